What follows belongs to an exercise in optimizing a design on an open flow for small area, a short achievable clock period and few clock cycles per item; a production flow would make more cautious choices. Where RTL was checked, it was by simulation tests only, not by an equivalence proof against the original. Runs are listed by start time; runs that overlapped did not see each other's results, and the first one shown may already differ from the original design. The series may have gaps, and a smaller design here may also do less where the tests do not look. Only the layout flow was run in runs 2 to 8, 14, 16 to 18, 29, 30, 34, 35, 46 and 47; the RTL was not checked for function there. The clock input has no modelled driver; a real chip could not lean on it and would need a root buffer or a full tree. Power figures rest on the tool's default switching activity, not on a simulated workload.

## design/flow/design.v

```verilog
`timescale 1ns / 1ps
module bin2bcd(
    input clk,
    input reset,
    input start,               
    input [11:0] bin_in,       
    output reg [15:0] bcd_out,  
    output reg done             
);
    reg [11:0] bin_q;
    always @(posedge clk)
        bin_q <= bin_in;
    always @(posedge clk or posedge reset)
    begin
        if (reset)
            done <= 1'b0;
        else
            done <= start;
    end
    integer i;
    reg [27:0] d;
    always @(*)
    begin
        d = {16'd0, bin_q};
        for (i = 0; i < 12; i = i + 1) begin
            if (d[15:12] > 4) d[15:12] = d[15:12] + 4'd3;
            if (d[19:16] > 4) d[19:16] = d[19:16] + 4'd3;
            if (d[23:20] > 4) d[23:20] = d[23:20] + 4'd3;
            if (d[27:24] > 4) d[27:24] = d[27:24] + 4'd3;
            d = d << 1;
        end
        bcd_out = d[27:12];
    end
endmodule
```

## design/flow/run.sh

```bash
#!/bin/bash
# synth_recipe.tcl (not shown) runs the flow's synth.tcl, then flattens the netlist and writes it again
# the make line also repeats each setting of config.mk as NAME=value (left out here)
make -C /OpenROAD-flow-scripts/flow DESIGN_CONFIG=/design/flow/config.mk WORK_HOME=/design/flow/orfs CLKGATE_MAP_FILE= SYNTH_SCRIPT=/design/flow/synth_recipe.tcl finish
```

## design/flow/config.mk

```make
export PLATFORM = sky130hd
export DESIGN_NAME = bin2bcd
export DESIGN_NICKNAME = bin2bcd
export VERILOG_FILES = /design/flow/design.v
export SDC_FILE = /design/flow/constraint.sdc
export NUM_CORES = 4
export LEC_CHECK = 0
export CAP_MARGIN = 20
export CORE_MARGIN = 2
export CORE_UTILIZATION = 40
export SLEW_MARGIN = 20
```

## design/flow/constraint.sdc

```tcl
create_clock -name core_clock -period 5.0 [get_ports {clk}]
set_input_delay 1.0000 -clock core_clock [delete_from_list [all_inputs] [get_ports {clk}]]
set_output_delay 1.0000 -clock core_clock [all_outputs]
set_load 0.01 [all_outputs]
```

==> impl_results.md, run 1 <==
* Outcome: complete, but fails checks
* Fail Reasons: negative setup slack
* Root buffer cell: clkbuf_8
* CP max stage delay at 390 ps
* Clock Sinks at 13
* Pwr dens at 537 nW/µm²
* Post-DP HPWL at 7260 µm
* Antenna diodes at 0
* F_max at 142 MHz
* CTS tree: done
* Clock buffer depth at 2
* Setup violators final at 12
* Fill cells at 528
* EDFF count, synth at 0
* Non-Filler Instances at ~670
* Endpoints failing hold at 0
* Power, Total at 2.64 mW
* Clock slew at reported path FFs at 70 ps
* Total GRT Usage at 0.272
* Die area at 7570 µm²
* Leak at 2.14 nW
* IO Count at 32
* First-pass iteration count of the detailed router at 5
* Starting DRT DRC Count at 364
* Max_slew headroom at 0.591
* Most used cell, CP: ha_4
* Layout area overhead at 78.2%
* Final period utilization at 1.41
* Vias in the first global route at 3817
* Drt drc at 0
* Placer Congestion at 0.942
* Area of the mapped netlist at 2760 µm²
* Drt via density at 5.88
* Register share of total power at 0.043
* Switching Share at 0.435
* Distinct cells, synth at 80
* Initial antenna violation count at 0
* Hold WS at 872 ps
* RSZ-0062 raised after global routing: yes
* CP arrival at 6050 ps
* Logic pwr share at 0.917
* P_int at 1.49 mW
* Fin. max-slew vios at 0
* Detail Route Antenna Nets at 0
* Synth warn at 1
* Initial Util at 0.410
* Setup Crit Path Kind: reg -> out
* Layout cells sized above 1 at 0.493
* Post-synthesis area per instance at 6.91 µm²
* CP startpoint kind: flop
* Max-cap violations at 0
* #FFs+latches synth at 13
* Slowest-stage cell, CP: a2111oi_4
* GRT overflow at 0
* Detailed Route WL at 10600 µm
* Mapped Nets at 427
* Input/output buffers at 30
* Drt wl/cell at 15.8 µm
* Placeable Area at between 6000 and 7000 µm²
* Final WS setup at -2050 ps
* Top_reg_cell synth: dfxtp_1
* Placed Cells at 631
* Die span in x at roughly 87 µm
* Clock network fraction of total power at 0.039
* Final nets at a little over 600
* Post-layout min period at approximately 7000 ps
* Max H-tree Level at 1
* Register area share after synthesis at 0.0963
* Req. time, crit path at 4000 ps
* First-pass GRT wire length at 17100 µm
* Crit. End Element: output pin
* Die H at 87.0 µm
* Synth Instances at 399
* Largest net degree at the start of global routing at 24
* Worst VDD drop at 0.000840 V
* Post-synth ARST share at 0.0769
* Worst slew pin tran at 605 ps
* NetSw at 1.15 mW
* Hold buffers post-CTS at 0
* Crit-path max FO at 7
* DR vias at 3929
* TritonCTS Buffers at 3
* Num rows at 30
* Hold WC Path Type: in -> async
[cells in the mapped netlist (5+ instances only)]
master / instances / area share
a21oi_1: 31 / 0.056
a31oi_1: 5 / 0.011
buf_2: 6 / 0.011
clkbuf_1: 18 / 0.025
dfxtp_1: 12 / 0.087
ha_1: 13 / 0.059
inv_1: 17 / 0.023
mux2_2: 5 / 0.020
mux2i_1: 10 / 0.036
nand2_1: 42 / 0.057
nand2b_1: 7 / 0.016
nand3_1: 18 / 0.033
nor2_1: 44 / 0.060
nor3_1: 13 / 0.024
nor4_1: 6 / 0.014
o211ai_1: 10 / 0.027
o21ai_0: 25 / 0.045
xnor2_1: 11 / 0.035
[state kept, by name, summed over array words and instances (netlist names)]
name	count
done	1
bin_q	12
[path summary, 6_finish.rpt]
| check | start | slack (ps) | cells past startpoint | to |
|---|---|---|---|---|
| min in group core_clock | bin_in[9] | 1170 | 1 | bin_q[9] |
| worst max-delay path | bin_q[9] | -2050 | 32 | bcd_out[10] |
| worst min-delay path | reset | 870 | 2 | done |
| max in group asynchronous | reset | 4040 | 2 | done |
[cell families after synthesis]
kind of cell    after synthesis  share of synthesized area
buf+inv                      44                     0.0681
mux                          20                     0.0808
flops                        13                     0.0963
fa+ha+maj                    13                     0.0590
simple gates                158                      0.284
other cells                   1                    0.00136
xor+xnor                     15                     0.0531
compound gates              135                      0.357
[final cells by class]
cell class | instances | area, µm² | area share
Tap cell | 80 | 100 | 0.0204
Inverter | 17 | 66.3 | 0.0135
Multi-Input combinational cell | 342 | 2760 | 0.562
Clock buffer | 3 | 41.3 | 0.00841
Clock inverter | 1 | 5.00 | 0.00102
Sequential cell | 13 | 270 | 0.0550
Timing Repair Buffer | 212 | 1670 | 0.339
[stage by stage]
step / setup TNS, ps / area [µm²] / worst slack, ps / utilization
after detailed placement: -24600 / 4410 / -2230 / 0.657
after floorplan: -18700 / 3020 / -1740 / -
after CTS: -21670 / 4740 / -2020 / 0.706
after global routing: -25650 / 4910 / -2360 / 0.731
after global placement: -23170 / 4410 / -2130 / 0.657
final: -22280 / 4910 / -2050 / 0.731
[worst max-delay path, delay by kind of cell, from the launching register on]
kind | cells | cell delay, ps
fa+ha+maj | 5 | 1000
mux | 3 | 760
flops | 1 | 360
buf+inv | 5 | 550
simple gates | 7 | 700
compound gates | 11 | 2210
xor+xnor | 1 | 200
[routing by layer]
layer / vias to the layer above / GRT usage / wire length, µm
met2: 164 / 0.474 / 5250
met5: - / 0 / 0
met4: 0 / 0.0696 / 217
met1: 1860 / 0.346 / 4560
li1: 1875 / - / -
met3: 30 / 0.0436 / 534
[layout by cell type (no fill, tap or decap), drive strengths merged, types with 6 or more instances in the layout]
cell type	Yosys	final
nor3	14	14
a31oi	6	6
inv	17	17
dfxtp	12	12
o21ai	29	29
nand2	42	42
a21oi	33	33
ha	13	13
nand2b	7	7
o211ai	11	11
mux2	9	9
nor4	8	8
xnor2	12	12
mux2i	11	11
nand3	19	19
clkdlybuf4s50	0	16
nor2	44	44
buf	9	195
[power groups by stage]
stage                     Sequential (mW)  Combinational (mW)  Clock (mW)
after floorplan                     0.116                1.29           0
after global placement              0.116                2.16           0
after detailed placement            0.116                2.19           0
after CTS                           0.114                2.24       0.106
after global routing                0.115                2.60       0.109
final                               0.114                2.42       0.104
[timing repair]
item                       in CTS  in global routing
gates resized for setup        75                 38
setup buffers                  29                  8
pin swaps                      21                 19
setup endpoints to repair      14                 14
Testbench counts, summed over its fixed seeds: cycles 3,200, conversions 3,200.
==> run 2: changes to the inputs <==
==> design/flow/design.v (replaced) <==
`timescale 1ns / 1ps
module bin2bcd(
    input clk,
    input reset,
    input start,               
    input [11:0] bin_in,       
    output reg [15:0] bcd_out,  
    output reg done             
);
    function [3:0] div5_step;    
        input [2:0] r;
        input b;
        reg [3:0] t;
        begin
            t = {r, b};          
            if (t >= 4'd5) div5_step = {1'b1, t[2:0] - 3'd5};
            else           div5_step = {1'b0, t[2:0]};
        end
    endfunction
    reg [8:0]  q1;
    reg [2:0]  r1;
    reg [3:0]  s;
    integer i;
    always @(*)
    begin : in_side
        r1 = 3'd0;
        q1 = 9'd0;
        for (i = 11; i >= 1; i = i - 1) begin
            s = div5_step(r1, bin_in[i]);
            if (i <= 9) q1[i-1] = s[3];
            r1 = s[2:0];
        end
    end
    reg [8:0] q1_q;      
    reg [2:0] r1_q;      
    reg       b0_q;      
    always @(posedge clk)
    begin
        q1_q <= q1;
        r1_q <= r1;
        b0_q <= bin_in[0];
    end
    always @(posedge clk or posedge reset)
    begin
        if (reset)
            done <= 1'b0;
        else
            done <= start;
    end
    reg [5:0] q2;
    reg [2:0] r2;
    reg [2:0] q3;
    reg [2:0] r3;
    reg [3:0] t;
    integer j;
    always @(*)
    begin
        r2 = 3'd0;
        q2 = 6'd0;
        for (j = 8; j >= 1; j = j - 1) begin
            t = div5_step(r2, q1_q[j]);
            if (j <= 6) q2[j-1] = t[3];
            r2 = t[2:0];
        end
        r3 = 3'd0;
        q3 = 3'd0;
        for (j = 5; j >= 1; j = j - 1) begin
            t = div5_step(r3, q2[j]);
            if (j <= 3) q3[j-1] = t[3];
            r3 = t[2:0];
        end
        bcd_out = {1'b0, q3, r3, q2[0], r2, q1_q[0], r1_q, b0_q};
    end
endmodule
==> run 2 against run 1 <==
Final cell count decreased by 26%; critical path type is now in -> reg; synthesized area shrank 20%; highest routed layer unchanged; count of clock-buffer cells in the layout up 1; synthesized cell count fell by 36%; first-iteration DRC count down 76%; the layout still fails its checks (negative setup slack); sequential share of layout area increased by 0.78 points; die area is 19% lower; routed wire length down 31%; core utilization grew 15 points; critical path depth increased by 18.
==> impl_results.md, run 2 <==
* Max-cap violations at 0
* Place WS at -5080 ps
* Setup violators final at 17
* Max_slew headroom at 0.660
* Die H at between 70 and 80 µm
* CP arrival at 9280 ps
* Worst setup startpoint: bin_in[9]
* Max FFs per register at 9
* Detailed Route WL at 7330 µm
* RSZ-0062 raised after global routing: yes
* Input/output buffers at 30
* Finished Cell Area at 4580 µm²
* Hold WC Path Type: in -> async
* Hold buffers post-CTS at 0
* First-pass iteration count of the detailed router at 7
* Die area at 6100 µm²
* Endpoints failing hold at 0
* Largest registers: q1_q: 9 flops, r1_q: 3 flops
* Slowest-stage cell, CP: a221oi_4
* Largest net degree at the start of global routing at 9
* Count leader, synth: ha_1
* Max H-tree Level at 1
* Top cells by count, synth: 39 x ha_1, 38 x inv_1, 16 x nor2_1
* Die span in x at 78.1 µm
* Synth warn at 1
* Synth top area share at 0.222
* Initial Util at 0.422
* CP Buf/Inv Count at 6
* Placeable Area at 5200 µm²
* Most common cell after layout, fill and taps aside: buf_4
* Crit-path max FO at 3
* Detail Route Antenna Nets at 0
* Final period utilization at 1.83
* GRT overflow at 0
* Top_reg_cell synth: dfxtp_1
* Fail Reasons: negative setup slack
* Final WS setup at -4160 ps
* Placer Congestion at 0.804
* Post-DP HPWL at 4480 µm
* Crit. End Element: flop
* Drt wl/cell at 14.9 µm
* Leading area contributor after synthesis: ha_1
* #FFs+latches synth at 14
* Drt via density at approximately 4.9
* Final nets at 478
* Total GRT Usage at 0.212
* TritonCTS Buffers at 3
* First-pass GRT wire length at around 11000 µm
* Fin. max-slew vios at 0
* Initial antenna violation count at 0
* Vias in the first global route at 2353
* CTS tree: done
* Post-synth ARST share at 0.0714
* Outcome: complete, but fails checks
* Layout cells sized above 1 at 0.695
* Clock buffer depth at 2
* Layout area overhead at 109%
* Most frequent cells in the layout: 120 x buf_4, 27 x inv_1, 24 x buf_6
* Synth Instances at 255
* Hold WS at slightly below 900 ps
* Distinct cells, synth at around 60
* Area of the mapped netlist at approximately 2200 µm²
* Root buffer cell: clkbuf_8
* Starting DRT DRC Count at 89
* Clock slew at reported path FFs at 70 ps
* CP top delay family: compound AO/OA/AOI/OAI gates
* Num rows at 26
* Clock Sinks at 14
* CP startpoint kind: input port
* Largest Register: q1_q
* DR vias at 2406
* Setup Crit Path Kind: in -> reg
* Synth top area cells: ha_1 22%, dfxtp_1 12%, inv_1 6.5%
* F_max at 109 MHz
* Mapped Nets at between 300 and 400
* Post-synthesis area per instance at approximately 8.6 µm²
* Req. time, crit path at 5130 ps
* EDFF count, synth at 0
* Register area share after synthesis at 0.130
* Antenna diodes at 0
* Placement Cell Area at 3750 µm²
* CP max stage delay at 350 ps
* Final core utilization at 0.880
* IO Count at 32
* Post-layout min period at 9160 ps
* Worst slew pin tran at 507 ps
* Drt drc at 0
## run 2: changes by cell type in the layout (fill, tap and decap cells not counted), moves of 13 or more
cell	change
nor2_1	-24
ha_4	+13
buf_6	+14
nand3_1	-15
inv_1	+15
buf_4	-52
o21ai_0	-14
ha_2	+13
a21oi_1	-19
nand2_1	-39
## run 2: routing by layer
layer | up-vias | part of all wire | track usage
li1 | 1226 | - | -
met1 | 1138 | 0.45 | 0.283
met2 | 34 | 0.52 | 0.377
met3 | 8 | 0.016 | 0.0103
met4 | 0 | 0.014 | 0.0509
met5 | - | 0 | 0
## run 2: metrics by stage
stage	cells	TNS [ps]
2_1_floorplan	255	-30240
3_3_place_gp	448	-37610
3_5_place_dp	448	-39820
4_1_cts	478	-29970
5_1_grt	493	-37190
6_report	493	-32820
## run 2: layout make-up
| class | count | area, µm² |
|---|---|---|
| Multi-Input combinational cell | 199 | 2600 |
| Fill cell | 258 | 624 |
| Timing Repair Buffer | 168 | 1400 |
| Tap cell | 70 | 87.6 |
| Clock buffer | 4 | 55.1 |
| Inverter | 38 | 149 |
| Sequential cell | 14 | 288 |
## run 2: worst max-delay path by stage
| stage | end | slack, ps | cells past startpoint |
|---|---|---|---|
| after CTS | r1_q[1] | -3950 | 50 |
| after detailed placement | r1_q[1] | -5080 | 53 |
| after floorplan | r1_q[1] | -4560 | 51 |
| after global routing | r1_q[1] | -4570 | 51 |
| after global placement | r1_q[1] | -4880 | 51 |
| final | r1_q[1] | -4160 | 50 |
## run 2: logic make-up after synthesis
family                   count (synthesis)  share of synthesized area
AND/OR/NAND/NOR                         62                      0.158
adder cells (fa/ha/maj)                 39                      0.222
XOR/XNOR                                15                     0.0633
flip-flops                              14                      0.130
AO/OA/AOI/OAI                           58                      0.224
buffers and inverters                   42                     0.0786
multiplexers                            24                      0.122
other                                    1                    0.00171
## run 2: timing repair
| item | 4_1_cts | 5_1_grt |
|---|---|---|
| gates resized for setup | 109 | 39 |
| pin swaps | 51 | 24 |
| endpoints found under the setup margin | 18 | 18 |
| endpoints found under the hold margin | 0 | 0 |
| buffers inserted | 26 | 20 |
Power of run 2 is not shown: default switching activity piles up to over one toggle a cycle in this logic, so the estimate is an artifact.
==> run 3: changes to the inputs <==
==> design/flow/design.v (replaced) <==
`timescale 1ns / 1ps
module bin2bcd(
    input clk,
    input reset,
    input start,               
    input [11:0] bin_in,       
    output reg [15:0] bcd_out,  
    output reg done             
);
    reg [11:0] bin_q;
    always @(posedge clk)
        bin_q <= bin_in;
    always @(posedge clk or posedge reset)
    begin
        if (reset)
            done <= 1'b0;
        else
            done <= start;
    end
    function [3:0] add3;
        input [3:0] d;
        reg ge5;
        begin
            ge5 = d[3] | (d[2] & (d[1] | d[0]));
            add3[3] = ge5;
            add3[2] = (d[2] & ~d[1] & ~d[0]) | (d[3] & d[0]);
            add3[1] = (d[1] & (~d[2] | d[0])) | (d[3] & ~d[0]);
            add3[0] = ge5 ? ~d[0] : d[0];
        end
    endfunction
    integer i;
    reg [27:0] d;
    always @(*)
    begin
        d = {16'd0, bin_q};
        for (i = 0; i < 12; i = i + 1) begin
            if (i >= 3) d[15:12] = add3(d[15:12]);
            if (i >= 6) d[19:16] = add3(d[19:16]);
            if (i >= 9) d[23:20] = add3(d[23:20]);
            d = d << 1;
        end
        bcd_out = d[27:12];
    end
endmodule
==> run 3 against run 2 <==
Routed wire length fell by 21%; setup slack improved by 4300 ps; highest routed layer unchanged; final cell count fell by 18%; now clean on timing, DRC and antenna.
==> impl_results.md, run 3 <==
* Total GRT Usage at 0.183
* Clock Sinks at 13
* CTS tree: done
* Setup violators final at 0
* Max-cap violations at 0
* Critical Path Stages at 15
* Leak at 1.14 nW
* Largest net degree at the start of global routing at 22
* Layout area overhead at 29.6%
* Most Crowded Layer GR: met2
* Input/output buffers at 30
* Crit-path max FO at 10
* Grt met2 use at 0.322
* Synth warn at 1
* CP max stage delay at 550 ps
* Drt drc at 0
* Fin. max-slew vios at 0
* EDFF count, synth at 0
* Final period utilization at 0.969
* CP arrival at 3840 ps
* Die area at 6080 µm²
* Most frequent cells in the layout: 22 x clkdlybuf4s50_1, 21 x nand2_1, 20 x buf_4
* First-pass GRT wire length at 9630 µm
* Die H at 78.0 µm
* Layout cells sized above 1 at 0.226
* Most common cell after layout, fill and taps aside: clkdlybuf4s50_1
* Detailed Route WL at 5800 µm
* Grt met3 use at 0.00814
* Hold WC Path Type: in -> async
* First-pass iteration count of the detailed router at 4
* Die span in x at 78.0 µm
* GRT overflow at 0
* Post-synthesis area per instance at 7.16 µm²
* Slowest-stage cell, CP: clkdlybuf4s50_1
* CP top delay family: compound AO/OA/AOI/OAI gates
* Mapped Nets at 321
* Register area share after synthesis at 0.121
* Non-Filler Instances at 406
* Largest Register: bin_q
* Area of the mapped netlist at 2190 µm²
* Largest registers: bin_q: 12 flops, done: 1 flops
* Final nets at between 300 and 400
* Root buffer cell: clkbuf_8
* Antenna diodes at 0
* Synth top area cells: dfxtp_1 11%, o21ai_0 3.9%, nand3_1 3.7%
* Worst slew pin tran at 620 ps
* Req. time, crit path at 4000 ps
* Post-layout min period at 4840 ps
* Endpoints failing hold at 0
* CP Buf/Inv Count at 4
* Placed Cells at 398
* Fill cells at 529
* M1 GR Usage at 0.246
* CP startpoint kind: flop
* Critical path cell sequence: nor4bb_4 > a221o_1 > buf_4 > o31ai_4 > nand3_1 > buf_4 > o21ai_1 > a211oi_1 > buf_4 > a211o_1 > nand3_2 > nor2_2 > o32a_1 > o21ai_1 > clkdlybuf4s50_1
* Synth top area share at 0.110
* Pwr dens at about 240 nW/µm²
* Leading area contributor after synthesis: dfxtp_1
* Hold WS at 894 ps
* Top cells by count, synth: 21 x nand2_1, 21 x nor2_1, 17 x o21ai_0
* Placer Congestion at approximately 0.85
* Post-synth ARST share at 0.0769
* TritonCTS Buffers at 3
* Vias in the first global route at 2145
* Top_reg_cell synth: dfxtp_1
* Synth Instances at 306
* #FFs+latches synth at 13
* Final core utilization at 0.545
* Num rows at 26
* Starting DRT DRC Count at around 230
* Max H-tree Level at 1
* Initial antenna violation count at 0
* F_max at 206 MHz
* Detail Route Antenna Nets at 0
* Setup Crit Path Kind: reg -> out
* Outcome: finished clean
* IO Count at 32
* Most used cell, CP: buf_4
* Initial Util at 0.421
* Post-route setup TNS at 0 ps
* Max_slew headroom at 0.587
* Post-DP HPWL at roughly 4200 µm
* Drt via density at 6.04
* Crit. End Element: output pin
* DR vias at about 2500
* Distinct cells, synth at 80
* Max FFs per register at 12
* Clock buffer depth at 2
* Clock slew at reported path FFs at 50 ps
* Drt wl/cell at 14.3 µm
* Placeable Area at 5200 µm²
* Worst VDD drop at 0.000184 V
## run 3: cell count changes in the layout (fill, tap and decap cells not counted), sizes merged, moves of 12 or more
cell   delta
nor3     +12
ha       -39
buf     -125
inv      -27
nand3    +13
nand2    +16
o21ai    +13
## run 3: worst max-delay path by stage
stage | start | endpoint | slack [ps]
after floorplan | bin_q[9] | bcd_out[7] | 620
after global routing | bin_q[7] | bcd_out[10] | -20
after global placement | bin_q[11] | bcd_out[7] | 160
after detailed placement | bin_q[7] | bcd_out[7] | 150
after CTS | bin_q[11] | bcd_out[9] | -20
final | bin_q[7] | bcd_out[10] | 160
## run 3: cell type report
cell class / count / area (µm²) / share of cell area
Timing Repair Buffer: 54 / 512 / 0.180
Multi-Input combinational cell: 255 / 1880 / 0.664
Clock buffer: 4 / 45.0 / 0.0159
Inverter: 10 / 37.5 / 0.0132
Tap cell: 70 / 87.6 / 0.0309
Sequential cell: 13 / 272 / 0.0957
## run 3: metal layers
layer / part of all wire / routed length [µm] / up-vias
met5: 0 / 0 / -
met4: 0.0060 / 35 / 0
met3: 0.041 / 236 / 4
met2: 0.48 / 2770 / 66
met1: 0.47 / 2750 / 1149
li1: - / - / 1234
## run 3: kinds of logic (layout without fill, tap and decap cells)
logic type	Yosys count	in the layout	synth area share
DFF	13	13	0.121
muxes	6	6	0.0303
other	1	1	0.00171
xor gates and xnor gates	5	5	0.0200
adders and majority gates	5	5	0.0246
buffers and inverters	38	68	0.0846
AOI/OAI and AO/OA	106	106	0.367
and+or+nand+nor	132	132	0.350
## run 3: through the flow
step	setup WS, ps	instance area (µm²)	power [mW]
3_3_place_gp	165	2580	0.576
4_1_cts	-18.1	2650	0.664
6_report	156	2840	0.693
2_1_floorplan	622	2190	0.428
5_1_grt	-22.8	2840	0.748
3_5_place_dp	151	2580	0.577
## run 3: power by group
part           switching [mW]  internal, mW
logic                   0.250         0.232
registers              0.0136         0.110
clock network          0.0317        0.0558
## run 3: timing repair
item,in CTS,in global routing
pin swaps,1,7
endpoints found under the setup margin,5,12
cloned,0,0
setup buffers,1,3
gates resized for setup,6,41
hold endpoints to repair,0,0
hold buffers,0,0
==> run 4: changes to the inputs <==
==> design/flow/design.v (replaced) <==
`timescale 1ns / 1ps
module bin2bcd(
    input clk,
    input reset,
    input start,               
    input [11:0] bin_in,       
    output reg [15:0] bcd_out,  
    output reg done             
);
    function [3:0] div5_step;    
        input [2:0] r;
        input b;
        begin
            div5_step[3] = r[2] | (r[1] & (r[0] | b));
            div5_step[2] = (r[1] & ~r[0] & ~b) | (r[2] & b);
            div5_step[1] = (~r[2] & ~r[1] & r[0]) | (r[1] & r[0] & b) | (r[2] & ~b);
            div5_step[0] = (~r[2] & ~r[1] & b) | (r[1] & r[0] & ~b) | (r[2] & ~b);
        end
    endfunction
    reg [8:0]  q1;
    reg [2:0]  r1;
    reg [3:0]  s;
    integer i;
    always @(*)
    begin : in_side
        r1 = 3'd0;
        q1 = 9'd0;
        for (i = 11; i >= 1; i = i - 1) begin
            s = div5_step(r1, bin_in[i]);
            if (i <= 9) q1[i-1] = s[3];
            r1 = s[2:0];
        end
    end
    reg [8:0] q1_q;      
    reg [2:0] r1_q;      
    reg       b0_q;      
    always @(posedge clk)
    begin
        q1_q <= q1;
        r1_q <= r1;
        b0_q <= bin_in[0];
    end
    always @(posedge clk or posedge reset)
    begin
        if (reset)
            done <= 1'b0;
        else
            done <= start;
    end
    reg [5:0] q2;
    reg [2:0] r2;
    reg [2:0] q3;
    reg [2:0] r3;
    reg [3:0] t;
    integer j;
    always @(*)
    begin
        r2 = 3'd0;
        q2 = 6'd0;
        for (j = 8; j >= 1; j = j - 1) begin
            t = div5_step(r2, q1_q[j]);
            if (j <= 6) q2[j-1] = t[3];
            r2 = t[2:0];
        end
        r3 = 3'd0;
        q3 = 3'd0;
        for (j = 5; j >= 1; j = j - 1) begin
            t = div5_step(r3, q2[j]);
            if (j <= 3) q3[j-1] = t[3];
            r3 = t[2:0];
        end
        bcd_out = {1'b0, q3, r3, q2[0], r2, q1_q[0], r1_q, b0_q};
    end
endmodule
==> run 4 against run 3 <==
Still clean on timing, DRC and antenna; synthesized cell count rose by 32%; global-route usage is 0.21 points higher; die area grew 21%; clock power rose by 22%; routed wire length up 19%; critical path type unchanged.
==> impl_results.md, run 4 <==
* CP arrival at roughly 3400 ps
* Largest registers: q1_q: 9 flops, r1_q: 3 flops
* Detailed Route WL at 6880 µm
* Input/output buffers at 30
* Crit-path max FO at 20
* First-pass GRT wire length at 11700 µm
* Most common cell after layout, fill and taps aside: nand2_1
* Drt wl/cell at 14.4 µm
* Area of the mapped netlist at 2680 µm²
* GRT overflow at 0
* Total GRT Usage at 0.185
* Worst slew pin tran at 831 ps
* Layout area overhead at 10.6%
* Clock slew at reported path FFs at 60 ps
* Synth top area cells: dfxtp_1 9.7%, a21oi_1 5.8%, nand2_1 5.8%
* Vias in the first global route at about 2500
* Setup Crit Path Kind: reg -> out
* Drt via density at between 6 and 7
* Clock Sinks at 14
* Final nets at 416
* Synth warn at 1
* Most used cell, CP: inv_1
* Top_reg_cell synth: dfxtp_1
* TritonCTS Buffers at 3
* Drt drc at 0
* CTS tree: done
* Distinct cells, synth at 83
* EDFF count, synth at 0
* Most frequent cells in the layout: 41 x nand2_1, 35 x nor2_1, 31 x a21oi_1
* Worst VDD drop at 0.0000937 V
* Starting DRT DRC Count at 279
* Hold WC Path Type: in -> async
* Hold WS at 885 ps
* Leading area contributor after synthesis: dfxtp_1
* Critical path cell sequence: inv_1 > and4_1 > o21ai_0 > a31oi_1 > a211oi_1 > buf_4 > inv_1 > mux2_2 > o311ai_0 > clkdlybuf4s50_1
* Count leader, synth: nand2_1
* Die H at 85.8 µm
* Detail Route Antenna Nets at 0
* Post-synthesis area per instance at 6.64 µm²
* Initial Util at 0.417
* Post-CTS setup buffers at 0
* Mapped Nets at 418
* RSZ-0062 raised after global routing: no
* CP startpoint kind: flop
* Register area share after synthesis at 0.107
* Clock buffer depth at 2
* Num rows at 29
* Pwr dens at 253 nW/µm²
* Endpoints failing hold at 0
* Post-layout min period at 4410 ps
* Post_cts resized at 0
* Root buffer cell: clkbuf_8
* Top cells by count, synth: 41 x nand2_1, 35 x nor2_1, 31 x a21oi_1
* Die span in x at 85.8 µm
* Outcome: finished clean
* Largest net degree at the start of global routing at 35
* Crit. End Element: output pin
* Max FFs per register at 9
* Hold buffers post-CTS at 0
* CP max stage delay at about 730 ps
* Req. time, crit path at 4000 ps
* #FFs+latches synth at 14
* Synth top area share at 0.0973
* CP top delay family: buffers and inverters
* First-pass iteration count of the detailed router at 19
* Layout cells sized above 1 at 0.0900
* Max_slew headroom at 0.444
* Post-DP HPWL at a little under 5000 µm
* Antenna diodes at 0
* Leak at between 1 and 1.5 nW
* DR vias at 3017
* Setup violators final at 0
* Post-route setup TNS at 0 ps
* IO Count at 32
* Die area at 7360 µm²
* Final period utilization at 0.882
* Fin. max-slew vios at 0
* Power, Total at 747 µW
* Largest Register: q1_q
* Post-synth ARST share at 0.0714
* F_max at 227 MHz
* Max-cap violations at 0
* Placer Congestion at about 0.92
* CP Buf/Inv Count at 4
* Max H-tree Level at 1
* Synth Instances at 403
* Slowest-stage cell, CP: dfxtp_1
* Placeable Area at 6420 µm²
* Initial antenna violation count at 0
==> run 4: cell types whose count changed after synthesis, sizes merged, moves of 6 or more <==
| cell | delta |
|---|---|
| a21oi | +22 |
| nand2 | +20 |
| nor2 | +14 |
| clkbuf | +11 |
| o21ai | +11 |
| nand3 | -8 |
| buf | +7 |
| a211oi | +6 |
==> run 4: worst paths after layout <==
check / from / to / depth (start not counted)
worst min-delay path: reset / done / 2
min in group core_clock: start / done / 1
max in group asynchronous: reset / done / 2
worst max-delay path: q1_q[5] / bcd_out[5] / 10
==> run 4: final cells by class <==
type / count / area [µm²]
clock buffers: 4 / 55.1
fillers: 673 / 3460
inverters: 13 / 48.8
multi-input cells: 330 / 2100
flip-flops and latches: 14 / 285
well taps: 77 / 96.3
repair buffers: 39 / 368
==> run 4: logic make-up after synthesis <==
family / share of synthesized area
AO/OA/AOI/OAI: 0.423
other: 0.00140
flip-flops: 0.107
buffers and inverters: 0.107
adder cells (fa/ha/maj): 0.00374
AND/OR/NAND/NOR: 0.295
XOR/XNOR: 0.0290
multiplexers: 0.0341
==> run 4: per-stage QoR <==
stage	setup WS (ps)	util	cells	area, µm²
after floorplan	1640	-	403	2680
after global placement	675	0.452	473	2900
after detailed placement	569	0.452	473	2900
after CTS	617	0.461	477	2960
after global routing	173	0.461	477	2960
final	591	0.461	477	2960
==> run 4: report_power, final <==
part           switching, mW  internal [mW]  total, mW
registers             0.0356          0.130      0.166
logic                  0.254          0.220      0.475
clock network         0.0371         0.0696      0.107
==> run 4: layer usage <==
metal,vias up,share of wire,track usage
li1,1521,-,-
met1,1359,0.48,0.277
met2,130,0.44,0.291
met3,7,0.070,0.00962
met4,0,0.0089,0.0418
met5,-,0,0
==> run 5: changes to the inputs <==
--- a/design/flow/config.mk
+++ b/design/flow/config.mk
@@ -8,4 +8,5 @@
 export CAP_MARGIN = 20
 export CORE_MARGIN = 2
 export CORE_UTILIZATION = 40
+export SETUP_SLACK_MARGIN = 1.5
 export SLEW_MARGIN = 20
==> run 5 against run 4 <==
Routed wire length increased by 11%; setup slack gained 1000 ps; die area unchanged; core utilization is 4.8 points higher; power grew 7.7%; via count grew 5.5%; non-clock buffer count up 19; critical path depth rose by 2; still clean; global-route usage grew 0.85 points; combinational power increased by 13%; first-iteration DRC count shrank 10%.
==> impl_results.md, run 5 <==
* Outcome: finished clean
* Highest-power group: combinational cells
* #FFs+latches synth at 14
* Crit. End Element: flop
* Largest net degree at the start of global routing at 35
* Final nets at 437
* Logic pwr share at 0.667
* Register area share after synthesis at 0.107
* Root buffer cell: clkbuf_8
* F_max at just under 300 MHz
* Most frequent cells in the layout: 39 x nand2_1, 30 x nor2_1, 29 x a21oi_1
* Input/output buffers at 30
* Largest family of logic cells by synthesized area: compound AO/OA/AOI/OAI gates
* Layout area overhead at 22.2%
* Top cells by count, synth: 41 x nand2_1, 35 x nor2_1, 31 x a21oi_1
* Final period utilization at 0.680
* Starting DRT DRC Count at approximately 250
* Initial Util at 0.417
* IO Count at 32
* GRT overflow at 0
* Seq pwr at ~160 µW
* CTS tree: done
* Largest registers: q1_q: 9 flops, r1_q: 3 flops
* DR vias at roughly 3200
* Setup violators final at 0
* Clock Sinks at 14
* Switching Share at 0.448
* Post-synth ARST share at 0.0714
* Max FFs per register at 9
* Vias in the first global route at 2591
* Fill cells at 645
* P_clk at 107 µW
* Max-cap violations at 0
* Comb. pwr at 537 µW
* Placed Cells at 473
* DR top layer: met4
* Top_reg_cell synth: dfxtp_1
* Mapped Nets at 418
* Synth top area share at 0.0973
* RSZ-0062 raised after global routing: yes
* Final WS setup at 1600 ps
* Die H at 85.8 µm
* CP startpoint kind: input port
* Post-DP HPWL at between 4000 and 5000 µm
* Clock network fraction of total power at 0.133
* Met2 wire length at 3540 µm
* Pwr dens at about 250 nW/µm²
* Multiplexer area fraction after synthesis at 0.0341
* Count leader, synth: nand2_1
* Placeable Area at around 6400 µm²
* Drt via density at between 6 and 7
* Post-synthesis simple-gate area fraction at 0.295
* Most common cell after layout, fill and taps aside: nand2_1
* Final core utilization at 0.509
* Num rows at 29
* Max_slew headroom at 0.439
* NetSw at 360 µW
* Met3 routed WL at 552 µm
* Initial antenna violation count at 0
* Placer Congestion at 0.922
* Detail Route Antenna Nets at 0
* Worst VDD drop at between 0.00009 and 0.0001 V
* Area of the mapped netlist at 2680 µm²
* Setup Crit Path Kind: in -> reg
* Non-Filler Instances at 498
* Leading area contributor after synthesis: dfxtp_1
* Fin. max-slew vios at 0
* Die area at 7360 µm²
* Register share of total power at 0.200
* Antenna diodes at 0
* P_int at 444 µW
* Synth warn at 1
* TritonCTS Buffers at 3
* Drt drc at 0
* Req. time, crit path at 5160 ps
* Worst slew pin tran at 839 ps
* Clock buffer depth at 2
* Die span in x at 85.8 µm
* Adder-Cell Fraction of Synth Area at 0.00374
* Post-layout min period at between 3000 and 4000 ps
* Detailed Route WL at 7610 µm
* Post-route setup TNS at 0 ps
* EDFF count, synth at 0
* Drt wl/cell at 15.3 µm
* Total GRT Usage at 0.193
* CP arrival at between 3000 and 4000 ps
* Post-synthesis area per instance at 6.64 µm²
* XOR/XNOR Fraction of Synth Area at 0.0290
* First-pass GRT wire length at around 12000 µm
* Largest Register: q1_q
* Max H-tree Level at 1
* Endpoints failing hold at 0
* WL met1 at 3410 µm
* Hold WC Path Type: in -> async
* Clock slew at reported path FFs at 60 ps
* Synth Instances at 403
* Leak at 1.26 nW
* Layout cells sized above 1 at 0.228
* Post-synthesis compound-gate area fraction at 0.423
* Distinct cells, synth at 83
* Crit-path max FO at 17
* First-pass iteration count of the detailed router at 23
* Place WS at roughly 570 ps
* Synth top area cells: dfxtp_1 9.7%, a21oi_1 5.8%, nand2_1 5.8%
## run 5: changes by cell type in the layout (fill, tap and decap cells not counted), sizes merged
cell	previous run	this run
buf	9	33
clkbuf	4	8
or2	1	2
dlygate4sd2	0	4
clkdlybuf4s50	30	16
dlymetal6s2s	0	1
nor2	36	37
## run 5: worst max-delay path: stages
cell and delay, ps:
clkbuf_4 250, nand2b_1 280, o21ai_0 240, a32oi_4 360, nor2_4 110, buf_4 160
a21oi_2 180, nand3_1 100, a31o_1 240, o211a_1 250, and2_1 180, a221oi_2 210
## run 5: cells by family (layout without fill, tap and decap cells)
logic type	count (synthesis)	after routing
DFF	14	14
adders and majority gates	1	1
and+or+nand+nor	153	155
AOI/OAI and AO/OA	159	159
muxes	8	8
other	1	1
buffers and inverters	59	75
xor gates and xnor gates	8	8
## run 5: layer usage
metal / vias to the layer above / global-route usage
li1: 1561 / -
met1: 1452 / 0.283
met2: 150 / 0.312
met3: 20 / 0.00962
met4: 0 / 0.0462
met5: - / 0
## run 5: worst max path at each step
stage	start	to	slack [ps]	cells after the start
4_1_cts	q1_q[5]	bcd_out[5]	1420	10
3_5_place_dp	bin_in[7]	r1_q[2]	570	11
5_1_grt	q1_q[3]	bcd_out[12]	1420	12
6_report	bin_in[7]	r1_q[0]	1600	12
2_1_floorplan	q1_q[8]	bcd_out[5]	1640	9
3_3_place_gp	bin_in[6]	r1_q[2]	670	11
## run 5: timing repair
item                                    CTS  global route
endpoints found under the setup margin   15            11
resized for setup                        53            50
gates cloned                              0             2
buffers inserted                          9            10
pin swaps                                 3            11
hold buffers                              0             0
## run 5: final cells by class
| cell class | instances | area (µm²) | area share |
|---|---|---|---|
| clock buffer | 4 | 55.1 | 0.0168 |
| inverter | 13 | 51.3 | 0.0157 |
| multi-input combinational | 332 | 2280 | 0.698 |
| sequential | 14 | 304 | 0.0930 |
| tap | 77 | 96.3 | 0.0295 |
| timing repair buffer | 58 | 480 | 0.147 |
## run 5: through the flow
stage / power [mW] / hold slack [ps] / instance area (µm²)
6_report: 0.805 / 885 / 3270
4_1_cts: 0.766 / 878 / 3110
3_3_place_gp: 0.638 / 1140 / 2900
2_1_floorplan: 0.496 / 729 / 2680
5_1_grt: 0.869 / 887 / 3270
3_5_place_dp: 0.638 / 1140 / 2900
==> run 6: changes to the inputs <==
--- a/design/flow/config.mk
+++ b/design/flow/config.mk
@@ -5,6 +5,7 @@
 export SDC_FILE = /design/flow/constraint.sdc
 export NUM_CORES = 4
 export LEC_CHECK = 0
+export ABC_CLOCK_PERIOD_IN_PS = 2500
 export CAP_MARGIN = 20
 export CORE_MARGIN = 2
 export CORE_UTILIZATION = 40
==> run 6 against run 5 <==
Hold slack unchanged; die area did not move; synthesized cell count unchanged; critical path type unchanged; highest routed layer unchanged.
==> impl_results.md, run 6 <==
* Synth Instances at 403
* CP startpoint kind: input port
* CP max stage delay at 360 ps
* Placement Cell Area at 2900 µm²
* Vias in the first global route at 2591
* Max H-tree Level at 1
* EDFF count, synth at 0
* GRT overflow at 0
* Outcome: finished clean
* Hold WC Path Type: in -> async
* Pwr dens at about 250 nW/µm²
* #FFs+latches synth at 14
* Post-synthesis area per instance at 6.64 µm²
* Grt met3 use at 0.00962
* Top_reg_cell synth: dfxtp_1
* Input/output buffers at 30
* Most frequent cells in the layout: 39 x nand2_1, 30 x nor2_1, 29 x a21oi_1
* Setup violators final at 0
* Finished Cell Area at around 3300 µm²
* CTS tree: done
* Leak at 1.26 nW
* Final nets at ~440
* Critical path cell sequence: clkbuf_4 > nand2b_1 > o21ai_0 > a32oi_4 > nor2_4 > buf_4 > a21oi_2 > nand3_1 > a31o_1 > o211a_1 > and2_1 > a221oi_2
* M1 GR Usage at 0.283
* Most Crowded Layer GR: met2
* First-pass GRT wire length at 12200 µm
* Post-DP HPWL at 4820 µm
* Drt via density at 6.39
* Crit-path max FO at 17
* Die span in x at 85.8 µm
* Antenna diodes at 0
* Die area at between 7000 and 8000 µm²
* Synth top area cells: dfxtp_1 9.7%, a21oi_1 5.8%, nand2_1 5.8%
* Root buffer cell: clkbuf_8
* IO Count at 32
* RSZ-0062 raised after global routing: yes
* Worst slew pin tran at 839 ps
* TritonCTS Buffers at 3
* Post-synth ARST share at 0.0714
* Layout cells sized above 1 at 0.228
* Placeable Area at 6420 µm²
* Worst VDD drop at 0.0000995 V
* Max FFs per register at 9
* Clock buffer depth at 2
* Clock Sinks at 14
* Setup Crit Path Kind: in -> reg
* Hold buffers post-CTS at 0
* Synth warn at 1
* Placed Cells at 473
* Die H at 85.8 µm
* Top cells by count, synth: 41 x nand2_1, 35 x nor2_1, 31 x a21oi_1
* Largest registers: q1_q: 9 flops, r1_q: 3 flops
* Largest Register: q1_q
* Drt wl/cell at 15.3 µm
* CP endpoint: r1_q[0]
* Initial Util at 0.417
* F_max at between 200 and 300 MHz
* Clock slew at reported path FFs at 60 ps
* Max_slew headroom at 0.439
* Detailed Route WL at roughly 7600 µm
* Hold WS at slightly below 900 ps
* Placer Congestion at roughly 0.9
* Most common cell after layout, fill and taps aside: nand2_1
* First-pass iteration count of the detailed router at 23
* Max-cap violations at 0
* Req. time, crit path at 5160 ps
* Num rows at 29
* Distinct cells, synth at 83
* Total GRT Usage at 0.193
* Largest net degree at the start of global routing at 35
* CP arrival at 3560 ps
* Mapped Nets at between 400 and 500
* Slowest-stage cell, CP: a32oi_4
* Drt drc at 0
* DR vias at 3183
* Worst setup startpoint: bin_in[7]
* Fin. max-slew vios at 0
* Count leader, synth: nand2_1
* Post-route setup TNS at 0 ps
* Grt met2 use at 0.312
* Layout area overhead at 22.2%
* Non-Filler Instances at 498
* Post-layout min period at ~3400 ps
* Leading area contributor after synthesis: dfxtp_1
* Starting DRT DRC Count at ~250
* Crit. End Element: flop
* Power, Total at 805 µW
* Endpoints failing hold at 0
* Detail Route Antenna Nets at 0
* Synth top area share at 0.0973
* Area of the mapped netlist at ~2700 µm²
* Final period utilization at 0.680
* Register area share after synthesis at 0.107
* Initial antenna violation count at 0
-- run 6: cell counts in the layout (fill, tap and decap cells not counted) --
No cell type changed its count.
-- run 6: metal layers --
layer,share of wire,routed length [µm]
met5,0,0
met4,0.014,106
met3,0.073,552
met2,0.47,3540
met1,0.45,3410
-- run 6: logic make-up after synthesis --
family / Yosys count / synth area share
AOI/OAI and AO/OA: 159 / 0.423
xor gates and xnor gates: 8 / 0.0290
adders and majority gates: 1 / 0.00374
buffers and inverters: 59 / 0.107
DFF: 14 / 0.107
muxes: 8 / 0.0341
other: 1 / 0.00140
and+or+nand+nor: 153 / 0.295
-- run 6: how the worst min path moves through the flow --
stage / start / end / slack, ps
after global routing: reset / done / 890
final: reset / done / 880
after detailed placement: reset / done / 1140
after global placement: reset / done / 1140
after floorplan: reset / done / 730
after CTS: reset / done / 880
-- run 6: layout make-up --
class	instances	area [µm²]
Multi-Input combinational cell	332	2280
Timing Repair Buffer	58	480
Inverter	13	51.3
Tap cell	77	96.3
Sequential cell	14	304
Clock buffer	4	55.1
Fill cell	645	3150
-- run 6: power by group --
part,switching [mW],internal (mW)
sequential,0.0294,0.132
combinational,0.294,0.243
clock,0.0372,0.0696
total,0.360,0.444
-- run 6: what timing repair did --
item                       4_1_cts  5_1_grt
pin swaps                        3       11
gates cloned                     0        2
gates resized for setup         53       50
setup endpoints to repair       15       11
setup buffers                    9       10
-- run 6: critical path: cells and delay by family --
| kind | cells | cell delay (ps) |
|---|---|---|
| compound gates | 6 | 1480 |
| simple gates | 4 | 670 |
| buf+inv | 2 | 410 |
-- run 6: per-stage QoR --
stage	setup slack, ps	utilization
floorplan	1640	-
global placement	675	0.452
detailed placement	569	0.452
CTS	1420	0.484
global route	1420	0.509
finish	1600	0.509
==> run 7: changes to the inputs <==
--- a/design/flow/config.mk
+++ b/design/flow/config.mk
@@ -5,7 +5,7 @@
 export SDC_FILE = /design/flow/constraint.sdc
 export NUM_CORES = 4
 export LEC_CHECK = 0
-export ABC_CLOCK_PERIOD_IN_PS = 2500
+export ABC_AREA = 1
 export CAP_MARGIN = 20
 export CORE_MARGIN = 2
 export CORE_UTILIZATION = 40
==> run 7 against run 6 <==
Clock power grew 4%; via count fell by 36%; non-clock buffer count fell by 18; synthesized area is 37% lower; sequential power decreased by 9%; combinational power rose by 21%; synthesized cell count fell by 21%; setup slack got worse by 400 ps; power grew 13%; routed wire length down 43%; largest power group unchanged.
==> impl_results.md, run 7 <==
* Synth warn at 1
* Post-layout min period at 3810 ps
* Crit-path max FO at 4
* Count leader, synth: nand2_1
* TritonCTS Buffers at 3
* Largest family of logic cells by synthesized area: simple AND/OR/NAND/NOR gates
* Hold WC Path Type: in -> async
* Distinct cells, synth at 29
* CP startpoint kind: flop
* Layout area overhead at 49.6%
* Most frequent cells in the layout: 70 x nand2_1, 40 x inv_1, 27 x nand2_2
* Fill cells at 402
* Synth top area cells: nand2_1 20%, dfxtp_1 15%, inv_1 11%
* CP max stage delay at 330 ps
* Total GRT Usage at 0.172
* Vias in the first global route at ~1600
* CTS tree: done
* Post-route setup TNS at 0 ps
* Clock network fraction of total power at 0.123
* Synth top area share at 0.203
* Final WS setup at between 1000 and 1500 ps
* Outcome: finished clean
* Input/output buffers at 30
* RSZ-0062 raised after global routing: yes
* Most common cell after layout, fill and taps aside: nand2_1
* Placer Congestion at ~0.83
* Root buffer cell: clkbuf_8
* Post-synthesis simple-gate area fraction at 0.524
* Setup violators final at 0
* Detailed Route WL at 4370 µm
* Largest Register: q1_q
* Final period utilization at 0.761
* IO Count at 32
* Mapped Nets at 335
* Endpoints failing hold at 0
* Die area at 4750 µm²
* Req. time, crit path at 4000 ps
* Layout cells sized above 1 at 0.414
* Register share of total power at 0.161
* Hold buffers post-CTS at 0
* Drt drc at 0
* Clock Sinks at 14
* Top cells by count, synth: 91 x nand2_1, 49 x inv_1, 37 x nor2_1
* Clock slew at reported path FFs at 60 ps
* Max H-tree Level at 1
* NetSw at 439 µW
* Most used cell, CP: inv_2
* Leading area contributor after synthesis: nand2_1
* #FFs+latches synth at 14
* Placeable Area at 4030 µm²
* Area of the mapped netlist at 1690 µm²
* Hold WS at 880 ps
* Top_reg_cell synth: dfxtp_1
* F_max at between 200 and 300 MHz
* First-pass GRT wire length at roughly 6400 µm
* Worst VDD drop at 0.000121 V
* Drt via density at 5.00
* Setup Crit Path Kind: reg -> out
* EDFF count, synth at 0
* Initial antenna violation count at 0
* Post-synthesis area per instance at ~5.3 µm²
* Max FFs per register at 9
* Post-synth ARST share at 0.0714
* Placement Cell Area at between 2000 and 2500 µm²
* Antenna diodes at 0
* DR vias at ~2000
* Crit. End Element: output pin
* Max-cap violations at 0
* Post-synthesis compound-gate area fraction at 0.154
* Critical path cell sequence: inv_2 > nor2_4 > inv_2 > nor2_4 > inv_2 > nor2_2 > inv_2 > nand3_4 > o31ai_4 > nand2_1 > nand3_1 > o21a_1 > nor2_2 > inv_2 > o21ai_4 > buf_4 > buf_4 > o22ai_4 > nor2_2 > nor2_1 > a31oi_1 > buf_2
* Place WS at 782 ps
* Final core utilization at 0.626
* Pwr dens at 359 nW/µm²
* Switching Share at 0.484
* Multiplexer area fraction after synthesis at 0
* Register area at 287 µm²
* CP Buf/Inv Count at 8
* Leak at 1.28 nW
* Largest net degree at the start of global routing at 9
* Post-DP HPWL at 2980 µm
* Num rows at 23
* Fin. max-slew vios at 0
* GRT overflow at 0
* Die H at 68.9 µm
* CP top delay family: simple AND/OR/NAND/NOR gates
* First-pass iteration count of the detailed router at 4
* Synth Instances at 320
* P_int at 467 µW
* Die span in x at 68.9 µm
* Register area share after synthesis at 0.169
* Largest registers: q1_q: 9 flops, r1_q: 3 flops
* Initial Util at 0.419
* XOR/XNOR Fraction of Synth Area at 0
* Slowest-stage cell, CP: dfxtp_2
* Finished Cell Area at 2520 µm²
* Starting DRT DRC Count at 46
* Logic pwr share at 0.716
* Adder-Cell Fraction of Synth Area at 0
* Detail Route Antenna Nets at 0
* Multi-input logic area at roughly 1600 µm²
* CP arrival at 2810 ps
* Drt wl/cell at 10.7 µm
* Final nets at approximately 380
* Clock buffer depth at 2
[run 7: changes by cell type after synthesis, moves of 12 or more]
cell	delta
nand2_1	+50
inv_1	+36
a21oi_1	-24
nand3_1	+24
clkbuf_1	-21
nor3_1	-14
buf_2	-12
inv_2	+12
nand2_2	+12
o21ai_0	-12
[run 7: area by class of cell]
class                   instances  share of cell area
inverters                      61              0.0918
multi-input cells             241               0.621
clock buffers                   4              0.0218
well taps                      50              0.0248
flip-flops and latches         14               0.114
repair buffers                 40               0.127
[run 7: per-stage QoR]
step                total power, mW  instances
floorplan                     0.477        320
global placement              0.657        396
detailed placement            0.657        396
CTS                           0.802        405
global route                  0.991        410
finish                        0.906        410
[run 7: cell families (layout without fill, tap and decap cells)]
| group | after synthesis | in the layout |
|---|---|---|
| other | 1 | 1 |
| flip-flops | 14 | 14 |
| AO/OA/AOI/OAI | 46 | 46 |
| buffers and inverters | 65 | 105 |
| AND/OR/NAND/NOR | 194 | 194 |
[run 7: routing by layer]
layer	vias up	GRT usage	routed length, µm
met1	922	0.226	2020
met4	0	0.0662	61
li1	1094	-	-
met3	4	0.0276	112
met2	29	0.282	2180
met5	-	0	0
[run 7: repair_timing]
item / CTS / global route
endpoints found under the setup margin: 13 / 15
resized for setup: 70 / 109
buffers inserted: 5 / 5
cloned: 0 / 0
pin swaps: 13 / 41
[run 7: worst max-delay path by stage]
stage | slack, ps | cells after the start | end | start
6_report | 1190 | 22 | bcd_out[9] | q1_q[8]
5_1_grt | 990 | 22 | bcd_out[10] | q1_q[8]
4_1_cts | 1130 | 20 | bcd_out[5] | q1_q[8]
3_5_place_dp | 780 | 22 | bcd_out[11] | q1_q[8]
3_3_place_gp | 820 | 20 | bcd_out[11] | q1_q[8]
2_1_floorplan | 1530 | 19 | bcd_out[11] | q1_q[8]
[run 7: power groups by stage]
stage          Clock, mW  Combinational [mW]  Sequential [mW]
2_1_floorplan          0               0.331            0.146
3_3_place_gp           0               0.513            0.144
3_5_place_dp           0               0.513            0.145
4_1_cts            0.116               0.541            0.144
5_1_grt            0.123               0.719            0.149
6_report           0.111               0.649            0.146
==> run 8: changes to the inputs <==
--- a/design/flow/config.mk
+++ b/design/flow/config.mk
@@ -9,5 +9,4 @@
 export CAP_MARGIN = 20
 export CORE_MARGIN = 2
 export CORE_UTILIZATION = 40
-export SETUP_SLACK_MARGIN = 1.5
 export SLEW_MARGIN = 20
==> run 8 against run 7 <==
Via count is 7.7% lower; core utilization fell by 11 points; fmax is 16% lower; critical path type unchanged; highest routed layer unchanged.
==> impl_results.md, run 8 <==
* GRT overflow at 0
* Input/output buffers at 30
* Largest net degree at the start of global routing at 9
* Most frequent cells in the layout: 91 x nand2_1, 49 x inv_1, 37 x nor2_1
* Clock slew at reported path FFs at 60 ps
* Clock Sinks at 14
* Synth Instances at 320
* Largest Register: q1_q
* CTS tree: done
* Req. time, crit path at 4000 ps
* Placement Cell Area at 2020 µm²
* Drt via density at 4.73
* Hold WC Path Type: in -> async
* Max-cap violations at 0
* Mapped Nets at 335
* Top_reg_cell synth: dfxtp_1
* Root buffer cell: clkbuf_8
* Place WS at 782 ps
* Drt wl/cell at 8.84 µm
* Antenna diodes at 0
* F_max at approximately 220 MHz
* Fill cells at 434
* Num rows at 23
* Post-layout min period at 4520 ps
* Drt drc at 0
* Detailed Route WL at 3530 µm
* Synth top area share at 0.203
* Leading area contributor after synthesis: nand2_1
* Most common cell after layout, fill and taps aside: nand2_1
* CP arrival at 3520 ps
* Post-route setup TNS at 0 ps
* Top cells by count, synth: 91 x nand2_1, 49 x inv_1, 37 x nor2_1
* XOR/XNOR Fraction of Synth Area at 0
* Hold buffers post-CTS at 0
* Setup violators final at 0
* IO Count at 32
* Post-synthesis compound-gate area fraction at 0.154
* P_int at 429 µW
* Outcome: finished clean
* Fin. max-slew vios at 0
* Max FFs per register at 9
* Largest registers: q1_q: 9 flops, r1_q: 3 flops
* Register area share after synthesis at 0.169
* Clock network fraction of total power at 0.144
* DR vias at 1891
* Crit. End Element: output pin
* Total GRT Usage at 0.160
* Die area at about 4800 µm²
* CP startpoint kind: flop
* Post-DP HPWL at between 2000 and 3000 µm
* Final WS setup at 483 ps
* Post-CTS setup buffers at 0
* Detail Route Antenna Nets at 0
* Max H-tree Level at 1
* Setup Crit Path Kind: reg -> out
* Placer Congestion at 0.828
* Final period utilization at 0.903
* Final core utilization at 0.516
* Synth top area cells: nand2_1 20%, dfxtp_1 15%, inv_1 11%
* Die span in x at ~69 µm
* Pwr dens at 367 nW/µm²
* Area of the mapped netlist at 1690 µm²
* TritonCTS Buffers at 3
* First-pass GRT wire length at about 6000 µm
* Placeable Area at roughly 4000 µm²
* #FFs+latches synth at 14
* Leak at between 1 and 1.5 nW
* Final nets at 366
* Synth warn at 1
* Count leader, synth: nand2_1
* Worst VDD drop at 0.000121 V
* Multiplexer area fraction after synthesis at 0
* Vias in the first global route at around 1500
* Register area at about 290 µm²
* NetSw at 335 µW
* Post-synthesis simple-gate area fraction at 0.524
* Finished Cell Area at 2080 µm²
* Power, Total at around 760 µW
* Register share of total power at 0.186
* RSZ-0062 raised after global routing: no
* First-pass iteration count of the detailed router at 4
* Crit-path max FO at 4
* Post-synth ARST share at 0.0714
* EDFF count, synth at 0
* Starting DRT DRC Count at slightly above 70
* Clock buffer depth at 2
* Endpoints failing hold at 0
* Logic pwr share at 0.670
* Initial Util at 0.419
* Layout cells sized above 1 at 0.123
* Switching Share at 0.439
* Post-synthesis area per instance at 5.27 µm²
* Distinct cells, synth at 29
* Die H at 68.9 µm
* Initial antenna violation count at 0
* Largest family of logic cells by synthesized area: simple AND/OR/NAND/NOR gates
* Layout area overhead at 23.2%
* Post_cts resized at 0
* Multi-input logic area at 1150 µm²
* Adder-Cell Fraction of Synth Area at 0
-- run 8: changes by cell type in the layout (fill, tap and decap cells not counted), moves of 9 or more --
cell / change
nand2_1: +21
nor2_1: +17
nand2_2: -15
clkdlybuf4s50_1: +14
nand3_1: +13
buf_4: -11
o21ai_0: +11
buf_2: -9
inv_1: +9
nor2_2: -9
-- run 8: final timing paths --
kind                         start           to  slack (ps)  depth (start not counted)
max                        q1_q[8]  bcd_out[11]         480                         20
min                          reset         done         880                          2
max in group asynchronous    reset         done        4030                          2
min in group core_clock      start         done        1190                          1
-- run 8: power groups by stage --
| stage | combinational (mW) | clock (mW) | sequential [mW] |
|---|---|---|---|
| floorplan | 0.331 | 0 | 0.146 |
| detailed placement | 0.513 | 0 | 0.145 |
| global placement | 0.513 | 0 | 0.144 |
| CTS | 0.514 | 0.116 | 0.142 |
| finish | 0.512 | 0.110 | 0.142 |
| global route | 0.583 | 0.123 | 0.145 |
-- run 8: cell families (layout without fill, tap and decap cells) --
kind of cell	after synthesis	count (layout)
other	1	1
and+or+nand+nor	194	194
DFF	14	14
AOI/OAI and AO/OA	46	46
buffers and inverters	65	95
-- run 8: cell type report --
cell class                 count  area share
multi-input combinational    241       0.551
timing repair buffer          30       0.144
inverter                      61       0.110
sequential                    14       0.137
clock buffer                   4      0.0265
tap                           50      0.0301
-- run 8: per-layer routing --
metal  vias up  wire (µm)  track usage
met4         0         35       0.0613
met5         -          0            0
li1       1071          -            -
met2        21       1460        0.243
met3         2         68       0.0211
met1       797       1970        0.228
-- run 8: through the flow --
stage	cells	hold slack, ps
global placement	396	1140
detailed placement	396	1140
CTS	400	874
finish	400	883
global route	400	892
floorplan	320	729
-- run 8: critical path, stage by stage (launching register included) --
cell and delay [ps]:
dfxtp_1 320, inv_1 50, nor2_1 130, inv_1 70, nor2_1 120, inv_1 70
nor2_1 80, inv_1 60, o21ai_1 160, nor2_1 100, o21a_1 210, nor2_1 120
inv_1 40, o21ai_0 380, inv_1 140, nor2_1 140, inv_1 50, o22ai_1 210
inv_1 110, o21ai_0 170, clkdlybuf4s50_1 550
==> run 9: changes to the inputs <==
==> design/flow/design.v (replaced) <==
`timescale 1ns / 1ps
module bin2bcd(
    input clk,
    input reset,
    input start,               
    input [11:0] bin_in,       
    output reg [15:0] bcd_out,  
    output reg done             
);
    wire [10:0] x = bin_in[11:1];
    wire [8:0]  q1;
    wire [2:0]  r1;
    wire i_24, i_25, i_26, i_27, i_28, i_29, i_30, i_31, i_32, i_33, i_34, i_35, i_36, i_37, i_38, i_39, i_40, i_41, i_42, i_43, i_44, i_45, i_46, i_47, i_48, i_49, i_50, i_51, i_52, i_53, i_54, i_55, i_56, i_57, i_58, i_59, i_60, i_61, i_62, i_63, i_64, i_65, i_66, i_67, i_68, i_69, i_70, i_71, i_72, i_73, i_74, i_75, i_76, i_77, i_78, i_79, i_80, i_81, i_82, i_83, i_84, i_85, i_86, i_87, i_88, i_89, i_90, i_91, i_92, i_93, i_94, i_95, i_96, i_97, i_98, i_99, i_100, i_101, i_102, i_103, i_104, i_105, i_106, i_107, i_108, i_116, i_117, i_120, i_121, i_123, i_124, i_125;
    assign i_24 = ~x[7]& x[9];
    assign i_25 = x[8]& ~x[10];
    assign i_26 = ~i_24 & i_25;
    assign i_27 = x[7]& ~x[9];
    assign i_28 = ~x[8]& x[10];
    assign i_29 = ~i_27 & i_28;
    assign i_30 = ~i_26 & ~i_29;
    assign i_31 = ~i_24 & ~i_27;
    assign i_32 = ~x[7]& ~i_25;
    assign i_33 = ~i_28 & ~i_32;
    assign i_34 = ~i_31 & ~i_33;
    assign i_35 = i_30 & i_34;
    assign i_36 = x[6]& i_35;
    assign i_37 = ~x[6]& ~i_30;
    assign i_38 = ~i_28 & i_31;
    assign i_39 = i_28 & ~i_31;
    assign i_40 = ~i_38 & ~i_39;
    assign i_41 = i_37 & ~i_40;
    assign i_42 = ~i_36 & ~i_41;
    assign i_43 = ~x[5]& ~i_42;
    assign i_44 = ~i_37 & i_40;
    assign i_45 = ~i_35 & ~i_44;
    assign i_46 = ~x[5]& ~i_36;
    assign i_47 = ~i_45 & i_46;
    assign i_48 = i_30 & ~i_34;
    assign i_49 = ~x[6]& ~i_48;
    assign i_50 = x[6]& i_48;
    assign i_51 = ~i_49 & ~i_50;
    assign i_52 = ~i_41 & ~i_51;
    assign i_53 = ~i_47 & i_52;
    assign i_54 = ~i_43 & ~i_53;
    assign i_55 = ~x[4]& ~i_54;
    assign i_56 = ~i_41 & i_45;
    assign i_57 = x[5]& ~i_56;
    assign i_58 = ~x[5]& i_56;
    assign i_59 = ~i_57 & ~i_58;
    assign i_60 = i_55 & ~i_59;
    assign i_61 = i_47 & i_51;
    assign i_62 = x[5]& ~i_42;
    assign i_63 = ~i_61 & ~i_62;
    assign i_64 = ~i_60 & i_63;
    assign i_65 = ~x[4]& ~i_60;
    assign i_66 = ~i_64 & ~i_65;
    assign i_67 = x[3]& i_66;
    assign i_68 = i_54 & i_63;
    assign i_69 = x[4]& ~i_68;
    assign i_70 = ~x[4]& i_68;
    assign i_71 = ~i_69 & ~i_70;
    assign i_72 = ~i_55 & i_59;
    assign i_73 = ~x[3]& ~i_61;
    assign i_74 = i_72 & i_73;
    assign i_75 = ~i_71 & i_74;
    assign i_76 = ~i_67 & ~i_75;
    assign i_77 = x[2]& ~i_76;
    assign i_78 = i_64 & ~i_72;
    assign i_79 = ~x[3]& ~i_78;
    assign i_80 = i_71 & ~i_79;
    assign i_81 = ~i_66 & ~i_75;
    assign i_82 = ~i_80 & i_81;
    assign i_83 = ~x[2]& ~i_82;
    assign i_84 = x[3]& i_78;
    assign i_85 = ~i_79 & ~i_84;
    assign i_86 = ~i_66 & i_85;
    assign i_87 = i_83 & i_86;
    assign i_88 = ~i_77 & ~i_87;
    assign i_89 = x[2]& i_82;
    assign i_90 = ~i_83 & ~i_89;
    assign i_91 = i_88 & i_90;
    assign i_92 = x[1]& ~i_88;
    assign i_93 = ~i_83 & ~i_85;
    assign i_94 = i_76 & ~i_93;
    assign i_95 = ~i_87 & i_94;
    assign i_96 = ~x[1]& ~i_95;
    assign i_97 = i_88 & i_96;
    assign i_98 = ~i_92 & ~i_97;
    assign i_99 = ~i_91 & i_98;
    assign i_100 = ~x[0]& i_99;
    assign i_101 = x[1]& i_95;
    assign i_102 = ~i_96 & ~i_101;
    assign i_103 = i_100 & i_102;
    assign i_104 = ~x[1]& i_90;
    assign i_105 = ~i_77 & ~i_94;
    assign i_106 = ~i_104 & i_105;
    assign i_107 = ~i_98 & ~i_106;
    assign i_108 = ~i_99 & ~i_107;
    assign q1[0]= ~i_103 & ~i_108;
    assign q1[1]= ~i_88 | i_106;
    assign q1[2]= ~i_82 & ~i_87;
    assign q1[3]= ~i_75 & ~i_78;
    assign q1[4]= ~i_60 & ~i_68;
    assign q1[5]= ~i_56 & ~i_61;
    assign q1[6]= ~i_41 & ~i_48;
    assign i_116 = x[9]& i_33;
    assign i_117 = ~x[9]& i_28;
    assign q1[7]= i_116 | i_117;
    assign q1[8]= x[10]& ~i_117;
    assign i_120 = x[0]& ~i_108;
    assign i_121 = ~x[0]& ~q1[0];
    assign r1[0]= ~i_120 & ~i_121;
    assign i_123 = i_102 & ~i_107;
    assign i_124 = x[0]& i_107;
    assign i_125 = ~i_100 & ~i_124;
    assign r1[1]= ~i_123 & i_125;
    assign r1[2]= i_103 | i_124;
    reg [8:0] q1_q;      
    reg [2:0] r1_q;      
    reg       b0_q;      
    always @(posedge clk)
    begin
        q1_q <= q1;
        r1_q <= r1;
        b0_q <= bin_in[0];
    end
    always @(posedge clk or posedge reset)
    begin
        if (reset)
            done <= 1'b0;
        else
            done <= start;
    end
    wire [7:0] y = q1_q[8:1];
    wire [9:0] o;
    wire o_19, o_20, o_21, o_22, o_23, o_24, o_25, o_26, o_27, o_28, o_29, o_30, o_31, o_32, o_33, o_34, o_35, o_36, o_37, o_38, o_39, o_40, o_41, o_42, o_43, o_44, o_45, o_46, o_47, o_48, o_49, o_50, o_51, o_52, o_53, o_54, o_55, o_56, o_57, o_58, o_59, o_60, o_61, o_62, o_63, o_64, o_65, o_66, o_67, o_68, o_69, o_70, o_71, o_72, o_73, o_75, o_77, o_78, o_79, o_82, o_83, o_84, o_85, o_86, o_87, o_88, o_89, o_90, o_91, o_92, o_93, o_94, o_95, o_96, o_97, o_98, o_99, o_100, o_101, o_102, o_103, o_104, o_105, o_106, o_108, o_109, o_111, o_112, o_114, o_115;
    assign o_19 = ~y[5]& y[7];
    assign o_20 = ~y[6]& o_19;
    assign o_21 = y[4]& o_20;
    assign o_22 = y[6]& ~o_19;
    assign o_23 = ~y[4]& o_22;
    assign o_24 = y[5]& ~y[7];
    assign o_25 = o_23 & ~o_24;
    assign o_26 = ~o_21 & ~o_25;
    assign o_27 = y[3]& ~o_26;
    assign o_28 = ~o_19 & ~o_24;
    assign o_29 = ~y[3]& o_26;
    assign o_30 = ~o_20 & ~o_22;
    assign o_31 = y[4]& o_30;
    assign o_32 = ~y[4]& ~o_30;
    assign o_33 = ~o_31 & ~o_32;
    assign o_34 = o_29 & o_33;
    assign o_35 = ~o_28 & o_34;
    assign o_36 = ~o_27 & ~o_35;
    assign o_37 = y[2]& ~o_36;
    assign o_38 = ~o_23 & ~o_28;
    assign o_39 = ~o_33 & o_38;
    assign o_40 = y[3]& ~o_39;
    assign o_41 = ~o_29 & ~o_40;
    assign o_42 = o_26 & ~o_38;
    assign o_43 = ~o_33 & o_42;
    assign o_44 = ~o_41 & ~o_43;
    assign o_45 = ~y[2]& ~o_44;
    assign o_46 = ~y[3]& ~o_42;
    assign o_47 = y[3]& o_42;
    assign o_48 = ~o_46 & ~o_47;
    assign o_49 = o_45 & o_48;
    assign o_50 = ~o_37 & ~o_49;
    assign o_51 = y[1]& ~o_50;
    assign o_52 = o_36 & o_48;
    assign o_53 = ~o_37 & ~o_45;
    assign o_54 = ~o_52 & o_53;
    assign o_55 = ~y[1]& o_54;
    assign o_56 = o_36 & o_44;
    assign o_57 = ~y[2]& ~o_56;
    assign o_58 = y[2]& o_56;
    assign o_59 = ~o_57 & ~o_58;
    assign o_60 = o_55 & o_59;
    assign o_61 = ~o_51 & ~o_60;
    assign o_62 = ~y[1]& ~o_50;
    assign o_63 = ~o_49 & ~o_59;
    assign o_64 = ~o_55 & o_63;
    assign o_65 = ~o_62 & ~o_64;
    assign o_66 = o_61 & o_65;
    assign o_67 = y[0]& ~o_66;
    assign o_68 = ~y[0]& ~o_65;
    assign o_69 = o_50 & ~o_54;
    assign o_70 = ~y[1]& ~o_69;
    assign o_71 = y[1]& o_69;
    assign o_72 = ~o_70 & ~o_71;
    assign o_73 = o_68 & o_72;
    assign o[3]= ~o_66 & ~o_73;
    assign o_75 = ~y[0]& ~o[3];
    assign o[0]= ~o_67 & ~o_75;
    assign o_77 = y[0]& ~o_61;
    assign o_78 = o_61 & o_72;
    assign o_79 = ~o_68 & ~o_78;
    assign o[1]= ~o_77 & o_79;
    assign o[2]= o_73 | o_77;
    assign o_82 = ~o_60 & ~o_69;
    assign o_83 = ~o_49 & ~o_56;
    assign o_84 = ~o_25 & ~o_30;
    assign o_85 = ~o_34 & ~o_42;
    assign o_86 = y[7]& ~o_20;
    assign o_87 = ~o_85 & o_86;
    assign o_88 = ~o_84 & o_87;
    assign o_89 = o_83 & o_88;
    assign o_90 = o_84 & ~o_86;
    assign o_91 = ~o_85 & o_90;
    assign o_92 = ~o_83 & o_91;
    assign o_93 = ~o_89 & ~o_92;
    assign o_94 = ~o_88 & ~o_90;
    assign o_95 = o_85 & ~o_86;
    assign o_96 = ~o_87 & ~o_95;
    assign o_97 = ~o_83 & ~o_96;
    assign o_98 = ~o_94 & ~o_97;
    assign o_99 = ~o_83 & o_94;
    assign o_100 = ~o_98 & ~o_99;
    assign o_101 = ~o_82 & ~o_100;
    assign o_102 = o_20 & o_83;
    assign o_103 = ~o_90 & ~o_96;
    assign o_104 = ~o_89 & o_103;
    assign o_105 = ~o_102 & ~o_104;
    assign o_106 = ~o_101 & ~o_105;
    assign o[7]= ~o_93 | o_106;
    assign o_108 = ~o_82 & o[7];
    assign o_109 = o_82 & ~o[7];
    assign o[4]= o_108 | o_109;
    assign o_111 = ~o_82 & ~o_93;
    assign o_112 = o_100 & ~o_108;
    assign o[5]= o_111 | o_112;
    assign o_114 = o_82 & ~o_93;
    assign o_115 = o_101 & ~o_105;
    assign o[6]= o_114 | o_115;
    assign o[8]= ~o_92 & ~o_94;
    assign o[9]= y[7]& o_94;
    always @(*)
        bcd_out = {1'b0, o, q1_q[0], r1_q, b0_q};
endmodule
==> run 9 against run 8 <==
Count of clock-buffer cells in the layout stayed put; non-clock buffer count up 1; power up 17%; core utilization up 1.9 points; clock power is about 30% lower; hold slack got worse by 33 ps; sequential share of layout area grew 1.9 points; critical path depth is 2 lower; sequential power is 15% higher; critical endpoint is now bcd_out[10]; setup slack worse by 94 ps; largest power group unchanged; cell area down 12%; still clean on timing, DRC and antenna.
==> impl_results.md, run 9 <==
* Outcome: finished clean
* Hold WS at approximately 850 ps
* Count leader, synth: nand2_1
* Root buffer cell: clkbuf_4
* #FFs+latches synth at 14
* Top_reg_cell synth: dfxtp_1
* DR vias at 1379
* First-pass GRT wire length at roughly 4400 µm
* Max H-tree Level at 1
* Antenna diodes at 0
* Largest net degree at the start of global routing at 9
* Largest family of logic cells by synthesized area: simple AND/OR/NAND/NOR gates
* Slowest-stage cell, CP: clkdlybuf4s50_1
* Post-layout min period at 4610 ps
* Post-route setup TNS at 0 ps
* CTS tree: done
* Placeable Area at 3420 µm²
* CP arrival at 3610 ps
* Fin. max-slew vios at 0
* Crit-path max FO at 4
* Critical path cell sequence: inv_1 > ha_1 > ha_1 > xnor2_1 > nor3_1 > a21boi_1 > inv_1 > nand2_1 > nand3b_1 > or2_1 > or2_1 > nand2_1 > nand2_1 > inv_1 > o21ai_0 > ha_1 > o21ai_0 > clkdlybuf4s50_1
* Register area share after synthesis at 0.197
* XOR/XNOR Fraction of Synth Area at 0.0354
* Area of the mapped netlist at ~1400 µm²
* Final nets at 282
* RSZ-0062 raised after global routing: no
* Max FFs per register at 9
* Req. time, crit path at about 4000 ps
* CP startpoint kind: flop
* Largest Register: q1_q
* Die span in x at roughly 64 µm
* F_max at 217 MHz
* Placer Congestion at 0.790
* Pwr dens at 488 nW/µm²
* Detailed Route WL at approximately 2500 µm
* Post-synth ARST share at 0.0714
* Drt via density at 4.58
* Die H at 64.2 µm
* Final period utilization at 0.922
* Top cells by count, synth: 48 x nand2_1, 46 x inv_1, 19 x nand3_1
* Multiplexer area fraction after synthesis at 0
* Synth Instances at 223
* Clock Sinks at 14
* Post-CTS setup buffers at 0
* TritonCTS Buffers at 3
* Adder-Cell Fraction of Synth Area at 0.0951
* Most common cell after layout, fill and taps aside: nand2_1
* Post-DP HPWL at 2200 µm
* Clock buffer depth at 2
* IO Count at 32
* CP max stage delay at 550 ps
* Clock network fraction of total power at 0.087
* Worst VDD drop at 0.000148 V
* Die area at 4120 µm²
* Layout area overhead at 26.2%
* Leak at 0.973 nW
* Hold buffers post-CTS at 0
* Drt wl/cell at 8.30 µm
* Num rows at 21
* First-pass iteration count of the detailed router at 4
* Post-synthesis compound-gate area fraction at 0.114
* Clock slew at reported path FFs at roughly 80 ps
* Starting DRT DRC Count at 24
* Most frequent cells in the layout: 48 x nand2_1, 46 x inv_1, 30 x clkdlybuf4s50_1
* Setup Crit Path Kind: reg -> out
* Initial antenna violation count at 0
* Vias in the first global route at 1159
* Synth top area share at 0.180
* Input/output buffers at 30
* Mapped Nets at 249
* Final core utilization at 0.535
* Crit. End Element: output pin
* Post_cts resized at 0
* Setup violators final at 0
* Layout cells sized above 1 at 0.145
* Power, Total at ~900 µW
* Switching Share at 0.427
* Detail Route Antenna Nets at 0
* GRT overflow at 0
* Placement Cell Area at 1790 µm²
* Initial Util at 0.424
* Max-cap violations at 0
* EDFF count, synth at 0
* Drt drc at 0
* Logic pwr share at 0.730
* Distinct cells, synth at 37
* Endpoints failing hold at 0
* Total GRT Usage at 0.128
* Register share of total power at 0.183
* Largest registers: q1_q: 9 flops, r1_q: 3 flops
* Leading area contributor after synthesis: dfxtp_1
* Post-synthesis area per instance at 6.49 µm²
* NetSw at 381 µW
* Synth warn at 1
* Post-synthesis simple-gate area fraction at 0.411
* Hold WC Path Type: in -> async
* Synth top area cells: dfxtp_1 18%, nand2_1 12%, inv_1 12%
* P_int at 511 µW
* Finished Cell Area at 1830 µm²
-- run 9: cell types whose count changed after synthesis, moves of 8 or more --
| cell | change |
|---|---|
| ha_1 | +11 |
| inv_2 | -8 |
| nand2_1 | -43 |
| nand3_1 | -13 |
| nor2_1 | -24 |
| o21ai_0 | -10 |
-- run 9: cells by family (layout without fill, tap and decap cells) --
logic type | Yosys count | count (layout)
flops | 14 | 14
other cells | 1 | 1
simple gates | 113 | 113
compound gates | 26 | 26
fa+ha+maj | 11 | 11
buf+inv | 53 | 85
xor+xnor | 5 | 5
-- run 9: per-stage QoR --
stage          instances  setup slack, ps
5_1_grt              301             46.7
6_report             301              389
2_1_floorplan        223             1130
3_3_place_gp         297              564
4_1_cts              301              350
3_5_place_dp         297              423
-- run 9: worst max path at each step --
stage	depth (start not counted)	to	start
6_report	18	bcd_out[10]	q1_q[6]
3_5_place_dp	22	r1_q[0]	bin_in[8]
2_1_floorplan	21	r1_q[0]	bin_in[8]
3_3_place_gp	22	r1_q[0]	bin_in[8]
5_1_grt	20	bcd_out[10]	q1_q[6]
4_1_cts	18	bcd_out[10]	q1_q[6]
-- run 9: layout make-up --
| type | instances | area, µm² |
|---|---|---|
| Fill cell | 351 | 1590 |
| Timing Repair Buffer | 31 | 308 |
| Multi-Input combinational cell | 156 | 952 |
| Clock buffer | 4 | 36.3 |
| Tap cell | 46 | 57.6 |
| Sequential cell | 14 | 285 |
| Inverter | 50 | 188 |
-- run 9: layer usage --
layer  vias up  GRT usage  wire length [µm]
met1       581      0.170              1300
met5         -          0                 0
li1        768          -                 -
met3         4    0.00528                57
met4         0     0.0559                23
met2        26      0.214              1110
-- run 9: critical path, delay by kind of cell, from the launching register on --
kind	cells	cell delay, ps
XOR/XNOR	1	220
adder cells (fa/ha/maj)	3	710
buffers and inverters	4	710
flip-flops	1	340
AND/OR/NAND/NOR	7	910
AO/OA/AOI/OAI	3	470
-- run 9: power by group through the flow --
stage	combinational, mW	sequential, mW	clock (mW)
floorplan	0.400	0.170	0
finish	0.651	0.163	0.0773
global route	0.730	0.167	0.0865
detailed placement	0.658	0.166	0
CTS	0.659	0.163	0.0822
global placement	0.661	0.166	0
Testbench counts for the RTL of run 9, summed over its fixed seeds: cycles 3,200, conversions 3,200.
==> run 10: changes to the inputs <==
--- a/design/flow/config.mk
+++ b/design/flow/config.mk
@@ -9,4 +9,5 @@
 export CAP_MARGIN = 20
 export CORE_MARGIN = 2
 export CORE_UTILIZATION = 40
+export SETUP_SLACK_MARGIN = 1.0
 export SLEW_MARGIN = 20
==> run 10 against run 9 <==
Synthesized area unchanged; largest power group unchanged; sequential cell count unchanged; highest routed layer is now met3; clock power decreased by 0.8%.
==> impl_results.md, run 10 <==
* Post-DP HPWL at roughly 2200 µm
* Placeable Area at 3420 µm²
* Post-layout min period at 3920 ps
* Non-Filler Instances at 310
* Die area at 4120 µm²
* Synth warn at 1
* Max FFs per register at 9
* GRT overflow at 0
* Most common cell after layout, fill and taps aside: inv_1
* Most frequent cells in the layout: 42 x inv_1, 41 x nand2_1, 18 x clkdlybuf4s50_1
* Final nets at 291
* Final period utilization at 0.785
* Vias in the first global route at around 1200
* Synth top area share at 0.180
* Die span in x at 64.2 µm
* Input/output buffers at 30
* Mapped Nets at 249
* Initial Util at 0.424
* Leak at 1.07 nW
* Distinct cells, synth at 37
* Top_reg_cell synth: dfxtp_1
* Layout cells sized above 1 at 0.326
* Outcome: finished clean
* IO Count at 32
* Detail Route Antenna Nets at 0
* Placed Cells at just under 300
* Detailed Route WL at 2960 µm
* Fill cells at 328
* Clock slew at reported path FFs at 80 ps
* Endpoints failing hold at 0
* Final core utilization at 0.606
* Req. time, crit path at around 4000 ps
* Initial antenna violation count at 0
* TritonCTS Buffers at 3
* Starting DRT DRC Count at 25
* Synth top area cells: dfxtp_1 18%, nand2_1 12%, inv_1 12%
* Post-synthesis area per instance at 6.49 µm²
* Synth Instances at 223
* Max H-tree Level at 1
* CP max stage delay at 340 ps
* Post-synth ARST share at 0.0714
* Count leader, synth: nand2_1
* Fin. max-slew vios at 0
* First-pass GRT wire length at 4730 µm
* EDFF count, synth at 0
* Worst VDD drop at approximately 0.00015 V
* Post-route setup TNS at 0 ps
* First-pass iteration count of the detailed router at 4
* Drt wl/cell at 9.55 µm
* Root buffer cell: clkbuf_4
* Setup violators final at 0
* Placement Cell Area at 1790 µm²
* Crit. End Element: output pin
* Die H at 64.2 µm
* Register area at roughly 290 µm²
* Finished Cell Area at 2070 µm²
* Drt via density at 4.67
* Setup Crit Path Kind: reg -> out
* Most used cell, CP: inv_2
* Largest net degree at the start of global routing at 9
* Register area share after synthesis at 0.197
* Antenna diodes at 0
* Crit-path max FO at 4
* Placer Congestion at between 0.7 and 0.8
* Leading area contributor after synthesis: dfxtp_1
* Area of the mapped netlist at 1450 µm²
* Hold WC Path Type: in -> async
* Slowest-stage cell, CP: dfxtp_2
* Max-cap violations at 0
* CP arrival at 2920 ps
* Clock buffer depth at 2
* Multi-input logic area at between 1000 and 1500 µm²
* Largest Register: q1_q
* Power, Total at 946 µW
* Pwr dens at 457 nW/µm²
* CP startpoint kind: flop
* RSZ-0062 raised after global routing: yes
* #FFs+latches synth at 14
* Drt drc at 0
* DR vias at between 1000 and 1500
* Total GRT Usage at 0.137
* Largest registers: q1_q: 9 flops, r1_q: 3 flops
* F_max at approximately 250 MHz
* Clock Sinks at 14
* Top cells by count, synth: 48 x nand2_1, 46 x inv_1, 19 x nand3_1
* CTS tree: done
* Critical path cell sequence: inv_2 > ha_4 > inv_2 > ha_4 > nand3b_1 > o21ai_2 > nor2_2 > and2_4 > nor2_4 > nor2_2 > nand3b_1 > or2_1 > or2_1 > nand2_2 > nand2_2 > inv_2 > o21ai_2 > ha_1 > inv_1 > buf_2
* Layout area overhead at 43.0%
* Num rows at 21
run 10: changes by cell type in the layout (fill, tap and decap cells not counted), sizes merged:
cell / delta
clkdlybuf4s50: -12
buf: +11
dlymetal6s2s: +2
clkdlybuf4s15: +1
dlygate4sd2: +4
clkbuf: +3
run 10: timing repair:
item | CTS | global route
gates resized for setup | 40 | 34
hold buffers | 0 | 0
endpoints found under the setup margin | 12 | 12
setup buffers | 6 | 3
hold endpoints to repair | 0 | 0
pin swaps | 14 | 16
run 10: worst max path at each step:
stage                         start     endpoint  slack (ps)  depth (start not counted)
after floorplan           bin_in[8]      r1_q[0]        1130                         21
after global placement    bin_in[8]      r1_q[0]         560                         22
after detailed placement  bin_in[8]      r1_q[0]         420                         22
after CTS                   q1_q[6]  bcd_out[10]         970                         20
after global routing        q1_q[6]   bcd_out[9]         860                         20
final                       q1_q[6]   bcd_out[9]        1080                         20
run 10: cell families after synthesis:
| kind of cell | share of synthesized area |
|---|---|
| other | 0.00259 |
| buffers and inverters | 0.145 |
| XOR/XNOR | 0.0354 |
| AO/OA/AOI/OAI | 0.114 |
| adder cells (fa/ha/maj) | 0.0951 |
| flip-flops | 0.197 |
| AND/OR/NAND/NOR | 0.411 |
run 10: through the flow:
step                      hold slack, ps  setup slack, ps
final                                852             1080
after global routing                 835              858
after CTS                            837              966
after detailed placement            1150              423
after global placement              1150              564
after floorplan                      729             1130
run 10: power breakdown:
| part | internal (mW) | switching, mW | leakage [nW] | total [mW] |
|---|---|---|---|---|
| logic | 0.325 | 0.377 | 0.932 | 0.702 |
| clock network | 0.0442 | 0.0324 | 0.0210 | 0.0767 |
| registers | 0.145 | 0.0224 | 0.121 | 0.168 |
| total | 0.514 | 0.432 | 1.07 | 0.946 |
run 10: area by class of cell:
| class | count | share of cell area |
|---|---|---|
| multi-input cells | 156 | 0.555 |
| repair buffers | 40 | 0.169 |
| flip-flops and latches | 14 | 0.139 |
| inverters | 50 | 0.0918 |
| well taps | 46 | 0.0278 |
| clock buffers | 4 | 0.0175 |
run 10: critical path, delay by kind of cell, from the launching register on:
kind	cells	cell delay [ps]
adders and majority gates	3	560
buffers and inverters	5	320
and+or+nand+nor	10	1260
DFF	1	340
AOI/OAI and AO/OA	2	180
run 10: layer usage:
layer	vias to the layer above	global-route usage	share of wire
met2	18	0.249	0.52
met5	-	0	0
li1	788	-	-
met1	642	0.169	0.46
met4	0	0.0559	0
met3	0	0.00528	0.019
==> run 11: changes to the inputs <==
==> design/flow/flow/run.sh (new file) <==
#!/bin/bash
# Own flow: the standard layout, with two changes:
#  - synthesis maps the logic with an area-oriented ABC script (flow/abc_map.script);
#    everything else in synthesis is the standard script;
#  - ports are buffered with sky130_fd_sc_hd__buf_1 instead of the default buffer.
set -euo pipefail
W=$(pwd)
F=$W/flow
export MY_ABC_SCRIPT=$F/abc_map.script
export FLOW_SYNTH_TCL=$W/synth_recipe.tcl
make -C "$FLOW_HOME" DESIGN_CONFIG="$W/config.mk" WORK_HOME="$W/orfs" CLKGATE_MAP_FILE= \
  SYNTH_SCRIPT="$F/my_synth.tcl" synth > "$W/synth.log" 2>&1
export BUFFER_PORTS_ARGS="-buffer_cell sky130_fd_sc_hd__buf_1"
cp standard.sh standard_used.sh
bash standard.sh > "$W/layout.log" 2>&1
==> design/flow/flow/abc_map.script (new file) <==
strash
dch
amap
topo
stime -c
==> design/flow/flow/my_synth.tcl (new file) <==
# The standard synthesis script (synth_recipe.tcl), with only the script
# that ABC maps the logic with replaced by MY_ABC_SCRIPT. Yosys's -import skips
# commands that already exist, so this abc wrapper is the one synth.tcl calls.
proc abc {args} {
  set i [lsearch -exact $args -script]
  if {$i >= 0} { lset args [expr {$i + 1}] $::env(MY_ABC_SCRIPT) }
  yosys abc {*}$args
}
source $::env(FLOW_SYNTH_TCL)
==> design/flow/standard.sh (new file) <==
#!/bin/bash
# synth_recipe.tcl (not shown) runs the flow's synth.tcl, then flattens the netlist and writes it again
# the make line also repeats each setting of config.mk as NAME=value (left out here)
make -C /OpenROAD-flow-scripts/flow DESIGN_CONFIG=/design/flow/config.mk WORK_HOME=/design/flow/orfs CLKGATE_MAP_FILE= SYNTH_SCRIPT=/design/flow/synth_recipe.tcl "${@:-finish}"
--- a/design/flow/config.mk
+++ b/design/flow/config.mk
@@ -5,7 +5,6 @@
 export SDC_FILE = /design/flow/constraint.sdc
 export NUM_CORES = 4
 export LEC_CHECK = 0
-export ABC_AREA = 1
 export CAP_MARGIN = 20
 export CORE_MARGIN = 2
 export CORE_UTILIZATION = 40
removed: design/flow/run.sh
==> run 11 against run 10 <==
Hold slack worse by 330 ps; power up 29%; still clean on timing, DRC and antenna; first-iteration DRC count up 110%; die area down 20%; cell area up 9.5%; routed wire length up 30%; non-clock buffer count up 27.
==> impl_results.md, run 11 <==
* Largest family of logic cells by synthesized area: simple AND/OR/NAND/NOR gates
* Clock buffer depth at 2
* Setup violators final at 0
* Post-layout min period at 4290 ps
* Max FFs per register at 9
* Switching Share at 0.462
* Die H at 57.6 µm
* Max-cap violations at 0
* Distinct cells, synth at 27
* XOR/XNOR Fraction of Synth Area at 0
* Post-synth ARST share at 0.0714
* Die span in x at 57.6 µm
* Hold WC Path Type: in -> async
* Final nets at 271
* Clock network fraction of total power at 0.053
* Largest net degree at the start of global routing at 9
* Initial Util at 0.420
* Antenna diodes at 0
* Total GRT Usage at 0.201
* Initial antenna violation count at 0
* Count leader, synth: nor2_1
* Drt drc at 0
* CTS tree: done
* #FFs+latches synth at 14
* Synth top area share at 0.227
* GRT overflow at 0
* Register area share after synthesis at 0.249
* Detailed Route WL at 3850 µm
* Layout cells sized above 1 at 0.615
* Post-synthesis simple-gate area fraction at 0.269
* Starting DRT DRC Count at between 50 and 60
* Clock slew at reported path FFs at 80 ps
* CP max stage delay at 260 ps
* Crit-path max FO at 4
* Outcome: finished clean
* Fin. max-slew vios at 0
* Req. time, crit path at about 5200 ps
* Placeable Area at 2730 µm²
* Clock Sinks at 14
* Input/output buffers at 30
* Fill cells at roughly 150
* Multiplexer area fraction after synthesis at 0
* Detail Route Antenna Nets at 0
* CP top delay family: compound AO/OA/AOI/OAI gates
* TritonCTS Buffers at 3
* NetSw at 562 µW
* F_max at 233 MHz
* Top_reg_cell synth: dfxtp_1
* Slowest-stage cell, CP: o22ai_4
* First-pass GRT wire length at 5260 µm
* Post-synthesis area per instance at 6.52 µm²
* Drt via density at 5.28
* Vias in the first global route at 1303
* Post-synthesis compound-gate area fraction at 0.241
* Final period utilization at 0.858
* Num rows at 19
* Endpoints failing hold at 0
* Hold WS at 521 ps
* Synth warn at 1
* CP startpoint kind: input port
* EDFF count, synth at 0
* Top cells by count, synth: 38 x nor2_1, 30 x clkinv_1, 15 x o21ai_0
* Largest Register: q1_q
* Max H-tree Level at 1
* Leading area contributor after synthesis: dfxtp_1
* Critical Path Stages at 25
* Area of the mapped netlist at 1150 µm²
* RSZ-0062 raised after global routing: yes
* Die area at 3310 µm²
* Crit. End Element: flop
* P_int at 656 µW
* Leak at 0.881 nW
* First-pass iteration count of the detailed router at 4
* Most common cell after layout, fill and taps aside: buf_4
* Setup Crit Path Kind: in -> reg
* DR vias at 1452
* Largest registers: q1_q: 9 flops, r1_q: 3 flops
* Placer Congestion at approximately 0.76
* Mapped Nets at around 200
* IO Count at 32
* CP arrival at ~4500 ps
* Root buffer cell: clkbuf_4
* Post-DP HPWL at roughly 2000 µm
* CP Buf/Inv Count at 5
* Synth top area cells: dfxtp_1 23%, nor2_1 12%, ha_1 12%
* Synth Instances at roughly 180
* Adder-Cell Fraction of Synth Area at 0.120
* Worst VDD drop at 0.000608 V
* Post-route setup TNS at 0 ps
* Logic pwr share at 0.814
* Register share of total power at 0.133
* Drt wl/cell at around 14 µm
* Layout area overhead at 97.7%
* Pwr dens at 537 nW/µm²
* Most frequent cells in the layout: 26 x buf_4, 18 x buf_1, 17 x clkinv_1
[run 11: changes by cell type in the layout (fill, tap and decap cells not counted), sizes merged, moves of 5 or more]
| cell | delta |
|---|---|
| nor2 | +21 |
| inv | -47 |
| clkdlybuf4s50 | -18 |
| o22ai | +6 |
| buf | +54 |
| nand3 | -24 |
| a21oi | +5 |
| nand2 | -44 |
| clkinv | +27 |
[run 11: logic make-up (layout without fill, tap and decap cells)]
logic type,Yosys count,after routing
fa+ha+maj,11,11
simple gates,71,71
compound gates,46,46
buf+inv,33,101
flops,14,14
other cells,1,1
[run 11: what timing repair did]
action | in CTS | in global routing
setup buffers | 31 | 6
pin swaps | 39 | 30
resized for setup | 87 | 70
hold buffers | 0 | 0
endpoints found under the setup margin | 12 | 12
[run 11: layout make-up]
type / count / area, µm² / area share
Clock buffer: 4 / 26.3 / 0.0116
Timing Repair Buffer: 67 / 495 / 0.218
Tap cell: 31 / 38.8 / 0.0171
Multi-Input combinational cell: 129 / 1260 / 0.555
Inverter: 30 / 160 / 0.0706
Sequential cell: 14 / 288 / 0.127
[run 11: power groups by stage]
stage	combinational, mW	clock [mW]	sequential, mW
6_report	0.992	0.0648	0.162
5_1_grt	1.05	0.0737	0.165
3_5_place_dp	0.462	0	0.160
2_1_floorplan	0.347	0	0.164
4_1_cts	0.723	0.0686	0.160
3_3_place_gp	0.444	0	0.159
[run 11: metrics by stage]
stage	worst slack, ps	instance area, µm²	power [mW]	util	cells
finish	712	2270	1.22	0.830	275
floorplan	701	1280	0.511	-	176
global route	489	2270	1.29	0.830	275
global placement	223	1410	0.603	0.516	234
CTS	698	1960	0.951	0.716	269
detailed placement	67.9	1410	0.621	0.516	234
[run 11: final timing paths]
check / from / end / slack [ps]
setup / recovery: bin_in[11] / r1_q[0] / 710
hold / removal: reset / done / 520
max in group asynchronous: reset / done / 4400
min in group core_clock: bin_in[0] / b0_q / 810
[run 11: per-layer routing]
metal	routed length (µm)	up-vias	GRT usage
li1	-	737	-
met1	1510	681	0.214
met4	74	0	0.0864
met3	87	8	0.0317
met2	2180	26	0.381
met5	0	-	0
==> run 12: changes to the inputs <==
--- a/design/flow/config.mk
+++ b/design/flow/config.mk
@@ -8,5 +8,5 @@
 export CAP_MARGIN = 20
 export CORE_MARGIN = 2
 export CORE_UTILIZATION = 40
-export SETUP_SLACK_MARGIN = 1.0
+export SETUP_SLACK_MARGIN = 0.5
 export SLEW_MARGIN = 20
==> run 12 against run 11 <==
Routed wire length is 25% lower; critical path depth stayed put; synthesized cell count unchanged; cell area is 28% lower; non-clock buffer count decreased by 25; fmax is 4.1% lower; core utilization down 23 points; largest cell class unchanged; highest routed layer unchanged.
==> impl_results.md, run 12 <==
* Largest net degree at the start of global routing at 9
* Hold WC Path Type: in -> async
* Setup violators final at 0
* Largest Register: q1_q
* GRT overflow at 0
* Most Crowded Layer GR: met2
* CP startpoint kind: input port
* First-pass GRT wire length at 4670 µm
* Synth Instances at 176
* Total GRT Usage at 0.173
* Drt wl/cell at 11.6 µm
* CTS tree: done
* Post-route setup TNS at 0 ps
* Input/output buffers at 30
* Grt met3 use at 0.0204
* Max H-tree Level at 1
* Clock buffer depth at 2
* Outcome: finished clean
* Detailed Route WL at 2900 µm
* Max-cap violations at 0
* Antenna diodes at 0
* Mapped Nets at 202
* F_max at about 220 MHz
* Crit. End Element: flop
* Logic pwr share at 0.701
* Distinct cells, synth at 27
* Final period utilization at 0.894
* DR vias at between 1000 and 1500
* Die H at 57.6 µm
* First-pass iteration count of the detailed router at 4
* Endpoints failing hold at 0
* TritonCTS Buffers at 3
* Post-synth ARST share at 0.0714
* Synth top area cells: dfxtp_1 23%, nor2_1 12%, ha_1 12%
* Layout area overhead at 43.0%
* Synth warn at 1
* Pwr dens at 489 nW/µm²
* Register area share after synthesis at 0.249
* Crit-path max FO at 5
* Post-DP HPWL at roughly 2000 µm
* Hold buffers post-CTS at 0
* Most common cell after layout, fill and taps aside: nor2_1
* NetSw at 384 µW
* RSZ-0062 raised after global routing: yes
* M1 GR Usage at 0.201
* Placement Cell Area at between 1000 and 1500 µm²
* Leak at 0.661 nW
* Post-layout min period at 4470 ps
* Critical Path Stages at 25
* Leading area contributor after synthesis: dfxtp_1
* Placeable Area at 2730 µm²
* Hold WS at 513 ps
* Slowest-stage cell, CP: ha_4
* Top_reg_cell synth: dfxtp_1
* Power, Total at about 800 µW
* Detail Route Antenna Nets at 0
* Die area at 3310 µm²
* CP Buf/Inv Count at 4
* CP arrival at 4650 ps
* Fin. max-slew vios at 0
* CP max stage delay at 310 ps
* Final core utilization at 0.600
* Starting DRT DRC Count at 40
* Root buffer cell: clkbuf_4
* Placer Congestion at 0.774
* Fill cells at approximately 270
* Initial Util at 0.420
* Initial antenna violation count at 0
* CP top delay family: compound AO/OA/AOI/OAI gates
* Synth top area share at 0.227
* IO Count at 32
* Worst VDD drop at 0.000453 V
* Clock network fraction of total power at 0.101
* Final nets at 246
* Most frequent cells in the layout: 28 x nor2_1, 26 x buf_1, 20 x clkinv_1
* Setup Crit Path Kind: in -> reg
* Drt drc at 0
* Switching Share at 0.479
* Vias in the first global route at 1175
* P_int at 418 µW
* Layout cells sized above 1 at 0.320
* Top cells by count, synth: 38 x nor2_1, 30 x clkinv_1, 15 x o21ai_0
* Req. time, crit path at ~5200 ps
* Grt met2 use at 0.318
* Clock Sinks at 14
* Max FFs per register at 9
* Drt via density at slightly above 5
* Num rows at 19
* EDFF count, synth at 0
* Finished Cell Area at 1640 µm²
* Post-synthesis area per instance at 6.52 µm²
* Largest registers: q1_q: 9 flops, r1_q: 3 flops
* Area of the mapped netlist at 1150 µm²
* Die span in x at 57.6 µm
* #FFs+latches synth at 14
* Clock slew at reported path FFs at 90 ps
* Register share of total power at 0.198
* Count leader, synth: nor2_1
## run 12: cell counts after synthesis
No cell type changed its count.
## run 12: routing by layer
| metal | vias up | wire length (µm) |
|---|---|---|
| met3 | 8 | 73 |
| li1 | 672 | - |
| met4 | 0 | 76 |
| met2 | 25 | 1550 |
| met5 | - | 0 |
| met1 | 594 | 1200 |
## run 12: cells by family (layout without fill, tap and decap cells)
| kind of cell | after synthesis | after routing | share of synthesized area |
|---|---|---|---|
| other cells | 1 | 1 | 0.00327 |
| flops | 14 | 14 | 0.249 |
| fa+ha+maj | 11 | 11 | 0.120 |
| compound gates | 46 | 46 | 0.241 |
| buf+inv | 33 | 76 | 0.118 |
| simple gates | 71 | 71 | 0.269 |
## run 12: path summary, 6_finish.rpt
path | startpoint | endpoint | slack [ps]
worst max-delay path | bin_in[8] | r1_q[0] | 530
max in group asynchronous | reset | done | 4400
min in group core_clock | bin_in[0] | b0_q | 810
worst min-delay path | reset | done | 510
## run 12: metrics by stage
step	cells	worst slack, ps
2_1_floorplan	176	510
3_3_place_gp	234	105
3_5_place_dp	234	-114
4_1_cts	239	449
5_1_grt	250	348
6_report	250	529
## run 12: repair_timing
item | in CTS | in global routing
resized for setup | 22 | 54
pin swaps | 3 | 21
buffers inserted | 1 | 11
setup endpoints to repair | 6 | 12
cloned | 0 | 0
## run 12: power by group through the flow
stage          logic (mW)  clock network [mW]  registers [mW]
4_1_cts             0.458              0.0814           0.157
5_1_grt             0.626              0.0888           0.163
3_3_place_gp        0.416                   0           0.159
6_report            0.562              0.0807           0.159
2_1_floorplan       0.320                   0           0.164
3_5_place_dp        0.434                   0           0.160
## run 12: final cells by class
class | instances | area [µm²] | share of cell area
multi-input cells | 129 | 955 | 0.582
flip-flops and latches | 14 | 285 | 0.174
repair buffers | 42 | 208 | 0.127
well taps | 31 | 38.8 | 0.0236
clock buffers | 4 | 36.3 | 0.0221
inverters | 30 | 118 | 0.0717
==> run 13: changes to the inputs <==
--- a/design/flow/config.mk
+++ b/design/flow/config.mk
@@ -8,5 +8,4 @@
 export CAP_MARGIN = 20
 export CORE_MARGIN = 2
 export CORE_UTILIZATION = 40
-export SETUP_SLACK_MARGIN = 0.5
 export SLEW_MARGIN = 20
==> run 13 against run 12 <==
Sequential power about the same; sequential share of layout area up 3.6 points; setup slack worse by 150 ps; non-clock buffer count down 11; hold slack worse by 3.9 ps; combinational power down about 20%; global-route usage down 2.0 points; clock power down 19%; first-iteration DRC count up 25%; critical endpoint unchanged.
==> impl_results.md, run 13 <==
* Finished Cell Area at 1360 µm²
* Max-cap violations at 0
* Setup violators final at 0
* IO Count at 32
* Die area at 3310 µm²
* Synth warn at 1
* Clock Sinks at 14
* Most frequent cells in the layout: 38 x nor2_1, 30 x buf_1, 29 x clkinv_1
* Area of the mapped netlist at ~1100 µm²
* CTS tree: done
* Placement Cell Area at 1280 µm²
* Fin. max-slew vios at 0
* Outcome: finished clean
* Root buffer cell: clkbuf_4
* Max FFs per register at 9
* Layout area overhead at 18.4%
* Synth top area share at 0.227
* Adder-Cell Fraction of Synth Area at 0.120
* CP Buf/Inv Count at 3
* Placed Cells at ~240
* Largest net degree at the start of global routing at 9
* CP max stage delay at 330 ps
* Final period utilization at 0.923
* Leak at 0.529 nW
* Initial antenna violation count at 0
* Post-DP HPWL at 1990 µm
* Register area share after synthesis at 0.249
* Endpoints failing hold at 0
* Starting DRT DRC Count at 50
* Grt met2 use at 0.279
* Most used cell, CP: ha_1
* Die H at 57.6 µm
* Max H-tree Level at 1
* GRT overflow at 0
* Num rows at 19
* Largest registers: q1_q: 9 flops, r1_q: 3 flops
* First-pass iteration count of the detailed router at 4
* Leading area contributor after synthesis: dfxtp_1
* Detailed Route WL at approximately 2400 µm
* Critical path cell sequence: buf_1 > clkinv_1 > ha_1 > o22ai_4 > nor3_1 > o21ai_0 > nor3_1 > o32ai_1 > nand2b_1 > nor2_1 > a211oi_2 > clkinv_1 > ha_1 > o211ai_1 > ha_1 > and3_1 > or2_0 > ha_1 > o22ai_1 > o21ai_1 > nor2_1 > and2_0 > a21oi_1 > a32o_1
* Hold buffers post-CTS at 0
* Hold WC Path Type: in -> async
* Drt wl/cell at 10.0 µm
* Total GRT Usage at 0.154
* Most Crowded Layer GR: met2
* Grt met3 use at 0.0204
* Final nets at 235
* CP top delay family: compound AO/OA/AOI/OAI gates
* F_max at roughly 220 MHz
* DR vias at 1224
* Pwr dens at between 400 and 500 nW/µm²
* Distinct cells, synth at 27
* Placeable Area at 2730 µm²
* Synth top area cells: dfxtp_1 23%, nor2_1 12%, ha_1 12%
* Top cells by count, synth: 38 x nor2_1, 30 x clkinv_1, 15 x o21ai_0
* Count leader, synth: nor2_1
* Post-layout min period at around 4600 ps
* Clock slew at reported path FFs at 90 ps
* #FFs+latches synth at 14
* Synth Instances at between 150 and 200
* First-pass GRT wire length at around 4100 µm
* XOR/XNOR Fraction of Synth Area at 0
* Crit-path max FO at 4
* RSZ-0062 raised after global routing: yes
* Setup Crit Path Kind: in -> reg
* Drt drc at 0
* Largest Register: q1_q
* M1 GR Usage at 0.172
* Drt via density at 5.12
* Detail Route Antenna Nets at 0
* Largest family of logic cells by synthesized area: simple AND/OR/NAND/NOR gates
* Most common cell after layout, fill and taps aside: nor2_1
* CP startpoint kind: input port
* Multiplexer area fraction after synthesis at 0
* Post-synth ARST share at 0.0714
* Layout cells sized above 1 at 0.0625
* Post-synthesis area per instance at 6.52 µm²
* Non-Filler Instances at 239
* Vias in the first global route at 1089
* Slowest-stage cell, CP: o32ai_1
* Die span in x at 57.6 µm
* CP arrival at 4780 ps
* Worst VDD drop at ~0.00038 V
* Placer Congestion at about 0.74
* TritonCTS Buffers at 3
* Req. time, crit path at between 5000 and 6000 ps
* Clock buffer depth at 2
* Post-synthesis simple-gate area fraction at 0.269
* Initial Util at 0.420
* Crit. End Element: flop
* EDFF count, synth at 0
* Antenna diodes at 0
* Post-synthesis compound-gate area fraction at 0.241
* Mapped Nets at 202
* Top_reg_cell synth: dfxtp_1
* Input/output buffers at 30
[run 13: area by class of cell]
| cell class | instances | area [µm²] |
|---|---|---|
| well taps | 31 | 38.8 |
| multi-input cells | 129 | 776 |
| flip-flops and latches | 14 | 285 |
| clock buffers | 4 | 26.3 |
| fillers | 285 | 1380 |
| repair buffers | 31 | 120 |
| inverters | 30 | 113 |
[run 13: metrics by stage]
stage / setup slack, ps / hold WS [ps] / power, mW / utilization / TNS (ps)
floorplan: 417 / 723 / 0.481 / - / 0
global placement: 113 / 809 / 0.576 / 0.470 / 0
detailed placement: -192 / 808 / 0.596 / 0.470 / -192
CTS: 93.4 / 498 / 0.663 / 0.479 / 0
global route: -17.0 / 496 / 0.745 / 0.497 / -17.0
finish: 383 / 509 / 0.673 / 0.497 / 0
[run 13: timing repair]
action,in CTS,in global routing
hold endpoints to repair,0,0
buffers inserted,0,0
setup endpoints to repair,0,6
gates resized for setup,0,14
[run 13: report_power, final]
| part | internal, mW | switching (mW) |
|---|---|---|
| combinational | 0.169 | 0.281 |
| sequential | 0.144 | 0.0137 |
| clock | 0.0309 | 0.0343 |
| total | 0.344 | 0.329 |
[run 13: final timing paths]
path | slack, ps | depth (start not counted) | endpoint | from
min | 510 | 2 | done | reset
max | 380 | 24 | r1_q[0] | bin_in[10]
min in group core_clock | 820 | 1 | b0_q | bin_in[0]
max in group asynchronous | 4410 | 2 | done | reset
[run 13: logic make-up after synthesis]
kind of cell	Yosys count
buffers and inverters	33
AND/OR/NAND/NOR	71
other	1
AO/OA/AOI/OAI	46
flip-flops	14
adder cells (fa/ha/maj)	11
[run 13: routing by layer]
layer | share of wire | wire, µm
met5 | 0 | 0
met4 | 0.018 | 44
met3 | 0.047 | 112
met2 | 0.52 | 1250
met1 | 0.41 | 990
==> run 14: changes to the inputs <==
==> design/flow/design.v (replaced) <==
`timescale 1ns / 1ps
module bin2bcd(
    input clk,
    input reset,
    input start,               
    input [11:0] bin_in,       
    output reg [15:0] bcd_out,  
    output reg done             
);
    wire [11:0] x = bin_in;
    wire [13:0] s;          
    wire i_27, i_28, i_29, i_30, i_31, i_32, i_33, i_34, i_35, i_36, i_37, i_38, i_39, i_40, i_41, i_42, i_43, i_44, i_45, i_46, i_47, i_48, i_49, i_50, i_51, i_52, i_53, i_54, i_55, i_56, i_57, i_58, i_59, i_60, i_61, i_62, i_63, i_64, i_65, i_66, i_67, i_68, i_69, i_70, i_71, i_72, i_73, i_74, i_75, i_76, i_77, i_78, i_79, i_80, i_82, i_83, i_85, i_87, i_89, i_90, i_91, i_92, i_93, i_94, i_95, i_97, i_98, i_99, i_100, i_101, i_102, i_103, i_104, i_105, i_106, i_107, i_109, i_110, i_112, i_113, i_115;
    assign i_27 = ~x[9]& x[11];
    assign i_28 = x[8]& ~x[10];
    assign i_29 = i_27 & ~i_28;
    assign i_30 = x[9]& ~x[11];
    assign i_31 = ~x[8]& x[10];
    assign i_32 = i_30 & ~i_31;
    assign i_33 = ~i_29 & ~i_32;
    assign i_34 = ~x[7]& ~i_33;
    assign i_35 = ~x[10]& i_27;
    assign i_36 = x[10]& ~i_27;
    assign i_37 = ~x[8]& ~i_30;
    assign i_38 = i_36 & ~i_37;
    assign i_39 = ~i_35 & ~i_38;
    assign i_40 = x[8]& ~i_39;
    assign i_41 = ~x[8]& i_39;
    assign i_42 = ~i_40 & ~i_41;
    assign i_43 = i_34 & ~i_42;
    assign i_44 = ~i_33 & ~i_43;
    assign i_45 = i_36 & i_37;
    assign i_46 = x[8]& i_35;
    assign i_47 = ~i_45 & ~i_46;
    assign i_48 = ~i_44 & i_47;
    assign i_49 = ~x[7]& ~i_48;
    assign i_50 = ~i_42 & ~i_49;
    assign i_51 = ~i_34 & ~i_50;
    assign i_52 = ~x[6]& i_51;
    assign i_53 = x[7]& i_48;
    assign i_54 = ~i_49 & ~i_53;
    assign i_55 = x[7]& ~i_47;
    assign i_56 = ~i_43 & ~i_55;
    assign i_57 = i_52 & i_54;
    assign i_58 = i_51 & ~i_57;
    assign i_59 = i_56 & ~i_58;
    assign i_60 = ~x[6]& ~i_59;
    assign i_61 = i_54 & ~i_60;
    assign i_62 = ~i_52 & ~i_61;
    assign i_63 = ~x[5]& i_62;
    assign i_64 = x[6]& i_59;
    assign i_65 = ~i_60 & ~i_64;
    assign i_66 = i_63 & i_65;
    assign i_67 = x[6]& ~i_56;
    assign i_68 = ~i_57 & ~i_67;
    assign i_69 = x[5]& ~i_68;
    assign i_70 = ~i_66 & ~i_69;
    assign i_71 = i_62 & ~i_66;
    assign i_72 = i_68 & ~i_71;
    assign i_73 = ~x[5]& ~i_72;
    assign i_74 = i_65 & ~i_73;
    assign i_75 = ~i_63 & ~i_74;
    assign i_76 = ~x[4]& i_75;
    assign i_77 = x[5]& i_72;
    assign i_78 = ~i_73 & ~i_77;
    assign i_79 = i_76 & i_78;
    assign i_80 = i_75 & ~i_79;
    assign s[7]= ~i_70 | i_80;
    assign i_82 = ~x[4]& s[7];
    assign i_83 = x[4]& ~s[7];
    assign s[4]= i_82 | i_83;
    assign i_85 = i_78 & ~i_82;
    assign s[5]= ~i_76 & ~i_85;
    assign i_87 = x[4]& ~i_70;
    assign s[6]= i_79 | i_87;
    assign i_89 = x[11]& ~i_35;
    assign i_90 = i_48 & i_89;
    assign i_91 = i_59 & i_90;
    assign i_92 = ~i_48 & ~i_89;
    assign i_93 = ~i_38 & i_90;
    assign i_94 = i_59 & ~i_92;
    assign i_95 = ~i_39 & ~i_94;
    assign s[12]= i_93 | i_95;
    assign i_97 = i_59 & s[12];
    assign i_98 = i_92 & ~i_97;
    assign i_99 = ~i_91 & ~i_98;
    assign i_100 = ~i_59 & ~s[12];
    assign i_101 = ~i_97 & ~i_100;
    assign i_102 = i_72 & ~i_99;
    assign i_103 = i_101 & i_102;
    assign i_104 = ~i_99 & ~i_103;
    assign i_105 = ~i_39 & i_94;
    assign i_106 = ~i_90 & ~i_105;
    assign i_107 = ~i_91 & ~i_106;
    assign s[11]= i_104 | i_107;
    assign i_109 = ~i_72 & ~s[11];
    assign i_110 = i_72 & s[11];
    assign s[8]= i_109 | i_110;
    assign i_112 = ~i_101 & ~i_102;
    assign i_113 = i_72 & i_107;
    assign s[9]= i_112 | i_113;
    assign i_115 = ~i_72 & i_107;
    assign s[10]= i_103 | i_115;
    assign s[13]= i_89 & ~i_93;
    assign s[0]= x[0];
    assign s[1]= x[1];
    assign s[2]= x[2];
    assign s[3]= x[3];
    reg [13:0] s_q;
    always @(posedge clk)
        s_q <= s;
    always @(posedge clk or posedge reset)
    begin
        if (reset)
            done <= 1'b0;
        else
            done <= start;
    end
    wire [13:0] y = s_q;
    wire [15:0] o;
    wire o_32, o_33, o_34, o_35, o_36, o_37, o_38, o_39, o_40, o_41, o_42, o_43, o_44, o_45, o_46, o_47, o_48, o_49, o_50, o_51, o_52, o_53, o_54, o_55, o_56, o_57, o_58, o_60, o_61, o_63, o_64, o_66, o_68, o_69, o_70, o_71, o_72, o_73, o_74, o_75, o_76, o_77, o_78, o_79, o_80, o_81, o_82, o_83, o_84, o_85, o_86, o_87, o_88, o_89, o_90, o_91, o_92, o_93, o_94, o_96, o_97, o_99, o_100, o_102, o_104, o_105, o_106, o_107, o_108, o_109, o_110, o_111, o_112, o_113, o_114, o_115, o_116, o_118, o_119, o_120, o_121, o_122, o_124, o_125, o_127, o_128, o_130;
    assign o_32 = ~y[3]& y[5];
    assign o_33 = y[4]& ~o_32;
    assign o_34 = ~y[3]& y[6];
    assign o_35 = ~o_33 & ~o_34;
    assign o_36 = ~y[2]& ~o_35;
    assign o_37 = ~y[4]& o_32;
    assign o_38 = y[5]& ~o_37;
    assign o_39 = ~y[6]& ~o_38;
    assign o_40 = ~y[3]& ~o_39;
    assign o_41 = y[3]& o_39;
    assign o_42 = ~o_40 & ~o_41;
    assign o_43 = o_36 & o_42;
    assign o_44 = y[3]& y[6];
    assign o_45 = ~o_37 & ~o_44;
    assign o_46 = y[2]& ~o_45;
    assign o_47 = ~o_43 & ~o_46;
    assign o_48 = ~o_36 & ~o_42;
    assign o_49 = ~y[2]& ~o_45;
    assign o_50 = ~o_48 & ~o_49;
    assign o_51 = ~y[1]& ~o_50;
    assign o_52 = ~o_35 & ~o_43;
    assign o_53 = o_45 & ~o_52;
    assign o_54 = ~y[2]& ~o_53;
    assign o_55 = y[2]& o_53;
    assign o_56 = ~o_54 & ~o_55;
    assign o_57 = o_51 & o_56;
    assign o_58 = ~o_50 & ~o_57;
    assign o[4]= ~o_47 | o_58;
    assign o_60 = ~y[1]& o[4];
    assign o_61 = y[1]& ~o[4];
    assign o[1]= o_60 | o_61;
    assign o_63 = ~o_51 & ~o_56;
    assign o_64 = ~y[1]& ~o_47;
    assign o[2]= o_63 | o_64;
    assign o_66 = y[1]& ~o_47;
    assign o[3]= o_57 | o_66;
    assign o_68 = ~y[7]& y[9];
    assign o_69 = y[8]& ~o_68;
    assign o_70 = ~y[7]& y[10];
    assign o_71 = ~o_69 & ~o_70;
    assign o_72 = o_39 & ~o_71;
    assign o_73 = ~y[8]& o_68;
    assign o_74 = y[9]& ~o_73;
    assign o_75 = ~y[10]& ~o_74;
    assign o_76 = ~y[7]& ~o_75;
    assign o_77 = y[7]& o_75;
    assign o_78 = ~o_76 & ~o_77;
    assign o_79 = o_72 & o_78;
    assign o_80 = y[7]& y[10];
    assign o_81 = ~o_73 & ~o_80;
    assign o_82 = ~o_39 & ~o_81;
    assign o_83 = ~o_79 & ~o_82;
    assign o_84 = ~o_72 & ~o_78;
    assign o_85 = o_39 & ~o_81;
    assign o_86 = ~o_84 & ~o_85;
    assign o_87 = o_53 & ~o_86;
    assign o_88 = ~o_71 & ~o_79;
    assign o_89 = o_81 & ~o_88;
    assign o_90 = o_39 & ~o_89;
    assign o_91 = ~o_39 & o_89;
    assign o_92 = ~o_90 & ~o_91;
    assign o_93 = o_87 & o_92;
    assign o_94 = ~o_86 & ~o_93;
    assign o[8]= ~o_83 | o_94;
    assign o_96 = o_53 & o[8];
    assign o_97 = ~o_53 & ~o[8];
    assign o[5]= o_96 | o_97;
    assign o_99 = o_53 & ~o_83;
    assign o_100 = ~o_87 & ~o_92;
    assign o[6]= o_99 | o_100;
    assign o_102 = ~o_53 & ~o_83;
    assign o[7]= o_93 | o_102;
    assign o_104 = y[11]& ~y[13];
    assign o_105 = ~y[11]& y[13];
    assign o_106 = y[12]& ~o_105;
    assign o_107 = o_75 & o_106;
    assign o_108 = ~o_104 & o_107;
    assign o_109 = ~y[12]& o_105;
    assign o_110 = ~o_75 & o_109;
    assign o_111 = ~o_108 & ~o_110;
    assign o_112 = o_105 & ~o_110;
    assign o_113 = ~o_104 & ~o_112;
    assign o_114 = ~o_107 & ~o_113;
    assign o_115 = o_89 & o_114;
    assign o_116 = o_106 & ~o_108;
    assign o[13]= o_109 | o_116;
    assign o_118 = o_75 & o[13];
    assign o_119 = ~o_75 & ~o[13];
    assign o_120 = ~o_118 & ~o_119;
    assign o_121 = o_115 & o_120;
    assign o_122 = o_114 & ~o_121;
    assign o[12]= ~o_111 | o_122;
    assign o_124 = o_89 & o[12];
    assign o_125 = ~o_89 & ~o[12];
    assign o[9]= o_124 | o_125;
    assign o_127 = ~o_115 & ~o_120;
    assign o_128 = o_89 & ~o_111;
    assign o[10]= o_127 | o_128;
    assign o_130 = ~o_89 & ~o_111;
    assign o[11]= o_121 | o_130;
    assign o[14]= y[13]& ~o_109;
    assign o[15]= 1'b0;
    assign o[0]= y[0];
    always @(*)
        bcd_out = o;
endmodule
==> design/flow/flow/run.sh (replaced) <==
#!/bin/bash
# Own flow: the standard layout, with two changes:
#  - synthesis maps the logic with an area-oriented ABC script (flow/abc_map.script);
#    Yosys does not extract half/full adders (ADDER_MAP_FILE empty);
#    everything else in synthesis is the standard script;
#  - ports are buffered with sky130_fd_sc_hd__buf_1 instead of the default buffer.
set -euo pipefail
W=$(pwd)
F=$W/flow
export MY_ABC_SCRIPT=$F/abc_map.script
export FLOW_SYNTH_TCL=$W/synth_recipe.tcl
make -C "$FLOW_HOME" DESIGN_CONFIG="$W/config.mk" WORK_HOME="$W/orfs" CLKGATE_MAP_FILE= \
  SYNTH_SCRIPT="$F/my_synth.tcl" ADDER_MAP_FILE= synth > "$W/synth.log" 2>&1
export BUFFER_PORTS_ARGS="-buffer_cell sky130_fd_sc_hd__buf_1"
cp standard.sh standard_used.sh
bash standard.sh > "$W/layout.log" 2>&1
==> run 14 against run 13 <==
Sequential cell count grew 1; final cell count shrank 0.42%; core utilization grew 1.5 points; routed wire length shrank 11%; sequential power is essentially flat; via count shrank 2.5%; setup slack gained 280 ps; synthesized area shrank 9.1%; power shrank 16%; synthesized cell count shrank 3.4%; sequential share of layout area grew 3.1 points.
==> impl_results.md, run 14 <==
* Setup Crit Path Kind: in -> reg
* Post-layout min period at 4330 ps
* Clock slew at reported path FFs at 80 ps
* Outcome: finished clean
* F_max at 231 MHz
* IO Count at 32
* CTS tree: done
* Drt via density at 5.02
* Drt wl/cell at around 9.0 µm
* CP startpoint kind: input port
* Area of the mapped netlist at 1040 µm²
* Mapped Nets at 185
* Input/output buffers at 30
* Register area share after synthesis at 0.293
* Hold WC Path Type: in -> async
* Largest registers: s_q: 14 flops, done: 1 flops
* Antenna diodes at 0
* Starting DRT DRC Count at 17
* Non-Filler Instances at 238
* Detailed Route WL at around 2100 µm
* Fin. max-slew vios at 0
* Final nets at between 200 and 250
* Placed Cells at 234
* Most common cell after layout, fill and taps aside: nor2_1
* Leading area contributor after synthesis: dfxtp_1
* RSZ-0062 raised after global routing: no
* Post-DP HPWL at 1840 µm
* EDFF count, synth at 0
* Power, Total at 566 µW
* Pwr dens at 446 nW/µm²
* Setup violators final at 0
* First-pass GRT wire length at 3410 µm
* Placer Congestion at 0.736
* Req. time, crit path at 5220 ps
* Synth top area cells: dfxtp_1 27%, nor2_1 14%, o21ai_0 12%
* Synth Instances at 170
* CP arrival at 4550 ps
* Max-cap violations at 0
* Post-synth ARST share at 0.0667
* Root buffer cell: clkbuf_4
* Synth top area share at 0.269
* Clock buffer depth at 2
* Most frequent cells in the layout: 37 x nor2_1, 28 x clkinv_1, 28 x buf_1
* Post-CTS setup buffers at 0
* Placeable Area at 2480 µm²
* #FFs+latches synth at 15
* DR top layer: met4
* Drt drc at 0
* Leak at 0.474 nW
* GRT overflow at 0
* Layout area overhead at 21.5%
* Layout cells sized above 1 at 0.0769
* Synth warn at 1
* First-pass iteration count of the detailed router at 4
* DR vias at 1194
* Crit-path max FO at 4
* Count leader, synth: nor2_1
* Max FFs per register at 14
* Crit. End Element: flop
* Largest net degree at the start of global routing at 9
* Post-synthesis area per instance at 6.14 µm²
* Largest Register: s_q
* Met2 wire length at 1060 µm
* Detail Route Antenna Nets at 0
* Initial Util at 0.421
* Initial antenna violation count at 0
* Num rows at 18
* WL met1 at 983 µm
* Met3 routed WL at 77 µm
* Die span in x at 55.1 µm
* Endpoints failing hold at 0
* Final period utilization at 0.867
* Worst VDD drop at 0.000247 V
* Clock Sinks at 15
* Die area at 3030 µm²
* Vias in the first global route at 951
* Top_reg_cell synth: dfxtp_1
* TritonCTS Buffers at 3
* Top cells by count, synth: 38 x nor2_1, 29 x clkinv_1, 24 x o21ai_0
* Distinct cells, synth at 20
* Total GRT Usage at 0.151
* Max H-tree Level at 1
* Die H at 55.1 µm
## run 14: metrics by stage
stage	TNS [ps]	hold WS, ps	utilization	instance area [µm²]	setup WS [ps]
floorplan	0	723	-	1040	171
global placement	0	804	0.494	1220	95.5
detailed placement	-94.8	808	0.494	1220	-83.4
CTS	0	504	0.505	1250	195
global route	0	516	0.512	1270	40.5
finish	0	519	0.512	1270	665
## run 14: cells by family (layout without fill, tap and decap cells)
family | Yosys count | in the layout | synth area share
AOI/OAI and AO/OA | 58 | 58 | 0.326
buffers and inverters | 31 | 69 | 0.119
DFF | 15 | 15 | 0.293
other | 1 | 1 | 0.00359
and+or+nand+nor | 65 | 65 | 0.259
## run 14: routing by layer
| metal | vias to the layer above | GRT usage |
|---|---|---|
| met2 | 22 | 0.282 |
| met1 | 516 | 0.172 |
| met3 | 2 | 0.0161 |
| li1 | 654 | - |
| met5 | - | 0 |
| met4 | 0 | 0.0610 |
## run 14: timing repair
| action | 4_1_cts | 5_1_grt |
|---|---|---|
| endpoints found under the setup margin | 0 | 5 |
| resized for setup | 0 | 13 |
| hold buffers | 0 | 0 |
## run 14: critical path, stage by stage
cell	delay, ps
buf_1	170
nor2_1	70
nor3_1	130
a31oi_1	80
or2_0	230
nor2_1	140
o21ai_1	90
clkinv_1	100
nor2_1	50
o21ai_0	200
or2_0	170
nor2_1	60
o21ai_0	220
clkinv_1	130
nor2_1	100
o21ai_1	70
or2_0	220
nor2_1	150
o21ai_1	100
clkinv_1	80
nor2_1	40
o21ai_0	180
or2_0	200
nor2_1	60
o21ai_1	170
clkinv_1	110
nor2_1	110
o21a_1	120
## run 14: final cells by class
cell class / instances / area, µm²
repair buffers: 36 / 160
well taps: 30 / 37.5
flip-flops and latches: 15 / 305
fillers: 255 / 1210
clock buffers: 4 / 26.3
multi-input cells: 124 / 629
inverters: 29 / 109
## run 14: power by group
part	switching, mW	internal (mW)	total [mW]
logic	0.220	0.128	0.348
clock network	0.0321	0.0309	0.0630
registers	0.0126	0.143	0.155
total	0.264	0.301	0.566
## run 14: worst paths after layout
check / start / end / slack, ps / cells after the start
worst max-delay path: bin_in[10] / s_q[5] / 670 / 28
worst min-delay path: reset / done / 520 / 2
max in group asynchronous: reset / done / 4400 / 2
min in group core_clock: bin_in[0] / s_q[0] / 820 / 1
==> run 15: changes to the inputs <==
==> design/flow/design.v (replaced) <==
`timescale 1ns / 1ps
module bin2bcd(
    input clk,
    input reset,
    input start,               
    input [11:0] bin_in,       
    output reg [15:0] bcd_out,  
    output reg done             
);
    wire [11:0] x = bin_in;
    wire [13:0] s;          
    wire i_27, i_28, i_29, i_30, i_31, i_32, i_33, i_34, i_35, i_36, i_37, i_38, i_39, i_40, i_41, i_42, i_43, i_44, i_45, i_46, i_47, i_48, i_49, i_50, i_51, i_52, i_53, i_54, i_55, i_56, i_57, i_58, i_59, i_60, i_61, i_62, i_63, i_64, i_65, i_66, i_67, i_68, i_69, i_71, i_72, i_74, i_76, i_78, i_79, i_80, i_81, i_82, i_83, i_84, i_85, i_86, i_88, i_89, i_91, i_92, i_94;
    assign i_27 = ~x[9]& x[11];
    assign i_28 = x[8]& ~x[10];
    assign i_29 = i_27 & ~i_28;
    assign i_30 = x[9]& ~x[11];
    assign i_31 = ~x[8]& x[10];
    assign i_32 = i_30 & ~i_31;
    assign i_33 = ~i_29 & ~i_32;
    assign i_34 = ~x[7]& ~i_33;
    assign i_35 = ~x[10]& i_27;
    assign i_36 = x[10]& ~i_27;
    assign i_37 = ~x[8]& ~i_30;
    assign i_38 = i_36 & ~i_37;
    assign i_39 = ~i_35 & ~i_38;
    assign i_40 = x[8]& ~i_39;
    assign i_41 = ~x[8]& i_39;
    assign i_42 = ~i_40 & ~i_41;
    assign i_43 = i_34 & ~i_42;
    assign i_44 = ~i_33 & ~i_43;
    assign i_45 = i_36 & i_37;
    assign i_46 = x[8]& i_35;
    assign i_47 = ~i_45 & ~i_46;
    assign i_48 = ~i_44 & i_47;
    assign i_49 = ~x[7]& ~i_48;
    assign i_50 = ~i_42 & ~i_49;
    assign i_51 = ~i_34 & ~i_50;
    assign i_52 = ~x[6]& i_51;
    assign i_53 = x[7]& i_48;
    assign i_54 = ~i_49 & ~i_53;
    assign i_55 = i_52 & i_54;
    assign i_56 = x[7]& ~i_47;
    assign i_57 = ~i_43 & ~i_56;
    assign i_58 = x[6]& ~i_57;
    assign i_59 = ~i_55 & ~i_58;
    assign i_60 = i_51 & ~i_55;
    assign i_61 = i_57 & ~i_60;
    assign i_62 = ~x[6]& ~i_61;
    assign i_63 = i_54 & ~i_62;
    assign i_64 = ~i_52 & ~i_63;
    assign i_65 = ~x[5]& i_64;
    assign i_66 = x[6]& i_61;
    assign i_67 = ~i_62 & ~i_66;
    assign i_68 = i_65 & i_67;
    assign i_69 = i_64 & ~i_68;
    assign s[8]= ~i_59 | i_69;
    assign i_71 = ~x[5]& s[8];
    assign i_72 = x[5]& ~s[8];
    assign s[5]= i_71 | i_72;
    assign i_74 = i_67 & ~i_71;
    assign s[6]= ~i_65 & ~i_74;
    assign i_76 = x[5]& ~i_59;
    assign s[7]= i_68 | i_76;
    assign i_78 = x[11]& ~i_35;
    assign i_79 = ~i_36 & i_48;
    assign i_80 = i_78 & i_79;
    assign i_81 = ~i_48 & ~i_78;
    assign i_82 = x[11]& i_38;
    assign i_83 = ~i_81 & ~i_82;
    assign i_84 = i_61 & i_83;
    assign i_85 = ~i_39 & ~i_78;
    assign i_86 = ~i_84 & i_85;
    assign s[12]= i_80 | i_86;
    assign i_88 = i_61 & s[12];
    assign i_89 = ~i_61 & ~s[12];
    assign s[9]= i_88 | i_89;
    assign i_91 = i_61 & i_85;
    assign i_92 = i_83 & ~i_88;
    assign s[10]= ~i_91 & ~i_92;
    assign i_94 = ~i_80 & ~i_91;
    assign s[11]= ~i_88 & ~i_94;
    assign s[13]= i_78 & ~i_79;
    assign s[0]= x[0];
    assign s[1]= x[1];
    assign s[2]= x[2];
    assign s[3]= x[3];
    assign s[4]= x[4];
    reg [13:0] s_q;
    always @(posedge clk)
        s_q <= s;
    always @(posedge clk or posedge reset)
    begin
        if (reset)
            done <= 1'b0;
        else
            done <= start;
    end
    wire [13:0] y = s_q;
    wire [15:0] o;
    wire o_32, o_33, o_34, o_35, o_36, o_37, o_38, o_39, o_40, o_41, o_42, o_43, o_44, o_45, o_46, o_47, o_48, o_49, o_50, o_51, o_52, o_53, o_54, o_55, o_56, o_57, o_58, o_59, o_60, o_61, o_62, o_63, o_64, o_65, o_66, o_67, o_68, o_69, o_70, o_72, o_73, o_75, o_76, o_78, o_80, o_81, o_82, o_83, o_84, o_85, o_86, o_87, o_88, o_89, o_90, o_91, o_92, o_93, o_94, o_95, o_96, o_97, o_98, o_99, o_100, o_101, o_102, o_103, o_104, o_105, o_106, o_107, o_108, o_109, o_110, o_111, o_112, o_113, o_114, o_115, o_116, o_117, o_118, o_120, o_121, o_123, o_124, o_126, o_128, o_129, o_130, o_131, o_132, o_133, o_134, o_135, o_136, o_137, o_138, o_139, o_140, o_142, o_143, o_144, o_145, o_146, o_148, o_149, o_151, o_152, o_154;
    assign o_32 = ~y[4]& y[6];
    assign o_33 = y[5]& ~o_32;
    assign o_34 = ~y[4]& y[7];
    assign o_35 = ~o_33 & ~o_34;
    assign o_36 = ~y[3]& ~o_35;
    assign o_37 = ~y[5]& o_32;
    assign o_38 = y[6]& ~o_37;
    assign o_39 = ~y[7]& ~o_38;
    assign o_40 = ~y[4]& ~o_39;
    assign o_41 = y[4]& o_39;
    assign o_42 = ~o_40 & ~o_41;
    assign o_43 = ~o_36 & ~o_42;
    assign o_44 = y[4]& y[7];
    assign o_45 = ~o_37 & ~o_44;
    assign o_46 = ~y[3]& ~o_45;
    assign o_47 = ~o_43 & ~o_46;
    assign o_48 = ~y[2]& ~o_47;
    assign o_49 = o_36 & o_42;
    assign o_50 = ~o_35 & ~o_49;
    assign o_51 = o_45 & ~o_50;
    assign o_52 = ~y[3]& ~o_51;
    assign o_53 = y[3]& o_51;
    assign o_54 = ~o_52 & ~o_53;
    assign o_55 = o_48 & o_54;
    assign o_56 = y[3]& ~o_45;
    assign o_57 = ~o_49 & ~o_56;
    assign o_58 = y[2]& ~o_57;
    assign o_59 = ~o_55 & ~o_58;
    assign o_60 = ~o_48 & ~o_54;
    assign o_61 = ~y[2]& ~o_57;
    assign o_62 = ~o_60 & ~o_61;
    assign o_63 = ~y[1]& ~o_62;
    assign o_64 = ~o_47 & ~o_55;
    assign o_65 = o_57 & ~o_64;
    assign o_66 = ~y[2]& ~o_65;
    assign o_67 = y[2]& o_65;
    assign o_68 = ~o_66 & ~o_67;
    assign o_69 = o_63 & o_68;
    assign o_70 = ~o_62 & ~o_69;
    assign o[4]= ~o_59 | o_70;
    assign o_72 = ~y[1]& o[4];
    assign o_73 = y[1]& ~o[4];
    assign o[1]= o_72 | o_73;
    assign o_75 = ~o_63 & ~o_68;
    assign o_76 = ~y[1]& ~o_59;
    assign o[2]= o_75 | o_76;
    assign o_78 = y[1]& ~o_59;
    assign o[3]= o_69 | o_78;
    assign o_80 = ~y[8]& y[10];
    assign o_81 = y[9]& ~o_80;
    assign o_82 = ~y[8]& y[11];
    assign o_83 = ~o_81 & ~o_82;
    assign o_84 = o_39 & ~o_83;
    assign o_85 = ~y[9]& o_80;
    assign o_86 = y[10]& ~o_85;
    assign o_87 = ~y[11]& ~o_86;
    assign o_88 = ~y[8]& ~o_87;
    assign o_89 = y[8]& o_87;
    assign o_90 = ~o_88 & ~o_89;
    assign o_91 = ~o_84 & ~o_90;
    assign o_92 = y[8]& y[11];
    assign o_93 = ~o_85 & ~o_92;
    assign o_94 = o_39 & ~o_93;
    assign o_95 = ~o_91 & ~o_94;
    assign o_96 = o_51 & ~o_95;
    assign o_97 = o_84 & o_90;
    assign o_98 = ~o_83 & ~o_97;
    assign o_99 = o_93 & ~o_98;
    assign o_100 = o_39 & ~o_99;
    assign o_101 = ~o_39 & o_99;
    assign o_102 = ~o_100 & ~o_101;
    assign o_103 = o_96 & o_102;
    assign o_104 = ~o_39 & ~o_93;
    assign o_105 = ~o_97 & ~o_104;
    assign o_106 = ~o_51 & ~o_105;
    assign o_107 = ~o_103 & ~o_106;
    assign o_108 = ~o_96 & ~o_102;
    assign o_109 = o_51 & ~o_105;
    assign o_110 = ~o_108 & ~o_109;
    assign o_111 = o_65 & ~o_110;
    assign o_112 = ~o_95 & ~o_103;
    assign o_113 = o_105 & ~o_112;
    assign o_114 = o_51 & ~o_113;
    assign o_115 = ~o_51 & o_113;
    assign o_116 = ~o_114 & ~o_115;
    assign o_117 = o_111 & o_116;
    assign o_118 = ~o_110 & ~o_117;
    assign o[8]= ~o_107 | o_118;
    assign o_120 = o_65 & o[8];
    assign o_121 = ~o_65 & ~o[8];
    assign o[5]= o_120 | o_121;
    assign o_123 = ~o_111 & ~o_116;
    assign o_124 = o_65 & ~o_107;
    assign o[6]= o_123 | o_124;
    assign o_126 = ~o_65 & ~o_107;
    assign o[7]= o_117 | o_126;
    assign o_128 = y[13]& o_87;
    assign o_129 = ~y[12]& o_128;
    assign o_130 = ~o_99 & o_129;
    assign o_131 = ~y[13]& ~o_87;
    assign o_132 = y[12]& ~o_128;
    assign o_133 = o_99 & o_132;
    assign o_134 = ~o_131 & o_133;
    assign o_135 = ~o_130 & ~o_134;
    assign o_136 = o_128 & ~o_130;
    assign o_137 = o_131 & ~o_133;
    assign o_138 = ~o_136 & ~o_137;
    assign o_139 = o_113 & ~o_138;
    assign o_140 = o_132 & ~o_134;
    assign o[13]= o_129 | o_140;
    assign o_142 = o_99 & o[13];
    assign o_143 = ~o_99 & ~o[13];
    assign o_144 = ~o_142 & ~o_143;
    assign o_145 = o_139 & o_144;
    assign o_146 = ~o_138 & ~o_145;
    assign o[12]= ~o_135 | o_146;
    assign o_148 = o_113 & o[12];
    assign o_149 = ~o_113 & ~o[12];
    assign o[9]= o_148 | o_149;
    assign o_151 = ~o_139 & ~o_144;
    assign o_152 = o_113 & ~o_135;
    assign o[10]= o_151 | o_152;
    assign o_154 = ~o_113 & ~o_135;
    assign o[11]= o_145 | o_154;
    assign o[14]= y[13]& ~o_129;
    assign o[15]= 1'b0;
    assign o[0]= y[0];
    always @(*)
        bcd_out = o;
endmodule
==> run 15 against run 14 <==
Sequential cell count is the same; final cell count shrank 0.42%; sequential power shrank 6%; first-iteration DRC count grew 59%; setup slack lost 76 ps; die area grew 1.4%; routed wire length shrank 8.0%; sequential share of layout area grew 0.76 points; highest routed layer unchanged.
==> impl_results.md, run 15 <==
* Outcome: finished clean
* Clock Sinks at 15
* Post-synth ARST share at 0.0667
* Final period utilization at 0.882
* Drt via density at 5.00
* Largest Register: s_q
* First-pass iteration count of the detailed router at 4
* Post-DP HPWL at 1760 µm
* Switching Share at 0.474
* Non-Filler Instances at around 240
* Die H at 55.5 µm
* Fin. max-slew vios at 0
* Count leader, synth: nor2_1
* Most frequent cells in the layout: 48 x nor2_1, 30 x buf_1, 29 x clkinv_1
* Power, Total at 535 µW
* TritonCTS Buffers at 3
* Clock slew at reported path FFs at 90 ps
* Post-CTS setup buffers at 0
* Post-route setup TNS at 0 ps
* CP arrival at 3410 ps
* EDFF count, synth at 0
* Synth warn at 1
* CP startpoint kind: flop
* Fill cells at 266
* RSZ-0062 raised after global routing: no
* Setup Crit Path Kind: reg -> out
* Layout area overhead at 15.9%
* Drt drc at 0
* Synth top area share at 0.264
* Register area share after synthesis at 0.288
* Hold WC Path Type: in -> async
* Largest net degree at the start of global routing at 11
* Die area at 3080 µm²
* Placed Cells at 233
* Max FFs per register at 14
* Placeable Area at 2500 µm²
* Placement Cell Area at 1190 µm²
* Clock network fraction of total power at 0.126
* Num rows at 18
* Worst VDD drop at ~0.00025 V
* Leak at around 0.44 nW
* Logic pwr share at 0.602
* Top_reg_cell synth: dfxtp_1
* Placer Congestion at 0.812
* Post-layout min period at 4410 ps
* IO Count at 32
* First-pass GRT wire length at between 3000 and 4000 µm
* Worst slew pin tran at around 560 ps
* Distinct cells, synth at 18
* Starting DRT DRC Count at 27
* Detailed Route WL at around 2000 µm
* DR vias at 1186
* Max-cap violations at 0
* Max_slew headroom at 0.622
* Endpoints failing hold at 0
* Clock buffer depth at 2
* Antenna diodes at 0
* Setup violators final at 0
* Layout cells sized above 1 at 0.0242
* Synth Instances at 175
* Drt wl/cell at 8.31 µm
* Synth top area cells: dfxtp_1 26%, nor2_1 17%, o21ai_0 10%
* Most common cell after layout, fill and taps aside: nor2_1
* Initial Util at 0.424
* Req. time, crit path at roughly 4000 ps
* Top cells by count, synth: 48 x nor2_1, 29 x clkinv_1, 22 x o21ai_0
* Max H-tree Level at 1
* Vias in the first global route at between 900 and 1000
* Initial antenna violation count at 0
* Finished Cell Area at 1230 µm²
* #FFs+latches synth at 15
* Register share of total power at 0.272
* Largest registers: s_q: 14 flops, done: 1 flops
* Total GRT Usage at 0.136
* Die span in x at 55.5 µm
* Area of the mapped netlist at 1060 µm²
* Input/output buffers at 30
* Pwr dens at 436 nW/µm²
* GRT overflow at 0
* P_int at 282 µW
* NetSw at 254 µW
* Leading area contributor after synthesis: dfxtp_1
* Root buffer cell: clkbuf_4
* Post-synthesis area per instance at 6.06 µm²
* Final core utilization at 0.491
* CTS tree: done
* Mapped Nets at 190
* Detail Route Antenna Nets at 0
* Register area at 305 µm²
* Multi-input logic area at 634 µm²
* Crit-path max FO at 5
* Crit. End Element: output pin
* F_max at 227 MHz
* Final nets at 223
-- run 15: cell families (layout without fill, tap and decap cells) --
kind of cell           count (synthesis)  after routing  share of synthesized area
flip-flops                            15             15                      0.288
AND/OR/NAND/NOR                       76             76                      0.299
AO/OA/AOI/OAI                         52             52                      0.293
other                                  1              1                    0.00354
buffers and inverters                 31             63                      0.117
-- run 15: per-stage QoR --
stage / setup slack (ps) / hold slack (ps)
floorplan: 933 / 723
global placement: 593 / 805
detailed placement: 305 / 812
CTS: 231 / 495
global route: 24.6 / 479
finish: 589 / 502
-- run 15: worst paths after layout --
kind	start	to	slack, ps	cells after the start
worst min-delay path	reset	done	500	2
worst max-delay path	s_q[8]	bcd_out[5]	590	18
max in group asynchronous	reset	done	4420	2
min in group core_clock	bin_in[0]	s_q[0]	800	1
-- run 15: critical path, stage by stage (launching register included) --
cell      delay [ps]
dfxtp_1          350
nor2b_1          200
nand2_1           80
a21oi_1          240
o22ai_1          120
and2_0           180
o21ai_0          390
clkinv_1         170
o22ai_1          170
and2_0           190
o21ai_1          120
clkinv_1         110
o22ai_1           80
nand2_1          100
clkinv_1          50
o21ai_0          250
nand2_1           80
o21ai_0           70
buf_1            160
-- run 15: what timing repair did --
action | 4_1_cts | 5_1_grt
hold buffers | 0 | 0
resized for setup | 0 | 4
endpoints found under the setup margin | 0 | 4
-- run 15: per-layer routing --
metal	track usage	wire length, µm
met2	0.233	950
met5	0	0
met3	0.0141	69
met4	0.0627	36
met1	0.169	912
-- run 15: area by class of cell --
| cell class | instances | area share |
|---|---|---|
| clock inverter | 1 | 0.00611 |
| multi-input combinational | 129 | 0.516 |
| clock buffer | 3 | 0.0183 |
| sequential | 15 | 0.248 |
| inverter | 29 | 0.0886 |
| tap | 30 | 0.0305 |
| timing repair buffer | 30 | 0.0916 |
-- run 15: power groups by stage --
stage | sequential, mW | combinational (mW) | clock, mW
after floorplan | 0.146 | 0.241 | 0
after global placement | 0.148 | 0.315 | 0
after detailed placement | 0.148 | 0.321 | 0
after CTS | 0.146 | 0.323 | 0.0703
after global routing | 0.148 | 0.375 | 0.0767
final | 0.146 | 0.322 | 0.0673
Testbench counts for the RTL of run 15, summed over its fixed seeds: cycles 3,200, conversions 3,200.
==> run 16: changes to the inputs <==
==> design/flow/design.v (replaced) <==
`timescale 1ns / 1ps
module bin2bcd(
    input clk,
    input reset,
    input start,               
    input [11:0] bin_in,       
    output reg [15:0] bcd_out,  
    output reg done             
);
    wire [11:0] x = bin_in;
    wire [13:0] s;          
    wire i_27, i_28, i_29, i_30, i_31, i_32, i_33, i_34, i_35, i_36, i_37, i_38, i_39, i_40, i_41, i_42, i_43, i_44, i_45, i_46, i_47, i_48, i_49, i_50, i_51, i_52, i_53, i_54, i_55, i_56, i_57, i_58, i_59, i_60, i_61, i_62, i_63, i_64, i_65, i_66, i_67, i_68, i_69, i_70, i_71, i_72, i_73, i_74, i_76, i_77, i_79, i_80, i_81, i_83, i_84, i_86, i_87, i_88, i_89, i_90, i_91, i_92, i_93, i_94, i_95, i_97, i_98, i_100, i_101, i_102, i_104, i_105;
    assign i_27 = ~x[9]& x[11];
    assign i_28 = ~x[10]& i_27;
    assign i_29 = x[8]& i_28;
    assign i_30 = x[10]& ~i_27;
    assign i_31 = ~x[8]& i_30;
    assign i_32 = x[9]& x[11];
    assign i_33 = x[10]& x[11];
    assign i_34 = ~x[9]& ~i_33;
    assign i_35 = ~i_32 & ~i_34;
    assign i_36 = i_31 & ~i_35;
    assign i_37 = ~i_29 & ~i_36;
    assign i_38 = x[7]& ~i_37;
    assign i_39 = ~i_31 & i_35;
    assign i_40 = ~x[8]& i_28;
    assign i_41 = ~i_39 & ~i_40;
    assign i_42 = ~x[7]& ~i_41;
    assign i_43 = ~x[8]& ~i_35;
    assign i_44 = i_30 & ~i_43;
    assign i_45 = ~i_28 & ~i_44;
    assign i_46 = ~x[8]& ~i_45;
    assign i_47 = x[8]& i_45;
    assign i_48 = ~i_46 & ~i_47;
    assign i_49 = i_42 & i_48;
    assign i_50 = ~i_38 & ~i_49;
    assign i_51 = ~x[6]& ~i_50;
    assign i_52 = ~i_42 & ~i_48;
    assign i_53 = ~x[7]& ~i_37;
    assign i_54 = ~i_52 & ~i_53;
    assign i_55 = ~x[6]& ~i_54;
    assign i_56 = ~x[7]& i_48;
    assign i_57 = ~i_41 & ~i_56;
    assign i_58 = i_37 & ~i_57;
    assign i_59 = ~x[7]& ~i_58;
    assign i_60 = x[7]& i_58;
    assign i_61 = ~i_59 & ~i_60;
    assign i_62 = ~i_55 & ~i_61;
    assign i_63 = ~i_51 & ~i_62;
    assign i_64 = ~x[6]& i_61;
    assign i_65 = ~i_54 & ~i_64;
    assign i_66 = i_50 & ~i_65;
    assign i_67 = x[6]& ~i_66;
    assign i_68 = ~x[6]& i_66;
    assign i_69 = ~i_67 & ~i_68;
    assign i_70 = ~x[5]& ~i_69;
    assign i_71 = ~i_63 & ~i_70;
    assign i_72 = x[6]& ~i_50;
    assign i_73 = i_55 & i_61;
    assign i_74 = ~i_72 & ~i_73;
    assign s[8]= i_71 | ~i_74;
    assign i_76 = x[5]& s[8];
    assign i_77 = ~x[5]& ~s[8];
    assign s[5]= ~i_76 & ~i_77;
    assign i_79 = ~x[5]& ~i_74;
    assign i_80 = ~x[5]& ~i_63;
    assign i_81 = i_69 & ~i_80;
    assign s[6]= i_79 | i_81;
    assign i_83 = x[5]& ~i_74;
    assign i_84 = ~i_69 & i_80;
    assign s[7]= i_83 | i_84;
    assign i_86 = ~i_32 & ~i_33;
    assign i_87 = i_58 & ~i_86;
    assign i_88 = ~i_45 & ~i_87;
    assign i_89 = ~i_44 & i_58;
    assign i_90 = ~i_58 & i_86;
    assign i_91 = ~i_87 & ~i_90;
    assign i_92 = ~i_89 & ~i_91;
    assign i_93 = i_66 & ~i_92;
    assign i_94 = i_88 & ~i_93;
    assign i_95 = ~i_44 & i_87;
    assign s[12]= i_94 | i_95;
    assign i_97 = i_66 & ~s[12];
    assign i_98 = ~i_66 & s[12];
    assign s[9]= ~i_97 & ~i_98;
    assign i_100 = i_66 & i_95;
    assign i_101 = i_66 & i_88;
    assign i_102 = i_92 & ~i_101;
    assign s[10]= i_100 | i_102;
    assign i_104 = ~i_66 & i_95;
    assign i_105 = i_88 & i_93;
    assign s[11]= i_104 | i_105;
    assign s[13]= ~i_86 & ~i_89;
    assign s[0]= x[0];
    assign s[1]= x[1];
    assign s[2]= x[2];
    assign s[3]= x[3];
    assign s[4]= x[4];
    reg [13:0] s_q;
    always @(posedge clk)
        s_q <= s;
    always @(posedge clk or posedge reset)
    begin
        if (reset)
            done <= 1'b0;
        else
            done <= start;
    end
    wire [13:0] y = s_q;
    wire [15:0] o;
    wire o_32, o_33, o_34, o_35, o_36, o_37, o_38, o_39, o_40, o_41, o_42, o_43, o_44, o_45, o_46, o_47, o_48, o_49, o_50, o_51, o_52, o_53, o_54, o_55, o_56, o_57, o_58, o_59, o_60, o_61, o_62, o_63, o_64, o_65, o_66, o_67, o_68, o_69, o_70, o_71, o_72, o_74, o_75, o_77, o_78, o_79, o_81, o_82, o_84, o_85, o_86, o_87, o_88, o_89, o_90, o_91, o_92, o_93, o_94, o_95, o_96, o_97, o_98, o_99, o_100, o_101, o_102, o_103, o_104, o_105, o_106, o_107, o_108, o_109, o_110, o_111, o_112, o_113, o_114, o_115, o_116, o_117, o_118, o_119, o_120, o_121, o_122, o_123, o_124, o_126, o_127, o_129, o_130, o_131, o_133, o_134, o_136, o_137, o_138, o_139, o_140, o_141, o_142, o_143, o_144, o_145, o_146, o_147, o_148, o_150, o_151, o_152, o_153, o_154, o_155, o_156, o_157, o_159, o_160, o_162, o_163, o_164, o_166, o_167;
    assign o_32 = y[4]& y[7];
    assign o_33 = ~y[4]& ~y[5];
    assign o_34 = y[6]& o_33;
    assign o_35 = ~o_32 & ~o_34;
    assign o_36 = y[3]& ~o_35;
    assign o_37 = ~y[4]& y[6];
    assign o_38 = y[5]& ~o_37;
    assign o_39 = ~y[4]& y[7];
    assign o_40 = ~o_38 & ~o_39;
    assign o_41 = ~y[3]& ~o_40;
    assign o_42 = y[6]& ~o_33;
    assign o_43 = ~y[7]& ~o_42;
    assign o_44 = ~y[4]& ~o_43;
    assign o_45 = y[4]& o_43;
    assign o_46 = ~o_44 & ~o_45;
    assign o_47 = o_41 & o_46;
    assign o_48 = ~o_36 & ~o_47;
    assign o_49 = ~y[2]& ~o_48;
    assign o_50 = ~o_41 & ~o_46;
    assign o_51 = ~y[3]& ~o_35;
    assign o_52 = ~o_50 & ~o_51;
    assign o_53 = ~y[2]& ~o_52;
    assign o_54 = ~y[3]& o_46;
    assign o_55 = ~o_40 & ~o_54;
    assign o_56 = o_35 & ~o_55;
    assign o_57 = y[3]& ~o_56;
    assign o_58 = ~y[3]& o_56;
    assign o_59 = ~o_57 & ~o_58;
    assign o_60 = ~o_53 & o_59;
    assign o_61 = ~o_49 & ~o_60;
    assign o_62 = ~y[2]& ~o_59;
    assign o_63 = ~o_52 & ~o_62;
    assign o_64 = o_48 & ~o_63;
    assign o_65 = y[2]& ~o_64;
    assign o_66 = ~y[2]& o_64;
    assign o_67 = ~o_65 & ~o_66;
    assign o_68 = ~y[1]& ~o_67;
    assign o_69 = ~o_61 & ~o_68;
    assign o_70 = y[2]& ~o_48;
    assign o_71 = o_53 & ~o_59;
    assign o_72 = ~o_70 & ~o_71;
    assign o[4]= o_69 | ~o_72;
    assign o_74 = y[1]& o[4];
    assign o_75 = ~y[1]& ~o[4];
    assign o[1]= ~o_74 & ~o_75;
    assign o_77 = ~y[1]& ~o_72;
    assign o_78 = ~y[1]& ~o_61;
    assign o_79 = o_67 & ~o_78;
    assign o[2]= o_77 | o_79;
    assign o_81 = y[1]& ~o_72;
    assign o_82 = ~o_67 & o_78;
    assign o[3]= o_81 | o_82;
    assign o_84 = y[8]& y[11];
    assign o_85 = ~y[8]& ~y[9];
    assign o_86 = y[10]& o_85;
    assign o_87 = ~o_84 & ~o_86;
    assign o_88 = ~o_43 & ~o_87;
    assign o_89 = ~y[8]& y[11];
    assign o_90 = ~y[8]& y[10];
    assign o_91 = y[9]& ~o_90;
    assign o_92 = ~o_89 & ~o_91;
    assign o_93 = o_43 & ~o_92;
    assign o_94 = y[10]& ~o_85;
    assign o_95 = ~y[11]& ~o_94;
    assign o_96 = ~y[8]& ~o_95;
    assign o_97 = y[8]& o_95;
    assign o_98 = ~o_96 & ~o_97;
    assign o_99 = o_93 & o_98;
    assign o_100 = ~o_88 & ~o_99;
    assign o_101 = o_56 & ~o_100;
    assign o_102 = o_43 & ~o_87;
    assign o_103 = ~o_93 & ~o_98;
    assign o_104 = ~o_102 & ~o_103;
    assign o_105 = o_56 & ~o_104;
    assign o_106 = o_43 & o_98;
    assign o_107 = ~o_92 & ~o_106;
    assign o_108 = o_87 & ~o_107;
    assign o_109 = o_43 & ~o_108;
    assign o_110 = ~o_43 & o_108;
    assign o_111 = ~o_109 & ~o_110;
    assign o_112 = ~o_105 & ~o_111;
    assign o_113 = ~o_101 & ~o_112;
    assign o_114 = o_56 & o_111;
    assign o_115 = ~o_104 & ~o_114;
    assign o_116 = o_100 & ~o_115;
    assign o_117 = o_56 & ~o_116;
    assign o_118 = ~o_56 & o_116;
    assign o_119 = ~o_117 & ~o_118;
    assign o_120 = o_64 & o_119;
    assign o_121 = ~o_113 & ~o_120;
    assign o_122 = ~o_56 & ~o_100;
    assign o_123 = o_105 & o_111;
    assign o_124 = ~o_122 & ~o_123;
    assign o[8]= o_121 | ~o_124;
    assign o_126 = ~o_64 & o[8];
    assign o_127 = o_64 & ~o[8];
    assign o[5]= ~o_126 & ~o_127;
    assign o_129 = o_64 & ~o_124;
    assign o_130 = o_64 & ~o_113;
    assign o_131 = ~o_119 & ~o_130;
    assign o[6]= o_129 | o_131;
    assign o_133 = ~o_64 & ~o_124;
    assign o_134 = o_119 & o_130;
    assign o[7]= o_133 | o_134;
    assign o_136 = y[13]& o_95;
    assign o_137 = ~y[12]& o_136;
    assign o_138 = o_108 & o_137;
    assign o_139 = y[13]& ~o_95;
    assign o_140 = y[12]& y[13];
    assign o_141 = o_95 & ~o_140;
    assign o_142 = ~o_139 & ~o_141;
    assign o_143 = y[12]& ~o_136;
    assign o_144 = o_108 & o_143;
    assign o_145 = o_142 & ~o_144;
    assign o_146 = ~o_138 & ~o_145;
    assign o_147 = o_108 & ~o_142;
    assign o_148 = o_143 & ~o_147;
    assign o[13]= o_137 | o_148;
    assign o_150 = o_108 & o[13];
    assign o_151 = ~o_108 & ~o[13];
    assign o_152 = ~o_150 & ~o_151;
    assign o_153 = o_116 & o_152;
    assign o_154 = ~o_146 & ~o_153;
    assign o_155 = ~o_108 & o_137;
    assign o_156 = ~o_142 & o_144;
    assign o_157 = ~o_155 & ~o_156;
    assign o[12]= o_154 | ~o_157;
    assign o_159 = o_116 & o[12];
    assign o_160 = ~o_116 & ~o[12];
    assign o[9]= o_159 | o_160;
    assign o_162 = o_116 & ~o_157;
    assign o_163 = o_116 & ~o_146;
    assign o_164 = ~o_152 & ~o_163;
    assign o[10]= o_162 | o_164;
    assign o_166 = ~o_116 & ~o_157;
    assign o_167 = o_152 & o_163;
    assign o[11]= o_166 | o_167;
    assign o[14]= o_139 | o_140;
    assign o[15]= 1'b0;
    assign o[0]= y[0];
    always @(*)
        bcd_out = o;
endmodule
--- a/design/flow/config.mk
+++ b/design/flow/config.mk
@@ -6,6 +6,6 @@
 export NUM_CORES = 4
 export LEC_CHECK = 0
 export CAP_MARGIN = 20
-export CORE_MARGIN = 2
-export CORE_UTILIZATION = 40
+export CORE_AREA = 2.3 2.72 59.8 59.84
+export DIE_AREA = 0 0 62 62
 export SLEW_MARGIN = 20
==> run 16 against run 15 <==
Synthesized cell count decreased by 2.3%; sequential share of layout area decreased by 0.37 points; sequential cell count unchanged; die area increased by 25%; still clean; non-clock buffer count increased by 1; cell area increased by 1.5%; critical endpoint unchanged; sequential power about the same; largest cell class unchanged.
==> impl_results.md, run 16 <==
* Mapped Nets at between 150 and 200
* Detailed Route WL at 1960 µm
* Antenna diodes at 0
* Input/output buffers at 30
* Crit. End Element: output pin
* Leading area contributor after synthesis: dfxtp_1
* Largest family of logic cells by synthesized area: compound AO/OA/AOI/OAI gates
* Req. time, crit path at 4000 ps
* Die H at 62 µm
* Top_reg_cell synth: dfxtp_1
* Total GRT Usage at 0.112
* Synth top area cells: dfxtp_1 26%, o21ai_0 13%, clkinv_1 11%
* Post-synth ARST share at 0.0667
* Die span in x at 62 µm
* Post-layout min period at roughly 4400 ps
* Register area share after synthesis at 0.288
* Area of the mapped netlist at 1060 µm²
* Placer Congestion at 0.753
* Setup violators final at 0
* CP startpoint kind: flop
* Max-cap violations at 0
* Vias in the first global route at 888
* Critical path cell sequence: nor2_1 > o21ai_1 > a21oi_1 > o21a_1 > nor2_1 > clkinv_1 > o22ai_1 > a21oi_1 > nor2_1 > clkinv_1 > o22ai_1 > nor2_1 > o21ai_0 > nand2_1 > o21ai_0 > buf_1
* Top cells by count, synth: 31 x clkinv_1, 29 x nor2_1, 28 x o21ai_0
* Initial antenna violation count at 0
* Post-route setup TNS at 0 ps
* Final period utilization at 0.887
* Synth top area share at 0.265
* Layout cells sized above 1 at 0.0196
* Hold buffers post-CTS at 0
* RSZ-0062 raised after global routing: no
* Largest net degree at the start of global routing at 9
* Worst VDD drop at between 0.00009 and 0.0001 V
* Crit-path max FO at 6
* Drt wl/cell at 7.82 µm
* Count leader, synth: clkinv_1
* Post-synthesis compound-gate area fraction at 0.396
* Max H-tree Level at 1
* Most common cell after layout, fill and taps aside: clkinv_1
* Outcome: finished clean
* Hold WC Path Type: in -> async
* Distinct cells, synth at 18
* Post-synthesis area per instance at 6.19 µm²
* Slowest-stage cell, CP: dfxtp_1
* Setup Crit Path Kind: reg -> out
* Post-CTS setup buffers at 0
* Clock buffer depth at 2
* CP max stage delay at 410 ps
* CP arrival at 3440 ps
* Leak at 0.438 nW
* EDFF count, synth at 0
* Multiplexer area fraction after synthesis at 0
* Max FFs per register at 14
* Clock Sinks at 15
* Root buffer cell: clkbuf_4
* Most used cell, CP: nor2_1
* Detail Route Antenna Nets at 0
* Starting DRT DRC Count at 35
* Drt drc at 0
* CTS tree: done
* #FFs+latches synth at 15
* First-pass GRT wire length at 3310 µm
* Synth Instances at 171
* Num rows at 21
* Endpoints failing hold at 0
* IO Count at 32
* Synth warn at 1
* Most frequent cells in the layout: 31 x clkinv_1, 30 x buf_1, 29 x nor2_1
* Final nets at 220
* Largest registers: s_q: 14 flops, done: 1 flops
* First-pass iteration count of the detailed router at 4
* Largest Register: s_q
* Fin. max-slew vios at 0
* Post-DP HPWL at about 1700 µm
* Layout area overhead at 17.8%
* Placeable Area at 3280 µm²
* Die area at 3840 µm²
* TritonCTS Buffers at 3
* XOR/XNOR Fraction of Synth Area at 0
* Post-synthesis simple-gate area fraction at 0.188
* Power, Total at 573 µW
* DR vias at 1167
* Pwr dens at roughly 460 nW/µm²
* Initial Util at 0.322
* Clock slew at reported path FFs at 80 ps
* Drt via density at 4.67
* F_max at about 230 MHz
* Adder-Cell Fraction of Synth Area at 0
* Hold WS at 519 ps
* GRT overflow at 0
run 16: cell types whose count changed in the layout (fill, tap and decap cells not counted), moves of 2 or more:
cell	delta
o22ai_1	+2
and2_0	-5
o22a_1	-5
a21oi_1	+9
o32ai_1	+2
a22oi_1	+6
nor2_1	-19
o21ai_0	+6
or2_0	-2
clkinv_1	+2
run 16: what timing repair did:
item                                   CTS  global route
gates resized for setup                  0             3
setup endpoints to repair                0             3
endpoints found under the hold margin    0             0
run 16: worst max path at each step:
| stage | slack [ps] | start | cells past startpoint | endpoint |
|---|---|---|---|---|
| after floorplan | 990 | s_q[8] | 15 | bcd_out[5] |
| after global placement | 640 | s_q[4] | 16 | bcd_out[1] |
| after detailed placement | 650 | s_q[4] | 16 | bcd_out[1] |
| after CTS | 360 | s_q[4] | 16 | bcd_out[1] |
| after global routing | 30 | s_q[8] | 16 | bcd_out[5] |
| final | 560 | s_q[8] | 16 | bcd_out[5] |
run 16: final cells by class:
cell class,instances,area (µm²)
Clock buffer,4,26.3
Sequential cell,15,305
Timing Repair Buffer,31,120
Fill cell,380,2040
Inverter,31,116
Multi-Input combinational cell,123,622
Tap cell,46,57.6
run 16: logic make-up after synthesis:
logic type,count (synthesis)
other cells,1
flops,15
buf+inv,33
simple gates,50
compound gates,72
run 16: worst max-delay path, delay by kind of cell, from the launching register on:
kind                   cells  cell delay [ps]
AOI/OAI and AO/OA          8             1550
buffers and inverters      3              530
DFF                        1              410
and+or+nand+nor            5              700
run 16: where the power goes:
part / switching (mW) / leakage (nW) / internal (mW)
clock network: 0.0321 / 0.0150 / 0.0308
logic: 0.235 / 0.294 / 0.127
registers: 0.0109 / 0.129 / 0.137
run 16: through the flow:
stage               worst slack, ps  instances  utilization  instance area, µm²
global route                   25.1        250        0.380                1250
detailed placement              649        246        0.372                1220
CTS                             356        250        0.380                1250
global placement                639        246        0.372                1220
floorplan                       987        171            -                1060
finish                          564        250        0.380                1250
run 16: metal layers:
layer	global-route usage	vias up	share of wire	wire length, µm
met5	0	-	0	0
met3	0.0207	2	0.033	64
met4	0.0547	0	0.011	22
met2	0.196	18	0.47	912
li1	-	668	-	-
met1	0.131	479	0.49	955
==> run 17: changes to the inputs <==
==> design/flow/design.v (replaced) <==
`timescale 1ns / 1ps
module bin2bcd(
    input clk,
    input reset,
    input start,               
    input [11:0] bin_in,       
    output reg [15:0] bcd_out,  
    output reg done             
);
    wire [11:0] x = bin_in;
    wire [13:0] s;          
    wire i_27, i_28, i_29, i_30, i_31, i_32, i_33, i_34, i_35, i_36, i_37, i_38, i_39, i_40, i_41, i_42, i_43, i_44, i_45, i_46, i_47, i_48, i_49, i_50, i_51, i_52, i_53, i_54, i_55, i_56, i_57, i_58, i_60, i_61, i_63, i_65, i_67, i_68, i_69, i_72;
    assign i_27 = ~x[9]& x[11];
    assign i_28 = x[8]& ~x[10];
    assign i_29 = i_27 & ~i_28;
    assign i_30 = x[9]& ~x[11];
    assign i_31 = ~x[8]& x[10];
    assign i_32 = i_30 & ~i_31;
    assign i_33 = ~i_29 & ~i_32;
    assign i_34 = ~x[7]& ~i_33;
    assign i_35 = ~x[10]& i_27;
    assign i_36 = x[10]& ~i_27;
    assign i_37 = ~x[8]& ~i_30;
    assign i_38 = i_36 & ~i_37;
    assign i_39 = ~i_35 & ~i_38;
    assign i_40 = x[8]& ~i_39;
    assign i_41 = ~x[8]& i_39;
    assign i_42 = ~i_40 & ~i_41;
    assign i_43 = i_34 & ~i_42;
    assign i_44 = i_36 & i_37;
    assign i_45 = x[8]& i_35;
    assign i_46 = ~i_44 & ~i_45;
    assign i_47 = x[7]& ~i_46;
    assign i_48 = ~i_43 & ~i_47;
    assign i_49 = ~i_33 & ~i_43;
    assign i_50 = i_46 & ~i_49;
    assign i_51 = ~x[7]& ~i_50;
    assign i_52 = ~i_42 & ~i_51;
    assign i_53 = ~i_34 & ~i_52;
    assign i_54 = ~x[6]& i_53;
    assign i_55 = x[7]& i_50;
    assign i_56 = ~i_51 & ~i_55;
    assign i_57 = i_54 & i_56;
    assign i_58 = i_53 & ~i_57;
    assign s[9]= ~i_48 | i_58;
    assign i_60 = ~x[6]& s[9];
    assign i_61 = x[6]& ~s[9];
    assign s[6]= i_60 | i_61;
    assign i_63 = i_56 & ~i_60;
    assign s[7]= ~i_54 & ~i_63;
    assign i_65 = x[6]& ~i_48;
    assign s[8]= i_57 | i_65;
    assign i_67 = x[11]& ~i_35;
    assign i_68 = ~i_50 & ~i_67;
    assign i_69 = x[11]& i_38;
    assign s[10]= i_68 | i_69;
    assign s[11]= ~i_39 & ~i_67;
    assign i_72 = ~i_36 & i_50;
    assign s[12]= i_67 & i_72;
    assign s[13]= i_67 & ~i_72;
    assign s[0]= x[0];
    assign s[1]= x[1];
    assign s[2]= x[2];
    assign s[3]= x[3];
    assign s[4]= x[4];
    assign s[5]= x[5];
    reg [13:0] s_q;
    always @(posedge clk)
        s_q <= s;
    always @(posedge clk or posedge reset)
    begin
        if (reset)
            done <= 1'b0;
        else
            done <= start;
    end
    wire [13:0] y = s_q;
    wire [15:0] o;
    wire o_32, o_33, o_34, o_35, o_36, o_37, o_38, o_39, o_40, o_41, o_42, o_43, o_44, o_45, o_46, o_47, o_48, o_49, o_50, o_51, o_52, o_53, o_54, o_55, o_56, o_57, o_58, o_59, o_60, o_61, o_62, o_63, o_64, o_65, o_66, o_67, o_68, o_69, o_70, o_71, o_72, o_73, o_74, o_75, o_76, o_77, o_78, o_79, o_80, o_81, o_82, o_84, o_85, o_87, o_88, o_90, o_92, o_93, o_94, o_95, o_96, o_97, o_98, o_99, o_100, o_101, o_102, o_103, o_104, o_105, o_106, o_107, o_108, o_109, o_110, o_111, o_112, o_113, o_114, o_115, o_116, o_117, o_118, o_119, o_120, o_121, o_122, o_123, o_124, o_125, o_126, o_127, o_128, o_129, o_130, o_131, o_132, o_133, o_134, o_135, o_136, o_137, o_138, o_139, o_140, o_141, o_142, o_144, o_145, o_147, o_148, o_150, o_152, o_153, o_154, o_155, o_156, o_157, o_158, o_159, o_160, o_162, o_163, o_164, o_165, o_166, o_167, o_168, o_169, o_171, o_172, o_174, o_175, o_177, o_178;
    assign o_32 = ~y[5]& y[7];
    assign o_33 = y[6]& ~o_32;
    assign o_34 = ~y[5]& y[8];
    assign o_35 = ~o_33 & ~o_34;
    assign o_36 = ~y[4]& ~o_35;
    assign o_37 = ~y[6]& o_32;
    assign o_38 = y[7]& ~o_37;
    assign o_39 = ~y[8]& ~o_38;
    assign o_40 = ~y[5]& ~o_39;
    assign o_41 = y[5]& o_39;
    assign o_42 = ~o_40 & ~o_41;
    assign o_43 = ~o_36 & ~o_42;
    assign o_44 = y[5]& y[8];
    assign o_45 = ~o_37 & ~o_44;
    assign o_46 = ~y[4]& ~o_45;
    assign o_47 = ~o_43 & ~o_46;
    assign o_48 = ~y[3]& ~o_47;
    assign o_49 = o_36 & o_42;
    assign o_50 = ~o_35 & ~o_49;
    assign o_51 = o_45 & ~o_50;
    assign o_52 = ~y[4]& ~o_51;
    assign o_53 = y[4]& o_51;
    assign o_54 = ~o_52 & ~o_53;
    assign o_55 = ~o_48 & ~o_54;
    assign o_56 = y[4]& ~o_45;
    assign o_57 = ~o_49 & ~o_56;
    assign o_58 = ~y[3]& ~o_57;
    assign o_59 = ~o_55 & ~o_58;
    assign o_60 = ~y[2]& ~o_59;
    assign o_61 = o_48 & o_54;
    assign o_62 = ~o_47 & ~o_61;
    assign o_63 = o_57 & ~o_62;
    assign o_64 = ~y[3]& ~o_63;
    assign o_65 = y[3]& o_63;
    assign o_66 = ~o_64 & ~o_65;
    assign o_67 = o_60 & o_66;
    assign o_68 = y[3]& ~o_57;
    assign o_69 = ~o_61 & ~o_68;
    assign o_70 = y[2]& ~o_69;
    assign o_71 = ~o_67 & ~o_70;
    assign o_72 = ~o_60 & ~o_66;
    assign o_73 = ~y[2]& ~o_69;
    assign o_74 = ~o_72 & ~o_73;
    assign o_75 = ~y[1]& ~o_74;
    assign o_76 = ~o_59 & ~o_67;
    assign o_77 = o_69 & ~o_76;
    assign o_78 = ~y[2]& ~o_77;
    assign o_79 = y[2]& o_77;
    assign o_80 = ~o_78 & ~o_79;
    assign o_81 = o_75 & o_80;
    assign o_82 = ~o_74 & ~o_81;
    assign o[4]= ~o_71 | o_82;
    assign o_84 = ~y[1]& o[4];
    assign o_85 = y[1]& ~o[4];
    assign o[1]= o_84 | o_85;
    assign o_87 = ~o_75 & ~o_80;
    assign o_88 = ~y[1]& ~o_71;
    assign o[2]= o_87 | o_88;
    assign o_90 = y[1]& ~o_71;
    assign o[3]= o_81 | o_90;
    assign o_92 = ~y[9]& y[11];
    assign o_93 = y[10]& ~o_92;
    assign o_94 = ~y[9]& y[12];
    assign o_95 = ~o_93 & ~o_94;
    assign o_96 = o_39 & ~o_95;
    assign o_97 = ~y[10]& o_92;
    assign o_98 = y[11]& ~o_97;
    assign o_99 = ~y[12]& ~o_98;
    assign o_100 = ~y[9]& ~o_99;
    assign o_101 = y[9]& o_99;
    assign o_102 = ~o_100 & ~o_101;
    assign o_103 = o_96 & o_102;
    assign o_104 = y[9]& y[12];
    assign o_105 = ~o_97 & ~o_104;
    assign o_106 = ~o_39 & ~o_105;
    assign o_107 = ~o_103 & ~o_106;
    assign o_108 = o_51 & ~o_107;
    assign o_109 = ~o_96 & ~o_102;
    assign o_110 = o_39 & ~o_105;
    assign o_111 = ~o_109 & ~o_110;
    assign o_112 = o_51 & ~o_111;
    assign o_113 = ~o_95 & ~o_103;
    assign o_114 = o_105 & ~o_113;
    assign o_115 = o_39 & ~o_114;
    assign o_116 = ~o_39 & o_114;
    assign o_117 = ~o_115 & ~o_116;
    assign o_118 = ~o_112 & ~o_117;
    assign o_119 = ~o_108 & ~o_118;
    assign o_120 = o_63 & ~o_119;
    assign o_121 = o_112 & o_117;
    assign o_122 = ~o_111 & ~o_121;
    assign o_123 = o_107 & ~o_122;
    assign o_124 = o_51 & ~o_123;
    assign o_125 = ~o_51 & o_123;
    assign o_126 = ~o_124 & ~o_125;
    assign o_127 = o_120 & o_126;
    assign o_128 = ~o_51 & ~o_107;
    assign o_129 = ~o_121 & ~o_128;
    assign o_130 = ~o_63 & ~o_129;
    assign o_131 = ~o_127 & ~o_130;
    assign o_132 = ~o_120 & ~o_126;
    assign o_133 = o_63 & ~o_129;
    assign o_134 = ~o_132 & ~o_133;
    assign o_135 = o_77 & ~o_134;
    assign o_136 = ~o_119 & ~o_127;
    assign o_137 = o_129 & ~o_136;
    assign o_138 = o_63 & ~o_137;
    assign o_139 = ~o_63 & o_137;
    assign o_140 = ~o_138 & ~o_139;
    assign o_141 = o_135 & o_140;
    assign o_142 = ~o_134 & ~o_141;
    assign o[8]= ~o_131 | o_142;
    assign o_144 = o_77 & o[8];
    assign o_145 = ~o_77 & ~o[8];
    assign o[5]= o_144 | o_145;
    assign o_147 = ~o_135 & ~o_140;
    assign o_148 = o_77 & ~o_131;
    assign o[6]= o_147 | o_148;
    assign o_150 = ~o_77 & ~o_131;
    assign o[7]= o_141 | o_150;
    assign o_152 = y[13]& o_114;
    assign o_153 = o_99 & o_152;
    assign o_154 = ~o_123 & o_153;
    assign o_155 = ~o_99 & ~o_152;
    assign o_156 = o_123 & o_155;
    assign o_157 = ~y[13]& ~o_114;
    assign o_158 = o_156 & ~o_157;
    assign o_159 = ~o_154 & ~o_158;
    assign o_160 = o_155 & ~o_158;
    assign o[13]= o_153 | o_160;
    assign o_162 = o_123 & o[13];
    assign o_163 = ~o_123 & ~o[13];
    assign o_164 = ~o_162 & ~o_163;
    assign o_165 = o_137 & o_164;
    assign o_166 = ~o_156 & o_157;
    assign o_167 = o_152 & ~o_154;
    assign o_168 = ~o_166 & ~o_167;
    assign o_169 = ~o_165 & ~o_168;
    assign o[12]= ~o_159 | o_169;
    assign o_171 = o_137 & o[12];
    assign o_172 = ~o_137 & ~o[12];
    assign o[9]= o_171 | o_172;
    assign o_174 = o_137 & ~o_159;
    assign o_175 = ~o_164 & ~o_171;
    assign o[10]= o_174 | o_175;
    assign o_177 = o_165 & ~o_168;
    assign o_178 = ~o_137 & ~o_159;
    assign o[11]= o_177 | o_178;
    assign o[14]= y[13]& ~o_153;
    assign o[15]= 1'b0;
    assign o[0]= y[0];
    always @(*)
        bcd_out = o;
endmodule
==> run 17 against run 16 <==
Final cell count grew 3.2%; sequential power shrank 5%; count of clock-buffer cells in the layout is the same; clock power is essentially flat; still clean on timing, DRC and antenna; critical endpoint is now bcd_out[9]; global-route usage grew 0.18 points; synthesized cell count grew 2.9%; via count grew 0.69%.
==> impl_results.md, run 17 <==
* Outcome: finished clean
* Final nets at 228
* Worst setup startpoint: s_q[5]
* Largest Register: s_q
* Layout cells sized above 1 at 0.142
* Initial Util at 0.322
* Detailed Route WL at 2040 µm
* Total GRT Usage at 0.114
* Synth warn at 1
* Starting DRT DRC Count at 22
* CP arrival at 3560 ps
* Die H at slightly above 60 µm
* Die area at 3840 µm²
* Crit. End Element: output pin
* Final core utilization at 0.408
* CP startpoint kind: flop
* First-pass GRT wire length at 3370 µm
* Detail Route Antenna Nets at 0
* Max FFs per register at 14
* Max H-tree Level at 1
* Top cells by count, synth: 48 x nor2_1, 30 x clkinv_1, 19 x o21ai_0
* Clock slew at reported path FFs at around 80 ps
* Most frequent cells in the layout: 45 x nor2_1, 28 x buf_1, 26 x clkinv_1
* Post-synth ARST share at 0.0667
* Crit-path max FO at 5
* Post-layout min period at 4560 ps
* Synth Instances at 176
* Req. time, crit path at around 4000 ps
* Non-Filler Instances at 258
* Leak at 0.496 nW
* Register area share after synthesis at 0.289
* Synth top area share at 0.265
* Post-CTS setup buffers at 0
* Post-route setup TNS at 0 ps
* Drt drc at 0
* Antenna diodes at 0
* Placed Cells at 254
* Distinct cells, synth at 19
* #FFs+latches synth at 15
* Initial antenna violation count at 0
* Fill cells at about 380
* Count leader, synth: nor2_1
* Hold WS at 521 ps
* Setup violators final at 0
* Hold WC Path Type: in -> async
* Power, Total at just under 600 µW
* Max-cap violations at 0
* Pwr dens at 434 nW/µm²
* Worst VDD drop at 0.000154 V
* Clock Sinks at 15
* GRT overflow at 0
* Top_reg_cell synth: dfxtp_1
* Largest registers: s_q: 14 flops, done: 1 flops
* Post-DP HPWL at 1680 µm
* Setup Crit Path Kind: reg -> out
* IO Count at 32
* DR vias at around 1200
* Leading area contributor after synthesis: dfxtp_1
* Place WS at roughly 130 ps
* Finished Cell Area at 1340 µm²
* Final period utilization at 0.913
* TritonCTS Buffers at 3
* Synth top area cells: dfxtp_1 27%, nor2_1 17%, clkinv_1 11%
* Placement Cell Area at 1240 µm²
* EDFF count, synth at 0
* Area of the mapped netlist at 1060 µm²
* Drt wl/cell at around 7.9 µm
* Largest net degree at the start of global routing at 9
* Placeable Area at 3280 µm²
* Placer Congestion at 0.768
* CTS tree: done
* Clock buffer depth at 2
* Input/output buffers at 30
* First-pass iteration count of the detailed router at 4
* F_max at 219 MHz
* Num rows at 21
* Root buffer cell: clkbuf_4
* Drt via density at 4.55
* Layout area overhead at 27.0%
* Die span in x at between 60 and 70 µm
* Fin. max-slew vios at 0
* Most common cell after layout, fill and taps aside: nor2_1
* Post-synthesis area per instance at between 6 and 7 µm²
* Endpoints failing hold at 0
* Final WS setup at 437 ps
* Vias in the first global route at 906
* Mapped Nets at ~190
==> run 17: changes by cell type after synthesis, moves of 2 or more <==
cell / delta
a21oi_1: -2
or2_0: +6
nand2_1: -3
o32ai_1: -2
nor2_1: +19
o21ai_0: -9
o22a_1: +2
a22oi_1: -6
and2_0: +2
==> run 17: timing repair <==
| item | 4_1_cts | 5_1_grt |
|---|---|---|
| gates resized for setup | 4 | 27 |
| setup endpoints to repair | 5 | 11 |
| hold buffers | 0 | 0 |
| pin swaps | 0 | 2 |
==> run 17: cells by family (layout without fill, tap and decap cells) <==
family / count (synthesis) / after routing / synth area share
other: 1 / 1 / 0.00355
AOI/OAI and AO/OA: 54 / 54 / 0.294
and+or+nand+nor: 74 / 74 / 0.293
buffers and inverters: 32 / 68 / 0.121
DFF: 15 / 15 / 0.289
==> run 17: how the worst max path moves through the flow <==
stage                   to  slack (ps)  cells after the start
3_5_place_dp    bcd_out[1]         130                     25
3_3_place_gp    bcd_out[9]         130                     23
6_report        bcd_out[9]         440                     25
4_1_cts         bcd_out[1]          50                     25
5_1_grt        bcd_out[10]         -30                     26
2_1_floorplan   bcd_out[9]          70                     22
==> run 17: area by class of cell <==
type	instances	area, µm²	share of cell area
multi-input cells	129	694	0.518
inverters	30	113	0.0840
clock buffers	4	26.3	0.0196
flip-flops and latches	15	305	0.228
repair buffers	34	145	0.108
well taps	46	57.6	0.0429
==> run 17: worst max-delay path, cell delays in order, from the launching register on <==
cell      delay [ps]
dfxtp_1          340
clkinv_1          80
nand2_1           60
nor2_1           140
clkinv_1         100
a21oi_2          170
inv_2             60
o22ai_2          150
nor2_1            70
o21ai_0          140
buf_4            160
clkinv_1         130
o22ai_2          180
nor2_1            80
o21ai_2          150
buf_4            150
or2_1            130
nor2_2            60
o21ai_2          160
inv_2             70
nand2_1           80
clkinv_1          70
o21ai_2          150
clkinv_1         100
o22ai_1          140
buf_1            170
==> run 17: per-layer routing <==
metal / up-vias / GRT usage / share of wire
met5: - / 0 / 0
met2: 16 / 0.171 / 0.45
met4: 0 / 0.0729 / 0.013
met3: 2 / 0.0124 / 0.022
li1: 661 / - / -
met1: 496 / 0.155 / 0.51
==> run 17: power breakdown <==
group	leakage (nW)	internal [mW]	switching [mW]	total, mW
combinational	0.352	0.147	0.233	0.380
sequential	0.129	0.131	0.00838	0.139
clock	0.0150	0.0308	0.0317	0.0626
total	0.496	0.309	0.273	0.582
==> run 18: changes to the inputs <==
==> design/flow/design.v: back to that of run 14 <==
==> design/flow/flow/abc_map.script (replaced) <==
strash
dch
map -D 2000
topo
stime -c
==> run 18 against run 17 <==
Synthesized cell count rose by 8.5%; power rose by 7.8%; critical endpoint is now s_q[5]; via count rose by 0.43%; first-iteration DRC count rose by 4.5%; sequential share of layout area rose by 0.11 points; final cell count rose by 4.3%; core utilization fell by 0.19 points; setup slack improved by 840 ps; synthesized area rose by 9.1%; largest power group unchanged.
==> impl_results.md, run 18 <==
* Outcome: finished clean
* Drt wl/cell at between 7 and 8 µm
* IO Count at 32
* F_max at 269 MHz
* Count leader, synth: clkinv_1
* Antenna diodes at 0
* Clock slew at reported path FFs at 80 ps
* Input/output buffers at 30
* Critical path cell sequence: buf_1 > clkinv_1 > o21ai_0 > nand2_1 > nand2_1 > xor2_1 > nand2_1 > a21oi_1 > nand2_1 > nand2_1 > o21ai_0 > nand2_1 > nand2_1 > a21oi_1 > o31ai_1 > a21oi_1 > o22ai_1 > a21oi_1 > o21ai_0 > a21oi_1
* Synth warn at 1
* Vias in the first global route at about 870
* #FFs+latches synth at 15
* Most used cell, CP: nand2_1
* Placer Congestion at 0.773
* Hold buffers post-CTS at 0
* Top cells by count, synth: 45 x clkinv_1, 32 x nand2_1, 27 x nor2_1
* GRT overflow at 0
* First-pass GRT wire length at about 3200 µm
* Drt drc at 0
* Root buffer cell: clkbuf_4
* Hold WS at 510 ps
* Fin. max-slew vios at 0
* CP Buf/Inv Count at 2
* TritonCTS Buffers at 3
* Hold WC Path Type: in -> async
* Max-cap violations at 0
* Post-synthesis compound-gate area fraction at 0.250
* Max H-tree Level at 1
* Die area at 3840 µm²
* Crit. End Element: flop
* Setup Crit Path Kind: in -> reg
* Initial antenna violation count at 0
* Total GRT Usage at 0.109
* Detailed Route WL at between 1500 and 2000 µm
* Post-route setup TNS at 0 ps
* CP max stage delay at 270 ps
* M1 GR Usage at 0.130
* Final period utilization at 0.745
* Most common cell after layout, fill and taps aside: clkinv_1
* Largest registers: s_q: 14 flops, done: 1 flops
* Slowest-stage cell, CP: a21oi_1
* Post-synthesis area per instance at 6.03 µm²
* Die span in x at 62 µm
* Area of the mapped netlist at 1150 µm²
* Num rows at 21
* Grt met3 use at 0.0124
* Synth top area cells: dfxtp_1 24%, clkinv_1 15%, nand2_1 10%
* Initial Util at 0.351
* Die H at between 60 and 70 µm
* Most frequent cells in the layout: 45 x clkinv_1, 32 x nand2_1, 30 x buf_1
* Most Crowded Layer GR: met2
* Layout area overhead at 15.9%
* Drt via density at roughly 4.4
* Top_reg_cell synth: dfxtp_1
* Multiplexer area fraction after synthesis at 0
* DR vias at 1180
* Grt met2 use at 0.177
* CP startpoint kind: input port
* Adder-Cell Fraction of Synth Area at 0
* Req. time, crit path at between 5000 and 6000 ps
* Starting DRT DRC Count at 23
* Final WS setup at 1280 ps
* RSZ-0062 raised after global routing: no
* First-pass iteration count of the detailed router at 4
* Placeable Area at 3280 µm²
* Clock Sinks at 15
* Layout cells sized above 1 at 0.0538
* Leading area contributor after synthesis: dfxtp_1
* Synth Instances at 191
* Post-CTS setup buffers at 0
* XOR/XNOR Fraction of Synth Area at 0.0760
* CP top delay family: compound AO/OA/AOI/OAI gates
* Leak at 0.531 nW
* CP arrival at 3940 ps
* Worst VDD drop at 0.0000982 V
* Largest net degree at the start of global routing at 10
* Post-synth ARST share at 0.0667
* Register area share after synthesis at 0.265
* Max FFs per register at 14
* Largest family of logic cells by synthesized area: compound AO/OA/AOI/OAI gates
* Largest Register: s_q
* Crit-path max FO at 5
* Mapped Nets at 206
* Clock buffer depth at 2
* Post_cts resized at 0
* Detail Route Antenna Nets at 0
* Pwr dens at 470 nW/µm²
* Post-layout min period at between 3000 and 4000 ps
* Place WS at 1040 ps
* Endpoints failing hold at 0
* Final nets at 239
* Post-synthesis simple-gate area fraction at 0.246
* EDFF count, synth at 0
* Synth top area share at 0.243
* Distinct cells, synth at 23
* Setup violators final at 0
* Post-DP HPWL at 1700 µm
* CTS tree: done
-- run 18: path summary, 6_finish.rpt --
path / cells after the start / endpoint / startpoint
max: 20 / s_q[5] / bin_in[9]
min: 2 / done / reset
max in group asynchronous: 2 / done / reset
min in group core_clock: 1 / s_q[0] / bin_in[0]
-- run 18: cell families (layout without fill, tap and decap cells) --
logic type / Yosys count / count (layout)
AND/OR/NAND/NOR: 69 / 69
AO/OA/AOI/OAI: 49 / 49
buffers and inverters: 47 / 79
flip-flops: 15 / 15
XOR/XNOR: 10 / 10
other: 1 / 1
-- run 18: final cells by class --
cell class | instances | area (µm²)
Inverter | 45 | 169
Tap cell | 46 | 57.6
Timing Repair Buffer | 30 | 113
Clock buffer | 3 | 22.5
Fill cell | 371 | 1950
Sequential cell | 15 | 305
Clock inverter | 1 | 5.00
Multi-Input combinational cell | 129 | 663
-- run 18: power by group --
part	total, mW	leakage [nW]	switching (mW)	internal, mW
Combinational	0.406	0.384	0.259	0.147
Clock	0.0640	0.0177	0.0343	0.0296
Sequential	0.157	0.129	0.0135	0.144
-- run 18: stage by stage --
| step | total power, mW | util | instance area, µm² | std cells |
|---|---|---|---|---|
| 6_report | 0.627 | 0.406 | 1340 | 269 |
| 5_1_grt | 0.711 | 0.406 | 1340 | 269 |
| 4_1_cts | 0.637 | 0.406 | 1340 | 269 |
| 2_1_floorplan | 0.472 | - | 1150 | 191 |
| 3_5_place_dp | 0.570 | 0.398 | 1310 | 265 |
| 3_3_place_gp | 0.569 | 0.398 | 1310 | 265 |
-- run 18: metal layers --
metal  share of wire  routed length (µm)
met5               0                   0
met4           0.026                  50
met3           0.031                  60
met2            0.43                 828
met1            0.51                 970
==> run 19: changes to the inputs <==
==> design/flow/design.v: back to that of run 15 <==
==> run 19 against run 18 <==
Still clean on timing, DRC and antenna; core utilization is 1.6 points lower; clock power decreased by 1%; die area is the same; sequential share of layout area up 0.91 points; global-route usage fell by 0.37 points; first-iteration DRC count grew 22%; synthesized cell count is 5.8% lower; combinational power about the same; via count fell by 4.8%; hold slack better by 7.1 ps; final cell count decreased by 4.1%; critical path type is now reg -> out; largest power group unchanged.
==> impl_results.md, run 19 <==
* IO Count at 32
* Initial Util at 0.336
* Worst setup startpoint: s_q[8]
* Die span in x at approximately 62 µm
* Fin. max-slew vios at 0
* Leading area contributor after synthesis: dfxtp_1
* Final period utilization at 0.772
* Distinct cells, synth at 23
* Post-layout min period at approximately 3900 ps
* Mapped Nets at 195
* Clock network fraction of total power at 0.102
* Final nets at 228
* Layout area overhead at 16.5%
* Setup Crit Path Kind: reg -> out
* Starting DRT DRC Count at 28
* Setup violators final at 0
* Hold WS at 517 ps
* Detail Route Antenna Nets at 0
* Place WS at 1400 ps
* Max H-tree Level at 1
* Drt via density at roughly 4.4
* Register share of total power at 0.236
* EDFF count, synth at 0
* Switching Share at 0.495
* Final core utilization at 0.391
* CTS tree: done
* First-pass iteration count of the detailed router at 4
* Placement Cell Area at 1260 µm²
* Synth top area share at 0.254
* Die H at between 60 and 70 µm
* Post-route setup TNS at 0 ps
* Fill cells at 383
* RSZ-0062 raised after global routing: no
* Final WS setup at 1140 ps
* Count leader, synth: nand2_1
* Layout cells sized above 1 at 0.0425
* Total GRT Usage at 0.105
* First-pass GRT wire length at 3060 µm
* Most frequent cells in the layout: 41 x nand2_1, 37 x clkinv_1, 30 x buf_1
* F_max at 259 MHz
* Detailed Route WL at between 1500 and 2000 µm
* Placed Cells at 254
* Clock slew at reported path FFs at about 80 ps
* Placer Congestion at ~0.7
* GRT overflow at 0
* Largest net degree at the start of global routing at 9
* Pwr dens at 482 nW/µm²
* Hold WC Path Type: in -> async
* DR vias at 1123
* Outcome: finished clean
* Crit-path max FO at 4
* Drt wl/cell at 7.00 µm
* Req. time, crit path at 4000 ps
* Hold buffers post-CTS at 0
* Clock buffer depth at 2
* Register area share after synthesis at 0.277
* Clock Sinks at 15
* Most common cell after layout, fill and taps aside: nand2_1
* Vias in the first global route at 875
* CP endpoint: bcd_out[9]
* Drt drc at 0
* #FFs+latches synth at 15
* Synth Instances at 180
* Post_cts resized at 0
* Power, Total at 619 µW
* Top cells by count, synth: 41 x nand2_1, 37 x clkinv_1, 20 x nor2_1
* Finished Cell Area at 1280 µm²
* TritonCTS Buffers at 3
* Initial antenna violation count at 0
* Post-DP HPWL at 1600 µm
* CP arrival at 2860 ps
* Top_reg_cell synth: dfxtp_1
* Worst VDD drop at 0.000116 V
* Max-cap violations at 0
* Root buffer cell: clkbuf_4
* Input/output buffers at 30
* Post-synth ARST share at 0.0667
* Post-synthesis area per instance at between 6 and 7 µm²
* Area of the mapped netlist at 1100 µm²
* Num rows at 21
* Placeable Area at 3280 µm²
* Die area at 3840 µm²
* P_int at 313 µW
* Endpoints failing hold at 0
* Largest registers: s_q: 14 flops, done: 1 flops
* Leak at 0.531 nW
* Post-CTS setup buffers at 0
* Synth top area cells: dfxtp_1 25%, nand2_1 14%, clkinv_1 13%
* Non-Filler Instances at around 260
* NetSw at 306 µW
* Largest Register: s_q
* CP startpoint kind: flop
* Max FFs per register at 14
* Synth warn at 1
* Antenna diodes at 0
* Crit. End Element: output pin
* Logic pwr share at 0.662
run 19: cell types whose count changed in the layout (fill, tap and decap cells not counted), moves of 2 or more:
cell | before | now
nand2_1 | 32 | 41
nor2_1 | 27 | 20
a22o_2 | 2 | 0
a22oi_1 | 4 | 2
xor2_1 | 9 | 11
and2_2 | 3 | 1
a21oi_1 | 15 | 10
o21ai_0 | 15 | 18
clkinv_1 | 45 | 37
a21o_2 | 0 | 2
run 19: metal layers:
| metal | share of wire | GRT usage | wire [µm] | vias to the layer above |
|---|---|---|---|---|
| met2 | 0.47 | 0.198 | 849 | 18 |
| met1 | 0.48 | 0.110 | 875 | 466 |
| met4 | 0.015 | 0.0547 | 27 | 0 |
| met3 | 0.029 | 0.0186 | 52 | 2 |
| met5 | 0 | 0 | 0 | - |
| li1 | - | - | - | 637 |
run 19: worst max-delay path, stage by stage (launching register included):
cell and delay, ps:
dfxtp_1 380, nor2_1 70, clkinv_1 50, nor2_1 40, o21ai_0 320, xnor2_1 180
nand2_1 90, nand2_1 80, nand2_1 110, nor3b_1 330, nand2_1 90, nand3_1 80
nand2_1 70, xor2_1 200, o21ai_0 100, nand2_1 100, xor2_1 140, buf_1 160
run 19: power by group through the flow:
stage / logic, mW / clock network (mW) / registers, mW
3_5_place_dp: 0.414 / 0 / 0.149
5_1_grt: 0.489 / 0.0733 / 0.148
6_report: 0.409 / 0.0632 / 0.146
4_1_cts: 0.415 / 0.0682 / 0.146
3_3_place_gp: 0.414 / 0 / 0.149
2_1_floorplan: 0.314 / 0 / 0.147
run 19: worst min-delay path by stage:
stage,cells after the start,startpoint,slack (ps),endpoint
after floorplan,1,reset,720,done
after global placement,2,reset,810,done
after detailed placement,2,reset,810,done
after CTS,2,reset,500,done
after global routing,2,reset,510,done
final,2,reset,520,done
run 19: kinds of logic after synthesis:
| logic type | share of synthesized area |
|---|---|
| compound gates | 0.238 |
| xor+xnor | 0.0953 |
| buf+inv | 0.140 |
| flops | 0.277 |
| other cells | 0.00340 |
| simple gates | 0.246 |
run 19: final cells by class:
cell class	count	area, µm²	area share
multi-input cells	126	643	0.501
repair buffers	30	113	0.0877
clock buffers	4	26.3	0.0205
inverters	37	139	0.108
well taps	46	57.6	0.0448
flip-flops and latches	15	305	0.238
Testbench counts for the RTL of run 19, summed over its fixed seeds: cycles 3,200, conversions 3,200.
==> run 20: changes to the inputs <==
==> design/flow/flow/abc_map.script (replaced) <==
strash
dch
map -D 1500
topo
stime -c
==> run 20 against run 19 <==
Still clean; first-iteration DRC count rose by 79%; global-route usage rose by 0.93 points; synthesized cell count grew 9.4%; die area unchanged; final cell count is 6.6% higher; clock power about the same; combinational power grew 4%; sequential share of layout area fell by 1.6 points; non-clock buffer count did not move; fmax rose by 3.2%; synthesized area up 8.2%; largest power group unchanged.
==> impl_results.md, run 20 <==
* Power, Total at ~640 µW
* Final period utilization at 0.748
* Clock buffer depth at 2
* Largest net degree at the start of global routing at 9
* Post_cts resized at 0
* Slowest-stage cell, CP: dfxtp_1
* Drt wl/cell at 7.71 µm
* Die area at roughly 3800 µm²
* First-pass GRT wire length at 3430 µm
* Pwr dens at 463 nW/µm²
* Distinct cells, synth at 26
* CP arrival at 2740 ps
* Post-route setup TNS at 0 ps
* Count leader, synth: nand2_1
* Critical path cell sequence: o21ai_0 > nand2_1 > xor2_1 > a21oi_1 > nor2_1 > clkinv_1 > o21ai_0 > and2_2 > nand2_1 > or2_2 > o21ai_0 > buf_1
* Hold WC Path Type: in -> async
* Placer Congestion at 0.758
* Largest registers: s_q: 14 flops, done: 1 flops
* Starting DRT DRC Count at 50
* Max-cap violations at 0
* Placeable Area at about 3300 µm²
* Synth Instances at 197
* Crit-path max FO at 5
* Req. time, crit path at ~4000 ps
* GRT overflow at 0
* Synth top area cells: dfxtp_1 24%, nand2_1 14%, clkinv_1 12%
* DR vias at 1287
* Largest Register: s_q
* #FFs+latches synth at 15
* Input/output buffers at 30
* Leak at 0.554 nW
* Antenna diodes at 0
* Detailed Route WL at about 2100 µm
* Post-synthesis area per instance at around 6.1 µm²
* CP max stage delay at between 300 and 400 ps
* Register area share after synthesis at 0.256
* F_max at 267 MHz
* Top_reg_cell synth: dfxtp_1
* Mapped Nets at 212
* IO Count at 32
* Crit. End Element: output pin
* Post-layout min period at approximately 3700 ps
* Endpoints failing hold at 0
* Drt drc at 0
* Top cells by count, synth: 46 x nand2_1, 38 x clkinv_1, 19 x nor2_1
* EDFF count, synth at 0
* Most common cell after layout, fill and taps aside: nand2_1
* Hold buffers post-CTS at 0
* Synth warn at 1
* Layout cells sized above 1 at 0.0437
* Max H-tree Level at 1
* Clock slew at reported path FFs at 80 ps
* Post-synth ARST share at 0.0667
* Die span in x at 62 µm
* Detail Route Antenna Nets at 0
* Setup Crit Path Kind: reg -> out
* Post-CTS setup buffers at 0
* Most frequent cells in the layout: 46 x nand2_1, 38 x clkinv_1, 30 x buf_1
* Fin. max-slew vios at 0
* CTS tree: done
* Drt via density at 4.68
* Leading area contributor after synthesis: dfxtp_1
* Clock Sinks at 15
* Outcome: finished clean
* First-pass iteration count of the detailed router at 4
* Initial Util at 0.363
* Layout area overhead at 15.2%
* TritonCTS Buffers at 3
* Post-DP HPWL at about 1800 µm
* Setup violators final at 0
* Worst VDD drop at 0.000106 V
* Vias in the first global route at 964
* Area of the mapped netlist at 1190 µm²
* Final nets at between 200 and 250
* Root buffer cell: clkbuf_4
* Die H at approximately 62 µm
* Initial antenna violation count at 0
* Most used cell, CP: o21ai_0
* CP startpoint kind: flop
* Synth top area share at 0.235
* Max FFs per register at 14
* Num rows at 21
* RSZ-0062 raised after global routing: no
* Total GRT Usage at 0.115
[run 20: how the worst max path moves through the flow]
| stage | startpoint | endpoint | slack, ps | depth (start not counted) |
|---|---|---|---|---|
| 6_report | s_q[5] | bcd_out[11] | 1260 | 12 |
| 2_1_floorplan | s_q[4] | bcd_out[11] | 1870 | 11 |
| 3_5_place_dp | s_q[5] | bcd_out[11] | 1550 | 12 |
| 3_3_place_gp | s_q[4] | bcd_out[11] | 1540 | 12 |
| 4_1_cts | s_q[5] | bcd_out[11] | 1240 | 12 |
| 5_1_grt | s_q[5] | bcd_out[12] | 880 | 13 |
[run 20: final cells by class]
cell class / instances / area, µm²
tap: 46 / 57.6
timing repair buffer: 30 / 113
sequential: 15 / 305
multi-input combinational: 142 / 729
fill: 363 / 1910
inverter: 38 / 143
clock buffer: 4 / 26.3
[run 20: metrics by stage]
stage               hold WS, ps  setup WS, ps  utilization  cell area [µm²]  std cells
floorplan                   723          1870            -             1190        197
global placement            805          1540        0.410             1350        271
detailed placement          811          1550        0.410             1350        271
CTS                         509          1240        0.418             1370        275
global route                499           877        0.418             1370        275
finish                      518          1260        0.418             1370        275
[run 20: critical path: cells and delay by family, from the launching register on]
family | cells | cell delay (ps)
compound gates | 4 | 560
buf+inv | 2 | 360
flops | 1 | 320
simple gates | 5 | 990
xor+xnor | 1 | 230
[run 20: where the power goes]
group | internal, mW | switching (mW)
sequential | 0.136 | 0.0102
clock | 0.0309 | 0.0322
combinational | 0.155 | 0.271
total | 0.322 | 0.313
[run 20: cells by family (layout without fill, tap and decap cells)]
| logic type | count (synthesis) | in the layout | share of synthesized area |
|---|---|---|---|
| AO/OA/AOI/OAI | 55 | 55 | 0.281 |
| XOR/XNOR | 7 | 7 | 0.0514 |
| flip-flops | 15 | 15 | 0.256 |
| buffers and inverters | 40 | 72 | 0.132 |
| other | 1 | 1 | 0.00314 |
| AND/OR/NAND/NOR | 79 | 79 | 0.276 |
[run 20: per-layer routing]
metal  vias up  GRT usage  part of all wire
met5         -          0                 0
met4         0     0.0638             0.013
met3         2    0.00621             0.024
met2        20      0.210              0.47
met1       538      0.131              0.50
li1        727          -                 -
==> run 21: changes to the inputs <==
==> design/flow/flow/abc_map.script (replaced) <==
strash
dch
map -D 2500
topo
stime -c
==> run 21 against run 20 <==
Sequential power barely moved; core utilization fell by 2.6 points; critical path depth is 6 higher; synthesized cell count shrank 8.6%; clock power about the same; non-clock buffer count is the same; sequential cell count is the same; count of clock-buffer cells in the layout is the same; hold slack gained 3.3 ps; largest cell class unchanged; power increased by 0.23%.
==> impl_results.md, run 21 <==
* First-pass iteration count of the detailed router at 4
* Post_cts resized at 0
* Leading area contributor after synthesis: dfxtp_1
* Placer Congestion at 0.737
* Hold WC Path Type: in -> async
* Post-layout min period at between 4000 and 5000 ps
* Worst VDD drop at 0.000103 V
* Final WS setup at 894 ps
* Outcome: finished clean
* Final nets at approximately 230
* Total GRT Usage at 0.113
* Setup violators final at 0
* Fill cells at 371
* Final period utilization at 0.821
* Pwr dens at 494 nW/µm²
* Clock slew at reported path FFs at 80 ps
* Die H at a little over 60 µm
* Initial antenna violation count at 0
* Req. time, crit path at 4000 ps
* Multi-input logic area at 633 µm²
* Starting DRT DRC Count at 19
* Largest net degree at the start of global routing at 9
* DR vias at 1135
* IO Count at 32
* Hold buffers post-CTS at 0
* Hold WS at 521 ps
* Distinct cells, synth at 23
* Post-DP HPWL at 1670 µm
* Power, Total at 637 µW
* Crit. End Element: output pin
* Input/output buffers at 30
* Leak at 0.508 nW
* Post-CTS setup buffers at 0
* Area of the mapped netlist at between 1000 and 1500 µm²
* Post-synth ARST share at 0.0667
* Num rows at 21
* Max H-tree Level at 1
* Layout cells sized above 1 at 0.0425
* Fin. max-slew vios at 0
* Placement Cell Area at 1260 µm²
* EDFF count, synth at 0
* GRT overflow at 0
* First-pass GRT wire length at 3280 µm
* Post-synthesis area per instance at 6.15 µm²
* CP startpoint kind: flop
* Most common cell after layout, fill and taps aside: clkinv_1
* Drt drc at 0
* Max-cap violations at 0
* Crit-path max FO at 4
* Drt wl/cell at 7.29 µm
* CP arrival at 3110 ps
* Max FFs per register at 14
* Vias in the first global route at 969
* Drt via density at 4.40
* Synth Instances at 180
* Endpoints failing hold at 0
* Clock Sinks at 15
* Initial Util at 0.337
* Detailed Route WL at ~1900 µm
* Top_reg_cell synth: dfxtp_1
* Detail Route Antenna Nets at 0
* Finished Cell Area at 1290 µm²
* Largest Register: s_q
* Setup Crit Path Kind: reg -> out
* Place WS at a little over 1000 ps
* Mapped Nets at 195
* Die area at 3840 µm²
* Post-route setup TNS at 0 ps
* Root buffer cell: clkbuf_4
* Synth top area cells: dfxtp_1 25%, clkinv_1 14%, nand2_1 10%
* RSZ-0062 raised after global routing: no
* Clock buffer depth at 2
* #FFs+latches synth at 15
* Synth warn at 1
* TritonCTS Buffers at 3
* Die span in x at around 62 µm
* Largest registers: s_q: 14 flops, done: 1 flops
* Synth top area share at 0.253
* Antenna diodes at 0
* Register area share after synthesis at 0.276
* Top cells by count, synth: 41 x clkinv_1, 30 x nand2_1, 26 x nor2_1
* Most frequent cells in the layout: 41 x clkinv_1, 30 x nand2_1, 30 x buf_1
* F_max at 244 MHz
* Layout area overhead at 16.4%
* Placeable Area at 3280 µm²
* CTS tree: done
* Count leader, synth: clkinv_1
* Register area at slightly above 300 µm²
-- run 21: cell type report --
type,count,area share
multi-input combinational,122,0.491
sequential,15,0.237
inverter,41,0.119
timing repair buffer,30,0.0874
tap,46,0.0447
clock buffer,4,0.0204
-- run 21: worst max path at each step --
stage                            end       start  cells after the start
after CTS                 bcd_out[5]     s_q[10]                     18
after detailed placement      s_q[6]  bin_in[11]                     20
final                     bcd_out[5]     s_q[10]                     18
after global routing      bcd_out[5]     s_q[10]                     18
after global placement        s_q[6]  bin_in[11]                     20
after floorplan           bcd_out[5]     s_q[10]                     17
-- run 21: stage by stage --
step	util	instances
3_3_place_gp	0.384	254
6_report	0.392	258
4_1_cts	0.392	258
3_5_place_dp	0.384	254
2_1_floorplan	-	180
5_1_grt	0.392	258
-- run 21: cell families (layout without fill, tap and decap cells) --
| group | after synthesis | count (layout) | share of synthesized area |
|---|---|---|---|
| simple gates | 65 | 65 | 0.238 |
| flops | 15 | 15 | 0.276 |
| buf+inv | 43 | 75 | 0.153 |
| other cells | 1 | 1 | 0.00339 |
| compound gates | 43 | 43 | 0.227 |
| xor+xnor | 13 | 13 | 0.103 |
-- run 21: worst max-delay path: stages (launching register included) --
cell and delay [ps]:
dfxtp_1 320, clkinv_1 60, nor2_1 90, clkinv_1 80
nor2_1 130, nor2_1 50, nor2_1 160, xor2_1 200
nand2_1 90, a21oi_1 310, xor2_1 160, o21ai_0 170
nand2_1 140, xor2_1 170, or2_2 290, nand2_1 60
nand2_1 70, xor2_1 130, buf_1 160
-- run 21: layer usage --
| metal | track usage | vias up | share of wire |
|---|---|---|---|
| met3 | 0.0186 | 2 | 0.039 |
| met5 | 0 | - | 0 |
| met1 | 0.105 | 480 | 0.46 |
| met2 | 0.225 | 20 | 0.49 |
| met4 | 0.0638 | 0 | 0.014 |
| li1 | - | 633 | - |
-- run 21: power breakdown --
group / internal [mW] / switching (mW)
combinational: 0.153 / 0.274
clock: 0.0308 / 0.0324
sequential: 0.137 / 0.00941
total: 0.321 / 0.315
==> run 22: changes to the inputs <==
==> design/flow/flow/run.sh (replaced) <==
#!/bin/bash
# Own flow: the standard layout (standard.sh), with these changes:
#  - synthesis maps the logic with its own ABC scripts: flow/abc_in.script for
#    the logic before the registers, flow/abc_out.script for the logic after
#    them (flow/my_synth.tcl); Yosys does not extract half/full adders
#    (ADDER_MAP_FILE empty); everything else in synthesis is the standard
#    script (synth_recipe.tcl);
#  - ports are buffered with sky130_fd_sc_hd__buf_1 instead of the default buffer.
# Each tool's output goes to a log file of its own in the work folder.
set -euo pipefail
W=$(pwd)
F=$W/flow
export MY_ABC_IN=$F/abc_in.script
export MY_ABC_OUT=$F/abc_out.script
export FLOW_SYNTH_TCL=$W/synth_recipe.tcl
make -C "$FLOW_HOME" DESIGN_CONFIG="$W/config.mk" WORK_HOME="$W/orfs" CLKGATE_MAP_FILE= \
  SYNTH_SCRIPT="$F/my_synth.tcl" ADDER_MAP_FILE= synth > "$W/synth.log" 2>&1
export BUFFER_PORTS_ARGS="-buffer_cell sky130_fd_sc_hd__buf_1"
bash standard.sh > "$W/layout.log" 2>&1
==> design/flow/flow/abc_in.script (new file) <==
strash
dch
map -D 2500
topo
stime -c
==> design/flow/flow/abc_out.script (new file) <==
strash
dch
map -D 1750
topo
stime -c
==> design/flow/flow/my_synth.tcl (replaced) <==
# The standard synthesis script (synth_recipe.tcl), with only ABC's mapping
# scripts replaced. The logic in the input cone of the output ports (after the
# registers) is mapped with MY_ABC_OUT, the rest (before the registers) with
# MY_ABC_IN. Yosys's -import skips commands that already exist, so this abc
# wrapper is the one synth.tcl calls.
proc abc {args} {
  set i [lsearch -exact $args -script]
  set a_out $args
  set a_in $args
  if {$i >= 0} {
    lset a_out [expr {$i + 1}] $::env(MY_ABC_OUT)
    lset a_in [expr {$i + 1}] $::env(MY_ABC_IN)
  }
  yosys select -set my_out_cone o:* %cie*
  yosys abc {*}$a_out @my_out_cone
  yosys select -clear
  yosys abc {*}$a_in
}
source $::env(FLOW_SYNTH_TCL)
removed: design/flow/flow/abc_map.script
==> run 22 against run 21 <==
Largest power group unchanged; setup slack improved by 400 ps; sequential power about the same; power up 1.6%; highest routed layer unchanged; largest cell class unchanged; die area is the same; clock power grew 3%; first-iteration DRC count rose by 63%; synthesized area fell by 2.3%; cell area shrank 1.8%; non-clock buffer count is the same; global-route usage shrank 0.41 points.
==> impl_results.md, run 22 <==
* Outcome: finished clean
* Placed Cells at ~250
* Critical path cell sequence: o21ai_0 > nand2_1 > xor2_1 > a21oi_1 > nor2_1 > clkinv_1 > o21ai_0 > nand2_1 > xor2_1 > o21ai_0 > nand2_1 > xor2_1 > buf_1
* Hold WC Path Type: in -> async
* Die area at 3840 µm²
* Most frequent cells in the layout: 36 x nand2_1, 33 x clkinv_1, 30 x buf_1
* Slowest-stage cell, CP: dfxtp_1
* Clock buffer depth at 2
* Drt via density at 4.47
* Most common cell after layout, fill and taps aside: nand2_1
* Leak at 0.512 nW
* Num rows at 21
* CP startpoint kind: flop
* Req. time, crit path at roughly 4000 ps
* Leading area contributor after synthesis: dfxtp_1
* Placeable Area at 3280 µm²
* Input/output buffers at 30
* First-pass GRT wire length at 3170 µm
* Layout area overhead at 16.9%
* Post-synthesis area per instance at approximately 6.3 µm²
* Post-layout min period at 3710 ps
* TritonCTS Buffers at 3
* Register area at between 300 and 400 µm²
* Antenna diodes at 0
* Synth top area cells: dfxtp_1 26%, nand2_1 12%, clkinv_1 11%
* Largest Register: s_q
* #FFs+latches synth at 15
* Post-CTS setup buffers at 0
* Clock slew at reported path FFs at 90 ps
* Largest net degree at the start of global routing at 10
* CP arrival at 2710 ps
* Register area share after synthesis at 0.282
* Distinct cells, synth at 23
* CTS tree: done
* F_max at between 200 and 300 MHz
* Multi-input logic area at 638 µm²
* Final period utilization at 0.742
* Mapped Nets at 188
* Top cells by count, synth: 36 x nand2_1, 33 x clkinv_1, 21 x nor2_1
* Synth warn at 1
* Max H-tree Level at 1
* Root buffer cell: clkbuf_4
* Layout cells sized above 1 at 0.0390
* Final core utilization at 0.385
* Placer Congestion at 0.759
* EDFF count, synth at 0
* Top_reg_cell synth: dfxtp_1
* Drt drc at 0
* Die H at 62 µm
* Endpoints failing hold at 0
* GRT overflow at 0
* Clock Sinks at 15
* Detail Route Antenna Nets at 0
* Setup violators final at 0
* Fill cells at 381
* Max-cap violations at 0
* Detailed Route WL at 1860 µm
* Final WS setup at 1290 ps
* CP max stage delay at 320 ps
* RSZ-0062 raised after global routing: no
* Synth Instances at 173
* Place WS at 1020 ps
* Fin. max-slew vios at 0
* Count leader, synth: nand2_1
* Max FFs per register at 14
* Vias in the first global route at about 880
* Die span in x at 62 µm
* First-pass iteration count of the detailed router at 4
* Starting DRT DRC Count at 31
* Hold buffers post-CTS at 0
* Worst setup startpoint: s_q[4]
* Post-DP HPWL at 1620 µm
* Post-synth ARST share at 0.0667
* CP top delay family: simple AND/OR/NAND/NOR gates
* Hold WS at 511 ps
* Initial Util at 0.330
* Setup Crit Path Kind: reg -> out
* IO Count at 32
* Drt wl/cell at 7.41 µm
* Crit. End Element: output pin
* Non-Filler Instances at 251
* Worst VDD drop at between 0.0001 and 0.00015 V
* Post_cts resized at 0
* Area of the mapped netlist at 1080 µm²
* Crit-path max FO at 5
* Largest registers: s_q: 14 flops, done: 1 flops
* Final nets at 221
* Synth top area share at 0.259
* DR vias at 1122
* CP Buf/Inv Count at 2
* Total GRT Usage at 0.109
* Post-route setup TNS at 0 ps
* Pwr dens at 511 nW/µm²
* Initial antenna violation count at 0
==> run 22: cell types whose count changed after synthesis, sizes merged <==
cell     before  now
a21oi        12   10
a22oi         3    4
clkinv       41   33
nand2        30   36
nor2         26   21
nor3b         0    1
o21ai        15   16
o22ai         7    9
o2bb2ai       1    0
or2           4    2
==> run 22: worst max-delay path by stage <==
stage | end | cells after the start
2_1_floorplan | s_q[6] | 17
3_3_place_gp | s_q[6] | 18
3_5_place_dp | s_q[6] | 19
4_1_cts | bcd_out[5] | 13
5_1_grt | s_q[6] | 19
6_report | bcd_out[5] | 13
==> run 22: cell type report <==
class,count,share of cell area
multi-input combinational,123,0.504
sequential,15,0.241
inverter,33,0.0979
timing repair buffer,30,0.0890
tap,46,0.0455
clock buffer,3,0.0178
clock inverter,1,0.00396
==> run 22: per-layer routing <==
metal,GRT usage,part of all wire,vias to the layer above
met1,0.120,0.47,480
met3,0.0186,0.038,2
met4,0.0638,0.015,0
met5,0,0,-
met2,0.193,0.47,22
li1,-,-,618
==> run 22: kinds of logic after synthesis <==
kind of cell    share of synthesized area
simple gates                        0.243
flops                               0.282
xor+xnor                            0.105
compound gates                      0.238
other cells                       0.00346
buf+inv                             0.128
==> run 22: per-stage QoR <==
stage,cell area (µm²),total power [mW]
2_1_floorplan,1080,0.480
3_3_place_gp,1240,0.585
3_5_place_dp,1240,0.589
4_1_cts,1260,0.656
5_1_grt,1260,0.739
6_report,1260,0.647
==> run 22: power by group <==
part | switching [mW] | internal [mW]
sequential | 0.0109 | 0.138
combinational | 0.280 | 0.153
clock | 0.0354 | 0.0296
total | 0.327 | 0.320
==> run 23: changes to the inputs <==
==> design/flow/flow/abc_in.script (replaced) <==
strash
dch
map -D 3000
topo
stime -c
==> design/flow/flow/abc_out.script (replaced) <==
strash
dch
map -D 1500
topo
stime -c
==> run 23 against run 22 <==
Critical endpoint is now bcd_out[11]; power grew 3.4%; largest cell class unchanged; combinational power grew 5.3%; critical path depth is 1 lower; via count is 6.6% higher; non-clock buffer count did not move; largest power group unchanged; final cell count grew 5.6%; cell area rose by 5.3%; sequential power is essentially flat.
==> impl_results.md, run 23 <==
* Outcome: finished clean
* RSZ-0062 raised after global routing: no
* Total GRT Usage at 0.112
* Layout area overhead at 15.8%
* Post-DP HPWL at 1720 µm
* Crit. End Element: output pin
* Placer Congestion at 0.751
* Worst VDD drop at 0.000114 V
* Placement Cell Area at 1310 µm²
* Req. time, crit path at 4000 ps
* Root buffer cell: clkbuf_4
* Final WS setup at 1250 ps
* Clock Sinks at 15
* Largest Register: s_q
* Detailed Route WL at 1980 µm
* Max H-tree Level at 1
* Antenna diodes at 0
* First-pass iteration count of the detailed router at 4
* Finished Cell Area at 1330 µm²
* Input/output buffers at 30
* Place WS at 1070 ps
* Hold WC Path Type: in -> async
* Drt wl/cell at 7.45 µm
* #FFs+latches synth at 15
* Post-CTS setup buffers at 0
* Post-synth ARST share at 0.0667
* First-pass GRT wire length at 3270 µm
* Endpoints failing hold at 0
* Pwr dens at 502 nW/µm²
* Largest registers: s_q: 14 flops, done: 1 flops
* Synth top area share at 0.243
* Fin. max-slew vios at 0
* Max-cap violations at 0
* Die H at 62 µm
* CTS tree: done
* Largest net degree at the start of global routing at 9
* DR vias at 1196
* GRT overflow at 0
* Mapped Nets at approximately 200
* Distinct cells, synth at 25
* Placeable Area at 3280 µm²
* Detail Route Antenna Nets at 0
* Setup violators final at 0
* Leak at 0.530 nW
* Crit-path max FO at 5
* Register area share after synthesis at 0.265
* Leading area contributor after synthesis: dfxtp_1
* EDFF count, synth at 0
* Starting DRT DRC Count at 41
* IO Count at 32
* Top cells by count, synth: 41 x nand2_1, 35 x clkinv_1, 23 x nor2_1
* Initial antenna violation count at 0
* Initial Util at 0.350
* Post-route setup TNS at 0 ps
* Layout cells sized above 1 at 0.0457
* Count leader, synth: nand2_1
* Most frequent cells in the layout: 41 x nand2_1, 35 x clkinv_1, 30 x buf_1
* Top_reg_cell synth: dfxtp_1
* Hold buffers post-CTS at 0
* Most common cell after layout, fill and taps aside: nand2_1
* Max FFs per register at 14
* CP arrival at approximately 2800 ps
* Area of the mapped netlist at roughly 1200 µm²
* Synth warn at 1
* Clock buffer depth at 2
* Setup Crit Path Kind: reg -> out
* Die area at 3840 µm²
* Final nets at 235
* Synth Instances at ~190
* Die span in x at 62 µm
* Hold WS at a little over 500 ps
* Drt drc at 0
* Power, Total at 669 µW
* Num rows at 21
* TritonCTS Buffers at 3
* F_max at 266 MHz
* Final period utilization at 0.750
* Post-synthesis area per instance at 6.16 µm²
* Clock slew at reported path FFs at 80 ps
* Vias in the first global route at 928
* CP startpoint kind: flop
* Post_cts resized at 0
* Drt via density at 4.51
* Synth top area cells: dfxtp_1 24%, nand2_1 13%, clkinv_1 11%
* Post-layout min period at 3750 ps
run 23: power breakdown:
group	switching, mW	total [mW]	internal (mW)	leakage (nW)
combinational	0.288	0.456	0.168	0.386
clock	0.0330	0.0639	0.0309	0.0150
sequential	0.0114	0.149	0.138	0.129
run 23: routing by layer:
| layer | share of wire | GRT usage | vias to the layer above | wire [µm] |
|---|---|---|---|---|
| met1 | 0.48 | 0.114 | 496 | 941 |
| met5 | 0 | 0 | - | 0 |
| li1 | - | - | 677 | - |
| met3 | 0.034 | 0.0228 | 2 | 68 |
| met4 | 0.014 | 0.0638 | 0 | 27 |
| met2 | 0.47 | 0.210 | 21 | 937 |
run 23: path summary, 6_finish.rpt:
check	start	endpoint	slack (ps)
max in group asynchronous	reset	done	4400
setup / recovery	s_q[4]	bcd_out[11]	1250
min in group core_clock	bin_in[1]	s_q[1]	810
hold / removal	reset	done	520
run 23: kinds of logic after synthesis:
logic type | after synthesis | synth area share
AOI/OAI and AO/OA | 50 | 0.268
and+or+nand+nor | 75 | 0.267
buffers and inverters | 37 | 0.127
DFF | 15 | 0.265
other | 1 | 0.00326
xor gates and xnor gates | 9 | 0.0685
run 23: layout make-up:
cell class	count	area (µm²)
Multi-Input combinational cell	135	699
Inverter	35	131
Fill cell	373	1950
Sequential cell	15	305
Tap cell	46	57.6
Timing Repair Buffer	30	113
Clock buffer	4	26.3
run 23: critical path, stage by stage (launching register included):
cell and delay, ps:
dfxtp_1 320, o21ai_0 180, nand2_1 140, xor2_1 230, a21oi_1 90, nor2_1 290
clkinv_1 210, o21ai_0 220, and2_2 190, nand2_1 60, or2_2 310, o21ai_0 80
buf_1 160
run 23: stage by stage:
step	util	std cells
final	0.406	265
after global routing	0.406	265
after CTS	0.406	265
after detailed placement	0.398	261
after global placement	0.398	261
after floorplan	-	187
==> run 24: changes to the inputs <==
==> design/flow/flow/abc_out.script (replaced) <==
strash
dch
map -D 1750
topo
stime -c
==> run 24 against run 23 <==
Count of clock-buffer cells in the layout is 1 lower; sequential power about the same; non-clock buffer count stayed put; synthesized area shrank 6.0%; power shrank 3.3%; synthesized cell count is 7.5% lower; setup slack improved by 44 ps; cell area is 5.1% lower; sequential share of layout area rose by 1.2 points; still clean on timing, DRC and antenna; routed wire length decreased by 5.8%; critical path depth increased by 1.
==> impl_results.md, run 24 <==
* Outcome: finished clean
* Distinct cells, synth at 23
* Most common cell after layout, fill and taps aside: nand2_1
* Place WS at approximately 1000 ps
* RSZ-0062 raised after global routing: no
* Die span in x at 62 µm
* CTS tree: done
* Hold WS at 511 ps
* Final WS setup at 1290 ps
* Power, Total at 647 µW
* P_int at 320 µW
* Pwr dens at 511 nW/µm²
* Hold WC Path Type: in -> async
* Vias in the first global route at 878
* Detailed Route WL at 1860 µm
* Initial Util at 0.330
* CP arrival at 2710 ps
* GRT overflow at 0
* Final core utilization at 0.385
* Non-Filler Instances at 251
* Req. time, crit path at 4000 ps
* Most frequent cells in the layout: 36 x nand2_1, 33 x clkinv_1, 30 x buf_1
* Placeable Area at between 3000 and 4000 µm²
* First-pass iteration count of the detailed router at 4
* Max-cap violations at 0
* Initial antenna violation count at 0
* Post-layout min period at 3710 ps
* Leak at 0.512 nW
* Largest Register: s_q
* Root buffer cell: clkbuf_4
* Fin. max-slew vios at 0
* CP startpoint kind: flop
* Clock slew at reported path FFs at roughly 90 ps
* Synth warn at 1
* Largest registers: s_q: 14 flops, done: 1 flops
* Clock Sinks at 15
* Clock network fraction of total power at 0.101
* Register area share after synthesis at 0.282
* Top_reg_cell synth: dfxtp_1
* Logic pwr share at 0.670
* Antenna diodes at 0
* Num rows at 21
* Die H at 62 µm
* Total GRT Usage at 0.109
* Synth Instances at 173
* Synth top area share at 0.259
* Final period utilization at 0.742
* DR vias at between 1000 and 1500
* Switching Share at 0.505
* Max FFs per register at 14
* EDFF count, synth at 0
* Setup Crit Path Kind: reg -> out
* Placer Congestion at 0.759
* Layout cells sized above 1 at 0.0390
* Placement Cell Area at 1240 µm²
* Register share of total power at 0.229
* First-pass GRT wire length at between 3000 and 4000 µm
* Post-DP HPWL at 1620 µm
* Count leader, synth: nand2_1
* Largest net degree at the start of global routing at 10
* #FFs+latches synth at 15
* Post-CTS setup buffers at 0
* Layout area overhead at 16.9%
* NetSw at 327 µW
* Leading area contributor after synthesis: dfxtp_1
* Post-route setup TNS at 0 ps
* Drt drc at 0
* Setup violators final at 0
* Finished Cell Area at 1260 µm²
* Area of the mapped netlist at 1080 µm²
* Post_cts resized at 0
* F_max at 270 MHz
* Post-synth ARST share at 0.0667
* Placed Cells at approximately 250
* Hold buffers post-CTS at 0
* Post-synthesis area per instance at around 6.3 µm²
* Final nets at ~220
* Endpoints failing hold at 0
* Die area at 3840 µm²
* Drt wl/cell at 7.41 µm
* Mapped Nets at 188
* Top cells by count, synth: 36 x nand2_1, 33 x clkinv_1, 21 x nor2_1
* Max H-tree Level at 1
* Starting DRT DRC Count at 31
* Input/output buffers at 30
* Crit-path max FO at 5
* IO Count at 32
* TritonCTS Buffers at 3
* Crit. End Element: output pin
* Worst VDD drop at 0.000118 V
* Clock buffer depth at 2
* Detail Route Antenna Nets at 0
* Synth top area cells: dfxtp_1 26%, nand2_1 12%, clkinv_1 11%
* Drt via density at 4.47
run 24: cell types whose count changed after synthesis, sizes merged, moves of 2 or more:
cell    delta
nand2      -5
xor2       +4
a21oi      +3
o21a       -3
a311oi     -2
and2       -2
clkinv     -2
nor2       -2
run 24: logic make-up (layout without fill, tap and decap cells):
family / Yosys count / in the layout / synth area share
AO/OA/AOI/OAI: 44 / 44 / 0.238
flip-flops: 15 / 15 / 0.282
other: 1 / 1 / 0.00346
buffers and inverters: 35 / 67 / 0.128
AND/OR/NAND/NOR: 65 / 65 / 0.243
XOR/XNOR: 13 / 13 / 0.105
run 24: power groups by stage:
stage                     combinational [mW]  clock (mW)  sequential, mW
after floorplan                        0.331           0           0.149
final                                  0.433      0.0650           0.148
after global placement                 0.434           0           0.151
after global routing                   0.512      0.0750           0.152
after detailed placement               0.437           0           0.151
after CTS                              0.438      0.0691           0.149
run 24: worst max-delay path by stage:
stage	from	to	slack (ps)
finish	s_q[4]	bcd_out[5]	1290
global route	bin_in[11]	s_q[6]	790
CTS	s_q[4]	bcd_out[5]	1260
detailed placement	bin_in[11]	s_q[6]	1020
global placement	bin_in[10]	s_q[6]	1160
floorplan	bin_in[10]	s_q[6]	1500
run 24: area by class of cell:
class | count | area (µm²)
timing repair buffer | 30 | 113
sequential | 15 | 305
multi-input combinational | 123 | 638
fill | 381 | 2020
clock buffer | 3 | 22.5
tap | 46 | 57.6
clock inverter | 1 | 5.00
inverter | 33 | 124
run 24: metal layers:
layer / up-vias / wire length [µm] / GRT usage
met2: 22 / 878 / 0.193
met1: 480 / 882 / 0.120
li1: 618 / - / -
met4: 0 / 27 / 0.0638
met3: 2 / 71 / 0.0186
met5: - / 0 / 0
run 24: worst max-delay path: stages, from the launching register on:
cell,delay (ps)
dfxtp_1,320
o21ai_0,160
nand2_1,160
xor2_1,240
a21oi_1,90
nor2_1,220
clkinv_1,180
o21ai_0,180
nand2_1,150
xor2_1,190
o21ai_0,160
nand2_1,100
xor2_1,130
buf_1,160
==> run 25: changes to the inputs <==
==> design/flow/flow/abc_in.script (replaced) <==
strash
dch
map -D 2500
topo
stime -c
==> design/flow/flow/abc_out.script (replaced) <==
strash
dch
map -D 2000
topo
stime -c
==> run 25 against run 24 <==
Still clean; count of clock-buffer cells in the layout rose by 1; final cell count rose by 1.6%; via count barely moved; die area did not move; first-iteration DRC count fell by 13%; global-route usage fell by 0.081 points; non-clock buffer count did not move.
==> impl_results.md, run 25 <==
* DR top layer: met4
* Clock buffer depth at 2
* Pwr dens at 504 nW/µm²
* Hold WC Path Type: in -> async
* Die span in x at 62 µm
* Initial antenna violation count at 0
* Post_cts resized at 0
* Layout cells sized above 1 at 0.0335
* Input/output buffers at 30
* First-pass GRT wire length at 3150 µm
* Final nets at between 200 and 250
* CP Buf/Inv Count at 2
* IO Count at 32
* Outcome: finished clean
* Final WS setup at 1130 ps
* DR vias at roughly 1100
* Num rows at 21
* Drt drc at 0
* CP top delay family: simple AND/OR/NAND/NOR gates
* CP arrival at 2870 ps
* Met3 routed WL at 63 µm
* Place WS at roughly 1000 ps
* Most used cell, CP: nand2_1
* Post-CTS setup buffers at 0
* CP startpoint kind: flop
* Vias in the first global route at 901
* Post-layout min period at 3870 ps
* Final period utilization at 0.775
* Max-cap violations at 0
* Starting DRT DRC Count at 27
* Most frequent cells in the layout: 38 x clkinv_1, 32 x nand2_1, 30 x buf_1
* Post-synthesis area per instance at just over 6 µm²
* #FFs+latches synth at 15
* Placer Congestion at a little under 0.8
* GRT overflow at 0
* Placeable Area at between 3000 and 4000 µm²
* Crit. End Element: output pin
* RSZ-0062 raised after global routing: no
* Final core utilization at 0.389
* Max FFs per register at 14
* Top_reg_cell synth: dfxtp_1
* Antenna diodes at 0
* Post-DP HPWL at between 1500 and 2000 µm
* Synth Instances at between 150 and 200
* Fill cells at 386
* F_max at 258 MHz
* Clock Sinks at 15
* Leak at 0.504 nW
* Leading area contributor after synthesis: dfxtp_1
* Max H-tree Level at 1
* Most common cell after layout, fill and taps aside: clkinv_1
* Detailed Route WL at 1870 µm
* Layout area overhead at 16.6%
* Req. time, crit path at 4000 ps
* Top cells by count, synth: 38 x clkinv_1, 32 x nand2_1, 22 x nor2_1
* Setup Crit Path Kind: reg -> out
* EDFF count, synth at 0
* Endpoints failing hold at 0
* Met2 wire length at just under 900 µm
* TritonCTS Buffers at 3
* Synth top area cells: dfxtp_1 26%, clkinv_1 13%, nand2_1 11%
* Initial Util at 0.333
* Root buffer cell: clkbuf_4
* Crit-path max FO at 4
* CTS tree: done
* Critical path cell sequence: nor2_1 > clkinv_1 > nor2_1 > o21ai_0 > xnor2_1 > nand2_1 > nand2_1 > nand2_1 > nor3b_1 > nand2_1 > nand3_1 > nand2_1 > xor2_1 > o21ai_0 > nand2_1 > xor2_1 > buf_1
* Largest registers: s_q: 14 flops, done: 1 flops
* Die area at 3840 µm²
* Register area share after synthesis at 0.279
* Drt via density at about 4.4
* Area of the mapped netlist at 1090 µm²
* Fin. max-slew vios at 0
* Synth top area share at 0.256
* Slowest-stage cell, CP: dfxtp_1
* Post-route setup TNS at 0 ps
* Largest Register: s_q
* Die H at around 62 µm
* Hold buffers post-CTS at 0
* Largest net degree at the start of global routing at 9
* Worst VDD drop at 0.000116 V
* Total GRT Usage at 0.108
* Count leader, synth: clkinv_1
* First-pass iteration count of the detailed router at 4
* Clock slew at reported path FFs at 80 ps
* Mapped Nets at between 150 and 200
* Distinct cells, synth at 23
* Drt wl/cell at between 7 and 8 µm
* Synth warn at 1
* CP max stage delay at 380 ps
* Setup violators final at 0
* Post-synth ARST share at 0.0667
* Detail Route Antenna Nets at 0
* WL met1 at slightly below 900 µm
[run 25: changes by cell type after synthesis, sizes merged]
cell and delta:
a21oi +1, a22oi -2, clkinv +5, nand2 -4, nor2 +1, o21ai +3
[run 25: metrics by stage]
step | instances | total power, mW | hold WS [ps] | cell area [µm²]
floorplan | 177 | 0.477 | 723 | 1090
global placement | 251 | 0.583 | 805 | 1250
CTS | 255 | 0.653 | 502 | 1280
detailed placement | 251 | 0.585 | 812 | 1250
finish | 255 | 0.643 | 514 | 1280
global route | 255 | 0.736 | 491 | 1280
[run 25: kinds of logic (layout without fill, tap and decap cells)]
logic type      Yosys count  after routing  share of synthesized area
simple gates             62             62                      0.230
compound gates           46             46                      0.240
flops                    15             15                      0.279
buf+inv                  40             72                      0.144
xor+xnor                 13             13                      0.104
other cells               1              1                    0.00343
[run 25: power breakdown]
part	leakage (nW)	switching, mW	internal, mW
sequential	0.129	0.00983	0.138
combinational	0.359	0.280	0.151
clock	0.0150	0.0335	0.0309
total	0.504	0.324	0.320
[run 25: area by class of cell]
class                   instances  area, µm²  area share
repair buffers                 30        113      0.0882
multi-input cells             122        632       0.495
well taps                      46       57.6      0.0451
flip-flops and latches         15        305       0.239
clock buffers                   4       26.3      0.0206
inverters                      38        143       0.112
[run 25: path summary, 6_finish.rpt]
| check | startpoint | to | slack, ps | cells past startpoint |
|---|---|---|---|---|
| worst max-delay path | s_q[8] | bcd_out[9] | 1130 | 17 |
| max in group asynchronous | reset | done | 4410 | 2 |
| min in group core_clock | bin_in[4] | s_q[4] | 810 | 1 |
| worst min-delay path | reset | done | 510 | 2 |
[run 25: metal layers]
metal  vias to the layer above  global-route usage
li1                        625                   -
met2                        21               0.195
met5                         -                   0
met4                         0              0.0638
met1                       475               0.116
met3                         2              0.0186
==> run 26: changes to the inputs <==
==> design/flow/flow/abc_in.script (replaced) <==
strash
dch
amap
topo
stime -c
==> design/flow/flow/abc_out.script (replaced) <==
strash
dch
map -D 1750
topo
stime -c
==> run 26 against run 25 <==
Via count grew 0.80%; synthesized cell count unchanged; clock power down 3%; sequential share of layout area rose by 0.33 points; critical endpoint is now s_q[6].
==> impl_results.md, run 26 <==
* Outcome: finished clean
* Layout cells sized above 1 at 0.0191
* P_int at 303 µW
* Logic pwr share at 0.652
* Clock buffer depth at 2
* Synth warn at 1
* Post-DP HPWL at 1640 µm
* Initial antenna violation count at 0
* Die span in x at between 60 and 70 µm
* Max FFs per register at 14
* CP startpoint kind: input port
* Setup violators final at 0
* CP top delay family: compound AO/OA/AOI/OAI gates
* Num rows at 21
* Initial Util at 0.328
* Max H-tree Level at 1
* Post-synthesis area per instance at 6.09 µm²
* Clock slew at reported path FFs at 80 ps
* CP arrival at 4550 ps
* Layout area overhead at 16.8%
* Drt via density at ~4.4
* Leading area contributor after synthesis: dfxtp_1
* Pwr dens at around 480 nW/µm²
* Post-route setup TNS at 0 ps
* Finished Cell Area at 1260 µm²
* Distinct cells, synth at 20
* Synth Instances at 177
* Detailed Route WL at approximately 1900 µm
* Post-synth ARST share at 0.0667
* TritonCTS Buffers at 3
* Largest Register: s_q
* Clock network fraction of total power at 0.105
* Most used cell, CP: nor2_1
* CTS tree: done
* Setup Crit Path Kind: in -> reg
* RSZ-0062 raised after global routing: no
* Total GRT Usage at 0.114
* Area of the mapped netlist at 1080 µm²
* Die area at 3840 µm²
* Worst VDD drop at between 0.00009 and 0.0001 V
* Most frequent cells in the layout: 35 x nor2_1, 31 x clkinv_1, 30 x nand2_1, 30 x buf_1, 19 x o21ai_0
* Placeable Area at 3280 µm²
* Leak at 0.496 nW
* Largest net degree at the start of global routing at 9
* GRT overflow at 0
* Crit-path max FO at 6
* Max-cap violations at 0
* Vias in the first global route at 957
* IO Count at 32
* Starting DRT DRC Count at 26
* Final nets at 225
* Register area share after synthesis at 0.283
* #FFs+latches synth at 15
* Critical path cell sequence: buf_1 > clkinv_1 > nor3_1 > nor2_1 > o21ai_0 > nor2_1 > o21ai_0 > clkinv_1 > o22ai_1 > nor2_1 > o21ai_0 > clkinv_1 > nor2_1 > o21ai_0 > or2_0 > nor2_1 > o21ai_0 > clkinv_1 > nor2_1 > o21a_1
* Most common cell after layout, fill and taps aside: nor2_1
* Input/output buffers at 30
* Root buffer cell: clkbuf_4
* EDFF count, synth at 0
* Count leader, synth: nor2_1
* Worst slew pin tran at around 580 ps
* Final core utilization at 0.383
* F_max at 228 MHz
* Hold buffers post-CTS at 0
* Hold WS at roughly 520 ps
* DR vias at 1132
* Placement Cell Area at between 1000 and 1500 µm²
* Clock Sinks at 15
* CP Buf/Inv Count at 5
* NetSw at 295 µW
* Synth top area share at 0.260
* Post-layout min period at 4380 ps
* Drt wl/cell at 7.35 µm
* Synth top area cells: dfxtp_1 26%, nor2_1 12%, clkinv_1 11%
* Top_reg_cell synth: dfxtp_1
* Die H at 62 µm
* Register share of total power at 0.243
* Final period utilization at 0.876
* Hold WC Path Type: in -> async
* First-pass iteration count of the detailed router at 4
* Top cells by count, synth: 35 x nor2_1, 31 x clkinv_1, 30 x nand2_1
* CP max stage delay at 470 ps
* Placer Congestion at 0.757
* Req. time, crit path at 5170 ps
* Drt drc at 0
* Post_cts resized at 0
* First-pass GRT wire length at 3420 µm
* Detail Route Antenna Nets at 0
* Fill cells at 363
* Largest registers: s_q: 14 flops, done: 1 flops
* Crit. End Element: flop
* Endpoints failing hold at 0
* Slowest-stage cell, CP: o21ai_0
* Antenna diodes at 0
* Max_slew headroom at 0.611
* Mapped Nets at 192
* Switching Share at 0.493
* Fin. max-slew vios at 0
* Post-CTS setup buffers at 0
-- run 26: stage by stage --
step	worst slack, ps	power [mW]	instances
final	620	0.599	255
after global routing	84.5	0.686	255
after detailed placement	335	0.543	251
after floorplan	954	0.444	177
after CTS	631	0.608	255
after global placement	465	0.539	251
-- run 26: path summary, 6_finish.rpt --
check	startpoint	end	slack (ps)	cells past startpoint
max	bin_in[11]	s_q[6]	620	20
min	reset	done	520	2
max in group asynchronous	reset	done	4400	2
min in group core_clock	bin_in[0]	s_q[0]	820	1
-- run 26: routing by layer --
metal	vias to the layer above	track usage	wire length [µm]
met5	-	0	0
met4	0	0.0547	27
met3	2	0.0124	65
met2	21	0.213	898
met1	476	0.127	881
li1	633	-	-
-- run 26: kinds of logic (layout without fill, tap and decap cells) --
family | Yosys count | count (layout) | share of synthesized area
simple gates | 75 | 75 | 0.282
flops | 15 | 15 | 0.283
xor+xnor | 10 | 10 | 0.0813
compound gates | 43 | 43 | 0.228
other cells | 1 | 1 | 0.00348
buf+inv | 33 | 65 | 0.122
-- run 26: cell type report --
class,instances,area [µm²],area share
tap,46,57.6,0.0457
clock buffer,4,26.3,0.0209
timing repair buffer,30,113,0.0895
sequential,15,305,0.243
inverter,31,116,0.0924
multi-input combinational,129,641,0.509
-- run 26: power groups by stage --
stage / Clock (mW) / Sequential, mW / Combinational [mW]
CTS: 0.0667 / 0.146 / 0.396
global placement: 0 / 0.148 / 0.391
floorplan: 0 / 0.147 / 0.297
finish: 0.0626 / 0.146 / 0.390
global route: 0.0728 / 0.148 / 0.465
detailed placement: 0 / 0.149 / 0.394
==> run 27: changes to the inputs <==
==> design/flow/flow/abc_in.script (replaced) <==
strash
dch
map -D 2500
topo
stime -c
==> design/flow/flow/abc_out.script (replaced) <==
strash
dch
map -D 1650
topo
stime -c
==> run 27 against run 26 <==
Via count fell by 0.18%; sequential share of layout area fell by 0.54 points; clock power rose by 3.4%; core utilization rose by 0.88 points.
==> impl_results.md, run 27 <==
* Largest Register: s_q
* Synth top area share at 0.254
* Pwr dens at a little over 500 nW/µm²
* Outcome: finished clean
* Placeable Area at 3280 µm²
* IO Count at 32
* TritonCTS Buffers at 3
* Drt via density at 4.43
* Post-synth ARST share at 0.0667
* DR vias at 1130
* Die area at 3840 µm²
* Vias in the first global route at 916
* Die span in x at 62 µm
* Critical path cell sequence: o21ai_0 > nand2_1 > xor2_1 > nand2_1 > a21boi_0 > nand2_1 > nand2_1 > nand2_1 > a21oi_1 > xor2_1 > nand2_1 > nand2_1 > nand2_1 > xor2_1 > buf_1
* Top_reg_cell synth: dfxtp_1
* Leading area contributor after synthesis: dfxtp_1
* Worst VDD drop at roughly 0.0001 V
* EDFF count, synth at 0
* GRT overflow at 0
* Input/output buffers at 30
* Count leader, synth: nand2_1
* Endpoints failing hold at 0
* Synth top area cells: dfxtp_1 25%, nand2_1 13%, clkinv_1 12%
* Multi-input logic area at 657 µm²
* CTS tree: done
* Num rows at 21
* Die H at 62 µm
* Max H-tree Level at 1
* Setup Crit Path Kind: reg -> out
* Req. time, crit path at 4000 ps
* Post_cts resized at 0
* Post-synthesis area per instance at ~6.2 µm²
* Worst setup startpoint: s_q[4]
* Total GRT Usage at 0.118
* Slowest-stage cell, CP: dfxtp_1
* Layout cells sized above 1 at 0.0478
* Clock slew at reported path FFs at 90 ps
* Antenna diodes at 0
* Largest registers: s_q: 14 flops, done: 1 flops
* Critical Path Stages at 15
* Most used cell, CP: nand2_1
* Synth warn at 1
* CP max stage delay at 330 ps
* First-pass iteration count of the detailed router at 4
* Root buffer cell: clkbuf_4
* Most frequent cells in the layout: 39 x nand2_1, 34 x clkinv_1, 30 x buf_1
* Max FFs per register at 14
* Final nets at about 230
* Clock buffer depth at 2
* Area of the mapped netlist at 1100 µm²
* Post-DP HPWL at 1650 µm
* Initial antenna violation count at 0
* Top cells by count, synth: 39 x nand2_1, 34 x clkinv_1, 18 x nor2_1
* Placer Congestion at 0.728
* Drt wl/cell at ~7.4 µm
* CP Buf/Inv Count at 1
* Largest net degree at the start of global routing at 10
* Detail Route Antenna Nets at 0
* F_max at 263 MHz
* CP top delay family: compound AO/OA/AOI/OAI gates
* Most common cell after layout, fill and taps aside: nand2_1
* Detailed Route WL at approximately 1900 µm
* CP startpoint kind: flop
* Setup violators final at 0
* #FFs+latches synth at 15
* Hold buffers post-CTS at 0
* Hold WS at roughly 500 ps
* Final period utilization at 0.761
* First-pass GRT wire length at 3390 µm
* Leak at 0.518 nW
* Starting DRT DRC Count at 60
* Mapped Nets at 192
* Drt drc at 0
* Crit. End Element: output pin
* Post-route setup TNS at 0 ps
* Post-CTS setup buffers at 0
* RSZ-0062 raised after global routing: no
* Layout area overhead at 16.5%
* Distinct cells, synth at 24
* Synth Instances at ~180
* Register area at 305 µm²
* Initial Util at 0.336
* Clock Sinks at 15
* Register area share after synthesis at 0.276
* Crit-path max FO at 5
* Post-layout min period at approximately 3800 ps
* Max-cap violations at 0
* Hold WC Path Type: in -> async
* CP arrival at 2810 ps
* Fill cells at 391
* Fin. max-slew vios at 0
[run 27: changes by cell type after synthesis, sizes merged, moves of 2 or more]
| cell | change |
|---|---|
| a21oi | +2 |
| a22oi | +2 |
| clkinv | +3 |
| nand2 | +9 |
| nand3 | +2 |
| nor2 | -17 |
| nor3 | -2 |
| o21ai | -2 |
| o21bai | +2 |
| o22ai | -4 |
[run 27: logic make-up (layout without fill, tap and decap cells)]
family | count (synthesis) | count (layout) | share of synthesized area
AO/OA/AOI/OAI | 47 | 47 | 0.256
flip-flops | 15 | 15 | 0.276
other | 1 | 1 | 0.00339
buffers and inverters | 36 | 68 | 0.129
AND/OR/NAND/NOR | 67 | 67 | 0.248
XOR/XNOR | 11 | 11 | 0.0872
[run 27: per-layer routing]
| layer | vias up | track usage | part of all wire |
|---|---|---|---|
| met5 | - | 0 | 0 |
| met4 | 0 | 0.0729 | 0.014 |
| met3 | 2 | 0.0186 | 0.029 |
| met2 | 15 | 0.196 | 0.48 |
| met1 | 470 | 0.141 | 0.48 |
| li1 | 643 | - | - |
[run 27: final timing paths]
check	to	slack, ps
min in group core_clock	s_q[1]	810
max in group asynchronous	done	4410
worst min-delay path	done	510
worst max-delay path	bcd_out[1]	1190
[run 27: power breakdown]
group | switching [mW] | internal [mW] | total, mW
registers | 0.0115 | 0.138 | 0.149
clock network | 0.0351 | 0.0296 | 0.0647
logic | 0.279 | 0.156 | 0.435
[run 27: cell type report]
type / instances / share of cell area
flip-flops and latches: 15 / 0.237
inverters: 34 / 0.0991
well taps: 46 / 0.0447
repair buffers: 30 / 0.0875
clock buffers: 3 / 0.0175
clock inverters: 1 / 0.00389
multi-input cells: 126 / 0.510
[run 27: metrics by stage]
step / cell area, µm² / power, mW / utilization / instances / worst slack [ps]
2_1_floorplan: 1100 / 0.483 / - / 177 / 1500
3_3_place_gp: 1260 / 0.585 / 0.384 / 251 / 1120
3_5_place_dp: 1260 / 0.592 / 0.384 / 251 / 1030
4_1_cts: 1290 / 0.659 / 0.392 / 255 / 1140
5_1_grt: 1290 / 0.739 / 0.392 / 255 / 793
6_report: 1290 / 0.649 / 0.392 / 255 / 1190
==> run 28: changes to the inputs <==
==> design/flow/flow/abc_out.script (replaced) <==
strash
dch
map -D 1850
topo
stime -c
==> run 28 against run 27 <==
Hold slack better by 3.0 ps; cell area about the same; setup slack worse by 100 ps; sequential power about the same; sequential cell count unchanged; critical path depth up 3; global-route usage down 1.4 points; critical path type unchanged; critical endpoint is now bcd_out[9].
==> impl_results.md, run 28 <==
* Outcome: finished clean
* Post-CTS setup buffers at 0
* Input/output buffers at 30
* TritonCTS Buffers at 3
* Endpoints failing hold at 0
* Synth top area cells: dfxtp_1 25%, clkinv_1 13%, nand2_1 13%
* RSZ-0062 raised after global routing: no
* Mapped Nets at 196
* Final nets at between 200 and 250
* Drt via density at ~4.4
* Largest net degree at the start of global routing at 9
* First-pass GRT wire length at 3020 µm
* XOR/XNOR Fraction of Synth Area at 0.103
* Placer Congestion at 0.800
* Post-synthesis compound-gate area fraction at 0.223
* Placed Cells at 255
* Register area share after synthesis at 0.276
* CP max stage delay at 350 ps
* Largest Register: s_q
* Adder-Cell Fraction of Synth Area at 0
* Largest family of logic cells by synthesized area: simple AND/OR/NAND/NOR gates
* Root buffer cell: clkbuf_4
* Starting DRT DRC Count at 25
* Layout cells sized above 1 at 0.0376
* Post_cts resized at 0
* Post-synthesis area per instance at 6.12 µm²
* Crit-path max FO at 4
* #FFs+latches synth at 15
* CP arrival at 2910 ps
* Post-synthesis simple-gate area fraction at 0.253
* Hold buffers post-CTS at 0
* Most frequent cells in the layout: 38 x clkinv_1, 37 x nand2_1, 30 x buf_1
* CP Buf/Inv Count at 3
* Req. time, crit path at 4000 ps
* Top cells by count, synth: 38 x clkinv_1, 37 x nand2_1, 23 x nor2_1
* Die H at 62 µm
* Most used cell, CP: nand2_1
* Final period utilization at 0.782
* Placeable Area at 3280 µm²
* CP top delay family: simple AND/OR/NAND/NOR gates
* Area of the mapped netlist at 1110 µm²
* Fin. max-slew vios at 0
* Clock slew at reported path FFs at 80 ps
* Crit. End Element: output pin
* GRT overflow at 0
* Hold WS at ~510 ps
* Non-Filler Instances at 259
* Initial antenna violation count at 0
* Worst VDD drop at between 0.0001 and 0.00015 V
* IO Count at 32
* Final core utilization at 0.392
* Top_reg_cell synth: dfxtp_1
* Largest registers: s_q: 14 flops, done: 1 flops
* Post-route setup TNS at 0 ps
* Max FFs per register at 14
* CP startpoint kind: flop
* Drt wl/cell at around 7.0 µm
* Pwr dens at 499 nW/µm²
* Worst setup startpoint: s_q[4]
* CTS tree: done
* Total GRT Usage at 0.104
* Layout area overhead at 16.4%
* Distinct cells, synth at 23
* F_max at 256 MHz
* Synth warn at 1
* Most common cell after layout, fill and taps aside: clkinv_1
* Post-synth ARST share at 0.0667
* Die area at between 3000 and 4000 µm²
* Count leader, synth: clkinv_1
* EDFF count, synth at 0
* Hold WC Path Type: in -> async
* Post-layout min period at 3910 ps
* Synth Instances at 181
* First-pass iteration count of the detailed router at 4
* Critical path cell sequence: clkinv_1 > a21oi_1 > nor2_1 > clkinv_1 > nor2_1 > nand2_1 > nand2_1 > nand2_1 > nor3b_1 > nand2_1 > nand3_1 > nand2_1 > xor2_1 > or2_2 > nand2_1 > nand2_1 > xor2_1 > buf_1
* Synth top area share at 0.253
* Post-DP HPWL at 1640 µm
* Multiplexer area fraction after synthesis at 0
* DR vias at 1138
* Fill cells at 384
* Clock Sinks at 15
* Max H-tree Level at 1
* Vias in the first global route at between 800 and 900
* Leading area contributor after synthesis: dfxtp_1
* Leak at 0.521 nW
* Max-cap violations at 0
* Drt drc at 0
* Clock buffer depth at 2
* Setup Crit Path Kind: reg -> out
* Setup violators final at 0
* Slowest-stage cell, CP: dfxtp_1
* Antenna diodes at 0
* Detail Route Antenna Nets at 0
* Die span in x at 62 µm
* Initial Util at 0.337
* Num rows at 21
* Detailed Route WL at 1820 µm
## run 28: cell count changes in the layout (fill, tap and decap cells not counted), sizes merged, moves of 2 or more
cell,change
nor2,+5
a21oi,+3
a22oi,-3
clkinv,+3
xor2,+3
nand2,-2
## run 28: report_power, final
group          internal (mW)  switching (mW)
combinational          0.153           0.278
sequential             0.137         0.00893
clock                 0.0309          0.0346
## run 28: kinds of logic after synthesis
family | Yosys count
xor+xnor | 13
simple gates | 69
buf+inv | 40
flops | 15
compound gates | 43
other cells | 1
## run 28: routing by layer
layer	vias up	share of wire	global-route usage
li1	639	-	-
met2	24	0.46	0.168
met5	-	0	0
met3	4	0.040	0.0186
met4	0	0.023	0.0638
met1	471	0.48	0.128
## run 28: worst max-delay path by stage
stage / end / slack [ps] / depth (start not counted)
global route: bcd_out[9] / 650 / 16
detailed placement: s_q[6] / 1030 / 18
CTS: bcd_out[9] / 1040 / 18
global placement: s_q[6] / 1130 / 18
finish: bcd_out[9] / 1090 / 18
floorplan: s_q[6] / 1500 / 17
## run 28: per-stage QoR
step	setup WS [ps]	total power, mW	area [µm²]
2_1_floorplan	1500	0.480	1110
3_3_place_gp	1130	0.583	1260
3_5_place_dp	1030	0.586	1260
4_1_cts	1040	0.653	1290
5_1_grt	652	0.734	1290
6_report	1090	0.643	1290
## run 28: final cells by class
type | instances | area (µm²) | share of cell area
clock buffers | 4 | 26.3 | 0.0204
inverters | 38 | 143 | 0.111
multi-input cells | 126 | 644 | 0.500
flip-flops and latches | 15 | 305 | 0.237
well taps | 46 | 57.6 | 0.0447
repair buffers | 30 | 113 | 0.0874
==> run 29: changes to the inputs <==
==> design/flow/design.v: back to that of run 14 <==
==> design/flow/flow/abc_out.script (replaced) <==
strash
dch
map -D 1750
topo
stime -c
==> run 29 against run 28 <==
Final cell count up 2.3%; fmax decreased by 0.65%; highest routed layer is now met3; first-iteration DRC count is 20% higher; still clean on timing, DRC and antenna; critical path type is now in -> reg; setup slack worse by 25 ps; hold slack worse by 5.0 ps.
==> impl_results.md, run 29 <==
* Outcome: finished clean
* TritonCTS Buffers at 3
* Input/output buffers at 30
* Count leader, synth: clkinv_1
* Detailed Route WL at 1860 µm
* Die span in x at 62 µm
* Most common cell after layout, fill and taps aside: clkinv_1
* Placeable Area at 3280 µm²
* Total GRT Usage at 0.110
* Area of the mapped netlist at roughly 1100 µm²
* Drt drc at 0
* First-pass GRT wire length at around 3200 µm
* Placer Congestion at between 0.8 and 0.9
* Slowest-stage cell, CP: o21ai_0
* Register share of total power at 0.246
* Setup violators final at 0
* Clock slew at reported path FFs at 90 ps
* Critical Path Stages at 26
* Placement Cell Area at 1270 µm²
* Switching Share at 0.495
* Power, Total at 638 µW
* Starting DRT DRC Count at 30
* Synth warn at 1
* Top cells by count, synth: 44 x clkinv_1, 39 x nand2_1, 23 x nor2_1
* NetSw at 316 µW
* Clock network fraction of total power at 0.102
* Worst setup startpoint: bin_in[11]
* Largest Register: s_q
* EDFF count, synth at 0
* Clock buffer depth at 2
* Endpoints failing hold at 0
* Root buffer cell: clkbuf_4
* Initial antenna violation count at 0
* Synth top area cells: dfxtp_1 25%, clkinv_1 15%, nand2_1 13%
* RSZ-0062 raised after global routing: no
* Hold WC Path Type: in -> async
* Crit. End Element: flop
* Max FFs per register at 14
* P_int at 322 µW
* Final core utilization at 0.396
* #FFs+latches synth at 15
* Most frequent cells in the layout: 44 x clkinv_1, 39 x nand2_1, 30 x buf_1
* Req. time, crit path at 5160 ps
* CP startpoint kind: input port
* CP endpoint: s_q[5]
* Finished Cell Area at 1300 µm²
* Register area share after synthesis at 0.273
* Synth top area share at 0.251
* Placed Cells at between 200 and 300
* Largest registers: s_q: 14 flops, done: 1 flops
* DR vias at about 1100
* Distinct cells, synth at 22
* Post-synth ARST share at 0.0667
* Hold buffers post-CTS at 0
* Max H-tree Level at 1
* Post_cts resized at 0
* F_max at about 250 MHz
* Most used cell, CP: nand2_1
* Num rows at 21
* CP Buf/Inv Count at 5
* Leading area contributor after synthesis: dfxtp_1
* Setup Crit Path Kind: in -> reg
* Pwr dens at ~490 nW/µm²
* Drt via density at 4.31
* Antenna diodes at 0
* Leak at 0.531 nW
* Logic pwr share at 0.652
* CP top delay family: simple AND/OR/NAND/NOR gates
* First-pass iteration count of the detailed router at 3
* Layout cells sized above 1 at 0.0365
* Detail Route Antenna Nets at 0
* Largest net degree at the start of global routing at 10
* Synth Instances at 187
* Die H at a little over 60 µm
* Post-route setup TNS at 0 ps
* Fin. max-slew vios at 0
* IO Count at 32
* Worst VDD drop at 0.000109 V
* Post-layout min period at slightly below 4000 ps
* GRT overflow at 0
* Max-cap violations at 0
* Initial Util at 0.340
* Post-synthesis area per instance at 5.97 µm²
* Die area at around 3800 µm²
* Vias in the first global route at 932
* CTS tree: done
* Final nets at ~240
* Mapped Nets at 202
* Top_reg_cell synth: dfxtp_1
* Clock Sinks at 15
* CP arrival at 4100 ps
* Non-Filler Instances at about 270
* Layout area overhead at 16.3%
* Post-CTS setup buffers at 0
* Post-DP HPWL at 1700 µm
* Final period utilization at 0.787
* CP max stage delay at 230 ps
* Drt wl/cell at approximately 7 µm
* Crit-path max FO at 4
==> run 29: power by group through the flow <==
stage	sequential [mW]	combinational, mW	clock, mW
after floorplan	0.158	0.319	0
after global placement	0.160	0.417	0
after detailed placement	0.160	0.422	0
after CTS	0.157	0.423	0.0688
after global routing	0.161	0.490	0.0729
final	0.157	0.416	0.0650
==> run 29: how the worst min path moves through the flow <==
stage	end	cells after the start	slack, ps	startpoint
after floorplan	done	1	720	reset
final	done	2	510	reset
after global routing	done	2	480	reset
after global placement	done	2	810	reset
after detailed placement	done	2	810	reset
after CTS	done	2	490	reset
==> run 29: kinds of logic after synthesis <==
logic type | after synthesis | synth area share
simple gates | 70 | 0.250
buf+inv | 46 | 0.161
compound gates | 44 | 0.226
flops | 15 | 0.273
xor+xnor | 11 | 0.0862
other cells | 1 | 0.00336
==> run 29: cell type report <==
class                           count  area, µm²
Tap cell                           46       57.6
Multi-Input combinational cell    126        632
Sequential cell                    15        305
Timing Repair Buffer               30        113
Fill cell                         365       1980
Clock buffer                        3       22.5
Clock inverter                      1       5.00
Inverter                           44        165
==> run 29: per-layer routing <==
layer	wire length, µm	global-route usage	vias to the layer above	part of all wire
li1	-	-	649	-
met1	862	0.114	474	0.46
met2	935	0.199	19	0.50
met3	60	0.0186	0	0.032
met4	0	0.0729	0	0
met5	0	0	-	0
==> run 29: through the flow <==
step	setup slack (ps)	hold WS, ps
after global routing	566	483
after global placement	804	806
final	1060	508
after floorplan	1310	723
after detailed placement	736	808
after CTS	1030	492
==> run 30: changes to the inputs <==
==> design/flow/design.v: back to that of run 17 <==
==> run 30 against run 29 <==
First-iteration DRC count fell by 6.7%; fmax shrank 10%; routed wire length is 19% higher; clock power is essentially flat; final cell count rose by 6.4%; sequential cell count stayed put; count of clock-buffer cells in the layout is 1 higher; sequential share of layout area fell by 1.2 points; cell area increased by 5.5%; largest power group unchanged.
==> impl_results.md, run 30 <==
* Place WS at 924 ps
* First-pass GRT wire length at 3770 µm
* Fill cells at 374
* Die area at 3840 µm²
* Count leader, synth: nand2_1
* Synth top area share at 0.236
* Largest net degree at the start of global routing at 9
* Largest registers: s_q: 14 flops, done: 1 flops
* Synth warn at 1
* Die span in x at around 62 µm
* Pwr dens at roughly 450 nW/µm²
* Most frequent cells in the layout: 56 x nand2_1, 33 x clkinv_1, 30 x buf_1
* #FFs+latches synth at 15
* Final WS setup at approximately 630 ps
* Post_cts resized at 0
* Die H at 62 µm
* CP Buf/Inv Count at 2
* M1 GR Usage at 0.176
* Input/output buffers at 30
* Drt drc at 0
* Post-synthesis area per instance at 5.83 µm²
* Detail Route Antenna Nets at 0
* Most common cell after layout, fill and taps aside: nand2_1
* P_int at 310 µW
* Slowest-stage cell, CP: dfxtp_1
* Post-synth ARST share at 0.0667
* Non-Filler Instances at around 280
* Endpoints failing hold at 0
* Initial antenna violation count at 0
* Placed Cells at approximately 280
* Drt via density at around 4.6
* Placeable Area at roughly 3300 µm²
* Post-DP HPWL at ~1900 µm
* Num rows at 21
* Placement Cell Area at 1350 µm²
* Hold WS at 515 ps
* Total GRT Usage at 0.129
* EDFF count, synth at 0
* DR vias at 1307
* IO Count at 32
* Clock buffer depth at 2
* Vias in the first global route at between 1000 and 1500
* Max H-tree Level at 1
* Outcome: finished clean
* First-pass iteration count of the detailed router at 5
* Top_reg_cell synth: dfxtp_1
* Worst VDD drop at 0.000125 V
* Clock slew at reported path FFs at roughly 80 ps
* CP startpoint kind: flop
* CP top delay family: compound AO/OA/AOI/OAI gates
* Most Crowded Layer GR: met2
* Register area share after synthesis at 0.257
* Distinct cells, synth at 28
* Power, Total at roughly 620 µW
* Detailed Route WL at 2220 µm
* CP arrival at 3370 ps
* Critical path cell sequence: clkinv_1 > nand2_1 > nand2_1 > o21ai_0 > and2_2 > nand2_1 > a21oi_1 > nand4_1 > a21boi_0 > nand2_1 > nand2_1 > nand3_1 > nand2_1 > nand2_1 > o21ai_0 > a21oi_1 > o22ai_1 > buf_1
* Post-CTS setup buffers at 0
* Initial Util at 0.362
* Clock network fraction of total power at 0.104
* Leak at 0.584 nW
* Max FFs per register at 14
* Drt wl/cell at 7.85 µm
* RSZ-0062 raised after global routing: no
* Final core utilization at 0.418
* Register share of total power at 0.223
* Layout cells sized above 1 at 0.0424
* Hold WC Path Type: in -> async
* Leading area contributor after synthesis: dfxtp_1
* Synth Instances at between 200 and 250
* GRT overflow at 0
* Crit. End Element: output pin
* CP max stage delay at approximately 360 ps
* Setup Crit Path Kind: reg -> out
* Mapped Nets at 219
* Fin. max-slew vios at 0
* Max-cap violations at 0
* Layout area overhead at 15.2%
* Synth top area cells: dfxtp_1 24%, nand2_1 18%, clkinv_1 10%
* Largest Register: s_q
* NetSw at 313 µW
* Crit-path max FO at 6
* CTS tree: done
* Area of the mapped netlist at approximately 1200 µm²
* TritonCTS Buffers at 3
* Post-layout min period at 4370 ps
* Req. time, crit path at 4000 ps
* Grt met3 use at 0.0186
* Placer Congestion at about 0.77
* Setup violators final at 0
* Clock Sinks at 15
* Logic pwr share at 0.673
* Switching Share at 0.502
* Most used cell, CP: nand2_1
* Hold buffers post-CTS at 0
* F_max at around 230 MHz
* Final period utilization at 0.874
* Root buffer cell: clkbuf_4
* Grt met2 use at 0.193
* Post-route setup TNS at 0 ps
* Final nets at 252
* Finished Cell Area at 1370 µm²
* Starting DRT DRC Count at 28
* Antenna diodes at 0
* Top cells by count, synth: 56 x nand2_1, 33 x clkinv_1, 24 x nor2_1
-- run 30: changes by cell type in the layout (fill, tap and decap cells not counted), sizes merged, moves of 2 or more --
cell and delta:
nand2 +17, clkinv -12, xor2 -8, a21oi +4
nand3 +4, a21boi +3, a31o +2, nand4 +2
-- run 30: worst paths after layout --
| kind | to | startpoint | slack (ps) | cells after the start |
|---|---|---|---|---|
| max | bcd_out[10] | s_q[5] | 630 | 18 |
| min | done | reset | 510 | 2 |
| max in group asynchronous | done | reset | 4410 | 2 |
| min in group core_clock | s_q[1] | bin_in[1] | 810 | 1 |
-- run 30: cells by family after synthesis --
| kind of cell | Yosys count | synth area share |
|---|---|---|
| AO/OA/AOI/OAI | 53 | 0.263 |
| AND/OR/NAND/NOR | 97 | 0.339 |
| XOR/XNOR | 3 | 0.0221 |
| flip-flops | 15 | 0.257 |
| other | 1 | 0.00315 |
| buffers and inverters | 35 | 0.117 |
-- run 30: metal layers --
layer | vias up | routed length (µm)
li1 | 739 | -
met1 | 543 | 1140
met2 | 20 | 959
met3 | 5 | 67
met4 | 0 | 51
met5 | - | 0
-- run 30: final cells by class --
type                    instances  area (µm²)  share of cell area
inverters                      33         124              0.0903
flip-flops and latches         15         305               0.223
well taps                      46        57.6              0.0420
repair buffers                 30         113              0.0821
multi-input cells             154         746               0.544
clock buffers                   4        26.3              0.0192
-- run 30: power groups by stage --
stage	clock network [mW]	registers [mW]	logic [mW]
detailed placement	0	0.142	0.423
global placement	0	0.142	0.424
finish	0.0648	0.139	0.420
global route	0.0753	0.140	0.507
CTS	0.0692	0.139	0.425
floorplan	0	0.140	0.325
==> run 31: changes to the inputs <==
==> design/flow/design.v: back to that of run 15 <==
==> design/flow/flow/abc_in.script (replaced) <==
strash
dch
map -D 2000
topo
stime -c
--- a/design/flow/config.mk
+++ b/design/flow/config.mk
@@ -7,5 +7,8 @@
 export LEC_CHECK = 0
 export CAP_MARGIN = 20
 export CORE_AREA = 2.3 2.72 59.8 59.84
+export CTS_BUF_LIST = sky130_fd_sc_hd__clkbuf_8
+export CTS_CLUSTER_DIAMETER = 100
+export CTS_CLUSTER_SIZE = 30
 export DIE_AREA = 0 0 62 62
 export SLEW_MARGIN = 20
==> run 31 against run 30 <==
Still clean; count of clock-buffer cells in the layout shrank 1; power grew 4.2%; combinational power shrank 2%; hold slack gained 34 ps; largest cell class unchanged; largest power group unchanged.
==> impl_results.md, run 31 <==
* Outcome: finished clean
* DR top layer: met4
* Setup Crit Path Kind: reg -> out
* Die H at 62 µm
* Leading area contributor after synthesis: dfxtp_1
* Final WS setup at 1320 ps
* Vias in the first global route at 890
* Multiplexer area fraction after synthesis at 0
* CP arrival at 2680 ps
* Final nets at 224
* CP endpoint: bcd_out[9]
* Initial antenna violation count at 0
* Synth Instances at between 150 and 200
* Hold WC Path Type: in -> async
* Leak at 0.549 nW
* Most common cell after layout, fill and taps aside: nand2_1
* Worst VDD drop at 0.000122 V
* Synth top area cells: dfxtp_1 26%, nand2_1 15%, clkinv_1 11%
* EDFF count, synth at 0
* Clock buffer depth at 2
* Fin. max-slew vios at 0
* RSZ-0062 raised after global routing: no
* Slowest-stage cell, CP: dfxtp_1
* Num rows at 21
* Worst setup startpoint: s_q[8]
* Placeable Area at roughly 3300 µm²
* Die area at 3840 µm²
* Largest net degree at the start of global routing at 9
* Hold buffers post-CTS at 0
* Placed Cells at 250
* Non-Filler Instances at 254
* Synth warn at 1
* Clock slew at reported path FFs at ~50 ps
* Max-cap violations at 0
* Crit. End Element: output pin
* Post-synth ARST share at 0.0667
* Final period utilization at 0.737
* Critical path cell sequence: nor2_1 > o22ai_1 > clkinv_1 > nor2_1 > nand2_1 > nand2_1 > nand2_1 > nor3b_1 > nand2_1 > nand3_1 > nand2_1 > xor2_1 > o21ai_0 > nand2_1 > xor2_1 > buf_1
* Layout area overhead at 18.4%
* Detailed Route WL at between 1500 and 2000 µm
* IO Count at 32
* Most frequent cells in the layout: 45 x nand2_1, 32 x clkinv_1, 30 x buf_1
* Detail Route Antenna Nets at 0
* Post-DP HPWL at 1610 µm
* Root buffer cell: clkbuf_8
* Setup violators final at 0
* Input/output buffers at 30
* Drt drc at 0
* Met2 wire length at 822 µm
* Layout cells sized above 1 at 0.0433
* Drt wl/cell at 7.25 µm
* Top cells by count, synth: 45 x nand2_1, 32 x clkinv_1, 19 x nor2_1
* Drt via density at 4.34
* Post-layout min period at about 3700 ps
* Power, Total at 650 µW
* Synth top area share at 0.257
* Post_cts resized at 0
* Clock Sinks at 15
* Total GRT Usage at 0.115
* Place WS at 1500 ps
* Count leader, synth: nand2_1
* Crit-path max FO at 5
* Die span in x at 62 µm
* Post-synthesis compound-gate area fraction at 0.237
* Pwr dens at between 500 and 600 nW/µm²
* Met3 routed WL at 69 µm
* Post-synthesis simple-gate area fraction at 0.259
* Largest family of logic cells by synthesized area: simple AND/OR/NAND/NOR gates
* GRT overflow at 0
* Antenna diodes at 0
* TritonCTS Buffers at 3
* Area of the mapped netlist at ~1100 µm²
* Placer Congestion at 0.724
* Post-synthesis area per instance at 6.19 µm²
* #FFs+latches synth at 15
* Register area share after synthesis at 0.280
* Endpoints failing hold at 0
* F_max at 271 MHz
* Top_reg_cell synth: dfxtp_1
* CTS tree: done
* DR vias at approximately 1100
* Mapped Nets at 191
* Largest Register: s_q
* Most used cell, CP: nand2_1
* CP max stage delay at 400 ps
* Req. time, crit path at 4000 ps
* Adder-Cell Fraction of Synth Area at 0
* First-pass iteration count of the detailed router at 4
* Post-CTS setup buffers at 0
* Distinct cells, synth at 23
* Max FFs per register at 14
* Post-route setup TNS at 0 ps
* WL met1 at 883 µm
* Starting DRT DRC Count at 45
* XOR/XNOR Fraction of Synth Area at 0.0964
* Initial Util at 0.332
* Max H-tree Level at 1
* Largest registers: s_q: 14 flops, done: 1 flops
* CP startpoint kind: flop
* First-pass GRT wire length at about 3200 µm
-- run 31: cell types whose count changed after synthesis, sizes merged, moves of 2 or more --
| cell | change |
|---|---|
| a21oi | -3 |
| xor2 | +8 |
| nor2 | -5 |
| a21boi | -3 |
| o21ai | -5 |
| nand3 | -6 |
| a22oi | +2 |
| nand4 | -2 |
| a31o | -2 |
| nand2 | -11 |
-- run 31: routing by layer --
layer  track usage  vias to the layer above
li1              -                      631
met1         0.129                      445
met2         0.186                       23
met3        0.0248                        4
met4        0.0912                        0
met5             0                        -
-- run 31: worst min-delay path by stage --
stage | slack, ps | to
floorplan | 720 | done
global placement | 800 | done
detailed placement | 810 | done
CTS | 550 | done
global route | 550 | done
finish | 550 | done
-- run 31: critical path, delay by kind of cell, from the launching register on --
kind	cells	cell delay, ps
compound gates	2	350
xor+xnor	2	300
buf+inv	2	240
flops	1	400
simple gates	10	1150
-- run 31: power by group --
part	internal [mW]	total [mW]	switching (mW)
clock network	0.0543	0.0920	0.0377
logic	0.146	0.411	0.264
registers	0.137	0.147	0.0102
-- run 31: stage by stage --
step	utilization	hold WS (ps)	instance area, µm²
final	0.393	549	1290
after global placement	0.379	805	1240
after floorplan	-	723	1090
after CTS	0.393	547	1290
after global routing	0.393	553	1290
after detailed placement	0.379	811	1240
-- run 31: cell type report --
| cell class | count | area [µm²] |
|---|---|---|
| clock buffer | 3 | 41.3 |
| clock inverter | 1 | 3.75 |
| sequential | 15 | 305 |
| timing repair buffer | 30 | 113 |
| fill | 373 | 1990 |
| inverter | 32 | 120 |
| multi-input combinational | 127 | 649 |
| tap | 46 | 57.6 |
-- run 31: cells by family after synthesis --
group                     Yosys count
buffers and inverters              34
DFF                                15
other                               1
and+or+nand+nor                    71
xor gates and xnor gates           12
AOI/OAI and AO/OA                  43
Testbench counts for the RTL of run 31, summed over its fixed seeds: cycles 3,200, conversions 3,200.
==> run 32: changes to the inputs <==
--- a/design/flow/config.mk
+++ b/design/flow/config.mk
@@ -7,7 +7,6 @@
 export LEC_CHECK = 0
 export CAP_MARGIN = 20
 export CORE_AREA = 2.3 2.72 59.8 59.84
-export CTS_BUF_LIST = sky130_fd_sc_hd__clkbuf_8
 export CTS_CLUSTER_DIAMETER = 100
 export CTS_CLUSTER_SIZE = 30
 export DIE_AREA = 0 0 62 62
==> run 32 against run 31 <==
Still clean on timing, DRC and antenna; first-iteration DRC count is 20% higher; routed wire length is 1.8% lower; sequential power hardly changed; non-clock buffer count stayed put; critical path depth is 3 lower; synthesized area stayed put; hold slack worse by 29 ps; fmax is 0.76% lower; die area stayed put; count of clock-buffer cells in the layout is 1 higher; clock power is 32% lower; via count is 0.73% lower; critical path type unchanged; largest power group unchanged.
==> impl_results.md, run 32 <==
* Hold WC Path Type: in -> async
* F_max at 269 MHz
* Synth Instances at 176
* Clock buffer depth at 2
* Post-DP HPWL at 1610 µm
* Post-CTS setup buffers at 0
* First-pass iteration count of the detailed router at 4
* Largest net degree at the start of global routing at 9
* Placeable Area at ~3300 µm²
* Drt wl/cell at 7.11 µm
* Final core utilization at 0.387
* Synth top area share at 0.257
* Initial Util at 0.332
* Non-Filler Instances at 254
* Leading area contributor after synthesis: dfxtp_1
* Count leader, synth: nand2_1
* Fin. max-slew vios at 0
* GRT overflow at 0
* #FFs+latches synth at 15
* EDFF count, synth at 0
* Antenna diodes at 0
* Post-layout min period at 3710 ps
* Fill cells at 370
* IO Count at 32
* Synth top area cells: dfxtp_1 26%, nand2_1 15%, clkinv_1 11%
* Mapped Nets at 191
* Crit-path max FO at 5
* Layout cells sized above 1 at 0.0433
* Hold WS at 520 ps
* Drt via density at between 4 and 5
* Die H at roughly 62 µm
* Post-synth ARST share at 0.0667
* Distinct cells, synth at 23
* CP arrival at 2710 ps
* Most frequent cells in the layout: 45 x nand2_1, 32 x clkinv_1, 30 x buf_1
* First-pass GRT wire length at 3190 µm
* Input/output buffers at 30
* Starting DRT DRC Count at 54
* TritonCTS Buffers at 3
* Leak at between 0.5 and 0.6 nW
* Endpoints failing hold at 0
* Final nets at 224
* Setup Crit Path Kind: reg -> out
* CTS tree: done
* Synth warn at 1
* Max-cap violations at 0
* Clock Sinks at 15
* Most common cell after layout, fill and taps aside: nand2_1
* Setup violators final at 0
* Top cells by count, synth: 45 x nand2_1, 32 x clkinv_1, 19 x nor2_1
* Layout area overhead at 16.6%
* CP startpoint kind: flop
* Drt drc at 0
* Detail Route Antenna Nets at 0
* Die area at 3840 µm²
* Pwr dens at 488 nW/µm²
* Vias in the first global route at 886
* Top_reg_cell synth: dfxtp_1
* Outcome: finished clean
* Num rows at 21
* Req. time, crit path at ~4000 ps
* Post-synthesis area per instance at 6.19 µm²
* Largest Register: s_q
* Final period utilization at 0.743
* Area of the mapped netlist at 1090 µm²
* Initial antenna violation count at 0
* Clock slew at reported path FFs at 80 ps
* Post-route setup TNS at 0 ps
* Post_cts resized at 0
* Root buffer cell: clkbuf_4
* Largest registers: s_q: 14 flops, done: 1 flops
* RSZ-0062 raised after global routing: no
* Max H-tree Level at 1
* Crit. End Element: output pin
* Placer Congestion at 0.724
* Worst VDD drop at 0.000105 V
* Total GRT Usage at 0.109
* Placed Cells at 250
* Die span in x at between 60 and 70 µm
* Max FFs per register at 14
* Detailed Route WL at 1810 µm
* Register area share after synthesis at 0.280
* Hold buffers post-CTS at 0
* DR vias at 1095
## run 32: cell types whose count changed in the layout (fill, tap and decap cells not counted), sizes merged
| cell | change |
|---|---|
| clkbuf | +1 |
| inv | -1 |
## run 32: cell type report
| cell class | instances | area [µm²] | share of cell area |
|---|---|---|---|
| Timing Repair Buffer | 30 | 113 | 0.0886 |
| Inverter | 32 | 120 | 0.0945 |
| Sequential cell | 15 | 305 | 0.240 |
| Clock buffer | 4 | 26.3 | 0.0207 |
| Tap cell | 46 | 57.6 | 0.0453 |
| Multi-Input combinational cell | 127 | 649 | 0.511 |
## run 32: worst max-delay path: stages (launching register included)
cell and delay (ps):
dfxtp_1 320, o21ai_0 170, nand2_1 170, xor2_1 240, a21oi_1 100, nor2_1 210, clkinv_1 170, o21ai_0 180
nand2_1 150, xor2_1 230, o21ai_0 100, nand2_1 100, xor2_1 140, buf_1 160
## run 32: stage by stage
stage	cell area, µm²	power [mW]	setup slack [ps]
2_1_floorplan	1090	0.464	1770
3_3_place_gp	1240	0.562	1510
3_5_place_dp	1240	0.566	1500
4_1_cts	1270	0.631	1250
5_1_grt	1270	0.710	802
6_report	1270	0.620	1290
## run 32: worst paths after layout
kind	from	endpoint	depth (start not counted)
setup / recovery	s_q[4]	bcd_out[5]	13
hold / removal	reset	done	2
max in group asynchronous	reset	done	2
min in group core_clock	bin_in[3]	s_q[3]	1
## run 32: logic make-up after synthesis
| logic type | synth area share |
|---|---|
| AOI/OAI and AO/OA | 0.237 |
| xor gates and xnor gates | 0.0964 |
| buffers and inverters | 0.124 |
| DFF | 0.280 |
| other | 0.00344 |
| and+or+nand+nor | 0.259 |
## run 32: routing by layer
metal | share of wire | vias up | GRT usage
met1 | 0.49 | 442 | 0.130
met3 | 0.033 | 2 | 0.0186
met2 | 0.46 | 20 | 0.188
li1 | - | 631 | -
met5 | 0 | - | 0
met4 | 0.015 | 0 | 0.0547
## run 32: report_power, final
part	switching [mW]	internal (mW)
logic	0.264	0.146
registers	0.0104	0.137
clock network	0.0316	0.0308
total	0.306	0.314
==> run 33: changes to the inputs <==
--- a/design/flow/flow/run.sh
+++ b/design/flow/flow/run.sh
@@ -16,4 +16,5 @@
 make -C "$FLOW_HOME" DESIGN_CONFIG="$W/config.mk" WORK_HOME="$W/orfs" CLKGATE_MAP_FILE= \
   SYNTH_SCRIPT="$F/my_synth.tcl" ADDER_MAP_FILE= synth > "$W/synth.log" 2>&1
 export BUFFER_PORTS_ARGS="-buffer_cell sky130_fd_sc_hd__buf_1"
+export CTS_ARGS="-buf_list sky130_fd_sc_hd__clkbuf_8 -root_buf sky130_fd_sc_hd__clkbuf_8 -dont_use_dummy_load -repair_clock_nets"
 bash standard.sh > "$W/layout.log" 2>&1
--- a/design/flow/config.mk
+++ b/design/flow/config.mk
@@ -7,7 +7,5 @@
 export LEC_CHECK = 0
 export CAP_MARGIN = 20
 export CORE_AREA = 2.3 2.72 59.8 59.84
-export CTS_CLUSTER_DIAMETER = 100
-export CTS_CLUSTER_SIZE = 30
 export DIE_AREA = 0 0 62 62
 export SLEW_MARGIN = 20
==> run 33 against run 32 <==
Critical endpoint unchanged; routed wire length increased by 1.7%; fmax increased by 0.84%; sequential share of layout area decreased by 0.28 points.
==> impl_results.md, run 33 <==
* Root buffer cell: clkbuf_8
* Input/output buffers at 30
* Num rows at 21
* Placeable Area at 3280 µm²
* Antenna diodes at 0
* CP top delay family: simple AND/OR/NAND/NOR gates
* Most common cell after layout, fill and taps aside: nand2_1
* Power, Total at 646 µW
* Pwr dens at 503 nW/µm²
* Clock Sinks at 15
* First-pass iteration count of the detailed router at 4
* Clock buffer depth at 2
* EDFF count, synth at 0
* Register area share after synthesis at 0.280
* Initial Util at 0.332
* CP arrival at 2680 ps
* Distinct cells, synth at 23
* Logic pwr share at 0.635
* Slowest-stage cell, CP: dfxtp_1
* Top_reg_cell synth: dfxtp_1
* Layout area overhead at 18.0%
* Endpoints failing hold at 0
* Detailed Route WL at 1840 µm
* Mapped Nets at 191
* Fin. max-slew vios at 0
* Multi-input logic area at 649 µm²
* Clock slew at reported path FFs at 50 ps
* Post-synth ARST share at 0.0667
* Max FFs per register at 14
* CP startpoint kind: flop
* Post_cts resized at 0
* Die area at slightly below 4000 µm²
* Post-route setup TNS at 0 ps
* Crit. End Element: output pin
* RSZ-0062 raised after global routing: no
* Setup Crit Path Kind: reg -> out
* Largest registers: s_q: 14 flops, done: 1 flops
* Post-CTS setup buffers at 0
* Max H-tree Level at 1
* Detail Route Antenna Nets at 0
* Most frequent cells in the layout: 45 x nand2_1, 32 x clkinv_1, 30 x buf_1
* Largest Register: s_q
* Area of the mapped netlist at roughly 1100 µm²
* Die H at between 60 and 70 µm
* Max-cap violations at 0
* Final nets at 224
* First-pass GRT wire length at 3230 µm
* Drt wl/cell at 7.26 µm
* Post-DP HPWL at 1610 µm
* Worst VDD drop at 0.000120 V
* TritonCTS Buffers at 3
* Register share of total power at 0.228
* Synth warn at 1
* Starting DRT DRC Count at 50
* GRT overflow at 0
* Critical Path Stages at 13
* Layout cells sized above 1 at 0.0435
* DR vias at approximately 1100
* Die span in x at 62 µm
* Leak at 0.543 nW
* NetSw at 310 µW
* Drt via density at about 4.3
* Initial antenna violation count at 0
* Top cells by count, synth: 45 x nand2_1, 32 x clkinv_1, 19 x nor2_1
* Vias in the first global route at a little under 900
* Critical path cell sequence: o21ai_0 > nand2_1 > xor2_1 > a21oi_1 > nor2_1 > clkinv_1 > o21ai_0 > nand2_1 > xor2_1 > o21ai_0 > nand2_1 > xor2_1 > buf_1
* Hold buffers post-CTS at 0
* CP max stage delay at slightly above 300 ps
* Synth top area cells: dfxtp_1 26%, nand2_1 15%, clkinv_1 11%
* Fill cells at ~370
* Post-synthesis area per instance at between 6 and 7 µm²
* Worst setup startpoint: s_q[4]
* Total GRT Usage at 0.115
* Clock network fraction of total power at 0.137
* Setup violators final at 0
* Synth Instances at 176
* #FFs+latches synth at 15
* CP Buf/Inv Count at 2
* Register area at 305 µm²
* Post-layout min period at 3680 ps
* Final period utilization at 0.736
* Count leader, synth: nand2_1
* Placer Congestion at 0.724
* Outcome: finished clean
* F_max at 272 MHz
* CTS tree: done
* Crit-path max FO at 5
* Switching Share at 0.479
* P_int at around 340 µW
* Largest net degree at the start of global routing at 9
* Leading area contributor after synthesis: dfxtp_1
* Synth top area share at 0.257
* IO Count at 32
* Hold WC Path Type: in -> async
* Req. time, crit path at 4000 ps
* Drt drc at 0
run 33: cell counts after synthesis:
No cell type changed its count.
run 33: layout make-up:
type,count,area share
multi-input cells,127,0.505
repair buffers,30,0.0875
clock buffers,3,0.0321
inverters,32,0.0934
flip-flops and latches,15,0.237
well taps,46,0.0447
run 33: through the flow:
stage / std cells / hold slack, ps / setup WS [ps] / cell area [µm²] / util
detailed placement: 250 / 811 / 1500 / 1240 / 0.379
floorplan: 176 / 723 / 1770 / 1090 / -
global placement: 250 / 805 / 1510 / 1240 / 0.379
finish: 253 / 549 / 1320 / 1290 / 0.392
global route: 253 / 553 / 851 / 1290 / 0.392
CTS: 253 / 547 / 1290 / 1290 / 0.392
run 33: worst paths after layout:
path | endpoint | slack, ps
max in group asynchronous | done | 4370
max | bcd_out[5] | 1320
min in group core_clock | s_q[4] | 840
min | done | 550
run 33: metal layers:
metal / track usage / share of wire / vias to the layer above
met3: 0.0248 / 0.038 / 4
met4: 0.0912 / 0.035 / 0
met2: 0.186 / 0.45 / 23
li1: - / - / 630
met5: 0 / 0 / -
met1: 0.129 / 0.48 / 440
run 33: kinds of logic (layout without fill, tap and decap cells):
group	count (synthesis)	count (layout)	synth area share
XOR/XNOR	12	12	0.0964
AND/OR/NAND/NOR	71	71	0.259
flip-flops	15	15	0.280
AO/OA/AOI/OAI	43	43	0.237
buffers and inverters	34	65	0.124
other	1	1	0.00344
run 33: power by group through the flow:
stage / Clock, mW / Sequential, mW / Combinational [mW]
finish: 0.0884 / 0.147 / 0.411
detailed placement: 0 / 0.150 / 0.416
floorplan: 0 / 0.148 / 0.316
global placement: 0 / 0.150 / 0.413
CTS: 0.0914 / 0.147 / 0.417
global route: 0.0975 / 0.150 / 0.487
==> run 34: changes to the inputs <==
==> design/flow/design.v: back to that of run 14 <==
--- a/design/flow/flow/run.sh
+++ b/design/flow/flow/run.sh
@@ -16,5 +16,4 @@
 make -C "$FLOW_HOME" DESIGN_CONFIG="$W/config.mk" WORK_HOME="$W/orfs" CLKGATE_MAP_FILE= \
   SYNTH_SCRIPT="$F/my_synth.tcl" ADDER_MAP_FILE= synth > "$W/synth.log" 2>&1
 export BUFFER_PORTS_ARGS="-buffer_cell sky130_fd_sc_hd__buf_1"
-export CTS_ARGS="-buf_list sky130_fd_sc_hd__clkbuf_8 -root_buf sky130_fd_sc_hd__clkbuf_8 -dont_use_dummy_load -repair_clock_nets"
 bash standard.sh > "$W/layout.log" 2>&1
==> design/flow/flow/abc_in.script (replaced) <==
strash
dch
map -D 1750
topo
stime -c
==> design/flow/flow/abc_out.script (replaced) <==
strash
dch
map -D 2250
topo
stime -c
==> run 34 against run 33 <==
Via count up 12%; setup slack worse by 210 ps; core utilization up 1.9 points; routed wire length up 6.2%; critical endpoint is now bcd_out[9]; largest power group unchanged.
==> impl_results.md, run 34 <==
* Count leader, synth: clkinv_1
* Slowest-stage cell, CP: o21ai_0
* Antenna diodes at 0
* CP arrival at 2890 ps
* GRT overflow at 0
* Most common cell after layout, fill and taps aside: clkinv_1
* RSZ-0062 raised after global routing: no
* Max FFs per register at 14
* Placeable Area at 3280 µm²
* Hold buffers post-CTS at 0
* CP startpoint kind: flop
* Drt via density at ~4.5
* Endpoints failing hold at 0
* Die H at 62 µm
* Synth top area cells: dfxtp_1 24%, clkinv_1 13%, nor2_1 11%
* Multi-input logic area at 701 µm²
* Post-synthesis area per instance at 6.02 µm²
* Post-route setup TNS at 0 ps
* Die span in x at roughly 62 µm
* Total GRT Usage at 0.113
* Drt wl/cell at 7.18 µm
* Drt drc at 0
* Vias in the first global route at between 900 and 1000
* Distinct cells, synth at 24
* Setup violators final at 0
* Post_cts resized at 0
* Clock slew at reported path FFs at 80 ps
* EDFF count, synth at 0
* Starting DRT DRC Count at 29
* Die area at 3840 µm²
* Input/output buffers at 30
* Most used cell, CP: nor2_1
* Final period utilization at 0.778
* Worst VDD drop at 0.000107 V
* Worst slew pin tran at between 500 and 600 ps
* Register area share after synthesis at 0.262
* DR vias at 1234
* Setup Crit Path Kind: reg -> out
* Max_slew headroom at 0.598
* CTS tree: done
* Mapped Nets at about 210
* Non-Filler Instances at 272
* Critical path cell sequence: clkinv_1 > nor2_1 > clkinv_1 > nor2_1 > nor2_1 > nor2_1 > xor2_1 > and2_2 > o21ai_0 > nor2_1 > nand2_1 > clkinv_1 > o21ai_0 > xor2_1 > buf_1
* Num rows at 21
* Hold WC Path Type: in -> async
* Layout cells sized above 1 at 0.0442
* Most frequent cells in the layout: 39 x clkinv_1, 34 x nor2_1, 30 x buf_1
* First-pass iteration count of the detailed router at 4
* CP max stage delay at around 480 ps
* Clock buffer depth at 2
* Largest net degree at the start of global routing at 9
* Crit-path max FO at 5
* Largest registers: s_q: 14 flops, done: 1 flops
* TritonCTS Buffers at 3
* Leak at 0.544 nW
* Top cells by count, synth: 39 x clkinv_1, 34 x nor2_1, 29 x nand2_1
* Post-DP HPWL at 1730 µm
* Detailed Route WL at 1950 µm
* Detail Route Antenna Nets at 0
* Fin. max-slew vios at 0
* Largest Register: s_q
* Leading area contributor after synthesis: dfxtp_1
* Synth Instances at 194
* Post-layout min period at about 4000 ps
* Pwr dens at 441 nW/µm²
* Outcome: finished clean
* Synth warn at 1
* Post-synth ARST share at 0.0667
* Register area at 305 µm²
* #FFs+latches synth at 15
* F_max at roughly 260 MHz
* Clock Sinks at 15
* Max-cap violations at 0
* Crit. End Element: output pin
* Max H-tree Level at 1
* Synth top area share at 0.240
* First-pass GRT wire length at 3420 µm
* Placer Congestion at slightly below 0.9
* IO Count at 32
* Initial Util at 0.355
* Area of the mapped netlist at approximately 1200 µm²
* Placed Cells at approximately 270
* Root buffer cell: clkbuf_4
* Power, Total at between 500 and 600 µW
* Top_reg_cell synth: dfxtp_1
* Final nets at 242
* Layout area overhead at 15.5%
* Fill cells at between 300 and 400
* Post-CTS setup buffers at 0
* Initial antenna violation count at 0
* Req. time, crit path at approximately 4000 ps
## run 34: metrics by stage
stage | setup slack, ps | utilization | cell area [µm²] | hold slack (ps)
finish | 1110 | 0.411 | 1350 | 515
global route | 648 | 0.411 | 1350 | 510
CTS | 1060 | 0.411 | 1350 | 507
detailed placement | 1230 | 0.403 | 1320 | 811
global placement | 1290 | 0.403 | 1320 | 806
floorplan | 1510 | - | 1170 | 723
## run 34: cell families after synthesis
kind of cell / share of synthesized area
xor gates and xnor gates: 0.0600
other: 0.00321
buffers and inverters: 0.138
AOI/OAI and AO/OA: 0.253
and+or+nand+nor: 0.284
DFF: 0.262
## run 34: worst max-delay path by stage
stage | from | end | slack [ps] | cells after the start
detailed placement | bin_in[11] | s_q[7] | 1230 | 15
global placement | bin_in[11] | s_q[7] | 1290 | 15
CTS | s_q[9] | bcd_out[9] | 1060 | 15
floorplan | s_q[9] | bcd_out[9] | 1510 | 14
finish | s_q[9] | bcd_out[9] | 1110 | 15
global route | s_q[9] | bcd_out[9] | 650 | 15
## run 34: critical path: cells and delay by family, from the launching register on
| family | cells | cell delay, ps |
|---|---|---|
| AO/OA/AOI/OAI | 2 | 700 |
| XOR/XNOR | 2 | 280 |
| buffers and inverters | 4 | 350 |
| flip-flops | 1 | 320 |
| AND/OR/NAND/NOR | 7 | 940 |
## run 34: layout make-up
cell class	instances	share of cell area
Timing Repair Buffer	30	0.0835
Inverter	39	0.109
Multi-Input combinational cell	138	0.519
Sequential cell	15	0.226
Clock buffer	4	0.0195
Tap cell	46	0.0427
## run 34: layer usage
layer  part of all wire  GRT usage
met5                  0          0
met4              0.019     0.0547
met3              0.026    0.00621
met2               0.41      0.188
met1               0.54      0.149
## run 34: report_power, final
group	internal (mW)	switching, mW
sequential	0.142	0.0128
combinational	0.137	0.238
clock	0.0309	0.0346
total	0.310	0.285
==> run 35: changes to the inputs <==
==> design/flow/flow/abc_in.script (replaced) <==
strash
dch
map -D 2000
topo
stime -c
==> design/flow/flow/abc_out.script (replaced) <==
strash
dch
map -D 2000
topo
stime -c
==> run 35 against run 34 <==
Critical path depth up 5; first-iteration DRC count down 34%; sequential share of layout area increased by 0.38 points; fmax rose by 2.4%; routed wire length rose by 2.9%.
==> impl_results.md, run 35 <==
* Hold WC Path Type: in -> async
* Initial Util at 0.349
* Top cells by count, synth: 43 x clkinv_1, 33 x nand2_1, 32 x nor2_1
* Hold WS at 516 ps
* Req. time, crit path at 5200 ps
* EDFF count, synth at 0
* Hold buffers post-CTS at 0
* Distinct cells, synth at 25
* Post-layout min period at approximately 3800 ps
* Endpoints failing hold at 0
* Most Crowded Layer GR: met2
* Largest registers: s_q: 14 flops, done: 1 flops
* Root buffer cell: clkbuf_4
* Vias in the first global route at 923
* Die area at 3840 µm²
* Critical path cell sequence: buf_1 > clkinv_1 > o21ai_0 > nand2_1 > nand2_1 > nand2_1 > and3_2 > o21bai_1 > nand2_1 > a21oi_1 > o21ai_0 > nand2_1 > nand2_1 > a21oi_1 > o31ai_1 > a21oi_1 > o21ai_0 > a21oi_1 > o21ai_0 > a21oi_1
* Largest family of logic cells by synthesized area: compound AO/OA/AOI/OAI gates
* Drt wl/cell at 7.41 µm
* Top_reg_cell synth: dfxtp_1
* Synth warn at 1
* RSZ-0062 raised after global routing: no
* Final nets at about 240
* Area of the mapped netlist at 1140 µm²
* Crit-path max FO at 6
* M1 GR Usage at 0.133
* Synth top area share at 0.245
* Antenna diodes at 0
* Final period utilization at 0.760
* Post-DP HPWL at approximately 1800 µm
* First-pass GRT wire length at 3310 µm
* Layout cells sized above 1 at 0.0311
* Mapped Nets at 208
* Die H at 62 µm
* Clock slew at reported path FFs at roughly 80 ps
* Grt met2 use at 0.192
* Initial antenna violation count at 0
* Post-route setup TNS at 0 ps
* Register area share after synthesis at 0.267
* IO Count at 32
* Largest Register: s_q
* First-pass iteration count of the detailed router at 4
* Outcome: finished clean
* Max-cap violations at 0
* Detailed Route WL at 2010 µm
* Post_cts resized at 0
* Drt via density at between 4 and 5
* Grt met3 use at 0.0186
* Post-CTS setup buffers at 0
* Synth top area cells: dfxtp_1 24%, clkinv_1 14%, nand2_1 11%
* Post-synthesis compound-gate area fraction at 0.262
* Fin. max-slew vios at 0
* Post-synth ARST share at 0.0667
* Worst VDD drop at 0.000100 V
* TritonCTS Buffers at 3
* CP max stage delay at approximately 260 ps
* Setup Crit Path Kind: in -> reg
* Input/output buffers at 30
* F_max at 263 MHz
* Placer Congestion at slightly above 0.8
* Slowest-stage cell, CP: a21oi_1
* Synth Instances at 193
* Largest net degree at the start of global routing at 9
* CTS tree: done
* Setup violators final at 0
* Starting DRT DRC Count at 19
* Die span in x at 62 µm
* Fill cells at 371
* Clock buffer depth at 2
* Multiplexer area fraction after synthesis at 0
* Placeable Area at about 3300 µm²
* Total GRT Usage at 0.115
* Max FFs per register at 14
* Leading area contributor after synthesis: dfxtp_1
* Most common cell after layout, fill and taps aside: clkinv_1
* XOR/XNOR Fraction of Synth Area at 0.0689
* Drt drc at 0
* DR vias at 1211
* Adder-Cell Fraction of Synth Area at 0
* Detail Route Antenna Nets at 0
* Most frequent cells in the layout: 43 x clkinv_1, 33 x nand2_1, 32 x nor2_1
* Max H-tree Level at 1
* Most used cell, CP: nand2_1
* GRT overflow at 0
* Clock Sinks at 15
* Num rows at 21
* Post-synthesis area per instance at roughly 5.9 µm²
* Leak at 0.529 nW
* Layout area overhead at 15.8%
* Crit. End Element: flop
* CP arrival at 4000 ps
* #FFs+latches synth at 15
* Pwr dens at 462 nW/µm²
* CP startpoint kind: input port
* Post-synthesis simple-gate area fraction at 0.245
* Count leader, synth: clkinv_1
[run 35: changes by cell type after synthesis, moves of 2 or more]
cell,change
a21oi_1,+3
clkinv_1,+4
and2_2,-3
nor2_1,-2
nand2_1,+4
nand3_1,-4
[run 35: cell families after synthesis]
kind of cell,Yosys count
other,1
AND/OR/NAND/NOR,71
flip-flops,15
XOR/XNOR,9
buffers and inverters,45
AO/OA/AOI/OAI,52
[run 35: path summary, 6_finish.rpt]
check	startpoint	endpoint	slack, ps	cells after the start
worst max-delay path	bin_in[9]	s_q[5]	1200	20
worst min-delay path	reset	done	520	2
max in group asynchronous	reset	done	4400	2
min in group core_clock	bin_in[1]	s_q[1]	810	1
[run 35: worst max-delay path: cells and delay by family]
kind | cells | cell delay (ps)
and+or+nand+nor | 7 | 860
AOI/OAI and AO/OA | 11 | 1860
buffers and inverters | 2 | 240
[run 35: routing by layer]
layer | part of all wire | up-vias
met3 | 0.032 | 2
li1 | - | 688
met2 | 0.46 | 21
met4 | 0.013 | 0
met1 | 0.49 | 500
met5 | 0 | -
[run 35: report_power, final]
part           leakage [nW]  internal (mW)  switching, mW
registers             0.129          0.143         0.0132
logic                 0.385          0.140          0.253
clock network        0.0150         0.0309         0.0324
total                 0.529          0.314          0.298
[run 35: cell type report]
type                            count  area (µm²)  share of cell area
Sequential cell                    15         305               0.230
Inverter                           43         161               0.122
Multi-Input combinational cell    133         663               0.500
Clock buffer                        4        26.3              0.0198
Timing Repair Buffer               30         113              0.0849
Tap cell                           46        57.6              0.0434
[run 35: through the flow]
step / instance area (µm²) / instances / setup slack (ps) / utilization / power, mW
after floorplan: 1140 / 193 / 1490 / - / 0.459
after global placement: 1300 / 267 / 1070 / 0.396 / 0.553
after detailed placement: 1300 / 267 / 944 / 0.396 / 0.556
after CTS: 1330 / 271 / 1220 / 0.404 / 0.623
after global routing: 1330 / 271 / 800 / 0.404 / 0.697
final: 1330 / 271 / 1200 / 0.404 / 0.612
==> run 36: changes to the inputs <==
==> design/flow/design.v: back to that of run 15 <==
==> design/flow/flow/abc_out.script (replaced) <==
strash
dch
map -D 1750
topo
stime -c
--- a/design/flow/config.mk
+++ b/design/flow/config.mk
@@ -8,4 +8,5 @@
 export CAP_MARGIN = 20
 export CORE_AREA = 2.3 2.72 59.8 59.84
 export DIE_AREA = 0 0 62 62
+export SETUP_SLACK_MARGIN = 1.3
 export SLEW_MARGIN = 20
==> run 36 against run 35 <==
Still clean; cell area rose by 10%; critical path depth fell by 4; non-clock buffer count rose by 9; synthesized cell count fell by 8.8%; clock power fell by 0.6%; count of clock-buffer cells in the layout did not move; via count fell by 5.9%; sequential power fell by 4%; synthesized area fell by 4.8%; largest cell class unchanged.
==> impl_results.md, run 36 <==
* Synth top area share at 0.257
* Crit-path max FO at 3
* Total GRT Usage at 0.111
* Num rows at 21
* Final nets at 233
* Synth top area cells: dfxtp_1 26%, nand2_1 15%, clkinv_1 11%
* Top cells by count, synth: 45 x nand2_1, 32 x clkinv_1, 19 x nor2_1
* Post-DP HPWL at ~1600 µm
* Drt wl/cell at roughly 7.5 µm
* IO Count at 32
* Drt via density at 4.33
* Count leader, synth: nand2_1
* Synth warn at 1
* Max FFs per register at 14
* Distinct cells, synth at 23
* Clock Sinks at 15
* Most common cell after layout, fill and taps aside: nand2_1
* First-pass iteration count of the detailed router at 4
* Mapped Nets at 191
* Critical path cell sequence: o21ai_2 > nand2_2 > buf_4 > nor2_2 > nand2_1 > nand2_2 > nand2_4 > nor3b_4 > nand2_1 > nand3_2 > nand2_2 > xor2_2 > o21ai_1 > nand2_1 > xor2_1 > buf_2
* NetSw at 347 µW
* Register share of total power at 0.206
* Endpoints failing hold at 0
* Finished Cell Area at ~1500 µm²
* Place WS at about 1500 ps
* Top_reg_cell synth: dfxtp_1
* Fin. max-slew vios at 0
* Area of the mapped netlist at 1090 µm²
* Crit. End Element: output pin
* Max-cap violations at 0
* GRT overflow at 0
* Worst VDD drop at around 0.00012 V
* Synth Instances at 176
* Multi-input logic area at 763 µm²
* Largest registers: s_q: 14 flops, done: 1 flops
* Detail Route Antenna Nets at 0
* Placement Cell Area at around 1200 µm²
* Post-route setup TNS at 0 ps
* Layout cells sized above 1 at 0.230
* Max H-tree Level at 1
* Largest net degree at the start of global routing at 9
* Power, Total at between 700 and 800 µW
* Leak at 0.621 nW
* Pwr dens at 498 nW/µm²
* Largest Register: s_q
* CP arrival at approximately 2500 ps
* Placer Congestion at 0.724
* F_max at 284 MHz
* Final period utilization at 0.705
* Placeable Area at 3280 µm²
* EDFF count, synth at 0
* Register area at just over 300 µm²
* Setup violators final at 0
* Post-synth ARST share at 0.0667
* Post-synthesis area per instance at a little over 6 µm²
* Logic pwr share at 0.707
* #FFs+latches synth at 15
* Vias in the first global route at 897
* Drt drc at 0
* Worst setup startpoint: s_q[5]
* Hold buffers post-CTS at 0
* Leading area contributor after synthesis: dfxtp_1
* First-pass GRT wire length at 3250 µm
* Die H at approximately 62 µm
* Most frequent cells in the layout: 39 x nand2_1, 29 x clkinv_1, 27 x buf_1
* Switching Share at 0.477
* Hold WC Path Type: in -> async
* Clock buffer depth at 2
* CTS tree: done
* Outcome: finished clean
* Final WS setup at 1470 ps
* CP startpoint kind: flop
* Initial Util at 0.332
* Starting DRT DRC Count at 43
* Root buffer cell: clkbuf_4
* Req. time, crit path at about 4000 ps
* RSZ-0062 raised after global routing: no
* Input/output buffers at 30
* Fill cells at 354
* CP max stage delay at 330 ps
* Register area share after synthesis at 0.280
* Clock slew at reported path FFs at 80 ps
* Detailed Route WL at between 1500 and 2000 µm
* Setup Crit Path Kind: reg -> out
* Slowest-stage cell, CP: dfxtp_2
* P_int at 381 µW
* Initial antenna violation count at 0
* Antenna diodes at 0
* DR vias at 1139
* Layout area overhead at 34.1%
* Die area at 3840 µm²
* Die span in x at 62 µm
* Post-layout min period at ~3500 ps
* TritonCTS Buffers at 3
* Clock network fraction of total power at 0.086
* Hold WS at 518 ps
## run 36: worst max-delay path, delay by kind of cell, from the launching register on
| family | cells | cell delay (ps) |
|---|---|---|
| and+or+nand+nor | 10 | 1030 |
| DFF | 1 | 330 |
| AOI/OAI and AO/OA | 2 | 300 |
| buffers and inverters | 2 | 280 |
| xor gates and xnor gates | 2 | 330 |
## run 36: kinds of logic (layout without fill, tap and decap cells)
group	count (synthesis)	in the layout	synth area share
and+or+nand+nor	71	71	0.259
AOI/OAI and AO/OA	43	43	0.237
buffers and inverters	34	75	0.124
DFF	15	15	0.280
xor gates and xnor gates	12	12	0.0964
other	1	1	0.00344
## run 36: layer usage
layer	global-route usage	vias to the layer above	part of all wire	routed length (µm)
met2	0.192	20	0.49	969
met5	0	-	0	0
li1	-	644	-	-
met1	0.131	473	0.46	911
met3	0.0186	2	0.029	58
met4	0.0547	0	0.014	27
## run 36: power by group through the flow
stage	Clock [mW]	Sequential (mW)	Combinational, mW
6_report	0.0629	0.150	0.515
5_1_grt	0.0732	0.153	0.593
4_1_cts	0.0666	0.147	0.419
3_5_place_dp	0	0.150	0.416
3_3_place_gp	0	0.150	0.413
2_1_floorplan	0	0.148	0.316
## run 36: path summary, 6_finish.rpt
kind                       slack [ps]    endpoint
min in group core_clock           810      s_q[4]
hold / removal                    520        done
setup / recovery                 1470  bcd_out[9]
max in group asynchronous        4400        done
## run 36: repair_timing
item / CTS / global route
pin swaps: 0 / 14
resized for setup: 2 / 38
hold endpoints to repair: 0 / 0
setup endpoints to repair: 2 / 12
buffers inserted: 0 / 9
## run 36: metrics by stage
| step | util | instances |
|---|---|---|
| after floorplan | - | 176 |
| after global placement | 0.379 | 250 |
| after global routing | 0.445 | 263 |
| after detailed placement | 0.379 | 250 |
| after CTS | 0.389 | 254 |
| final | 0.445 | 263 |
## run 36: final cells by class
cell class              count  area share
multi-input cells         127       0.522
flip-flops and latches     15       0.212
repair buffers             39       0.126
inverters                  32      0.0822
clock buffers               4      0.0180
well taps                  46      0.0394
Testbench counts for the RTL of run 36, summed over its fixed seeds: cycles 3,200, conversions 3,200.
==> run 37: changes to the inputs <==
--- a/design/flow/config.mk
+++ b/design/flow/config.mk
@@ -8,5 +8,5 @@
 export CAP_MARGIN = 20
 export CORE_AREA = 2.3 2.72 59.8 59.84
 export DIE_AREA = 0 0 62 62
-export SETUP_SLACK_MARGIN = 1.3
+export SETUP_SLACK_MARGIN = 1.5
 export SLEW_MARGIN = 20
==> run 37 against run 36 <==
Sequential cell count unchanged; hold slack barely moved; fmax increased by 3.6%; core utilization rose by 1.1 points; setup slack better by 120 ps; still clean; first-iteration DRC count rose by 7.0%; largest power group unchanged; largest cell class unchanged; sequential power barely moved; via count increased by 2.7%; final cell count grew 1.9%; critical path depth down 2.
==> impl_results.md, run 37 <==
* Outcome: finished clean
* Die span in x at just over 60 µm
* Detail Route Antenna Nets at 0
* Root buffer cell: clkbuf_4
* Clock buffer depth at 2
* Top cells by count, synth: 45 x nand2_1, 32 x clkinv_1, 19 x nor2_1
* CTS tree: done
* Hold buffers post-CTS at 0
* Post-route setup TNS at 0 ps
* Non-Filler Instances at between 200 and 300
* Synth top area cells: dfxtp_1 26%, nand2_1 15%, clkinv_1 11%
* Post-synthesis area per instance at 6.19 µm²
* Setup Crit Path Kind: reg -> out
* Distinct cells, synth at 23
* Clock slew at reported path FFs at about 80 ps
* First-pass GRT wire length at 3320 µm
* Register area at between 300 and 400 µm²
* RSZ-0062 raised after global routing: yes
* Drt drc at 0
* Drt wl/cell at 7.68 µm
* Crit. End Element: output pin
* CP Buf/Inv Count at 2
* #FFs+latches synth at 15
* Mapped Nets at roughly 190
* Post-DP HPWL at 1610 µm
* Largest Register: s_q
* Critical path cell sequence: o21ai_2 > nand2_2 > xor2_2 > a21oi_2 > nor2_2 > xor2_1 > nand2_1 > nand2_1 > nand2_2 > buf_4 > o21ai_1 > nand2_1 > xor2_1 > buf_2
* Layout area overhead at 37.5%
* Pwr dens at between 500 and 600 nW/µm²
* CP startpoint kind: flop
* Drt via density at about 4.4
* Multi-input logic area at 758 µm²
* Die area at 3840 µm²
* Max FFs per register at 14
* Post-layout min period at 3400 ps
* Initial antenna violation count at 0
* Power, Total at approximately 760 µW
* Synth warn at 1
* GRT overflow at 0
* EDFF count, synth at 0
* Total GRT Usage at 0.114
* Clock Sinks at 15
* Layout cells sized above 1 at 0.270
* IO Count at 32
* Register area share after synthesis at 0.280
* Detailed Route WL at 2060 µm
* Area of the mapped netlist at 1090 µm²
* Slowest-stage cell, CP: dfxtp_2
* First-pass iteration count of the detailed router at 4
* F_max at about 290 MHz
* CP arrival at 2400 ps
* Top_reg_cell synth: dfxtp_1
* Final nets at 238
* Req. time, crit path at about 4000 ps
* Endpoints failing hold at 0
* Synth Instances at 176
* Largest net degree at the start of global routing at 9
* Placer Congestion at 0.724
* Initial Util at 0.332
* Antenna diodes at 0
* Starting DRT DRC Count at 46
* Worst VDD drop at 0.000121 V
* TritonCTS Buffers at 3
* Setup violators final at 0
* CP max stage delay at ~330 ps
* Leak at ~0.65 nW
* Largest registers: s_q: 14 flops, done: 1 flops
* Count leader, synth: nand2_1
* Most frequent cells in the layout: 38 x nand2_1, 28 x clkinv_1, 26 x buf_1
* Max H-tree Level at 1
* Vias in the first global route at 915
* Fin. max-slew vios at 0
* Most used cell, CP: nand2_1
* Final core utilization at 0.456
* Leading area contributor after synthesis: dfxtp_1
* Max-cap violations at 0
* CP top delay family: simple AND/OR/NAND/NOR gates
* Input/output buffers at 30
* Post-synth ARST share at 0.0667
* Final period utilization at 0.681
* Placed Cells at 250
* Die H at a little over 60 µm
* Synth top area share at 0.257
* DR vias at approximately 1200
* Most common cell after layout, fill and taps aside: nand2_1
* Crit-path max FO at 4
* Fill cells at 356
* Hold WC Path Type: in -> async
* Num rows at 21
* Placeable Area at ~3300 µm²
==> run 37: layer usage <==
layer	vias to the layer above	global-route usage	wire, µm	part of all wire
li1	658	-	-	-
met3	2	0.0186	58	0.028
met4	0	0.0547	27	0.013
met1	490	0.129	912	0.44
met5	-	0	0	0
met2	20	0.205	1060	0.51
==> run 37: where the power goes <==
group          internal [mW]  switching (mW)  leakage [nW]
clock                 0.0308          0.0321        0.0150
sequential             0.139          0.0131         0.130
combinational          0.238           0.306         0.502
==> run 37: cells by family after synthesis <==
| logic type | after synthesis | share of synthesized area |
|---|---|---|
| AO/OA/AOI/OAI | 43 | 0.237 |
| XOR/XNOR | 12 | 0.0964 |
| buffers and inverters | 34 | 0.124 |
| flip-flops | 15 | 0.280 |
| other | 1 | 0.00344 |
| AND/OR/NAND/NOR | 71 | 0.259 |
==> run 37: cell type report <==
| class | count | share of cell area |
|---|---|---|
| clock buffers | 4 | 0.0175 |
| inverters | 32 | 0.0801 |
| multi-input cells | 127 | 0.506 |
| flip-flops and latches | 15 | 0.210 |
| well taps | 46 | 0.0384 |
| repair buffers | 44 | 0.149 |
==> run 37: worst max path at each step <==
stage                          start    endpoint  slack [ps]  cells past startpoint
after floorplan               s_q[8]  bcd_out[9]        1770                     15
after global placement    bin_in[11]      s_q[6]        1510                     21
after detailed placement  bin_in[11]      s_q[6]        1500                     21
after CTS                     s_q[8]  bcd_out[5]        1490                     14
after global routing          s_q[5]  bcd_out[1]        1340                     15
final                         s_q[5]  bcd_out[5]        1600                     14
==> run 37: stage by stage <==
stage | area [µm²] | hold WS, ps | setup slack, ps
finish | 1500 | 518 | 1600
global placement | 1240 | 805 | 1510
CTS | 1370 | 508 | 1490
floorplan | 1090 | 723 | 1770
global route | 1500 | 503 | 1340
detailed placement | 1240 | 811 | 1500
==> run 37: what timing repair did <==
item                       CTS  global route
resized for setup           14            30
pin swaps                    9            22
buffers inserted             7             7
setup endpoints to repair    8            13
hold endpoints to repair     0             0
==> run 38: changes to the inputs <==
--- a/design/flow/config.mk
+++ b/design/flow/config.mk
@@ -8,5 +8,4 @@
 export CAP_MARGIN = 20
 export CORE_AREA = 2.3 2.72 59.8 59.84
 export DIE_AREA = 0 0 62 62
-export SETUP_SLACK_MARGIN = 1.5
 export SLEW_MARGIN = 20
==> run 38 against run 37 <==
Clock power fell by 0.8%; fmax down 8.3%; hold slack gained 1.5 ps; die area unchanged; sequential cell count did not move; final cell count down 5.2%; synthesized area is the same; power fell by 18%; first-iteration DRC count up 17%; routed wire length fell by 12%; core utilization decreased by 6.9 points.
==> impl_results.md, run 38 <==
* Place WS at 1500 ps
* Detailed Route WL at 1810 µm
* Crit. End Element: output pin
* Fin. max-slew vios at 0
* RSZ-0062 raised after global routing: no
* Layout area overhead at 16.6%
* Hold buffers post-CTS at 0
* Top cells by count, synth: 45 x nand2_1, 32 x clkinv_1, 19 x nor2_1
* #FFs+latches synth at 15
* Leak at 0.537 nW
* CP startpoint kind: flop
* EDFF count, synth at 0
* F_max at 269 MHz
* Finished Cell Area at 1270 µm²
* Drt wl/cell at 7.11 µm
* Outcome: finished clean
* Synth Instances at 176
* Endpoints failing hold at 0
* Die H at 62 µm
* Num rows at 21
* DR vias at 1095
* Root buffer cell: clkbuf_4
* Post-CTS setup buffers at 0
* Placement Cell Area at 1240 µm²
* CTS tree: done
* Area of the mapped netlist at roughly 1100 µm²
* Largest registers: s_q: 14 flops, done: 1 flops
* Max FFs per register at 14
* Final core utilization at 0.387
* Post_cts resized at 0
* Die span in x at 62 µm
* M1 GR Usage at 0.130
* Detail Route Antenna Nets at 0
* Placeable Area at 3280 µm²
* Hold WC Path Type: in -> async
* GRT overflow at 0
* CP arrival at 2710 ps
* Final period utilization at 0.743
* Input/output buffers at 30
* IO Count at 32
* Vias in the first global route at 886
* Crit-path max FO at 5
* Placer Congestion at approximately 0.72
* Max-cap violations at 0
* Clock Sinks at 15
* Total GRT Usage at 0.109
* First-pass GRT wire length at about 3200 µm
* Most Crowded Layer GR: met2
* Largest net degree at the start of global routing at 9
* Synth warn at 1
* Largest Register: s_q
* Max H-tree Level at 1
* Count leader, synth: nand2_1
* Power, Total at about 620 µW
* Most frequent cells in the layout: 45 x nand2_1, 32 x clkinv_1, 30 x buf_1
* Leading area contributor after synthesis: dfxtp_1
* Clock buffer depth at 2
* Post-DP HPWL at 1610 µm
* Clock slew at reported path FFs at 80 ps
* Post-synth ARST share at 0.0667
* Drt via density at 4.31
* Synth top area cells: dfxtp_1 26%, nand2_1 15%, clkinv_1 11%
* Antenna diodes at 0
* Die area at just under 4000 µm²
* Post-synthesis area per instance at 6.19 µm²
* Register area share after synthesis at 0.280
* Final WS setup at between 1000 and 1500 ps
* Post-route setup TNS at 0 ps
* First-pass iteration count of the detailed router at 4
* Starting DRT DRC Count at 54
* Post-layout min period at 3710 ps
* Drt drc at 0
* Mapped Nets at 191
* Worst VDD drop at roughly 0.00011 V
* Fill cells at 370
* Initial Util at 0.332
* TritonCTS Buffers at 3
* Distinct cells, synth at 23
* Setup violators final at 0
* Layout cells sized above 1 at 0.0433
* Final nets at 224
* Setup Crit Path Kind: reg -> out
* Synth top area share at 0.257
* Grt met3 use at 0.0186
* Pwr dens at ~490 nW/µm²
* Top_reg_cell synth: dfxtp_1
* Most common cell after layout, fill and taps aside: nand2_1
* Req. time, crit path at 4000 ps
* Grt met2 use at 0.188
* Initial antenna violation count at 0
[run 38: cell counts after synthesis]
Identical to the previous run, type by type.
[run 38: path summary, 6_finish.rpt]
kind,start,end,slack [ps],depth (start not counted)
max,s_q[4],bcd_out[5],1290,13
min,reset,done,520,2
max in group asynchronous,reset,done,4400,2
min in group core_clock,bin_in[3],s_q[3],820,1
[run 38: layout make-up]
type,count,area [µm²],share of cell area
Clock buffer,4,26.3,0.0207
Tap cell,46,57.6,0.0453
Inverter,32,120,0.0945
Timing Repair Buffer,30,113,0.0886
Sequential cell,15,305,0.240
Multi-Input combinational cell,127,649,0.511
[run 38: where the power goes]
group / switching [mW] / internal [mW] / leakage [nW]
Sequential: 0.0104 / 0.137 / 0.129
Clock: 0.0316 / 0.0308 / 0.0150
Combinational: 0.264 / 0.146 / 0.392
Total: 0.306 / 0.314 / 0.537
[run 38: routing by layer]
metal  part of all wire  up-vias  wire [µm]
li1                   -      631          -
met3              0.033        2         59
met5                  0        -          0
met1               0.49      442        890
met4              0.015        0         27
met2               0.46       20        828
[run 38: cells by family after synthesis]
kind of cell    Yosys count  synth area share
other cells               1           0.00344
compound gates           43             0.237
xor+xnor                 12            0.0964
flops                    15             0.280
buf+inv                  34             0.124
simple gates             71             0.259
[run 38: critical path, stage by stage, from the launching register on]
cell and delay, ps:
dfxtp_1 320, o21ai_0 170, nand2_1 170, xor2_1 240, a21oi_1 100, nor2_1 210, clkinv_1 170, o21ai_0 180
nand2_1 150, xor2_1 230, o21ai_0 100, nand2_1 100, xor2_1 140, buf_1 160
[run 38: metrics by stage]
step                instances  hold slack (ps)
global route              254              507
finish                    254              520
global placement          250              805
floorplan                 176              723
detailed placement        250              811
CTS                       254              508
==> run 39: changes to the inputs <==
--- a/design/flow/flow/run.sh
+++ b/design/flow/flow/run.sh
@@ -16,4 +16,5 @@
 make -C "$FLOW_HOME" DESIGN_CONFIG="$W/config.mk" WORK_HOME="$W/orfs" CLKGATE_MAP_FILE= \
   SYNTH_SCRIPT="$F/my_synth.tcl" ADDER_MAP_FILE= synth > "$W/synth.log" 2>&1
 export BUFFER_PORTS_ARGS="-buffer_cell sky130_fd_sc_hd__buf_1"
+export SETUP_MOVE_SEQUENCE=sizeup
 bash standard.sh > "$W/layout.log" 2>&1
--- a/design/flow/config.mk
+++ b/design/flow/config.mk
@@ -8,4 +8,5 @@
 export CAP_MARGIN = 20
 export CORE_AREA = 2.3 2.72 59.8 59.84
 export DIE_AREA = 0 0 62 62
+export SETUP_SLACK_MARGIN = 1.4
 export SLEW_MARGIN = 20
==> run 39 against run 38 <==
Sequential cell count unchanged; first-iteration DRC count unchanged; power up 12%; setup slack gained 310 ps; hold slack hardly changed; fmax rose by 9.0%; via count up 2.1%; final cell count stayed put; combinational power increased by 17%; clock power about the same; highest routed layer unchanged.
==> impl_results.md, run 39 <==
* Outcome: finished clean
* GRT overflow at 0
* Antenna diodes at 0
* Clock Sinks at 15
* Register area share after synthesis at 0.280
* Synth warn at 1
* Total GRT Usage at 0.110
* Input/output buffers at 30
* Max H-tree Level at 1
* Post-CTS setup buffers at 0
* CTS tree: done
* Detail Route Antenna Nets at 0
* Final WS setup at 1590 ps
* IO Count at 32
* Root buffer cell: clkbuf_4
* F_max at 294 MHz
* CP arrival at approximately 2400 ps
* Synth Instances at 176
* First-pass GRT wire length at 3240 µm
* Drt wl/cell at 7.48 µm
* Synth top area share at 0.257
* Clock slew at reported path FFs at 80 ps
* Max FFs per register at 14
* Max-cap violations at 0
* Distinct cells, synth at 23
* Vias in the first global route at 892
* Die H at roughly 62 µm
* Drt drc at 0
* Num rows at 21
* Largest net degree at the start of global routing at 9
* #FFs+latches synth at 15
* Hold WC Path Type: in -> async
* Most common cell after layout, fill and taps aside: nand2_1
* Non-Filler Instances at 254
* TritonCTS Buffers at 3
* RSZ-0062 raised after global routing: yes
* Post-layout min period at between 3000 and 4000 ps
* Leak at 0.582 nW
* Post-synthesis area per instance at around 6.2 µm²
* Placeable Area at 3280 µm²
* First-pass iteration count of the detailed router at 4
* DR vias at between 1000 and 1500
* Pwr dens at 494 nW/µm²
* Placer Congestion at 0.724
* Mapped Nets at ~190
* Worst VDD drop at 0.000109 V
* Most frequent cells in the layout: 37 x nand2_1, 27 x clkinv_1, 27 x buf_1
* Initial antenna violation count at 0
* Top cells by count, synth: 45 x nand2_1, 32 x clkinv_1, 19 x nor2_1
* Hold WS at 520 ps
* Clock buffer depth at 2
* Synth top area cells: dfxtp_1 26%, nand2_1 15%, clkinv_1 11%
* Setup Crit Path Kind: reg -> out
* Post-synth ARST share at 0.0667
* Crit-path max FO at 5
* EDFF count, synth at 0
* Detailed Route WL at 1900 µm
* CP startpoint kind: flop
* Leading area contributor after synthesis: dfxtp_1
* Starting DRT DRC Count at 54
* Drt via density at around 4.4
* Final period utilization at 0.681
* Layout cells sized above 1 at 0.207
* Placed Cells at 250
* Largest Register: s_q
* Largest registers: s_q: 14 flops, done: 1 flops
* Initial Util at 0.332
* Endpoints failing hold at 0
* Die area at 3840 µm²
* Place WS at roughly 1500 ps
* Top_reg_cell synth: dfxtp_1
* Crit. End Element: output pin
* Die span in x at 62 µm
* Layout area overhead at 29.2%
* Fin. max-slew vios at 0
* Post-DP HPWL at 1610 µm
* Final core utilization at 0.429
* Count leader, synth: nand2_1
* Setup violators final at 0
* Area of the mapped netlist at about 1100 µm²
* Req. time, crit path at 4000 ps
* Final nets at 224
* Post-route setup TNS at 0 ps
## run 39: worst max-delay path by stage
stage | from | end | slack, ps | depth (start not counted)
CTS | s_q[11] | bcd_out[5] | 1440 | 15
global placement | bin_in[11] | s_q[6] | 1510 | 21
finish | s_q[8] | bcd_out[5] | 1590 | 14
floorplan | s_q[8] | bcd_out[9] | 1770 | 15
global route | s_q[8] | bcd_out[5] | 1330 | 14
detailed placement | bin_in[11] | s_q[6] | 1500 | 21
## run 39: worst max-delay path: stages (launching register included)
cell and delay, ps:
dfxtp_4 370, o21ai_2 140, nand2_2 90, xnor2_2 150
nand2_1 100, nand2_2 90, nand2_4 80, xor2_1 180
o21ai_1 150, nand2_2 120, xor2_2 170, o21ai_1 120
nand2_1 90, xor2_1 140, buf_2 140
## run 39: kinds of logic after synthesis
family,share of synthesized area
xor gates and xnor gates,0.0964
buffers and inverters,0.124
DFF,0.280
and+or+nand+nor,0.259
other,0.00344
AOI/OAI and AO/OA,0.237
## run 39: area by class of cell
class / count / area, µm²
fill: 356 / 1880
multi-input combinational: 127 / 773
sequential: 15 / 313
inverter: 32 / 121
timing repair buffer: 30 / 116
tap: 46 / 57.6
clock buffer: 4 / 26.3
## run 39: through the flow
stage / instance area (µm²) / power, mW
after detailed placement: 1240 / 0.566
after CTS: 1310 / 0.651
after floorplan: 1090 / 0.464
after global routing: 1410 / 0.782
final: 1410 / 0.696
after global placement: 1240 / 0.562
## run 39: report_power, final
part           internal [mW]  switching (mW)
Sequential             0.139          0.0149
Clock                 0.0308          0.0319
Combinational          0.183           0.296
## run 39: what timing repair did
action,4_1_cts,5_1_grt
pin swaps,0,0
resized for setup,12,34
setup endpoints to repair,4,9
hold buffers,0,0
## run 39: routing by layer
layer | vias to the layer above | track usage | wire (µm)
li1 | 628 | - | -
met5 | - | 0 | 0
met2 | 20 | 0.192 | 926
met4 | 0 | 0.0547 | 27
met3 | 2 | 0.0186 | 58
met1 | 468 | 0.130 | 887
==> run 40: changes to the inputs <==
--- a/design/flow/config.mk
+++ b/design/flow/config.mk
@@ -8,5 +8,5 @@
 export CAP_MARGIN = 20
 export CORE_AREA = 2.3 2.72 59.8 59.84
 export DIE_AREA = 0 0 62 62
-export SETUP_SLACK_MARGIN = 1.4
+export SETUP_SLACK_MARGIN = 1.7
 export SLEW_MARGIN = 20
==> run 40 against run 39 <==
Hold slack is essentially flat; power grew 3.4%; largest power group unchanged; critical path depth grew 1; synthesized area is the same; global-route usage is essentially flat.
==> impl_results.md, run 40 <==
* Outcome: finished clean
* Fin. max-slew vios at 0
* TritonCTS Buffers at 3
* Hold WC Path Type: in -> async
* Vias in the first global route at slightly below 900
* Place WS at 1500 ps
* Register area at 315 µm²
* Power, Total at 719 µW
* Most common cell after layout, fill and taps aside: nand2_1
* DR vias at 1112
* Max H-tree Level at 1
* Largest Register: s_q
* First-pass GRT wire length at 3230 µm
* Most frequent cells in the layout: 36 x nand2_1, 26 x clkinv_1, 20 x buf_1
* Synth top area cells: dfxtp_1 26%, nand2_1 15%, clkinv_1 11%
* Met2 wire length at 957 µm
* Final period utilization at 0.686
* Post-synthesis area per instance at 6.19 µm²
* CTS tree: done
* Root buffer cell: clkbuf_4
* CP max stage delay at 370 ps
* Endpoints failing hold at 0
* DR top layer: met4
* Input/output buffers at 30
* Area of the mapped netlist at 1090 µm²
* Non-Filler Instances at about 250
* Top_reg_cell synth: dfxtp_1
* Largest registers: s_q: 14 flops, done: 1 flops
* Crit. End Element: output pin
* Fill cells at 347
* First-pass iteration count of the detailed router at 4
* F_max at approximately 290 MHz
* Clock buffer depth at 2
* Max-cap violations at 0
* Layout area overhead at 34.1%
* Count leader, synth: nand2_1
* Post-layout min period at around 3400 ps
* Setup Crit Path Kind: reg -> out
* CP arrival at 2430 ps
* Detail Route Antenna Nets at 0
* IO Count at 32
* Synth Instances at 176
* Post-DP HPWL at 1610 µm
* Synth warn at 1
* Antenna diodes at 0
* Post-synth ARST share at 0.0667
* Mapped Nets at about 190
* Initial Util at 0.332
* Final WS setup at 1570 ps
* Leak at 0.609 nW
* RSZ-0062 raised after global routing: yes
* Worst VDD drop at 0.000111 V
* Post-route setup TNS at 0 ps
* CP startpoint kind: flop
* Distinct cells, synth at 23
* Drt wl/cell at 7.61 µm
* Critical path cell sequence: o21ai_4 > nand2_4 > xor2_4 > a21oi_2 > nor2_2 > xor2_1 > nand2_1 > nand2_1 > nand2_2 > xor2_2 > nand2_1 > nand2_1 > nand2_2 > xor2_1 > buf_2
* Synth top area share at 0.257
* Req. time, crit path at 4000 ps
* Largest net degree at the start of global routing at 9
* #FFs+latches synth at 15
* Max FFs per register at 14
* Most used cell, CP: nand2_1
* Post-CTS setup buffers at 0
* Placeable Area at 3280 µm²
* Pwr dens at 492 nW/µm²
* Starting DRT DRC Count at 68
* Setup violators final at 0
* Initial antenna violation count at 0
* Top cells by count, synth: 45 x nand2_1, 32 x clkinv_1, 19 x nor2_1
* Die area at 3840 µm²
* Detailed Route WL at 1930 µm
* CP Buf/Inv Count at 1
* Register area share after synthesis at 0.280
* Slowest-stage cell, CP: dfxtp_4
* Leading area contributor after synthesis: dfxtp_1
* Total GRT Usage at 0.110
* Layout cells sized above 1 at 0.279
* Drt drc at 0
* EDFF count, synth at 0
* WL met1 at approximately 890 µm
* Crit-path max FO at 5
* Multi-input logic area at 811 µm²
* Met3 routed WL at approximately 57 µm
* Placer Congestion at 0.724
* Die H at 62 µm
* Num rows at 21
* Clock Sinks at 15
* CP top delay family: simple AND/OR/NAND/NOR gates
* Placed Cells at 250
* GRT overflow at 0
* Drt via density at around 4.4
* Final nets at approximately 220
* Clock slew at reported path FFs at 80 ps
* Die span in x at 62 µm
[run 40: cell counts after synthesis]
Identical to the previous run, type by type.
[run 40: how the worst max path moves through the flow]
stage | depth (start not counted) | slack (ps) | start | end
detailed placement | 21 | 1500 | bin_in[11] | s_q[6]
global route | 15 | 1310 | s_q[4] | bcd_out[1]
floorplan | 15 | 1770 | s_q[8] | bcd_out[9]
CTS | 15 | 1530 | s_q[8] | bcd_out[9]
finish | 15 | 1570 | s_q[4] | bcd_out[1]
global placement | 21 | 1510 | bin_in[11] | s_q[6]
[run 40: report_power, final]
group	switching, mW	internal, mW	total (mW)
clock network	0.0320	0.0308	0.0628
logic	0.302	0.199	0.501
registers	0.0167	0.138	0.155
[run 40: cell families (layout without fill, tap and decap cells)]
family	count (synthesis)	in the layout	share of synthesized area
xor gates and xnor gates	12	12	0.0964
and+or+nand+nor	71	71	0.259
AOI/OAI and AO/OA	43	43	0.237
buffers and inverters	34	66	0.124
DFF	15	15	0.280
other	1	1	0.00344
[run 40: stage by stage]
step	cell area, µm²	utilization	hold WS (ps)
CTS	1340	0.407	508
floorplan	1090	-	723
global route	1460	0.445	506
detailed placement	1240	0.379	811
global placement	1240	0.379	805
finish	1460	0.445	520
[run 40: timing repair]
item,4_1_cts,5_1_grt
hold buffers,0,0
pin swaps,0,0
setup endpoints to repair,12,19
resized for setup,26,43
[run 40: area by class of cell]
cell class,instances,area share
clock buffer,4,0.0180
sequential,15,0.216
timing repair buffer,30,0.0856
tap,46,0.0394
inverter,32,0.0865
multi-input combinational,127,0.555
[run 40: per-layer routing]
metal / track usage / vias to the layer above
met5: 0 / -
met4: 0.0547 / 0
met3: 0.0186 / 2
met2: 0.189 / 20
met1: 0.132 / 464
li1: - / 626
==> run 41: changes to the inputs <==
--- a/design/flow/flow/run.sh
+++ b/design/flow/flow/run.sh
@@ -5,16 +5,20 @@
 #    them (flow/my_synth.tcl); Yosys does not extract half/full adders
 #    (ADDER_MAP_FILE empty); everything else in synthesis is the standard
 #    script (synth_recipe.tcl);
-#  - ports are buffered with sky130_fd_sc_hd__buf_1 instead of the default buffer.
+#  - ports are buffered with sky130_fd_sc_hd__buf_1 instead of the default buffer;
+#  - after CTS, the clock tree is flattened to one buffer that drives all the
+#    flip-flops (flow/flat_cts.tcl): the design has only 15 of them.
 # Each tool's output goes to a log file of its own in the work folder.
 set -euo pipefail
 W=$(pwd)
 F=$W/flow
+R=$W/orfs/results/$FLOW_PLATFORM/bin2bcd/base
 export MY_ABC_IN=$F/abc_in.script
 export MY_ABC_OUT=$F/abc_out.script
 export FLOW_SYNTH_TCL=$W/synth_recipe.tcl
 make -C "$FLOW_HOME" DESIGN_CONFIG="$W/config.mk" WORK_HOME="$W/orfs" CLKGATE_MAP_FILE= \
   SYNTH_SCRIPT="$F/my_synth.tcl" ADDER_MAP_FILE= synth > "$W/synth.log" 2>&1
 export BUFFER_PORTS_ARGS="-buffer_cell sky130_fd_sc_hd__buf_1"
-export SETUP_MOVE_SEQUENCE=sizeup
+bash standard.sh cts > "$W/layout_to_cts.log" 2>&1
+CTS_ODB=$R/4_cts.odb CLK_NET=clk ROOT_BUF=sky130_fd_sc_hd__clkbuf_8 openroad -no_init -exit "$F/flat_cts.tcl" > "$W/flat_cts.log" 2>&1
 bash standard.sh > "$W/layout.log" 2>&1
==> design/flow/flow/abc_in.script (replaced) <==
strash
dch
map -D 2500
topo
stime -c
==> design/flow/flow/abc_out.script (replaced) <==
strash
dch
map -D 1500
topo
stime -c
==> design/flow/flow/flat_cts.tcl (new file) <==
# Flatten the clock tree that CTS built into a single buffer: every clock sink
# is driven by the root clock buffer (the one the clock port drives); the
# other clock buffers and CTS's dummy clock loads are removed. Then the
# placement is legalised again.
read_db $::env(CTS_ODB)
set block [ord::get_db_block]
set clk [$block findNet $::env(CLK_NET)]
set root ""
foreach it [$clk getITerms] {
  if {[$it isInputSignal] || [[$it getMTerm] getSigType] eq "CLOCK" || [$it getIoType] eq "INPUT"} { set root [$it getInst] }
}
if {$root eq ""} { error "no root clock buffer" }
set rootnet ""
foreach it [$root getITerms] {
  if {[$it getIoType] eq "OUTPUT"} { set rootnet [$it getNet] }
}
puts "root buffer [$root getName] ([[$root getMaster] getName]) drives [$rootnet getName]"
set removed 0
set again 1
while {$again} {
  set again 0
  foreach it [$rootnet getITerms] {
    set inst [$it getInst]
    if {$inst eq $root} { continue }
    set m [[$inst getMaster] getName]
    if {![string match "sky130_fd_sc_hd__clkbuf_*" $m] && ![string match "sky130_fd_sc_hd__clkinv*" $m] && ![string match "sky130_fd_sc_hd__buf_*" $m] && ![string match "sky130_fd_sc_hd__inv*" $m]} { continue }
    # a buffer in the tree: move its sinks to the root net
    set out ""
    foreach jt [$inst getITerms] { if {[$jt getIoType] eq "OUTPUT"} { set out [$jt getNet] } }
    if {$out ne "" && $out ne "NULL"} {
      foreach jt [$out getITerms] {
        if {[$jt getInst] eq $inst} { continue }
        $jt disconnect
        $jt connect $rootnet
      }
      odb::dbNet_destroy $out
    }
    puts "removed [$inst getName] ($m)"
    odb::dbInst_destroy $inst
    incr removed
    set again 1
    break
  }
}
if {[info exists ::env(ROOT_BUF)]} {
  set master [[ord::get_db] findMaster $::env(ROOT_BUF)]
  $root swapMaster $master
  puts "root buffer is now $::env(ROOT_BUF)"
}
set n 0
foreach it [$rootnet getITerms] { incr n }
puts "removed $removed clock tree cells; root net has $n pins"
detailed_placement
check_placement
write_db $::env(CTS_ODB)
--- a/design/flow/config.mk
+++ b/design/flow/config.mk
@@ -8,5 +8,4 @@
 export CAP_MARGIN = 20
 export CORE_AREA = 2.3 2.72 59.8 59.84
 export DIE_AREA = 0 0 62 62
-export SETUP_SLACK_MARGIN = 1.7
 export SLEW_MARGIN = 20
==> run 41 against run 40 <==
First-iteration DRC count is 22% lower; cell area decreased by 9.7%; synthesized area up 5.6%; critical path type is now in -> reg; still clean on timing, DRC and antenna; die area unchanged; highest routed layer unchanged; critical path depth is 4 higher; largest cell class unchanged.
==> impl_results.md, run 41 <==
* Crit-path max FO at 4
* Most frequent cells in the layout: 41 x nand2_1, 35 x clkinv_1, 30 x buf_1
* Total GRT Usage at 0.121
* GRT overflow at 0
* Mapped Nets at roughly 200
* Finished Cell Area at around 1300 µm²
* Layout area overhead at 14.7%
* Post-DP HPWL at roughly 1700 µm
* Distinct cells, synth at 25
* Synth top area share at 0.243
* Synth Instances at 187
* Worst VDD drop at ~0.00011 V
* Placement Cell Area at between 1000 and 1500 µm²
* Setup Crit Path Kind: in -> reg
* Logic pwr share at 0.700
* Outcome: finished clean
* Detail Route Antenna Nets at 0
* Synth top area cells: dfxtp_1 24%, nand2_1 13%, clkinv_1 11%
* Top cells by count, synth: 41 x nand2_1, 35 x clkinv_1, 23 x nor2_1
* Grt met3 use at 0.0166
* Grt met2 use at 0.232
* IO Count at 32
* Die span in x at 62 µm
* Initial antenna violation count at 0
* Post-layout min period at between 3000 and 4000 ps
* Post-synthesis area per instance at 6.16 µm²
* Largest registers: s_q: 14 flops, done: 1 flops
* Post_cts resized at 0
* M1 GR Usage at 0.137
* Switching Share at 0.502
* Synth warn at 1
* F_max at about 260 MHz
* Initial Util at 0.350
* Count leader, synth: nand2_1
* Post-CTS setup buffers at 0
* Post-synth ARST share at 0.0667
* Fin. max-slew vios at 0
* Setup violators final at 0
* Max-cap violations at 0
* Drt via density at 4.54
* P_int at 324 µW
* Detailed Route WL at 1980 µm
* Hold WC Path Type: in -> async
* DR vias at 1190
* Die area at 3840 µm²
* Clock network fraction of total power at 0.071
* Post-route setup TNS at 0 ps
* CP arrival at 3840 ps
* Largest net degree at the start of global routing at 16
* Area of the mapped netlist at 1150 µm²
* EDFF count, synth at 0
* Most common cell after layout, fill and taps aside: nand2_1
* Final nets at 233
* Drt drc at 0
* Hold buffers post-CTS at 0
* #FFs+latches synth at 15
* Placer Congestion at 0.751
* Register share of total power at 0.229
* Crit. End Element: flop
* Die H at 62 µm
* Req. time, crit path at 5050 ps
* Input/output buffers at 30
* Clock Sinks at 15
* NetSw at 327 µW
* Final period utilization at 0.758
* Top_reg_cell synth: dfxtp_1
* Endpoints failing hold at 0
* Pwr dens at 493 nW/µm²
* CP startpoint kind: input port
* Leading area contributor after synthesis: dfxtp_1
* Max FFs per register at 14
* Drt wl/cell at between 7 and 8 µm
* Register area share after synthesis at 0.265
* Vias in the first global route at 906
* Most Crowded Layer GR: met2
* Largest Register: s_q
* Clock slew at reported path FFs at 90 ps
* Leak at approximately 0.52 nW
* Antenna diodes at 0
* First-pass GRT wire length at approximately 3300 µm
* Starting DRT DRC Count at 53
* Placeable Area at 3280 µm²
* First-pass iteration count of the detailed router at 6
* RSZ-0062 raised after global routing: no
* Layout cells sized above 1 at 0.0370
* Num rows at 21
[run 41: through the flow]
stage,hold WS [ps],std cells,utilization,total power [mW],worst slack [ps]
2_1_floorplan,723,187,-,0.507,1500
6_report,639,262,0.402,0.651,1210
5_1_grt,628,262,0.402,0.749,732
3_3_place_gp,805,261,0.398,0.613,1140
4_1_cts,506,265,0.406,0.681,1190
3_5_place_dp,812,261,0.398,0.614,1070
[run 41: power by group through the flow]
| stage | Clock [mW] | Combinational, mW | Sequential [mW] |
|---|---|---|---|
| floorplan | 0 | 0.357 | 0.150 |
| global placement | 0 | 0.461 | 0.152 |
| detailed placement | 0 | 0.462 | 0.152 |
| CTS | 0.0685 | 0.464 | 0.149 |
| global route | 0.0547 | 0.543 | 0.152 |
| finish | 0.0464 | 0.456 | 0.149 |
[run 41: layer usage]
layer | vias up | share of wire | routed length (µm)
met1 | 496 | 0.47 | 939
met5 | - | 0 | 0
met2 | 22 | 0.47 | 938
met4 | 0 | 0.014 | 27
met3 | 2 | 0.037 | 73
li1 | 670 | - | -
[run 41: final cells by class]
class / count / area (µm²)
flip-flops and latches: 15 / 305
clock buffers: 1 / 13.8
fillers: 373 / 1960
repair buffers: 30 / 113
well taps: 46 / 57.6
inverters: 35 / 131
multi-input cells: 135 / 699
[run 41: worst max path at each step]
stage / startpoint / to / slack [ps]
floorplan: bin_in[10] / s_q[6] / 1500
global placement: bin_in[11] / s_q[6] / 1140
detailed placement: bin_in[11] / s_q[6] / 1070
CTS: s_q[4] / bcd_out[11] / 1190
global route: bin_in[11] / s_q[6] / 730
finish: bin_in[11] / s_q[6] / 1210
[run 41: cells by family after synthesis]
group / synth area share
compound gates: 0.268
simple gates: 0.267
other cells: 0.00326
buf+inv: 0.127
flops: 0.265
xor+xnor: 0.0685
[run 41: critical path: stages]
cell and delay, ps:
buf_1 110, clkinv_1 50, nor2_1 50, nor2_1 170, clkinv_1 130, o21ai_0 260
xor2_1 240, nand2_1 70, a21oi_1 290, xnor2_1 200, o21bai_1 90, nand2_1 130
clkinv_1 130, nor2_1 180, o21ai_0 170, nor4_1 240, o21ai_0 150, nand2_1 100
a21oi_1 60
==> run 42: changes to the inputs <==
==> design/flow/flow/abc_in.script (replaced) <==
strash
dch
map -D 2000
topo
stime -c
==> run 42 against run 41 <==
Combinational power fell by 4%; largest cell class unchanged; via count rose by 3.0%; sequential share of layout area fell by 0.13 points; fmax rose by 5.5%; count of clock-buffer cells in the layout did not move; non-clock buffer count did not move; clock power barely moved.
==> impl_results.md, run 42 <==
* Antenna diodes at 0
* CP Buf/Inv Count at 2
* Input/output buffers at 30
* Drt drc at 0
* CP top delay family: simple AND/OR/NAND/NOR gates
* Hold WC Path Type: in -> async
* Synth warn at 1
* Multiplexer area fraction after synthesis at 0
* Logic pwr share at 0.694
* Largest family of logic cells by synthesized area: simple AND/OR/NAND/NOR gates
* Max FFs per register at 14
* Placeable Area at roughly 3300 µm²
* Finished Cell Area at approximately 1300 µm²
* Most frequent cells in the layout: 50 x nand2_1, 34 x clkinv_1, 30 x buf_1
* Slowest-stage cell, CP: dfxtp_1
* Final WS setup at between 1000 and 1500 ps
* P_int at roughly 320 µW
* Layout cells sized above 1 at 0.0457
* Post-layout min period at 3590 ps
* #FFs+latches synth at 15
* Top cells by count, synth: 50 x nand2_1, 34 x clkinv_1, 21 x nor2_1
* DR vias at 1226
* Synth top area share at 0.242
* Die span in x at 62 µm
* Most common cell after layout, fill and taps aside: nand2_1
* Pwr dens at 477 nW/µm²
* Post-route setup TNS at 0 ps
* Most used cell, CP: o21ai_0
* Largest registers: s_q: 14 flops, done: 1 flops
* Die H at 62 µm
* Placed Cells at 264
* Non-Filler Instances at 265
* Area of the mapped netlist at approximately 1200 µm²
* Synth Instances at 190
* Register area share after synthesis at 0.263
* Post-synth ARST share at 0.0667
* Initial Util at 0.353
* Largest Register: s_q
* XOR/XNOR Fraction of Synth Area at 0.0605
* CP startpoint kind: flop
* Crit. End Element: output pin
* Setup Crit Path Kind: reg -> out
* Adder-Cell Fraction of Synth Area at 0
* Drt wl/cell at 7.52 µm
* IO Count at 32
* Clock slew at reported path FFs at 90 ps
* Outcome: finished clean
* Max-cap violations at 0
* NetSw at 317 µW
* Detailed Route WL at 1990 µm
* Worst VDD drop at 0.000129 V
* Vias in the first global route at ~900
* Distinct cells, synth at 25
* Detail Route Antenna Nets at 0
* Post_cts resized at 0
* Crit-path max FO at 5
* Synth top area cells: dfxtp_1 24%, nand2_1 16%, clkinv_1 11%
* Fill cells at roughly 370
* First-pass GRT wire length at 3310 µm
* Endpoints failing hold at 0
* Place WS at ~1500 ps
* Leading area contributor after synthesis: dfxtp_1
* Switching Share at 0.501
* Post-DP HPWL at 1740 µm
* Initial antenna violation count at 0
* Placer Congestion at approximately 0.76
* Clock Sinks at 15
* Post-CTS setup buffers at 0
* Drt via density at 4.63
* F_max at ~280 MHz
* Die area at 3840 µm²
* Placement Cell Area at 1310 µm²
* Largest net degree at the start of global routing at 16
* Final period utilization at 0.719
* Critical path cell sequence: o21ai_0 > nand2_1 > xor2_1 > a21oi_1 > nor2_1 > clkinv_1 > o21ai_0 > and2_2 > nand2_1 > or2_2 > o21ai_0 > buf_1
* Final nets at about 240
* Top_reg_cell synth: dfxtp_1
* Num rows at 21
* Req. time, crit path at 4000 ps
* Layout area overhead at 14.6%
* Register share of total power at 0.233
* Total GRT Usage at 0.123
* CP arrival at around 2600 ps
* GRT overflow at 0
* Setup violators final at 0
* CP max stage delay at around 320 ps
* Power, Total at 633 µW
* First-pass iteration count of the detailed router at 4
* Clock network fraction of total power at 0.073
* RSZ-0062 raised after global routing: no
* Count leader, synth: nand2_1
* EDFF count, synth at 0
* Post-synthesis compound-gate area fraction at 0.267
* Post-synthesis area per instance at 6.10 µm²
* Mapped Nets at 205
* Hold WS at 639 ps
* Leak at approximately 0.55 nW
* Hold buffers post-CTS at 0
* Post-synthesis simple-gate area fraction at 0.283
* Starting DRT DRC Count at 90
* Final core utilization at 0.404
* Fin. max-slew vios at 0
==> run 42: layout make-up <==
cell class	count	area, µm²	share of cell area
clock buffer	1	13.8	0.0104
inverter	34	128	0.0961
multi-input combinational	139	711	0.535
sequential	15	305	0.230
timing repair buffer	30	113	0.0848
tap	46	57.6	0.0434
==> run 42: cells by family after synthesis <==
group,count (synthesis)
buffers and inverters,36
DFF,15
AOI/OAI and AO/OA,49
xor gates and xnor gates,8
other,1
and+or+nand+nor,81
==> run 42: metal layers <==
metal	vias up	track usage	wire length (µm)
li1	678	-	-
met1	523	0.168	1000
met2	23	0.204	897
met3	2	0.0124	66
met4	0	0.0365	27
met5	-	0	0
==> run 42: path summary, 6_finish.rpt <==
| kind | to | slack, ps | from | cells past startpoint |
|---|---|---|---|---|
| max | bcd_out[11] | 1410 | s_q[4] | 12 |
| min | done | 640 | reset | 2 |
| max in group asynchronous | done | 4280 | reset | 2 |
| min in group core_clock | s_q[1] | 940 | bin_in[1] | 1 |
==> run 42: power by group through the flow <==
stage,clock network [mW],logic (mW),registers [mW]
floorplan,0,0.340,0.148
global placement,0,0.440,0.150
detailed placement,0,0.443,0.150
CTS,0.0681,0.445,0.148
global route,0.0537,0.517,0.150
finish,0.0461,0.439,0.147
==> run 43: changes to the inputs <==
==> design/flow/flow/abc_in.script (replaced) <==
strash
dch
map -D 2500
topo
stime -c
==> design/flow/flow/abc_out.script (replaced) <==
strash
dch
map -D 1750
topo
stime -c
==> run 43 against run 42 <==
Via count is 8.9% lower; critical path depth is 7 higher; count of clock-buffer cells in the layout stayed put; routed wire length is 6.9% lower; die area stayed put; combinational power is 1% lower; sequential share of layout area is 1.4 points higher; hold slack better by 3.5 ps; setup slack worse by 250 ps; sequential power hardly changed; power is 0.87% lower; largest cell class unchanged; highest routed layer unchanged.
==> impl_results.md, run 43 <==
* Outcome: finished clean
* Leading area contributor after synthesis: dfxtp_1
* Crit. End Element: flop
* Max FFs per register at 14
* Place WS at 1020 ps
* Endpoints failing hold at 0
* Synth top area share at 0.259
* Num rows at 21
* Final period utilization at 0.769
* Largest family of logic cells by synthesized area: simple AND/OR/NAND/NOR gates
* P_int at 309 µW
* Max-cap violations at 0
* Largest Register: s_q
* Layout cells sized above 1 at 0.0248
* Count leader, synth: nand2_1
* Die span in x at 62 µm
* Drt drc at 0
* Switching Share at 0.507
* Pwr dens at about 500 nW/µm²
* Post-synthesis compound-gate area fraction at 0.238
* Distinct cells, synth at 23
* Register share of total power at 0.237
* GRT overflow at 0
* F_max at roughly 260 MHz
* Top cells by count, synth: 36 x nand2_1, 33 x clkinv_1, 21 x nor2_1
* Starting DRT DRC Count at 42
* Fill cells at 378
* Clock slew at reported path FFs at 80 ps
* Drt wl/cell at 7.48 µm
* Initial Util at 0.330
* RSZ-0062 raised after global routing: no
* CP arrival at 3880 ps
* Clock Sinks at 15
* Register area share after synthesis at 0.282
* CP max stage delay at 290 ps
* Detail Route Antenna Nets at 0
* Fin. max-slew vios at 0
* Post-synthesis area per instance at 6.26 µm²
* Placeable Area at 3280 µm²
* Placer Congestion at 0.759
* Logic pwr share at 0.692
* Initial antenna violation count at 0
* Antenna diodes at 0
* Post-DP HPWL at 1620 µm
* Post-CTS setup buffers at 0
* Area of the mapped netlist at 1080 µm²
* Multiplexer area fraction after synthesis at 0
* First-pass GRT wire length at 3130 µm
* Hold buffers post-CTS at 0
* Total GRT Usage at 0.116
* Die H at a little over 60 µm
* Adder-Cell Fraction of Synth Area at 0
* Drt via density at approximately 4.5
* Detailed Route WL at 1860 µm
* Crit-path max FO at 4
* Placed Cells at 247
* Top_reg_cell synth: dfxtp_1
* Post-layout min period at between 3000 and 4000 ps
* Critical path cell sequence: buf_1 > clkinv_1 > nor2_1 > nor2_1 > clkinv_1 > o21ai_0 > xor2_1 > nand2_1 > a21oi_1 > xnor2_1 > o21bai_1 > nand2_1 > clkinv_1 > nor2_1 > o21ai_0 > nor4_1 > o21ai_0 > nand2_1 > a21oi_1
* Die area at a little under 4000 µm²
* Post-synthesis simple-gate area fraction at 0.243
* Non-Filler Instances at 248
* Hold WC Path Type: in -> async
* IO Count at 32
* NetSw at 318 µW
* Largest net degree at the start of global routing at 16
* Setup Crit Path Kind: in -> reg
* Vias in the first global route at approximately 850
* Largest registers: s_q: 14 flops, done: 1 flops
* Synth warn at 1
* Post-synth ARST share at 0.0667
* XOR/XNOR Fraction of Synth Area at 0.105
* Post-route setup TNS at 0 ps
* Post_cts resized at 0
* Worst VDD drop at between 0.0001 and 0.00015 V
* Synth Instances at ~170
* Clock network fraction of total power at 0.071
* Power, Total at 627 µW
* Layout area overhead at 15.6%
* Req. time, crit path at 5040 ps
* First-pass iteration count of the detailed router at 4
* CP startpoint kind: input port
* Synth top area cells: dfxtp_1 26%, nand2_1 12%, clkinv_1 11%
* Final nets at around 220
* Slowest-stage cell, CP: a21oi_1
* Most common cell after layout, fill and taps aside: nand2_1
* Setup violators final at 0
* #FFs+latches synth at 15
* Most frequent cells in the layout: 36 x nand2_1, 33 x clkinv_1, 30 x buf_1
* Input/output buffers at 30
* Leak at 0.501 nW
* DR vias at 1117
* EDFF count, synth at 0
* Mapped Nets at 188
* Final WS setup at 1160 ps
==> run 43: layout make-up <==
type,count,area [µm²],share of cell area
multi-input combinational,123,638,0.510
sequential,15,305,0.244
inverter,33,124,0.0990
timing repair buffer,30,113,0.0900
tap,46,57.6,0.0460
clock buffer,1,13.8,0.0110
==> run 43: cells by family after synthesis <==
group	Yosys count
and+or+nand+nor	65
AOI/OAI and AO/OA	44
buffers and inverters	35
DFF	15
xor gates and xnor gates	13
other	1
==> run 43: critical path, delay by kind of cell <==
kind	cells	cell delay, ps
and+or+nand+nor	7	940
AOI/OAI and AO/OA	6	1040
xor gates and xnor gates	2	460
buffers and inverters	4	420
==> run 43: layer usage <==
metal / GRT usage / part of all wire / wire, µm
met4: 0.0365 / 0.015 / 27
met1: 0.139 / 0.48 / 883
met3: 0.0124 / 0.044 / 81
met5: 0 / 0 / 0
met2: 0.214 / 0.46 / 862
==> run 43: through the flow <==
stage | hold WS [ps] | instance area [µm²] | utilization
after floorplan | 723 | 1080 | -
after CTS | 498 | 1260 | 0.385
after detailed placement | 812 | 1240 | 0.377
after global routing | 633 | 1250 | 0.381
final | 643 | 1250 | 0.381
after global placement | 805 | 1240 | 0.377
==> run 43: power groups by stage <==
stage | sequential, mW | clock [mW] | combinational, mW
floorplan | 0.149 | 0 | 0.331
global placement | 0.151 | 0 | 0.434
detailed placement | 0.151 | 0 | 0.437
CTS | 0.149 | 0.0691 | 0.438
global route | 0.152 | 0.0532 | 0.512
finish | 0.148 | 0.0448 | 0.434
==> run 43: path summary, 6_finish.rpt <==
check                      startpoint      to  slack (ps)  depth (start not counted)
worst max-delay path       bin_in[11]  s_q[6]        1160                         19
worst min-delay path            reset    done         640                          2
max in group asynchronous       reset    done        4280                          2
min in group core_clock     bin_in[0]  s_q[0]         940                          1
==> run 44: changes to the inputs <==
==> design/flow/flow/abc_in.script (replaced) <==
strash
dch
map -D 3000
topo
stime -c
==> run 44 against run 43 <==
Still clean on timing, DRC and antenna; routed wire length stayed put; synthesized area unchanged; fmax is the same; combinational power barely moved; global-route usage unchanged; die area is the same; sequential power about the same; clock power about the same; sequential cell count stayed put; critical endpoint unchanged.
==> impl_results.md, run 44 <==
* Outcome: finished clean
* Leading area contributor after synthesis: dfxtp_1
* Register share of total power at 0.237
* First-pass iteration count of the detailed router at 4
* Placeable Area at 3280 µm²
* Synth warn at 1
* Pwr dens at 501 nW/µm²
* Post-route setup TNS at 0 ps
* Die H at 62 µm
* Final period utilization at 0.769
* Crit. End Element: flop
* Register area share after synthesis at 0.282
* Leak at roughly 0.5 nW
* Switching Share at 0.507
* Placer Congestion at 0.759
* Antenna diodes at 0
* Top_reg_cell synth: dfxtp_1
* Most frequent cells in the layout: 36 x nand2_1, 33 x clkinv_1, 30 x buf_1
* Num rows at 21
* Initial Util at 0.330
* Clock Sinks at 15
* Post-layout min period at 3840 ps
* First-pass GRT wire length at approximately 3100 µm
* Synth Instances at 173
* Layout area overhead at 15.6%
* Detail Route Antenna Nets at 0
* Drt drc at 0
* CP top delay family: compound AO/OA/AOI/OAI gates
* CP max stage delay at 290 ps
* Met2 wire length at around 860 µm
* Top cells by count, synth: 36 x nand2_1, 33 x clkinv_1, 21 x nor2_1
* DR vias at between 1000 and 1500
* Hold buffers post-CTS at 0
* Largest net degree at the start of global routing at 16
* Distinct cells, synth at 23
* F_max at 260 MHz
* Clock slew at reported path FFs at roughly 80 ps
* Initial antenna violation count at 0
* Max-cap violations at 0
* Finished Cell Area at 1250 µm²
* Endpoints failing hold at 0
* Fin. max-slew vios at 0
* Setup violators final at 0
* Req. time, crit path at just over 5000 ps
* RSZ-0062 raised after global routing: no
* Mapped Nets at 188
* Largest Register: s_q
* Drt wl/cell at ~7.5 µm
* Post-DP HPWL at approximately 1600 µm
* CP arrival at 3880 ps
* Detailed Route WL at 1860 µm
* NetSw at between 300 and 400 µW
* Worst VDD drop at 0.000133 V
* Placed Cells at 247
* Critical path cell sequence: buf_1 > clkinv_1 > nor2_1 > nor2_1 > clkinv_1 > o21ai_0 > xor2_1 > nand2_1 > a21oi_1 > xnor2_1 > o21bai_1 > nand2_1 > clkinv_1 > nor2_1 > o21ai_0 > nor4_1 > o21ai_0 > nand2_1 > a21oi_1
* CP Buf/Inv Count at 4
* Starting DRT DRC Count at 42
* Placement Cell Area at ~1200 µm²
* Total GRT Usage at 0.116
* Input/output buffers at 30
* Fill cells at 378
* Final nets at between 200 and 250
* Synth top area share at 0.259
* Post-synth ARST share at 0.0667
* IO Count at 32
* Drt via density at 4.50
* Die area at 3840 µm²
* Crit-path max FO at 4
* Post_cts resized at 0
* Post-CTS setup buffers at 0
* Hold WC Path Type: in -> async
* Met3 routed WL at just over 80 µm
* CP startpoint kind: input port
* Clock network fraction of total power at 0.071
* Final core utilization at 0.381
* #FFs+latches synth at 15
* Count leader, synth: nand2_1
* P_int at 309 µW
* GRT overflow at 0
* Power, Total at 627 µW
* Slowest-stage cell, CP: a21oi_1
* EDFF count, synth at 0
* Max FFs per register at 14
* Logic pwr share at 0.692
* DR top layer: met4
* Non-Filler Instances at 248
* Post-synthesis area per instance at 6.26 µm²
* Setup Crit Path Kind: in -> reg
* Largest registers: s_q: 14 flops, done: 1 flops
* Most common cell after layout, fill and taps aside: nand2_1
* Layout cells sized above 1 at 0.0248
* Area of the mapped netlist at 1080 µm²
* Die span in x at slightly above 60 µm
* Vias in the first global route at ~850
* WL met1 at 883 µm
* Synth top area cells: dfxtp_1 26%, nand2_1 12%, clkinv_1 11%
## run 44: cell counts in the layout (fill, tap and decap cells not counted)
No cell type changed its count.
## run 44: cell families after synthesis
| family | Yosys count | synth area share |
|---|---|---|
| AO/OA/AOI/OAI | 44 | 0.238 |
| XOR/XNOR | 13 | 0.105 |
| buffers and inverters | 35 | 0.128 |
| flip-flops | 15 | 0.282 |
| other | 1 | 0.00346 |
| AND/OR/NAND/NOR | 65 | 0.243 |
## run 44: metrics by stage
step / worst slack (ps) / hold slack [ps]
2_1_floorplan: 1500 / 723
3_3_place_gp: 1160 / 805
3_5_place_dp: 1020 / 812
4_1_cts: 1260 / 498
5_1_grt: 648 / 633
6_report: 1160 / 643
## run 44: layout make-up
cell class,count,area (µm²),area share
Multi-Input combinational cell,123,638,0.510
Sequential cell,15,305,0.244
Inverter,33,124,0.0990
Clock buffer,1,13.8,0.0110
Timing Repair Buffer,30,113,0.0900
Tap cell,46,57.6,0.0460
## run 44: power groups by stage
stage                     combinational (mW)  sequential, mW  clock [mW]
after floorplan                        0.331           0.149           0
after global placement                 0.434           0.151           0
after detailed placement               0.437           0.151           0
after CTS                              0.438           0.149      0.0691
after global routing                   0.512           0.152      0.0532
final                                  0.434           0.148      0.0448
## run 44: final timing paths
| check | from | end | slack (ps) | cells past startpoint |
|---|---|---|---|---|
| max | bin_in[11] | s_q[6] | 1160 | 19 |
| min | reset | done | 640 | 2 |
| max in group asynchronous | reset | done | 4280 | 2 |
| min in group core_clock | bin_in[0] | s_q[0] | 940 | 1 |
## run 44: metal layers
metal / global-route usage / up-vias
met5: 0 / -
met4: 0.0365 / 0
met3: 0.0124 / 2
met2: 0.214 / 26
met1: 0.139 / 475
li1: - / 614
==> run 45: changes to the inputs <==
==> design/flow/flow/abc_in.script (replaced) <==
strash
dch
map -D 2000
topo
stime -c
==> run 45 against run 44 <==
First-iteration DRC count is 62% higher; sequential cell count stayed put; global-route usage is 0.34 points higher; power is 3.8% lower; clock power is 0.9% higher; routed wire length is 1.8% lower; hold slack worse by 2.2 ps; cell area is 0.60% higher; sequential share of layout area is 0.15 points lower; synthesized cell count is 1.7% higher.
==> impl_results.md, run 45 <==
* Synth warn at 1
* Die area at approximately 3800 µm²
* Post-synth ARST share at 0.0667
* Antenna diodes at 0
* Logic pwr share at 0.682
* #FFs+latches synth at 15
* Slowest-stage cell, CP: dfxtp_1
* Synth Instances at approximately 180
* Placement Cell Area at around 1200 µm²
* NetSw at slightly above 300 µW
* Crit. End Element: output pin
* Total GRT Usage at 0.119
* Leading area contributor after synthesis: dfxtp_1
* Worst VDD drop at 0.0000954 V
* Input/output buffers at 30
* Distinct cells, synth at 23
* Most used cell, CP: nand2_1
* Synth top area share at 0.257
* Post-synthesis area per instance at 6.19 µm²
* Drt wl/cell at 7.25 µm
* CP startpoint kind: flop
* GRT overflow at 0
* First-pass GRT wire length at approximately 3200 µm
* Area of the mapped netlist at 1090 µm²
* Initial Util at 0.332
* Outcome: finished clean
* Setup violators final at 0
* Finished Cell Area at 1260 µm²
* Post-route setup TNS at 0 ps
* Drt via density at 4.33
* Clock network fraction of total power at 0.075
* Setup Crit Path Kind: reg -> out
* Max-cap violations at 0
* Fin. max-slew vios at 0
* Starting DRT DRC Count at between 60 and 70
* Largest net degree at the start of global routing at 16
* Final core utilization at 0.383
* Endpoints failing hold at 0
* Most Crowded Layer GR: met2
* Grt met2 use at 0.207
* Post-layout min period at between 3000 and 4000 ps
* Grt met3 use at 0.0124
* Crit-path max FO at 5
* Detailed Route WL at ~1800 µm
* RSZ-0062 raised after global routing: no
* Top_reg_cell synth: dfxtp_1
* Hold WS at approximately 640 ps
* F_max at 278 MHz
* Initial antenna violation count at 0
* Leak at 0.529 nW
* Synth top area cells: dfxtp_1 26%, nand2_1 15%, clkinv_1 11%
* Placeable Area at 3280 µm²
* Clock Sinks at 15
* EDFF count, synth at 0
* Most common cell after layout, fill and taps aside: nand2_1
* Switching Share at 0.500
* Layout cells sized above 1 at 0.0341
* P_int at about 300 µW
* Placer Congestion at 0.724
* Drt drc at 0
* Layout area overhead at 15.5%
* Post_cts resized at 0
* Clock slew at reported path FFs at 80 ps
* Placed Cells at 250
* Most frequent cells in the layout: 45 x nand2_1, 32 x clkinv_1, 30 x buf_1
* Hold buffers post-CTS at 0
* Non-Filler Instances at between 200 and 300
* CP arrival at 2600 ps
* Register share of total power at 0.243
* Hold WC Path Type: in -> async
* Detail Route Antenna Nets at 0
* Final nets at 222
* Register area share after synthesis at 0.280
* Pwr dens at 479 nW/µm²
* DR vias at 1086
* Largest registers: s_q: 14 flops, done: 1 flops
* Die H at 62 µm
* Critical path cell sequence: nor2_1 > o22ai_1 > clkinv_1 > nor2_1 > nand2_1 > nand2_1 > nand2_1 > nor3b_1 > nand2_1 > nand3_1 > nand2_1 > xor2_1 > o21ai_0 > nand2_1 > xor2_1 > buf_1
* First-pass iteration count of the detailed router at 4
* Final period utilization at 0.720
* Largest Register: s_q
* Mapped Nets at 191
* Post-CTS setup buffers at 0
* IO Count at 32
* Req. time, crit path at approximately 4000 ps
* Die span in x at between 60 and 70 µm
* Max FFs per register at 14
* Vias in the first global route at slightly below 900
* M1 GR Usage at 0.155
* Num rows at 21
* Post-DP HPWL at approximately 1600 µm
* Count leader, synth: nand2_1
* CP max stage delay at 410 ps
* Top cells by count, synth: 45 x nand2_1, 32 x clkinv_1, 19 x nor2_1
run 45: final timing paths:
kind                            from         end  slack (ps)  cells past startpoint
worst max-delay path          s_q[8]  bcd_out[9]        1400                     16
worst min-delay path           reset        done         640                      2
max in group asynchronous      reset        done        4280                      2
min in group core_clock    bin_in[3]      s_q[3]         940                      1
run 45: layer usage:
layer | wire length [µm] | share of wire | vias to the layer above
li1 | - | - | 623
met2 | 827 | 0.45 | 20
met5 | 0 | 0 | -
met1 | 906 | 0.50 | 441
met3 | 59 | 0.032 | 2
met4 | 27 | 0.015 | 0
run 45: kinds of logic after synthesis:
group | count (synthesis) | synth area share
AOI/OAI and AO/OA | 43 | 0.237
xor gates and xnor gates | 12 | 0.0964
buffers and inverters | 34 | 0.124
DFF | 15 | 0.280
other | 1 | 0.00344
and+or+nand+nor | 71 | 0.259
run 45: final cells by class:
type / instances / area, µm²
fill: 372 / 2030
sequential: 15 / 305
multi-input combinational: 127 / 649
inverter: 32 / 120
clock buffer: 1 / 13.8
timing repair buffer: 30 / 113
tap: 46 / 57.6
run 45: power by group through the flow:
stage	combinational (mW)	sequential, mW	clock (mW)
after global routing	0.487	0.150	0.0542
after detailed placement	0.416	0.150	0
after global placement	0.413	0.150	0
final	0.411	0.147	0.0452
after CTS	0.417	0.147	0.0666
after floorplan	0.316	0.148	0
run 45: through the flow:
stage | power, mW | setup WS [ps]
6_report | 0.603 | 1400
4_1_cts | 0.631 | 1250
3_5_place_dp | 0.566 | 1500
2_1_floorplan | 0.464 | 1770
5_1_grt | 0.691 | 931
3_3_place_gp | 0.562 | 1510
run 45: critical path, delay by kind of cell, from the launching register on:
kind | cells | cell delay [ps]
compound gates | 2 | 350
buf+inv | 2 | 240
simple gates | 10 | 1150
flops | 1 | 410
xor+xnor | 2 | 300
==> run 46: changes to the inputs <==
==> design/flow/design.v: back to that of run 14 <==
==> run 46 against run 45 <==
Still clean; via count grew 11%; hold slack lost 0.69 ps; synthesized cell count grew 10%; count of clock-buffer cells in the layout is the same; sequential power grew 5%; non-clock buffer count is the same; critical endpoint is now s_q[5].
==> impl_results.md, run 46 <==
* Hold WS at 640 ps
* RSZ-0062 raised after global routing: no
* Synth warn at 1
* XOR/XNOR Fraction of Synth Area at 0.0686
* Area of the mapped netlist at 1150 µm²
* Layout area overhead at 14.7%
* Hold WC Path Type: in -> async
* Top_reg_cell synth: dfxtp_1
* Leak at 0.529 nW
* IO Count at 32
* Req. time, crit path at slightly above 5000 ps
* Drt wl/cell at 7.28 µm
* Met3 routed WL at 83 µm
* Initial Util at 0.350
* NetSw at around 290 µW
* Most frequent cells in the layout: 43 x clkinv_1, 38 x nand2_1, 30 x buf_1
* Switching Share at 0.494
* Max FFs per register at 14
* Drt drc at 0
* Clock network fraction of total power at 0.077
* Detailed Route WL at 1960 µm
* Vias in the first global route at 906
* Crit-path max FO at 6
* Post-synthesis compound-gate area fraction at 0.261
* DR vias at 1205
* CP startpoint kind: input port
* Post-layout min period at about 3900 ps
* Total GRT Usage at 0.122
* Final nets at 240
* Met2 wire length at approximately 850 µm
* P_int at about 300 µW
* Synth top area cells: dfxtp_1 24%, clkinv_1 14%, nand2_1 12%
* Crit. End Element: flop
* Clock Sinks at 15
* GRT overflow at 0
* Largest registers: s_q: 14 flops, done: 1 flops
* Detail Route Antenna Nets at 0
* Post-synthesis area per instance at 5.93 µm²
* Post_cts resized at 0
* Post-route setup TNS at 0 ps
* EDFF count, synth at 0
* Setup Crit Path Kind: in -> reg
* Synth top area share at 0.244
* Placer Congestion at 0.836
* Antenna diodes at 0
* Die area at 3840 µm²
* Endpoints failing hold at 0
* Hold buffers post-CTS at 0
* Input/output buffers at 30
* Largest net degree at the start of global routing at 16
* Mapped Nets at 209
* Logic pwr share at 0.663
* Final WS setup at 1110 ps
* Layout cells sized above 1 at 0.0224
* Pwr dens at between 400 and 500 nW/µm²
* Worst VDD drop at around 0.00011 V
* CP arrival at 3980 ps
* First-pass GRT wire length at 3330 µm
* Leading area contributor after synthesis: dfxtp_1
* Place WS at 962 ps
* Placeable Area at 3280 µm²
* Initial antenna violation count at 0
* Die H at around 62 µm
* Most common cell after layout, fill and taps aside: clkinv_1
* Synth Instances at roughly 190
* F_max at 257 MHz
* Outcome: finished clean
* Post-synth ARST share at 0.0667
* Drt via density at 4.48
* Count leader, synth: clkinv_1
* Setup violators final at 0
* Largest Register: s_q
* Worst slew pin tran at 519 ps
* Adder-Cell Fraction of Synth Area at 0
* Max_slew headroom at 0.651
* Final period utilization at 0.778
* First-pass iteration count of the detailed router at 4
* Top cells by count, synth: 43 x clkinv_1, 38 x nand2_1, 27 x nor2_1
* Max-cap violations at 0
* Num rows at 21
* #FFs+latches synth at 15
* Post-synthesis simple-gate area fraction at 0.248
* Post-CTS setup buffers at 0
* Multiplexer area fraction after synthesis at 0
* DR top layer: met4
* Clock slew at reported path FFs at 90 ps
* WL met1 at between 900 and 1000 µm
* Distinct cells, synth at 24
* Register area share after synthesis at 0.266
* Register share of total power at 0.260
* Fin. max-slew vios at 0
* Largest family of logic cells by synthesized area: compound AO/OA/AOI/OAI gates
* Starting DRT DRC Count at 56
* Die span in x at 62 µm
* Post-DP HPWL at 1720 µm
[run 46: changes by cell type after synthesis, moves of 4 or more]
cell,previous run,this run
clkinv_1,32,43
nor2_1,19,27
nand2_1,45,38
a21oi_1,9,14
o21ai_0,15,19
[run 46: path summary, 6_finish.rpt]
kind / from / endpoint / slack [ps] / depth (start not counted)
worst min-delay path: reset / done / 640 / 2
min in group core_clock: bin_in[2] / s_q[2] / 940 / 1
max in group asynchronous: reset / done / 4280 / 2
worst max-delay path: bin_in[9] / s_q[5] / 1110 / 20
[run 46: routing by layer]
layer | track usage | vias up
li1 | - | 680
met1 | 0.166 | 496
met2 | 0.207 | 27
met3 | 0.00621 | 2
met4 | 0.0365 | 0
met5 | 0 | -
[run 46: area by class of cell]
| type | count | area [µm²] |
|---|---|---|
| fillers | 378 | 1970 |
| multi-input cells | 134 | 668 |
| clock buffers | 1 | 13.8 |
| flip-flops and latches | 15 | 305 |
| repair buffers | 30 | 113 |
| well taps | 46 | 57.6 |
| inverters | 43 | 161 |
[run 46: per-stage QoR]
stage	power, mW	util	instance area (µm²)	instances
2_1_floorplan	0.457	-	1150	194
3_3_place_gp	0.551	0.397	1310	268
5_1_grt	0.675	0.402	1320	269
6_report	0.592	0.402	1320	269
4_1_cts	0.621	0.406	1330	272
3_5_place_dp	0.554	0.397	1310	268
[run 46: cell families after synthesis]
| kind of cell | Yosys count |
|---|---|
| AOI/OAI and AO/OA | 52 |
| xor gates and xnor gates | 9 |
| buffers and inverters | 45 |
| DFF | 15 |
| other | 1 |
| and+or+nand+nor | 72 |
[run 46: critical path, stage by stage]
cell	delay [ps]
buf_1	140
clkinv_1	100
o21ai_0	200
nand2_1	120
nand2_1	150
nand2_1	60
and3_2	200
o21bai_1	210
nand2_1	100
a21oi_1	170
o21ai_0	140
nand2_1	180
nand2_1	70
a21oi_1	260
o31ai_1	150
a21oi_1	180
o21ai_0	120
a21oi_1	160
o21ai_0	130
a21oi_1	140
[run 46: power groups by stage]
stage,sequential (mW),clock (mW),combinational (mW)
finish,0.154,0.0457,0.393
CTS,0.155,0.0688,0.398
global route,0.158,0.0546,0.462
floorplan,0.156,0,0.302
global placement,0.157,0,0.394
detailed placement,0.157,0,0.397
==> run 47: changes to the inputs <==
--- a/design/flow/design.v
+++ b/design/flow/design.v
@@ -9,98 +9,113 @@
 );
     wire [11:0] x = bin_in;
     wire [13:0] s;          
-    wire i_27, i_28, i_29, i_30, i_31, i_32, i_33, i_34, i_35, i_36, i_37, i_38, i_39, i_40, i_41, i_42, i_43, i_44, i_45, i_46, i_47, i_48, i_49, i_50, i_51, i_52, i_53, i_54, i_55, i_56, i_57, i_58, i_59, i_60, i_61, i_62, i_63, i_64, i_65, i_66, i_67, i_68, i_69, i_70, i_71, i_72, i_73, i_74, i_75, i_76, i_77, i_78, i_79, i_80, i_82, i_83, i_85, i_87, i_89, i_90, i_91, i_92, i_93, i_94, i_95, i_97, i_98, i_99, i_100, i_101, i_102, i_103, i_104, i_105, i_106, i_107, i_109, i_110, i_112, i_113, i_115;
+    wire i_27, i_28, i_29, i_30, i_31, i_32, i_33, i_34, i_35, i_36, i_37, i_38, i_39, i_40, i_41, i_42, i_43, i_44, i_45, i_46, i_47, i_48, i_49, i_50, i_51, i_52, i_53, i_54, i_55, i_56, i_57, i_58, i_59, i_60, i_61, i_62, i_63, i_64, i_65, i_66, i_67, i_68, i_69, i_70, i_71, i_72, i_73, i_74, i_75, i_76, i_77, i_78, i_79, i_80, i_81, i_82, i_83, i_84, i_85, i_86, i_87, i_89, i_90, i_92, i_93, i_94, i_96, i_97, i_99, i_100, i_101, i_102, i_103, i_104, i_105, i_106, i_107, i_108, i_109, i_110, i_112, i_113, i_114, i_115, i_116, i_117, i_118, i_119, i_121, i_122, i_124, i_125, i_126, i_128, i_129, i_131;
     assign i_27 = ~x[9]& x[11];
-    assign i_28 = x[8]& ~x[10];
-    assign i_29 = i_27 & ~i_28;
-    assign i_30 = x[9]& ~x[11];
-    assign i_31 = ~x[8]& x[10];
-    assign i_32 = i_30 & ~i_31;
-    assign i_33 = ~i_29 & ~i_32;
-    assign i_34 = ~x[7]& ~i_33;
-    assign i_35 = ~x[10]& i_27;
-    assign i_36 = x[10]& ~i_27;
-    assign i_37 = ~x[8]& ~i_30;
-    assign i_38 = i_36 & ~i_37;
-    assign i_39 = ~i_35 & ~i_38;
-    assign i_40 = x[8]& ~i_39;
-    assign i_41 = ~x[8]& i_39;
-    assign i_42 = ~i_40 & ~i_41;
-    assign i_43 = i_34 & ~i_42;
-    assign i_44 = ~i_33 & ~i_43;
-    assign i_45 = i_36 & i_37;
-    assign i_46 = x[8]& i_35;
+    assign i_28 = ~x[10]& i_27;
+    assign i_29 = x[8]& i_28;
+    assign i_30 = ~x[9]& ~x[10];
+    assign i_31 = x[9]& ~x[11];
+    assign i_32 = ~i_27 & ~i_31;
+    assign i_33 = ~i_30 & ~i_32;
+    assign i_34 = x[10]& ~i_27;
+    assign i_35 = ~x[8]& i_34;
+    assign i_36 = ~i_33 & i_35;
+    assign i_37 = ~i_29 & ~i_36;
+    assign i_38 = x[7]& ~i_37;
+    assign i_39 = ~x[8]& ~i_31;
+    assign i_40 = i_34 & ~i_39;
+    assign i_41 = ~i_28 & ~i_40;
+    assign i_42 = x[8]& i_41;
+    assign i_43 = ~x[8]& ~i_41;
+    assign i_44 = ~i_42 & ~i_43;
+    assign i_45 = i_33 & ~i_35;
+    assign i_46 = ~x[8]& i_28;
     assign i_47 = ~i_45 & ~i_46;
-    assign i_48 = ~i_44 & i_47;
-    assign i_49 = ~x[7]& ~i_48;
-    assign i_50 = ~i_42 & ~i_49;
-    assign i_51 = ~i_34 & ~i_50;
-    assign i_52 = ~x[6]& i_51;
-    assign i_53 = x[7]& i_48;
-    assign i_54 = ~i_49 & ~i_53;
-    assign i_55 = x[7]& ~i_47;
-    assign i_56 = ~i_43 & ~i_55;
-    assign i_57 = i_52 & i_54;
-    assign i_58 = i_51 & ~i_57;
-    assign i_59 = i_56 & ~i_58;
-    assign i_60 = ~x[6]& ~i_59;
-    assign i_61 = i_54 & ~i_60;
-    assign i_62 = ~i_52 & ~i_61;
-    assign i_63 = ~x[5]& i_62;
-    assign i_64 = x[6]& i_59;
-    assign i_65 = ~i_60 & ~i_64;
-    assign i_66 = i_63 & i_65;
-    assign i_67 = x[6]& ~i_56;
-    assign i_68 = ~i_57 & ~i_67;
-    assign i_69 = x[5]& ~i_68;
-    assign i_70 = ~i_66 & ~i_69;
-    assign i_71 = i_62 & ~i_66;
-    assign i_72 = i_68 & ~i_71;
-    assign i_73 = ~x[5]& ~i_72;
-    assign i_74 = i_65 & ~i_73;
-    assign i_75 = ~i_63 & ~i_74;
-    assign i_76 = ~x[4]& i_75;
-    assign i_77 = x[5]& i_72;
-    assign i_78 = ~i_73 & ~i_77;
-    assign i_79 = i_76 & i_78;
-    assign i_80 = i_75 & ~i_79;
-    assign s[7]= ~i_70 | i_80;
-    assign i_82 = ~x[4]& s[7];
-    assign i_83 = x[4]& ~s[7];
-    assign s[4]= i_82 | i_83;
-    assign i_85 = i_78 & ~i_82;
-    assign s[5]= ~i_76 & ~i_85;
-    assign i_87 = x[4]& ~i_70;
-    assign s[6]= i_79 | i_87;
-    assign i_89 = x[11]& ~i_35;
-    assign i_90 = i_48 & i_89;
-    assign i_91 = i_59 & i_90;
-    assign i_92 = ~i_48 & ~i_89;
-    assign i_93 = ~i_38 & i_90;
-    assign i_94 = i_59 & ~i_92;
-    assign i_95 = ~i_39 & ~i_94;
-    assign s[12]= i_93 | i_95;
-    assign i_97 = i_59 & s[12];
-    assign i_98 = i_92 & ~i_97;
-    assign i_99 = ~i_91 & ~i_98;
-    assign i_100 = ~i_59 & ~s[12];
-    assign i_101 = ~i_97 & ~i_100;
-    assign i_102 = i_72 & ~i_99;
-    assign i_103 = i_101 & i_102;
-    assign i_104 = ~i_99 & ~i_103;
-    assign i_105 = ~i_39 & i_94;
-    assign i_106 = ~i_90 & ~i_105;
-    assign i_107 = ~i_91 & ~i_106;
-    assign s[11]= i_104 | i_107;
-    assign i_109 = ~i_72 & ~s[11];
-    assign i_110 = i_72 & s[11];
-    assign s[8]= i_109 | i_110;
-    assign i_112 = ~i_101 & ~i_102;
-    assign i_113 = i_72 & i_107;
-    assign s[9]= i_112 | i_113;
-    assign i_115 = ~i_72 & i_107;
-    assign s[10]= i_103 | i_115;
-    assign s[13]= i_89 & ~i_93;
+    assign i_48 = ~x[7]& ~i_47;
+    assign i_49 = i_44 & i_48;
+    assign i_50 = ~i_38 & ~i_49;
+    assign i_51 = x[6]& ~i_50;
+    assign i_52 = ~x[7]& i_44;
+    assign i_53 = ~i_47 & ~i_52;
+    assign i_54 = i_37 & ~i_53;
+    assign i_55 = ~x[7]& ~i_54;
+    assign i_56 = x[7]& i_54;
+    assign i_57 = ~i_55 & ~i_56;
+    assign i_58 = ~i_44 & ~i_48;
+    assign i_59 = ~x[7]& ~i_37;
+    assign i_60 = ~i_58 & ~i_59;
+    assign i_61 = ~x[6]& ~i_60;
+    assign i_62 = i_57 & i_61;
+    assign i_63 = ~i_51 & ~i_62;
+    assign i_64 = ~x[5]& ~i_63;
+    assign i_65 = ~i_57 & ~i_61;
+    assign i_66 = ~x[6]& ~i_50;
+    assign i_67 = ~i_65 & ~i_66;
+    assign i_68 = ~x[5]& ~i_67;
+    assign i_69 = ~x[6]& i_57;
+    assign i_70 = ~i_60 & ~i_69;
+    assign i_71 = i_50 & ~i_70;
+    assign i_72 = ~x[6]& ~i_71;
+    assign i_73 = x[6]& i_71;
+    assign i_74 = ~i_72 & ~i_73;
+    assign i_75 = ~i_68 & ~i_74;
+    assign i_76 = ~i_64 & ~i_75;
+    assign i_77 = ~x[5]& i_74;
+    assign i_78 = ~i_67 & ~i_77;
+    assign i_79 = i_63 & ~i_78;
+    assign i_80 = ~x[5]& ~i_79;
+    assign i_81 = x[5]& i_79;
+    assign i_82 = ~i_80 & ~i_81;
+    assign i_83 = ~x[4]& i_82;
+    assign i_84 = ~i_76 & ~i_83;
+    assign i_85 = x[5]& ~i_63;
+    assign i_86 = i_68 & i_74;
+    assign i_87 = ~i_85 & ~i_86;
+    assign s[7]= i_84 | ~i_87;
+    assign i_89 = x[4]& s[7];
+    assign i_90 = ~x[4]& ~s[7];
+    assign s[4]= ~i_89 & ~i_90;
+    assign i_92 = ~x[4]& ~i_87;
+    assign i_93 = ~x[4]& ~i_76;
+    assign i_94 = ~i_82 & ~i_93;
+    assign s[5]= i_92 | i_94;
+    assign i_96 = x[4]& ~i_87;
+    assign i_97 = i_82 & i_93;
+    assign s[6]= i_96 | i_97;
+    assign i_99 = x[11]& ~i_30;
+    assign i_100 = ~i_54 & ~i_99;
+    assign i_101 = ~i_41 & i_71;
+    assign i_102 = i_100 & ~i_101;
+    assign i_103 = i_54 & i_99;
+    assign i_104 = i_41 & ~i_71;
+    assign i_105 = i_103 & ~i_104;
+    assign i_106 = ~i_102 & ~i_105;
+    assign i_107 = ~i_41 & ~i_103;
+    assign i_108 = i_71 & ~i_100;
+    assign i_109 = i_107 & ~i_108;
+    assign i_110 = i_41 & i_103;
+    assign s[12]= i_109 | i_110;
+    assign i_112 = i_71 & s[12];
+    assign i_113 = ~i_71 & ~s[12];
+    assign i_114 = ~i_112 & ~i_113;
+    assign i_115 = i_79 & i_114;
+    assign i_116 = ~i_106 & ~i_115;
+    assign i_117 = i_107 & i_108;
+    assign i_118 = ~i_71 & i_110;
+    assign i_119 = ~i_117 & ~i_118;
+    assign s[11]= i_116 | ~i_119;
+    assign i_121 = i_79 & s[11];
+    assign i_122 = ~i_79 & ~s[11];
+    assign s[8]= i_121 | i_122;
+    assign i_124 = i_79 & ~i_119;
+    assign i_125 = i_79 & ~i_106;
+    assign i_126 = ~i_114 & ~i_125;
+    assign s[9]= i_124 | i_126;
+    assign i_128 = ~i_79 & ~i_119;
+    assign i_129 = i_114 & i_125;
+    assign s[10]= i_128 | i_129;
+    assign i_131 = i_41 & i_54;
+    assign s[13]= i_99 & ~i_131;
     assign s[0]= x[0];
     assign s[1]= x[1];
     assign s[2]= x[2];
==> run 47 against run 46 <==
Still clean; via count shrank 3.7%; clock power down 3%; count of clock-buffer cells in the layout did not move; synthesized area fell by 0.11%; non-clock buffer count unchanged; highest routed layer unchanged.
==> impl_results.md, run 47 <==
* Outcome: finished clean
* Max_slew headroom at 0.613
* Mapped Nets at 203
* First-pass GRT wire length at ~3000 µm
* CP max stage delay at 530 ps
* Initial antenna violation count at 0
* Largest registers: s_q: 14 flops, done: 1 flops
* Placement Cell Area at 1300 µm²
* Synth top area cells: dfxtp_1 24%, clkinv_1 14%, nand2_1 12%
* Worst slew pin tran at 575 ps
* Drt wl/cell at 7.04 µm
* Setup violators final at 0
* Post-DP HPWL at 1640 µm
* Fin. max-slew vios at 0
* Largest family of logic cells by synthesized area: compound AO/OA/AOI/OAI gates
* Register area share after synthesis at 0.266
* IO Count at 32
* Crit. End Element: flop
* Finished Cell Area at 1320 µm²
* Placer Congestion at 0.791
* DR vias at between 1000 and 1500
* Placeable Area at ~3300 µm²
* Critical path cell sequence: buf_1 > clkinv_1 > nand2_1 > nand2_1 > o22ai_1 > xor2_1 > o21ai_0 > nand2_1 > xor2_1 > a22oi_1 > a21boi_0 > xor2_1 > o21ai_0 > nand2_1 > nand2_1 > nand2_1
* Max FFs per register at 14
* Placed Cells at 262
* Non-Filler Instances at roughly 260
* CP arrival at 3950 ps
* Largest net degree at the start of global routing at 16
* Most used cell, CP: nand2_1
* Vias in the first global route at 837
* Initial Util at 0.350
* Post-synthesis simple-gate area fraction at 0.228
* Detailed Route WL at 1850 µm
* Post-route setup TNS at 0 ps
* Synth top area share at 0.244
* Leading area contributor after synthesis: dfxtp_1
* Pwr dens at 486 nW/µm²
* EDFF count, synth at 0
* Clock slew at reported path FFs at 80 ps
* Final period utilization at 0.780
* Hold buffers post-CTS at 0
* Post-synth ARST share at 0.0667
* Drt via density at 4.41
* Synth Instances at about 190
* Num rows at 21
* Hold WC Path Type: in -> async
* Total GRT Usage at 0.110
* Endpoints failing hold at 0
* Leak at around 0.53 nW
* Largest Register: s_q
* Post-layout min period at 3900 ps
* Post_cts resized at 0
* Clock Sinks at 15
* Drt drc at 0
* Setup Crit Path Kind: in -> reg
* Slowest-stage cell, CP: a21boi_0
* Distinct cells, synth at 21
* Post-synthesis area per instance at 6.11 µm²
* Layout area overhead at 14.7%
* Adder-Cell Fraction of Synth Area at 0
* Antenna diodes at 0
* Post-CTS setup buffers at 0
* #FFs+latches synth at 15
* Detail Route Antenna Nets at 0
* XOR/XNOR Fraction of Synth Area at 0.0991
* Most frequent cells in the layout: 43 x clkinv_1, 37 x nand2_1, 30 x buf_1
* Layout cells sized above 1 at 0.0184
* Die H at 62 µm
* CP startpoint kind: input port
* RSZ-0062 raised after global routing: no
* First-pass iteration count of the detailed router at 4
* Post-synthesis compound-gate area fraction at 0.251
* Final nets at 234
* Count leader, synth: clkinv_1
* Final core utilization at 0.401
* Crit-path max FO at 6
* Synth warn at 1
* Die area at 3840 µm²
* GRT overflow at 0
* F_max at 257 MHz
* Worst VDD drop at 0.000148 V
* Die span in x at about 62 µm
* Req. time, crit path at a little over 5000 ps
* Multiplexer area fraction after synthesis at 0
* Top cells by count, synth: 43 x clkinv_1, 37 x nand2_1, 19 x nor2_1
* Input/output buffers at 30
* Top_reg_cell synth: dfxtp_1
* Max-cap violations at 0
* Starting DRT DRC Count at 41
* Area of the mapped netlist at 1150 µm²
* Most common cell after layout, fill and taps aside: clkinv_1
## run 47: cell count changes after synthesis, sizes merged, moves of 2 or more
| cell | change |
|---|---|
| o22ai | +4 |
| o21ai | -2 |
| xor2 | +4 |
| a21oi | -5 |
| nand3 | +3 |
| nor2 | -8 |
## run 47: worst paths after layout
path / end / slack [ps] / from
max in group asynchronous: done / 4280 / reset
min: done / 640 / reset
max: s_q[4] / 1100 / bin_in[9]
min in group core_clock: s_q[3] / 940 / bin_in[3]
## run 47: logic make-up after synthesis
family	Yosys count
AOI/OAI and AO/OA	49
xor gates and xnor gates	13
buffers and inverters	45
DFF	15
other	1
and+or+nand+nor	65
## run 47: area by class of cell
| class | instances | area (µm²) |
|---|---|---|
| Clock buffer | 1 | 13.8 |
| Multi-Input combinational cell | 128 | 667 |
| Timing Repair Buffer | 30 | 113 |
| Fill cell | 370 | 1970 |
| Tap cell | 46 | 57.6 |
| Sequential cell | 15 | 305 |
| Inverter | 43 | 161 |
## run 47: worst max-delay path: cells and delay by family
| family | cells | cell delay (ps) |
|---|---|---|
| AND/OR/NAND/NOR | 6 | 520 |
| buffers and inverters | 2 | 210 |
| AO/OA/AOI/OAI | 5 | 1670 |
| XOR/XNOR | 3 | 550 |
## run 47: per-stage QoR
stage	hold WS (ps)	total power [mW]	worst slack (ps)
global placement	805	0.600	1040
global route	650	0.726	487
finish	642	0.640	1100
floorplan	723	0.497	1450
detailed placement	809	0.601	906
CTS	498	0.667	1210
## run 47: metal layers
metal / share of wire / global-route usage / vias to the layer above / routed length, µm
met1: 0.49 / 0.137 / 471 / 902
met2: 0.45 / 0.196 / 26 / 840
li1: - / - / 662 / -
met4: 0.015 / 0.0365 / 0 / 27
met5: 0 / 0 / - / 0
met3: 0.044 / 0.0124 / 2 / 82
## run 47: report_power, final
| part | internal [mW] | total [mW] | switching [mW] |
|---|---|---|---|
| Combinational | 0.156 | 0.437 | 0.281 |
| Sequential | 0.146 | 0.158 | 0.0124 |
| Clock | 0.0184 | 0.0443 | 0.0260 |
| Total | 0.320 | 0.640 | 0.320 |
==> run 48: changes to the inputs <==
==> design/flow/design.v: back to that of run 15 <==
--- a/design/flow/config.mk
+++ b/design/flow/config.mk
@@ -8,4 +8,5 @@
 export CAP_MARGIN = 20
 export CORE_AREA = 2.3 2.72 59.8 59.84
 export DIE_AREA = 0 0 62 62
+export PLACE_DENSITY = 0.9
 export SLEW_MARGIN = 20
==> run 48 against run 47 <==
Still clean; critical path depth is 3 lower; core utilization decreased by 1.8 points; global-route usage rose by 0.52 points; sequential cell count unchanged; clock power about the same; sequential share of layout area grew 1.1 points; cell area fell by 4.5%; routed wire length up 5.9%; synthesized area down 5.1%; fmax increased by 7.8%; count of clock-buffer cells in the layout unchanged; power decreased by 4.9%; largest cell class unchanged; largest power group unchanged.
==> impl_results.md, run 48 <==
* Outcome: finished clean
* Distinct cells, synth at 23
* Synth top area share at 0.257
* Synth warn at 1
* Req. time, crit path at roughly 4000 ps
* DR vias at 1125
* Placeable Area at ~3300 µm²
* #FFs+latches synth at 15
* Hold WC Path Type: in -> async
* Initial Util at 0.332
* Post-DP HPWL at 1720 µm
* Detail Route Antenna Nets at 0
* CP max stage delay at approximately 320 ps
* Synth top area cells: dfxtp_1 26%, nand2_1 15%, clkinv_1 11%
* Starting DRT DRC Count at 59
* F_max at 276 MHz
* Crit-path max FO at 5
* Post-synthesis simple-gate area fraction at 0.259
* Finished Cell Area at between 1000 and 1500 µm²
* Largest Register: s_q
* Final period utilization at 0.724
* Leak at 0.529 nW
* GRT overflow at 0
* Register area share after synthesis at 0.280
* Die area at 3840 µm²
* Post-CTS setup buffers at 0
* Layout area overhead at 15.5%
* Max FFs per register at 14
* Drt wl/cell at a little under 8 µm
* Placer Congestion at 0.779
* Hold buffers post-CTS at 0
* Largest registers: s_q: 14 flops, done: 1 flops
* Crit. End Element: output pin
* Drt drc at 0
* Post-route setup TNS at 0 ps
* Die span in x at 62 µm
* Top cells by count, synth: 45 x nand2_1, 32 x clkinv_1, 19 x nor2_1
* Die H at 62 µm
* Leading area contributor after synthesis: dfxtp_1
* CP arrival at 2620 ps
* Synth Instances at 176
* Input/output buffers at 30
* Setup Crit Path Kind: reg -> out
* Post-synthesis compound-gate area fraction at 0.237
* CP startpoint kind: flop
* Largest family of logic cells by synthesized area: simple AND/OR/NAND/NOR gates
* Most frequent cells in the layout: 45 x nand2_1, 32 x clkinv_1, 30 x buf_1
* Pwr dens at a little under 500 nW/µm²
* Num rows at 21
* Count leader, synth: nand2_1
* Post-synth ARST share at 0.0667
* Clock slew at reported path FFs at roughly 80 ps
* Post-synthesis area per instance at 6.19 µm²
* Adder-Cell Fraction of Synth Area at 0
* Worst VDD drop at 0.000104 V
* Top_reg_cell synth: dfxtp_1
* Placement Cell Area at 1240 µm²
* Drt via density at 4.48
* Final nets at 222
* Post-layout min period at 3620 ps
* Critical path cell sequence: o21ai_0 > nand2_1 > xor2_1 > a21oi_1 > nor2_1 > clkinv_1 > o21ai_0 > nand2_1 > xor2_1 > o21ai_0 > nand2_1 > xor2_1 > buf_1
* First-pass iteration count of the detailed router at 5
* Max-cap violations at 0
* XOR/XNOR Fraction of Synth Area at 0.0964
* Layout cells sized above 1 at 0.0341
* Endpoints failing hold at 0
* Area of the mapped netlist at 1090 µm²
* First-pass GRT wire length at ~3200 µm
* Vias in the first global route at 899
* RSZ-0062 raised after global routing: no
* Clock Sinks at 15
* Setup violators final at 0
* EDFF count, synth at 0
* Post_cts resized at 0
* Largest net degree at the start of global routing at 16
* IO Count at 32
* Most common cell after layout, fill and taps aside: nand2_1
* Fill cells at ~360
* Fin. max-slew vios at 0
* Multiplexer area fraction after synthesis at 0
* Total GRT Usage at 0.115
* Detailed Route WL at 1960 µm
* Slowest-stage cell, CP: dfxtp_1
* Worst setup startpoint: s_q[4]
* Antenna diodes at 0
* Initial antenna violation count at 0
* Mapped Nets at 191
## run 48: cell types whose count changed in the layout (fill, tap and decap cells not counted), sizes merged, moves of 3 or more
cell    delta
clkinv    -11
o22ai      -4
nand2      +8
nand3      -3
## run 48: power breakdown
| group | switching [mW] | leakage (nW) | internal [mW] | total (mW) |
|---|---|---|---|---|
| clock network | 0.0257 | 0.00719 | 0.0184 | 0.0441 |
| logic | 0.271 | 0.392 | 0.146 | 0.417 |
| registers | 0.0106 | 0.129 | 0.137 | 0.147 |
## run 48: final cells by class
type | count | area [µm²] | share of cell area
Inverter | 32 | 120 | 0.0954
Sequential cell | 15 | 305 | 0.243
Clock buffer | 1 | 13.8 | 0.0109
Multi-Input combinational cell | 127 | 649 | 0.516
Timing Repair Buffer | 30 | 113 | 0.0895
Tap cell | 46 | 57.6 | 0.0457
## run 48: critical path: cells and delay by family, from the launching register on
family	cells	cell delay, ps
compound gates	4	600
xor+xnor	3	600
buf+inv	2	330
flops	1	320
simple gates	4	620
## run 48: cell families after synthesis
logic type / Yosys count
flops: 15
buf+inv: 34
compound gates: 43
xor+xnor: 12
other cells: 1
simple gates: 71
## run 48: layer usage
metal / GRT usage / vias up / share of wire
met1: 0.136 / 469 / 0.45
li1: - / 625 / -
met3: 0.0104 / 2 / 0.057
met4: 0.0274 / 0 / 0.0097
met2: 0.222 / 29 / 0.48
met5: 0 / - / 0
## run 48: stage by stage
step,utilization,instances,setup WS (ps),hold WS (ps),power (mW)
floorplan,-,176,1770,723,0.464
global placement,0.379,250,1600,805,0.557
detailed placement,0.379,250,1460,817,0.568
CTS,0.387,254,1260,521,0.631
global route,0.383,251,958,637,0.687
finish,0.383,251,1380,649,0.608
## run 48: path summary, 6_finish.rpt
path,to,depth (start not counted)
max,bcd_out[5],13
min,done,2
max in group asynchronous,done,2
min in group core_clock,s_q[4],1
Testbench counts for the RTL of run 48, summed over its fixed seeds: cycles 3,200, conversions 3,200.
==> run 49: changes to the inputs <==
--- a/design/flow/config.mk
+++ b/design/flow/config.mk
@@ -8,5 +8,5 @@
 export CAP_MARGIN = 20
 export CORE_AREA = 2.3 2.72 59.8 59.84
 export DIE_AREA = 0 0 62 62
-export PLACE_DENSITY = 0.9
+export GPL_TIMING_DRIVEN = 1
 export SLEW_MARGIN = 20
==> run 49 against run 48 <==
Still clean on timing, DRC and antenna; hold slack worse by 8.1 ps; count of clock-buffer cells in the layout stayed put; sequential share of layout area stayed put; first-iteration DRC count is 15% higher; sequential cell count stayed put; setup slack better by 18 ps; highest routed layer unchanged.
==> impl_results.md, run 49 <==
* Outcome: finished clean
* Post-layout min period at 3600 ps
* Grt met2 use at 0.207
* Logic pwr share at 0.682
* Antenna diodes at 0
* Layout cells sized above 1 at 0.0341
* Input/output buffers at 30
* #FFs+latches synth at 15
* Initial antenna violation count at 0
* Drt via density at 4.33
* Finished Cell Area at 1260 µm²
* IO Count at 32
* Die area at 3840 µm²
* Clock slew at reported path FFs at 80 ps
* Switching Share at 0.500
* Endpoints failing hold at 0
* Hold WS at ~640 ps
* Post-route setup TNS at 0 ps
* Hold WC Path Type: in -> async
* Multiplexer area fraction after synthesis at 0
* Most frequent cells in the layout: 45 x nand2_1, 32 x clkinv_1, 30 x buf_1
* Post-synthesis area per instance at 6.19 µm²
* Worst setup startpoint: s_q[8]
* Leading area contributor after synthesis: dfxtp_1
* Max FFs per register at 14
* EDFF count, synth at 0
* GRT overflow at 0
* Die span in x at 62 µm
* Layout area overhead at 15.5%
* Largest registers: s_q: 14 flops, done: 1 flops
* Drt drc at 0
* Detail Route Antenna Nets at 0
* Leak at 0.529 nW
* Post-synthesis compound-gate area fraction at 0.237
* Mapped Nets at 191
* Num rows at 21
* Hold buffers post-CTS at 0
* Setup violators final at 0
* DR vias at 1086
* CP startpoint kind: flop
* Crit-path max FO at 5
* Total GRT Usage at 0.119
* Pwr dens at 479 nW/µm²
* XOR/XNOR Fraction of Synth Area at 0.0964
* Most Crowded Layer GR: met2
* First-pass iteration count of the detailed router at 4
* Clock network fraction of total power at 0.075
* Initial Util at 0.332
* Top_reg_cell synth: dfxtp_1
* Setup Crit Path Kind: reg -> out
* Fin. max-slew vios at 0
* M1 GR Usage at 0.155
* Post-CTS setup buffers at 0
* Worst VDD drop at 0.0000954 V
* Placer Congestion at 0.724
* Max-cap violations at 0
* CP endpoint: bcd_out[9]
* Vias in the first global route at 866
* NetSw at ~300 µW
* Post-DP HPWL at 1610 µm
* Post-synthesis simple-gate area fraction at 0.259
* Final nets at about 220
* Largest Register: s_q
* Post_cts resized at 0
* Die H at 62 µm
* Register share of total power at 0.243
* Drt wl/cell at 7.25 µm
* Synth Instances at 176
* Placement Cell Area at 1240 µm²
* Starting DRT DRC Count at 68
* First-pass GRT wire length at about 3200 µm
* RSZ-0062 raised after global routing: no
* Adder-Cell Fraction of Synth Area at 0
* Distinct cells, synth at 23
* Synth top area share at 0.257
* Area of the mapped netlist at 1090 µm²
* Synth warn at 1
* Largest net degree at the start of global routing at 16
* CP arrival at roughly 2600 ps
* Placeable Area at roughly 3300 µm²
* Top cells by count, synth: 45 x nand2_1, 32 x clkinv_1, 19 x nor2_1
* Most common cell after layout, fill and taps aside: nand2_1
* Crit. End Element: output pin
* Detailed Route WL at 1820 µm
* Clock Sinks at 15
* Synth top area cells: dfxtp_1 26%, nand2_1 15%, clkinv_1 11%
* P_int at 302 µW
* Final period utilization at 0.720
* Post-synth ARST share at 0.0667
* Grt met3 use at 0.0124
* Register area share after synthesis at 0.280
* Largest family of logic cells by synthesized area: simple AND/OR/NAND/NOR gates
* F_max at 278 MHz
* Count leader, synth: nand2_1
* Req. time, crit path at 4000 ps
-- run 49: cell counts after synthesis --
Identical to the previous run, type by type.
-- run 49: worst min path at each step --
stage | from | slack (ps) | to | cells after the start
after global routing | reset | 640 | done | 2
after CTS | reset | 510 | done | 2
after floorplan | reset | 720 | done | 1
after global placement | reset | 800 | done | 2
final | reset | 640 | done | 2
after detailed placement | reset | 810 | done | 2
-- run 49: cell type report --
cell class / count / area, µm²
clock buffers: 1 / 13.8
fillers: 372 / 2030
inverters: 32 / 120
multi-input cells: 127 / 649
flip-flops and latches: 15 / 305
well taps: 46 / 57.6
repair buffers: 30 / 113
-- run 49: stage by stage --
| step | util | setup slack [ps] | std cells | total power, mW |
|---|---|---|---|---|
| after floorplan | - | 1770 | 176 | 0.464 |
| after global placement | 0.379 | 1510 | 250 | 0.562 |
| after detailed placement | 0.379 | 1500 | 250 | 0.566 |
| after CTS | 0.387 | 1250 | 254 | 0.631 |
| after global routing | 0.383 | 931 | 251 | 0.691 |
| final | 0.383 | 1400 | 251 | 0.603 |
-- run 49: logic make-up after synthesis --
logic type,Yosys count
other,1
flip-flops,15
AO/OA/AOI/OAI,43
buffers and inverters,34
AND/OR/NAND/NOR,71
XOR/XNOR,12
-- run 49: power by group through the flow --
stage               Clock, mW  Sequential, mW  Combinational, mW
global placement            0           0.150              0.413
finish                 0.0452           0.147              0.411
floorplan                   0           0.148              0.316
global route           0.0542           0.150              0.487
CTS                    0.0666           0.147              0.417
detailed placement          0           0.150              0.416
-- run 49: layer usage --
| layer | vias to the layer above | routed length (µm) |
|---|---|---|
| li1 | 623 | - |
| met1 | 441 | 906 |
| met2 | 20 | 827 |
| met3 | 2 | 59 |
| met4 | 0 | 27 |
| met5 | - | 0 |
-- run 49: worst max-delay path: stages, from the launching register on --
cell      delay, ps
dfxtp_1         410
nor2_1           80
o22ai_1         170
clkinv_1         80
nor2_1          120
nand2_1          80
nand2_1          80
nand2_1         110
nor3b_1         350
nand2_1          90
nand3_1          70
nand2_1          70
xor2_1          160
o21ai_0         180
nand2_1         100
xor2_1          140
buf_1           160
==> run 50: changes to the inputs <==
==> design/flow/flow/abc_in.script (replaced) <==
strash
dch
map -D 2250
topo
stime -c
--- a/design/flow/config.mk
+++ b/design/flow/config.mk
@@ -8,5 +8,4 @@
 export CAP_MARGIN = 20
 export CORE_AREA = 2.3 2.72 59.8 59.84
 export DIE_AREA = 0 0 62 62
-export GPL_TIMING_DRIVEN = 1
 export SLEW_MARGIN = 20
==> run 50 against run 49 <==
Die area is the same; core utilization shrank 0.11 points; power grew 3.9%; critical path type is now in -> reg; still clean; first-iteration DRC count shrank 41%; combinational power grew 5.6%; critical path depth grew 5; routed wire length shrank 0.82%; critical endpoint is now s_q[6]; hold slack gained 0.84 ps; largest cell class unchanged; final cell count shrank 1.2%.
==> impl_results.md, run 50 <==
* Leak at 0.514 nW
* Detailed Route WL at between 1500 and 2000 µm
* Synth Instances at 173
* Layout cells sized above 1 at 0.0297
* Most frequent cells in the layout: 38 x nand2_1, 32 x clkinv_1, 30 x buf_1
* Req. time, crit path at ~5000 ps
* CP startpoint kind: input port
* DR vias at 1097
* Placer Congestion at 0.787
* Input/output buffers at 30
* Die span in x at between 60 and 70 µm
* Count leader, synth: nand2_1
* Area of the mapped netlist at between 1000 and 1500 µm²
* Max-cap violations at 0
* Placeable Area at 3280 µm²
* Post-synth ARST share at 0.0667
* Setup Crit Path Kind: in -> reg
* Worst VDD drop at roughly 0.00014 V
* Crit. End Element: flop
* Post-synthesis area per instance at 6.28 µm²
* Hold WC Path Type: in -> async
* Max FFs per register at 14
* Slowest-stage cell, CP: nor4_1
* Final period utilization at 0.719
* EDFF count, synth at 0
* First-pass GRT wire length at 3100 µm
* Drt drc at 0
* Post-layout min period at around 3600 ps
* Mapped Nets at roughly 190
* Synth warn at 1
* Multi-input logic area at 646 µm²
* First-pass iteration count of the detailed router at 6
* Register area at 305 µm²
* Crit-path max FO at 4
* #FFs+latches synth at 15
* RSZ-0062 raised after global routing: no
* IO Count at 32
* Starting DRT DRC Count at 40
* Antenna diodes at 0
* Die H at 62 µm
* Post-CTS setup buffers at 0
* Hold WS at 641 ps
* Distinct cells, synth at 24
* Initial antenna violation count at 0
* Largest net degree at the start of global routing at 16
* Top cells by count, synth: 38 x nand2_1, 32 x clkinv_1, 20 x nor2_1
* Die area at 3840 µm²
* GRT overflow at 0
* Leading area contributor after synthesis: dfxtp_1
* Total GRT Usage at 0.117
* Post-DP HPWL at 1620 µm
* Most used cell, CP: nand2_1
* Drt via density at 4.42
* Fin. max-slew vios at 0
* Setup violators final at 0
* Drt wl/cell at 7.28 µm
* CP arrival at between 3000 and 4000 ps
* Clock slew at reported path FFs at 80 ps
* Synth top area cells: dfxtp_1 26%, nand2_1 13%, clkinv_1 11%
* Outcome: finished clean
* Fill cells at approximately 380
* Register area share after synthesis at 0.281
* Worst setup startpoint: bin_in[11]
* CP max stage delay at approximately 250 ps
* Largest Register: s_q
* Synth top area share at 0.258
* Initial Util at 0.331
* Post_cts resized at 0
* Num rows at 21
* Top_reg_cell synth: dfxtp_1
* Endpoints failing hold at 0
* Critical path cell sequence: buf_1 > clkinv_1 > nor2_1 > nor2_1 > nand2_1 > nand2_1 > xor2_1 > nand2_1 > a21o_2 > clkinv_1 > o21ai_0 > o21ai_0 > o21bai_1 > nand2_1 > clkinv_1 > nor2_1 > o21ai_0 > nor4_1 > o21ai_0 > nand2_1 > a21oi_1
* Vias in the first global route at 817
* Clock Sinks at 15
* Post-route setup TNS at 0 ps
* F_max at approximately 280 MHz
* Most common cell after layout, fill and taps aside: nand2_1
* Largest registers: s_q: 14 flops, done: 1 flops
* Pwr dens at 500 nW/µm²
* Hold buffers post-CTS at 0
* Final nets at 219
* Detail Route Antenna Nets at 0
* Layout area overhead at 15.6%
## run 50: cell count changes after synthesis, sizes merged
cell / delta
a21o: -1
a22oi: -1
nand2: -7
nor2: +1
nor4: +1
o21a: +1
o21ai: +1
o21bai: +1
xor2: +1
## run 50: path summary, 6_finish.rpt
path	endpoint	slack (ps)	cells past startpoint
setup / recovery	s_q[6]	1400	21
hold / removal	done	640	2
max in group asynchronous	done	4280	2
min in group core_clock	s_q[4]	940	1
## run 50: cell families after synthesis
kind of cell,share of synthesized area
simple gates,0.245
buf+inv,0.124
compound gates,0.241
xor+xnor,0.105
other cells,0.00345
flops,0.281
## run 50: critical path: cells and delay by family
family / cells / cell delay, ps
AOI/OAI and AO/OA: 7 / 940
xor gates and xnor gates: 1 / 160
and+or+nand+nor: 9 / 1120
buffers and inverters: 4 / 400
## run 50: through the flow
step	utilization	std cells	power, mW	cell area, µm²	setup WS (ps)
finish	0.382	248	0.627	1250	1400
floorplan	-	173	0.481	1090	1710
CTS	0.386	251	0.654	1270	1250
global route	0.382	248	0.721	1250	874
detailed placement	0.378	247	0.588	1240	1200
global placement	0.378	247	0.585	1240	1280
## run 50: final cells by class
type / instances / share of cell area
multi-input cells: 124 / 0.514
flip-flops and latches: 15 / 0.243
inverters: 32 / 0.0957
repair buffers: 30 / 0.0897
well taps: 46 / 0.0459
clock buffers: 1 / 0.0110
## run 50: per-layer routing
metal | global-route usage | vias to the layer above | share of wire
li1 | - | 618 | -
met1 | 0.156 | 454 | 0.48
met2 | 0.196 | 23 | 0.46
met3 | 0.0124 | 2 | 0.047
met4 | 0.0365 | 0 | 0.015
met5 | 0 | - | 0
## run 50: report_power, final
part	total (mW)	switching, mW	internal [mW]
Sequential	0.148	0.0105	0.138
Clock	0.0452	0.0268	0.0184
Combinational	0.434	0.280	0.154
Total	0.627	0.317	0.310
==> run 51: changes to the inputs <==
==> design/flow/flow/abc_in.script (replaced) <==
strash
dch
map -D 2000
topo
stime -c
==> design/flow/flow/abc_out.script (replaced) <==
strash
dch
map -D 1650
topo
stime -c
==> run 51 against run 50 <==
Highest routed layer unchanged; synthesized area grew 2.4%; fmax shrank 2.6%; final cell count grew 2.8%; synthesized cell count grew 4.0%; hold slack gained 2.1 ps; combinational power shrank 4.6%.
==> impl_results.md, run 51 <==
* Clock slew at reported path FFs at 80 ps
* P_int at 304 µW
* Crit-path max FO at 5
* Post-CTS setup buffers at 0
* Placer Congestion at 0.779
* Post-layout min period at 3690 ps
* Leak at about 0.54 nW
* Req. time, crit path at 4000 ps
* Final nets at 226
* Leading area contributor after synthesis: dfxtp_1
* EDFF count, synth at 0
* RSZ-0062 raised after global routing: no
* Top cells by count, synth: 48 x nand2_1, 33 x clkinv_1, 16 x nor2_1, 16 x o21ai_0, 14 x dfxtp_1
* Starting DRT DRC Count at 56
* IO Count at 32
* CP arrival at about 2700 ps
* Clock Sinks at 15
* Post-DP HPWL at 1670 µm
* Antenna diodes at 0
* Detailed Route WL at about 1900 µm
* Outcome: finished clean
* Synth warn at 1
* Switching Share at 0.497
* Final core utilization at 0.390
* Non-Filler Instances at between 200 and 300
* Area of the mapped netlist at 1110 µm²
* Synth top area cells: dfxtp_1 25%, nand2_1 16%, clkinv_1 11%
* Total GRT Usage at 0.125
* Adder-Cell Fraction of Synth Area at 0
* Most frequent cells in the layout: 48 x nand2_1, 33 x clkinv_1, 30 x buf_1
* Most common cell after layout, fill and taps aside: nand2_1
* Die area at 3840 µm²
* Setup violators final at 0
* CP startpoint kind: flop
* Largest Register: s_q
* F_max at about 270 MHz
* Fin. max-slew vios at 0
* Layout area overhead at 15.2%
* Post-synthesis area per instance at 6.18 µm²
* Drt via density at ~4.6
* Initial antenna violation count at 0
* Max-cap violations at 0
* Post_cts resized at 0
* Drt wl/cell at between 7 and 8 µm
* Register area share after synthesis at 0.274
* Post-route setup TNS at 0 ps
* Final period utilization at 0.738
* Count leader, synth: nand2_1
* Clock network fraction of total power at 0.073
* Largest net degree at the start of global routing at 16
* Input/output buffers at 30
* Largest family of logic cells by synthesized area: simple AND/OR/NAND/NOR gates
* Hold buffers post-CTS at 0
* Drt drc at 0
* Synth Instances at 180
* Detail Route Antenna Nets at 0
* Crit. End Element: output pin
* NetSw at roughly 300 µW
* Post-synthesis compound-gate area fraction at 0.254
* Post-synth ARST share at 0.0667
* Initial Util at 0.339
* Distinct cells, synth at 24
* Layout cells sized above 1 at 0.0431
* Post-synthesis simple-gate area fraction at 0.264
* Max FFs per register at 14
* Hold WC Path Type: in -> async
* Placed Cells at 254
* Placeable Area at 3280 µm²
* Logic pwr share at 0.683
* Endpoints failing hold at 0
* #FFs+latches synth at 15
* Fill cells at 363
* Pwr dens at 473 nW/µm²
* GRT overflow at 0
* Setup Crit Path Kind: reg -> out
* Mapped Nets at slightly below 200
* Register share of total power at 0.244
* XOR/XNOR Fraction of Synth Area at 0.0787
* Synth top area share at 0.252
* Die H at between 60 and 70 µm
* Num rows at 21
* Worst VDD drop at 0.000110 V
* First-pass iteration count of the detailed router at 6
* Multiplexer area fraction after synthesis at 0
* Top_reg_cell synth: dfxtp_1
* First-pass GRT wire length at 3400 µm
* DR vias at 1166
* Vias in the first global route at approximately 900
* Largest registers: s_q: 14 flops, done: 1 flops
* Power, Total at 606 µW
* Die span in x at 62 µm
-- run 51: cell types whose count changed after synthesis, moves of 2 or more --
cell | before | now
a21oi_1 | 9 | 7
a22oi_1 | 3 | 5
nand2_1 | 38 | 48
nor2_1 | 20 | 16
xor2_1 | 12 | 9
-- run 51: final timing paths --
check / start / to / slack, ps / cells after the start
min in group core_clock: bin_in[1] / s_q[1] / 940 / 1
min: reset / done / 640 / 2
max: s_q[4] / bcd_out[1] / 1310 / 15
max in group asynchronous: reset / done / 4280 / 2
-- run 51: critical path, stage by stage, from the launching register on --
cell	delay, ps
dfxtp_1	330
o21ai_0	170
nand2_1	170
xor2_1	210
nand2_1	110
a21boi_0	310
nand2_1	80
nand2_1	100
nand2_1	60
a21oi_1	300
xor2_1	210
nand2_1	80
nand2_1	60
nand2_1	70
xor2_1	130
buf_1	160
-- run 51: kinds of logic (layout without fill, tap and decap cells) --
kind of cell    after synthesis  after routing
compound gates               46             46
other cells                   1              1
buf+inv                      35             64
xor+xnor                     10             10
flops                        15             15
simple gates                 73             73
-- run 51: metrics by stage --
step	cell area, µm²	hold WS, ps	worst slack [ps]
final	1280	643	1310
after global routing	1280	637	911
after CTS	1290	498	1130
after detailed placement	1270	811	1460
after global placement	1270	805	1460
after floorplan	1110	723	1770
-- run 51: cell type report --
| type | instances | area (µm²) | share of cell area |
|---|---|---|---|
| repair buffers | 30 | 113 | 0.0879 |
| well taps | 46 | 57.6 | 0.0449 |
| clock buffers | 1 | 13.8 | 0.0107 |
| flip-flops and latches | 15 | 305 | 0.238 |
| inverters | 33 | 124 | 0.0967 |
| multi-input cells | 130 | 668 | 0.521 |
-- run 51: power by group through the flow --
stage	Combinational, mW	Clock [mW]	Sequential (mW)
2_1_floorplan	0.317	0	0.149
3_3_place_gp	0.414	0	0.150
3_5_place_dp	0.416	0	0.151
4_1_cts	0.418	0.0679	0.148
5_1_grt	0.492	0.0522	0.151
6_report	0.414	0.0441	0.148
-- run 51: metal layers --
metal | GRT usage | vias to the layer above | share of wire
li1 | - | 643 | -
met1 | 0.156 | 498 | 0.48
met2 | 0.222 | 23 | 0.47
met3 | 0.00621 | 2 | 0.028
met4 | 0.0547 | 0 | 0.021
met5 | 0 | - | 0
==> run 52: changes to the inputs <==
==> design/flow/flow/abc_out.script (replaced) <==
strash
dch
map -D 1850
topo
stime -c
==> run 52 against run 51 <==
Synthesized cell count increased by 2.2%; still clean; fmax decreased by 2.7%; core utilization increased by 0.076 points; critical path depth increased by 3; clock power increased by 3%; highest routed layer unchanged.
==> impl_results.md, run 52 <==
* Outcome: finished clean
* Detailed Route WL at 1840 µm
* Final period utilization at 0.758
* Synth warn at 1
* Detail Route Antenna Nets at 0
* Post-layout min period at about 3800 ps
* Critical path cell sequence: clkinv_1 > a21oi_1 > nor2_1 > clkinv_1 > nor2_1 > nand2_1 > nand2_1 > nand2_1 > nor3b_1 > nand2_1 > nand3_1 > nand2_1 > xor2_1 > or2_2 > nand2_1 > nand2_1 > xor2_1 > buf_1
* Starting DRT DRC Count at 47
* Most used cell, CP: nand2_1
* Distinct cells, synth at 22
* Clock slew at reported path FFs at about 80 ps
* Finished Cell Area at approximately 1300 µm²
* Most common cell after layout, fill and taps aside: nand2_1
* Layout cells sized above 1 at 0.0376
* First-pass iteration count of the detailed router at 4
* Top cells by count, synth: 46 x nand2_1, 37 x clkinv_1, 21 x nor2_1
* Post_cts resized at 0
* Die area at 3840 µm²
* CP arrival at between 2000 and 3000 ps
* Register area at 305 µm²
* CP max stage delay at 350 ps
* Initial antenna violation count at 0
* First-pass GRT wire length at 3270 µm
* Slowest-stage cell, CP: dfxtp_1
* Placer Congestion at 0.731
* RSZ-0062 raised after global routing: no
* Max FFs per register at 14
* Final WS setup at between 1000 and 1500 ps
* Count leader, synth: nand2_1
* Die span in x at 62 µm
* Crit-path max FO at 4
* Most frequent cells in the layout: 46 x nand2_1, 37 x clkinv_1, 30 x buf_1
* Pwr dens at 468 nW/µm²
* Register area share after synthesis at 0.274
* Crit. End Element: output pin
* DR vias at 1135
* Top_reg_cell synth: dfxtp_1
* CP startpoint kind: flop
* Post-route setup TNS at 0 ps
* Endpoints failing hold at 0
* Largest net degree at the start of global routing at 16
* Multi-input logic area at roughly 660 µm²
* Placement Cell Area at around 1300 µm²
* Area of the mapped netlist at 1110 µm²
* Hold WC Path Type: in -> async
* Synth Instances at 184
* Drt via density at 4.38
* Fill cells at 376
* Mapped Nets at 199
* Place WS at 1380 ps
* Initial Util at 0.339
* CP Buf/Inv Count at 3
* GRT overflow at 0
* Synth top area cells: dfxtp_1 25%, nand2_1 15%, clkinv_1 12%
* Leak at 0.540 nW
* Post-synth ARST share at 0.0667
* Die H at 62 µm
* Setup violators final at 0
* Drt drc at 0
* Hold buffers post-CTS at 0
* Clock Sinks at 15
* Vias in the first global route at 929
* CP top delay family: simple AND/OR/NAND/NOR gates
* Total GRT Usage at 0.123
* Non-Filler Instances at about 260
* Antenna diodes at 0
* Post-DP HPWL at roughly 1600 µm
* Req. time, crit path at 4000 ps
* Synth top area share at 0.251
* Layout area overhead at 15.2%
* Worst VDD drop at 0.000111 V
* F_max at 264 MHz
* Placeable Area at 3280 µm²
* Num rows at 21
* IO Count at 32
* Final nets at 230
* Fin. max-slew vios at 0
* Max-cap violations at 0
* Placed Cells at 258
* #FFs+latches synth at 15
* Post-CTS setup buffers at 0
* EDFF count, synth at 0
* Leading area contributor after synthesis: dfxtp_1
* Drt wl/cell at roughly 7.1 µm
* Input/output buffers at 30
* Setup Crit Path Kind: reg -> out
* Largest registers: s_q: 14 flops, done: 1 flops
* Post-synthesis area per instance at 6.06 µm²
* Largest Register: s_q
[run 52: cell count changes in the layout (fill, tap and decap cells not counted), moves of 2 or more]
| cell | change |
|---|---|
| a21oi_1 | +3 |
| xor2_1 | +3 |
| nor2_1 | +5 |
| clkinv_1 | +4 |
| nand2_1 | -2 |
| a22oi_1 | -3 |
[run 52: worst max-delay path by stage]
stage                     slack (ps)  depth (start not counted)          to   start
final                           1210                         18  bcd_out[9]  s_q[4]
after global routing             810                         16  bcd_out[9]  s_q[4]
after CTS                       1060                         18  bcd_out[9]  s_q[4]
after detailed placement        1380                         18  bcd_out[9]  s_q[4]
after global placement          1390                         18  bcd_out[9]  s_q[4]
after floorplan                 1550                         17  bcd_out[9]  s_q[4]
[run 52: logic make-up after synthesis]
family / synth area share
other: 0.00336
buffers and inverters: 0.138
and+or+nand+nor: 0.269
AOI/OAI and AO/OA: 0.221
DFF: 0.274
xor gates and xnor gates: 0.0943
[run 52: metrics by stage]
| step | power [mW] | hold WS, ps | util |
|---|---|---|---|
| after floorplan | 0.463 | 723 | - |
| after global placement | 0.562 | 806 | 0.387 |
| after detailed placement | 0.564 | 810 | 0.387 |
| after CTS | 0.629 | 505 | 0.395 |
| after global routing | 0.693 | 651 | 0.391 |
| final | 0.601 | 641 | 0.391 |
[run 52: final cells by class]
type | count | area share
sequential | 15 | 0.238
tap | 46 | 0.0448
clock buffer | 1 | 0.0107
multi-input combinational | 130 | 0.511
timing repair buffer | 30 | 0.0877
inverter | 37 | 0.108
[run 52: layer usage]
| layer | GRT usage | vias to the layer above | wire length, µm | part of all wire |
|---|---|---|---|---|
| li1 | - | 640 | - | - |
| met1 | 0.144 | 473 | 837 | 0.45 |
| met2 | 0.231 | 20 | 909 | 0.49 |
| met3 | 0.0124 | 2 | 67 | 0.036 |
| met4 | 0.0365 | 0 | 27 | 0.015 |
| met5 | 0 | - | 0 | 0 |
[run 52: where the power goes]
part | switching, mW | internal, mW
Clock | 0.0269 | 0.0184
Sequential | 0.00865 | 0.137
Combinational | 0.264 | 0.146
Total | 0.300 | 0.301
==> run 53: changes to the inputs <==
==> design/flow/flow/abc_in.script (replaced) <==
strash
dch
map -D 2250
topo
stime -c
==> design/flow/flow/abc_out.script (replaced) <==
strash
dch
map -D 1650
topo
stime -c
==> run 53 against run 52 <==
Largest power group unchanged; power is 4.5% higher; core utilization is 0.19 points lower; first-iteration DRC count is 13% higher; still clean; sequential power is 3% higher; synthesized cell count is 3.8% lower.
==> impl_results.md, run 53 <==
* Top_reg_cell synth: dfxtp_1
* Register area share after synthesis at 0.275
* Drt via density at 4.48
* Most frequent cells in the layout: 41 x nand2_1, 33 x clkinv_1, 30 x buf_1
* Synth Instances at about 180
* Die H at 62 µm
* Worst VDD drop at 0.000101 V
* Detail Route Antenna Nets at 0
* Power, Total at 629 µW
* Input/output buffers at 30
* Total GRT Usage at 0.121
* Max FFs per register at 14
* Top cells by count, synth: 41 x nand2_1, 33 x clkinv_1, 17 x nor2_1, 17 x o21ai_0, 14 x dfxtp_1
* Layout area overhead at 15.2%
* Mapped Nets at 192
* Starting DRT DRC Count at 53
* Post-layout min period at between 3000 and 4000 ps
* Crit. End Element: output pin
* Register share of total power at 0.238
* Die area at 3840 µm²
* Outcome: finished clean
* EDFF count, synth at 0
* F_max at 270 MHz
* DR vias at between 1000 and 1500
* Final nets at ~220
* IO Count at 32
* GRT overflow at 0
* Placeable Area at roughly 3300 µm²
* Fill cells at ~370
* CP arrival at 2710 ps
* Logic pwr share at 0.690
* Largest Register: s_q
* Drt wl/cell at 7.55 µm
* Largest registers: s_q: 14 flops, done: 1 flops
* Clock slew at reported path FFs at about 90 ps
* Fin. max-slew vios at 0
* Placer Congestion at roughly 0.79
* Post_cts resized at 0
* Initial antenna violation count at 0
* Detailed Route WL at around 1900 µm
* Clock network fraction of total power at 0.073
* Largest net degree at the start of global routing at 16
* P_int at 313 µW
* Die span in x at 62 µm
* Endpoints failing hold at 0
* Post-synth ARST share at 0.0667
* Area of the mapped netlist at between 1000 and 1500 µm²
* Initial Util at 0.338
* Num rows at 21
* Drt drc at 0
* Switching Share at 0.502
* Setup violators final at 0
* Max-cap violations at 0
* Synth top area cells: dfxtp_1 25%, nand2_1 14%, clkinv_1 11%
* Synth warn at 1
* Setup Crit Path Kind: reg -> out
* #FFs+latches synth at 15
* Hold buffers post-CTS at 0
* NetSw at 316 µW
* Leading area contributor after synthesis: dfxtp_1
* First-pass iteration count of the detailed router at 5
* Layout cells sized above 1 at 0.0388
* CP startpoint kind: flop
* Antenna diodes at 0
* Pwr dens at 492 nW/µm²
* Leak at 0.521 nW
* Count leader, synth: nand2_1
* Crit-path max FO at 5
* Post-route setup TNS at 0 ps
* Req. time, crit path at 4000 ps
* Distinct cells, synth at 25
* Post-synthesis area per instance at approximately 6.3 µm²
* Synth top area share at 0.253
* Post-DP HPWL at 1670 µm
* Most common cell after layout, fill and taps aside: nand2_1
* RSZ-0062 raised after global routing: no
* Clock Sinks at 15
* Final period utilization at 0.741
* Post-CTS setup buffers at 0
* Hold WC Path Type: in -> async
* Vias in the first global route at around 910
* First-pass GRT wire length at 3350 µm
[run 53: layout make-up]
type	instances	area, µm²	share of cell area
repair buffers	30	113	0.0881
inverters	33	124	0.0970
flip-flops and latches	15	305	0.239
clock buffers	1	13.8	0.0108
well taps	46	57.6	0.0451
multi-input cells	127	664	0.520
[run 53: cells by family (layout without fill, tap and decap cells)]
family          count (synthesis)  after routing  share of synthesized area
flops                          15             15                      0.275
buf+inv                        35             64                      0.125
compound gates                 47             47                      0.258
other cells                     1              1                    0.00338
xor+xnor                       11             11                     0.0869
simple gates                   68             68                      0.251
[run 53: through the flow]
stage / utilization / instance area (µm²) / instances / worst slack (ps) / hold slack (ps)
after global routing: 0.389 / 1280 / 252 / 851 / 631
after floorplan: - / 1110 / 177 / 1710 / 723
after global placement: 0.385 / 1260 / 251 / 1300 / 805
after CTS: 0.393 / 1290 / 255 / 1120 / 506
after detailed placement: 0.385 / 1260 / 251 / 1240 / 812
final: 0.389 / 1280 / 252 / 1290 / 642
[run 53: worst max path at each step]
stage                     cells after the start          to  slack, ps  startpoint
after floorplan                              20      s_q[6]       1710  bin_in[11]
after global placement                       21      s_q[6]       1300  bin_in[11]
after detailed placement                     21      s_q[6]       1240  bin_in[11]
after CTS                                    15  bcd_out[1]       1120      s_q[4]
after global routing                         15  bcd_out[1]        850      s_q[4]
final                                        15  bcd_out[1]       1290      s_q[4]
[run 53: layer usage]
metal	global-route usage	wire length, µm	vias up
li1	-	-	636
met1	0.163	911	477
met2	0.216	935	17
met3	0.00621	56	0
met4	0.0182	0	0
met5	0	0	-
[run 53: power groups by stage]
stage                     Clock, mW  Combinational, mW  Sequential [mW]
final                        0.0456              0.434            0.149
after global routing         0.0527              0.512            0.152
after CTS                    0.0678              0.439            0.150
after detailed placement          0              0.438            0.152
after global placement            0              0.435            0.152
after floorplan                   0              0.334            0.150
[run 53: critical path, cell delays in order, from the launching register on]
cell	delay [ps]
dfxtp_1	330
o21ai_0	160
nand2_1	170
xor2_1	220
nand2_1	110
a21boi_0	330
nand2_1	80
nand2_1	100
nand2_1	60
a21oi_1	290
xor2_1	210
nand2_1	90
nand2_1	60
nand2_1	70
xor2_1	130
buf_1	160

==> afterwards: timing with drivers on the ports <==
How much do the figures lean on ideal ports? The routed layouts below were timed once more, with nothing changed but the port constraints. Step 1, drivers: a clkbuf_16 drives clk and a buf_2 each remaining input, both assumed. Step 2 also shifts input and output timing later by t, the mid clock arrival at the registers, as if the neighbouring blocks saw the same clock. a / b / c = ideal ports / drivers / drivers and shift; a / b = the first two.
run	t, ns	setup slack, ns	worst setup path at the end
run 1	0.279	-2.048 / -2.073 / -1.794	register to output
run 2	0.273	-4.158 / -4.169 / -4.442	input to register
run 3	0.253	0.156 / 0.136 / 0.389	register to output
run 4	0.262	0.591 / 0.568 / 0.503	input to register
run 5	0.262	1.599 / 1.579 / 1.338	input to register
run 6	0.262	1.599 / 1.579 / 1.338	input to register
run 7	0.267	1.194 / 1.169 / 1.405	input to register
run 8	0.268	0.483 / 0.456 / 0.724	register to output
run 9	0.287	0.389 / 0.370 / 0.412	input to register
run 10	0.284	1.077 / 1.059 / 0.978	input to register
run 11	0.298	0.712 / 0.679 / 0.381	input to register
run 12	0.292	0.529 / 0.528 / 0.236	input to register
run 13	0.293	0.383 / 0.383 / 0.090	input to register
run 14	0.287	0.665 / 0.662 / 0.374	input to register
run 15	0.294	0.589 / 0.570 / 0.327	input to register
run 16	0.285	0.564 / 0.544 / 0.829	register to output
run 17	0.286	0.437 / 0.415 / 0.701	register to output
run 18	0.293	1.276 / 1.266 / 0.983	input to register
run 19	0.286	1.142 / 1.121 / 1.407	register to output
run 20	0.286	1.261 / 1.241 / 1.527	register to output
run 21	0.287	0.894 / 0.873 / 0.964	input to register
run 22	0.293	1.292 / 1.270 / 1.006	input to register
run 23	0.289	1.248 / 1.226 / 1.037	input to register
run 24	0.293	1.292 / 1.270 / 1.006	input to register
run 25	0.289	1.126 / 1.105 / 1.013	input to register
run 26	0.284	0.620 / 0.618 / 0.334	input to register
run 27	0.292	1.193 / 1.172 / 1.029	input to register
run 28	0.295	1.089 / 1.068 / 1.049	input to register
run 29	0.292	1.064 / 1.063 / 0.770	input to register
run 30	0.294	0.628 / 0.607 / 0.901	register to output
run 31	0.270	1.315 / 1.289 / 1.518	input to register
run 32	0.285	1.287 / 1.266 / 1.524	input to register
run 33	0.267	1.318 / 1.292 / 1.520	input to register
run 34	0.291	1.111 / 1.092 / 1.213	input to register
run 35	0.290	1.201 / 1.200 / 0.910	input to register
run 36	0.287	1.475 / 1.454 / 1.517	input to register
run 37	0.287	1.596 / 1.575 / 1.548	input to register
run 38	0.285	1.287 / 1.266 / 1.524	input to register
run 39	0.285	1.595 / 1.574 / 1.519	input to register
run 40	0.286	1.570 / 1.549 / 1.697	input to register
run 41	0.170	1.209 / 1.213 / 1.044	input to register
run 42	0.168	1.407 / 1.385 / 1.480	input to register
run 43	0.167	1.157 / 1.161 / 0.994	input to register
run 44	0.167	1.157 / 1.161 / 0.994	input to register
run 45	0.167	1.400 / 1.377 / 1.523	input to register
run 46	0.168	1.108 / 1.110 / 0.943	input to register
run 47	0.165	1.102 / 1.103 / 0.939	input to register
run 48	0.163	1.382 / 1.361 / 1.453	input to register
run 49	0.167	1.400 / 1.377 / 1.523	input to register
run 50	0.168	1.404 / 1.398 / 1.238	input to register
run 51	0.167	1.309 / 1.283 / 1.445	input to register
run 52	0.167	1.208 / 1.184 / 1.351	register to output
run 53	0.164	1.293 / 1.273 / 1.246	input to register
The setup slack of run 11, which loses most, moves by -0.033 ns with the drivers and by -0.331 ns with both steps.
